Background: an optimization exercise with open tools, aiming at small area. Do not read the settings as production practice.
At most, simulation tests tie the RTL to the original design; equivalence was not proved.
The runs stand in the order in which they began. Some may have run side by side, so a run need not build on the results above it, and the first need not be the original design.
The series may have gaps, and a smaller design here may also do less where the tests do not look.
No functional check of the RTL was part of runs 1, 6, 7 and 9.
Power figures rest on the tool's default switching activity, not on a simulated workload.

[design/flow/run.sh]
#!/bin/bash
# synth_recipe.tcl (not shown) runs the flow's synth.tcl, then flattens the netlist and writes it again
# the make line also repeats each setting of config.mk as NAME=value (left out here)
make -C /OpenROAD-flow-scripts/flow DESIGN_CONFIG=/design/flow/config.mk WORK_HOME=/design/flow/orfs CLKGATE_MAP_FILE= SYNTH_SCRIPT=/design/flow/synth_recipe.tcl finish
[design/flow/config.mk]
export PLATFORM = sky130hd
export DESIGN_NAME = countdisplay_VGA
export DESIGN_NICKNAME = countdisplay_VGA
export VERILOG_FILES = /design/flow/design.v
export SDC_FILE = /design/flow/constraint.sdc
export NUM_CORES = 4
export LEC_CHECK = 0
export CAP_MARGIN = 20
export CORE_MARGIN = 2
export CORE_UTILIZATION = 40
export SLEW_MARGIN = 20
export SYNTH_MEMORY_MAX_BITS = 65536
[design/flow/constraint.sdc]
create_clock -name core_clock -period 20.0 [get_ports {clk}]
set_input_delay 4.0000 -clock core_clock [delete_from_list [all_inputs] [get_ports {clk}]]
set_output_delay 4.0000 -clock core_clock [all_outputs]
set_load 0.01 [all_outputs]
[design/flow/design.v]
`timescale 1ns / 1ps    
    module countdisplay_VGA(
        input clk,    
        input rst,    
        input [1:0]btn,
        input [1:0]btn2,
        input [1:0]count_light,
        input [3:0]count_55_0,
        input [3:0]count_55_1,
        input [3:0]turn_left_en,
        output reg [2:0] r,    
        output reg [2:0] g,    
        output reg [1:0] b,    
        output hs,    
        output vs    
        );    
        parameter UP_BOUND = 31;    
        parameter DOWN_BOUND = 510;    
        parameter LEFT_BOUND = 144;    
        parameter RIGHT_BOUND = 783;
        reg [9:0]jiantou_up_position[7:0],jiantou_down_position[7:0],jiantou_left_position[7:0],jiantou_right_position[7:0];        
        reg [10:0]jiantou_down_left[10:0],jiantou_down_right[10:0],jiantou_down_up[10:0],jiantou_down_down[10:0];
        reg [19:0]jiantou_double_left[19:0],jiantou_double_right[19:0],jiantou_double_up[19:0],jiantou_double_down[19:0];
        reg [19:0]jiantou_double_left1[19:0],jiantou_double_right1[19:0],jiantou_double_up1[19:0],jiantou_double_down1[19:0];
        reg h_speed[3:0], v_speed[3:0];    
        reg [9:0]up_pos[3:0],down_pos[3:0],left_pos[3:0],right_pos[3:0];    
        reg [9:0]black_line_up[3:0],black_line_down[3:0],black_line_left[3:0],black_line_right[3:0];
        wire pclk;    
        reg [1:0]count;    
        reg [9:0]hcount, vcount;
        reg [9:0]yellow_line_up[3:0],yellow_line_down[3:0],yellow_line_left[3:0],yellow_line_right[3:0]; 
        reg [9:0]down_car_position_up[4:0],down_car_position_down[4:0],down_car_position_left[4:0],down_car_position_right[4:0];
        reg [9:0]up_car_position_up[4:0],up_car_position_down[4:0],up_car_position_left[4:0],up_car_position_right[4:0];
        reg [9:0]left_car_position_up[4:0],left_car_position_down[4:0],left_car_position_left[4:0],left_car_position_right[4:0];
        reg [9:0]right_car_position_up[4:0],right_car_position_down[4:0],right_car_position_left[4:0],right_car_position_right[4:0];
        reg [9:0]VGA_count_up[3:0],VGA_count_down[3:0],VGA_count_left[3:0],VGA_count_right[3:0];   
        reg [9:0]divide_line_up[3:0],divide_line_down[3:0],divide_line_left[3:0],divide_line_right[3:0];
        reg [9:0]car_turn_right_up[3:0],car_turn_right_down[3:0],car_turn_right_left[3:0],car_turn_right_right[3:0];
        reg [9:0]car_turn_left_up[3:0],car_turn_left_down[3:0],car_turn_left_left[3:0],car_turn_left_right[3:0];
        assign pclk = count[1]; 
        wire pix_en = 1'b1;  
        wire vs_rise = pix_en && (hcount == 799) && (vcount == 1);
        reg [9:0]shuzi_up,shuzi_down,shuzi_left,shuzi_right;
        reg [19:0]count_left[19:0],count_right[19:0];
        always @ (posedge clk)    
        begin
            if (rst==0)    
                count <= 0;    
            else    
                count <= count+1;    
        end    
        assign hs = (hcount < 96) ? 0 : 1;    
        always @ (posedge clk) if (rst==0 || pix_en)    
        begin    
            if (rst==0)    
                hcount <= 0;    
            else if (hcount == 799)    
                hcount <= 0;    
            else    
                hcount <= hcount+1;    
        end    
        assign vs = (vcount < 2) ? 0 : 1;    
        always @ (posedge clk) if (rst==0 || pix_en)    
        begin    
            if (rst==0)    
                vcount <= 0;    
            else if (hcount == 799) begin    
                if (vcount == 520)    
                    vcount <= 0;    
                else    
                    vcount <= vcount+1;    
            end    
            else    
                vcount <= vcount;    
        end    
        always @ (posedge clk) if (rst==0 || pix_en)    
        begin    
                if (rst==0) 
                begin    
                r <= 0;    
                g <= 0;    
                b <= 0;
                end    
                else begin
                if(((vcount>=up_pos[0] && vcount<=down_pos[0]    
                && hcount>=left_pos[0] && hcount<=right_pos[0]&&btn==2'b00)
                ||(vcount>=up_pos[0] && vcount<=down_pos[0]    
                && hcount>=(left_pos[0]-30) && hcount<=(right_pos[0]-30)&&btn==2'b00))&&count_light==2'b01)
                begin    
                r <= 3'b111;    
                g <= 3'b000;    
                b <= 2'b00;    
                end
                else if(((vcount>=up_pos[0] && vcount<=down_pos[0]    
                && hcount>=left_pos[0] && hcount<=right_pos[0]&&btn==2'b01)
                ||(vcount>=up_pos[0] && vcount<=down_pos[0]    
                && hcount>=(left_pos[0]-30) && hcount<=(right_pos[0]-30)&&btn==2'b01))&&count_light==2'b01)                  
                begin    
                r <= 3'b111;    
                g <= 3'b111;    
                b <= 2'b00;    
                end 
                else if(((vcount>=up_pos[0] && vcount<=down_pos[0]&& hcount>=left_pos[0] && hcount<=right_pos[0]&&btn==2'b11)
                ||(vcount>=up_pos[0] && vcount<=down_pos[0]    
                && hcount>=(left_pos[0]-30) && hcount<=(right_pos[0]-30)&&btn==2'b11))&&count_light==2'b01) 
                begin    
                r <= 3'b000;    
                g <= 3'b111;    
                b <= 2'b00;    
                end
                else if(((vcount>=up_pos[0] && vcount<=down_pos[0]    
                && hcount>=left_pos[0] && hcount<=right_pos[0])
                ||(vcount>=up_pos[0] && vcount<=down_pos[0]    
                && hcount>=(left_pos[0]-30) && hcount<=(right_pos[0]-30)))&&count_light!=2'b01)
                begin    
                r <= 3'b111;    
                g <= 3'b000;    
                b <= 2'b00;    
                end
                else if(vcount>=up_pos[0] && vcount<=down_pos[0]&& hcount>=(left_pos[0]+30) && hcount<=(right_pos[0]+30)) 
                begin    
                r <= 3'b000;    
                g <= 3'b111;    
                b <= 2'b00;    
                end                                                                            
                else if(((vcount>=up_pos[1] && vcount<=down_pos[1]&&hcount>=left_pos[1]&&hcount<=right_pos[1]&&btn2==2'b00)
                ||(vcount>=(up_pos[1]+30) && vcount<=(down_pos[1]+30)&&hcount>=left_pos[1]&&hcount<=right_pos[1]&&btn2==2'b00))&&count_light==2'b10)
                begin    
                r <= 3'b111;    
                g <= 3'b000;    
                b <= 2'b00;    
                end   
                else if(((vcount>=up_pos[1]&&vcount<=down_pos[1]&&hcount>=left_pos[1]&&hcount<=right_pos[1]&&btn2==2'b01)
                ||(vcount>=(up_pos[1]+30) && vcount<=(down_pos[1]+30)&&hcount>=left_pos[1]&&hcount<=right_pos[1]&&btn2==2'b01))&&count_light==2'b10)                
                begin    
                r <= 3'b111;    
                g <= 3'b111;    
                b <= 2'b00;    
                end
                else if(((vcount>=up_pos[1]&&vcount<=down_pos[1]&&hcount>=left_pos[1]&&hcount<=right_pos[1]&&btn2==2'b11)
                ||(vcount>=(up_pos[1]+30) && vcount<=(down_pos[1]+30)&&hcount>=left_pos[1]&&hcount<=right_pos[1]&&btn2==2'b11))&&count_light==2'b10)
                begin    
                r <= 3'b000;    
                g <= 3'b111;    
                b <= 2'b00;      
                end
                else if(((vcount>=up_pos[1]&&vcount<=down_pos[1]&&hcount>=left_pos[1]&&hcount<=right_pos[1])
                ||(vcount>=(up_pos[1]+30) && vcount<=(down_pos[1]+30)&&hcount>=left_pos[1]&&hcount<=right_pos[1]))&&count_light!=2'b10)
                begin    
                r <= 3'b111;    
                g <= 3'b000;    
                b <= 2'b00;      
                end 
                else if(vcount>=(up_pos[1]-30) && vcount<=(down_pos[1]-30)&& hcount>=(left_pos[1]) && hcount<=(right_pos[1])) 
                begin    
                r <= 3'b000;    
                g <= 3'b111;    
                b <= 2'b00;    
                end
                else if(((vcount>=up_pos[2] && vcount<=down_pos[2]    
                && hcount>=left_pos[2] && hcount<=right_pos[2])
                ||(vcount>=up_pos[2] && vcount<=down_pos[2]    
                && hcount>=(left_pos[2]+30) && hcount<=(right_pos[2]+30)))&&count_light==2'b11)
                begin 
                if(btn==2'b01||btn2==2'b01)
                begin   
                r <= 3'b111;    
                g <= 3'b111;    
                b <= 2'b00;    
                end
                else begin
                r <= 3'b000;    
                g <= 3'b111;    
                b <= 2'b00;
                end
                end
                else if(((vcount>=up_pos[2] && vcount<=down_pos[2]    
                && hcount>=left_pos[2] && hcount<=right_pos[2])
                ||(vcount>=up_pos[2] && vcount<=down_pos[2]    
                && hcount>=(left_pos[2]+30) && hcount<=(right_pos[2]+30)))&&count_light!=2'b11)
                begin    
                r <= 3'b111;    
                g <= 3'b000;    
                b <= 2'b00;    
                end
                else if(vcount>=up_pos[2] && vcount<=down_pos[2]&& hcount>=(left_pos[2]-30) && hcount<=(right_pos[2]-30)) 
                begin    
                r <= 3'b000;    
                g <= 3'b111;    
                b <= 2'b00;    
                end 
                else if(((vcount>=up_pos[3] && vcount<=down_pos[3]&&hcount>=left_pos[3]&&hcount<=right_pos[3]&&btn2==2'b00)
                ||(vcount>=(up_pos[3]-30) && vcount<=(down_pos[3]-30)&&hcount>=left_pos[3]&&hcount<=right_pos[3]&&btn2==2'b00))&&count_light!=2'b11&&count_light!=2'b10&&count_light!=2'b01)
                begin    
                r <= 3'b111;    
                g <= 3'b000;    
                b <= 2'b00;    
                end   
                else if(((vcount>=up_pos[3]&&vcount<=down_pos[3]&&hcount>=left_pos[3]&&hcount<=right_pos[3]&&btn2==2'b01)
                ||(vcount>=(up_pos[3]-30) && vcount<=(down_pos[3]-30)&&hcount>=left_pos[3]&&hcount<=right_pos[3]&&btn2==2'b01))&&count_light!=2'b11&&count_light!=2'b10&&count_light!=2'b01)                
                begin    
                r <= 3'b111;    
                g <= 3'b111;    
                b <= 2'b00;    
                end
                else if(((vcount>=up_pos[3]&&vcount<=down_pos[3]&&hcount>=left_pos[3]&&hcount<=right_pos[3]&&btn2==2'b11)
                ||(vcount>=(up_pos[3]-30) && vcount<=(down_pos[3]-30)&&hcount>=left_pos[3]&&hcount<=right_pos[3]&&btn2==2'b11))&&count_light!=2'b11&&count_light!=2'b10&&count_light!=2'b01)
                begin    
                r <= 3'b000;    
                g <= 3'b111;    
                b <= 2'b00;      
                end                                               
                else if(((vcount>=up_pos[3]&&vcount<=down_pos[3]&&hcount>=left_pos[3]&&hcount<=right_pos[3])
                ||(vcount>=(up_pos[3]-30) && vcount<=(down_pos[3]-30)&&hcount>=left_pos[3]&&hcount<=right_pos[3]))&&count_light!=2'b00)
                begin    
                r <= 3'b111;    
                g <= 3'b000;    
                b <= 2'b00;      
                end 
                else if(vcount>=(up_pos[3]+30) && vcount<=(down_pos[3]+30)&& hcount>=(left_pos[3]) && hcount<=(right_pos[3])) 
                begin    
                r <= 3'b000;    
                g <= 3'b111;    
                b <= 2'b00;    
                end                                                                                
                else if(vcount>=black_line_up[0]&&vcount<=black_line_down[0]
                &&hcount>=black_line_left[0]&&hcount<=black_line_right[0]
                &&(hcount%10)<3&&btn==2'b00)
                begin
                r <= 3'b000;    
                g <= 3'b111;    
                b <= 2'b00; 
                end
                else if(vcount>=black_line_up[0]&&vcount<=black_line_down[0]
                &&hcount>=black_line_left[0]&&hcount<=black_line_right[0]
                &&(hcount%10)<3&&btn==2'b01)
                begin
                r <= 3'b111;    
                g <= 3'b111;    
                b <= 2'b00; 
                end
                else if(vcount>=black_line_up[0]&&vcount<=black_line_down[0]
                &&hcount>=black_line_left[0]&&hcount<=black_line_right[0]
                &&(hcount%10)<3&&btn==2'b11)
                begin
                r <= 3'b111;    
                g <= 3'b000;    
                b <= 2'b00; 
                end                  
                else if(vcount>=black_line_up[1]&&vcount<=black_line_down[1]
                &&hcount>=black_line_left[1]&&hcount<=black_line_right[1]
                &&(hcount%10)<3&&btn==2'b00)
                begin
                r <= 3'b000;    
                g <= 3'b111;    
                b <= 2'b00; 
                end
                else if(vcount>=black_line_up[1]&&vcount<=black_line_down[1]
                &&hcount>=black_line_left[1]&&hcount<=black_line_right[1]
                &&(hcount%10)<3&&btn==2'b01)
                begin
                r <= 3'b111;    
                g <= 3'b111;    
                b <= 2'b00; 
                end
                else if(vcount>=black_line_up[1]&&vcount<=black_line_down[1]
                &&hcount>=black_line_left[1]&&hcount<=black_line_right[1]
                &&(hcount%10)<3&&btn==2'b11)
                begin
                r <= 3'b111;    
                g <= 3'b000;    
                b <= 2'b00; 
                end
                else if(hcount>=black_line_left[2]&&hcount<=black_line_right[2]
                &&vcount>=black_line_up[2]
                &&(vcount%10)<3&&vcount<=black_line_down[2]&&btn2==2'b00)
                begin
                r <= 3'b000;    
                g <= 3'b111;    
                b <= 2'b00; 
                end
                else if(hcount>=black_line_left[2]&&hcount<=black_line_right[2]
                &&vcount>=black_line_up[2]
                &&(vcount%10)<3&&vcount<=black_line_down[2]&&btn2==2'b01)
                begin
                r <= 3'b111;    
                g <= 3'b111;    
                b <= 2'b00; 
                end
                else if(hcount>=black_line_left[2]&&hcount<=black_line_right[2]
                &&vcount>=black_line_up[2]
                &&(vcount%10)<3&&vcount<=black_line_down[2]&&btn2==2'b11)
                begin
                r <= 3'b111;    
                g <= 3'b000;    
                b <= 2'b00; 
                end                      
                else if(hcount>=black_line_left[3]&&hcount<=black_line_right[3]
                &&vcount>=black_line_up[3]
                &&(vcount%10)<3&&vcount<=black_line_down[3]&&btn2==2'b00)
                begin
                r <= 3'b000;    
                g <= 3'b111;    
                b <= 2'b00; 
                end
                else if(hcount>=black_line_left[3]&&hcount<=black_line_right[3]
                &&vcount>=black_line_up[3]
                &&(vcount%10)<3&&vcount<=black_line_down[3]&&btn2==2'b01)
                begin
                r <= 3'b111;    
                g <= 3'b111;    
                b <= 2'b00; 
                end
                else if(hcount>=black_line_left[3]&&hcount<=black_line_right[3]
                &&vcount>=black_line_up[3]
                &&(vcount%10)<3&&vcount<=black_line_down[3]&&btn2==2'b11)
                begin
                r <= 3'b111;    
                g <= 3'b000;    
                b <= 2'b00; 
                end                 
                else if(hcount>=yellow_line_left[0]&&hcount<=yellow_line_right[0]
                &&vcount>=yellow_line_up[0]&&vcount<=yellow_line_down[0])
                begin
                r <= 3'b111;    
                g <= 3'b111;    
                b <= 2'b00;                 
                end 
                else if(hcount>=yellow_line_left[2]&&hcount<=yellow_line_right[2]
                &&vcount>=yellow_line_up[2]&&vcount<=yellow_line_down[2])
                begin
                r <= 3'b111;    
                g <= 3'b111;    
                b <= 2'b00;                 
                end
                else if(hcount>=yellow_line_left[1]&&hcount<=yellow_line_right[1]
                &&vcount>=yellow_line_up[1]&&vcount<=yellow_line_down[1])
                begin
                r <= 3'b111;    
                g <= 3'b111;    
                b <= 2'b00;                 
                end  
                else if(hcount>=yellow_line_left[3]&&hcount<=yellow_line_right[3]
                &&vcount>=yellow_line_up[3]&&vcount<=yellow_line_down[3])
                begin
                r <= 3'b111;    
                g <= 3'b111;    
                b <= 2'b00;                 
                end
                else if(hcount>=divide_line_left[0]&&hcount<=divide_line_right[0]
                &&vcount>=divide_line_up[0]&&vcount<=divide_line_down[0]&&(hcount%10<3)&&(hcount<230||hcount>700))
                begin
                r<=3'b111;
                g<=3'b000;
                b<=2'b00;
                end
                else if(hcount>=divide_line_left[1]&&hcount<=divide_line_right[1]
                &&vcount>=divide_line_up[1]&&vcount<=divide_line_down[1]&&(hcount%10<3)&&(hcount<230||hcount>700))
                begin
                r<=3'b111;
                g<=3'b000;
                b<=2'b00;
                end                
                else if(hcount>=divide_line_left[2]&&hcount<=divide_line_right[2]
                &&vcount>=divide_line_up[2]&&vcount<=divide_line_down[2]&&(vcount%10<3)&&(vcount<120||vcount>415))
                begin
                r<=3'b111;
                g<=3'b000;
                b<=2'b00;
                end
                else if(hcount>=divide_line_left[3]&&hcount<=divide_line_right[3]
                &&vcount>=divide_line_up[3]&&vcount<=divide_line_down[3]&&(vcount%10<3)&&(vcount<120||vcount>415))
                begin
                r<=3'b111;
                g<=3'b000;
                b<=2'b00;
                end
                else if((hcount>=car_turn_right_left[0]&&hcount<=car_turn_right_right[0]&&
                vcount>=car_turn_right_up[0]&&vcount<=car_turn_right_down[0])||
                (hcount>=car_turn_right_left[0]&&hcount<=car_turn_right_right[0]&&
                vcount>=car_turn_right_up[0]+6&&vcount<=car_turn_right_down[0]+6)||
                (hcount>=car_turn_right_left[0]&&hcount<=car_turn_right_right[0]&&
                vcount>=car_turn_right_up[0]+12&&vcount<=car_turn_right_down[0]+12))
                begin
                r<=3'b111;
                g<=3'b000;
                b<=2'b00;               
                end                                           
                else if((hcount>=car_turn_right_left[2]&&hcount<=car_turn_right_right[2]&&
                vcount>=car_turn_right_up[2]&&vcount<=car_turn_right_down[2])||
                (hcount>=car_turn_right_left[2]&&hcount<=car_turn_right_right[2]&&
                vcount>=car_turn_right_up[2]-6&&vcount<=car_turn_right_down[2]-6)||
                (hcount>=car_turn_right_left[2]&&hcount<=car_turn_right_right[2]&&
                vcount>=car_turn_right_up[2]-12&&vcount<=car_turn_right_down[2]-12)||
                (hcount>=car_turn_right_left[2]&&hcount<=car_turn_right_right[2]&&
                vcount>=car_turn_right_up[2]-18&&vcount<=car_turn_right_down[2]-18))
                begin
                r<=3'b111;
                g<=3'b000;
                b<=2'b00;               
                end
                else if((hcount>=car_turn_right_left[3]&&hcount<=car_turn_right_right[3]&&
                vcount>=car_turn_right_up[3]&&vcount<=car_turn_right_down[3])||
                (hcount>=car_turn_right_left[3]-6&&hcount<=car_turn_right_right[3]-6&&
                vcount>=car_turn_right_up[3]&&vcount<=car_turn_right_down[3])||
                (hcount>=car_turn_right_left[3]-12&&hcount<=car_turn_right_right[3]-12&&
                vcount>=car_turn_right_up[3]&&vcount<=car_turn_right_down[3])||
                (hcount>=car_turn_right_left[3]-18&&hcount<=car_turn_right_right[3]-18&&
                vcount>=car_turn_right_up[3]&&vcount<=car_turn_right_down[3]))
                begin
                r<=3'b111;
                g<=3'b000;
                b<=2'b00;               
                end 
                else if((hcount>=car_turn_left_left[3]&&hcount<=car_turn_left_right[3]&&
                vcount>=car_turn_left_up[3]&&vcount<=car_turn_left_down[3])||
                (hcount>=car_turn_left_left[3]-6&&hcount<=car_turn_left_right[3]-6&&
                vcount>=car_turn_left_up[3]&&vcount<=car_turn_left_down[3])||
                (hcount>=car_turn_left_left[3]-12&&hcount<=car_turn_left_right[3]-12&&
                vcount>=car_turn_left_up[3]&&vcount<=car_turn_left_down[3]))
                begin
                r<=3'b111;
                g<=3'b000;
                b<=2'b00;                               
                end                                
                else if((hcount>=car_turn_left_left[0]&&hcount<=car_turn_left_right[0]&&
                vcount>=car_turn_left_up[0]&&vcount<=car_turn_left_down[0])||
                (hcount>=car_turn_left_left[0]&&hcount<=car_turn_left_right[0]&&
                vcount>=car_turn_left_up[0]+6&&vcount<=car_turn_left_down[0]+6)||
                (hcount>=car_turn_left_left[0]&&hcount<=car_turn_left_right[0]&&
                vcount>=car_turn_left_up[0]+12&&vcount<=car_turn_left_down[0]+12))
                begin
                r<=3'b111;
                g<=3'b000;
                b<=2'b00;                               
                end
                else if((hcount>=car_turn_left_left[1]&&hcount<=car_turn_left_right[1]&&
                vcount>=car_turn_left_up[1]&&vcount<=car_turn_left_down[1])||
                (hcount>=car_turn_left_left[1]+6&&hcount<=car_turn_left_right[1]+6&&
                vcount>=car_turn_left_up[1]&&vcount<=car_turn_left_down[1])||
                (hcount>=car_turn_left_left[1]+12&&hcount<=car_turn_left_right[1]+12&&
                vcount>=car_turn_left_up[1]&&vcount<=car_turn_left_down[1]))
                begin
                r<=3'b111;
                g<=3'b000;
                b<=2'b00;                               
                end
                else if((hcount>=car_turn_left_left[2]&&hcount<=car_turn_left_right[2]&&
                vcount>=car_turn_left_up[2]&&vcount<=car_turn_left_down[2])||
                (hcount>=car_turn_left_left[2]&&hcount<=car_turn_left_right[2]&&
                vcount>=car_turn_left_up[2]-6&&vcount<=car_turn_left_down[2]-6)||
                (hcount>=car_turn_left_left[2]&&hcount<=car_turn_left_right[2]&&
                vcount>=car_turn_left_up[2]-12&&vcount<=car_turn_left_down[2]-12))
                begin
                r<=3'b111;
                g<=3'b000;
                b<=2'b00;                               
                end                                  
                else if((hcount>=down_car_position_left[0]&&hcount<=down_car_position_right[0]
                &&vcount>=down_car_position_up[0]&&vcount<=down_car_position_down[0])||
                (hcount>=down_car_position_left[0]&&hcount<=down_car_position_right[0]
                &&vcount>=(down_car_position_up[0]+12)&&vcount<=(down_car_position_down[0]+12))||
                (hcount>=down_car_position_left[0]&&hcount<=down_car_position_right[0]
                &&vcount>=(down_car_position_up[0]+6)&&vcount<=(down_car_position_down[0]+6))||
                (hcount>=down_car_position_left[0]&&hcount<=down_car_position_right[0]
               &&vcount>=(down_car_position_up[0]+18)&&vcount<=(down_car_position_down[0]+18))|| 
               (hcount>=down_car_position_left[0]+15&&hcount<=down_car_position_right[0]+15
               &&vcount>=down_car_position_up[0]&&vcount<=down_car_position_down[0])||
               (hcount>=down_car_position_left[0]+15&&hcount<=down_car_position_right[0]+15
               &&vcount>=(down_car_position_up[0]+12)&&vcount<=(down_car_position_down[0]+12))||
               (hcount>=down_car_position_left[0]+15&&hcount<=down_car_position_right[0]+15
               &&vcount>=(down_car_position_up[0]+6)&&vcount<=(down_car_position_down[0]+6))||
               (hcount>=down_car_position_left[0]+15&&hcount<=down_car_position_right[0]+15
               &&vcount>=(down_car_position_up[0]+18)&&vcount<=(down_car_position_down[0]+18))||           
               (hcount>=down_car_position_left[0]+30&&hcount<=down_car_position_right[0]+30
               &&vcount>=down_car_position_up[0]&&vcount<=down_car_position_down[0])||
               (hcount>=down_car_position_left[0]+30&&hcount<=down_car_position_right[0]+30
               &&vcount>=(down_car_position_up[0]+12)&&vcount<=(down_car_position_down[0]+12))||
               (hcount>=down_car_position_left[0]+30&&hcount<=down_car_position_right[0]+30
               &&vcount>=(down_car_position_up[0]+6)&&vcount<=(down_car_position_down[0]+6))||
               (hcount>=down_car_position_left[0]+30&&hcount<=down_car_position_right[0]+30
               &&vcount>=(down_car_position_up[0]+18)&&vcount<=(down_car_position_down[0]+18))               
               )
                begin
                r<=3'b111;
                g<=3'b000;
                b<=2'b00;
                end
                else if((hcount>=down_car_position_left[0]+60+60&&hcount<=down_car_position_right[0]+60+60
                &&vcount>=down_car_position_up[0]&&vcount<=down_car_position_down[0])||
                (hcount>=down_car_position_left[0]+60+60&&hcount<=down_car_position_right[0]+60+60
                &&vcount>=(down_car_position_up[0]+12)&&vcount<=(down_car_position_down[0]+12))||
                (hcount>=down_car_position_left[0]+60+60&&hcount<=down_car_position_right[0]+60+60
                &&vcount>=(down_car_position_up[0]+6)&&vcount<=(down_car_position_down[0]+6))||
                (hcount>=down_car_position_left[0]+60+60&&hcount<=down_car_position_right[0]+60+60
               &&vcount>=(down_car_position_up[0]+18)&&vcount<=(down_car_position_down[0]+18))||
               (hcount>=down_car_position_left[0]+75+60&&hcount<=down_car_position_right[0]+75+60
               &&vcount>=down_car_position_up[0]&&vcount<=down_car_position_down[0])||
               (hcount>=down_car_position_left[0]+75+60&&hcount<=down_car_position_right[0]+75+60
               &&vcount>=(down_car_position_up[0]+12)&&vcount<=(down_car_position_down[0]+12))||
               (hcount>=down_car_position_left[0]+75+60&&hcount<=down_car_position_right[0]+75+60
               &&vcount>=(down_car_position_up[0]+6)&&vcount<=(down_car_position_down[0]+6))||
               (hcount>=down_car_position_left[0]+75+60&&hcount<=down_car_position_right[0]+75+60
               &&vcount>=(down_car_position_up[0]+18)&&vcount<=(down_car_position_down[0]+18))||                             
               (hcount>=down_car_position_left[0]+90+60&&hcount<=down_car_position_right[0]+90+60
               &&vcount>=down_car_position_up[0]&&vcount<=down_car_position_down[0])||
               (hcount>=down_car_position_left[0]+90+60&&hcount<=down_car_position_right[0]+90+60
               &&vcount>=(down_car_position_up[0]+12)&&vcount<=(down_car_position_down[0]+12))||
               (hcount>=down_car_position_left[0]+90+60&&hcount<=down_car_position_right[0]+90+60
               &&vcount>=(down_car_position_up[0]+6)&&vcount<=(down_car_position_down[0]+6))||
               (hcount>=down_car_position_left[0]+90+60&&hcount<=down_car_position_right[0]+90+60
               &&vcount>=(down_car_position_up[0]+18)&&vcount<=(down_car_position_down[0]+18))                              
               )
                begin
                r<=3'b111;
                g<=3'b000;
                b<=2'b00;
                end                 
                else if((hcount>=up_car_position_left[0]&&hcount<=up_car_position_right[0]
                &&vcount>=up_car_position_up[0]&&vcount<=up_car_position_down[0])||
                (hcount>=up_car_position_left[0]&&hcount<=up_car_position_right[0]
                &&vcount>=(up_car_position_up[0]-12)&&vcount<=(up_car_position_down[0]-12))||
                (hcount>=up_car_position_left[0]&&hcount<=up_car_position_right[0]
                &&vcount>=(up_car_position_up[0]-6)&&vcount<=(up_car_position_down[0]-6))||
                (hcount>=up_car_position_left[0]&&hcount<=up_car_position_right[0]
               &&vcount>=(up_car_position_up[0]-18)&&vcount<=(up_car_position_down[0]-18))||         
               (hcount>=up_car_position_left[0]+15&&hcount<=up_car_position_right[0]+15
               &&vcount>=up_car_position_up[0]&&vcount<=up_car_position_down[0])||
               (hcount>=up_car_position_left[0]+15&&hcount<=up_car_position_right[0]+15
               &&vcount>=(up_car_position_up[0]-12)&&vcount<=(up_car_position_down[0]-12))||
               (hcount>=up_car_position_left[0]+15&&hcount<=up_car_position_right[0]+15
               &&vcount>=(up_car_position_up[0]-6)&&vcount<=(up_car_position_down[0]-6))||
               (hcount>=up_car_position_left[0]+15&&hcount<=up_car_position_right[0]+15
               &&vcount>=(up_car_position_up[0]-18)&&vcount<=(up_car_position_down[0]-18))||                                         
               (hcount>=up_car_position_left[0]+30&&hcount<=up_car_position_right[0]+30
               &&vcount>=up_car_position_up[0]&&vcount<=up_car_position_down[0])||
               (hcount>=up_car_position_left[0]+30&&hcount<=up_car_position_right[0]+30
               &&vcount>=(up_car_position_up[0]-12)&&vcount<=(up_car_position_down[0]-12))||
               (hcount>=up_car_position_left[0]+30&&hcount<=up_car_position_right[0]+30
               &&vcount>=(up_car_position_up[0]-6)&&vcount<=(up_car_position_down[0]-6))||
               (hcount>=up_car_position_left[0]+30&&hcount<=up_car_position_right[0]+30
               &&vcount>=(up_car_position_up[0]-18)&&vcount<=(up_car_position_down[0]-18))                              
               )
                begin
                r<=3'b111;
                g<=3'b000;
                b<=2'b00;
                end
                else if((hcount>=up_car_position_left[0]-60-40&&hcount<=up_car_position_right[0]-60-40
                &&vcount>=up_car_position_up[0]&&vcount<=up_car_position_down[0])||
                (hcount>=up_car_position_left[0]-60-40&&hcount<=up_car_position_right[0]-60-40
                &&vcount>=(up_car_position_up[0]-12)&&vcount<=(up_car_position_down[0]-12))||
                (hcount>=up_car_position_left[0]-60-40&&hcount<=up_car_position_right[0]-60-40
                &&vcount>=(up_car_position_up[0]-6)&&vcount<=(up_car_position_down[0]-6))||
                (hcount>=up_car_position_left[0]-60-40&&hcount<=up_car_position_right[0]-60-40
               &&vcount>=(up_car_position_up[0]-18)&&vcount<=(up_car_position_down[0]-18))||
               (hcount>=up_car_position_left[0]-75-40&&hcount<=up_car_position_right[0]-75-40
               &&vcount>=up_car_position_up[0]&&vcount<=up_car_position_down[0])||
               (hcount>=up_car_position_left[0]-75-40&&hcount<=up_car_position_right[0]-75-40
               &&vcount>=(up_car_position_up[0]-12)&&vcount<=(up_car_position_down[0]-12))||
               (hcount>=up_car_position_left[0]-75-40&&hcount<=up_car_position_right[0]-75-40
               &&vcount>=(up_car_position_up[0]-6)&&vcount<=(up_car_position_down[0]-6))||
               (hcount>=up_car_position_left[0]-75-40&&hcount<=up_car_position_right[0]-75-40
               &&vcount>=(up_car_position_up[0]-18)&&vcount<=(up_car_position_down[0]-18))||                             
               (hcount>=up_car_position_left[0]-90-40&&hcount<=up_car_position_right[0]-90-40
               &&vcount>=up_car_position_up[0]&&vcount<=up_car_position_down[0])||
               (hcount>=up_car_position_left[0]-90-40&&hcount<=up_car_position_right[0]-90-40
               &&vcount>=(up_car_position_up[0]-12)&&vcount<=(up_car_position_down[0]-12))||
               (hcount>=up_car_position_left[0]-90-40&&hcount<=up_car_position_right[0]-90-40
               &&vcount>=(up_car_position_up[0]-6)&&vcount<=(up_car_position_down[0]-6))||
               (hcount>=up_car_position_left[0]-90-40&&hcount<=up_car_position_right[0]-90-40
               &&vcount>=(up_car_position_up[0]-18)&&vcount<=(up_car_position_down[0]-18))                              
               )
                begin
                r<=3'b111;
                g<=3'b000;
                b<=2'b00;
                end
                else if((hcount>=right_car_position_left[0]&&hcount<=right_car_position_right[0]
                &&vcount>=right_car_position_up[0]&&vcount<=right_car_position_down[0])||
                (hcount>=right_car_position_left[0]+6&&hcount<=right_car_position_right[0]+6
                &&vcount>=(right_car_position_up[0])&&vcount<=(right_car_position_down[0]))||
                (hcount>=right_car_position_left[0]+12&&hcount<=right_car_position_right[0]+12
                &&vcount>=(right_car_position_up[0])&&vcount<=(right_car_position_down[0]))||
                (hcount>=right_car_position_left[0]+18&&hcount<=right_car_position_right[0]+18
               &&vcount>=(right_car_position_up[0])&&vcount<=(right_car_position_down[0]))||          
               (hcount>=right_car_position_left[0]&&hcount<=right_car_position_right[0]
               &&vcount>=right_car_position_up[0]+10&&vcount<=right_car_position_down[0]+10)||
               (hcount>=right_car_position_left[0]+6&&hcount<=right_car_position_right[0]+6
               &&vcount>=(right_car_position_up[0]+10)&&vcount<=(right_car_position_down[0]+10))||
               (hcount>=right_car_position_left[0]+12&&hcount<=right_car_position_right[0]+12
               &&vcount>=(right_car_position_up[0]+10)&&vcount<=(right_car_position_down[0]+10))||
               (hcount>=right_car_position_left[0]+18&&hcount<=right_car_position_right[0]+18
               &&vcount>=(right_car_position_up[0]+10)&&vcount<=(right_car_position_down[0]+10))||                                          
               (hcount>=right_car_position_left[0]&&hcount<=right_car_position_right[0]
               &&vcount>=right_car_position_up[0]+20&&vcount<=right_car_position_down[0]+20)||
               (hcount>=right_car_position_left[0]+6&&hcount<=right_car_position_right[0]+6
               &&vcount>=(right_car_position_up[0]+20)&&vcount<=(right_car_position_down[0]+20))||
               (hcount>=right_car_position_left[0]+12&&hcount<=right_car_position_right[0]+12
               &&vcount>=(right_car_position_up[0]+20)&&vcount<=(right_car_position_down[0]+20))||
               (hcount>=right_car_position_left[0]+18&&hcount<=right_car_position_right[0]+18
               &&vcount>=(right_car_position_up[0]+20)&&vcount<=(right_car_position_down[0]+20))                              
               )
                begin
                r<=3'b111;
                g<=3'b000;
                b<=2'b00;
                end
                else if((hcount>=right_car_position_left[0]&&hcount<=right_car_position_right[0]
                &&vcount>=right_car_position_up[0]-40&&vcount<=right_car_position_down[0]-40)||
                (hcount>=right_car_position_left[0]+6&&hcount<=right_car_position_right[0]+6
                &&vcount>=(right_car_position_up[0]-40)&&vcount<=(right_car_position_down[0]-40))||
                (hcount>=right_car_position_left[0]+12&&hcount<=right_car_position_right[0]+12
                &&vcount>=(right_car_position_up[0]-40)&&vcount<=(right_car_position_down[0]-40))||
                (hcount>=right_car_position_left[0]+18&&hcount<=right_car_position_right[0]+18
               &&vcount>=(right_car_position_up[0]-40)&&vcount<=(right_car_position_down[0]-40))||           
               (hcount>=right_car_position_left[0]&&hcount<=right_car_position_right[0]
               &&vcount>=right_car_position_up[0]-20&&vcount<=right_car_position_down[0]-20)||
               (hcount>=right_car_position_left[0]+6&&hcount<=right_car_position_right[0]+6
               &&vcount>=(right_car_position_up[0]-20)&&vcount<=(right_car_position_down[0]-20))||
               (hcount>=right_car_position_left[0]+12&&hcount<=right_car_position_right[0]+12
               &&vcount>=(right_car_position_up[0]-20)&&vcount<=(right_car_position_down[0]-20))||
               (hcount>=right_car_position_left[0]+18&&hcount<=right_car_position_right[0]+18
               &&vcount>=(right_car_position_up[0]-20)&&vcount<=(right_car_position_down[0]-20))||
               (hcount>=right_car_position_left[0]&&hcount<=right_car_position_right[0]
               &&vcount>=right_car_position_up[0]-30&&vcount<=right_car_position_down[0]-30)||
               (hcount>=right_car_position_left[0]+6&&hcount<=right_car_position_right[0]+6
               &&vcount>=(right_car_position_up[0]-30)&&vcount<=(right_car_position_down[0]-30))||
               (hcount>=right_car_position_left[0]+12&&hcount<=right_car_position_right[0]+12
               &&vcount>=(right_car_position_up[0]-30)&&vcount<=(right_car_position_down[0]-30))||
               (hcount>=right_car_position_left[0]+18&&hcount<=right_car_position_right[0]+18
               &&vcount>=(right_car_position_up[0]-30)&&vcount<=(right_car_position_down[0]-30))                              
               )
                begin
                r<=3'b111;
                g<=3'b000;
                b<=2'b00;
                end 
                else if((hcount>=left_car_position_left[0]&&hcount<=left_car_position_right[0]
                &&vcount>=left_car_position_up[0]&&vcount<=left_car_position_down[0])||
                (hcount>=left_car_position_left[0]-6&&hcount<=left_car_position_right[0]-6
                &&vcount>=(left_car_position_up[0])&&vcount<=(left_car_position_down[0]))||
                (hcount>=left_car_position_left[0]-12&&hcount<=left_car_position_right[0]-12
                &&vcount>=(left_car_position_up[0])&&vcount<=(left_car_position_down[0]))||
                (hcount>=left_car_position_left[0]-18&&hcount<=left_car_position_right[0]-18
               &&vcount>=(left_car_position_up[0])&&vcount<=(left_car_position_down[0]))||                     
               (hcount>=left_car_position_left[0]&&hcount<=left_car_position_right[0]
               &&vcount>=left_car_position_up[0]-10&&vcount<=left_car_position_down[0]-10)||
               (hcount>=left_car_position_left[0]-6&&hcount<=left_car_position_right[0]-6
               &&vcount>=(left_car_position_up[0]-10)&&vcount<=(left_car_position_down[0]-10))||
               (hcount>=left_car_position_left[0]-12&&hcount<=left_car_position_right[0]-12
               &&vcount>=(left_car_position_up[0]-10)&&vcount<=(left_car_position_down[0]-10))||
               (hcount>=left_car_position_left[0]-18&&hcount<=left_car_position_right[0]-18
               &&vcount>=(left_car_position_up[0]-10)&&vcount<=(left_car_position_down[0]-10))||    
               (hcount>=left_car_position_left[0]&&hcount<=left_car_position_right[0]
               &&vcount>=left_car_position_up[0]-20&&vcount<=left_car_position_down[0]-20)||
               (hcount>=left_car_position_left[0]-6&&hcount<=left_car_position_right[0]-6
               &&vcount>=(left_car_position_up[0]-20)&&vcount<=(left_car_position_down[0]-20))||
               (hcount>=left_car_position_left[0]-12&&hcount<=left_car_position_right[0]-12
               &&vcount>=(left_car_position_up[0]-20)&&vcount<=(left_car_position_down[0]-20))||
               (hcount>=left_car_position_left[0]-18&&hcount<=left_car_position_right[0]-18
               &&vcount>=(left_car_position_up[0]-20)&&vcount<=(left_car_position_down[0]-20))                              
               )
                begin
                r<=3'b111;
                g<=3'b000;
                b<=2'b00;
                end
                else if((hcount>=left_car_position_left[0]&&hcount<=left_car_position_right[0]
                &&vcount>=left_car_position_up[0]+20&&vcount<=left_car_position_down[0]+20)||
                (hcount>=left_car_position_left[0]-6&&hcount<=left_car_position_right[0]-6
                &&vcount>=(left_car_position_up[0]+20)&&vcount<=(left_car_position_down[0]+20))||
                (hcount>=left_car_position_left[0]-12&&hcount<=left_car_position_right[0]-12
                &&vcount>=(left_car_position_up[0]+20)&&vcount<=(left_car_position_down[0]+20))||
                (hcount>=left_car_position_left[0]-18&&hcount<=left_car_position_right[0]-18
               &&vcount>=(left_car_position_up[0]+20)&&vcount<=(left_car_position_down[0]+20))||                           
               (hcount>=left_car_position_left[0]&&hcount<=left_car_position_right[0]
               &&vcount>=left_car_position_up[0]+30&&vcount<=left_car_position_down[0]+30)||
               (hcount>=left_car_position_left[0]-6&&hcount<=left_car_position_right[0]-6
               &&vcount>=(left_car_position_up[0]+30)&&vcount<=(left_car_position_down[0]+30))||
               (hcount>=left_car_position_left[0]-12&&hcount<=left_car_position_right[0]-12
               &&vcount>=(left_car_position_up[0]+30)&&vcount<=(left_car_position_down[0]+30))||
               (hcount>=left_car_position_left[0]-18&&hcount<=left_car_position_right[0]-18
               &&vcount>=(left_car_position_up[0]+30)&&vcount<=(left_car_position_down[0]+30))|| 
               (hcount>=left_car_position_left[0]&&hcount<=left_car_position_right[0]
               &&vcount>=left_car_position_up[0]+40&&vcount<=left_car_position_down[0]+40)||
               (hcount>=left_car_position_left[0]-6&&hcount<=left_car_position_right[0]-6
               &&vcount>=(left_car_position_up[0]+40)&&vcount<=(left_car_position_down[0]+40))||
               (hcount>=left_car_position_left[0]-12&&hcount<=left_car_position_right[0]-12
               &&vcount>=(left_car_position_up[0]+40)&&vcount<=(left_car_position_down[0]+40))||
               (hcount>=left_car_position_left[0]-18&&hcount<=left_car_position_right[0]-18
               &&vcount>=(left_car_position_up[0]+40)&&vcount<=(left_car_position_down[0]+40))                              
               )
                begin
                r<=3'b111;
                g<=3'b000;
                b<=2'b00;
                end                            
                else if((hcount>=car_turn_right_left[1]+6&&hcount<=car_turn_right_right[1]+6&&
                vcount>=car_turn_right_up[1]&&vcount<=car_turn_right_down[1])||
                (hcount>=car_turn_right_left[1]+12&&hcount<=car_turn_right_right[2]+12&&
                vcount>=car_turn_right_up[1]&&vcount<=car_turn_right_down[1])||
                (hcount>=car_turn_right_left[1]+18&&hcount<=car_turn_right_right[1]+18&&
                vcount>=car_turn_right_up[1]&&vcount<=car_turn_right_down[1])||
                (hcount>=car_turn_right_left[1]&&hcount<=car_turn_right_right[1]&&
                vcount>=car_turn_right_up[1]&&vcount<=car_turn_right_down[1]))
                begin
                r<=3'b111;
                g<=3'b000;
                b<=2'b00;               
                end  
                else if(hcount>=shuzi_left&&hcount<shuzi_right&&vcount>=shuzi_up&&vcount<shuzi_down&&
                (((((vcount-shuzi_up)) < 20) && ((19-(hcount-shuzi_left)) < 20)) ? count_left[(vcount-shuzi_up)][19-(hcount-shuzi_left)] : 1'b0)==1&&count_light==2'b01)
                begin
                r<=3'b000;
                g<=3'b111;
                b<=2'b00; 
                end
                else if(hcount>=shuzi_left-30&&hcount<shuzi_right-30&&vcount>=shuzi_up&&vcount<shuzi_down&&
                (((((vcount-shuzi_up)) < 20) && ((19-(hcount-shuzi_left+30)) < 20)) ? count_right[(vcount-shuzi_up)][19-(hcount-shuzi_left+30)] : 1'b0)==1&&count_light==2'b01)
                begin
                r<=3'b000;
                g<=3'b111;
                b<=2'b00; 
                end                         
                else if(hcount>=shuzi_left&&hcount<shuzi_right&&vcount>=shuzi_up-30&&vcount<shuzi_down-30&&
                ((((hcount-shuzi_left) < 20) && ((vcount-shuzi_up+30) < 20)) ? count_left[hcount-shuzi_left][vcount-shuzi_up+30] : 1'b0)==1&&count_light==2'b10)
                begin
                r<=3'b000;
                g<=3'b111;
                b<=2'b00; 
                end
                else if(hcount>=shuzi_left&&hcount<shuzi_right&&vcount>=shuzi_up&&vcount<shuzi_down&&
                ((((hcount-shuzi_left) < 20) && ((vcount-shuzi_up) < 20)) ? count_right[hcount-shuzi_left][vcount-shuzi_up] : 1'b0)==1&&count_light==2'b10)
                begin
                r<=3'b000;
                g<=3'b111;
                b<=2'b00; 
                end 
                else if(hcount>=shuzi_left&&hcount<shuzi_right&&vcount>=shuzi_up&&vcount<shuzi_down&&
                (((((vcount-shuzi_up)) < 20) && ((19-(hcount-shuzi_left)) < 20)) ? count_left[(vcount-shuzi_up)][19-(hcount-shuzi_left)] : 1'b0)==1&&count_light==2'b11)
                begin
                r<=3'b000;
                g<=3'b111;
                b<=2'b00; 
                end
                else if(hcount>=shuzi_left-30&&hcount<shuzi_right-30&&vcount>=shuzi_up&&vcount<shuzi_down&&
                (((((vcount-shuzi_up)) < 20) && ((19-(hcount-shuzi_left+30)) < 20)) ? count_right[(vcount-shuzi_up)][19-(hcount-shuzi_left+30)] : 1'b0)==1&&count_light==2'b11)
                begin
                r<=3'b000;
                g<=3'b111;
                b<=2'b00; 
                end                                     
                else if(hcount>=shuzi_left&&hcount<shuzi_right&&vcount>=shuzi_up&&vcount<shuzi_down&&
                ((((hcount-shuzi_left) < 20) && ((vcount-shuzi_up) < 20)) ? count_left[hcount-shuzi_left][vcount-shuzi_up] : 1'b0)==1&&count_light==2'b00)
                begin
                r<=3'b000;
                g<=3'b111;
                b<=2'b00; 
                end
                else if(hcount>=shuzi_left&&hcount<shuzi_right&&vcount>=shuzi_up+30&&vcount<shuzi_down+30&&
                ((((hcount-shuzi_left) < 20) && ((vcount-shuzi_up-30) < 20)) ? count_right[hcount-shuzi_left][vcount-shuzi_up-30] : 1'b0)==1&&count_light==2'b00)
                begin
                r<=3'b000;
                g<=3'b111;
                b<=2'b00; 
                end
                else if((hcount>=jiantou_left_position[0]&&hcount<=jiantou_right_position[0]
                &&vcount>=jiantou_up_position[0]&&vcount<=jiantou_down_position[0]
                &&((((vcount-jiantou_up_position[0]) < 11) && ((10-(hcount-jiantou_left_position[0])) < 11)) ? jiantou_down_down[vcount-jiantou_up_position[0]][10-(hcount-jiantou_left_position[0])] : 1'b0)==1))
                begin
                r<=3'b000;
                g<=3'b111;
                b<=2'b00; 
                end
                else if((hcount>=(jiantou_left_position[0]+120)&&hcount<=(jiantou_right_position[0]+120)
                &&vcount>=jiantou_up_position[0]&&vcount<=jiantou_down_position[0]
                &&((((vcount-jiantou_up_position[0]) < 11) && ((10-(hcount-jiantou_left_position[0]-120)) < 11)) ? jiantou_down_down[vcount-jiantou_up_position[0]][10-(hcount-jiantou_left_position[0]-120)] : 1'b0)==1))
                begin
                r<=3'b000;
                g<=3'b111;
                b<=2'b00; 
                end                      
                else if(hcount>=jiantou_left_position[1]&&hcount<=jiantou_right_position[1]
                &&vcount>=jiantou_up_position[1]&&vcount<=jiantou_down_position[1]
                &&((((vcount-jiantou_up_position[1]) < 20) && ((19-(hcount-jiantou_left_position[1])) < 20)) ? jiantou_double_down[vcount-jiantou_up_position[1]][19-(hcount-jiantou_left_position[1])] : 1'b0)==1)
                begin
                r<=3'b000;
                g<=3'b111;
                b<=2'b00; 
                end                 
                else if(hcount>=(jiantou_left_position[1]+120)&&hcount<=(jiantou_right_position[1]+120)
                &&vcount>=jiantou_up_position[1]&&vcount<=jiantou_down_position[1]
                &&((((vcount-jiantou_up_position[1]) < 20) && ((19-(hcount-jiantou_left_position[1]-120)) < 20)) ? jiantou_double_down1[vcount-jiantou_up_position[1]][19-(hcount-jiantou_left_position[1]-120)] : 1'b0)==1)
                begin
                r<=3'b000;
                g<=3'b111;
                b<=2'b00; 
                end        
                else if(hcount>=jiantou_left_position[2]&&hcount<=jiantou_right_position[2]
                &&vcount>=jiantou_up_position[2]&&vcount<=jiantou_down_position[2]
                &&((((vcount-jiantou_up_position[2]) < 11) && ((hcount-jiantou_left_position[2]) < 11)) ? jiantou_down_right[vcount-jiantou_up_position[2]][hcount-jiantou_left_position[2]] : 1'b0)==1)
                begin
                r<=3'b000;
                g<=3'b111;
                b<=2'b00; 
                end                 
                else if(hcount>=(jiantou_left_position[2])&&hcount<=(jiantou_right_position[2])
                &&vcount>=(jiantou_up_position[2]-60)&&vcount<=(jiantou_down_position[2]-60)
                &&((((vcount-jiantou_up_position[2]+60) < 11) && ((hcount-jiantou_left_position[2]) < 11)) ? jiantou_down_right[vcount-jiantou_up_position[2]+60][hcount-jiantou_left_position[2]] : 1'b0)==1)
                begin
                r<=3'b000;
                g<=3'b111;
                b<=2'b00; 
                end       
                else if(hcount>=jiantou_left_position[3]&&hcount<=jiantou_right_position[3]
                &&vcount>=jiantou_up_position[3]&&vcount<=jiantou_down_position[3]
                &&((((vcount-jiantou_up_position[3]) < 20) && ((hcount-jiantou_left_position[3]) < 20)) ? jiantou_double_right[vcount-jiantou_up_position[3]][hcount-jiantou_left_position[3]] : 1'b0)==1)
                begin
                r<=3'b000;
                g<=3'b111;
                b<=2'b00; 
                end                 
                else if(hcount>=(jiantou_left_position[3])&&hcount<=(jiantou_right_position[3])
                &&vcount>=(jiantou_up_position[3]-60)&&vcount<=(jiantou_down_position[3]-60)
                &&((((vcount-jiantou_up_position[3]+60) < 20) && ((hcount-jiantou_left_position[3]) < 20)) ? jiantou_double_right1[vcount-jiantou_up_position[3]+60][hcount-jiantou_left_position[3]] : 1'b0)==1)
                begin
                r<=3'b000;
                g<=3'b111;
                b<=2'b00; 
                end                 
                else if(hcount>=jiantou_left_position[4]&&hcount<=jiantou_right_position[4]
                &&vcount>=jiantou_up_position[4]&&vcount<=jiantou_down_position[4]
                &&((((vcount-jiantou_up_position[4]) < 11) && ((10-(hcount-jiantou_left_position[4])) < 11)) ? jiantou_down_up[vcount-jiantou_up_position[4]][10-(hcount-jiantou_left_position[4])] : 1'b0)==1)
                begin
                r<=3'b000;
                g<=3'b111;
                b<=2'b00; 
                end                 
                else if(hcount>=(jiantou_left_position[4]-120)&&hcount<=(jiantou_right_position[4]-120)
                &&vcount>=(jiantou_up_position[4])&&vcount<=(jiantou_down_position[4])
                &&((((vcount-jiantou_up_position[4]) < 11) && ((10-(hcount-jiantou_left_position[4]+120)) < 11)) ? jiantou_down_up[vcount-jiantou_up_position[4]][10-(hcount-jiantou_left_position[4]+120)] : 1'b0)==1)
                begin
                r<=3'b000;
                g<=3'b111;
                b<=2'b00; 
                end                
                else if(hcount>=jiantou_left_position[5]&&hcount<=jiantou_right_position[5]
                &&vcount>=jiantou_up_position[5]&&vcount<=jiantou_down_position[5]
                &&((((vcount-jiantou_up_position[5]) < 20) && ((19-(hcount-jiantou_left_position[5])) < 20)) ? jiantou_double_up[vcount-jiantou_up_position[5]][19-(hcount-jiantou_left_position[5])] : 1'b0)==1)
                begin
                r<=3'b000;
                g<=3'b111;
                b<=2'b00; 
                end                 
                else if(hcount>=(jiantou_left_position[5]-120)&&hcount<=(jiantou_right_position[5]-120)
                &&vcount>=(jiantou_up_position[5])&&vcount<=(jiantou_down_position[5])
                &&((((vcount-jiantou_up_position[5]) < 20) && ((19-(hcount-jiantou_left_position[5]+120)) < 20)) ? jiantou_double_up1[vcount-jiantou_up_position[5]][19-(hcount-jiantou_left_position[5]+120)] : 1'b0)==1)
                begin
                r<=3'b000;
                g<=3'b111;
                b<=2'b00; 
                end
                else if(hcount>=jiantou_left_position[6]&&hcount<=jiantou_right_position[6]
                &&vcount>=jiantou_up_position[6]&&vcount<=jiantou_down_position[6]
                &&((((vcount-jiantou_up_position[6]) < 11) && ((hcount-jiantou_left_position[6]) < 11)) ? jiantou_down_left[vcount-jiantou_up_position[6]][hcount-jiantou_left_position[6]] : 1'b0)==1)
                begin
                r<=3'b000;
                g<=3'b111;
                b<=2'b00; 
                end                 
                else if(hcount>=(jiantou_left_position[6])&&hcount<=(jiantou_right_position[6])
                &&vcount>=(jiantou_up_position[6]+60)&&vcount<=(jiantou_down_position[6]+60)
                &&((((vcount-jiantou_up_position[6]-60) < 11) && ((hcount-jiantou_left_position[6]) < 11)) ? jiantou_down_left[vcount-jiantou_up_position[6]-60][hcount-jiantou_left_position[6]] : 1'b0)==1)
                begin
                r<=3'b000;
                g<=3'b111;
                b<=2'b00; 
                end
                else if(hcount>=jiantou_left_position[7]&&hcount<=jiantou_right_position[7]
                &&vcount>=jiantou_up_position[7]&&vcount<=jiantou_down_position[7]
                &&((((19-(vcount-jiantou_up_position[7])) < 20) && ((hcount-jiantou_left_position[7]) < 20)) ? jiantou_double_left[19-(vcount-jiantou_up_position[7])][hcount-jiantou_left_position[7]] : 1'b0)==1)
                begin
                r<=3'b000;
                g<=3'b111;
                b<=2'b00; 
                end                 
                else if(hcount>=(jiantou_left_position[7])&&hcount<=(jiantou_right_position[7])
                &&vcount>=(jiantou_up_position[7]+60)&&vcount<=(jiantou_down_position[7]+60)
                &&((((19-(vcount-jiantou_up_position[7]-60)) < 20) && ((hcount-jiantou_left_position[7]) < 20)) ? jiantou_double_left1[19-(vcount-jiantou_up_position[7]-60)][hcount-jiantou_left_position[7]] : 1'b0)==1)
                begin
                r<=3'b000;
                g<=3'b111;
                b<=2'b00; 
                end                                                                                                                                                 
                else begin    
                r <= 3'b000;    
                g <= 3'b000;    
                b <= 2'b00;    
                end 
                end      
        end    
        always @ (posedge clk) if (rst==0 || vs_rise)    
        begin        
            if (rst==0) 
            begin 
            jiantou_down_up[0]<=11'b00000100000;
            jiantou_down_up[1]<=11'b00001110000;
            jiantou_down_up[2]<=11'b00011111000;
            jiantou_down_up[3]<=11'b00111111100;
            jiantou_down_up[4]<=11'b01111111110;
            jiantou_down_up[5]<=11'b00011111000;
            jiantou_down_up[6]<=11'b00011111000;
            jiantou_down_up[7]<=11'b00011111000;
            jiantou_down_up[8]<=11'b00011111000;
            jiantou_down_up[9]<=11'b00011111000;
            jiantou_down_up[10]<=11'b00011111000;              
            jiantou_down_down[0]<=11'b00011111000;
            jiantou_down_down[1]<=11'b00011111000;
            jiantou_down_down[2]<=11'b00011111000;
            jiantou_down_down[3]<=11'b00011111000;
            jiantou_down_down[4]<=11'b00011111000;
            jiantou_down_down[5]<=11'b00011111000; 
            jiantou_down_down[6]<=11'b01111111110;
            jiantou_down_down[7]<=11'b00111111100;
            jiantou_down_down[8]<=11'b00011111000;
            jiantou_down_down[9]<=11'b00001110000; 
            jiantou_down_down[10]<=11'b00000100000;
            jiantou_down_left[0]<=11'b00000000000;
            jiantou_down_left[1]<=11'b00001000000;
            jiantou_down_left[2]<=11'b00011000000;
            jiantou_down_left[3]<=11'b00111111111;
            jiantou_down_left[4]<=11'b01111111111;
            jiantou_down_left[5]<=11'b11111111111; 
            jiantou_down_left[6]<=11'b01111111111;
            jiantou_down_left[7]<=11'b00111111111;
            jiantou_down_left[8]<=11'b00011000000;
            jiantou_down_left[9]<=11'b00001000000; 
            jiantou_down_left[10]<=11'b00000000000;
            jiantou_down_right[0]<=11'b00000000000;
            jiantou_down_right[1]<=11'b00000010000;
            jiantou_down_right[2]<=11'b00000011000;
            jiantou_down_right[3]<=11'b11111111100;
            jiantou_down_right[4]<=11'b11111111110;
            jiantou_down_right[5]<=11'b11111111111; 
            jiantou_down_right[6]<=11'b11111111110;
            jiantou_down_right[7]<=11'b11111111100;
            jiantou_down_right[8]<=11'b00000011000;
            jiantou_down_right[9]<=11'b00000010000; 
            jiantou_down_right[10]<=11'b00000000000;   
            jiantou_double_left[0]<=20'b00000000000100000000;
            jiantou_double_left[1]<=20'b00000000001110000000; 
            jiantou_double_left[2]<=20'b00000000011111000000; 
            jiantou_double_left[3]<=20'b00000000111111100000; 
            jiantou_double_left[4]<=20'b00000001111111110000; 
            jiantou_double_left[5]<=20'b00000000011111000000; 
            jiantou_double_left[6]<=20'b00000000111110000000; 
            jiantou_double_left[7]<=20'b00000001111100000000; 
            jiantou_double_left[8]<=20'b00000011111000010000;
            jiantou_double_left[9]<=20'b00000111110000011000;
           jiantou_double_left[10]<=20'b11111111111111111100; 
           jiantou_double_left[11]<=20'b11111111111111111110; 
           jiantou_double_left[12]<=20'b11111111111111111111; 
           jiantou_double_left[13]<=20'b11111111111111111110; 
           jiantou_double_left[14]<=20'b11111111111111111100; 
           jiantou_double_left[15]<=20'b00000000000000011000; 
           jiantou_double_left[16]<=20'b00000000000000010000;
           jiantou_double_left[17]<=20'b00000000000000000000; 
           jiantou_double_left[18]<=20'b00000000000000000000; 
           jiantou_double_left[19]<=20'b00000000000000000000;               
           jiantou_double_right[0]<=20'b00001000000000000000;
           jiantou_double_right[1]<=20'b00011000000000000000;
           jiantou_double_right[2]<=20'b00111111111111111111;
           jiantou_double_right[3]<=20'b01111111111111111111;
           jiantou_double_right[4]<=20'b11111111111111111111; 
           jiantou_double_right[5]<=20'b01111111111111111111;; 
           jiantou_double_right[6]<=20'b00111111111111111111; 
           jiantou_double_right[7]<=20'b00011000001111100000; 
           jiantou_double_right[8]<=20'b00001000011111000000;
           jiantou_double_right[9]<=20'b00000000111110000000;
          jiantou_double_right[10]<=20'b00000001111100000000; 
          jiantou_double_right[11]<=20'b00000011111000000000; 
          jiantou_double_right[12]<=20'b00001111111110000000; 
          jiantou_double_right[13]<=20'b00000111111100000000; 
          jiantou_double_right[14]<=20'b00000011111000000000; 
          jiantou_double_right[15]<=20'b00000001110000000000; 
          jiantou_double_right[16]<=20'b00000000100000000000;
          jiantou_double_right[17]<=20'b00000000000000000000; 
          jiantou_double_right[18]<=20'b00000000000000000000; 
          jiantou_double_right[19]<=20'b00000000000000000000;                             
          jiantou_double_left1[0]<=20'b00000000000000000000;
          jiantou_double_left1[1]<=20'b00000000000000000000; 
          jiantou_double_left1[2]<=20'b00000000000000000000; 
          jiantou_double_left1[3]<=20'b00000000000000010000; 
          jiantou_double_left1[4]<=20'b00000000000000011000; 
          jiantou_double_left1[5]<=20'b11111111111111111100; 
          jiantou_double_left1[6]<=20'b11111111111111111110; 
          jiantou_double_left1[7]<=20'b11111111111111111111; 
          jiantou_double_left1[8]<=20'b11111111111111111110;
          jiantou_double_left1[9]<=20'b11111111111111111100;
         jiantou_double_left1[10]<=20'b00000111110000011000; 
         jiantou_double_left1[11]<=20'b00000011111000010000; 
         jiantou_double_left1[12]<=20'b00000001111100000000; 
         jiantou_double_left1[13]<=20'b00000000111110000000; 
         jiantou_double_left1[14]<=20'b00000000011111000000; 
         jiantou_double_left1[15]<=20'b00000001111111110000; 
         jiantou_double_left1[16]<=20'b00000000111111100000;
         jiantou_double_left1[17]<=20'b00000000011111000000; 
         jiantou_double_left1[18]<=20'b00000000001110000000; 
         jiantou_double_left1[19]<=20'b00000000000100000000;               
         jiantou_double_right1[0]<=20'b00000000000000000000;
         jiantou_double_right1[1]<=20'b00000000000000000000;
         jiantou_double_right1[2]<=20'b00000000000000000000;
         jiantou_double_right1[3]<=20'b00000000100000000000;
         jiantou_double_right1[4]<=20'b00000001110000000000; 
         jiantou_double_right1[5]<=20'b00000011111000000000;; 
         jiantou_double_right1[6]<=20'b00000111111100000000; 
         jiantou_double_right1[7]<=20'b00001111111110000000; 
         jiantou_double_right1[8]<=20'b00000011110000000000;
         jiantou_double_right1[9]<=20'b00000001111000000000;
        jiantou_double_right1[10]<=20'b0000000011110000000; 
        jiantou_double_right1[11]<=20'b00001000011110000000; 
        jiantou_double_right1[12]<=20'b00011000001111000000; 
        jiantou_double_right1[13]<=20'b00111111111111111111; 
        jiantou_double_right1[14]<=20'b01111111111111111111; 
        jiantou_double_right1[15]<=20'b11111111111111111111;
        jiantou_double_right1[16]<=20'b01111111111111111111; 
        jiantou_double_right1[17]<=20'b00111111111111111111; 
        jiantou_double_right1[18]<=20'b00011000000000000000;               
        jiantou_double_right1[19]<=20'b00001000000000000000;                
          jiantou_double_up[0]<=20'b00000000000001111100;
          jiantou_double_up[1]<=20'b00000000000001111100;
          jiantou_double_up[2]<=20'b00000000000001111100;
          jiantou_double_up[3]<=20'b00000000000001111100;
          jiantou_double_up[4]<=20'b00000001000001111100; 
          jiantou_double_up[5]<=20'b00000011000011111100;
          jiantou_double_up[6]<=20'b00000111000111111100; 
          jiantou_double_up[7]<=20'b00001111001111111100; 
          jiantou_double_up[8]<=20'b00011111011111111100;
          jiantou_double_up[9]<=20'b00111111111111111100;
         jiantou_double_up[10]<=20'b01111111111101111100; 
         jiantou_double_up[11]<=20'b11111111111001111100; 
         jiantou_double_up[12]<=20'b01111111110001111100; 
         jiantou_double_up[13]<=20'b00111111100001111100; 
         jiantou_double_up[14]<=20'b00011111000001111100; 
         jiantou_double_up[15]<=20'b00001111000111111111; 
         jiantou_double_up[16]<=20'b00000111000011111110;
         jiantou_double_up[17]<=20'b00000011000001111100; 
         jiantou_double_up[18]<=20'b00000001000000111000; 
         jiantou_double_up[19]<=20'b00000000000000010000;               
          jiantou_double_up1[0]<=20'b00111110000000000000;
          jiantou_double_up1[1]<=20'b00111110000000000000;
          jiantou_double_up1[2]<=20'b00111110000000000000;
          jiantou_double_up1[3]<=20'b00111110000000000000;
          jiantou_double_up1[4]<=20'b00111110000000000000; 
          jiantou_double_up1[5]<=20'b00111111000000000000;
          jiantou_double_up1[6]<=20'b00111111100001000000; 
          jiantou_double_up1[7]<=20'b00111111110001100000; 
          jiantou_double_up1[8]<=20'b00111111111001110000;
          jiantou_double_up1[9]<=20'b00111111111101111000;
         jiantou_double_up1[10]<=20'b00111110111111111100; 
         jiantou_double_up1[11]<=20'b00111110011111111110; 
         jiantou_double_up1[12]<=20'b00111110001111111111; 
         jiantou_double_up1[13]<=20'b00111110000111111110; 
         jiantou_double_up1[14]<=20'b00111110000011111100; 
         jiantou_double_up1[15]<=20'b11111111100001111000; 
         jiantou_double_up1[16]<=20'b01111111000001110000;
         jiantou_double_up1[17]<=20'b00111110000001100000; 
         jiantou_double_up1[18]<=20'b00011100000001000000; 
         jiantou_double_up1[19]<=20'b00001000000000000000;
             jiantou_double_down[0]<=20'b00000000000000010000;
             jiantou_double_down[1]<=20'b00000000000000111000;
             jiantou_double_down[2]<=20'b00000010000001111100;
             jiantou_double_down[3]<=20'b00000110000011111110;
             jiantou_double_down[4]<=20'b0000111000111111111; 
             jiantou_double_down[5]<=20'b00011111000001111100;; 
             jiantou_double_down[6]<=20'b00111111100001111100; 
             jiantou_double_down[7]<=20'b01111111110001111100; 
             jiantou_double_down[8]<=20'b11111111111001111100;
             jiantou_double_down[9]<=20'b01111111111101111100;
             jiantou_double_down[10]<=20'b00111110111111111100; 
             jiantou_double_down[11]<=20'b00011110011111111100; 
             jiantou_double_down[12]<=20'b00001110001111111100; 
             jiantou_double_down[13]<=20'b00000110000111111100; 
             jiantou_double_down[14]<=20'b00000010000011111100; 
             jiantou_double_down[15]<=20'b00000000000001111100; 
             jiantou_double_down[16]<=20'b00000000000001111100;
             jiantou_double_down[17]<=20'b00000000000001111100; 
             jiantou_double_down[18]<=20'b00000000000001111100; 
             jiantou_double_down[19]<=20'b00000000000001111100;
            jiantou_double_down1[0]<=20'b00001000000000000000;
            jiantou_double_down1[1]<=20'b00011100000001000000;
            jiantou_double_down1[2]<=20'b00111110000001100000;
            jiantou_double_down1[3]<=20'b01111111000001110000;
            jiantou_double_down1[4]<=20'b11111111100001111000; 
            jiantou_double_down1[5]<=20'b00111110000011111100;
            jiantou_double_down1[6]<=20'b00111110000111111110;
            jiantou_double_down1[7]<=20'b00111110001111111111; 
            jiantou_double_down1[8]<=20'b00111110011111111110;
            jiantou_double_down1[9]<=20'b00111110111111111100;
            jiantou_double_down1[10]<=20'b00111111111101111000; 
            jiantou_double_down1[11]<=20'b00111111111001110000; 
            jiantou_double_down1[12]<=20'b00111111110001100000; 
            jiantou_double_down1[13]<=20'b00111111100001000000; 
            jiantou_double_down1[14]<=20'b00111111000000000000; 
            jiantou_double_down1[15]<=20'b00111110000000000000; 
            jiantou_double_down1[16]<=20'b00111110000000000000;
            jiantou_double_down1[17]<=20'b00111110000000000000; 
            jiantou_double_down1[18]<=20'b00111110000000000000; 
            jiantou_double_down1[19]<=20'b00111110000000000000;               
            jiantou_up_position[0]<=416;
            jiantou_down_position[0]<=427;
            jiantou_left_position[0]<=276;
            jiantou_right_position[0]<=287;
            jiantou_up_position[1]<=416;
            jiantou_down_position[1]<=436;
            jiantou_left_position[1]<=516;
            jiantou_right_position[1]<=536;
            jiantou_up_position[2]<=370;
            jiantou_down_position[2]<=381;
            jiantou_left_position[2]<=715;
            jiantou_right_position[2]<=726;
            jiantou_up_position[3]<=235;
            jiantou_down_position[3]<=255;
            jiantou_left_position[3]<=715;
            jiantou_right_position[3]<=735;
            jiantou_up_position[4]<=104;
            jiantou_down_position[4]<=115;
            jiantou_left_position[4]<=637;
            jiantou_right_position[4]<=648;
            jiantou_up_position[5]<=115;
            jiantou_down_position[5]<=95;
            jiantou_left_position[5]<=400;
            jiantou_right_position[5]<=420;
            jiantou_up_position[6]<=162;
            jiantou_down_position[6]<=173;
            jiantou_left_position[6]<=214;
            jiantou_right_position[6]<=225;
            jiantou_up_position[7]<=305;
            jiantou_down_position[7]<=325;
            jiantou_left_position[7]<=205;
            jiantou_right_position[7]<=225;                                                               
            down_car_position_up[0]<=418;
            down_car_position_down[0]<=421;
            down_car_position_left[0]<=488;
            down_car_position_right[0]<=491;
            car_turn_left_up[0]<=418;
            car_turn_left_down[0]<=421;
            car_turn_left_left[0]<=471;
            car_turn_left_right[0]<=474;
            up_pos[0] <= 390;    
            down_pos[0] <= 410;    
            left_pos[0] <= 500;    
            right_pos[0] <= 520;   
            up_pos[1] <= 225;    
            down_pos[1] <= 245;    
            left_pos[1] <= 663;    
            right_pos[1] <= 683;        
            up_pos[2] <= 140;    
            down_pos[2] <= 160;    
            left_pos[2] <= 380;    
            right_pos[2] <=400 ; 
            up_pos[3] <= 350;    
            down_pos[3] <= 370;    
            left_pos[3] <= 243;    
            right_pos[3] <= 263;                                 
            black_line_up[0]<=405; 
            black_line_down[0]<=415;             
            black_line_left[0]<=15; 
            black_line_right[0]<=783;               
            black_line_up[1]<=120; 
            black_line_down[1]<=130;             
            black_line_left[1]<=15; 
            black_line_right[1]<=783;           
            black_line_up[2]<=15; 
            black_line_down[2]<=740;             
            black_line_left[2]<=230; 
            black_line_right[2]<=240;     
            black_line_up[3]<=15; 
            black_line_down[3]<=740;             
            black_line_left[3]<=700; 
            black_line_right[3]<=710;  
            yellow_line_up[0]<=282; 
            yellow_line_down[0]<=285;             
            yellow_line_left[0]<=15; 
            yellow_line_right[0]<=230;                 
            yellow_line_up[1]<=415; 
            yellow_line_down[1]<=480;             
            yellow_line_left[1]<=465; 
            yellow_line_right[1]<=468;                   
            yellow_line_up[2]<=282; 
            yellow_line_down[2]<=285;             
            yellow_line_left[2]<=710; 
            yellow_line_right[2]<=775;   
            yellow_line_up[3]<=15; 
            yellow_line_down[3]<=120;             
            yellow_line_left[3]<=465; 
            yellow_line_right[3]<=468; 
            divide_line_up[0]<=206;
            divide_line_down[0]<=209;
            divide_line_left[0]<=15;
            divide_line_right[0]<=783;
            divide_line_up[1]<=345;
            divide_line_down[1]<=348;
            divide_line_left[1]<=15;
            divide_line_right[1]<=783;
            divide_line_up[2]<=15;
            divide_line_down[2]<=783;
            divide_line_left[2]<=584;
            divide_line_right[2]<=587;
            divide_line_up[3]<=15;
            divide_line_down[3]<=783;
            divide_line_left[3]<=352;
            divide_line_right[3]<=355;                                                
            end 
            else if (down_car_position_up[0] == UP_BOUND)  
            begin
            down_car_position_up[0]<=418;
            down_car_position_down[0]<=421;
            down_car_position_left[0]<=488;
            down_car_position_right[0]<=491;  
            end
            else if((btn==2'b11&&count_light==2'b01)||((btn==2'b00||btn==2'b01)&&(down_car_position_up[0]<black_line_up[0]||car_turn_left_up[0]<black_line_up[0])))
            begin
            if((btn==2'b11&&count_light==2'b01)||((btn==2'b00||btn==2'b01)&&(down_car_position_up[0]<black_line_up[0])))
            begin
            down_car_position_up[0]<=down_car_position_up[0]-1;
            down_car_position_down[0]<=down_car_position_down[0]-1;
            down_car_position_left[0]<=down_car_position_left[0];
            down_car_position_right[0]<=down_car_position_right[0]; 
            end
            if(car_turn_left_up[0]>390)
            begin
            car_turn_left_up[0]<=car_turn_left_up[0]-1;
            car_turn_left_down[0]<=car_turn_left_down[0]-1;
            car_turn_left_left[0]<=car_turn_left_left[0];
            car_turn_left_right[0]<=car_turn_left_right[0];
            end
            else if(car_turn_left_up[0]<=390&&car_turn_left_up[0]>240)
            begin
            car_turn_left_up[0]<=car_turn_left_up[0]-1;
            car_turn_left_down[0]<=car_turn_left_down[0]-1;
            car_turn_left_left[0]<=car_turn_left_left[0]-1;
            car_turn_left_right[0]<=car_turn_left_right[0]-1;              
            end
            else if(car_turn_left_up[0]<=240&&car_turn_left_left[0]>80)
            begin
            car_turn_left_up[0]<=car_turn_left_up[0];
            car_turn_left_down[0]<=car_turn_left_down[0];
            car_turn_left_left[0]<=car_turn_left_left[0]-1;
            car_turn_left_right[0]<=car_turn_left_right[0]-1;      
            end 
            else if(car_turn_left_left[0]<=80)
            begin
            car_turn_left_up[0]<=418;
            car_turn_left_down[0]<=421;
            car_turn_left_left[0]<=471;
            car_turn_left_right[0]<=474;              
            end                                
            end 
        end    
        always @ (posedge clk) if (rst==0 || vs_rise)    
        begin
        if (rst==0)
        begin
        car_turn_right_up[0]<=448; 
        car_turn_right_down[0]<=451;
        car_turn_right_left[0]<=670;
        car_turn_right_right[0]<=673;              
        end
        else if(turn_left_en[0]==0||(car_turn_right_up[0]<405&&turn_left_en[0]==1))        
        begin
        if(car_turn_right_up[0]>385)
        begin
        car_turn_right_up[0]<=car_turn_right_up[0]-2; 
        car_turn_right_down[0]<=car_turn_right_down[0]-2;
        car_turn_right_left[0]<=car_turn_right_left[0]+1;
        car_turn_right_right[0]<=car_turn_right_right[0]+1;              
        end 
        else if(car_turn_right_up[0]<=385&&car_turn_right_left[0]<=733)
        begin
        car_turn_right_up[0]<=car_turn_right_up[0]; 
        car_turn_right_down[0]<=car_turn_right_down[0];
        car_turn_right_left[0]<=car_turn_right_left[0]+1;
        car_turn_right_right[0]<=car_turn_right_right[0]+1;                  
        end
        else if(car_turn_right_left[0]>733)
        begin
        car_turn_right_up[0]<=448; 
        car_turn_right_down[0]<=451;
        car_turn_right_left[0]<=670;
        car_turn_right_right[0]<=673;           
        end 
        end
        end
        always @ (posedge clk) if (rst==0 || vs_rise)    
        begin
        if (rst==0)
        begin
        car_turn_right_up[1]<=135; 
        car_turn_right_down[1]<=138;
        car_turn_right_left[1]<=715;
        car_turn_right_right[1]<=718;              
        end
        else if(turn_left_en[1]==0||(car_turn_right_left[1]<700&&turn_left_en[1]==1)) 
        begin
        if(car_turn_right_left[1]>643)
        begin
        car_turn_right_up[1]<=car_turn_right_up[1]-1; 
        car_turn_right_down[1]<=car_turn_right_down[1]-1;
        car_turn_right_left[1]<=car_turn_right_left[1]-2;
        car_turn_right_right[1]<=car_turn_right_right[1]-2;              
        end 
        else if(car_turn_right_left[1]<=643&&car_turn_right_up[1]>=30)
        begin
        car_turn_right_up[1]<=car_turn_right_up[1]-1; 
        car_turn_right_down[1]<=car_turn_right_down[1]-1;
        car_turn_right_left[1]<=car_turn_right_left[1];
        car_turn_right_right[1]<=car_turn_right_right[1];                  
        end
        else if(car_turn_right_up[1]<30)
        begin
        car_turn_right_up[1]<=135; 
        car_turn_right_down[1]<=138;
        car_turn_right_left[1]<=715;
        car_turn_right_right[1]<=718;          
        end 
        end         
        end     
        always @ (posedge clk) if (rst==0 || vs_rise)    
        begin
        if (rst==0)
        begin
        car_turn_right_up[2]<=112; 
        car_turn_right_down[2]<=115;
        car_turn_right_left[2]<=240;
        car_turn_right_right[2]<=243;              
        end
        else if(turn_left_en[2]==0||(car_turn_right_down[2]>130&&turn_left_en[2]==1))
        begin 
        if(car_turn_right_up[2]<168)
        begin
        car_turn_right_up[2]<=car_turn_right_up[2]+2; 
        car_turn_right_down[2]<=car_turn_right_down[2]+2;
        car_turn_right_left[2]<=car_turn_right_left[2]-1;
        car_turn_right_right[2]<=car_turn_right_right[2]-1;              
        end 
        else if(car_turn_right_up[2]>=168&&car_turn_right_left[2]>=30)
        begin
        car_turn_right_up[2]<=car_turn_right_up[2]; 
        car_turn_right_down[2]<=car_turn_right_down[2];
        car_turn_right_left[2]<=car_turn_right_left[2]-1;
        car_turn_right_right[2]<=car_turn_right_right[2]-1;                  
        end
        else if(car_turn_right_left[2]<30)
        begin
        car_turn_right_up[2]<=112; 
        car_turn_right_down[2]<=115;
        car_turn_right_left[2]<=240;
        car_turn_right_right[2]<=243;          
        end 
        end 
        end      
        always @ (posedge clk) if (rst==0 || vs_rise)    
        begin
        if (rst==0)
        begin
        car_turn_right_up[3]<=400; 
        car_turn_right_down[3]<=403;
        car_turn_right_left[3]<=220;
        car_turn_right_right[3]<=223;              
        end
        else if(turn_left_en[3]==0||(car_turn_right_right[3]>240&&turn_left_en[3]==1))
        begin 
        if(car_turn_right_left[3]<296)
        begin
        car_turn_right_up[3]<=car_turn_right_up[3]+1; 
        car_turn_right_down[3]<=car_turn_right_down[3]+1;
        car_turn_right_left[3]<=car_turn_right_left[3]+2;
        car_turn_right_right[3]<=car_turn_right_right[3]+2;              
        end 
        else if(car_turn_right_left[3]>=296&&car_turn_right_up[3]<=530)
        begin
        car_turn_right_up[3]<=car_turn_right_up[3]+1; 
        car_turn_right_down[3]<=car_turn_right_down[3]+1;
        car_turn_right_left[3]<=car_turn_right_left[3];
        car_turn_right_right[3]<=car_turn_right_right[3];                  
        end
        else if(car_turn_right_up[3]>530)
        begin
        car_turn_right_up[3]<=400; 
        car_turn_right_down[3]<=403;
        car_turn_right_left[3]<=220;
        car_turn_right_right[3]<=223;         
        end
        end 
        end        
        always @ (posedge clk) if (rst==0 || vs_rise)    
        begin
        if(rst==0)
        begin
        right_car_position_up[0]<=212;
        right_car_position_down[0]<=215;
        right_car_position_left[0]<=715;
        right_car_position_right[0]<=718;
        car_turn_left_up[1]<=240;
        car_turn_left_down[1]<=243;
        car_turn_left_left[1]<=715;
        car_turn_left_right[1]<=718;       
        end
        else if(right_car_position_right[0]==LEFT_BOUND)
        begin
        right_car_position_up[0]<=212;
        right_car_position_down[0]<=215;
        right_car_position_left[0]<=715;
        right_car_position_right[0]<=718;   
        end  
        else if((btn2==2'b11&&count_light==2'b10)||((btn2==2'b00||btn2==2'b01)&&(right_car_position_left[0]<black_line_left[3]||car_turn_left_left[1]<black_line_left[3])))
        begin
        if((btn2==2'b11&&count_light==2'b10)||((btn2==2'b00||btn2==2'b01)&&(right_car_position_left[0]<black_line_left[3])))
        begin
        right_car_position_up[0]<=right_car_position_up[0];
        right_car_position_down[0]<=right_car_position_down[0];
        right_car_position_left[0]<=right_car_position_left[0]-1;
        right_car_position_right[0]<=right_car_position_right[0]-1; 
        end
        if(car_turn_left_left[1]>690)
        begin
        car_turn_left_up[1]<=car_turn_left_up[1];
        car_turn_left_down[1]<=car_turn_left_down[1];
        car_turn_left_left[1]<=car_turn_left_left[1]-1;
        car_turn_left_right[1]<=car_turn_left_right[1]-1;              
        end
        else if(car_turn_left_left[1]<=690&&car_turn_left_up[1]<=403&&car_turn_left_left[1]>355)
        begin
        car_turn_left_up[1]<=car_turn_left_up[1]+1;
        car_turn_left_down[1]<=car_turn_left_down[1]+1;
        car_turn_left_left[1]<=car_turn_left_left[1]-2;
        car_turn_left_right[1]<=car_turn_left_right[1]-2;
        end
        else if(car_turn_left_up[1]<600&&car_turn_left_left[1]<=355)
        begin
        car_turn_left_up[1]<=car_turn_left_up[1]+1;
        car_turn_left_down[1]<=car_turn_left_down[1]+1;
        car_turn_left_left[1]<=car_turn_left_left[1];
        car_turn_left_right[1]<=car_turn_left_right[1];
        end
        else if(car_turn_left_up[1]>=600)
        begin
        car_turn_left_up[1]<=240;
        car_turn_left_down[1]<=243;
        car_turn_left_left[1]<=715;
        car_turn_left_right[1]<=718; 
        end
        end
        end
        always @ (posedge clk) if (rst==0 || vs_rise)    
        begin
        if(rst==0)
        begin
        left_car_position_up[0]<=339;
        left_car_position_down[0]<=342;
        left_car_position_left[0]<=214;
        left_car_position_right[0]<=217; 
        car_turn_left_up[3]<=290;  
        car_turn_left_down[3]<=293;
        car_turn_left_right[3]<=217;
        car_turn_left_left[3]<=214;               
        end
        else if(left_car_position_right[0]==RIGHT_BOUND)
        begin
        left_car_position_up[0]<=339;
        left_car_position_down[0]<=342;
        left_car_position_left[0]<=214;
        left_car_position_right[0]<=217; 
        end  
        else if((btn2==2'b11&&count_light==2'b00)||((btn2==2'b00||btn2==2'b01)&&(left_car_position_right[0]>black_line_right[2]||car_turn_left_right[3]>black_line_right[2])))
        begin
        if((btn2==2'b11&&count_light==2'b00)||((btn2==2'b00||btn2==2'b01)&&(left_car_position_right[0]>black_line_right[2])))
        begin
        left_car_position_up[0]<=left_car_position_up[0];
        left_car_position_down[0]<=left_car_position_down[0];
        left_car_position_left[0]<=left_car_position_left[0]+1;
        left_car_position_right[0]<=left_car_position_right[0]+1; 
        end
        if(car_turn_left_up[3]>148)
        begin
        car_turn_left_up[3]<=car_turn_left_up[3]-1;  
        car_turn_left_down[3]<=car_turn_left_down[3]-1;
        car_turn_left_right[3]<=car_turn_left_right[3]+2;
        car_turn_left_left[3]<=car_turn_left_left[3]+2; 
        end
        else if(car_turn_left_up[3]<=148&&car_turn_left_up[3]>=90)
        begin
        car_turn_left_up[3]<=car_turn_left_up[3]-1;  
        car_turn_left_down[3]<=car_turn_left_down[3]-1;
        car_turn_left_right[3]<=car_turn_left_right[3];
        car_turn_left_left[3]<=car_turn_left_left[3]; 
        end
        else if(car_turn_left_up[3]<90)
        begin
        car_turn_left_up[3]<=290;  
        car_turn_left_down[3]<=293;
        car_turn_left_right[3]<=217;
        car_turn_left_left[3]<=214;  
        end
        end
        end
        always @ (posedge clk) if (rst==0 || vs_rise)    
        begin
        if(rst==0)
        begin
        up_car_position_up[0]<=112;
        up_car_position_down[0]<=115;
        up_car_position_left[0]<=398+10;
        up_car_position_right[0]<=401+10; 
        car_turn_left_up[2]<=112;  
        car_turn_left_down[2]<=115;
        car_turn_left_right[2]<=445+3;
        car_turn_left_left[2]<=442+3;  
        end
        else if(up_car_position_down[0]==DOWN_BOUND)
        begin
        up_car_position_up[0]<=112;
        up_car_position_down[0]<=115;
        up_car_position_left[0]<=398+10;
        up_car_position_right[0]<=401+10;
        end  
        else if((btn==2'b11&&count_light==2'b11)||((btn==2'b00||btn==2'b01)&&(up_car_position_up[0]>black_line_up[1]||car_turn_left_up[2]>black_line_up[1])))
        begin
        if((btn==2'b11&&count_light==2'b11)||((btn==2'b00||btn==2'b01)&&(up_car_position_up[0]>black_line_up[1])))
        begin
        up_car_position_up[0]<=up_car_position_up[0]+1;
        up_car_position_down[0]<=up_car_position_down[0]+1;
        up_car_position_left[0]<=up_car_position_left[0];
        up_car_position_right[0]<=up_car_position_right[0]; 
        end
        if(car_turn_left_up[2]<190)
        begin
        car_turn_left_up[2]<=car_turn_left_up[2]+1;
        car_turn_left_down[2]<=car_turn_left_down[2]+1;
        car_turn_left_left[2]<=car_turn_left_left[2];
        car_turn_left_right[2]<=car_turn_left_right[2];   
        end
        else if(car_turn_left_up[2]>=190&&car_turn_left_left[2]<692)
        begin
        car_turn_left_up[2]<=car_turn_left_up[2]+1;
        car_turn_left_down[2]<=car_turn_left_down[2]+1;
        car_turn_left_left[2]<=car_turn_left_left[2]+2;
        car_turn_left_right[2]<=car_turn_left_right[2]+2;         
        end
        else if(car_turn_left_left[2]>=692&&car_turn_left_right[2]<RIGHT_BOUND)
        begin
        car_turn_left_up[2]<=car_turn_left_up[2];
        car_turn_left_down[2]<=car_turn_left_down[2];
        car_turn_left_left[2]<=car_turn_left_left[2]+1;
        car_turn_left_right[2]<=car_turn_left_right[2]+1;           
        end
        else if(car_turn_left_right[2]>=RIGHT_BOUND)
        begin
        car_turn_left_up[2]<=112;  
        car_turn_left_down[2]<=115;
        car_turn_left_right[2]<=445+3;
        car_turn_left_left[2]<=442+3;        
        end
        end
        end
        always @*
        begin
        case(count_light)
        2'b00:
        begin
        shuzi_up<=350;
        shuzi_down<=370;
        shuzi_left<=273;
        shuzi_right<=293;
        end
        2'b01:begin
        shuzi_up<=360;
        shuzi_down<=380;
        shuzi_left<=500;
        shuzi_right<=520;
        end        
        2'b10:
        begin
        shuzi_up<=225;
        shuzi_down<=245;
        shuzi_left<=620;
        shuzi_right<=640;
        end
        default:
        begin
        shuzi_up<=170;
        shuzi_down<=190;
        shuzi_left<=380;
        shuzi_right<=400;
        end
        endcase
        end        
        integer ci;
        always @*
        begin
        for (ci = 0; ci < 20; ci = ci + 1) begin
        count_left[ci] = 20'b0;
        count_right[ci] = 20'b0;
        end
        case(count_55_0)
        4'b0000:
        begin
        count_left[0]=20'b11111111111111111111;
        count_left[1]=20'b11111111111111111111;
        count_left[2]=20'b11111111111111111111;
        count_left[3]=20'b11111000000000011111;
        count_left[4]=20'b11111000000000011111;
        count_left[5]=20'b11111000000000011111;
        count_left[6]=20'b11111000000000011111;
        count_left[7]=20'b11111000000000011111;
        count_left[8]=20'b11111000000000011111;
        count_left[9]=20'b11111000000000011111;
        count_left[10]=20'b11111000000000011111;
        count_left[11]=20'b11111000000000011111;
        count_left[12]=20'b11111000000000011111;
        count_left[13]=20'b11111000000000011111;
        count_left[14]=20'b11111000000000011111;
        count_left[15]=20'b11111000000000011111;
        count_left[16]=20'b11111000000000011111;
        count_left[17]=20'b11111111111111111111;
        count_left[18]=20'b11111111111111111111;
        count_left[19]=20'b11111111111111111111;
        end        
        4'b0001:
        begin
        count_left[0]=20'b00000000001111100000;
        count_left[1]=20'b00000011111111100000;
        count_left[2]=20'b00011111111111100000;
        count_left[3]=20'b00000000001111100000;
        count_left[4]=20'b00000000001111100000;
        count_left[5]=20'b00000000001111100000;
        count_left[6]=20'b00000000001111100000;
        count_left[7]=20'b00000000001111100000;
        count_left[8]=20'b00000000001111100000;
        count_left[9]=20'b00000000001111100000;
        count_left[10]=20'b00000000001111100000 ;
        count_left[11]=20'b00000000001111100000 ;
        count_left[12]=20'b00000000001111100000 ;
        count_left[13]=20'b00000000001111100000 ;
        count_left[14]=20'b00000000001111100000 ;
        count_left[15]=20'b00000000001111100000 ;
        count_left[16]=20'b00000000001111100000 ;
        count_left[17]=20'b00000000001111100000 ;
        count_left[18]=20'b00000111111111111111 ;
        count_left[19]=20'b00000111111111111111 ;
        end
        4'b0010:
        begin
        count_left[0]=20'b11111111111111111111;
        count_left[1]=20'b11111111111111111111;
        count_left[2]=20'b11111111111111111111;
        count_left[3]=20'b00000000000000011111;
        count_left[4]=20'b00000000000000011111;
        count_left[5]=20'b00000000000000011111;
        count_left[6]=20'b00000000000000011111;
        count_left[7]=20'b00000000000000011111;
        count_left[8]=20'b00000000000000011111;
        count_left[9]=20'b11111111111111111111;
        count_left[10]=20'b11111111111111111111;
        count_left[11]=20'b11111000000000000000;
        count_left[12]=20'b11111000000000000000;
        count_left[13]=20'b11111000000000000000;
        count_left[14]=20'b11111000000000000000;
        count_left[15]=20'b11111000000000000000;
        count_left[16]=20'b11111000000000000000;
        count_left[17]=20'b11111111111111111111;
        count_left[18]=20'b11111111111111111111;
        count_left[19]=20'b11111111111111111111;
        end        
        4'b0011:
        begin
        count_left[0]=20'b11111111111111111111;
        count_left[1]=20'b11111111111111111111;
        count_left[2]=20'b11111111111111111111;
        count_left[3]=20'b00000000000000011111;
        count_left[4]=20'b00000000000000011111;
        count_left[5]=20'b00000000000000011111;
        count_left[6]=20'b00000000000000011111;
        count_left[7]=20'b00000000000000011111;
        count_left[8]=20'b00000000000000011111;
        count_left[9]=20'b11111111111111111111;
        count_left[10]=20'b11111111111111111111;
        count_left[11]=20'b00000000000000011111;
        count_left[12]=20'b00000000000000011111;
        count_left[13]=20'b00000000000000011111;
        count_left[14]=20'b00000000000000011111;
        count_left[15]=20'b00000000000000011111;
        count_left[16]=20'b00000000000000011111;
        count_left[17]=20'b11111111111111111111;
        count_left[18]=20'b11111111111111111111;
        count_left[19]=20'b11111111111111111111;
        end        
        4'b0100:
        begin
        count_left[0]=20'b11111000001111100000 ;
        count_left[1]=20'b11111000001111100000 ;
        count_left[2]=20'b11111000001111100000 ;
        count_left[3]=20'b11111000001111100000 ;
        count_left[4]=20'b11111000001111100000 ;
        count_left[5]=20'b11111000001111100000 ;
        count_left[6]=20'b11111000001111100000 ;
        count_left[7]=20'b11111000001111100000 ;
        count_left[8]=20'b11111000001111100000 ;
        count_left[9]=20'b11111111111111111111;
        count_left[10]=20'b11111111111111111111;
        count_left[11]=20'b00000000001111100000 ;
        count_left[12]=20'b00000000001111100000 ;
        count_left[13]=20'b00000000001111100000 ;
        count_left[14]=20'b00000000001111100000 ;
        count_left[15]=20'b00000000001111100000;
        count_left[16]=20'b00000000001111100000 ;
        count_left[17]=20'b00000000001111100000 ;
        count_left[18]=20'b00000000001111100000 ;
        count_left[19]=20'b00000000001111100000 ;
        end
        4'b0101:
        begin
        count_left[0]=20'b11111111111111111111;
        count_left[1]=20'b11111111111111111111;
        count_left[2]=20'b11111111111111111111;
        count_left[3]=20'b11111000000000000000 ;
        count_left[4]=20'b11111000000000000000 ;
        count_left[5]=20'b11111000000000000000 ;
        count_left[6]=20'b11111000000000000000 ;
        count_left[7]=20'b11111000000000000000 ;
        count_left[8]=20'b11111000000000000000 ;
        count_left[9]=20'b11111111111111111111;
        count_left[10]=20'b11111111111111111111;
        count_left[11]=20'b00000000000000011111;
        count_left[12]=20'b00000000000000011111;
        count_left[13]=20'b00000000000000011111;
        count_left[14]=20'b00000000000000011111;
        count_left[15]=20'b00000000000000011111;
        count_left[16]=20'b00000000000000011111;
        count_left[17]=20'b11111111111111111111;
        count_left[18]=20'b11111111111111111111;
        count_left[19]=20'b11111111111111111111;
        end        
        4'b0110:
        begin
        count_left[0]=20'b11111111111111111111;
        count_left[1]=20'b11111111111111111111;
        count_left[2]=20'b11111111111111111111;
        count_left[3]=20'b11111000000000000000 ;
        count_left[4]=20'b11111000000000000000 ;
        count_left[5]=20'b11111000000000000000 ;
        count_left[6]=20'b11111000000000000000 ;
        count_left[7]=20'b11111000000000000000 ;
        count_left[8]=20'b11111000000000000000 ;
        count_left[9]=20'b11111111111111111111;
        count_left[10]=20'b11111111111111111111;
        count_left[11]=20'b11111000000000011111;
        count_left[12]=20'b11111000000000011111;
        count_left[13]=20'b11111000000000011111;
        count_left[14]=20'b11111000000000011111;
        count_left[15]=20'b11111000000000011111;
        count_left[16]=20'b11111000000000011111;
        count_left[17]=20'b11111111111111111111;
        count_left[18]=20'b11111111111111111111;
        count_left[19]=20'b11111111111111111111;
        end        
        4'b0111:
        begin
        count_left[0]=20'b11111111111111111111;
        count_left[1]=20'b11111111111111111111;
        count_left[2]=20'b11111111111111111111;
        count_left[3]=20'b00000000000000011111;
        count_left[4]=20'b0000000000000011111;
        count_left[5]=20'b00000000000000011111;
        count_left[6]=20'b00000000000000011111;
        count_left[7]=20'b00000000000000011111;
        count_left[8]=20'b00000000000000011111;
        count_left[9]=20'b00000000000000011111;
        count_left[10]=20'b00000000000000011111;
        count_left[11]=20'b00000000000000011111;
        count_left[12]=20'b00000000000000011111;
        count_left[13]=20'b00000000000000011111;
        count_left[14]=20'b00000000000000011111;
        count_left[15]=20'b00000000000000011111;
        count_left[16]=20'b00000000000000011111;
        count_left[17]=20'b00000000000000011111;
        count_left[18]=20'b00000000000000011111;
        count_left[19]=20'b00000000000000011111;
        end        
        4'b1000:
        begin
        count_left[0]=20'b11111111111111111111;
        count_left[1]=20'b11111111111111111111;
        count_left[2]=20'b11111111111111111111;
        count_left[3]=20'b11111000000000011111;
        count_left[4]=20'b11111000000000011111;
        count_left[5]=20'b11111000000000011111;
        count_left[6]=20'b11111000000000011111;
        count_left[7]=20'b11111000000000011111;
        count_left[8]=20'b11111000000000011111;
        count_left[9]=20'b11111111111111111111;
        count_left[10]=20'b11111111111111111111;
        count_left[11]=20'b11111000000000011111;
        count_left[12]=20'b11111000000000011111;
        count_left[13]=20'b11111000000000011111;
        count_left[14]=20'b11111000000000011111;
        count_left[15]=20'b11111000000000011111;
        count_left[16]=20'b11111000000000011111;
        count_left[17]=20'b11111111111111111111;
        count_left[18]=20'b11111111111111111111;
        count_left[19]=20'b11111111111111111111;
        end        
        4'b1001:
        begin
        count_left[0]=20'b11111111111111111111;
        count_left[1]=20'b11111111111111111111;
        count_left[2]=20'b11111111111111111111;
        count_left[3]=20'b11111000000000011111;
        count_left[4]=20'b11111000000000011111;
        count_left[5]=20'b11111000000000011111;
        count_left[6]=20'b11111000000000011111;
        count_left[7]=20'b11111000000000011111;
        count_left[8]=20'b11111000000000011111;
        count_left[9]=20'b11111111111111111111;
        count_left[10]=20'b11111111111111111111;
        count_left[11]=20'b00000000000000011111;
        count_left[12]=20'b00000000000000011111;
        count_left[13]=20'b00000000000000011111;
        count_left[14]=20'b00000000000000011111;
        count_left[15]=20'b00000000000000011111;
        count_left[16]=20'b00000000000000011111;
        count_left[17]=20'b00000000000000011111;
        count_left[18]=20'b00000000000000011111;
        count_left[19]=20'b00000000000000011111;
        end        
        default:
        begin
        end                                
        endcase
        case(count_55_1)
        4'b0000:
        begin
        count_right[0]=20'b11111111111111111111;
        count_right[1]=20'b11111111111111111111;
        count_right[2]=20'b11111111111111111111;
        count_right[3]=20'b11111000000000011111;
        count_right[4]=20'b11111000000000011111;
        count_right[5]=20'b11111000000000011111;
        count_right[6]=20'b11111000000000011111;
        count_right[7]=20'b11111000000000011111;
        count_right[8]=20'b11111000000000011111;
        count_right[9]=20'b11111000000000011111;
        count_right[10]=20'b11111000000000011111;
        count_right[11]=20'b11111000000000011111;
        count_right[12]=20'b11111000000000011111;
        count_right[13]=20'b11111000000000011111;
        count_right[14]=20'b11111000000000011111;
        count_right[15]=20'b11111000000000011111;
        count_right[16]=20'b11111000000000011111;
        count_right[17]=20'b11111111111111111111;
        count_right[18]=20'b11111111111111111111;
        count_right[19]=20'b11111111111111111111;
        end        
        4'b0001:
        begin
        count_right[0]=20'b00000000001111100000;
        count_right[1]=20'b00000011111111100000;
        count_right[2]=20'b00011111111111100000;
        count_right[3]=20'b00000000001111100000;
        count_right[4]=20'b00000000001111100000;
        count_right[5]=20'b00000000001111100000;
        count_right[6]=20'b00000000001111100000;
        count_right[7]=20'b00000000001111100000;
        count_right[8]=20'b00000000001111100000;
        count_right[9]=20'b00000000001111100000;
        count_right[10]=20'b00000000001111100000 ;
        count_right[11]=20'b00000000001111100000 ;
        count_right[12]=20'b00000000001111100000 ;
        count_right[13]=20'b00000000001111100000 ;
        count_right[14]=20'b00000000001111100000 ;
        count_right[15]=20'b00000000001111100000 ;
        count_right[16]=20'b00000000001111100000 ;
        count_right[17]=20'b00000000001111100000 ;
        count_right[18]=20'b00000111111111111111 ;
        count_right[19]=20'b00000111111111111111 ;
        end
        4'b0010:
        begin
        count_right[0]=20'b11111111111111111111;
        count_right[1]=20'b11111111111111111111;
        count_right[2]=20'b11111111111111111111;
        count_right[3]=20'b00000000000000011111;
        count_right[4]=20'b00000000000000011111;
        count_right[5]=20'b00000000000000011111;
        count_right[6]=20'b00000000000000011111;
        count_right[7]=20'b00000000000000011111;
        count_right[8]=20'b00000000000000011111;
        count_right[9]=20'b11111111111111111111;
        count_right[10]=20'b11111111111111111111;
        count_right[11]=20'b11111000000000000000;
        count_right[12]=20'b11111000000000000000;
        count_right[13]=20'b11111000000000000000;
        count_right[14]=20'b11111000000000000000;
        count_right[15]=20'b11111000000000000000;
        count_right[16]=20'b11111000000000000000;
        count_right[17]=20'b11111111111111111111;
        count_right[18]=20'b11111111111111111111;
        count_right[19]=20'b11111111111111111111;
        end        
        4'b0011:
        begin
        count_right[0]=20'b11111111111111111111;
        count_right[1]=20'b11111111111111111111;
        count_right[2]=20'b11111111111111111111;
        count_right[3]=20'b00000000000000011111;
        count_right[4]=20'b00000000000000011111;
        count_right[5]=20'b00000000000000011111;
        count_right[6]=20'b00000000000000011111;
        count_right[7]=20'b00000000000000011111;
        count_right[8]=20'b00000000000000011111;
        count_right[9]=20'b11111111111111111111;
        count_right[10]=20'b11111111111111111111;
        count_right[11]=20'b00000000000000011111;
        count_right[12]=20'b00000000000000011111;
        count_right[13]=20'b00000000000000011111;
        count_right[14]=20'b00000000000000011111;
        count_right[15]=20'b00000000000000011111;
        count_right[16]=20'b00000000000000011111;
        count_right[17]=20'b11111111111111111111;
        count_right[18]=20'b11111111111111111111;
        count_right[19]=20'b11111111111111111111;
        end        
        4'b0100:
        begin
        count_right[0]=20'b11111000001111100000 ;
        count_right[1]=20'b11111000001111100000 ;
        count_right[2]=20'b11111000001111100000 ;
        count_right[3]=20'b11111000001111100000 ;
        count_right[4]=20'b11111000001111100000 ;
        count_right[5]=20'b11111000001111100000 ;
        count_right[6]=20'b11111000001111100000 ;
        count_right[7]=20'b11111000001111100000 ;
        count_right[8]=20'b11111000001111100000 ;
        count_right[9]=20'b11111111111111111111;
        count_right[10]=20'b11111111111111111111;
        count_right[11]=20'b00000000001111100000 ;
        count_right[12]=20'b00000000001111100000 ;
        count_right[13]=20'b00000000001111100000 ;
        count_right[14]=20'b00000000001111100000 ;
        count_right[15]=20'b00000000001111100000;
        count_right[16]=20'b00000000001111100000 ;
        count_right[17]=20'b00000000001111100000 ;
        count_right[18]=20'b00000000001111100000 ;
        count_right[19]=20'b00000000001111100000 ;
        end
        4'b0101:
        begin
        count_right[0]=20'b11111111111111111111;
        count_right[1]=20'b11111111111111111111;
        count_right[2]=20'b11111111111111111111;
        count_right[3]=20'b11111000000000000000 ;
        count_right[4]=20'b11111000000000000000 ;
        count_right[5]=20'b11111000000000000000 ;
        count_right[6]=20'b11111000000000000000 ;
        count_right[7]=20'b11111000000000000000 ;
        count_right[8]=20'b11111000000000000000 ;
        count_right[9]=20'b11111111111111111111;
        count_right[10]=20'b11111111111111111111;
        count_right[11]=20'b00000000000000011111;
        count_right[12]=20'b00000000000000011111;
        count_right[13]=20'b00000000000000011111;
        count_right[14]=20'b00000000000000011111;
        count_right[15]=20'b00000000000000011111;
        count_right[16]=20'b00000000000000011111;
        count_right[17]=20'b11111111111111111111;
        count_right[18]=20'b11111111111111111111;
        count_right[19]=20'b11111111111111111111;
        end        
        4'b0110:
        begin
        count_right[0]=20'b11111111111111111111;
        count_right[1]=20'b11111111111111111111;
        count_right[2]=20'b11111111111111111111;
        count_right[3]=20'b11111000000000000000 ;
        count_right[4]=20'b11111000000000000000 ;
        count_right[5]=20'b11111000000000000000 ;
        count_right[6]=20'b11111000000000000000 ;
        count_right[7]=20'b11111000000000000000 ;
        count_right[8]=20'b11111000000000000000 ;
        count_right[9]=20'b11111111111111111111;
        count_right[10]=20'b11111111111111111111;
        count_right[11]=20'b11111000000000011111;
        count_right[12]=20'b11111000000000011111;
        count_right[13]=20'b11111000000000011111;
        count_right[14]=20'b11111000000000011111;
        count_right[15]=20'b11111000000000011111;
        count_right[16]=20'b11111000000000011111;
        count_right[17]=20'b11111111111111111111;
        count_right[18]=20'b11111111111111111111;
        count_right[19]=20'b11111111111111111111;
        end        
        4'b0111:
        begin
        count_right[0]=20'b11111111111111111111;
        count_right[1]=20'b11111111111111111111;
        count_right[2]=20'b11111111111111111111;
        count_right[3]=20'b00000000000000011111;
        count_right[4]=20'b0000000000000011111;
        count_right[5]=20'b00000000000000011111;
        count_right[6]=20'b00000000000000011111;
        count_right[7]=20'b00000000000000011111;
        count_right[8]=20'b00000000000000011111;
        count_right[9]=20'b00000000000000011111;
        count_right[10]=20'b00000000000000011111;
        count_right[11]=20'b00000000000000011111;
        count_right[12]=20'b00000000000000011111;
        count_right[13]=20'b00000000000000011111;
        count_right[14]=20'b00000000000000011111;
        count_right[15]=20'b00000000000000011111;
        count_right[16]=20'b00000000000000011111;
        count_right[17]=20'b00000000000000011111;
        count_right[18]=20'b00000000000000011111;
        count_right[19]=20'b00000000000000011111;
        end        
        4'b1000:
        begin
        count_right[0]=20'b11111111111111111111;
        count_right[1]=20'b11111111111111111111;
        count_right[2]=20'b11111111111111111111;
        count_right[3]=20'b11111000000000011111;
        count_right[4]=20'b11111000000000011111;
        count_right[5]=20'b11111000000000011111;
        count_right[6]=20'b11111000000000011111;
        count_right[7]=20'b11111000000000011111;
        count_right[8]=20'b11111000000000011111;
        count_right[9]=20'b11111111111111111111;
        count_right[10]=20'b11111111111111111111;
        count_right[11]=20'b11111000000000011111;
        count_right[12]=20'b11111000000000011111;
        count_right[13]=20'b11111000000000011111;
        count_right[14]=20'b11111000000000011111;
        count_right[15]=20'b11111000000000011111;
        count_right[16]=20'b11111000000000011111;
        count_right[17]=20'b11111111111111111111;
        count_right[18]=20'b11111111111111111111;
        count_right[19]=20'b11111111111111111111;
        end        
        4'b1001:
        begin
        count_right[0]=20'b11111111111111111111;
        count_right[1]=20'b11111111111111111111;
        count_right[2]=20'b11111111111111111111;
        count_right[3]=20'b11111000000000011111;
        count_right[4]=20'b11111000000000011111;
        count_right[5]=20'b11111000000000011111;
        count_right[6]=20'b11111000000000011111;
        count_right[7]=20'b11111000000000011111;
        count_right[8]=20'b11111000000000011111;
        count_right[9]=20'b11111111111111111111;
        count_right[10]=20'b11111111111111111111;
        count_right[11]=20'b00000000000000011111;
        count_right[12]=20'b00000000000000011111;
        count_right[13]=20'b00000000000000011111;
        count_right[14]=20'b00000000000000011111;
        count_right[15]=20'b00000000000000011111;
        count_right[16]=20'b00000000000000011111;
        count_right[17]=20'b00000000000000011111;
        count_right[18]=20'b00000000000000011111;
        count_right[19]=20'b00000000000000011111;
        end        
        default:
        begin 
        end                                        
        endcase         
        end           
endmodule    
==> summary.txt, run 1 <==
Status
  – Run status: no timing/DRC/antenna violations

Timing
  – Worst slew margin: 10.7%
  – Clk_skew: 0.0358 ns
  – Hold Vio Cnt, Final: 0
  – FMAX: 0.0916 GHz
  – Finish-stage setup viols: 0
  – Final min period: between 10 and 15 ns
  – Tcrit/Tclk final: 54.6%
  – Setup TNS: 0 ns
  – RSZ-0062 raised after global routing: no
  – Slew @ Worst Pin: around 1.3 ns
  – Fin. max-slew vios: 0

Worst setup path
  – Stages on the worst setup path: 26
  – Slowest CP cell: o21ai_0
  – Critical Path Source: count_light[0]
  – CP max stage delay: 0.73 ns
  – WS Path Type: input pin to flop
  – Maximum fanout along the worst path: 12
  – Data arrival, critical path: 11.47 ns
  – Worst reg2reg path endpoint: r[1]$_SDFF_PN0_
  – R2r setup slk: ~12 ns
  – Delay-heaviest family, CP: compound AO/OA/AOI/OAI gates
  – Worst setup EP type: flop
  – Worst reg2reg startpoint: hcount[7]$_SDFF_PP0_
  – R2R cell count: 22
  – Worst Path Buf+Inv: 5
  – Worst Setup EP: g[1]$_SDFF_PP0_
  – Critical path startpoint category: input pin
  – WP data required: between 20 and 25 ns
  – Most common cell on crit path: inv_1

GRT
  – Initial antenna violation count: 9
  – GRT overflow: 0
  – Overall routing resource usage: between 20% and 30%
  – Largest net degree at the start of global routing: 70
  – First-pass GRT wire length: 342,000 um
  – Number of global-route vias before repair: 60,800

Clock network
  – # resized after CTS: 0
  – Clk slew on worst S/H paths: 0.06 ns
  – Total CTS buffers: 58
  – CTS tree: yes
  – CTS max path bufs: 3
  – Root cell of the clock tree: clkbuf_16
  – Clk Latency, worst-skew pair: between 0.6 and 0.7 ns
  – CTS H-tree lvls: 2
  – Post-CTS Setup Bufs: 0
  – # clock sinks: approximately 420
  – CTS Hold Bufs: 0

Yosys
  – Async SR Flop Fraction: 0%
  – EDFF count, synth: 400
  – Synth Register Bits: 422
  – Top_reg_cell synth: edfxtp_1
  – Sequential share of the synthesized area: between 15 and 20%
  – Distinct cell type count after synthesis: approximately 120
  – Mean Syn Cell Area: a little under 8 sq um
  – Synthesized area: 67,100 sq um
  – Cells after synthesis: 8,436
  – Yosys warns: 60

Run
  – Max Cap Viol: 0

Pwr
  – Cell Pwr Density: between 40 and 50 nW/um^2
  – Leakage power: 0.0327 uW
  – Tot Pwr: 2910 uW
  – Max VDD drop: slightly above 0.00007 V

Layout
  – Non-filler cells, final: 10,500
  – Core Util, Final: around 43%
  – Fill count: 16,700
  – Final instance area: 71,500 sq um
  – Area added between synthesis and finish: 6.54%
  – Final nets: 9,566
  – Share of cells above drive strength 1: 3.70%

Drt
  – DR iter-0 viols: 5,298
  – DR vias/cell: between 5 and 6
  – Final ANT Viol Nets: 0
  – DR DRC count: 0
  – Pre-antenna DRT Iters: 8
  – Via count: 62,500
  – Final WL: 217,000 um
  – Wire per inst: 20.6 um

Place
  – Post-DP HPWL: 159,000 um
  – Placed cells: about 10,000
  – GP Congestion: 0.991
  – Port Buffers: 27
  – Placed cell area: 69,600 sq um

Floorplan
  – Initial core utilization: 40.2%
  – Core ar.: approximately 170,000 sq um
  – Die area: between 150,000 and 200,000 sq um
  – Ports: 30
  – Die Y: 414 um
  – Num rows: 150
  – DIE WIDTH: 414 um

Min path
  – Hold crit path type: flop to flop
-- flip-flops by register name, indices dropped and copies added (netlist names), 40 cells and up --
signal / count
car_turn_left_right: 40
car_turn_right_down: 40
car_turn_right_right: 40
car_turn_left_down: 40
car_turn_left_up: 40
car_turn_right_up: 40
car_turn_left_left: 40
car_turn_right_left: 40
-- through the flow --
step	worst slack [ns]	hold WS, ns
2_1_floorplan	10.70	0.510
3_3_place_gp	8.59	0.536
3_5_place_dp	8.45	0.535
4_1_cts	9.16	0.556
5_1_grt	8.31	0.597
6_report	9.09	0.552
-- logic make-up after synthesis --
group / synth area share [%]
AOI/OAI and AO/OA: 20.8
other: 0.0112
DFF: 18.6
adders and majority gates: 23.9
buffers and inverters: 5.27
muxes: 0.421
and+or+nand+nor: 20.6
xor gates and xnor gates: 10.5
-- cells in the final DEF (no fill, tap or decap), drive strengths merged, types with 39 or more instances in the layout --
cell type	count
o2111ai	40
edfxtp	400
clkbuf	71
xnor2	726
inv	545
o21bai	68
and2	56
nand4	214
nand3	213
xor2	76
nand2b	173
buf	89
o31ai	39
o22ai	59
o21a	59
or3	51
nor2b	183
a21oi	618
o21ai	455
nand2	747
clkinv	49
a21o	332
nor2	681
nor3	248
and3	66
o211ai	53
ha	1276
nor4	86
a31oi	77
a211oi	57
-- layer usage --
metal | wire (um) | global-route usage, % | vias up
met1 | 99700 | 33.4 | 29800
met2 | 97100 | 40.4 | 2033
li1 | - | - | 30200
met5 | 34 | 0 | -
met3 | 12700 | 3.11 | 443
met4 | 7490 | 8.47 | 6
-- synthesized netlist by cell type (65+ instances only) --
master    number  area [sq um]
ha_1        1276         16000
nand2_1      746          2800
xnor2_1      726          6360
nor2_1       676          2540
a21oi_1      616          3080
inv_1        530          1990
o21ai_0      447          2240
edfxtp_1     400         12000
a21o_1       332          2490
clkbuf_1     283          1060
nor3_1       245          1230
nand4_1      213          1330
nand3_1      212          1060
nor2b_1      183          1140
nand2b_1     171          1070
nor4_1        84           526
a31oi_1       77           482
xor2_1        76           666
o21bai_1      68           510
and3_1        65           407
-- worst min-delay path by stage --
stage | start | end | slack, ns | cells after the start
2_1_floorplan | car_turn_right_left[1][0]$_SDFFCE_PN1P_ | car_turn_right_left[1][0]$_SDFFCE_PN1P_ | 0.51 | 1
3_3_place_gp | car_turn_right_left[1][0]$_SDFFCE_PN1P_ | car_turn_right_left[1][0]$_SDFFCE_PN1P_ | 0.54 | 1
3_5_place_dp | car_turn_right_left[1][0]$_SDFFCE_PN1P_ | car_turn_right_left[1][0]$_SDFFCE_PN1P_ | 0.54 | 1
4_1_cts | car_turn_right_left[1][0]$_SDFFCE_PN1P_ | car_turn_right_left[1][0]$_SDFFCE_PN1P_ | 0.56 | 1
5_1_grt | car_turn_right_down[2][0]$_SDFFCE_PN1P_ | car_turn_right_down[2][0]$_SDFFCE_PN1P_ | 0.60 | 2
6_report | car_turn_right_left[1][0]$_SDFFCE_PN1P_ | car_turn_right_left[1][0]$_SDFFCE_PN1P_ | 0.55 | 1
-- power by group --
part | total, uW | switching, uW | internal (uW)
Sequential | 1090 | 71.5 | 1010
Clock | 1050 | 449 | 606
Combinational | 768 | 472 | 296
-- layout make-up --
type | count | area, sq um | area share (%)
tap | 2204 | 2760 | 3.86
multi-input combinational | 7105 | 51300 | 71.7
clock inverter | 35 | 342 | 0.478
inverter | 566 | 2120 | 2.97
clock buffer | 71 | 1520 | 2.13
sequential | 422 | 12500 | 17.5
timing repair buffer | 115 | 945 | 1.32
antenna | 2 | 5.00 | 0.00700
==> inputs of run 2 (changes only) <==
==> design/flow/design.v (replaced) <==
`timescale 1ns / 1ps
module countdisplay_VGA(
    input clk,
    input rst,
    input [1:0]btn,
    input [1:0]btn2,
    input [1:0]count_light,
    input [3:0]count_55_0,
    input [3:0]count_55_1,
    input [3:0]turn_left_en,
    output [2:0] r,
    output [2:0] g,
    output [1:0] b,
    output hs,
    output vs
    );
    reg [9:0] hcount, vcount;
    reg rr, gg;
    assign r = {3{rr}};
    assign g = {3{gg}};
    assign b = 2'b00;
    assign hs = (hcount >= 10'd96);
    assign vs = (vcount >= 10'd2);
    wire [9:0] h = hcount;
    wire [9:0] v = vcount;
    wire h_end = (hcount == 10'd799);
    wire vs_rise = h_end && (vcount == 10'd1);
    always @(posedge clk) begin
        if (!rst) hcount <= 10'd0;
        else if (h_end) hcount <= 10'd0;
        else hcount <= hcount + 10'd1;
    end
    always @(posedge clk) begin
        if (!rst) vcount <= 10'd0;
        else if (h_end) begin
            if (vcount == 10'd520) vcount <= 10'd0;
            else vcount <= vcount + 10'd1;
        end
    end
    wire [1:0] cl = count_light;
    wire red1 = ~btn[1];           
    wire red2 = ~btn2[1];
    wire go_d = (btn == 2'b11) && (cl == 2'b01);
    wire go_r = (btn2 == 2'b11) && (cl == 2'b10);
    wire go_l = (btn2 == 2'b11) && (cl == 2'b00);
    wire go_u = (btn == 2'b11) && (cl == 2'b11);
    reg [9:0] dcu, tl0u, tl0l;
    always @(posedge clk) begin
        if (!rst) begin
            dcu <= 10'd418; tl0u <= 10'd418; tl0l <= 10'd471;
        end else if (vs_rise) begin
            if (dcu == 10'd31) dcu <= 10'd418;
            else if (go_d || (red1 && (dcu < 10'd405 || tl0u < 10'd405))) begin
                if (go_d || (red1 && dcu < 10'd405)) dcu <= dcu - 10'd1;
                if (tl0u > 10'd390) tl0u <= tl0u - 10'd1;
                else if (tl0u > 10'd240) begin tl0u <= tl0u - 10'd1; tl0l <= tl0l - 10'd1; end
                else if (tl0l > 10'd80) tl0l <= tl0l - 10'd1;
                else begin tl0u <= 10'd418; tl0l <= 10'd471; end
            end
        end
    end
    reg [9:0] tr0u, tr0l, tr1u, tr1l, tr2u, tr2l, tr3u, tr3l;
    always @(posedge clk) begin
        if (!rst) begin tr0u <= 10'd448; tr0l <= 10'd670; end
        else if (vs_rise && (!turn_left_en[0] || tr0u < 10'd405)) begin
            if (tr0u > 10'd385) begin tr0u <= tr0u - 10'd2; tr0l <= tr0l + 10'd1; end
            else if (tr0l <= 10'd733) tr0l <= tr0l + 10'd1;
            else begin tr0u <= 10'd448; tr0l <= 10'd670; end
        end
    end
    always @(posedge clk) begin
        if (!rst) begin tr1u <= 10'd135; tr1l <= 10'd715; end
        else if (vs_rise && (!turn_left_en[1] || tr1l < 10'd700)) begin
            if (tr1l > 10'd643) begin tr1u <= tr1u - 10'd1; tr1l <= tr1l - 10'd2; end
            else if (tr1u >= 10'd30) tr1u <= tr1u - 10'd1;
            else begin tr1u <= 10'd135; tr1l <= 10'd715; end
        end
    end
    always @(posedge clk) begin
        if (!rst) begin tr2u <= 10'd112; tr2l <= 10'd240; end
        else if (vs_rise && (!turn_left_en[2] || tr2u > 10'd127)) begin
            if (tr2u < 10'd168) begin tr2u <= tr2u + 10'd2; tr2l <= tr2l - 10'd1; end
            else if (tr2l >= 10'd30) tr2l <= tr2l - 10'd1;
            else begin tr2u <= 10'd112; tr2l <= 10'd240; end
        end
    end
    always @(posedge clk) begin
        if (!rst) begin tr3u <= 10'd400; tr3l <= 10'd220; end
        else if (vs_rise && (!turn_left_en[3] || tr3l > 10'd237)) begin
            if (tr3l < 10'd296) begin tr3u <= tr3u + 10'd1; tr3l <= tr3l + 10'd2; end
            else if (tr3u <= 10'd530) tr3u <= tr3u + 10'd1;
            else begin tr3u <= 10'd400; tr3l <= 10'd220; end
        end
    end
    reg [9:0] rcl, tl1u, tl1l;
    always @(posedge clk) begin
        if (!rst) begin
            rcl <= 10'd715; tl1u <= 10'd240; tl1l <= 10'd715;
        end else if (vs_rise) begin
            if (rcl == 10'd141) rcl <= 10'd715;
            else if (go_r || (red2 && (rcl < 10'd700 || tl1l < 10'd700))) begin
                if (go_r || (red2 && rcl < 10'd700)) rcl <= rcl - 10'd1;
                if (tl1l > 10'd690) tl1l <= tl1l - 10'd1;
                else if (tl1u <= 10'd403 && tl1l > 10'd355) begin tl1u <= tl1u + 10'd1; tl1l <= tl1l - 10'd2; end
                else if (tl1u < 10'd600 && tl1l <= 10'd355) tl1u <= tl1u + 10'd1;
                else if (tl1u >= 10'd600) begin tl1u <= 10'd240; tl1l <= 10'd715; end
            end
        end
    end
    reg [9:0] lcl, tl3u, tl3l;
    always @(posedge clk) begin
        if (!rst) begin
            lcl <= 10'd214; tl3u <= 10'd290; tl3l <= 10'd214;
        end else if (vs_rise) begin
            if (lcl == 10'd780) lcl <= 10'd214;
            else if (go_l || (red2 && (lcl > 10'd237 || tl3l > 10'd237))) begin
                if (go_l || (red2 && lcl > 10'd237)) lcl <= lcl + 10'd1;
                if (tl3u > 10'd148) begin tl3u <= tl3u - 10'd1; tl3l <= tl3l + 10'd2; end
                else if (tl3u >= 10'd90) tl3u <= tl3u - 10'd1;
                else begin tl3u <= 10'd290; tl3l <= 10'd214; end
            end
        end
    end
    reg [9:0] ucu, tl2u, tl2l;
    always @(posedge clk) begin
        if (!rst) begin
            ucu <= 10'd112; tl2u <= 10'd112; tl2l <= 10'd445;
        end else if (vs_rise) begin
            if (ucu == 10'd507) ucu <= 10'd112;
            else if (go_u || (red1 && (ucu > 10'd120 || tl2u > 10'd120))) begin
                if (go_u || (red1 && ucu > 10'd120)) ucu <= ucu + 10'd1;
                if (tl2u < 10'd190) tl2u <= tl2u + 10'd1;
                else if (tl2l < 10'd692) begin tl2u <= tl2u + 10'd1; tl2l <= tl2l + 10'd2; end
                else if (tl2l < 10'd780) tl2l <= tl2l + 10'd1;
                else begin tl2u <= 10'd112; tl2l <= 10'd445; end
            end
        end
    end
    wire [9:0] tr0_dh = h - tr0l;
    wire [9:0] tr0_dv = v - tr0u;
    wire tr0_hit = ((tr0_dh >= 10'd0 && tr0_dh <= 10'd3))
        && ((tr0_dv >= 10'd0 && tr0_dv <= 10'd3) || (tr0_dv >= 10'd6 && tr0_dv <= 10'd9) || (tr0_dv >= 10'd12 && tr0_dv <= 10'd15));
    wire [9:0] tr2_dh = h - tr2l;
    wire [9:0] tr2_dv = v - tr2u;
    wire tr2_hit = ((tr2_dh >= 10'd0 && tr2_dh <= 10'd3))
        && ((tr2_dv >= 10'd0 && tr2_dv <= 10'd3) || (tr2_dv >= 10'd1018 && tr2_dv <= 10'd1021) || (tr2_dv >= 10'd1012 && tr2_dv <= 10'd1015) || (tr2_dv >= 10'd1006 && tr2_dv <= 10'd1009));
    wire [9:0] tr3_dh = h - tr3l;
    wire [9:0] tr3_dv = v - tr3u;
    wire tr3_hit = ((tr3_dh >= 10'd0 && tr3_dh <= 10'd3) || (tr3_dh >= 10'd1018 && tr3_dh <= 10'd1021) || (tr3_dh >= 10'd1012 && tr3_dh <= 10'd1015) || (tr3_dh >= 10'd1006 && tr3_dh <= 10'd1009))
        && ((tr3_dv >= 10'd0 && tr3_dv <= 10'd3));
    wire [9:0] tl3_dh = h - tl3l;
    wire [9:0] tl3_dv = v - tl3u;
    wire tl3_hit = ((tl3_dh >= 10'd0 && tl3_dh <= 10'd3) || (tl3_dh >= 10'd1018 && tl3_dh <= 10'd1021) || (tl3_dh >= 10'd1012 && tl3_dh <= 10'd1015))
        && ((tl3_dv >= 10'd0 && tl3_dv <= 10'd3));
    wire [9:0] tl0_dh = h - tl0l;
    wire [9:0] tl0_dv = v - tl0u;
    wire tl0_hit = ((tl0_dh >= 10'd0 && tl0_dh <= 10'd3))
        && ((tl0_dv >= 10'd0 && tl0_dv <= 10'd3) || (tl0_dv >= 10'd6 && tl0_dv <= 10'd9) || (tl0_dv >= 10'd12 && tl0_dv <= 10'd15));
    wire [9:0] tl1_dh = h - tl1l;
    wire [9:0] tl1_dv = v - tl1u;
    wire tl1_hit = ((tl1_dh >= 10'd0 && tl1_dh <= 10'd3) || (tl1_dh >= 10'd6 && tl1_dh <= 10'd9) || (tl1_dh >= 10'd12 && tl1_dh <= 10'd15))
        && ((tl1_dv >= 10'd0 && tl1_dv <= 10'd3));
    wire [9:0] tl2_dh = h - tl2l;
    wire [9:0] tl2_dv = v - tl2u;
    wire tl2_hit = ((tl2_dh >= 10'd0 && tl2_dh <= 10'd3))
        && ((tl2_dv >= 10'd0 && tl2_dv <= 10'd3) || (tl2_dv >= 10'd1018 && tl2_dv <= 10'd1021) || (tl2_dv >= 10'd1012 && tl2_dv <= 10'd1015));
    wire [9:0] dc_dh = h - 10'd488;
    wire [9:0] dc_dv = v - dcu;
    wire dc_hit = ((dc_dh >= 10'd0 && dc_dh <= 10'd3) || (dc_dh >= 10'd15 && dc_dh <= 10'd18) || (dc_dh >= 10'd30 && dc_dh <= 10'd33) || (dc_dh >= 10'd120 && dc_dh <= 10'd123) || (dc_dh >= 10'd135 && dc_dh <= 10'd138) || (dc_dh >= 10'd150 && dc_dh <= 10'd153))
        && ((dc_dv >= 10'd0 && dc_dv <= 10'd3) || (dc_dv >= 10'd6 && dc_dv <= 10'd9) || (dc_dv >= 10'd12 && dc_dv <= 10'd15) || (dc_dv >= 10'd18 && dc_dv <= 10'd21));
    wire [9:0] uc_dh = h - 10'd408;
    wire [9:0] uc_dv = v - ucu;
    wire uc_hit = ((uc_dh >= 10'd0 && uc_dh <= 10'd3) || (uc_dh >= 10'd15 && uc_dh <= 10'd18) || (uc_dh >= 10'd30 && uc_dh <= 10'd33) || (uc_dh >= 10'd924 && uc_dh <= 10'd927) || (uc_dh >= 10'd909 && uc_dh <= 10'd912) || (uc_dh >= 10'd894 && uc_dh <= 10'd897))
        && ((uc_dv >= 10'd0 && uc_dv <= 10'd3) || (uc_dv >= 10'd1012 && uc_dv <= 10'd1015) || (uc_dv >= 10'd1018 && uc_dv <= 10'd1021) || (uc_dv >= 10'd1006 && uc_dv <= 10'd1009));
    wire [9:0] rc_dh = h - rcl;
    wire [9:0] rc_dv = v - 10'd212;
    wire rc_hit = ((rc_dh >= 10'd0 && rc_dh <= 10'd3) || (rc_dh >= 10'd6 && rc_dh <= 10'd9) || (rc_dh >= 10'd12 && rc_dh <= 10'd15) || (rc_dh >= 10'd18 && rc_dh <= 10'd21))
        && ((rc_dv >= 10'd0 && rc_dv <= 10'd3) || (rc_dv >= 10'd10 && rc_dv <= 10'd13) || (rc_dv >= 10'd20 && rc_dv <= 10'd23) || (rc_dv >= 10'd984 && rc_dv <= 10'd987) || (rc_dv >= 10'd1004 && rc_dv <= 10'd1007) || (rc_dv >= 10'd994 && rc_dv <= 10'd997));
    wire [9:0] lc_dh = h - lcl;
    wire [9:0] lc_dv = v - 10'd339;
    wire lc_hit = ((lc_dh >= 10'd0 && lc_dh <= 10'd3) || (lc_dh >= 10'd1018 && lc_dh <= 10'd1021) || (lc_dh >= 10'd1012 && lc_dh <= 10'd1015) || (lc_dh >= 10'd1006 && lc_dh <= 10'd1009))
        && ((lc_dv >= 10'd0 && lc_dv <= 10'd3) || (lc_dv >= 10'd1014 && lc_dv <= 10'd1017) || (lc_dv >= 10'd1004 && lc_dv <= 10'd1007) || (lc_dv >= 10'd20 && lc_dv <= 10'd23) || (lc_dv >= 10'd30 && lc_dv <= 10'd33) || (lc_dv >= 10'd40 && lc_dv <= 10'd43));
    wire [9:0] tr1_dh = h - tr1l;
    wire [9:0] tr1_dv = v - tr1u;
    wire tr1_hit = ((tr1_dh >= 10'd0 && tr1_dh <= 10'd3) || (tr1_dh >= 10'd6 && tr1_dh <= 10'd9) || (tr1_dh >= 10'd18 && tr1_dh <= 10'd21))
        && ((tr1_dv >= 10'd0 && tr1_dv <= 10'd3));
    wire car_hit = tr0_hit | tr2_hit | tr3_hit | tl3_hit | tl0_hit | tl1_hit | tl2_hit | dc_hit | uc_hit | rc_hit | lc_hit | tr1_hit;
    wire arrow_hit = ((v==104) && (h==522 || h==642))
      || ((v==105) && ((h>=521 && h<=523) || (h>=641 && h<=643)))
      || ((v==106 || (v>=109 && v<=114)) && ((h>=520 && h<=524) || (h>=640 && h<=644)))
      || ((v==107) && ((h>=519 && h<=525) || (h>=639 && h<=645)))
      || ((v==108) && ((h>=518 && h<=526) || (h>=638 && h<=646)))
      || ((v==163 || v==171 || v==223 || v==231) && (h==220))
      || ((v==164 || v==170 || v==224 || v==230) && ((h>=220 && h<=221)))
      || ((v==165 || v==169 || v==225 || v==229) && ((h>=214 && h<=222)))
      || ((v==166 || v==168 || v==226 || v==228) && ((h>=214 && h<=223)))
      || ((v==167 || v==227) && ((h>=214 && h<=224)))
      || ((v==178 || v==251) && (h==726))
      || ((v==179 || v==250) && ((h>=725 && h<=727)))
      || ((v==180 || v==246 || v==249) && ((h>=724 && h<=728)))
      || ((v==181 || v==248) && ((h>=723 && h<=729)))
      || ((v==182 || v==247) && ((h>=722 && h<=730)))
      || ((v==183) && ((h>=725 && h<=728)))
      || ((v==184) && ((h>=724 && h<=727)))
      || ((v==185) && ((h>=722 && h<=725)))
      || ((v==186) && ((h>=722 && h<=725) || h==730))
      || ((v==187) && ((h>=721 && h<=724) || (h>=730 && h<=731)))
      || ((v==188 || v==192 || v==237 || v==241) && ((h>=715 && h<=732)))
      || ((v==189 || v==191 || v==238 || v==240) && ((h>=715 && h<=733)))
      || ((v==190 || v==239) && ((h>=715 && h<=734)))
      || ((v==193 || v==236) && ((h>=730 && h<=731)))
      || ((v==194 || v==235) && (h==730))
      || ((v==242) && ((h>=720 && h<=724) || (h>=730 && h<=731)))
      || ((v==243) && ((h>=721 && h<=725) || h==730))
      || ((v==244) && ((h>=722 && h<=726)))
      || ((v==245) && ((h>=723 && h<=727)))
      || ((v==308 || v==381) && (h==209))
      || ((v==309 || v==380) && ((h>=208 && h<=209)))
      || ((v==310) && ((h>=207 && h<=224)))
      || ((v==311) && ((h>=206 && h<=224) || h==719))
      || ((v==312) && ((h>=205 && h<=224) || (h>=718 && h<=719)))
      || ((v==313) && ((h>=206 && h<=224) || (h>=717 && h<=725)))
      || ((v==314) && ((h>=207 && h<=224) || (h>=716 && h<=725)))
      || ((v==315) && ((h>=208 && h<=209) || (h>=215 && h<=219) || (h>=715 && h<=725)))
      || ((v==316) && (h==209 || (h>=214 && h<=218) || (h>=716 && h<=725)))
      || ((v==317) && ((h>=213 && h<=217) || (h>=717 && h<=725)))
      || ((v==318) && ((h>=212 && h<=216) || (h>=718 && h<=719)))
      || ((v==319) && ((h>=211 && h<=215) || h==719))
      || ((v==320 || v==369) && ((h>=209 && h<=217)))
      || ((v==321 || v==368) && ((h>=210 && h<=216)))
      || ((v==322 || v==367 || v==370) && ((h>=211 && h<=215)))
      || ((v==323 || v==366) && ((h>=212 && h<=214)))
      || ((v==324 || v==365) && (h==213))
      || ((v==371) && ((h>=212 && h<=216) || h==719))
      || ((v==372) && ((h>=213 && h<=217) || (h>=718 && h<=719)))
      || ((v==373) && (h==209 || (h>=214 && h<=218) || (h>=717 && h<=725)))
      || ((v==374) && ((h>=208 && h<=209) || (h>=215 && h<=219) || (h>=716 && h<=725)))
      || ((v==375) && ((h>=207 && h<=224) || (h>=715 && h<=725)))
      || ((v==376) && ((h>=206 && h<=224) || (h>=716 && h<=725)))
      || ((v==377) && ((h>=205 && h<=224) || (h>=717 && h<=725)))
      || ((v==378) && ((h>=206 && h<=224) || (h>=718 && h<=719)))
      || ((v==379) && ((h>=207 && h<=224) || h==719))
      || ((v==416) && ((h>=279 && h<=283) || (h>=399 && h<=403) || h==531 || h==640))
      || ((v==417) && ((h>=279 && h<=283) || (h>=399 && h<=403) || (h>=530 && h<=532) || (h>=639 && h<=641) || h==649))
      || ((v==418) && ((h>=279 && h<=283) || (h>=399 && h<=403) || h==522 || (h>=529 && h<=533) || (h>=638 && h<=642) || (h>=649 && h<=650)))
      || ((v==419) && ((h>=279 && h<=283) || (h>=399 && h<=403) || (h>=521 && h<=522) || (h>=528 && h<=534) || (h>=637 && h<=643) || (h>=649 && h<=651)))
      || ((v==420) && ((h>=279 && h<=283) || (h>=399 && h<=403) || (h>=521 && h<=523) || (h>=527 && h<=535) || (h>=636 && h<=644) || (h>=649 && h<=652)))
      || ((v==421) && ((h>=279 && h<=283) || (h>=399 && h<=403) || (h>=519 && h<=523) || (h>=529 && h<=533) || (h>=638 && h<=642) || (h>=648 && h<=653)))
      || ((v==422) && ((h>=277 && h<=285) || (h>=397 && h<=405) || (h>=518 && h<=524) || (h>=529 && h<=533) || (h>=638 && h<=642) || (h>=647 && h<=654)))
      || ((v==423) && ((h>=278 && h<=284) || (h>=398 && h<=404) || (h>=517 && h<=525) || (h>=529 && h<=533) || (h>=638 && h<=642) || (h>=646 && h<=655)))
      || ((v==424) && ((h>=279 && h<=283) || (h>=399 && h<=403) || (h>=516 && h<=526) || (h>=529 && h<=533) || (h>=638 && h<=642) || (h>=645 && h<=654)))
      || ((v==425) && ((h>=280 && h<=282) || (h>=400 && h<=402) || (h>=517 && h<=527) || (h>=529 && h<=533) || (h>=638 && h<=642) || (h>=644 && h<=653)))
      || ((v==426) && (h==281 || h==401 || (h>=518 && h<=522) || (h>=524 && h<=533) || (h>=638 && h<=647) || (h>=649 && h<=652)))
      || ((v==427) && ((h>=519 && h<=522) || (h>=525 && h<=533) || (h>=638 && h<=646) || (h>=649 && h<=651)))
      || ((v==428) && ((h>=520 && h<=522) || (h>=526 && h<=533) || (h>=638 && h<=645) || (h>=649 && h<=650)))
      || ((v==429) && ((h>=521 && h<=522) || (h>=527 && h<=533) || (h>=638 && h<=644) || h==649))
      || ((v==430) && (h==522 || (h>=528 && h<=533) || (h>=638 && h<=643)))
      || (((v>=431 && v<=435)) && ((h>=529 && h<=533) || (h>=638 && h<=642)));
    function glyph;
        input [3:0] d;
        input [4:0] x;
        input [4:0] y;
        reg T, M, B, U, L, Lc, Rc, Cc;
        begin
            T = (y <= 2); M = (y >= 9 && y <= 10); B = (y >= 17 && y <= 19);
            U = (y >= 3 && y <= 8); L = (y >= 11 && y <= 16);
            Lc = (x <= 4); Rc = (x >= 15 && x <= 19); Cc = (x >= 10 && x <= 14);
            case (d)
            4'd0: glyph = T | B | ((y >= 3 && y <= 16) & (Lc | Rc));
            4'd1: glyph = ((y == 0) & Cc) | ((y == 1) & (x >= 6 && x <= 14)) | ((y == 2) & (x >= 3 && x <= 14))
                        | ((y >= 3 && y <= 17) & Cc) | ((y >= 18 && y <= 19) & (x >= 5 && x <= 19));
            4'd2: glyph = T | M | B | (U & Rc) | (L & Lc);
            4'd3: glyph = T | M | B | ((U | L) & Rc);
            4'd4: glyph = ((y <= 8) & (Lc | Cc)) | M | ((y >= 11 && y <= 19) & Cc);
            4'd5: glyph = T | M | B | (U & Lc) | (L & Rc);
            4'd6: glyph = T | M | B | (U & Lc) | (L & (Lc | Rc));
            4'd7: glyph = T | ((y >= 3 && y <= 19) & Rc);
            4'd8: glyph = T | M | B | ((U | L) & (Lc | Rc));
            4'd9: glyph = T | M | (U & (Lc | Rc)) | ((y >= 11 && y <= 19) & Rc);
            default: glyph = 1'b0;
            endcase
        end
    endfunction
    reg win_l, win_r;
    reg [9:0] xl, yl, xr, yr;
    always @* begin
        case (cl)
        2'b01: begin
            win_l = h >= 500 && h < 520 && v >= 360 && v < 380; xl = h - 10'd500; yl = v - 10'd360;
            win_r = h >= 470 && h < 490 && v >= 360 && v < 380; xr = h - 10'd470; yr = v - 10'd360;
        end
        2'b10: begin
            win_l = h >= 620 && h < 640 && v >= 195 && v < 215; xl = 10'd214 - v; yl = h - 10'd620;
            win_r = h >= 620 && h < 640 && v >= 225 && v < 245; xr = 10'd244 - v; yr = h - 10'd620;
        end
        2'b11: begin
            win_l = h >= 380 && h < 400 && v >= 170 && v < 190; xl = h - 10'd380; yl = v - 10'd170;
            win_r = h >= 350 && h < 370 && v >= 170 && v < 190; xr = h - 10'd350; yr = v - 10'd170;
        end
        default: begin
            win_l = h >= 273 && h < 293 && v >= 350 && v < 370; xl = 10'd369 - v; yl = h - 10'd273;
            win_r = h >= 273 && h < 293 && v >= 380 && v < 400; xr = 10'd399 - v; yr = h - 10'd273;
        end
        endcase
    end
    wire digit_hit = (win_l & glyph(count_55_0, xl[4:0], yl[4:0])) | (win_r & glyph(count_55_1, xr[4:0], yr[4:0]));
    wire hm = (h % 10) < 3;
    wire vm = (v % 10) < 3;
    reg s_hit, s_r, s_g;
    always @* begin
        s_hit = 1'b1; s_r = 1'b0; s_g = 1'b0;
        if (v >= 390 && v <= 410 && ((h >= 500 && h <= 520) || (h >= 470 && h <= 490)) && cl == 2'b01 && btn == 2'b00) begin s_r = 1; s_g = 0; end
        else if (v >= 390 && v <= 410 && ((h >= 500 && h <= 520) || (h >= 470 && h <= 490)) && cl == 2'b01 && btn == 2'b01) begin s_r = 1; s_g = 1; end
        else if (v >= 390 && v <= 410 && ((h >= 500 && h <= 520) || (h >= 470 && h <= 490)) && cl == 2'b01 && btn == 2'b11) begin s_r = 0; s_g = 1; end
        else if (v >= 390 && v <= 410 && ((h >= 500 && h <= 520) || (h >= 470 && h <= 490)) && cl != 2'b01) begin s_r = 1; s_g = 0; end
        else if (v >= 390 && v <= 410 && h >= 530 && h <= 550) begin s_r = 0; s_g = 1; end
        else if (h >= 663 && h <= 683 && ((v >= 225 && v <= 245) || (v >= 255 && v <= 275)) && cl == 2'b10 && btn2 == 2'b00) begin s_r = 1; s_g = 0; end
        else if (h >= 663 && h <= 683 && ((v >= 225 && v <= 245) || (v >= 255 && v <= 275)) && cl == 2'b10 && btn2 == 2'b01) begin s_r = 1; s_g = 1; end
        else if (h >= 663 && h <= 683 && ((v >= 225 && v <= 245) || (v >= 255 && v <= 275)) && cl == 2'b10 && btn2 == 2'b11) begin s_r = 0; s_g = 1; end
        else if (h >= 663 && h <= 683 && ((v >= 225 && v <= 245) || (v >= 255 && v <= 275)) && cl != 2'b10) begin s_r = 1; s_g = 0; end
        else if (v >= 195 && v <= 215 && h >= 663 && h <= 683) begin s_r = 0; s_g = 1; end
        else if (v >= 140 && v <= 160 && ((h >= 380 && h <= 400) || (h >= 410 && h <= 430)) && cl == 2'b11) begin
            if (btn == 2'b01 || btn2 == 2'b01) begin s_r = 1; s_g = 1; end else begin s_r = 0; s_g = 1; end
        end
        else if (v >= 140 && v <= 160 && ((h >= 380 && h <= 400) || (h >= 410 && h <= 430)) && cl != 2'b11) begin s_r = 1; s_g = 0; end
        else if (v >= 140 && v <= 160 && h >= 350 && h <= 370) begin s_r = 0; s_g = 1; end
        else if (h >= 243 && h <= 263 && ((v >= 350 && v <= 370) || (v >= 320 && v <= 340)) && cl == 2'b00 && btn2 == 2'b00) begin s_r = 1; s_g = 0; end
        else if (h >= 243 && h <= 263 && ((v >= 350 && v <= 370) || (v >= 320 && v <= 340)) && cl == 2'b00 && btn2 == 2'b01) begin s_r = 1; s_g = 1; end
        else if (h >= 243 && h <= 263 && ((v >= 350 && v <= 370) || (v >= 320 && v <= 340)) && cl == 2'b00 && btn2 == 2'b11) begin s_r = 0; s_g = 1; end
        else if (h >= 243 && h <= 263 && ((v >= 350 && v <= 370) || (v >= 320 && v <= 340)) && cl != 2'b00) begin s_r = 1; s_g = 0; end
        else if (v >= 380 && v <= 400 && h >= 243 && h <= 263) begin s_r = 0; s_g = 1; end
        else if (v >= 405 && v <= 415 && h >= 15 && h <= 783 && hm && btn == 2'b00) begin s_r = 0; s_g = 1; end
        else if (v >= 405 && v <= 415 && h >= 15 && h <= 783 && hm && btn == 2'b01) begin s_r = 1; s_g = 1; end
        else if (v >= 405 && v <= 415 && h >= 15 && h <= 783 && hm && btn == 2'b11) begin s_r = 1; s_g = 0; end
        else if (v >= 120 && v <= 130 && h >= 15 && h <= 783 && hm && btn == 2'b00) begin s_r = 0; s_g = 1; end
        else if (v >= 120 && v <= 130 && h >= 15 && h <= 783 && hm && btn == 2'b01) begin s_r = 1; s_g = 1; end
        else if (v >= 120 && v <= 130 && h >= 15 && h <= 783 && hm && btn == 2'b11) begin s_r = 1; s_g = 0; end
        else if (h >= 230 && h <= 240 && v >= 15 && vm && v <= 740 && btn2 == 2'b00) begin s_r = 0; s_g = 1; end
        else if (h >= 230 && h <= 240 && v >= 15 && vm && v <= 740 && btn2 == 2'b01) begin s_r = 1; s_g = 1; end
        else if (h >= 230 && h <= 240 && v >= 15 && vm && v <= 740 && btn2 == 2'b11) begin s_r = 1; s_g = 0; end
        else if (h >= 700 && h <= 710 && v >= 15 && vm && v <= 740 && btn2 == 2'b00) begin s_r = 0; s_g = 1; end
        else if (h >= 700 && h <= 710 && v >= 15 && vm && v <= 740 && btn2 == 2'b01) begin s_r = 1; s_g = 1; end
        else if (h >= 700 && h <= 710 && v >= 15 && vm && v <= 740 && btn2 == 2'b11) begin s_r = 1; s_g = 0; end
        else if (h >= 15 && h <= 230 && v >= 282 && v <= 285) begin s_r = 1; s_g = 1; end
        else if (h >= 710 && h <= 775 && v >= 282 && v <= 285) begin s_r = 1; s_g = 1; end
        else if (h >= 465 && h <= 468 && v >= 415 && v <= 480) begin s_r = 1; s_g = 1; end
        else if (h >= 465 && h <= 468 && v >= 15 && v <= 120) begin s_r = 1; s_g = 1; end
        else if (h >= 15 && h <= 783 && v >= 206 && v <= 209 && hm && (h < 230 || h > 700)) begin s_r = 1; s_g = 0; end
        else if (h >= 15 && h <= 783 && v >= 345 && v <= 348 && hm && (h < 230 || h > 700)) begin s_r = 1; s_g = 0; end
        else if (h >= 584 && h <= 587 && v >= 15 && v <= 783 && vm && (v < 120 || v > 415)) begin s_r = 1; s_g = 0; end
        else if (h >= 352 && h <= 355 && v >= 15 && v <= 783 && vm && (v < 120 || v > 415)) begin s_r = 1; s_g = 0; end
        else s_hit = 1'b0;
    end
    wire r_next = s_hit ? s_r : car_hit;
    wire g_next = s_hit ? s_g : (!car_hit && (digit_hit || arrow_hit));
    always @(posedge clk) begin
        if (!rst) begin rr <= 1'b0; gg <= 1'b0; end
        else begin rr <= r_next; gg <= g_next; end
    end
endmodule
==> run 2 against run 1 <==
Compared with the run above: non-clock buffer count down 31; first-iteration DRC count shrank 26%; via count shrank 46%; synthesized cell count shrank 48%; area after synthesis is 55% lower; cell count shrank 49%; routed wire length down 45%; design area is 54% lower; clock skew fell by 0.020 ns.
==> summary.txt, run 2 <==
Timing
  – RSZ-0062 raised after global routing: no
  – Finish-stage setup viols: 0
  – FMAX: just under 0.09 GHz
  – Setup TNS: 0 ns
  – Hold Vio Cnt, Final: 0
  – Tcrit/Tclk final: between 50% and 60%
  – Worst slew margin: 14.5%
  – Fin. max-slew vios: 0
  – Final min period: 11.19 ns
  – Clk_skew: around 0.015 ns
  – Slew @ Worst Pin: about 1.3 ns

Drt
  – Pre-antenna DRT Iters: 9
  – DR DRC count: 0
  – Wire per inst: 22.2 um
  – DR vias/cell: 6.32
  – Final WL: between 100,000 and 150,000 um
  – DR iter-0 viols: 3,926
  – Final ANT Viol Nets: 0
  – Via count: 33,800

Worst setup path
  – Critical Path Source: hcount[4]$_SDFF_PP0_
  – R2r setup slk: 8.81 ns
  – Maximum fanout along the worst path: 27
  – Worst reg2reg startpoint: hcount[4]$_SDFF_PP0_
  – Slowest CP cell: a311oi_2
  – CP max stage delay: 0.93 ns
  – WP data required: 20.46 ns
  – R2R cell count: 36
  – Worst reg2reg path endpoint: gg$_SDFF_PN0_
  – Critical path startpoint category: flop
  – WS Path Type: flop to flop
  – Worst setup EP type: flop
  – Data arrival, critical path: 11.64 ns
  – Worst Setup EP: gg$_SDFF_PN0_
  – Most common cell on crit path: ha_1

Floorplan
  – Ports: 30
  – DIE WIDTH: 280 um
  – Initial core utilization: 40.3%
  – Die area: a little under 80,000 sq um
  – Num rows: 101
  – Die Y: 280 um
  – Core ar.: 75,700 sq um

Clock network
  – Post-CTS Setup Bufs: 0
  – Clk Latency, worst-skew pair: 0.58 ns
  – CTS tree: yes
  – # resized after CTS: 0
  – # clock sinks: 218
  – Root cell of the clock tree: clkbuf_16
  – CTS max path bufs: 3
  – CTS H-tree lvls: 1
  – Total CTS buffers: 29
  – CTS Hold Bufs: 0
  – Clk slew on worst S/H paths: 0.06 ns

Layout
  – Commonest cells after routing, fill and taps aside: nand2_1 (477), nor2_1 (411), a21oi_1 (377)
  – Final nets: 4,655
  – Fill count: roughly 7,900
  – Core Util, Final: 43.1%
  – ANT cells: 0
  – Share of cells above drive strength 1: 4.87%
  – Leading cell type in the layout, fill and taps excluded: nand2_1
  – Non-filler cells, final: 5,354
  – Area added between synthesis and finish: 6.99%

Yosys
  – Synthesized area: 30,500 sq um
  – Yosys top cell by area: dfxtp_1
  – EDFF count, synth: 0
  – Async SR Flop Fraction: 0%
  – Count leader, synth: nand2_1
  – Cells after synthesis: 4,423
  – Synth cell count leaders: nand2_1 (477), nor2_1 (411), a21oi_1 (377), inv_1 (286), xnor2_1 (282)
  – Yosys warns: 1
  – Top_reg_cell synth: dfxtp_1
  – Mean Syn Cell Area: 6.90 sq um
  – Distinct cell type count after synthesis: 117
  – Sequential share of the synthesized area: 14.3%
  – Top cell type's share of synthesized area: between 10% and 20%
  – Top area cells in the synthesized netlist: dfxtp_1 (14%), ha_1 (11%), xnor2_1 (8.1%), a21oi_1 (6.2%), nand2_1 (5.9%)
  – Synth Register Bits: roughly 220

Min path
  – Worst Hold Launch: tr1l[0]$_SDFFE_PN1P_
  – Hold crit path type: flop to flop

GRT
  – First-pass GRT wire length: 182,000 um
  – Number of global-route vias before repair: 31,000
  – Initial antenna violation count: 3
  – Largest net degree at the start of global routing: 61
  – GRT overflow: 0
  – Overall routing resource usage: 29.1%

Pwr
  – Max VDD drop: ~0.000061 V
  – Cell Pwr Density: 34.5 nW/um^2
  – Leakage power: ~0.013 uW
  – Tot Pwr: 1120 uW

Place
  – GP Congestion: 1.09
  – Placed cells: 5,300
  – Port Buffers: 27
  – Post-DP HPWL: 85,600 um

Run
  – Max Cap Viol: 0

Status
  – Run status: no timing/DRC/antenna violations
run 2: cell count changes after synthesis, sizes merged, moves of 142 or more:
cell | before | now
dfxtp | 22 | 218
xnor2 | 726 | 283
nor2b | 183 | 41
nand2 | 747 | 479
o21ai | 455 | 298
a21oi | 618 | 380
inv | 540 | 289
nor2 | 681 | 412
clkbuf | 284 | 132
ha | 1276 | 261
a21o | 332 | 109
edfxtp | 400 | 0
run 2: layout make-up:
class | instances | area, sq um | area share (%)
tap | 978 | 1220 | 3.75
inverter | 295 | 1110 | 3.39
sequential | 218 | 4390 | 13.4
clock inverter | 16 | 140 | 0.429
timing repair buffer | 84 | 693 | 2.12
clock buffer | 38 | 810 | 2.48
multi-input combinational | 3725 | 24300 | 74.4
run 2: worst min-delay path by stage:
| stage | end | slack [ns] | cells after the start |
|---|---|---|---|
| 2_1_floorplan | tr1l[0]$_SDFFE_PN1P_ | 0.42 | 1 |
| 3_3_place_gp | tl3u[1]$_SDFFE_PN1P_ | 0.46 | 2 |
| 3_5_place_dp | tr1l[0]$_SDFFE_PN1P_ | 0.46 | 1 |
| 4_1_cts | tr1l[0]$_SDFFE_PN1P_ | 0.48 | 1 |
| 5_1_grt | tl3u[1]$_SDFFE_PN1P_ | 0.49 | 2 |
| 6_report | tr1l[0]$_SDFFE_PN1P_ | 0.48 | 1 |
run 2: kinds of logic after synthesis:
family,after synthesis,share of synthesized area [%]
AOI/OAI and AO/OA,1366,29.2
xor gates and xnor gates,358,10.3
adders and majority gates,287,12.2
buffers and inverters,484,6.20
DFF,218,14.3
muxes,30,1.07
other,2,0.0246
and+or+nand+nor,1678,26.7
run 2: stage by stage:
| step | setup WS [ns] | hold slack [ns] | cell area (sq um) |
|---|---|---|---|
| 6_report | 8.81 | 0.480 | 32700 |
| 5_1_grt | 8.10 | 0.494 | 32700 |
| 4_1_cts | 9.14 | 0.481 | 32700 |
| 3_5_place_dp | 9.18 | 0.464 | 31700 |
| 3_3_place_gp | 9.28 | 0.458 | 31700 |
| 2_1_floorplan | 11.36 | 0.418 | 30500 |
run 2: layer usage:
metal | GRT usage, % | part of all wire (%) | vias up
li1 | - | - | 16000
met1 | 39.2 | 44 | 15700
met2 | 45.0 | 42 | 1686
met3 | 5.40 | 9.1 | 423
met4 | 13.4 | 5.0 | 6
met5 | 0 | 0.036 | -
run 2: power by group:
part	leakage (uW)	internal (uW)	switching, uW
registers	0.00177	435	3.10
clock network	0.000479	310	218
logic	0.0108	49.3	109
run 2: worst max-delay path, delay by kind of cell, from the launching register on:
family / cells / cell delay [ns]
adders and majority gates: 3 / 1.24
buffers and inverters: 5 / 1.58
muxes: 1 / 0.19
xor gates and xnor gates: 2 / 0.33
DFF: 1 / 0.31
and+or+nand+nor: 10 / 3.01
AOI/OAI and AO/OA: 15 / 4.38
==> inputs of run 3 (changes only) <==
--- a/design/flow/design.v
+++ b/design/flow/design.v
@@ -14,29 +14,60 @@
     output hs,
     output vs
     );
+    function [9:0] add10; input [9:0] a; input [9:0] b; integer i; reg c; begin
+        c = 1'b0;
+        for (i = 0; i < 10; i = i + 1) begin add10[i] = a[i] ^ b[i] ^ c; c = (a[i] & b[i]) | (c & (a[i] ^ b[i])); end
+    end endfunction
+    function [9:0] sub10; input [9:0] a; input [9:0] b; integer i; reg c; begin
+        c = 1'b0;   
+        for (i = 0; i < 10; i = i + 1) begin sub10[i] = a[i] ^ b[i] ^ c; c = (~a[i] & b[i]) | (c & ~(a[i] ^ b[i])); end
+    end endfunction
+    function [9:0] inc10; input [9:0] a; integer i; reg c; begin
+        c = 1'b1;
+        for (i = 0; i < 10; i = i + 1) begin inc10[i] = a[i] ^ c; c = a[i] & c; end
+    end endfunction
+    function lt10; input [9:0] a; input [9:0] b; integer i; reg r; begin
+        r = 1'b0;
+        for (i = 0; i < 10; i = i + 1) r = (~a[i] & b[i]) | (~(a[i] ^ b[i]) & r);
+        lt10 = r;
+    end endfunction
+    function inr; input [9:0] x; input [9:0] lo; input [9:0] hi; begin
+        inr = ~lt10(x, lo) & ~lt10(hi, x);
+    end endfunction
+    function ltc7; input [6:0] a; input [6:0] b; begin ltc7 = lt10({3'd0, a}, {3'd0, b}); end endfunction
+    function ltc8; input [7:0] a; input [7:0] b; begin ltc8 = lt10({2'd0, a}, {2'd0, b}); end endfunction
+    function ltc9; input [8:0] a; input [8:0] b; begin ltc9 = lt10({1'd0, a}, {1'd0, b}); end endfunction
+    function ltc10; input [9:0] a; input [9:0] b; begin ltc10 = lt10(a, b); end endfunction
     reg [9:0] hcount, vcount;
     reg rr, gg;
     assign r = {3{rr}};
     assign g = {3{gg}};
     assign b = 2'b00;
-    assign hs = (hcount >= 10'd96);
-    assign vs = (vcount >= 10'd2);
+    assign hs = ~lt10(hcount, 10'd96);
+    assign vs = ~lt10(vcount, 10'd2);
     wire [9:0] h = hcount;
     wire [9:0] v = vcount;
     wire h_end = (hcount == 10'd799);
     wire vs_rise = h_end && (vcount == 10'd1);
     always @(posedge clk) begin
-        if (!rst) hcount <= 10'd0;
-        else if (h_end) hcount <= 10'd0;
-        else hcount <= hcount + 10'd1;
+        if (!rst || h_end) hcount <= 10'd0;
+        else hcount <= inc10(hcount);
     end
     always @(posedge clk) begin
         if (!rst) vcount <= 10'd0;
-        else if (h_end) begin
-            if (vcount == 10'd520) vcount <= 10'd0;
-            else vcount <= vcount + 10'd1;
-        end
+        else if (h_end) vcount <= (vcount == 10'd520) ? 10'd0 : inc10(vcount);
+    end
+    reg [4:0] hj, vj;
+    always @(posedge clk) begin
+        if (!rst) hj <= 5'd0;
+        else hj <= {hj[3:0], ~hj[4]};
+    end
+    always @(posedge clk) begin
+        if (!rst) vj <= 5'd0;
+        else if (h_end) vj <= (vcount == 10'd520) ? 5'd0 : {vj[3:0], ~vj[4]};
     end
+    wire hm = ~hj[4] & ~hj[2];    
+    wire vm = ~vj[4] & ~vj[2];    
     wire [1:0] cl = count_light;
     wire red1 = ~btn[1];           
     wire red2 = ~btn2[1];
@@ -44,146 +75,132 @@
     wire go_r = (btn2 == 2'b11) && (cl == 2'b10);
     wire go_l = (btn2 == 2'b11) && (cl == 2'b00);
     wire go_u = (btn == 2'b11) && (cl == 2'b11);
-    reg [9:0] dcu, tl0u, tl0l;
+    reg [8:0] dc_k, tl0_k, uc_k, tl2_k;
+    reg [9:0] rc_k, lc_k;
+    reg [7:0] tl1_k, tl3_k, tr2_k, tr3_k;
+    reg [6:0] tr0_k, tr1_k;
+    wire dc_mv = go_d || (red1 && !ltc9(dc_k, 9'd14));
     always @(posedge clk) begin
-        if (!rst) begin
-            dcu <= 10'd418; tl0u <= 10'd418; tl0l <= 10'd471;
-        end else if (vs_rise) begin
-            if (dcu == 10'd31) dcu <= 10'd418;
-            else if (go_d || (red1 && (dcu < 10'd405 || tl0u < 10'd405))) begin
-                if (go_d || (red1 && dcu < 10'd405)) dcu <= dcu - 10'd1;
-                if (tl0u > 10'd390) tl0u <= tl0u - 10'd1;
-                else if (tl0u > 10'd240) begin tl0u <= tl0u - 10'd1; tl0l <= tl0l - 10'd1; end
-                else if (tl0l > 10'd80) tl0l <= tl0l - 10'd1;
-                else begin tl0u <= 10'd418; tl0l <= 10'd471; end
+        if (!rst) begin dc_k <= 9'd0; tl0_k <= 9'd0; end
+        else if (vs_rise) begin
+            if (dc_k == 9'd387) dc_k <= 9'd0;
+            else if (dc_mv || (red1 && !ltc9(tl0_k, 9'd14))) begin
+                if (dc_mv) dc_k <= inc10({1'b0, dc_k});
+                tl0_k <= (tl0_k == 9'd419) ? 9'd0 : inc10({1'b0, tl0_k});
             end
         end
     end
-    reg [9:0] tr0u, tr0l, tr1u, tr1l, tr2u, tr2l, tr3u, tr3l;
+    wire rc_mv = go_r || (red2 && !ltc10(rc_k, 10'd16));
     always @(posedge clk) begin
-        if (!rst) begin tr0u <= 10'd448; tr0l <= 10'd670; end
-        else if (vs_rise && (!turn_left_en[0] || tr0u < 10'd405)) begin
-            if (tr0u > 10'd385) begin tr0u <= tr0u - 10'd2; tr0l <= tr0l + 10'd1; end
-            else if (tr0l <= 10'd733) tr0l <= tr0l + 10'd1;
-            else begin tr0u <= 10'd448; tr0l <= 10'd670; end
+        if (!rst) begin rc_k <= 10'd0; tl1_k <= 8'd0; end
+        else if (vs_rise) begin
+            if (rc_k == 10'd574) rc_k <= 10'd0;
+            else if (rc_mv || (red2 && !ltc8(tl1_k, 8'd16))) begin
+                if (rc_mv) rc_k <= inc10(rc_k);
+                if (tl1_k != 8'd189) tl1_k <= inc10({2'b0, tl1_k});
+            end
         end
     end
+    wire lc_mv = go_l || (red2 && !ltc10(lc_k, 10'd24));
     always @(posedge clk) begin
-        if (!rst) begin tr1u <= 10'd135; tr1l <= 10'd715; end
-        else if (vs_rise && (!turn_left_en[1] || tr1l < 10'd700)) begin
-            if (tr1l > 10'd643) begin tr1u <= tr1u - 10'd1; tr1l <= tr1l - 10'd2; end
-            else if (tr1u >= 10'd30) tr1u <= tr1u - 10'd1;
-            else begin tr1u <= 10'd135; tr1l <= 10'd715; end
+        if (!rst) begin lc_k <= 10'd0; tl3_k <= 8'd0; end
+        else if (vs_rise) begin
+            if (lc_k == 10'd566) lc_k <= 10'd0;
+            else if (lc_mv || (red2 && !ltc8(tl3_k, 8'd12))) begin
+                if (lc_mv) lc_k <= inc10(lc_k);
+                tl3_k <= (tl3_k == 8'd201) ? 8'd0 : inc10({2'b0, tl3_k});
+            end
         end
     end
+    wire uc_mv = go_u || (red1 && !ltc9(uc_k, 9'd9));
     always @(posedge clk) begin
-        if (!rst) begin tr2u <= 10'd112; tr2l <= 10'd240; end
-        else if (vs_rise && (!turn_left_en[2] || tr2u > 10'd127)) begin
-            if (tr2u < 10'd168) begin tr2u <= tr2u + 10'd2; tr2l <= tr2l - 10'd1; end
-            else if (tr2l >= 10'd30) tr2l <= tr2l - 10'd1;
-            else begin tr2u <= 10'd112; tr2l <= 10'd240; end
+        if (!rst) begin uc_k <= 9'd0; tl2_k <= 9'd0; end
+        else if (vs_rise) begin
+            if (uc_k == 9'd395) uc_k <= 9'd0;
+            else if (uc_mv || (red1 && !ltc9(tl2_k, 9'd9))) begin
+                if (uc_mv) uc_k <= inc10({1'b0, uc_k});
+                tl2_k <= (tl2_k == 9'd289) ? 9'd0 : inc10({1'b0, tl2_k});
+            end
         end
     end
     always @(posedge clk) begin
-        if (!rst) begin tr3u <= 10'd400; tr3l <= 10'd220; end
-        else if (vs_rise && (!turn_left_en[3] || tr3l > 10'd237)) begin
-            if (tr3l < 10'd296) begin tr3u <= tr3u + 10'd1; tr3l <= tr3l + 10'd2; end
-            else if (tr3u <= 10'd530) tr3u <= tr3u + 10'd1;
-            else begin tr3u <= 10'd400; tr3l <= 10'd220; end
-        end
+        if (!rst) tr0_k <= 7'd0;
+        else if (vs_rise && (!turn_left_en[0] || !ltc7(tr0_k, 7'd22)))
+            tr0_k <= (tr0_k == 7'd64) ? 7'd0 : inc10({3'b0, tr0_k});
     end
-    reg [9:0] rcl, tl1u, tl1l;
     always @(posedge clk) begin
-        if (!rst) begin
-            rcl <= 10'd715; tl1u <= 10'd240; tl1l <= 10'd715;
-        end else if (vs_rise) begin
-            if (rcl == 10'd141) rcl <= 10'd715;
-            else if (go_r || (red2 && (rcl < 10'd700 || tl1l < 10'd700))) begin
-                if (go_r || (red2 && rcl < 10'd700)) rcl <= rcl - 10'd1;
-                if (tl1l > 10'd690) tl1l <= tl1l - 10'd1;
-                else if (tl1u <= 10'd403 && tl1l > 10'd355) begin tl1u <= tl1u + 10'd1; tl1l <= tl1l - 10'd2; end
-                else if (tl1u < 10'd600 && tl1l <= 10'd355) tl1u <= tl1u + 10'd1;
-                else if (tl1u >= 10'd600) begin tl1u <= 10'd240; tl1l <= 10'd715; end
-            end
-        end
+        if (!rst) tr1_k <= 7'd0;
+        else if (vs_rise && (!turn_left_en[1] || !ltc7(tr1_k, 7'd8)))
+            tr1_k <= (tr1_k == 7'd106) ? 7'd0 : inc10({3'b0, tr1_k});
     end
-    reg [9:0] lcl, tl3u, tl3l;
     always @(posedge clk) begin
-        if (!rst) begin
-            lcl <= 10'd214; tl3u <= 10'd290; tl3l <= 10'd214;
-        end else if (vs_rise) begin
-            if (lcl == 10'd780) lcl <= 10'd214;
-            else if (go_l || (red2 && (lcl > 10'd237 || tl3l > 10'd237))) begin
-                if (go_l || (red2 && lcl > 10'd237)) lcl <= lcl + 10'd1;
-                if (tl3u > 10'd148) begin tl3u <= tl3u - 10'd1; tl3l <= tl3l + 10'd2; end
-                else if (tl3u >= 10'd90) tl3u <= tl3u - 10'd1;
-                else begin tl3u <= 10'd290; tl3l <= 10'd214; end
-            end
-        end
+        if (!rst) tr2_k <= 8'd0;
+        else if (vs_rise && (!turn_left_en[2] || !ltc8(tr2_k, 8'd8)))
+            tr2_k <= (tr2_k == 8'd211) ? 8'd0 : inc10({2'b0, tr2_k});
     end
-    reg [9:0] ucu, tl2u, tl2l;
     always @(posedge clk) begin
-        if (!rst) begin
-            ucu <= 10'd112; tl2u <= 10'd112; tl2l <= 10'd445;
-        end else if (vs_rise) begin
-            if (ucu == 10'd507) ucu <= 10'd112;
-            else if (go_u || (red1 && (ucu > 10'd120 || tl2u > 10'd120))) begin
-                if (go_u || (red1 && ucu > 10'd120)) ucu <= ucu + 10'd1;
-                if (tl2u < 10'd190) tl2u <= tl2u + 10'd1;
-                else if (tl2l < 10'd692) begin tl2u <= tl2u + 10'd1; tl2l <= tl2l + 10'd2; end
-                else if (tl2l < 10'd780) tl2l <= tl2l + 10'd1;
-                else begin tl2u <= 10'd112; tl2l <= 10'd445; end
-            end
-        end
-    end
-    wire [9:0] tr0_dh = h - tr0l;
-    wire [9:0] tr0_dv = v - tr0u;
-    wire tr0_hit = ((tr0_dh >= 10'd0 && tr0_dh <= 10'd3))
-        && ((tr0_dv >= 10'd0 && tr0_dv <= 10'd3) || (tr0_dv >= 10'd6 && tr0_dv <= 10'd9) || (tr0_dv >= 10'd12 && tr0_dv <= 10'd15));
-    wire [9:0] tr2_dh = h - tr2l;
-    wire [9:0] tr2_dv = v - tr2u;
-    wire tr2_hit = ((tr2_dh >= 10'd0 && tr2_dh <= 10'd3))
-        && ((tr2_dv >= 10'd0 && tr2_dv <= 10'd3) || (tr2_dv >= 10'd1018 && tr2_dv <= 10'd1021) || (tr2_dv >= 10'd1012 && tr2_dv <= 10'd1015) || (tr2_dv >= 10'd1006 && tr2_dv <= 10'd1009));
-    wire [9:0] tr3_dh = h - tr3l;
-    wire [9:0] tr3_dv = v - tr3u;
-    wire tr3_hit = ((tr3_dh >= 10'd0 && tr3_dh <= 10'd3) || (tr3_dh >= 10'd1018 && tr3_dh <= 10'd1021) || (tr3_dh >= 10'd1012 && tr3_dh <= 10'd1015) || (tr3_dh >= 10'd1006 && tr3_dh <= 10'd1009))
-        && ((tr3_dv >= 10'd0 && tr3_dv <= 10'd3));
-    wire [9:0] tl3_dh = h - tl3l;
-    wire [9:0] tl3_dv = v - tl3u;
-    wire tl3_hit = ((tl3_dh >= 10'd0 && tl3_dh <= 10'd3) || (tl3_dh >= 10'd1018 && tl3_dh <= 10'd1021) || (tl3_dh >= 10'd1012 && tl3_dh <= 10'd1015))
-        && ((tl3_dv >= 10'd0 && tl3_dv <= 10'd3));
-    wire [9:0] tl0_dh = h - tl0l;
-    wire [9:0] tl0_dv = v - tl0u;
-    wire tl0_hit = ((tl0_dh >= 10'd0 && tl0_dh <= 10'd3))
-        && ((tl0_dv >= 10'd0 && tl0_dv <= 10'd3) || (tl0_dv >= 10'd6 && tl0_dv <= 10'd9) || (tl0_dv >= 10'd12 && tl0_dv <= 10'd15));
-    wire [9:0] tl1_dh = h - tl1l;
-    wire [9:0] tl1_dv = v - tl1u;
-    wire tl1_hit = ((tl1_dh >= 10'd0 && tl1_dh <= 10'd3) || (tl1_dh >= 10'd6 && tl1_dh <= 10'd9) || (tl1_dh >= 10'd12 && tl1_dh <= 10'd15))
-        && ((tl1_dv >= 10'd0 && tl1_dv <= 10'd3));
-    wire [9:0] tl2_dh = h - tl2l;
-    wire [9:0] tl2_dv = v - tl2u;
-    wire tl2_hit = ((tl2_dh >= 10'd0 && tl2_dh <= 10'd3))
-        && ((tl2_dv >= 10'd0 && tl2_dv <= 10'd3) || (tl2_dv >= 10'd1018 && tl2_dv <= 10'd1021) || (tl2_dv >= 10'd1012 && tl2_dv <= 10'd1015));
-    wire [9:0] dc_dh = h - 10'd488;
-    wire [9:0] dc_dv = v - dcu;
-    wire dc_hit = ((dc_dh >= 10'd0 && dc_dh <= 10'd3) || (dc_dh >= 10'd15 && dc_dh <= 10'd18) || (dc_dh >= 10'd30 && dc_dh <= 10'd33) || (dc_dh >= 10'd120 && dc_dh <= 10'd123) || (dc_dh >= 10'd135 && dc_dh <= 10'd138) || (dc_dh >= 10'd150 && dc_dh <= 10'd153))
-        && ((dc_dv >= 10'd0 && dc_dv <= 10'd3) || (dc_dv >= 10'd6 && dc_dv <= 10'd9) || (dc_dv >= 10'd12 && dc_dv <= 10'd15) || (dc_dv >= 10'd18 && dc_dv <= 10'd21));
-    wire [9:0] uc_dh = h - 10'd408;
-    wire [9:0] uc_dv = v - ucu;
-    wire uc_hit = ((uc_dh >= 10'd0 && uc_dh <= 10'd3) || (uc_dh >= 10'd15 && uc_dh <= 10'd18) || (uc_dh >= 10'd30 && uc_dh <= 10'd33) || (uc_dh >= 10'd924 && uc_dh <= 10'd927) || (uc_dh >= 10'd909 && uc_dh <= 10'd912) || (uc_dh >= 10'd894 && uc_dh <= 10'd897))
-        && ((uc_dv >= 10'd0 && uc_dv <= 10'd3) || (uc_dv >= 10'd1012 && uc_dv <= 10'd1015) || (uc_dv >= 10'd1018 && uc_dv <= 10'd1021) || (uc_dv >= 10'd1006 && uc_dv <= 10'd1009));
-    wire [9:0] rc_dh = h - rcl;
-    wire [9:0] rc_dv = v - 10'd212;
-    wire rc_hit = ((rc_dh >= 10'd0 && rc_dh <= 10'd3) || (rc_dh >= 10'd6 && rc_dh <= 10'd9) || (rc_dh >= 10'd12 && rc_dh <= 10'd15) || (rc_dh >= 10'd18 && rc_dh <= 10'd21))
-        && ((rc_dv >= 10'd0 && rc_dv <= 10'd3) || (rc_dv >= 10'd10 && rc_dv <= 10'd13) || (rc_dv >= 10'd20 && rc_dv <= 10'd23) || (rc_dv >= 10'd984 && rc_dv <= 10'd987) || (rc_dv >= 10'd1004 && rc_dv <= 10'd1007) || (rc_dv >= 10'd994 && rc_dv <= 10'd997));
-    wire [9:0] lc_dh = h - lcl;
-    wire [9:0] lc_dv = v - 10'd339;
-    wire lc_hit = ((lc_dh >= 10'd0 && lc_dh <= 10'd3) || (lc_dh >= 10'd1018 && lc_dh <= 10'd1021) || (lc_dh >= 10'd1012 && lc_dh <= 10'd1015) || (lc_dh >= 10'd1006 && lc_dh <= 10'd1009))
-        && ((lc_dv >= 10'd0 && lc_dv <= 10'd3) || (lc_dv >= 10'd1014 && lc_dv <= 10'd1017) || (lc_dv >= 10'd1004 && lc_dv <= 10'd1007) || (lc_dv >= 10'd20 && lc_dv <= 10'd23) || (lc_dv >= 10'd30 && lc_dv <= 10'd33) || (lc_dv >= 10'd40 && lc_dv <= 10'd43));
-    wire [9:0] tr1_dh = h - tr1l;
-    wire [9:0] tr1_dv = v - tr1u;
-    wire tr1_hit = ((tr1_dh >= 10'd0 && tr1_dh <= 10'd3) || (tr1_dh >= 10'd6 && tr1_dh <= 10'd9) || (tr1_dh >= 10'd18 && tr1_dh <= 10'd21))
-        && ((tr1_dv >= 10'd0 && tr1_dv <= 10'd3));
+        if (!rst) tr3_k <= 8'd0;
+        else if (vs_rise && (!turn_left_en[3] || !ltc8(tr3_k, 8'd9)))
+            tr3_k <= (tr3_k == 8'd131) ? 8'd0 : inc10({2'b0, tr3_k});
+    end
+    wire [9:0] tr0_h0 = sub10(h, {3'd0, tr0_k});
+    wire tr0_h = (inr(tr0_h0, 10'd670, 10'd673));
+    wire [9:0] tr0_v0 = add10(v, {2'd0, tr0_k, 1'b0});
+    wire tr0_v = ((ltc7(tr0_k, 7'd32)) && (inr(tr0_v0, 10'd448, 10'd451) | inr(tr0_v0, 10'd454, 10'd457) | inr(tr0_v0, 10'd460, 10'd463))) | ((!ltc7(tr0_k, 7'd32)) && (inr(v, 10'd384, 10'd387) | inr(v, 10'd390, 10'd393) | inr(v, 10'd396, 10'd399)));
+    wire tr0_hit = tr0_h & tr0_v;
+    wire [9:0] tr2_h0 = add10(h, {2'd0, tr2_k});
+    wire tr2_h = (inr(tr2_h0, 10'd240, 10'd243));
+    wire [9:0] tr2_v0 = sub10(v, {1'd0, tr2_k, 1'b0});
+    wire tr2_v = ((ltc8(tr2_k, 8'd28)) && (inr(tr2_v0, 10'd94, 10'd97) | inr(tr2_v0, 10'd100, 10'd103) | inr(tr2_v0, 10'd106, 10'd109) | inr(tr2_v0, 10'd112, 10'd115))) | ((!ltc8(tr2_k, 8'd28)) && (inr(v, 10'd150, 10'd153) | inr(v, 10'd156, 10'd159) | inr(v, 10'd162, 10'd165) | inr(v, 10'd168, 10'd171)));
+    wire tr2_hit = tr2_h & tr2_v;
+    wire [9:0] tr3_h0 = sub10(h, {1'd0, tr3_k, 1'b0});
+    wire tr3_h = ((ltc8(tr3_k, 8'd38)) && (inr(tr3_h0, 10'd202, 10'd205) | inr(tr3_h0, 10'd208, 10'd211) | inr(tr3_h0, 10'd214, 10'd217) | inr(tr3_h0, 10'd220, 10'd223))) | ((!ltc8(tr3_k, 8'd38)) && (inr(h, 10'd278, 10'd281) | inr(h, 10'd284, 10'd287) | inr(h, 10'd290, 10'd293) | inr(h, 10'd296, 10'd299)));
+    wire [9:0] tr3_v0 = sub10(v, {2'd0, tr3_k});
+    wire tr3_v = (inr(tr3_v0, 10'd400, 10'd403));
+    wire tr3_hit = tr3_h & tr3_v;
+    wire [9:0] tl3_h0 = sub10(h, {1'd0, tl3_k, 1'b0});
+    wire tl3_h = ((ltc8(tl3_k, 8'd142)) && (inr(tl3_h0, 10'd202, 10'd205) | inr(tl3_h0, 10'd208, 10'd211) | inr(tl3_h0, 10'd214, 10'd217))) | ((!ltc8(tl3_k, 8'd142)) && (inr(h, 10'd486, 10'd489) | inr(h, 10'd492, 10'd495) | inr(h, 10'd498, 10'd501)));
+    wire [9:0] tl3_v0 = add10(v, {2'd0, tl3_k});
+    wire tl3_v = (inr(tl3_v0, 10'd290, 10'd293));
+    wire tl3_hit = tl3_h & tl3_v;
+    wire [9:0] tl0_h1 = add10(h, {1'd0, tl0_k});
+    wire tl0_h = ((ltc9(tl0_k, 9'd28)) && (inr(h, 10'd471, 10'd474))) | ((!ltc9(tl0_k, 9'd28)) && (inr(tl0_h1, 10'd499, 10'd502)));
+    wire [9:0] tl0_v0 = add10(v, {1'd0, tl0_k});
+    wire tl0_v = ((ltc9(tl0_k, 9'd178)) && (inr(tl0_v0, 10'd418, 10'd421) | inr(tl0_v0, 10'd424, 10'd427) | inr(tl0_v0, 10'd430, 10'd433))) | ((!ltc9(tl0_k, 9'd178)) && (inr(v, 10'd240, 10'd243) | inr(v, 10'd246, 10'd249) | inr(v, 10'd252, 10'd255)));
+    wire tl0_hit = tl0_h & tl0_v;
+    wire [9:0] tl1_h0 = add10(h, {2'd0, tl1_k});
+    wire [9:0] tl1_h1 = add10(h, {1'd0, tl1_k, 1'b0});
+    wire tl1_h = ((ltc8(tl1_k, 8'd25)) && (inr(tl1_h0, 10'd715, 10'd718) | inr(tl1_h0, 10'd721, 10'd724) | inr(tl1_h0, 10'd727, 10'd730))) | ((!ltc8(tl1_k, 8'd25)) && (inr(tl1_h1, 10'd740, 10'd743) | inr(tl1_h1, 10'd746, 10'd749) | inr(tl1_h1, 10'd752, 10'd755)));
+    wire [9:0] tl1_v1 = sub10(v, {2'd0, tl1_k});
+    wire tl1_v = ((ltc8(tl1_k, 8'd25)) && (inr(v, 10'd240, 10'd243))) | ((!ltc8(tl1_k, 8'd25)) && (inr(tl1_v1, 10'd215, 10'd218)));
+    wire tl1_hit = tl1_h & tl1_v;
+    wire [9:0] tl2_h1 = sub10(h, {tl2_k[8:0],1'b0});
+    wire [9:0] tl2_h2 = sub10(h, {1'd0, tl2_k});
+    wire tl2_h = ((ltc9(tl2_k, 9'd78)) && (inr(h, 10'd445, 10'd448))) | ((!ltc9(tl2_k, 9'd78) && ltc9(tl2_k, 9'd202)) && (inr(tl2_h1, 10'd289, 10'd292))) | ((!ltc9(tl2_k, 9'd202)) && (inr(tl2_h2, 10'd491, 10'd494)));
+    wire [9:0] tl2_v0 = sub10(v, {1'd0, tl2_k});
+    wire tl2_v = ((ltc9(tl2_k, 9'd202)) && (inr(tl2_v0, 10'd100, 10'd103) | inr(tl2_v0, 10'd106, 10'd109) | inr(tl2_v0, 10'd112, 10'd115))) | ((!ltc9(tl2_k, 9'd202)) && (inr(v, 10'd302, 10'd305) | inr(v, 10'd308, 10'd311) | inr(v, 10'd314, 10'd317)));
+    wire tl2_hit = tl2_h & tl2_v;
+    wire dc_h = (inr(h, 10'd488, 10'd491) | inr(h, 10'd503, 10'd506) | inr(h, 10'd518, 10'd521) | inr(h, 10'd608, 10'd611) | inr(h, 10'd623, 10'd626) | inr(h, 10'd638, 10'd641));
+    wire [9:0] dc_v0 = add10(v, {1'd0, dc_k});
+    wire dc_v = (inr(dc_v0, 10'd418, 10'd421) | inr(dc_v0, 10'd424, 10'd427) | inr(dc_v0, 10'd430, 10'd433) | inr(dc_v0, 10'd436, 10'd439));
+    wire dc_hit = dc_h & dc_v;
+    wire uc_h = (inr(h, 10'd278, 10'd281) | inr(h, 10'd293, 10'd296) | inr(h, 10'd308, 10'd311) | inr(h, 10'd408, 10'd411) | inr(h, 10'd423, 10'd426) | inr(h, 10'd438, 10'd441));
+    wire [9:0] uc_v0 = sub10(v, {1'd0, uc_k});
+    wire uc_v = (inr(uc_v0, 10'd94, 10'd97) | inr(uc_v0, 10'd100, 10'd103) | inr(uc_v0, 10'd106, 10'd109) | inr(uc_v0, 10'd112, 10'd115));
+    wire uc_hit = uc_h & uc_v;
+    wire [9:0] rc_h0 = add10(h, rc_k);
+    wire rc_h = (inr(rc_h0, 10'd715, 10'd718) | inr(rc_h0, 10'd721, 10'd724) | inr(rc_h0, 10'd727, 10'd730) | inr(rc_h0, 10'd733, 10'd736));
+    wire rc_v = (inr(v, 10'd172, 10'd175) | inr(v, 10'd182, 10'd185) | inr(v, 10'd192, 10'd195) | inr(v, 10'd212, 10'd215) | inr(v, 10'd222, 10'd225) | inr(v, 10'd232, 10'd235));
+    wire rc_hit = rc_h & rc_v;
+    wire [9:0] lc_h0 = sub10(h, lc_k);
+    wire lc_h = (inr(lc_h0, 10'd196, 10'd199) | inr(lc_h0, 10'd202, 10'd205) | inr(lc_h0, 10'd208, 10'd211) | inr(lc_h0, 10'd214, 10'd217));
+    wire lc_v = (inr(v, 10'd319, 10'd322) | inr(v, 10'd329, 10'd332) | inr(v, 10'd339, 10'd342) | inr(v, 10'd359, 10'd362) | inr(v, 10'd369, 10'd372) | inr(v, 10'd379, 10'd382));
+    wire lc_hit = lc_h & lc_v;
+    wire [9:0] tr1_h0 = add10(h, {2'd0, tr1_k, 1'b0});
+    wire tr1_h = ((ltc7(tr1_k, 7'd36)) && (inr(tr1_h0, 10'd715, 10'd718) | inr(tr1_h0, 10'd721, 10'd724) | inr(tr1_h0, 10'd733, 10'd736))) | ((!ltc7(tr1_k, 7'd36)) && (inr(h, 10'd643, 10'd646) | inr(h, 10'd649, 10'd652) | inr(h, 10'd661, 10'd664)));
+    wire [9:0] tr1_v0 = add10(v, {3'd0, tr1_k});
+    wire tr1_v = (inr(tr1_v0, 10'd135, 10'd138));
+    wire tr1_hit = tr1_h & tr1_v;
     wire car_hit = tr0_hit | tr2_hit | tr3_hit | tl3_hit | tl0_hit | tl1_hit | tl2_hit | dc_hit | uc_hit | rc_hit | lc_hit | tr1_hit;
     wire arrow_hit = ((v==104) && (h==522 || h==642))
       || ((v==105) && ((h>=521 && h<=523) || (h>=641 && h<=643)))
@@ -303,9 +320,10 @@
         end
         endcase
     end
-    wire digit_hit = (win_l & glyph(count_55_0, xl[4:0], yl[4:0])) | (win_r & glyph(count_55_1, xr[4:0], yr[4:0]));
-    wire hm = (h % 10) < 3;
-    wire vm = (v % 10) < 3;
+    wire [3:0] dsel = win_l ? count_55_0 : count_55_1;
+    wire [4:0] xs = win_l ? xl[4:0] : xr[4:0];
+    wire [4:0] ys = win_l ? yl[4:0] : yr[4:0];
+    wire digit_hit = (win_l | win_r) & glyph(dsel, xs, ys);
     reg s_hit, s_r, s_g;
     always @* begin
         s_hit = 1'b1; s_r = 1'b0; s_g = 1'b0;
==> run 3 against run 2 <==
Compared with the run above: die area is 33% lower; clock power down 38%; sequential share of layout area decreased by 1.1 points; first-iteration DRC count shrank 29%; count of clock-buffer cells in the layout down 20; critical path depth down 21; critical path type is now input pin to flop; critical endpoint unchanged; largest power group unchanged.
==> summary.txt, run 3 <==
Yosys
  – Mean Syn Cell Area: 7.68 sq um
  – Top area cells in the synthesized netlist: fa_1 (16%), dfxtp_1 (13%), ha_1 (11%), a21oi_1 (4.9%), nor2_1 (4.8%)
  – Synth cell count leaders: nor2_1 (260), nand2_1 (246), a21oi_1 (198), inv_1 (188), ha_1 (176)
  – Top cell type's share of synthesized area: 15.6%
  – Synthesized area: 20,200 sq um
  – Sequential share of the synthesized area: 13.3%
  – Top_reg_cell synth: dfxtp_1
  – EDFF count, synth: 0
  – Synth Register Bits: 134
  – Distinct cell type count after synthesis: 96
  – Yosys warns: 1
  – Async SR Flop Fraction: 0%
  – Cells after synthesis: 2,632
  – Count leader, synth: nor2_1
  – Yosys top cell by area: fa_1

Worst setup path
  – Worst reg2reg path endpoint: rr$_SDFF_PN0_
  – R2R cell count: 16
  – Stages on the worst setup path: 15
  – CP max stage delay: 0.87 ns
  – Delay-heaviest family, CP: compound AO/OA/AOI/OAI gates
  – Worst setup EP type: flop
  – Data arrival, critical path: around 8.2 ns
  – Worst Path Buf+Inv: 2
  – Maximum fanout along the worst path: 30
  – Cell Chain, Critical Path: clkdlybuf4s50_1, buf_4, nand2_1, ha_1, ha_1, a21oi_1, xnor2_1, a2111oi_0, nand3_1, nand2_1, o32ai_1, o22ai_1, nor4bb_1, o211a_1, o21ai_1
  – Worst Setup EP: gg$_SDFF_PN0_
  – Critical Path Source: count_light[1]
  – WS Path Type: input pin to flop
  – Slowest CP cell: a2111oi_0
  – Critical path startpoint category: input pin
  – R2r setup slk: 13.92 ns
  – WP data required: between 20 and 25 ns
  – Worst reg2reg startpoint: hcount[4]$_SDFF_PP0_

Place
  – Port Buffers: 27
  – Post-DP HPWL: approximately 68,000 um
  – Placed cell area: between 20,000 and 25,000 sq um
  – GP Congestion: approximately 1.0
  – Placed cells: 3,247

Clock network
  – CTS max path bufs: 2
  – Clk slew on worst S/H paths: roughly 0.070 ns
  – CTS H-tree lvls: 4
  – # clock sinks: 134
  – CTS Hold Bufs: 0
  – Root cell of the clock tree: clkbuf_16
  – Clk Latency, worst-skew pair: approximately 0.46 ns
  – # resized after CTS: 0
  – Total CTS buffers: 17
  – Post-CTS Setup Bufs: 0
  – CTS tree: yes

Pwr
  – Comb pwr share: ~14%
  – Switch Pwr: 204 uW
  – Switching power share of the total: 29.6%
  – Leakage power: 0.00844 uW
  – Cell Pwr Density: 31.6 nW/um^2
  – Int Pwr: between 400 and 500 uW
  – Tot Pwr: between 600 and 700 uW
  – Clock power frac: 47.3%
  – Max VDD drop: 0.0000607 V
  – Sequential share of power: between 30 and 40%

Timing
  – Hold slack: 0.436 ns
  – Setup TNS: 0 ns
  – Hold Vio Cnt, Final: 0
  – Tcrit/Tclk final: approximately 40%
  – Slew @ Worst Pin: 1.14 ns
  – Fin. max-slew vios: 0
  – Final min period: 7.81 ns
  – Worst slew margin: a little under a quarter
  – Clk_skew: about 0.020 ns
  – RSZ-0062 raised after global routing: no
  – Finish-stage setup viols: 0
  – FMAX: around 0.13 GHz

Drt
  – Final ANT Viol Nets: 0
  – Pre-antenna DRT Iters: 8
  – DR iter-0 viols: 2,775
  – DR vias/cell: about 6.6
  – Final WL: 92,200 um
  – Wire per inst: 28.1 um
  – DR DRC count: 0
  – Via count: around 22,000

Status
  – Run status: no timing/DRC/antenna violations

GRT
  – GR Util met3: 8.25%
  – Overall routing resource usage: 34.5%
  – Grt met1 use: 43.9%
  – GRT overflow: 0
  – Gr busiest metal: met2
  – Largest net degree at the start of global routing: 67
  – First-pass GRT wire length: ~140,000 um
  – GR Util met2: between 50% and 60%
  – Number of global-route vias before repair: around 21,000
  – Initial antenna violation count: 4

Min path
  – Hold crit path type: flop to flop
  – Worst Hold Launch: hj[4]$_SDFF_PN0_
  – Worst hold path stage count: 1

Floorplan
  – DIE WIDTH: 229 um
  – Initial core utilization: 40.4%
  – Die Y: 229 um
  – Num rows: 82
  – Ports: 30
  – Core ar.: 50,000 sq um
  – Die area: 52,300 sq um

Layout
  – Fill count: 5,069
  – Final nets: 2,950
  – Commonest cells after routing, fill and taps aside: nor2_1 (260), nand2_1 (246), a21oi_1 (198)
  – Share of cells above drive strength 1: 5.52%
  – Non-filler cells, final: 3,283
  – Leading cell type in the layout, fill and taps excluded: nor2_1
  – Final instance area: 21,800 sq um
  – Area added between synthesis and finish: 8.07%

Run
  – Max Cap Viol: 0
==> run 3: cell count changes in the layout (fill, tap and decap cells not counted), sizes merged, moves of 97 or more <==
cell / delta
nand2: -233
a21oi: -182
nor2: -152
fa: +136
o21ai: -148
xnor2: -246
inv: -97
==> run 3: cells by family (layout without fill, tap and decap cells) <==
group	count (synthesis)	in the layout	synth area share, %
AND/OR/NAND/NOR	971	971	23.9
AO/OA/AOI/OAI	727	727	23.7
buffers and inverters	342	319	6.80
adder cells (fa/ha/maj)	335	335	26.5
flip-flops	134	134	13.3
XOR/XNOR	61	61	2.64
multiplexers	61	61	3.13
other	1	3	0.0186
==> run 3: routing by layer <==
metal / wire length, um / share of wire (%)
met5: 44 / 0.048
met4: 6860 / 7.4
met3: 9340 / 10
met2: 39600 / 43
met1: 36400 / 39
==> run 3: through the flow <==
stage / setup WS [ns] / utilization (%)
2_1_floorplan: 13.11 / -
3_3_place_gp: 11.79 / 42.4
3_5_place_dp: 11.71 / 42.4
4_1_cts: 12.20 / 43.6
5_1_grt: 11.82 / 43.7
6_report: 12.19 / 43.7
==> run 3: how the worst min path moves through the flow <==
| stage | to |
|---|---|
| 3_3_place_gp | hj[0]$_SDFF_PN0_ |
| 4_1_cts | hj[0]$_SDFF_PN0_ |
| 3_5_place_dp | hj[0]$_SDFF_PN0_ |
| 6_report | hj[0]$_SDFF_PN0_ |
| 5_1_grt | hj[2]$_SDFF_PN0_ |
| 2_1_floorplan | hj[0]$_SDFF_PN0_ |
==> run 3: power groups by stage <==
stage               Sequential [uW]  Clock, uW  Combinational, uW
finish                          268        327               96.3
global route                    268        344                102
CTS                             268        333               92.7
detailed placement              274          0               92.2
global placement                274          0               91.7
floorplan                       275          0               55.4
==> run 3: area by class of cell <==
class,instances,area (sq um),share of cell area [%]
Sequential cell,134,2700,12.3
Timing Repair Buffer,93,783,3.59
Inverter,194,728,3.33
Clock buffer,18,439,2.01
Multi-Input combinational cell,2157,16200,74.1
Clock inverter,14,163,0.745
Antenna cell,1,2.50,0.0115
Tap cell,672,841,3.85
==> inputs of run 4 (changes only) <==
==> design/flow/design.v (replaced) <==
`timescale 1ns / 1ps
module countdisplay_VGA(
    input clk,
    input rst,
    input [1:0]btn,
    input [1:0]btn2,
    input [1:0]count_light,
    input [3:0]count_55_0,
    input [3:0]count_55_1,
    input [3:0]turn_left_en,
    output [2:0] r,
    output [2:0] g,
    output [1:0] b,
    output hs,
    output vs
    );
    function [9:0] add10; input [9:0] a; input [9:0] b; integer i; reg c; begin
        c = 1'b0;
        for (i = 0; i < 10; i = i + 1) begin add10[i] = a[i] ^ b[i] ^ c; c = (a[i] & b[i]) | (c & (a[i] ^ b[i])); end
    end endfunction
    function [9:0] sub10; input [9:0] a; input [9:0] b; integer i; reg c; begin
        c = 1'b0;   
        for (i = 0; i < 10; i = i + 1) begin sub10[i] = a[i] ^ b[i] ^ c; c = (~a[i] & b[i]) | (c & ~(a[i] ^ b[i])); end
    end endfunction
    function [9:0] inc10; input [9:0] a; integer i; reg c; begin
        c = 1'b1;
        for (i = 0; i < 10; i = i + 1) begin inc10[i] = a[i] ^ c; c = a[i] & c; end
    end endfunction
    function lt10; input [9:0] a; input [9:0] b; integer i; reg r; begin
        r = 1'b0;
        for (i = 0; i < 10; i = i + 1) r = (~a[i] & b[i]) | (~(a[i] ^ b[i]) & r);
        lt10 = r;
    end endfunction
    function inr; input [9:0] x; input [9:0] lo; input [9:0] hi; begin
        inr = ~lt10(x, lo) & ~lt10(hi, x);
    end endfunction
    function ltc7; input [6:0] a; input [6:0] b; begin ltc7 = lt10({3'd0, a}, {3'd0, b}); end endfunction
    function ltc8; input [7:0] a; input [7:0] b; begin ltc8 = lt10({2'd0, a}, {2'd0, b}); end endfunction
    function ltc9; input [8:0] a; input [8:0] b; begin ltc9 = lt10({1'd0, a}, {1'd0, b}); end endfunction
    function ltc10; input [9:0] a; input [9:0] b; begin ltc10 = lt10(a, b); end endfunction
    function [9:0] stepk; input [9:0] a; input s; integer i; reg c; begin
        c = s;
        for (i = 0; i < 10; i = i + 1) begin stepk[i] = a[i] ^ c; c = a[i] & c; end
    end endfunction
    reg [9:0] hcount, vcount;
    reg rr, gg;
    assign r = {3{rr}};
    assign g = {3{gg}};
    assign b = 2'b00;
    assign hs = ~lt10(hcount, 10'd96);
    assign vs = |vcount[9:1];
    wire [9:0] h = hcount;
    wire [9:0] v = vcount;
    wire h_end = hcount[9] & hcount[8] & (&hcount[4:0]);           
    wire v_end = vcount[9] & vcount[3];                             
    wire vs_rise = h_end && (vcount[9:1] == 9'd0) && vcount[0];    
    always @(posedge clk) hcount <= (!rst || h_end) ? 10'd0 : stepk(hcount, 1'b1);
    always @(posedge clk) vcount <= (!rst || (h_end && v_end)) ? 10'd0 : stepk(vcount, h_end);
    reg [4:0] hj, vj;
    always @(posedge clk) begin
        if (!rst) hj <= 5'd0;
        else hj <= {hj[3:0], ~hj[4]};
    end
    always @(posedge clk) begin
        if (!rst) vj <= 5'd0;
        else if (h_end) vj <= v_end ? 5'd0 : {vj[3:0], ~vj[4]};
    end
    wire hm = ~hj[4] & ~hj[2];    
    wire vm = ~vj[4] & ~vj[2];    
    wire [1:0] cl = count_light;
    wire red1 = ~btn[1];           
    wire red2 = ~btn2[1];
    wire go_d = (btn == 2'b11) && (cl == 2'b01);
    wire go_r = (btn2 == 2'b11) && (cl == 2'b10);
    wire go_l = (btn2 == 2'b11) && (cl == 2'b00);
    wire go_u = (btn == 2'b11) && (cl == 2'b11);
    reg [8:0] dc_k, tl0_k, uc_k, tl2_k;
    reg [9:0] rc_k, lc_k;
    reg [7:0] tl1_k, tl3_k, tr2_k, tr3_k;
    reg [6:0] tr0_k, tr1_k;
    wire dc_last = (dc_k == 9'd387), tl0_last = (tl0_k == 9'd419);
    wire dc_mv = go_d || (red1 && !ltc9(dc_k, 9'd14));
    wire grpA = vs_rise && !dc_last && (dc_mv || (red1 && !ltc9(tl0_k, 9'd14)));
    always @(posedge clk) dc_k  <= (!rst || (vs_rise && dc_last)) ? 9'd0 : stepk({1'b0, dc_k}, grpA && dc_mv);
    always @(posedge clk) tl0_k <= (!rst || (grpA && tl0_last)) ? 9'd0 : stepk({1'b0, tl0_k}, grpA);
    wire rc_last = (rc_k == 10'd574);
    wire rc_mv = go_r || (red2 && !ltc10(rc_k, 10'd16));
    wire grpF = vs_rise && !rc_last && (rc_mv || (red2 && !ltc8(tl1_k, 8'd16)));
    always @(posedge clk) rc_k  <= (!rst || (vs_rise && rc_last)) ? 10'd0 : stepk(rc_k, grpF && rc_mv);
    always @(posedge clk) tl1_k <= !rst ? 8'd0 : stepk({2'b0, tl1_k}, grpF && (tl1_k != 8'd189));
    wire lc_last = (lc_k == 10'd566), tl3_last = (tl3_k == 8'd201);
    wire lc_mv = go_l || (red2 && !ltc10(lc_k, 10'd24));
    wire grpG = vs_rise && !lc_last && (lc_mv || (red2 && !ltc8(tl3_k, 8'd12)));
    always @(posedge clk) lc_k  <= (!rst || (vs_rise && lc_last)) ? 10'd0 : stepk(lc_k, grpG && lc_mv);
    always @(posedge clk) tl3_k <= (!rst || (grpG && tl3_last)) ? 8'd0 : stepk({2'b0, tl3_k}, grpG);
    wire uc_last = (uc_k == 9'd395), tl2_last = (tl2_k == 9'd289);
    wire uc_mv = go_u || (red1 && !ltc9(uc_k, 9'd9));
    wire grpH = vs_rise && !uc_last && (uc_mv || (red1 && !ltc9(tl2_k, 9'd9)));
    always @(posedge clk) uc_k  <= (!rst || (vs_rise && uc_last)) ? 9'd0 : stepk({1'b0, uc_k}, grpH && uc_mv);
    always @(posedge clk) tl2_k <= (!rst || (grpH && tl2_last)) ? 9'd0 : stepk({1'b0, tl2_k}, grpH);
    wire tr0_st = vs_rise && (!turn_left_en[0] || !ltc7(tr0_k, 7'd22));
    wire tr1_st = vs_rise && (!turn_left_en[1] || !ltc7(tr1_k, 7'd8));
    wire tr2_st = vs_rise && (!turn_left_en[2] || !ltc8(tr2_k, 8'd8));
    wire tr3_st = vs_rise && (!turn_left_en[3] || !ltc8(tr3_k, 8'd9));
    always @(posedge clk) tr0_k <= (!rst || (tr0_st && tr0_k == 7'd64)) ? 7'd0 : stepk({3'b0, tr0_k}, tr0_st);
    always @(posedge clk) tr1_k <= (!rst || (tr1_st && tr1_k == 7'd106)) ? 7'd0 : stepk({3'b0, tr1_k}, tr1_st);
    always @(posedge clk) tr2_k <= (!rst || (tr2_st && tr2_k == 8'd211)) ? 8'd0 : stepk({2'b0, tr2_k}, tr2_st);
    always @(posedge clk) tr3_k <= (!rst || (tr3_st && tr3_k == 8'd131)) ? 8'd0 : stepk({2'b0, tr3_k}, tr3_st);
    wire early = (hcount[9:4] == 6'd0);
    wire [9:0] bx_v   = early ? v : h;
    wire [9:0] bx_nvh = early ? ~{1'b0, v[9:1]} : h;
    wire [9:0] bx_v2  = early ? {v[8:0], 1'b0} : h;
    wire [9:0] bx_nv2 = early ? ~{v[8:0], 1'b0} : h;
    wire [9:0] tr0_op = {3'd0, tr0_k};
    wire [9:0] tr0_s = sub10(bx_nvh, tr0_op);
    wire tr0_h = (inr(tr0_s, 10'd670, 10'd673));
    wire [9:0] tr0_t = ~tr0_s;
    wire tr0_vt = ((ltc7(tr0_k, 7'd32)) && (inr(tr0_t, 10'd224, 10'd225) | inr(tr0_t, 10'd227, 10'd228) | inr(tr0_t, 10'd230, 10'd231))) | ((!ltc7(tr0_k, 7'd32)) && (inr(v, 10'd384, 10'd387) | inr(v, 10'd390, 10'd393) | inr(v, 10'd396, 10'd399)));
    reg tr0_vr;
    always @(posedge clk) if (early) tr0_vr <= tr0_vt;
    wire tr0_hit = tr0_h & tr0_vr;
    wire [9:0] tr2_op = {2'd0, tr2_k};
    wire [9:0] tr2_s = add10(bx_nvh, tr2_op);
    wire tr2_h = (inr(tr2_s, 10'd240, 10'd243));
    wire [9:0] tr2_t = ~tr2_s;
    wire tr2_vt = ((ltc8(tr2_k, 8'd28)) && (inr(tr2_t, 10'd47, 10'd48) | inr(tr2_t, 10'd50, 10'd51) | inr(tr2_t, 10'd53, 10'd54) | inr(tr2_t, 10'd56, 10'd57))) | ((!ltc8(tr2_k, 8'd28)) && (inr(v, 10'd150, 10'd153) | inr(v, 10'd156, 10'd159) | inr(v, 10'd162, 10'd165) | inr(v, 10'd168, 10'd171)));
    reg tr2_vr;
    always @(posedge clk) if (early) tr2_vr <= tr2_vt;
    wire tr2_hit = tr2_h & tr2_vr;
    wire [9:0] tr3_op = {1'd0, tr3_k, 1'b0};
    wire [9:0] tr3_s = sub10(bx_v2, tr3_op);
    wire tr3_h = ((ltc8(tr3_k, 8'd38)) && (inr(tr3_s, 10'd202, 10'd205) | inr(tr3_s, 10'd208, 10'd211) | inr(tr3_s, 10'd214, 10'd217) | inr(tr3_s, 10'd220, 10'd223))) | ((!ltc8(tr3_k, 8'd38)) && (inr(h, 10'd278, 10'd281) | inr(h, 10'd284, 10'd287) | inr(h, 10'd290, 10'd293) | inr(h, 10'd296, 10'd299)));
    wire [9:0] tr3_t = {1'b0, tr3_s[9:1]};
    wire tr3_vt = ((inr(tr3_t, 10'd400, 10'd403)) & (v[9] | v[8]));
    reg tr3_vr;
    always @(posedge clk) if (early) tr3_vr <= tr3_vt;
    wire tr3_hit = tr3_h & tr3_vr;
    wire [9:0] tl3_op = {1'd0, tl3_k, 1'b0};
    wire [9:0] tl3_s = sub10(bx_nv2, tl3_op);
    wire tl3_h = ((ltc8(tl3_k, 8'd142)) && (inr(tl3_s, 10'd202, 10'd205) | inr(tl3_s, 10'd208, 10'd211) | inr(tl3_s, 10'd214, 10'd217))) | ((!ltc8(tl3_k, 8'd142)) && (inr(h, 10'd486, 10'd489) | inr(h, 10'd492, 10'd495) | inr(h, 10'd498, 10'd501)));
    wire [9:0] tl3_t = {1'b0, ~tl3_s[9:1]};
    wire tl3_vt = (inr(tl3_t, 10'd290, 10'd293));
    reg tl3_vr;
    always @(posedge clk) if (early) tl3_vr <= tl3_vt;
    wire tl3_hit = tl3_h & tl3_vr;
    wire [9:0] tl0_op = {1'd0, tl0_k};
    wire [9:0] tl0_s = add10(bx_v, tl0_op);
    wire tl0_h = ((ltc9(tl0_k, 9'd28)) && (inr(h, 10'd471, 10'd474))) | ((!ltc9(tl0_k, 9'd28)) && (inr(tl0_s, 10'd499, 10'd502)));
    wire [9:0] tl0_t = tl0_s;
    wire tl0_vt = ((ltc9(tl0_k, 9'd178)) && (inr(tl0_t, 10'd418, 10'd421) | inr(tl0_t, 10'd424, 10'd427) | inr(tl0_t, 10'd430, 10'd433))) | ((!ltc9(tl0_k, 9'd178)) && (inr(v, 10'd240, 10'd243) | inr(v, 10'd246, 10'd249) | inr(v, 10'd252, 10'd255)));
    reg tl0_vr;
    always @(posedge clk) if (early) tl0_vr <= tl0_vt;
    wire tl0_hit = tl0_h & tl0_vr;
    wire [9:0] tl1_op = (ltc8(tl1_k, 8'd25)) ? {2'd0, tl1_k} : {1'd0, tl1_k, 1'b0};
    wire [9:0] tl1_s = add10(bx_nv2, tl1_op);
    wire tl1_h = ((ltc8(tl1_k, 8'd25)) && (inr(tl1_s, 10'd715, 10'd718) | inr(tl1_s, 10'd721, 10'd724) | inr(tl1_s, 10'd727, 10'd730))) | ((!ltc8(tl1_k, 8'd25)) && (inr(tl1_s, 10'd740, 10'd743) | inr(tl1_s, 10'd746, 10'd749) | inr(tl1_s, 10'd752, 10'd755)));
    wire [9:0] tl1_t = {1'b0, ~tl1_s[9:1]};
    wire tl1_vt = ((ltc8(tl1_k, 8'd25)) && (inr(v, 10'd240, 10'd243))) | ((!ltc8(tl1_k, 8'd25)) && (inr(tl1_t, 10'd215, 10'd218)));
    reg tl1_vr;
    always @(posedge clk) if (early) tl1_vr <= tl1_vt;
    wire tl1_hit = tl1_h & tl1_vr;
    wire [9:0] tl2_op = (ltc9(tl2_k, 9'd202)) ? {tl2_k[8:0],1'b0} : {1'd0, tl2_k};
    wire [9:0] tl2_s = sub10(bx_v2, tl2_op);
    wire tl2_h = ((ltc9(tl2_k, 9'd78)) && (inr(h, 10'd445, 10'd448))) | ((!ltc9(tl2_k, 9'd78) && ltc9(tl2_k, 9'd202)) && (inr(tl2_s, 10'd289, 10'd292))) | ((!ltc9(tl2_k, 9'd202)) && (inr(tl2_s, 10'd491, 10'd494)));
    wire [9:0] tl2_t = {1'b0, tl2_s[9:1]};
    wire tl2_vt = ((ltc9(tl2_k, 9'd202)) && (inr(tl2_t, 10'd100, 10'd103) | inr(tl2_t, 10'd106, 10'd109) | inr(tl2_t, 10'd112, 10'd115))) | ((!ltc9(tl2_k, 9'd202)) && (inr(v, 10'd302, 10'd305) | inr(v, 10'd308, 10'd311) | inr(v, 10'd314, 10'd317)));
    reg tl2_vr;
    always @(posedge clk) if (early) tl2_vr <= tl2_vt;
    wire tl2_hit = tl2_h & tl2_vr;
    wire [9:0] tr1_op = {2'd0, tr1_k, 1'b0};
    wire [9:0] tr1_s = add10(bx_v2, tr1_op);
    wire tr1_h = ((ltc7(tr1_k, 7'd36)) && (inr(tr1_s, 10'd715, 10'd718) | inr(tr1_s, 10'd721, 10'd724) | inr(tr1_s, 10'd733, 10'd736))) | ((!ltc7(tr1_k, 7'd36)) && (inr(h, 10'd643, 10'd646) | inr(h, 10'd649, 10'd652) | inr(h, 10'd661, 10'd664)));
    wire [9:0] tr1_t = {1'b0, tr1_s[9:1]};
    wire tr1_vt = (inr(tr1_t, 10'd135, 10'd138));
    reg tr1_vr;
    always @(posedge clk) if (early) tr1_vr <= tr1_vt;
    wire tr1_hit = tr1_h & tr1_vr;
    wire turn_hit = ~early & (tr0_hit | tr2_hit | tr3_hit | tl3_hit | tl0_hit | tl1_hit | tl2_hit | tr1_hit);
    wire dc_h = (inr(h, 10'd488, 10'd491) | inr(h, 10'd503, 10'd506) | inr(h, 10'd518, 10'd521) | inr(h, 10'd608, 10'd611) | inr(h, 10'd623, 10'd626) | inr(h, 10'd638, 10'd641));
    wire [9:0] dc_v0 = add10(v, {1'd0, dc_k});
    wire dc_v = (inr(dc_v0, 10'd418, 10'd421) | inr(dc_v0, 10'd424, 10'd427) | inr(dc_v0, 10'd430, 10'd433) | inr(dc_v0, 10'd436, 10'd439));
    wire dc_hit = dc_h & dc_v;
    wire uc_h = (inr(h, 10'd278, 10'd281) | inr(h, 10'd293, 10'd296) | inr(h, 10'd308, 10'd311) | inr(h, 10'd408, 10'd411) | inr(h, 10'd423, 10'd426) | inr(h, 10'd438, 10'd441));
    wire [9:0] uc_v0 = sub10(v, {1'd0, uc_k});
    wire uc_v = (inr(uc_v0, 10'd94, 10'd97) | inr(uc_v0, 10'd100, 10'd103) | inr(uc_v0, 10'd106, 10'd109) | inr(uc_v0, 10'd112, 10'd115));
    wire uc_hit = uc_h & uc_v;
    wire [9:0] rc_h0 = add10(h, rc_k);
    wire rc_h = (inr(rc_h0, 10'd715, 10'd718) | inr(rc_h0, 10'd721, 10'd724) | inr(rc_h0, 10'd727, 10'd730) | inr(rc_h0, 10'd733, 10'd736));
    wire rc_v = (inr(v, 10'd172, 10'd175) | inr(v, 10'd182, 10'd185) | inr(v, 10'd192, 10'd195) | inr(v, 10'd212, 10'd215) | inr(v, 10'd222, 10'd225) | inr(v, 10'd232, 10'd235));
    wire rc_hit = rc_h & rc_v;
    wire [9:0] lc_h0 = sub10(h, lc_k);
    wire lc_h = (inr(lc_h0, 10'd196, 10'd199) | inr(lc_h0, 10'd202, 10'd205) | inr(lc_h0, 10'd208, 10'd211) | inr(lc_h0, 10'd214, 10'd217));
    wire lc_v = (inr(v, 10'd319, 10'd322) | inr(v, 10'd329, 10'd332) | inr(v, 10'd339, 10'd342) | inr(v, 10'd359, 10'd362) | inr(v, 10'd369, 10'd372) | inr(v, 10'd379, 10'd382));
    wire lc_hit = lc_h & lc_v;
    wire car_hit = turn_hit | dc_hit | uc_hit | rc_hit | lc_hit;
    wire arrow_hit = ((v==104) && (h==522 || h==642))
      || ((v==105) && ((h>=521 && h<=523) || (h>=641 && h<=643)))
      || ((v==106 || (v>=109 && v<=114)) && ((h>=520 && h<=524) || (h>=640 && h<=644)))
      || ((v==107) && ((h>=519 && h<=525) || (h>=639 && h<=645)))
      || ((v==108) && ((h>=518 && h<=526) || (h>=638 && h<=646)))
      || ((v==163 || v==171 || v==223 || v==231) && (h==220))
      || ((v==164 || v==170 || v==224 || v==230) && ((h>=220 && h<=221)))
      || ((v==165 || v==169 || v==225 || v==229) && ((h>=214 && h<=222)))
      || ((v==166 || v==168 || v==226 || v==228) && ((h>=214 && h<=223)))
      || ((v==167 || v==227) && ((h>=214 && h<=224)))
      || ((v==178 || v==251) && (h==726))
      || ((v==179 || v==250) && ((h>=725 && h<=727)))
      || ((v==180 || v==246 || v==249) && ((h>=724 && h<=728)))
      || ((v==181 || v==248) && ((h>=723 && h<=729)))
      || ((v==182 || v==247) && ((h>=722 && h<=730)))
      || ((v==183) && ((h>=725 && h<=728)))
      || ((v==184) && ((h>=724 && h<=727)))
      || ((v==185) && ((h>=722 && h<=725)))
      || ((v==186) && ((h>=722 && h<=725) || h==730))
      || ((v==187) && ((h>=721 && h<=724) || (h>=730 && h<=731)))
      || ((v==188 || v==192 || v==237 || v==241) && ((h>=715 && h<=732)))
      || ((v==189 || v==191 || v==238 || v==240) && ((h>=715 && h<=733)))
      || ((v==190 || v==239) && ((h>=715 && h<=734)))
      || ((v==193 || v==236) && ((h>=730 && h<=731)))
      || ((v==194 || v==235) && (h==730))
      || ((v==242) && ((h>=720 && h<=724) || (h>=730 && h<=731)))
      || ((v==243) && ((h>=721 && h<=725) || h==730))
      || ((v==244) && ((h>=722 && h<=726)))
      || ((v==245) && ((h>=723 && h<=727)))
      || ((v==308 || v==381) && (h==209))
      || ((v==309 || v==380) && ((h>=208 && h<=209)))
      || ((v==310) && ((h>=207 && h<=224)))
      || ((v==311) && ((h>=206 && h<=224) || h==719))
      || ((v==312) && ((h>=205 && h<=224) || (h>=718 && h<=719)))
      || ((v==313) && ((h>=206 && h<=224) || (h>=717 && h<=725)))
      || ((v==314) && ((h>=207 && h<=224) || (h>=716 && h<=725)))
      || ((v==315) && ((h>=208 && h<=209) || (h>=215 && h<=219) || (h>=715 && h<=725)))
      || ((v==316) && (h==209 || (h>=214 && h<=218) || (h>=716 && h<=725)))
      || ((v==317) && ((h>=213 && h<=217) || (h>=717 && h<=725)))
      || ((v==318) && ((h>=212 && h<=216) || (h>=718 && h<=719)))
      || ((v==319) && ((h>=211 && h<=215) || h==719))
      || ((v==320 || v==369) && ((h>=209 && h<=217)))
      || ((v==321 || v==368) && ((h>=210 && h<=216)))
      || ((v==322 || v==367 || v==370) && ((h>=211 && h<=215)))
      || ((v==323 || v==366) && ((h>=212 && h<=214)))
      || ((v==324 || v==365) && (h==213))
      || ((v==371) && ((h>=212 && h<=216) || h==719))
      || ((v==372) && ((h>=213 && h<=217) || (h>=718 && h<=719)))
      || ((v==373) && (h==209 || (h>=214 && h<=218) || (h>=717 && h<=725)))
      || ((v==374) && ((h>=208 && h<=209) || (h>=215 && h<=219) || (h>=716 && h<=725)))
      || ((v==375) && ((h>=207 && h<=224) || (h>=715 && h<=725)))
      || ((v==376) && ((h>=206 && h<=224) || (h>=716 && h<=725)))
      || ((v==377) && ((h>=205 && h<=224) || (h>=717 && h<=725)))
      || ((v==378) && ((h>=206 && h<=224) || (h>=718 && h<=719)))
      || ((v==379) && ((h>=207 && h<=224) || h==719))
      || ((v==416) && ((h>=279 && h<=283) || (h>=399 && h<=403) || h==531 || h==640))
      || ((v==417) && ((h>=279 && h<=283) || (h>=399 && h<=403) || (h>=530 && h<=532) || (h>=639 && h<=641) || h==649))
      || ((v==418) && ((h>=279 && h<=283) || (h>=399 && h<=403) || h==522 || (h>=529 && h<=533) || (h>=638 && h<=642) || (h>=649 && h<=650)))
      || ((v==419) && ((h>=279 && h<=283) || (h>=399 && h<=403) || (h>=521 && h<=522) || (h>=528 && h<=534) || (h>=637 && h<=643) || (h>=649 && h<=651)))
      || ((v==420) && ((h>=279 && h<=283) || (h>=399 && h<=403) || (h>=521 && h<=523) || (h>=527 && h<=535) || (h>=636 && h<=644) || (h>=649 && h<=652)))
      || ((v==421) && ((h>=279 && h<=283) || (h>=399 && h<=403) || (h>=519 && h<=523) || (h>=529 && h<=533) || (h>=638 && h<=642) || (h>=648 && h<=653)))
      || ((v==422) && ((h>=277 && h<=285) || (h>=397 && h<=405) || (h>=518 && h<=524) || (h>=529 && h<=533) || (h>=638 && h<=642) || (h>=647 && h<=654)))
      || ((v==423) && ((h>=278 && h<=284) || (h>=398 && h<=404) || (h>=517 && h<=525) || (h>=529 && h<=533) || (h>=638 && h<=642) || (h>=646 && h<=655)))
      || ((v==424) && ((h>=279 && h<=283) || (h>=399 && h<=403) || (h>=516 && h<=526) || (h>=529 && h<=533) || (h>=638 && h<=642) || (h>=645 && h<=654)))
      || ((v==425) && ((h>=280 && h<=282) || (h>=400 && h<=402) || (h>=517 && h<=527) || (h>=529 && h<=533) || (h>=638 && h<=642) || (h>=644 && h<=653)))
      || ((v==426) && (h==281 || h==401 || (h>=518 && h<=522) || (h>=524 && h<=533) || (h>=638 && h<=647) || (h>=649 && h<=652)))
      || ((v==427) && ((h>=519 && h<=522) || (h>=525 && h<=533) || (h>=638 && h<=646) || (h>=649 && h<=651)))
      || ((v==428) && ((h>=520 && h<=522) || (h>=526 && h<=533) || (h>=638 && h<=645) || (h>=649 && h<=650)))
      || ((v==429) && ((h>=521 && h<=522) || (h>=527 && h<=533) || (h>=638 && h<=644) || h==649))
      || ((v==430) && (h==522 || (h>=528 && h<=533) || (h>=638 && h<=643)))
      || (((v>=431 && v<=435)) && ((h>=529 && h<=533) || (h>=638 && h<=642)));
    function glyph;
        input [3:0] d;
        input [4:0] x;
        input [4:0] y;
        reg T, M, B, U, L, Lc, Rc, Cc;
        begin
            T = (y <= 2); M = (y >= 9 && y <= 10); B = (y >= 17 && y <= 19);
            U = (y >= 3 && y <= 8); L = (y >= 11 && y <= 16);
            Lc = (x <= 4); Rc = (x >= 15 && x <= 19); Cc = (x >= 10 && x <= 14);
            case (d)
            4'd0: glyph = T | B | ((y >= 3 && y <= 16) & (Lc | Rc));
            4'd1: glyph = ((y == 0) & Cc) | ((y == 1) & (x >= 6 && x <= 14)) | ((y == 2) & (x >= 3 && x <= 14))
                        | ((y >= 3 && y <= 17) & Cc) | ((y >= 18 && y <= 19) & (x >= 5 && x <= 19));
            4'd2: glyph = T | M | B | (U & Rc) | (L & Lc);
            4'd3: glyph = T | M | B | ((U | L) & Rc);
            4'd4: glyph = ((y <= 8) & (Lc | Cc)) | M | ((y >= 11 && y <= 19) & Cc);
            4'd5: glyph = T | M | B | (U & Lc) | (L & Rc);
            4'd6: glyph = T | M | B | (U & Lc) | (L & (Lc | Rc));
            4'd7: glyph = T | ((y >= 3 && y <= 19) & Rc);
            4'd8: glyph = T | M | B | ((U | L) & (Lc | Rc));
            4'd9: glyph = T | M | (U & (Lc | Rc)) | ((y >= 11 && y <= 19) & Rc);
            default: glyph = 1'b0;
            endcase
        end
    endfunction
    reg win_l, win_r;
    reg [9:0] xl, yl, xr, yr;
    always @* begin
        case (cl)
        2'b01: begin
            win_l = h >= 500 && h < 520 && v >= 360 && v < 380; xl = h - 10'd500; yl = v - 10'd360;
            win_r = h >= 470 && h < 490 && v >= 360 && v < 380; xr = h - 10'd470; yr = v - 10'd360;
        end
        2'b10: begin
            win_l = h >= 620 && h < 640 && v >= 195 && v < 215; xl = 10'd214 - v; yl = h - 10'd620;
            win_r = h >= 620 && h < 640 && v >= 225 && v < 245; xr = 10'd244 - v; yr = h - 10'd620;
        end
        2'b11: begin
            win_l = h >= 380 && h < 400 && v >= 170 && v < 190; xl = h - 10'd380; yl = v - 10'd170;
            win_r = h >= 350 && h < 370 && v >= 170 && v < 190; xr = h - 10'd350; yr = v - 10'd170;
        end
        default: begin
            win_l = h >= 273 && h < 293 && v >= 350 && v < 370; xl = 10'd369 - v; yl = h - 10'd273;
            win_r = h >= 273 && h < 293 && v >= 380 && v < 400; xr = 10'd399 - v; yr = h - 10'd273;
        end
        endcase
    end
    wire [3:0] dsel = win_l ? count_55_0 : count_55_1;
    wire [4:0] xs = win_l ? xl[4:0] : xr[4:0];
    wire [4:0] ys = win_l ? yl[4:0] : yr[4:0];
    wire digit_hit = (win_l | win_r) & glyph(dsel, xs, ys);
    wire v390_410 = inr(v, 10'd390, 10'd410);
    wire a0 = v390_410 & (inr(h, 10'd470, 10'd490) | inr(h, 10'd500, 10'd520));
    wire c0 = v390_410 & inr(h, 10'd530, 10'd550);
    wire h663_683 = inr(h, 10'd663, 10'd683);
    wire a1 = h663_683 & (inr(v, 10'd225, 10'd245) | inr(v, 10'd255, 10'd275));
    wire c1 = h663_683 & inr(v, 10'd195, 10'd215);
    wire v140_160 = inr(v, 10'd140, 10'd160);
    wire a2 = v140_160 & (inr(h, 10'd380, 10'd400) | inr(h, 10'd410, 10'd430));
    wire c2 = v140_160 & inr(h, 10'd350, 10'd370);
    wire h243_263 = inr(h, 10'd243, 10'd263);
    wire a3 = h243_263 & (inr(v, 10'd350, 10'd370) | inr(v, 10'd320, 10'd340));
    wire c3 = h243_263 & inr(v, 10'd380, 10'd400);
    wire hwide = inr(h, 10'd15, 10'd783);
    wire vtall = ~lt10(v, 10'd15);
    wire bl01 = (inr(v, 10'd405, 10'd415) | inr(v, 10'd120, 10'd130)) & hwide & hm;
    wire bl23 = (inr(h, 10'd230, 10'd240) | inr(h, 10'd700, 10'd710)) & vtall & vm;
    wire ylin = (inr(v, 10'd282, 10'd285) & (inr(h, 10'd15, 10'd230) | inr(h, 10'd710, 10'd775)))
            | (inr(h, 10'd465, 10'd468) & (inr(v, 10'd415, 10'd480) | inr(v, 10'd15, 10'd120)));
    wire dl = ((inr(v, 10'd206, 10'd209) | inr(v, 10'd345, 10'd348)) & hwide & hm & (lt10(h, 10'd230) | lt10(10'd700, h)))
            | ((inr(h, 10'd584, 10'd587) | inr(h, 10'd352, 10'd355)) & vtall & vm & (lt10(v, 10'd120) | lt10(10'd415, v)));
    wire b1ok = ~(btn[1] & ~btn[0]);
    wire b2ok = ~(btn2[1] & ~btn2[0]);
    reg s_hit, s_r, s_g;
    always @* begin
        s_hit = 1'b1; s_r = 1'b1; s_g = 1'b0;
        if (a0 && (cl != 2'b01 || b1ok)) begin s_r = (cl != 2'b01) | ~btn[1]; s_g = (cl == 2'b01) & btn[0]; end
        else if (c0) begin s_r = 1'b0; s_g = 1'b1; end
        else if (a1 && (cl != 2'b10 || b2ok)) begin s_r = (cl != 2'b10) | ~btn2[1]; s_g = (cl == 2'b10) & btn2[0]; end
        else if (c1) begin s_r = 1'b0; s_g = 1'b1; end
        else if (a2) begin s_r = (cl != 2'b11) | (btn == 2'b01) | (btn2 == 2'b01); s_g = (cl == 2'b11); end
        else if (c2) begin s_r = 1'b0; s_g = 1'b1; end
        else if (a3 && (cl != 2'b00 || b2ok)) begin s_r = (cl != 2'b00) | ~btn2[1]; s_g = (cl == 2'b00) & btn2[0]; end
        else if (c3) begin s_r = 1'b0; s_g = 1'b1; end
        else if (bl01 && b1ok) begin s_r = btn[0]; s_g = ~btn[1]; end
        else if (bl23 && b2ok) begin s_r = btn2[0]; s_g = ~btn2[1]; end
        else if (ylin) begin s_r = 1'b1; s_g = 1'b1; end
        else if (dl) begin s_r = 1'b1; s_g = 1'b0; end
        else s_hit = 1'b0;
    end
    wire r_next = s_hit ? s_r : car_hit;
    wire g_next = s_hit ? s_g : (!car_hit && (digit_hit || arrow_hit));
    always @(posedge clk) begin
        if (!rst) begin rr <= 1'b0; gg <= 1'b0; end
        else begin rr <= r_next; gg <= g_next; end
    end
endmodule
==> run 4 against run 3 <==
Compared with the run above: highest routed layer is now met4; global-route usage fell by 0.23 points; critical endpoint unchanged; non-clock buffer count shrank 25; synthesized cell count is 11% lower; register-to-register slack worse by 2.2 ns; cell count shrank 12%; largest cell class unchanged; worst setup slack worse by 0.46 ns; fmax down 5.5%; die area decreased by 10%; area after synthesis shrank 10%; critical path type is now flop to flop; count of clock-buffer cells in the layout fell by 1.
==> summary.txt, run 4 <==
Pwr
  – Switch Pwr: 201 uW
  – Max VDD drop: ~0.000054 V
  – Leakage power: roughly 0.0077 uW
  – Int Pwr: 497 uW
  – Sequential share of power: 41.2%
  – Cell Pwr Density: 35.9 nW/um^2
  – Clock power frac: 46.5%
  – Switching power share of the total: 28.8%
  – Comb pwr share: around 12%

Timing
  – Tcrit/Tclk final: 41.3%
  – Final min period: 8.26 ns
  – Clk_skew: 0.0245 ns
  – Finish-stage setup viols: 0
  – Slew @ Worst Pin: 1.16 ns
  – Fin. max-slew vios: 0
  – FMAX: 0.121 GHz
  – RSZ-0062 raised after global routing: no
  – Hold Vio Cnt, Final: 0
  – Setup TNS: 0 ns
  – Worst slew margin: 20.8%

Yosys
  – Cells after synthesis: ~2,300
  – Top area cells in the synthesized netlist: dfxtp_1 (15%), ha_1 (11%), fa_1 (9.9%), and2_1 (4.5%), o21ai_0 (4.0%)
  – Mux cell area share after synthesis: 2.06%
  – EDFF count, synth: 8
  – Count leader, synth: nand2_1
  – Post-Synth Simple-Gate Area: between 20% and 30%
  – Synth cell count leaders: nand2_1 (187), ha_1 (166), nor2_1 (164), o21ai_0 (146), inv_1 (139)
  – Synth Area in Compound Gates: a little under a quarter
  – Adder-cell share of the synthesized area: roughly 21%
  – Sequential share of the synthesized area: 16.1%
  – Mean Syn Cell Area: 7.77 sq um
  – Top_reg_cell synth: dfxtp_1
  – Async SR Flop Fraction: 0%
  – Synth Register Bits: between 100 and 150
  – Largest family of logic cells by synthesized area: simple AND/OR/NAND/NOR gates
  – Top cell type's share of synthesized area: about 15%
  – Distinct cell type count after synthesis: 106
  – Yosys top cell by area: dfxtp_1
  – Post-Synth XOR/XNOR Area: roughly 2.5%
  – Yosys warns: 1
  – Synthesized area: 18,100 sq um

Clock network
  – # resized after CTS: 0
  – CTS H-tree lvls: 4
  – CTS tree: yes
  – Clk slew on worst S/H paths: 0.08 ns
  – Root cell of the clock tree: clkbuf_16
  – CTS max path bufs: 2
  – Total CTS buffers: 17
  – Post-CTS Setup Bufs: 0
  – Clk Latency, worst-skew pair: 0.47 ns
  – # clock sinks: 142
  – CTS Hold Bufs: 0

Worst setup path
  – WS Path Type: flop to flop
  – Maximum fanout along the worst path: 25
  – Data arrival, critical path: 8.59 ns
  – WP data required: 20.33 ns
  – Worst setup EP type: flop
  – Critical path startpoint category: flop
  – R2r setup slk: 11.74 ns

GRT
  – Largest net degree at the start of global routing: 57
  – First-pass GRT wire length: 122,000 um
  – Initial antenna violation count: 1
  – GRT overflow: 0
  – Number of global-route vias before repair: 19,300
  – Overall routing resource usage: 34.3%

Drt
  – Final ANT Viol Nets: 0
  – DR vias/cell: between 6 and 7
  – Final WL: approximately 81,000 um
  – Pre-antenna DRT Iters: 6
  – DR iter-0 viols: 2,517
  – DR DRC count: 0
  – Via count: 19,500
  – Wire per inst: between 20 and 30 um

Floorplan
  – Ports: 30
  – Die Y: 217 um
  – Core ar.: roughly 45,000 sq um
  – Die area: 47,000 sq um
  – DIE WIDTH: 217 um
  – Num rows: 77
  – Initial core utilization: 40.7%

Status
  – Run status: no timing/DRC/antenna violations

Layout
  – Final nets: around 2,600
  – Share of cells above drive strength 1: 5.45%
  – Area added between synthesis and finish: 7.16%
  – Fill count: between 4,000 and 5,000
  – Commonest cells after routing, fill and taps aside: nand2_1 (187), ha_1 (166), nor2_1 (163)
  – Leading cell type in the layout, fill and taps excluded: nand2_1
  – Non-filler cells, final: 2,885
  – Reg area: 2930 sq um
  – Area of the multi-input gates: 14,000 sq um

Run
  – Max Cap Viol: 0

Place
  – Post-DP HPWL: slightly above 60,000 um
  – Port Buffers: 27
  – GP Congestion: 1.05
  – Placed cells: 2,852

Min path
  – Hold crit path type: flop to flop
[run 4: cell types whose count changed in the layout (fill, tap and decap cells not counted), sizes merged, moves of 30 or more]
cell   change
a21oi     -70
inv       -48
and2     +111
mux2i     -30
fa        -67
nor2      -96
nand2     -58
[run 4: logic make-up (layout without fill, tap and decap cells)]
logic type,count (synthesis),after routing
xor gates and xnor gates,51,51
adders and majority gates,256,256
AOI/OAI and AO/OA,631,631
muxes,35,35
buffers and inverters,287,245
other,1,3
DFF,142,142
and+or+nand+nor,930,930
[run 4: per-stage QoR]
stage / setup slack (ns) / total power [uW] / hold WS, ns / util [%] / instance area (sq um)
after floorplan: 13.00 / 343 / 0.393 / - / 18100
after global placement: 12.00 / 376 / 0.414 / 42.3 / 18800
after detailed placement: 11.90 / 376 / 0.421 / 42.3 / 18800
after CTS: 12.08 / 701 / 0.437 / 43.6 / 19400
after global routing: 11.52 / 719 / 0.465 / 43.6 / 19400
final: 11.74 / 697 / 0.435 / 43.6 / 19400
[run 4: path summary, 6_finish.rpt]
path	startpoint	end	depth (start not counted)
worst min register to register	hj[1]$_SDFF_PN0_	hj[2]$_SDFF_PN0_	1
worst max-delay path	hcount[4]$_SDFF_PP0_	gg$_SDFF_PN0_	23
worst min-delay path	hj[1]$_SDFF_PN0_	hj[2]$_SDFF_PN0_	1
worst max register to register	hcount[4]$_SDFF_PP0_	gg$_SDFF_PN0_	23
[run 4: layer usage]
layer,global-route usage [%],routed length (um)
met5,0,0
met2,52.5,34500
met4,24.6,6490
met1,43.9,32300
met3,5.58,7500
[run 4: power groups by stage]
stage | logic [uW] | registers (uW) | clock network (uW)
after floorplan | 49.1 | 293 | 0
after global placement | 82.5 | 294 | 0
after detailed placement | 81.8 | 294 | 0
after CTS | 82.3 | 287 | 332
after global routing | 90.0 | 287 | 342
final | 85.7 | 287 | 324
[run 4: worst max-delay path, stage by stage, from the launching register on]
cell and delay (ns):
dfxtp_2 0.41, nor4_2 0.06, nand2_1 0.51, clkinv_1 0.89, nand2_1 0.42, nand2_1 0.21
fa_1 0.47, fa_1 0.39, fa_1 0.39, fa_1 0.40, fa_1 0.40, fa_1 0.40
fa_1 0.38, inv_1 0.08, fa_1 0.45, nor3b_1 0.28, nand4_1 0.12, mux2_2 0.28
o32ai_1 0.19, a22oi_1 0.15, a31oi_1 0.46, nor4_1 0.18, o21ai_0 0.52, a31oi_1 0.10
[run 4: area by class of cell]
cell class,count,area share (%)
clock buffer,17,2.19
sequential,142,15.1
antenna,1,0.0129
tap,592,3.81
clock inverter,15,0.825
timing repair buffer,68,2.98
inverter,145,2.80
multi-input combinational,1905,72.3
==> inputs of run 5 (changes only) <==
--- a/design/flow/config.mk
+++ b/design/flow/config.mk
@@ -5,6 +5,7 @@
 export SDC_FILE = /design/flow/constraint.sdc
 export NUM_CORES = 4
 export LEC_CHECK = 0
+export ABC_AREA = 1
 export CAP_MARGIN = 20
 export CORE_MARGIN = 2
 export CORE_UTILIZATION = 40
==> run 5 against run 4 <==
Compared with the run above: via count increased by 1.6%; routed wire length decreased by 0.96%; worst setup slack improved by 0.052 ns; hold slack got worse by 0.014 ns; clock power increased by 4%; die area decreased by 0.99%; fmax increased by 0.63%.
==> summary.txt, run 5 <==
Status
  – Run status: no timing/DRC/antenna violations

Yosys
  – Top cell type's share of synthesized area: 15.0%
  – Count leader, synth: inv_1
  – Distinct cell type count after synthesis: 72
  – Post-Synth XOR/XNOR Area: under 10%
  – Synth cell count leaders: inv_1 (484), nand2_1 (476), nor2_1 (402), o21ai_0 (189), ha_1 (166)
  – Mean Syn Cell Area: 6.50 sq um
  – Synth Register Bits: 142
  – Mux cell area share after synthesis: less than 1%
  – Largest family of logic cells by synthesized area: simple AND/OR/NAND/NOR gates
  – Adder-cell share of the synthesized area: about 22%
  – Async SR Flop Fraction: 0%
  – Synth Area in Compound Gates: 17.1%
  – Sequential share of the synthesized area: 16.3%
  – Yosys warns: 1
  – Post-Synth Simple-Gate Area: 30.5%
  – Top_reg_cell synth: dfxtp_1
  – Top area cells in the synthesized netlist: dfxtp_1 (15%), ha_1 (12%), inv_1 (10%), fa_1 (10%), nand2_1 (10%)
  – Cells after synthesis: 2,758
  – Yosys top cell by area: dfxtp_1
  – EDFF count, synth: 8
  – Synthesized area: 17,900 sq um

Worst setup path
  – Slowest CP cell: nor2_2
  – Data arrival, critical path: 8.60 ns
  – Most common cell on crit path: fa_1
  – Worst setup EP type: flop
  – R2R cell count: 28
  – Critical Path Source: hcount[9]$_SDFF_PP0_
  – R2r setup slk: around 12 ns
  – Maximum fanout along the worst path: 24
  – CP max stage delay: 0.71 ns
  – Worst reg2reg startpoint: hcount[9]$_SDFF_PP0_
  – Worst reg2reg path endpoint: rr$_SDFF_PN0_
  – WP data required: 20.39 ns
  – Critical path startpoint category: flop
  – Worst Setup EP: rr$_SDFF_PN0_
  – WS Path Type: flop to flop

Layout
  – Commonest cells after routing, fill and taps aside: inv_1 (484), nand2_1 (476), nor2_1 (401)
  – ANT cells: 0
  – Leading cell type in the layout, fill and taps excluded: inv_1
  – Share of cells above drive strength 1: under 10%
  – Area added between synthesis and finish: 8.08%
  – Final nets: 3,038
  – Fill count: ~4,700

Timing
  – Hold Vio Cnt, Final: 0
  – Final min period: ~8 ns
  – Finish-stage setup viols: 0
  – Setup TNS: 0 ns
  – Slew @ Worst Pin: 1.18 ns
  – FMAX: around 0.12 GHz
  – Clk_skew: 0.0102 ns
  – Fin. max-slew vios: 0
  – Tcrit/Tclk final: between 40% and 50%
  – Worst slew margin: 21.5%
  – RSZ-0062 raised after global routing: no

GRT
  – Largest net degree at the start of global routing: 30
  – Overall routing resource usage: 34.3%
  – First-pass GRT wire length: 121,000 um
  – Initial antenna violation count: 0
  – Number of global-route vias before repair: 19,500
  – GRT overflow: 0

Drt
  – Final WL: 80,000 um
  – DR iter-0 viols: 2,045
  – Final ANT Viol Nets: 0
  – DR vias/cell: just under 6
  – Via count: slightly below 20,000
  – Wire per inst: 23.8 um
  – Pre-antenna DRT Iters: 6
  – DR DRC count: 0

Clock network
  – Clk Latency, worst-skew pair: 0.45 ns
  – # resized after CTS: 0
  – CTS Hold Bufs: 0
  – Clk slew on worst S/H paths: 0.07 ns
  – Root cell of the clock tree: clkbuf_16
  – # clock sinks: 142
  – Post-CTS Setup Bufs: 0
  – CTS max path bufs: 2
  – CTS H-tree lvls: 4
  – Total CTS buffers: 17
  – CTS tree: yes

Floorplan
  – Initial core utilization: about 40%
  – Core ar.: 44,200 sq um
  – Ports: 30
  – Die area: between 40,000 and 50,000 sq um
  – Num rows: 77
  – DIE WIDTH: 216 um
  – Die Y: 216 um

Place
  – Port Buffers: 27
  – Post-DP HPWL: about 64,000 um
  – GP Congestion: 1.03

Pwr
  – Max VDD drop: between 0.00006 and 0.00007 V
  – Leakage power: 0.00886 uW
  – Tot Pwr: 717 uW
  – Cell Pwr Density: about 37 nW/um^2

Min path
  – Hold crit path type: flop to flop
  – Worst Hold Launch: hj[1]$_SDFF_PN0_

Run
  – Max Cap Viol: 0
-- run 5: changes by cell type in the layout (fill, tap and decap cells not counted), moves of 27 or more --
cell	before	now
and2_1	130	1
nand2_1	187	476
nor2b_1	34	0
inv_1	139	484
o21ai_0	146	189
nand2b_1	27	0
nand3_1	75	149
nor2_1	163	401
-- run 5: cell families (layout without fill, tap and decap cells) --
family / after synthesis / after routing
AND/OR/NAND/NOR: 1248 / 1248
buffers and inverters: 579 / 595
AO/OA/AOI/OAI: 498 / 498
adder cells (fa/ha/maj): 256 / 256
flip-flops: 142 / 142
XOR/XNOR: 33 / 33
other: 1 / 2
multiplexers: 1 / 1
-- run 5: power breakdown --
part | switching [uW] | internal, uW | total [uW]
Combinational | 66.5 | 26.0 | 92.5
Clock | 148 | 191 | 338
Sequential | 0.908 | 286 | 287
-- run 5: layer usage --
layer / vias up / share of wire (%) / GRT usage, %
met3: 319 / 7.6 / 4.67
met1: 9309 / 39 / 42.1
met5: - / 0 / 0
met4: 0 / 8.0 / 23.9
met2: 1072 / 45 / 55.6
li1: 9088 / - / -
-- run 5: worst max-delay path: cells and delay by family (launching register included) --
kind                     cells  cell delay, ns
AO/OA/AOI/OAI                6            0.77
adder cells (fa/ha/maj)      9            3.28
buffers and inverters        5            0.92
flip-flops                   1            0.70
AND/OR/NAND/NOR              8            2.46
-- run 5: worst min-delay path by stage --
stage	endpoint	slack, ns	depth (start not counted)
floorplan	hj[0]$_SDFF_PN0_	0.39	1
global placement	hj[2]$_SDFF_PN0_	0.40	2
detailed placement	hj[2]$_SDFF_PN0_	0.41	2
CTS	hj[2]$_SDFF_PN0_	0.43	2
global route	hj[4]$_SDFF_PN0_	0.44	2
finish	hj[2]$_SDFF_PN0_	0.42	2
-- run 5: stage by stage --
step / std cells / setup slack [ns] / hold WS [ns] / instance area [sq um] / util [%]
global placement: 3335 / 12.13 / 0.400 / 18800 / 42.5
global route: 3367 / 11.35 / 0.438 / 19400 / 43.8
finish: 3367 / 11.79 / 0.422 / 19400 / 43.8
detailed placement: 3335 / 12.02 / 0.413 / 18800 / 42.5
CTS: 3367 / 12.01 / 0.426 / 19400 / 43.8
floorplan: 2759 / 13.28 / 0.389 / 17900 / -
-- run 5: final cells by class --
| type | count | area [sq um] | share of cell area [%] |
|---|---|---|---|
| clock buffer | 17 | 425 | 2.19 |
| clock inverter | 15 | 186 | 0.961 |
| timing repair buffer | 52 | 458 | 2.36 |
| multi-input combinational | 2038 | 12700 | 65.7 |
| inverter | 511 | 1920 | 9.92 |
| tap | 592 | 741 | 3.82 |
| sequential | 142 | 2920 | 15.1 |
==> inputs of run 6 (changes only) <==
--- a/design/flow/design.v
+++ b/design/flow/design.v
@@ -289,32 +289,22 @@
             endcase
         end
     endfunction
-    reg win_l, win_r;
-    reg [9:0] xl, yl, xr, yr;
+    wire t = cl[0];
+    wire [4:0] P = t ? h[4:0] : v[4:0];
+    wire [4:0] Q = t ? v[4:0] : h[4:0];
+    reg rowin, inL, inR; reg [4:0] yc, xcL, xcR;
     always @* begin
         case (cl)
-        2'b01: begin
-            win_l = h >= 500 && h < 520 && v >= 360 && v < 380; xl = h - 10'd500; yl = v - 10'd360;
-            win_r = h >= 470 && h < 490 && v >= 360 && v < 380; xr = h - 10'd470; yr = v - 10'd360;
-        end
-        2'b10: begin
-            win_l = h >= 620 && h < 640 && v >= 195 && v < 215; xl = 10'd214 - v; yl = h - 10'd620;
-            win_r = h >= 620 && h < 640 && v >= 225 && v < 245; xr = 10'd244 - v; yr = h - 10'd620;
-        end
-        2'b11: begin
-            win_l = h >= 380 && h < 400 && v >= 170 && v < 190; xl = h - 10'd380; yl = v - 10'd170;
-            win_r = h >= 350 && h < 370 && v >= 170 && v < 190; xr = h - 10'd350; yr = v - 10'd170;
-        end
-        default: begin
-            win_l = h >= 273 && h < 293 && v >= 350 && v < 370; xl = 10'd369 - v; yl = h - 10'd273;
-            win_r = h >= 273 && h < 293 && v >= 380 && v < 400; xr = 10'd399 - v; yr = h - 10'd273;
-        end
+        2'b01: begin rowin = inr(v, 10'd360, 10'd379); inL = inr(h, 10'd500, 10'd519); inR = inr(h, 10'd470, 10'd489); yc = 5'd24; xcL = 5'd12; xcR = 5'd10; end
+        2'b11: begin rowin = inr(v, 10'd170, 10'd189); inL = inr(h, 10'd380, 10'd399); inR = inr(h, 10'd350, 10'd369); yc = 5'd22; xcL = 5'd4;  xcR = 5'd2;  end
+        2'b10: begin rowin = inr(h, 10'd620, 10'd639); inL = inr(v, 10'd195, 10'd214); inR = inr(v, 10'd225, 10'd244); yc = 5'd20; xcL = 5'd23; xcR = 5'd21; end
+        default: begin rowin = inr(h, 10'd273, 10'd292); inL = inr(v, 10'd350, 10'd369); inR = inr(v, 10'd380, 10'd399); yc = 5'd15; xcL = 5'd18; xcR = 5'd16; end
         endcase
     end
-    wire [3:0] dsel = win_l ? count_55_0 : count_55_1;
-    wire [4:0] xs = win_l ? xl[4:0] : xr[4:0];
-    wire [4:0] ys = win_l ? yl[4:0] : yr[4:0];
-    wire digit_hit = (win_l | win_r) & glyph(dsel, xs, ys);
+    wire [4:0] y = Q + yc;
+    wire [4:0] x = (t ? P : ~P) + (inL ? xcL : xcR);
+    wire [3:0] dsel = inL ? count_55_0 : count_55_1;
+    wire digit_hit = rowin & (inL | inR) & glyph(dsel, x, y);
     wire v390_410 = inr(v, 10'd390, 10'd410);
     wire a0 = v390_410 & (inr(h, 10'd470, 10'd490) | inr(h, 10'd500, 10'd520));
     wire c0 = v390_410 & inr(h, 10'd530, 10'd550);
--- a/design/flow/config.mk
+++ b/design/flow/config.mk
@@ -5,9 +5,9 @@
 export SDC_FILE = /design/flow/constraint.sdc
 export NUM_CORES = 4
 export LEC_CHECK = 0
-export ABC_AREA = 1
 export CAP_MARGIN = 20
 export CORE_MARGIN = 2
 export CORE_UTILIZATION = 40
+export CTS_BUF_LIST = sky130_fd_sc_hd__clkbuf_8
 export SLEW_MARGIN = 20
 export SYNTH_MEMORY_MAX_BITS = 65536
==> run 6 against run 5 <==
Compared with the run above: power down 12%; combinational power increased by 6.5%; worst setup slack got worse by 0.57 ns; via count shrank 4.6%; sequential power about the same; count of clock-buffer cells in the layout is 1 higher.
==> summary.txt, run 6 <==
Clock network
  – Total CTS buffers: 17
  – Root cell of the clock tree: clkbuf_8
  – # resized after CTS: 0
  – Post-CTS Setup Bufs: 0
  – CTS H-tree lvls: 4
  – CTS tree: yes
  – CTS Hold Bufs: 0
  – Clk slew on worst S/H paths: 0.10 ns
  – CTS max path bufs: 2
  – # clock sinks: 142
  – Clk Latency, worst-skew pair: about 0.54 ns

GRT
  – Overall routing resource usage: 34.4%
  – Largest net degree at the start of global routing: 59
  – Number of global-route vias before repair: 18,000
  – GRT overflow: 0
  – First-pass GRT wire length: 119,000 um
  – Initial antenna violation count: 2

Floorplan
  – Die area: 46,200 sq um
  – DIE WIDTH: between 200 and 250 um
  – Num rows: 77
  – Ports: 30
  – Core ar.: 44,100 sq um
  – Die Y: 215 um
  – Initial core utilization: 40.4%

Timing
  – Hold slack: 0.449 ns
  – Final min period: 8.78 ns
  – Hold Vio Cnt, Final: 0
  – Slew @ Worst Pin: a little over 1 ns
  – FMAX: 0.114 GHz
  – Fin. max-slew vios: 0
  – Finish-stage setup viols: 0
  – RSZ-0062 raised after global routing: no
  – Clk_skew: between 0.02 and 0.025 ns
  – Tcrit/Tclk final: ~44%
  – Setup TNS: 0 ns
  – Worst slew margin: a little under a third

Worst setup path
  – Critical Path Source: count_light[0]
  – R2R cell count: 21
  – WP data required: roughly 20 ns
  – Worst Setup EP: gg$_SDFF_PN0_
  – Worst setup EP type: flop
  – Worst reg2reg path endpoint: rr$_SDFF_PN0_
  – WS Path Type: input pin to flop
  – Data arrival, critical path: slightly above 9 ns
  – Critical path startpoint category: input pin
  – Maximum fanout along the worst path: 24
  – Worst reg2reg startpoint: hcount[6]$_SDFF_PP0_
  – R2r setup slk: 12.06 ns

Pwr
  – Max VDD drop: 0.0000632 V
  – Clock power frac: 38.9%
  – Int Pwr: 431 uW
  – Switching power share of the total: 31.5%
  – Cell Pwr Density: 33.3 nW/um^2
  – Comb pwr share: 15.7%
  – Leakage power: between 0.007 and 0.008 uW
  – Switch Pwr: 198 uW
  – Sequential share of power: 45.5%

Place
  – GP Congestion: between 1 and 1.5
  – Post-DP HPWL: 60,800 um
  – Port Buffers: 27

Yosys
  – Synth Register Bits: 142
  – Yosys warns: 1
  – Synthesized area: between 15,000 and 20,000 sq um
  – Top_reg_cell synth: dfxtp_1
  – Top area cells in the synthesized netlist: dfxtp_1 (15%), fa_1 (10%), ha_1 (10%), and2_1 (4.7%), nand2_1 (3.6%)
  – Count leader, synth: nand2_1
  – EDFF count, synth: 8
  – Cells after synthesis: 2,254
  – Sequential share of the synthesized area: 16.4%
  – Yosys top cell by area: dfxtp_1
  – Top cell type's share of synthesized area: between 10% and 20%
  – Synth cell count leaders: nand2_1 (170), nor2_1 (147), ha_1 (142), dfxtp_1 (134), and2_1 (133)
  – Mean Syn Cell Area: 7.90 sq um
  – Distinct cell type count after synthesis: 107
  – Async SR Flop Fraction: 0%

Status
  – Run status: no timing/DRC/antenna violations

Layout
  – Commonest cells after routing, fill and taps aside: nand2_1 (170), nor2_1 (147), ha_1 (142)
  – ANT cells: 0
  – Final nets: 2,447
  – Core Util, Final: 42.8%
  – Fill count: 4,593
  – Area added between synthesis and finish: 6.06%
  – Share of cells above drive strength 1: 6.62%
  – Leading cell type in the layout, fill and taps excluded: nand2_1

Drt
  – Final WL: 80,800 um
  – DR iter-0 viols: around 2,400
  – Via count: 18,900
  – Final ANT Viol Nets: 0
  – Wire per inst: 28.9 um
  – DR DRC count: 0
  – Pre-antenna DRT Iters: 7
  – DR vias/cell: ~6.7

Run
  – Max Cap Viol: 0

Min path
  – Hold crit path type: flop to flop
[run 6: changes by cell type after synthesis, moves of 33 or more]
cell      change
inv_1       -362
nand2_1     -306
nor2_1      -255
and2_1      +132
nand3_1      -85
o21ai_0      -75
clkbuf_1     +40
buf_2        +35
nand2b_1     +33
[run 6: per-stage QoR]
step	instance area, sq um	std cells	worst slack (ns)	total power (uW)
4_1_cts	18900	2799	11.36	634
2_1_floorplan	17800	2255	11.90	352
6_report	18900	2799	11.22	629
3_3_place_gp	18500	2767	10.84	387
3_5_place_dp	18500	2767	10.75	387
5_1_grt	18900	2799	10.92	653
[run 6: per-layer routing]
metal  part of all wire (%)  routed length (um)  GRT usage [%]
met4                    4.9                3920           15.0
met2                     43               34700           52.3
met1                     41               33300           45.8
met3                     11                8800           9.26
met5                  0.031                  25              0
[run 6: final cells by class]
| class | count | area, sq um | share of cell area, % |
|---|---|---|---|
| inverters | 133 | 499 | 2.64 |
| clock buffers | 18 | 248 | 1.31 |
| well taps | 592 | 741 | 3.92 |
| clock inverters | 14 | 156 | 0.828 |
| repair buffers | 74 | 623 | 3.30 |
| flip-flops and latches | 142 | 2940 | 15.5 |
| multi-input cells | 1826 | 13700 | 72.5 |
[run 6: cells by family after synthesis]
logic type      share of synthesized area, %
mux                                     1.66
buf+inv                                 6.94
fa+ha+maj                               20.2
other cells                           0.0211
xor+xnor                                2.59
simple gates                            29.3
compound gates                          22.9
flops                                   16.4
[run 6: how the worst min path moves through the flow]
stage	depth (start not counted)	slack [ns]	to	start
after floorplan	1	0.39	hj[0]$_SDFF_PN0_	hj[4]$_SDFF_PN0_
after global placement	1	0.42	hj[4]$_SDFF_PN0_	hj[3]$_SDFF_PN0_
after detailed placement	1	0.43	hj[4]$_SDFF_PN0_	hj[3]$_SDFF_PN0_
after CTS	1	0.45	hj[4]$_SDFF_PN0_	hj[3]$_SDFF_PN0_
after global routing	1	0.46	hj[4]$_SDFF_PN0_	hj[3]$_SDFF_PN0_
final	1	0.45	hj[4]$_SDFF_PN0_	hj[3]$_SDFF_PN0_
[run 6: power by group through the flow]
| stage | clock [uW] | combinational [uW] | sequential, uW |
|---|---|---|---|
| finish | 245 | 98.5 | 286 |
| global route | 264 | 104 | 286 |
| CTS | 254 | 94.5 | 286 |
| detailed placement | 0 | 94.0 | 293 |
| global placement | 0 | 94.1 | 293 |
| floorplan | 0 | 58.9 | 293 |
[run 6: worst max-delay path, stage by stage]
cell	delay, ns
clkdlybuf4s50_1	0.93
inv_1	0.21
ha_1	0.38
nand4_1	0.14
o32a_1	0.19
a31o_2	0.50
a21oi_1	0.15
ha_1	0.38
a21o_1	0.20
a21oi_1	0.16
xnor3_1	0.37
mux2i_1	0.50
a31oi_1	0.14
o311ai_1	0.28
o2111a_1	0.22
a211oi_1	0.05
a311o_1	0.34
o21ai_2	0.11
==> inputs of run 7 (changes only) <==
--- a/design/flow/config.mk
+++ b/design/flow/config.mk
@@ -5,6 +5,7 @@
 export SDC_FILE = /design/flow/constraint.sdc
 export NUM_CORES = 4
 export LEC_CHECK = 0
+export ABC_AREA = 1
 export CAP_MARGIN = 20
 export CORE_MARGIN = 2
 export CORE_UTILIZATION = 40
==> run 7 against run 6 <==
Compared with the run above: routed wire length is 14% lower; combinational power fell by 8.7%; global-route usage down 4.2 points; via count up 2.1%; area after synthesis is 0.92% lower; die area fell by 0.91%; clock skew fell by 0.0050 ns; count of clock-buffer cells in the layout increased by 1; worst setup slack improved by 0.25 ns; design area fell by 0.55%.
==> summary.txt, run 7 <==
Yosys
  – Synth Register Bits: 142
  – EDFF count, synth: 8
  – Synthesized area: ~18,000 sq um
  – Yosys warns: 1
  – Distinct cell type count after synthesis: ~70
  – Top area cells in the synthesized netlist: dfxtp_1 (15%), nand2_1 (15%), fa_1 (10%), ha_1 (10%), inv_1 (9.5%)
  – Count leader, synth: nand2_1
  – Synth cell count leaders: nand2_1 (683), inv_1 (445), nor2_1 (363), nand3_1 (222), o21ai_0 (143)
  – Sequential share of the synthesized area: roughly 17%
  – Mean Syn Cell Area: around 6.3 sq um
  – Yosys top cell by area: dfxtp_1
  – Top cell type's share of synthesized area: 15.2%
  – Top_reg_cell synth: dfxtp_1
  – Async SR Flop Fraction: 0%
  – Cells after synthesis: 2,781

Worst setup path
  – Delay-heaviest family, CP: buffers and inverters
  – Slowest CP cell: clkdlybuf4s50_1
  – R2R cell count: 27
  – WS Path Type: input pin to flop
  – Most common cell on crit path: nand2_1
  – Data arrival, critical path: 8.96 ns
  – Stages on the worst setup path: 27
  – CP max stage delay: roughly 0.9 ns
  – WP data required: 20.43 ns
  – Worst Path Buf+Inv: 5
  – Worst setup EP type: flop
  – Maximum fanout along the worst path: 23
  – Critical path startpoint category: input pin

Timing
  – Setup TNS: 0 ns
  – Tcrit/Tclk final: 42.7%
  – Worst slew margin: 34.7%
  – Final min period: 8.53 ns
  – FMAX: 0.117 GHz
  – Hold Vio Cnt, Final: 0
  – Finish-stage setup viols: 0
  – Hold slack: 0.416 ns
  – Fin. max-slew vios: 0
  – RSZ-0062 raised after global routing: no
  – Clk_skew: approximately 0.016 ns
  – Slew @ Worst Pin: 0.976 ns

Drt
  – Final ANT Viol Nets: 0
  – Pre-antenna DRT Iters: 6
  – DR vias/cell: 5.70
  – DR iter-0 viols: approximately 2,000
  – Via count: 19,300
  – Final WL: 69,700 um
  – DR DRC count: 0
  – Wire per inst: slightly above 20 um

GRT
  – Largest net degree at the start of global routing: 27
  – Initial antenna violation count: 2
  – First-pass GRT wire length: 107,000 um
  – GRT overflow: 0
  – Overall routing resource usage: 30.2%
  – Number of global-route vias before repair: around 19,000

Place
  – Post-DP HPWL: 55,500 um
  – GP Congestion: 1.05
  – Port Buffers: 27
  – Placed cells: 3,351

Floorplan
  – Core ar.: 43,300 sq um
  – Die Y: 214 um
  – Num rows: 76
  – Initial core utilization: 40.8%
  – Die area: 45,800 sq um
  – Ports: 30
  – DIE WIDTH: 214 um

Pwr
  – Cell Pwr Density: approximately 33 nW/um^2
  – Leakage power: 0.00936 uW
  – Switch Pwr: approximately 190 uW
  – Clock power frac: 38.8%
  – Comb pwr share: between 10% and 20%
  – Switching power share of the total: 30.2%
  – Max VDD drop: about 0.000046 V
  – Sequential share of power: 46.6%
  – Int Pwr: 429 uW
  – Tot Pwr: 614 uW

Layout
  – Reg area: 2920 sq um
  – Leading cell type in the layout, fill and taps excluded: nand2_1
  – Fill count: 4,654
  – Area of the multi-input gates: 12,600 sq um
  – Share of cells above drive strength 1: 6.36%
  – Core Util, Final: 43.4%
  – Commonest cells after routing, fill and taps aside: nand2_1 (683), inv_1 (446), nor2_1 (363)
  – Final nets: 3,038
  – Area added between synthesis and finish: 6.45%
  – Non-filler cells, final: 3,384

Clock network
  – CTS Hold Bufs: 0
  – Root cell of the clock tree: clkbuf_8
  – CTS max path bufs: 2
  – Total CTS buffers: 17
  – Clk Latency, worst-skew pair: 0.50 ns
  – Post-CTS Setup Bufs: 0
  – CTS H-tree lvls: 4
  – Clk slew on worst S/H paths: 0.09 ns
  – # clock sinks: around 140
  – # resized after CTS: 0
  – CTS tree: yes

Run
  – Max Cap Viol: 0

Min path
  – Hold crit path type: flop to flop
  – Worst hold path stage count: 1

Status
  – Run status: no timing/DRC/antenna violations
run 7: cell types whose count changed in the layout (fill, tap and decap cells not counted), sizes merged, moves of 34 or more:
cell,previous run,this run
nor2,149,405
inv,133,468
nor3,80,46
nand2,171,723
o21ai,118,175
and2,134,1
nand3,65,225
run 7: path summary, 6_finish.rpt:
| kind | start | to | slack, ns |
|---|---|---|---|
| hold reg to reg | hj[4]$_SDFF_PN0_ | hj[0]$_SDFF_PN0_ | 0.42 |
| setup reg to reg | hcount[8]$_SDFF_PP0_ | rr$_SDFF_PN0_ | 13.07 |
| hold / removal | hj[4]$_SDFF_PN0_ | hj[0]$_SDFF_PN0_ | 0.42 |
| setup / recovery | count_light[0] | gg$_SDFF_PN0_ | 11.47 |
run 7: through the flow:
stage	setup WS [ns]	instance area, sq um
after floorplan	12.84	17600
after global placement	11.20	18400
after detailed placement	10.99	18400
after CTS	11.53	18800
after global routing	10.92	18800
final	11.47	18800
run 7: final cells by class:
| class | instances | share of cell area (%) |
|---|---|---|
| Sequential cell | 142 | 15.6 |
| Clock inverter | 13 | 0.713 |
| Multi-Input combinational cell | 2112 | 66.8 |
| Timing Repair Buffer | 48 | 2.28 |
| Tap cell | 585 | 3.90 |
| Inverter | 464 | 9.30 |
| Antenna cell | 1 | 0.0133 |
| Clock buffer | 19 | 1.39 |
run 7: cells by family after synthesis:
| kind of cell | count (synthesis) | share of synthesized area (%) |
|---|---|---|
| adders and majority gates | 233 | 20.4 |
| buffers and inverters | 528 | 12.3 |
| and+or+nand+nor | 1486 | 36.9 |
| AOI/OAI and AO/OA | 360 | 12.2 |
| DFF | 142 | 16.6 |
| other | 1 | 0.0213 |
| xor gates and xnor gates | 30 | 1.49 |
| muxes | 1 | 0.0567 |
run 7: metal layers:
| layer | track usage, % | vias up | part of all wire (%) |
|---|---|---|---|
| li1 | - | 8952 | - |
| met4 | 22.0 | 2 | 8.0 |
| met2 | 47.2 | 1136 | 43 |
| met5 | 0 | - | 0.019 |
| met1 | 37.5 | 8840 | 39 |
| met3 | 5.36 | 345 | 9.3 |
run 7: power by group through the flow:
| stage | sequential, uW | clock, uW | combinational [uW] |
|---|---|---|---|
| floorplan | 293 | 0 | 59.3 |
| detailed placement | 293 | 0 | 86.9 |
| CTS | 286 | 246 | 87.2 |
| global placement | 293 | 0 | 85.1 |
| finish | 286 | 239 | 89.9 |
| global route | 286 | 257 | 98.3 |
==> inputs of run 8 (changes only) <==
--- a/design/flow/design.v
+++ b/design/flow/design.v
@@ -78,22 +78,22 @@
     reg [9:0] rc_k, lc_k;
     reg [7:0] tl1_k, tl3_k, tr2_k, tr3_k;
     reg [6:0] tr0_k, tr1_k;
-    wire dc_last = (dc_k == 9'd387), tl0_last = (tl0_k == 9'd419);
+    wire dc_last = (&{dc_k[8], dc_k[7], dc_k[1], dc_k[0]}), tl0_last = (&{tl0_k[8], tl0_k[7], tl0_k[5], tl0_k[1], tl0_k[0]});
     wire dc_mv = go_d || (red1 && !ltc9(dc_k, 9'd14));
     wire grpA = vs_rise && !dc_last && (dc_mv || (red1 && !ltc9(tl0_k, 9'd14)));
     always @(posedge clk) dc_k  <= (!rst || (vs_rise && dc_last)) ? 9'd0 : stepk({1'b0, dc_k}, grpA && dc_mv);
     always @(posedge clk) tl0_k <= (!rst || (grpA && tl0_last)) ? 9'd0 : stepk({1'b0, tl0_k}, grpA);
-    wire rc_last = (rc_k == 10'd574);
+    wire rc_last = (&{rc_k[9], rc_k[5], rc_k[4], rc_k[3], rc_k[2], rc_k[1]});
     wire rc_mv = go_r || (red2 && !ltc10(rc_k, 10'd16));
     wire grpF = vs_rise && !rc_last && (rc_mv || (red2 && !ltc8(tl1_k, 8'd16)));
     always @(posedge clk) rc_k  <= (!rst || (vs_rise && rc_last)) ? 10'd0 : stepk(rc_k, grpF && rc_mv);
-    always @(posedge clk) tl1_k <= !rst ? 8'd0 : stepk({2'b0, tl1_k}, grpF && (tl1_k != 8'd189));
-    wire lc_last = (lc_k == 10'd566), tl3_last = (tl3_k == 8'd201);
+    always @(posedge clk) tl1_k <= !rst ? 8'd0 : stepk({2'b0, tl1_k}, grpF && !(&{tl1_k[7], tl1_k[5], tl1_k[4], tl1_k[3], tl1_k[2], tl1_k[0]}));
+    wire lc_last = (&{lc_k[9], lc_k[5], lc_k[4], lc_k[2], lc_k[1]}), tl3_last = (&{tl3_k[7], tl3_k[6], tl3_k[3], tl3_k[0]});
     wire lc_mv = go_l || (red2 && !ltc10(lc_k, 10'd24));
     wire grpG = vs_rise && !lc_last && (lc_mv || (red2 && !ltc8(tl3_k, 8'd12)));
     always @(posedge clk) lc_k  <= (!rst || (vs_rise && lc_last)) ? 10'd0 : stepk(lc_k, grpG && lc_mv);
     always @(posedge clk) tl3_k <= (!rst || (grpG && tl3_last)) ? 8'd0 : stepk({2'b0, tl3_k}, grpG);
-    wire uc_last = (uc_k == 9'd395), tl2_last = (tl2_k == 9'd289);
+    wire uc_last = (&{uc_k[8], uc_k[7], uc_k[3], uc_k[1], uc_k[0]}), tl2_last = (&{tl2_k[8], tl2_k[5], tl2_k[0]});
     wire uc_mv = go_u || (red1 && !ltc9(uc_k, 9'd9));
     wire grpH = vs_rise && !uc_last && (uc_mv || (red1 && !ltc9(tl2_k, 9'd9)));
     always @(posedge clk) uc_k  <= (!rst || (vs_rise && uc_last)) ? 9'd0 : stepk({1'b0, uc_k}, grpH && uc_mv);
@@ -102,10 +102,10 @@
     wire tr1_st = vs_rise && (!turn_left_en[1] || !ltc7(tr1_k, 7'd8));
     wire tr2_st = vs_rise && (!turn_left_en[2] || !ltc8(tr2_k, 8'd8));
     wire tr3_st = vs_rise && (!turn_left_en[3] || !ltc8(tr3_k, 8'd9));
-    always @(posedge clk) tr0_k <= (!rst || (tr0_st && tr0_k == 7'd64)) ? 7'd0 : stepk({3'b0, tr0_k}, tr0_st);
-    always @(posedge clk) tr1_k <= (!rst || (tr1_st && tr1_k == 7'd106)) ? 7'd0 : stepk({3'b0, tr1_k}, tr1_st);
-    always @(posedge clk) tr2_k <= (!rst || (tr2_st && tr2_k == 8'd211)) ? 8'd0 : stepk({2'b0, tr2_k}, tr2_st);
-    always @(posedge clk) tr3_k <= (!rst || (tr3_st && tr3_k == 8'd131)) ? 8'd0 : stepk({2'b0, tr3_k}, tr3_st);
+    always @(posedge clk) tr0_k <= (!rst || (tr0_st && (&{tr0_k[6]}))) ? 7'd0 : stepk({3'b0, tr0_k}, tr0_st);
+    always @(posedge clk) tr1_k <= (!rst || (tr1_st && (&{tr1_k[6], tr1_k[5], tr1_k[3], tr1_k[1]}))) ? 7'd0 : stepk({3'b0, tr1_k}, tr1_st);
+    always @(posedge clk) tr2_k <= (!rst || (tr2_st && (&{tr2_k[7], tr2_k[6], tr2_k[4], tr2_k[1], tr2_k[0]}))) ? 8'd0 : stepk({2'b0, tr2_k}, tr2_st);
+    always @(posedge clk) tr3_k <= (!rst || (tr3_st && (&{tr3_k[7], tr3_k[1], tr3_k[0]}))) ? 8'd0 : stepk({2'b0, tr3_k}, tr3_st);
     wire early = (hcount[9:4] == 6'd0);
     wire [9:0] bx_v   = early ? v : h;
     wire [9:0] bx_nvh = early ? ~{1'b0, v[9:1]} : h;
@@ -193,98 +193,106 @@
     wire lc_v = (inr(v, 10'd319, 10'd322) | inr(v, 10'd329, 10'd332) | inr(v, 10'd339, 10'd342) | inr(v, 10'd359, 10'd362) | inr(v, 10'd369, 10'd372) | inr(v, 10'd379, 10'd382));
     wire lc_hit = lc_h & lc_v;
     wire car_hit = turn_hit | dc_hit | uc_hit | rc_hit | lc_hit;
-    wire arrow_hit = ((v==104) && (h==522 || h==642))
-      || ((v==105) && ((h>=521 && h<=523) || (h>=641 && h<=643)))
-      || ((v==106 || (v>=109 && v<=114)) && ((h>=520 && h<=524) || (h>=640 && h<=644)))
-      || ((v==107) && ((h>=519 && h<=525) || (h>=639 && h<=645)))
-      || ((v==108) && ((h>=518 && h<=526) || (h>=638 && h<=646)))
-      || ((v==163 || v==171 || v==223 || v==231) && (h==220))
-      || ((v==164 || v==170 || v==224 || v==230) && ((h>=220 && h<=221)))
-      || ((v==165 || v==169 || v==225 || v==229) && ((h>=214 && h<=222)))
-      || ((v==166 || v==168 || v==226 || v==228) && ((h>=214 && h<=223)))
-      || ((v==167 || v==227) && ((h>=214 && h<=224)))
-      || ((v==178 || v==251) && (h==726))
-      || ((v==179 || v==250) && ((h>=725 && h<=727)))
-      || ((v==180 || v==246 || v==249) && ((h>=724 && h<=728)))
-      || ((v==181 || v==248) && ((h>=723 && h<=729)))
-      || ((v==182 || v==247) && ((h>=722 && h<=730)))
-      || ((v==183) && ((h>=725 && h<=728)))
-      || ((v==184) && ((h>=724 && h<=727)))
-      || ((v==185) && ((h>=722 && h<=725)))
-      || ((v==186) && ((h>=722 && h<=725) || h==730))
-      || ((v==187) && ((h>=721 && h<=724) || (h>=730 && h<=731)))
-      || ((v==188 || v==192 || v==237 || v==241) && ((h>=715 && h<=732)))
-      || ((v==189 || v==191 || v==238 || v==240) && ((h>=715 && h<=733)))
-      || ((v==190 || v==239) && ((h>=715 && h<=734)))
-      || ((v==193 || v==236) && ((h>=730 && h<=731)))
-      || ((v==194 || v==235) && (h==730))
-      || ((v==242) && ((h>=720 && h<=724) || (h>=730 && h<=731)))
-      || ((v==243) && ((h>=721 && h<=725) || h==730))
-      || ((v==244) && ((h>=722 && h<=726)))
-      || ((v==245) && ((h>=723 && h<=727)))
-      || ((v==308 || v==381) && (h==209))
-      || ((v==309 || v==380) && ((h>=208 && h<=209)))
-      || ((v==310) && ((h>=207 && h<=224)))
-      || ((v==311) && ((h>=206 && h<=224) || h==719))
-      || ((v==312) && ((h>=205 && h<=224) || (h>=718 && h<=719)))
-      || ((v==313) && ((h>=206 && h<=224) || (h>=717 && h<=725)))
-      || ((v==314) && ((h>=207 && h<=224) || (h>=716 && h<=725)))
-      || ((v==315) && ((h>=208 && h<=209) || (h>=215 && h<=219) || (h>=715 && h<=725)))
-      || ((v==316) && (h==209 || (h>=214 && h<=218) || (h>=716 && h<=725)))
-      || ((v==317) && ((h>=213 && h<=217) || (h>=717 && h<=725)))
-      || ((v==318) && ((h>=212 && h<=216) || (h>=718 && h<=719)))
-      || ((v==319) && ((h>=211 && h<=215) || h==719))
-      || ((v==320 || v==369) && ((h>=209 && h<=217)))
-      || ((v==321 || v==368) && ((h>=210 && h<=216)))
-      || ((v==322 || v==367 || v==370) && ((h>=211 && h<=215)))
-      || ((v==323 || v==366) && ((h>=212 && h<=214)))
-      || ((v==324 || v==365) && (h==213))
-      || ((v==371) && ((h>=212 && h<=216) || h==719))
-      || ((v==372) && ((h>=213 && h<=217) || (h>=718 && h<=719)))
-      || ((v==373) && (h==209 || (h>=214 && h<=218) || (h>=717 && h<=725)))
-      || ((v==374) && ((h>=208 && h<=209) || (h>=215 && h<=219) || (h>=716 && h<=725)))
-      || ((v==375) && ((h>=207 && h<=224) || (h>=715 && h<=725)))
-      || ((v==376) && ((h>=206 && h<=224) || (h>=716 && h<=725)))
-      || ((v==377) && ((h>=205 && h<=224) || (h>=717 && h<=725)))
-      || ((v==378) && ((h>=206 && h<=224) || (h>=718 && h<=719)))
-      || ((v==379) && ((h>=207 && h<=224) || h==719))
-      || ((v==416) && ((h>=279 && h<=283) || (h>=399 && h<=403) || h==531 || h==640))
-      || ((v==417) && ((h>=279 && h<=283) || (h>=399 && h<=403) || (h>=530 && h<=532) || (h>=639 && h<=641) || h==649))
-      || ((v==418) && ((h>=279 && h<=283) || (h>=399 && h<=403) || h==522 || (h>=529 && h<=533) || (h>=638 && h<=642) || (h>=649 && h<=650)))
-      || ((v==419) && ((h>=279 && h<=283) || (h>=399 && h<=403) || (h>=521 && h<=522) || (h>=528 && h<=534) || (h>=637 && h<=643) || (h>=649 && h<=651)))
-      || ((v==420) && ((h>=279 && h<=283) || (h>=399 && h<=403) || (h>=521 && h<=523) || (h>=527 && h<=535) || (h>=636 && h<=644) || (h>=649 && h<=652)))
-      || ((v==421) && ((h>=279 && h<=283) || (h>=399 && h<=403) || (h>=519 && h<=523) || (h>=529 && h<=533) || (h>=638 && h<=642) || (h>=648 && h<=653)))
-      || ((v==422) && ((h>=277 && h<=285) || (h>=397 && h<=405) || (h>=518 && h<=524) || (h>=529 && h<=533) || (h>=638 && h<=642) || (h>=647 && h<=654)))
-      || ((v==423) && ((h>=278 && h<=284) || (h>=398 && h<=404) || (h>=517 && h<=525) || (h>=529 && h<=533) || (h>=638 && h<=642) || (h>=646 && h<=655)))
-      || ((v==424) && ((h>=279 && h<=283) || (h>=399 && h<=403) || (h>=516 && h<=526) || (h>=529 && h<=533) || (h>=638 && h<=642) || (h>=645 && h<=654)))
-      || ((v==425) && ((h>=280 && h<=282) || (h>=400 && h<=402) || (h>=517 && h<=527) || (h>=529 && h<=533) || (h>=638 && h<=642) || (h>=644 && h<=653)))
-      || ((v==426) && (h==281 || h==401 || (h>=518 && h<=522) || (h>=524 && h<=533) || (h>=638 && h<=647) || (h>=649 && h<=652)))
-      || ((v==427) && ((h>=519 && h<=522) || (h>=525 && h<=533) || (h>=638 && h<=646) || (h>=649 && h<=651)))
-      || ((v==428) && ((h>=520 && h<=522) || (h>=526 && h<=533) || (h>=638 && h<=645) || (h>=649 && h<=650)))
-      || ((v==429) && ((h>=521 && h<=522) || (h>=527 && h<=533) || (h>=638 && h<=644) || h==649))
-      || ((v==430) && (h==522 || (h>=528 && h<=533) || (h>=638 && h<=643)))
-      || (((v>=431 && v<=435)) && ((h>=529 && h<=533) || (h>=638 && h<=642)));
+    wire arrow_hit = (((v == 10'd104)) && ((h == 10'd522) || (h == 10'd642)))
+      || (((v == 10'd105)) && (inr(h, 10'd521, 10'd523) || inr(h, 10'd641, 10'd643)))
+      || (((v == 10'd106) || inr(v, 10'd109, 10'd114)) && (inr(h, 10'd520, 10'd524) || inr(h, 10'd640, 10'd644)))
+      || (((v == 10'd107)) && (inr(h, 10'd519, 10'd525) || inr(h, 10'd639, 10'd645)))
+      || (((v == 10'd108)) && (inr(h, 10'd518, 10'd526) || inr(h, 10'd638, 10'd646)))
+      || (((v == 10'd163) || (v == 10'd171) || (v == 10'd223) || (v == 10'd231)) && ((h == 10'd220)))
+      || (((v == 10'd164) || (v == 10'd170) || (v == 10'd224) || (v == 10'd230)) && (inr(h, 10'd220, 10'd221)))
+      || (((v == 10'd165) || (v == 10'd169) || (v == 10'd225) || (v == 10'd229)) && (inr(h, 10'd214, 10'd222)))
+      || (((v == 10'd166) || (v == 10'd168) || (v == 10'd226) || (v == 10'd228)) && (inr(h, 10'd214, 10'd223)))
+      || (((v == 10'd167) || (v == 10'd227)) && (inr(h, 10'd214, 10'd224)))
+      || (((v == 10'd178) || (v == 10'd251)) && ((h == 10'd726)))
+      || (((v == 10'd179) || (v == 10'd250)) && (inr(h, 10'd725, 10'd727)))
+      || (((v == 10'd180) || (v == 10'd246) || (v == 10'd249)) && (inr(h, 10'd724, 10'd728)))
+      || (((v == 10'd181) || (v == 10'd248)) && (inr(h, 10'd723, 10'd729)))
+      || (((v == 10'd182) || (v == 10'd247)) && (inr(h, 10'd722, 10'd730)))
+      || (((v == 10'd183)) && (inr(h, 10'd725, 10'd728)))
+      || (((v == 10'd184)) && (inr(h, 10'd724, 10'd727)))
+      || (((v == 10'd185)) && (inr(h, 10'd722, 10'd725)))
+      || (((v == 10'd186)) && (inr(h, 10'd722, 10'd725) || (h == 10'd730)))
+      || (((v == 10'd187)) && (inr(h, 10'd721, 10'd724) || inr(h, 10'd730, 10'd731)))
+      || (((v == 10'd188) || (v == 10'd192) || (v == 10'd237) || (v == 10'd241)) && (inr(h, 10'd715, 10'd732)))
+      || (((v == 10'd189) || (v == 10'd191) || (v == 10'd238) || (v == 10'd240)) && (inr(h, 10'd715, 10'd733)))
+      || (((v == 10'd190) || (v == 10'd239)) && (inr(h, 10'd715, 10'd734)))
+      || (((v == 10'd193) || (v == 10'd236)) && (inr(h, 10'd730, 10'd731)))
+      || (((v == 10'd194) || (v == 10'd235)) && ((h == 10'd730)))
+      || (((v == 10'd242)) && (inr(h, 10'd720, 10'd724) || inr(h, 10'd730, 10'd731)))
+      || (((v == 10'd243)) && (inr(h, 10'd721, 10'd725) || (h == 10'd730)))
+      || (((v == 10'd244)) && (inr(h, 10'd722, 10'd726)))
+      || (((v == 10'd245)) && (inr(h, 10'd723, 10'd727)))
+      || (((v == 10'd308) || (v == 10'd381)) && ((h == 10'd209)))
+      || (((v == 10'd309) || (v == 10'd380)) && (inr(h, 10'd208, 10'd209)))
+      || (((v == 10'd310)) && (inr(h, 10'd207, 10'd224)))
+      || (((v == 10'd311)) && (inr(h, 10'd206, 10'd224) || (h == 10'd719)))
+      || (((v == 10'd312)) && (inr(h, 10'd205, 10'd224) || inr(h, 10'd718, 10'd719)))
+      || (((v == 10'd313)) && (inr(h, 10'd206, 10'd224) || inr(h, 10'd717, 10'd725)))
+      || (((v == 10'd314)) && (inr(h, 10'd207, 10'd224) || inr(h, 10'd716, 10'd725)))
+      || (((v == 10'd315)) && (inr(h, 10'd208, 10'd209) || inr(h, 10'd215, 10'd219) || inr(h, 10'd715, 10'd725)))
+      || (((v == 10'd316)) && ((h == 10'd209) || inr(h, 10'd214, 10'd218) || inr(h, 10'd716, 10'd725)))
+      || (((v == 10'd317)) && (inr(h, 10'd213, 10'd217) || inr(h, 10'd717, 10'd725)))
+      || (((v == 10'd318)) && (inr(h, 10'd212, 10'd216) || inr(h, 10'd718, 10'd719)))
+      || (((v == 10'd319)) && (inr(h, 10'd211, 10'd215) || (h == 10'd719)))
+      || (((v == 10'd320) || (v == 10'd369)) && (inr(h, 10'd209, 10'd217)))
+      || (((v == 10'd321) || (v == 10'd368)) && (inr(h, 10'd210, 10'd216)))
+      || (((v == 10'd322) || (v == 10'd367) || (v == 10'd370)) && (inr(h, 10'd211, 10'd215)))
+      || (((v == 10'd323) || (v == 10'd366)) && (inr(h, 10'd212, 10'd214)))
+      || (((v == 10'd324) || (v == 10'd365)) && ((h == 10'd213)))
+      || (((v == 10'd371)) && (inr(h, 10'd212, 10'd216) || (h == 10'd719)))
+      || (((v == 10'd372)) && (inr(h, 10'd213, 10'd217) || inr(h, 10'd718, 10'd719)))
+      || (((v == 10'd373)) && ((h == 10'd209) || inr(h, 10'd214, 10'd218) || inr(h, 10'd717, 10'd725)))
+      || (((v == 10'd374)) && (inr(h, 10'd208, 10'd209) || inr(h, 10'd215, 10'd219) || inr(h, 10'd716, 10'd725)))
+      || (((v == 10'd375)) && (inr(h, 10'd207, 10'd224) || inr(h, 10'd715, 10'd725)))
+      || (((v == 10'd376)) && (inr(h, 10'd206, 10'd224) || inr(h, 10'd716, 10'd725)))
+      || (((v == 10'd377)) && (inr(h, 10'd205, 10'd224) || inr(h, 10'd717, 10'd725)))
+      || (((v == 10'd378)) && (inr(h, 10'd206, 10'd224) || inr(h, 10'd718, 10'd719)))
+      || (((v == 10'd379)) && (inr(h, 10'd207, 10'd224) || (h == 10'd719)))
+      || (((v == 10'd416)) && (inr(h, 10'd279, 10'd283) || inr(h, 10'd399, 10'd403) || (h == 10'd531) || (h == 10'd640)))
+      || (((v == 10'd417)) && (inr(h, 10'd279, 10'd283) || inr(h, 10'd399, 10'd403) || inr(h, 10'd530, 10'd532) || inr(h, 10'd639, 10'd641) || (h == 10'd649)))
+      || (((v == 10'd418)) && (inr(h, 10'd279, 10'd283) || inr(h, 10'd399, 10'd403) || (h == 10'd522) || inr(h, 10'd529, 10'd533) || inr(h, 10'd638, 10'd642) || inr(h, 10'd649, 10'd650)))
+      || (((v == 10'd419)) && (inr(h, 10'd279, 10'd283) || inr(h, 10'd399, 10'd403) || inr(h, 10'd521, 10'd522) || inr(h, 10'd528, 10'd534) || inr(h, 10'd637, 10'd643) || inr(h, 10'd649, 10'd651)))
+      || (((v == 10'd420)) && (inr(h, 10'd279, 10'd283) || inr(h, 10'd399, 10'd403) || inr(h, 10'd521, 10'd523) || inr(h, 10'd527, 10'd535) || inr(h, 10'd636, 10'd644) || inr(h, 10'd649, 10'd652)))
+      || (((v == 10'd421)) && (inr(h, 10'd279, 10'd283) || inr(h, 10'd399, 10'd403) || inr(h, 10'd519, 10'd523) || inr(h, 10'd529, 10'd533) || inr(h, 10'd638, 10'd642) || inr(h, 10'd648, 10'd653)))
+      || (((v == 10'd422)) && (inr(h, 10'd277, 10'd285) || inr(h, 10'd397, 10'd405) || inr(h, 10'd518, 10'd524) || inr(h, 10'd529, 10'd533) || inr(h, 10'd638, 10'd642) || inr(h, 10'd647, 10'd654)))
+      || (((v == 10'd423)) && (inr(h, 10'd278, 10'd284) || inr(h, 10'd398, 10'd404) || inr(h, 10'd517, 10'd525) || inr(h, 10'd529, 10'd533) || inr(h, 10'd638, 10'd642) || inr(h, 10'd646, 10'd655)))
+      || (((v == 10'd424)) && (inr(h, 10'd279, 10'd283) || inr(h, 10'd399, 10'd403) || inr(h, 10'd516, 10'd526) || inr(h, 10'd529, 10'd533) || inr(h, 10'd638, 10'd642) || inr(h, 10'd645, 10'd654)))
+      || (((v == 10'd425)) && (inr(h, 10'd280, 10'd282) || inr(h, 10'd400, 10'd402) || inr(h, 10'd517, 10'd527) || inr(h, 10'd529, 10'd533) || inr(h, 10'd638, 10'd642) || inr(h, 10'd644, 10'd653)))
+      || (((v == 10'd426)) && ((h == 10'd281) || (h == 10'd401) || inr(h, 10'd518, 10'd522) || inr(h, 10'd524, 10'd533) || inr(h, 10'd638, 10'd647) || inr(h, 10'd649, 10'd652)))
+      || (((v == 10'd427)) && (inr(h, 10'd519, 10'd522) || inr(h, 10'd525, 10'd533) || inr(h, 10'd638, 10'd646) || inr(h, 10'd649, 10'd651)))
+      || (((v == 10'd428)) && (inr(h, 10'd520, 10'd522) || inr(h, 10'd526, 10'd533) || inr(h, 10'd638, 10'd645) || inr(h, 10'd649, 10'd650)))
+      || (((v == 10'd429)) && (inr(h, 10'd521, 10'd522) || inr(h, 10'd527, 10'd533) || inr(h, 10'd638, 10'd644) || (h == 10'd649)))
+      || (((v == 10'd430)) && ((h == 10'd522) || inr(h, 10'd528, 10'd533) || inr(h, 10'd638, 10'd643)))
+      || ((inr(v, 10'd431, 10'd435)) && (inr(h, 10'd529, 10'd533) || inr(h, 10'd638, 10'd642)));
+    function le5; input [4:0] a; input [4:0] c; integer i; reg r; begin
+        r = 1'b1;
+        for (i = 0; i < 5; i = i + 1) r = (~a[i] & c[i]) | (~(a[i] ^ c[i]) & r);
+        le5 = r;
+    end endfunction
+    function in5; input [4:0] x; input [4:0] lo; input [4:0] hi; begin
+        in5 = le5(lo, x) & le5(x, hi);
+    end endfunction
     function glyph;
         input [3:0] d;
         input [4:0] x;
         input [4:0] y;
         reg T, M, B, U, L, Lc, Rc, Cc;
         begin
-            T = (y <= 2); M = (y >= 9 && y <= 10); B = (y >= 17 && y <= 19);
-            U = (y >= 3 && y <= 8); L = (y >= 11 && y <= 16);
-            Lc = (x <= 4); Rc = (x >= 15 && x <= 19); Cc = (x >= 10 && x <= 14);
+            T = le5(y, 5'd2); M = in5(y, 5'd9, 5'd10); B = in5(y, 5'd17, 5'd19);
+            U = in5(y, 5'd3, 5'd8); L = in5(y, 5'd11, 5'd16);
+            Lc = le5(x, 5'd4); Rc = in5(x, 5'd15, 5'd19); Cc = in5(x, 5'd10, 5'd14);
             case (d)
-            4'd0: glyph = T | B | ((y >= 3 && y <= 16) & (Lc | Rc));
-            4'd1: glyph = ((y == 0) & Cc) | ((y == 1) & (x >= 6 && x <= 14)) | ((y == 2) & (x >= 3 && x <= 14))
-                        | ((y >= 3 && y <= 17) & Cc) | ((y >= 18 && y <= 19) & (x >= 5 && x <= 19));
+            4'd0: glyph = T | B | (in5(y, 5'd3, 5'd16) & (Lc | Rc));
+            4'd1: glyph = ((y == 5'd0) & Cc) | ((y == 5'd1) & in5(x, 5'd6, 5'd14)) | ((y == 5'd2) & in5(x, 5'd3, 5'd14))
+                        | (in5(y, 5'd3, 5'd17) & Cc) | (in5(y, 5'd18, 5'd19) & in5(x, 5'd5, 5'd19));
             4'd2: glyph = T | M | B | (U & Rc) | (L & Lc);
             4'd3: glyph = T | M | B | ((U | L) & Rc);
-            4'd4: glyph = ((y <= 8) & (Lc | Cc)) | M | ((y >= 11 && y <= 19) & Cc);
+            4'd4: glyph = (le5(y, 5'd8) & (Lc | Cc)) | M | (in5(y, 5'd11, 5'd19) & Cc);
             4'd5: glyph = T | M | B | (U & Lc) | (L & Rc);
             4'd6: glyph = T | M | B | (U & Lc) | (L & (Lc | Rc));
-            4'd7: glyph = T | ((y >= 3 && y <= 19) & Rc);
+            4'd7: glyph = T | (in5(y, 5'd3, 5'd19) & Rc);
             4'd8: glyph = T | M | B | ((U | L) & (Lc | Rc));
-            4'd9: glyph = T | M | (U & (Lc | Rc)) | ((y >= 11 && y <= 19) & Rc);
+            4'd9: glyph = T | M | (U & (Lc | Rc)) | (in5(y, 5'd11, 5'd19) & Rc);
             default: glyph = 1'b0;
             endcase
         end
==> run 8 against run 7 <==
Compared with the run above: still clean on timing, DRC and antenna; combinational power fell by about 10%; hold slack better by 0.010 ns; cell count down 9.8%; critical path type unchanged; critical endpoint unchanged; largest power group unchanged; highest routed layer is now met4.
==> summary.txt, run 8 <==
Floorplan
  – Die Y: 205 um
  – Initial core utilization: 40.7%
  – Die area: between 40,000 and 50,000 sq um
  – Num rows: 73
  – Ports: 30
  – Core ar.: roughly 40,000 sq um
  – DIE WIDTH: approximately 210 um

Yosys
  – Post-Synth XOR/XNOR Area: around 1.5%
  – Synth Register Bits: 142
  – Synth Area in Compound Gates: between 10 and 15%
  – Sequential share of the synthesized area: between 10% and 20%
  – Async SR Flop Fraction: 0%
  – Mean Syn Cell Area: 6.48 sq um
  – Post-Synth Simple-Gate Area: 32.8%
  – Top cell type's share of synthesized area: 16.5%
  – Count leader, synth: nand2_1
  – Top_reg_cell synth: dfxtp_1
  – Cells after synthesis: 2,507
  – Yosys warns: 1
  – Synthesized area: 16,200 sq um
  – Mux cell area share after synthesis: less than 1%
  – Top area cells in the synthesized netlist: dfxtp_1 (17%), nand2_1 (12%), fa_1 (11%), ha_1 (11%), inv_1 (10%)
  – Distinct cell type count after synthesis: 69
  – Largest family of logic cells by synthesized area: simple AND/OR/NAND/NOR gates
  – Synth cell count leaders: nand2_1 (503), inv_1 (432), nor2_1 (381), nand3_1 (157), ha_1 (143)
  – Adder-cell share of the synthesized area: between 20% and 30%
  – Yosys top cell by area: dfxtp_1
  – EDFF count, synth: 8

Worst setup path
  – Worst setup EP type: flop
  – Delay-heaviest family, CP: buffers and inverters
  – Worst reg2reg startpoint: hcount[8]$_SDFF_PP0_
  – Most common cell on crit path: nand2_1
  – R2r setup slk: ~13 ns
  – Slowest CP cell: clkdlybuf4s50_1
  – Worst reg2reg path endpoint: gg$_SDFF_PN0_
  – R2R cell count: 30
  – CP max stage delay: 0.94 ns
  – WS Path Type: input pin to flop
  – Critical path startpoint category: input pin
  – Maximum fanout along the worst path: 26
  – WP data required: between 20 and 25 ns
  – Worst Path Buf+Inv: 5
  – Data arrival, critical path: about 9.2 ns

GRT
  – Number of global-route vias before repair: 17,200
  – Overall routing resource usage: 31.8%
  – GRT overflow: 0
  – Initial antenna violation count: 0
  – First-pass GRT wire length: just over 100,000 um
  – Largest net degree at the start of global routing: 27

Min path
  – Worst hold path stage count: 2
  – Hold crit path type: flop to flop
  – Worst Hold Launch: hj[1]$_SDFF_PN0_
  – WHS Endpoint: hj[2]$_SDFF_PN0_

Drt
  – Routed length on met2: 29,200 um
  – Pre-antenna DRT Iters: 9
  – Wire per inst: 21.6 um
  – Via count: between 15,000 and 20,000
  – DR iter-0 viols: about 1,900
  – Met3 WL post-DR: 5990 um
  – Final ANT Viol Nets: 0
  – DRT met1 WL: between 20,000 and 30,000 um
  – Final WL: roughly 66,000 um
  – DR vias/cell: 5.74
  – DR DRC count: 0
  – Top layer in use: met4

Layout
  – Fill count: 4,237
  – Final nets: 2,767
  – Share of cells above drive strength 1: 4.48%
  – Commonest cells after routing, fill and taps aside: nand2_1 (503), inv_1 (433), nor2_1 (381)
  – Area of the multi-input gates: 11,300 sq um
  – Leading cell type in the layout, fill and taps excluded: nand2_1
  – Final instance area: around 17,000 sq um
  – Core Util, Final: 43.5%
  – Area added between synthesis and finish: 6.94%
  – Reg area: slightly below 3000 sq um

Clock network
  – Root cell of the clock tree: clkbuf_8
  – # resized after CTS: 0
  – CTS Hold Bufs: 0
  – Clk Latency, worst-skew pair: approximately 0.5 ns
  – Total CTS buffers: 17
  – Clk slew on worst S/H paths: about 0.090 ns
  – CTS tree: yes
  – Post-CTS Setup Bufs: 0
  – CTS H-tree lvls: 4
  – CTS max path bufs: 2
  – # clock sinks: 142

Timing
  – FMAX: between 0.1 and 0.15 GHz
  – RSZ-0062 raised after global routing: no
  – Slew @ Worst Pin: 1.07 ns
  – Setup TNS: 0 ns
  – Finish-stage setup viols: 0
  – Final min period: between 8 and 9 ns
  – Clk_skew: 0.0154 ns
  – Final setup margin: 11.26 ns
  – Fin. max-slew vios: 0
  – Tcrit/Tclk final: 43.7%
  – Worst slew margin: 28.6%
  – Hold Vio Cnt, Final: 0

Status
  – Run status: no timing/DRC/antenna violations

Place
  – Port Buffers: 27
  – Post-DP HPWL: 52,000 um
  – Placed cell area: 17,000 sq um
  – GP Congestion: 1.02
  – Setup WS pre-CTS: 10.84 ns

Pwr
  – Leakage power: 0.00847 uW
  – Cell Pwr Density: 34.2 nW/um^2
  – Max VDD drop: ~0.000051 V

Run
  – Max Cap Viol: 0
-- run 8: cell types whose count changed after synthesis, moves of 8 or more --
cell,change
o31ai_1,+8
buf_4,-13
o21ai_0,-16
nand4_1,+33
a21oi_1,+13
o21ai_1,-10
nand2_2,-22
nor2_1,+18
nand2_1,-180
nor2_2,-23
nand3_1,-65
inv_1,-13
-- run 8: power breakdown --
group	switching [uW]	internal (uW)	leakage, uW
clock network	120	107	0.000197
registers	1.03	286	0.00118
logic	56.4	24.1	0.00709
total	178	416	0.00847
-- run 8: worst register-to-register path: cells and delay by family (launching register included) --
family | cells | cell delay (ns)
AOI/OAI and AO/OA | 2 | 0.18
adders and majority gates | 9 | 3.13
buffers and inverters | 5 | 0.93
DFF | 1 | 0.31
and+or+nand+nor | 14 | 2.51
-- run 8: worst max path at each step --
stage / startpoint / endpoint / slack (ns) / depth (start not counted)
after floorplan: count_light[0] / gg$_SDFF_PN0_ / 12.47 / 27
after global placement: count_light[0] / gg$_SDFF_PN0_ / 10.99 / 27
after detailed placement: count_light[0] / gg$_SDFF_PN0_ / 10.84 / 28
after CTS: count_light[0] / gg$_SDFF_PN0_ / 11.35 / 28
after global routing: count_light[0] / gg$_SDFF_PN0_ / 10.66 / 26
final: count_light[0] / gg$_SDFF_PN0_ / 11.26 / 26
-- run 8: layout make-up --
cell class                 instances  area share, %
timing repair buffer              49           2.51
antenna                            1         0.0144
clock buffer                      20           1.59
sequential                       142           16.8
tap                              525           3.78
inverter                         455           9.84
multi-input combinational       1848           64.9
clock inverter                    11          0.512
-- run 8: cells by family after synthesis --
family,Yosys count
buf+inv,518
compound gates,350
flops,142
mux,1
xor+xnor,28
other cells,1
simple gates,1233
fa+ha+maj,234
-- run 8: layer usage --
metal	vias to the layer above	track usage [%]
met5	-	0
met4	0	19.4
met3	271	5.81
li1	8126	-
met1	8128	39.6
met2	986	51.2
-- run 8: per-stage QoR --
| step | instances | power (uW) | hold slack, ns |
|---|---|---|---|
| after floorplan | 2508 | 346 | 0.390 |
| after global placement | 3019 | 371 | 0.393 |
| after detailed placement | 3019 | 372 | 0.404 |
| after CTS | 3050 | 599 | 0.426 |
| after global routing | 3050 | 621 | 0.448 |
| final | 3051 | 594 | 0.426 |
==> inputs of run 9 (changes only) <==
--- a/design/flow/design.v
+++ b/design/flow/design.v
@@ -106,11 +106,11 @@
     always @(posedge clk) tr1_k <= (!rst || (tr1_st && (&{tr1_k[6], tr1_k[5], tr1_k[3], tr1_k[1]}))) ? 7'd0 : stepk({3'b0, tr1_k}, tr1_st);
     always @(posedge clk) tr2_k <= (!rst || (tr2_st && (&{tr2_k[7], tr2_k[6], tr2_k[4], tr2_k[1], tr2_k[0]}))) ? 8'd0 : stepk({2'b0, tr2_k}, tr2_st);
     always @(posedge clk) tr3_k <= (!rst || (tr3_st && (&{tr3_k[7], tr3_k[1], tr3_k[0]}))) ? 8'd0 : stepk({2'b0, tr3_k}, tr3_st);
-    wire early = (hcount[9:4] == 6'd0);
-    wire [9:0] bx_v   = early ? v : h;
-    wire [9:0] bx_nvh = early ? ~{1'b0, v[9:1]} : h;
-    wire [9:0] bx_v2  = early ? {v[8:0], 1'b0} : h;
-    wire [9:0] bx_nv2 = early ? ~{v[8:0], 1'b0} : h;
+    wire early = (hcount == 10'd0);
+    wire [9:0] bx_v   = h | ({10{early}} & v);
+    wire [9:0] bx_nvh = h | ({10{early}} & ~{1'b0, v[9:1]});
+    wire [9:0] bx_v2  = h | ({10{early}} & {v[8:0], 1'b0});
+    wire [9:0] bx_nv2 = h | ({10{early}} & ~{v[8:0], 1'b0});
     wire [9:0] tr0_op = {3'd0, tr0_k};
     wire [9:0] tr0_s = sub10(bx_nvh, tr0_op);
     wire tr0_h = (inr(tr0_s, 10'd670, 10'd673));
==> run 9 against run 8 <==
Compared with the run above: first-iteration DRC count is 1.0% lower; power is 11% higher; hold slack worse by 0.012 ns; sequential power hardly changed; critical path type unchanged; area after synthesis is 0.27% higher.
==> summary.txt, run 9 <==
Status
  – Run status: no timing/DRC/antenna violations

Clock network
  – # resized after CTS: 0
  – Clk Latency, worst-skew pair: 0.50 ns
  – Clk slew on worst S/H paths: about 0.1 ns
  – # clock sinks: 142
  – CTS tree: yes
  – CTS Hold Bufs: 0
  – CTS max path bufs: 2
  – CTS H-tree lvls: 4
  – Post-CTS Setup Bufs: 0
  – Root cell of the clock tree: clkbuf_8
  – Total CTS buffers: 17

Yosys
  – Synth Register Bits: 142
  – Count leader, synth: nand2_1
  – Yosys top cell by area: dfxtp_1
  – Distinct cell type count after synthesis: 62
  – Sequential share of the synthesized area: around 18%
  – Synthesized area: around 16,000 sq um
  – Top_reg_cell synth: dfxtp_1
  – Yosys warns: 1
  – Mean Syn Cell Area: 6.52 sq um
  – EDFF count, synth: 8
  – Cells after synthesis: around 2,500
  – Synth cell count leaders: nand2_1 (472), inv_1 (442), nor2_1 (347), nand3_1 (183), o21ai_0 (155)
  – Async SR Flop Fraction: 0%
  – Top area cells in the synthesized netlist: dfxtp_1 (16%), fa_1 (11%), ha_1 (11%), nand2_1 (11%), inv_1 (10%)
  – Top cell type's share of synthesized area: 16.5%

Worst setup path
  – Critical Path Source: count_light[0]
  – Most common cell on crit path: nand2_1
  – WP data required: just over 20 ns
  – CP max stage delay: 0.75 ns
  – Worst setup EP type: flop
  – Critical path startpoint category: input pin
  – Data arrival, critical path: 8.58 ns
  – Slowest CP cell: clkdlybuf4s50_1
  – Worst reg2reg startpoint: hcount[4]$_SDFF_PP0_
  – Maximum fanout along the worst path: 24
  – WS Path Type: input pin to flop

Run
  – Max Cap Viol: 0

Place
  – Placed cells: 3,008
  – Port Buffers: 27
  – GP Congestion: 1.01
  – Post-DP HPWL: around 52,000 um

Floorplan
  – Initial core utilization: 40.8%
  – Num rows: 73
  – DIE WIDTH: around 210 um
  – Ports: 30
  – Core ar.: 39,900 sq um
  – Die area: about 42,000 sq um
  – Die Y: about 210 um

Timing
  – Fin. max-slew vios: 0
  – Slew @ Worst Pin: 1.02 ns
  – Hold Vio Cnt, Final: 0
  – Clk_skew: 0.0214 ns
  – Finish-stage setup viols: 0
  – Setup TNS: 0 ns
  – Final min period: 8.14 ns
  – Tcrit/Tclk final: 40.7%
  – Worst slew margin: a little under a third
  – RSZ-0062 raised after global routing: no
  – FMAX: ~0.12 GHz
  – Hold slack: 0.414 ns

GRT
  – Overall routing resource usage: 31.8%
  – Initial antenna violation count: 2
  – First-pass GRT wire length: 100,000 um
  – GRT overflow: 0
  – Largest net degree at the start of global routing: 26
  – Number of global-route vias before repair: 17,000

Layout
  – Core Util, Final: 43.6%
  – Share of cells above drive strength 1: ~4.6%
  – Fill count: 4,261
  – Reg area: 2920 sq um
  – Final nets: 2,756
  – Area of the multi-input gates: roughly 11,000 sq um
  – Non-filler cells, final: 3,040
  – Leading cell type in the layout, fill and taps excluded: nand2_1
  – Commonest cells after routing, fill and taps aside: nand2_1 (472), inv_1 (444), nor2_1 (347)
  – ANT cells: 0
  – Area added between synthesis and finish: 7.00%

Drt
  – Via count: 17,500
  – Final ANT Viol Nets: 0
  – Wire per inst: 21.8 um
  – DR vias/cell: 5.76
  – DR DRC count: 0
  – Pre-antenna DRT Iters: 8
  – DR iter-0 viols: between 1,500 and 2,000
  – Final WL: 66,400 um

Min path
  – Hold crit path type: flop to flop
  – Worst Hold Launch: hj[0]$_SDFF_PN0_

Pwr
  – Leakage power: 0.00855 uW
  – Max VDD drop: 0.0000510 V
  – Cell Pwr Density: 37.8 nW/um^2
-- run 9: cell types whose count changed after synthesis, sizes merged, moves of 8 or more --
cell / previous run / this run
a21oi: 86 / 98
nand2: 514 / 478
nand3: 159 / 186
nor2: 397 / 359
nor3: 51 / 59
o21ai: 148 / 163
-- run 9: stage by stage --
step                      setup WS, ns  power [uW]  instance area (sq um)
after global placement           11.51         434                  17100
after global routing             11.40         695                  17400
final                            11.86         659                  17400
after floorplan                  12.96         394                  16300
after CTS                        11.95         664                  17400
after detailed placement         11.40         436                  17100
-- run 9: worst max-delay path: cells and delay by family --
| family | cells | cell delay [ns] |
|---|---|---|
| adder cells (fa/ha/maj) | 2 | 0.99 |
| AO/OA/AOI/OAI | 2 | 0.38 |
| AND/OR/NAND/NOR | 17 | 1.59 |
| buffers and inverters | 6 | 1.62 |
-- run 9: cell families after synthesis --
logic type	share of synthesized area, %
AOI/OAI and AO/OA	13.2
xor gates and xnor gates	1.45
adders and majority gates	22.2
buffers and inverters	12.7
DFF	18.0
other	0.0230
and+or+nand+nor	32.5
-- run 9: final cells by class --
| class | count | share of cell area [%] |
|---|---|---|
| multi-input cells | 1834 | 64.8 |
| flip-flops and latches | 142 | 16.8 |
| inverters | 452 | 9.74 |
| well taps | 525 | 3.77 |
| repair buffers | 55 | 2.76 |
| clock buffers | 18 | 1.42 |
| clock inverters | 14 | 0.675 |
-- run 9: report_power, final --
group | total, uW | switching, uW | internal (uW)
registers | 289 | 0.947 | 288
clock network | 226 | 125 | 101
logic | 143 | 97.7 | 45.4
-- run 9: final timing paths --
path                                    endpoint  slack, ns  cells past startpoint
worst max-delay path               gg$_SDFF_PN0_      11.86                     27
worst min-delay path            hj[1]$_SDFF_PN0_       0.41                      2
worst max register to register     gg$_SDFF_PN0_      12.61                     31
worst min register to register  hj[1]$_SDFF_PN0_       0.41                      2
-- run 9: metal layers --
layer	global-route usage, %	wire [um]
met1	39.4	26400
met2	51.9	30500
met3	6.08	5900
met4	17.1	3580
met5	0	24
==> inputs of run 10 (changes only) <==
--- a/design/flow/design.v
+++ b/design/flow/design.v
@@ -276,25 +276,32 @@
         input [3:0] d;
         input [4:0] x;
         input [4:0] y;
-        reg T, M, B, U, L, Lc, Rc, Cc;
+        reg T, U, M, L, B, Lc, Cc, Rc, one;
+        reg [9:0] dd;
         begin
-            T = le5(y, 5'd2); M = in5(y, 5'd9, 5'd10); B = in5(y, 5'd17, 5'd19);
-            U = in5(y, 5'd3, 5'd8); L = in5(y, 5'd11, 5'd16);
-            Lc = le5(x, 5'd4); Rc = in5(x, 5'd15, 5'd19); Cc = in5(x, 5'd10, 5'd14);
+            T = le5(y, 5'd2); U = in5(y, 5'd3, 5'd8); M = in5(y, 5'd9, 5'd10);
+            L = in5(y, 5'd11, 5'd16); B = in5(y, 5'd17, 5'd19);
+            Lc = le5(x, 5'd4); Cc = in5(x, 5'd10, 5'd14); Rc = in5(x, 5'd15, 5'd19);
+            one = ((y == 5'd0) & Cc) | ((y == 5'd1) & in5(x, 5'd6, 5'd14)) | ((y == 5'd2) & in5(x, 5'd3, 5'd14))
+                | (in5(y, 5'd3, 5'd17) & Cc) | (in5(y, 5'd18, 5'd19) & in5(x, 5'd5, 5'd19));
+            dd = 10'd0;
             case (d)
-            4'd0: glyph = T | B | (in5(y, 5'd3, 5'd16) & (Lc | Rc));
-            4'd1: glyph = ((y == 5'd0) & Cc) | ((y == 5'd1) & in5(x, 5'd6, 5'd14)) | ((y == 5'd2) & in5(x, 5'd3, 5'd14))
-                        | (in5(y, 5'd3, 5'd17) & Cc) | (in5(y, 5'd18, 5'd19) & in5(x, 5'd5, 5'd19));
-            4'd2: glyph = T | M | B | (U & Rc) | (L & Lc);
-            4'd3: glyph = T | M | B | ((U | L) & Rc);
-            4'd4: glyph = (le5(y, 5'd8) & (Lc | Cc)) | M | (in5(y, 5'd11, 5'd19) & Cc);
-            4'd5: glyph = T | M | B | (U & Lc) | (L & Rc);
-            4'd6: glyph = T | M | B | (U & Lc) | (L & (Lc | Rc));
-            4'd7: glyph = T | (in5(y, 5'd3, 5'd19) & Rc);
-            4'd8: glyph = T | M | B | ((U | L) & (Lc | Rc));
-            4'd9: glyph = T | M | (U & (Lc | Rc)) | (in5(y, 5'd11, 5'd19) & Rc);
-            default: glyph = 1'b0;
+            4'd0: dd[0] = 1'b1; 4'd1: dd[1] = 1'b1; 4'd2: dd[2] = 1'b1; 4'd3: dd[3] = 1'b1; 4'd4: dd[4] = 1'b1;
+            4'd5: dd[5] = 1'b1; 4'd6: dd[6] = 1'b1; 4'd7: dd[7] = 1'b1; 4'd8: dd[8] = 1'b1; 4'd9: dd[9] = 1'b1;
+            default: dd = 10'd0;
             endcase
+            glyph = ((dd[0] | dd[2] | dd[3] | dd[5] | dd[6] | dd[7] | dd[8] | dd[9]) & T)
+                  | ((dd[2] | dd[3] | dd[4] | dd[5] | dd[6] | dd[8] | dd[9]) & M)
+                  | ((dd[0] | dd[2] | dd[3] | dd[5] | dd[6] | dd[8]) & B)
+                  | ((dd[0] | dd[4] | dd[5] | dd[6] | dd[8] | dd[9]) & U & Lc)
+                  | ((dd[0] | dd[2] | dd[3] | dd[7] | dd[8] | dd[9]) & U & Rc)
+                  | ((dd[0] | dd[2] | dd[6] | dd[8]) & L & Lc)
+                  | ((dd[0] | dd[3] | dd[5] | dd[6] | dd[7] | dd[8] | dd[9]) & L & Rc)
+                  | (dd[0] & M & Lc)
+                  | ((dd[0] | dd[7]) & M & Rc)
+                  | ((dd[7] | dd[9]) & B & Rc)
+                  | (dd[4] & (((T | U) & (Lc | Cc)) | ((L | B) & Cc)))
+                  | (dd[1] & one);
         end
     endfunction
     wire t = cl[0];
@@ -309,8 +316,12 @@
         default: begin rowin = inr(h, 10'd273, 10'd292); inL = inr(v, 10'd350, 10'd369); inR = inr(v, 10'd380, 10'd399); yc = 5'd15; xcL = 5'd18; xcR = 5'd16; end
         endcase
     end
-    wire [4:0] y = Q + yc;
-    wire [4:0] x = (t ? P : ~P) + (inL ? xcL : xcR);
+    function [4:0] add5; input [4:0] a; input [4:0] b; integer i; reg c; begin
+        c = 1'b0;
+        for (i = 0; i < 5; i = i + 1) begin add5[i] = a[i] ^ b[i] ^ c; c = (a[i] & b[i]) | (c & (a[i] ^ b[i])); end
+    end endfunction
+    wire [4:0] y = add5(Q, yc);
+    wire [4:0] x = add5(t ? P : ~P, inL ? xcL : xcR);
     wire [3:0] dsel = inL ? count_55_0 : count_55_1;
     wire digit_hit = rowin & (inL | inR) & glyph(dsel, x, y);
     wire v390_410 = inr(v, 10'd390, 10'd410);
==> run 10 against run 9 <==
Compared with the run above: power is 2.8% higher; via count is 4.2% lower; sequential cell count stayed put; clock power is 15% higher; non-clock buffer count stayed put; still clean on timing, DRC and antenna; clock skew is 0.00060 ns lower; core utilization is 0.14 points lower; global-route usage is 1.0 points higher; sequential share of layout area is 0.25 points higher; critical path type unchanged.
==> summary.txt, run 10 <==
Status
  – Run status: no timing/DRC/antenna violations

Yosys
  – Post-Synth Simple-Gate Area: 29.1%
  – Synth Register Bits: 142
  – Top cell type's share of synthesized area: approximately 17%
  – Distinct cell type count after synthesis: 66
  – Yosys top cell by area: dfxtp_1
  – Yosys warns: 1
  – Mux cell area share after synthesis: 0%
  – Top area cells in the synthesized netlist: dfxtp_1 (17%), fa_1 (12%), ha_1 (11%), inv_1 (10%), nand2_1 (8.6%)
  – Count leader, synth: inv_1
  – Async SR Flop Fraction: 0%
  – Top_reg_cell synth: dfxtp_1
  – Cells after synthesis: approximately 2,400
  – Synth Area in Compound Gates: approximately 16%
  – Adder-cell share of the synthesized area: 22.7%
  – EDFF count, synth: 8
  – Synth cell count leaders: inv_1 (438), nand2_1 (365), nor2_1 (331), o21ai_0 (171), nand3_1 (154)
  – Synthesized area: about 16,000 sq um
  – Post-Synth XOR/XNOR Area: 1.60%
  – Sequential share of the synthesized area: a little under a fifth
  – Mean Syn Cell Area: roughly 6.7 sq um
  – Largest family of logic cells by synthesized area: simple AND/OR/NAND/NOR gates

Worst setup path
  – Critical path startpoint category: input pin
  – WS Path Type: input pin to flop
  – Data arrival, critical path: 8.98 ns
  – Worst reg2reg path endpoint: rr$_SDFF_PN0_
  – R2R cell count: 27
  – Slowest CP cell: clkdlybuf4s50_1
  – Most common cell on crit path: nand2_1
  – Cell Chain, Critical Path: clkdlybuf4s50_1, inv_1, ha_1, inv_1, nand2_4, nand2_2, o32ai_1, inv_1, fa_1, fa_1, fa_1, a21oi_1, a21boi_0, nand2_1, nand4_1, o211ai_1, nand3b_1, nand2_1, a21oi_1, nand3_1, nand2_1, nand2_1, nand2_1, a21oi_2
  – Maximum fanout along the worst path: 26
  – WP data required: 20.43 ns
  – Worst setup EP type: flop
  – Worst reg2reg startpoint: hcount[1]$_SDFF_PP0_
  – R2r setup slk: 12.29 ns
  – CP max stage delay: 0.79 ns
  – Worst Path Buf+Inv: 4
  – Delay-heaviest family, CP: adder cells

Drt
  – Pre-antenna DRT Iters: 6
  – Final ANT Viol Nets: 0
  – Final WL: about 67,000 um
  – DR vias/cell: approximately 5.7
  – DR iter-0 viols: 1,669
  – Wire per inst: 22.9 um
  – DR DRC count: 0
  – Via count: 16,800

Layout
  – Core Util, Final: 43.5%
  – Leading cell type in the layout, fill and taps excluded: inv_1
  – Reg area: 2920 sq um
  – Area of the multi-input gates: about 11,000 sq um
  – Commonest cells after routing, fill and taps aside: inv_1 (439), nand2_1 (365), nor2_1 (331)
  – Final nets: roughly 2,600
  – Area added between synthesis and finish: 7.95%
  – Fill count: 4,270
  – Share of cells above drive strength 1: between 5 and 6%

GRT
  – Largest net degree at the start of global routing: 38
  – Number of global-route vias before repair: 16,500
  – First-pass GRT wire length: approximately 100,000 um
  – GRT overflow: 0
  – Initial antenna violation count: 2
  – Overall routing resource usage: around a third

Run
  – Max Cap Viol: 0

Clock network
  – Clk slew on worst S/H paths: 0.10 ns
  – Root cell of the clock tree: clkbuf_8
  – CTS Hold Bufs: 0
  – CTS H-tree lvls: 4
  – Total CTS buffers: 17
  – Post-CTS Setup Bufs: 0
  – # clock sinks: 142
  – CTS max path bufs: 2
  – # resized after CTS: 0
  – CTS tree: yes
  – Clk Latency, worst-skew pair: roughly 0.55 ns

Timing
  – RSZ-0062 raised after global routing: no
  – Clk_skew: roughly 0.021 ns
  – Worst slew margin: approximately 23%
  – Setup TNS: 0 ns
  – Slew @ Worst Pin: 1.15 ns
  – Hold Vio Cnt, Final: 0
  – Final setup margin: 11.45 ns
  – Final min period: 8.55 ns
  – FMAX: approximately 0.12 GHz
  – Tcrit/Tclk final: between 40% and 50%
  – Finish-stage setup viols: 0
  – Fin. max-slew vios: 0

Min path
  – WHS Endpoint: hj[0]$_SDFF_PN0_
  – Worst Hold Launch: hj[4]$_SDFF_PN0_
  – Hold crit path type: flop to flop
  – Worst hold path stage count: 1

Floorplan
  – Core ar.: 39,500 sq um
  – DIE WIDTH: 203 um
  – Num rows: 73
  – Ports: 30
  – Die area: just over 40,000 sq um
  – Die Y: just over 200 um
  – Initial core utilization: 40.3%

Pwr
  – Max VDD drop: 0.0000803 V
  – Leakage power: approximately 0.008 uW
  – Tot Pwr: 677 uW
  – Cell Pwr Density: 39.5 nW/um^2

Place
  – Post-DP HPWL: 52,900 um
  – GP Congestion: around 1.1
  – Setup WS pre-CTS: 10.87 ns
  – Port Buffers: 27
[run 10: area by class of cell]
type / count / area share, %
clock buffer: 18 / 1.44
antenna: 1 / 0.0146
timing repair buffer: 55 / 2.80
clock inverter: 14 / 1.05
tap: 525 / 3.83
multi-input combinational: 1714 / 63.9
inverter: 454 / 9.94
sequential: 142 / 17.0
[run 10: metal layers]
metal	track usage (%)	up-vias	routed length, um
met2	51.5	828	29600
met4	20.0	2	4550
met3	7.43	230	5200
met5	0	-	13
li1	-	7806	-
met1	40.9	7902	27600
[run 10: power by group]
group	leakage (uW)	switching, uW	internal, uW
logic	0.00661	87.9	40.3
clock network	0.000216	130	129
registers	0.00116	1.66	288
[run 10: how the worst max path moves through the flow]
stage	from	to	slack, ns	depth (start not counted)
after floorplan	count_light[0]	gg$_SDFF_PN0_	11.94	28
after global placement	count_light[0]	gg$_SDFF_PN0_	11.00	27
after detailed placement	count_light[0]	gg$_SDFF_PN0_	10.87	24
after CTS	count_light[0]	gg$_SDFF_PN0_	11.52	24
after global routing	count_light[0]	gg$_SDFF_PN0_	11.07	24
final	count_light[0]	gg$_SDFF_PN0_	11.45	24
[run 10: logic make-up after synthesis]
group                    Yosys count
AO/OA/AOI/OAI                    411
XOR/XNOR                          29
adder cells (fa/ha/maj)          232
buffers and inverters            516
flip-flops                       142
other                              1
AND/OR/NAND/NOR                 1040
[run 10: per-stage QoR]
| stage | cell area (sq um) | hold slack [ns] | instances |
|---|---|---|---|
| after floorplan | 15900 | 0.390 | 2372 |
| after global placement | 16700 | 0.394 | 2890 |
| after detailed placement | 16700 | 0.400 | 2890 |
| after CTS | 17200 | 0.423 | 2922 |
| after global routing | 17200 | 0.434 | 2922 |
| final | 17200 | 0.410 | 2923 |
==> inputs of run 11 (changes only) <==
--- a/design/flow/config.mk
+++ b/design/flow/config.mk
@@ -6,9 +6,9 @@
 export NUM_CORES = 4
 export LEC_CHECK = 0
 export ABC_AREA = 1
-export CAP_MARGIN = 20
+export CAP_MARGIN = 0
 export CORE_MARGIN = 2
 export CORE_UTILIZATION = 40
 export CTS_BUF_LIST = sky130_fd_sc_hd__clkbuf_8
-export SLEW_MARGIN = 20
+export SLEW_MARGIN = 0
 export SYNTH_MEMORY_MAX_BITS = 65536
==> run 11 against run 10 <==
Compared with the run above: power stayed put; clock skew stayed put; critical path type unchanged; critical endpoint unchanged; worst setup slack stayed put; first-iteration DRC count stayed put.
==> summary.txt, run 11 <==
Clock network
  – Clk slew on worst S/H paths: 0.10 ns
  – CTS tree: yes
  – Root cell of the clock tree: clkbuf_8
  – # resized after CTS: 0
  – # clock sinks: 142
  – Total CTS buffers: 17
  – Post-CTS Setup Bufs: 0
  – CTS H-tree lvls: 4
  – CTS max path bufs: 2
  – Clk Latency, worst-skew pair: 0.55 ns
  – CTS Hold Bufs: 0

Timing
  – Finish-stage setup viols: 0
  – FMAX: 0.117 GHz
  – Final setup margin: 11.45 ns
  – Tcrit/Tclk final: 42.8%
  – Final min period: 8.55 ns
  – Slew @ Worst Pin: 1.15 ns
  – Setup TNS: 0 ns
  – Hold Vio Cnt, Final: 0
  – RSZ-0062 raised after global routing: no
  – Fin. max-slew vios: 0
  – Clk_skew: 0.0208 ns
  – Worst slew margin: between 20% and 30%

GRT
  – Number of global-route vias before repair: around 16,000
  – First-pass GRT wire length: 100,000 um
  – Largest net degree at the start of global routing: 38
  – Initial antenna violation count: 2
  – Overall routing resource usage: roughly 33%
  – GRT overflow: 0

Min path
  – Hold crit path type: flop to flop
  – Worst hold path stage count: 1
  – Worst Hold Launch: hj[4]$_SDFF_PN0_

Yosys
  – Synth Area in Compound Gates: 15.5%
  – Top area cells in the synthesized netlist: dfxtp_1 (17%), fa_1 (12%), ha_1 (11%), inv_1 (10%), nand2_1 (8.6%)
  – Mux cell area share after synthesis: 0%
  – Cells after synthesis: 2,371
  – Post-Synth Simple-Gate Area: 29.1%
  – Top_reg_cell synth: dfxtp_1
  – Post-Synth XOR/XNOR Area: 1.60%
  – Synth Register Bits: about 140
  – Yosys top cell by area: dfxtp_1
  – Synth cell count leaders: inv_1 (438), nand2_1 (365), nor2_1 (331), o21ai_0 (171), nand3_1 (154)
  – Async SR Flop Fraction: 0%
  – EDFF count, synth: 8
  – Largest family of logic cells by synthesized area: simple AND/OR/NAND/NOR gates
  – Adder-cell share of the synthesized area: about 23%
  – Mean Syn Cell Area: 6.71 sq um
  – Count leader, synth: inv_1
  – Yosys warns: 1
  – Sequential share of the synthesized area: ~18%
  – Top cell type's share of synthesized area: 16.9%
  – Synthesized area: ~16,000 sq um
  – Distinct cell type count after synthesis: 66

Floorplan
  – Num rows: 73
  – Die Y: 203 um
  – DIE WIDTH: 203 um
  – Core ar.: 39,500 sq um
  – Ports: 30
  – Die area: around 41,000 sq um
  – Initial core utilization: 40.3%

Layout
  – Share of cells above drive strength 1: roughly 5.5%
  – Final nets: 2,636
  – Core Util, Final: 43.5%
  – Commonest cells after routing, fill and taps aside: inv_1 (439), nand2_1 (365), nor2_1 (331)
  – Fill count: approximately 4,300
  – Non-filler cells, final: 2,923
  – Leading cell type in the layout, fill and taps excluded: inv_1
  – Final instance area: 17,200 sq um
  – Area added between synthesis and finish: 7.95%

Worst setup path
  – Critical Path Source: count_light[0]
  – WP data required: 20.43 ns
  – WS Path Type: input pin to flop
  – Data arrival, critical path: 8.98 ns
  – Worst reg2reg startpoint: hcount[1]$_SDFF_PP0_
  – Maximum fanout along the worst path: 26
  – Critical path startpoint category: input pin
  – R2R cell count: 27
  – Worst setup EP type: flop

Place
  – Setup WS pre-CTS: 10.87 ns
  – Placed cells: 2,890
  – Placed cell area: 16,700 sq um
  – GP Congestion: roughly 1.1
  – Post-DP HPWL: ~53,000 um
  – Port Buffers: 27

Pwr
  – Leakage power: between 0.007 and 0.008 uW
  – Cell Pwr Density: 39.5 nW/um^2
  – Max VDD drop: ~0.00008 V

Drt
  – DR DRC count: 0
  – Final ANT Viol Nets: 0
  – Final WL: 66,900 um
  – DR iter-0 viols: 1,669
  – Via count: 16,800
  – Wire per inst: 22.9 um
  – Pre-antenna DRT Iters: 6
  – DR vias/cell: approximately 5.7

Run
  – Max Cap Viol: 0

Status
  – Run status: no timing/DRC/antenna violations
run 11: cell counts after synthesis:
Identical to the previous run, type by type.
run 11: path summary, 6_finish.rpt:
check                endpoint  slack [ns]
max             gg$_SDFF_PN0_       11.45
min          hj[0]$_SDFF_PN0_        0.41
max reg2reg     rr$_SDFF_PN0_       12.29
min reg2reg  hj[0]$_SDFF_PN0_        0.41
run 11: power by group:
part           leakage, uW  internal, uW  switching (uW)
combinational      0.00661          40.3            87.9
clock             0.000216           129             130
sequential         0.00116           288            1.66
run 11: area by class of cell:
| class | count | area (sq um) | share of cell area (%) |
|---|---|---|---|
| inverters | 454 | 1710 | 9.94 |
| well taps | 525 | 657 | 3.83 |
| multi-input cells | 1714 | 11000 | 63.9 |
| repair buffers | 55 | 480 | 2.80 |
| clock buffers | 18 | 248 | 1.44 |
| clock inverters | 14 | 180 | 1.05 |
| flip-flops and latches | 142 | 2920 | 17.0 |
| diodes | 1 | 2.50 | 0.0146 |
run 11: routing by layer:
metal  vias to the layer above  GRT usage (%)  share of wire (%)
met4                         2           20.0                6.8
met5                         -              0              0.019
met3                       230           7.43                7.8
li1                       7806              -                  -
met2                       828           51.5                 44
met1                      7902           40.9                 41
run 11: logic make-up (layout without fill, tap and decap cells):
logic type	Yosys count	in the layout
DFF	142	142
adders and majority gates	232	232
other	1	3
AOI/OAI and AO/OA	411	411
and+or+nand+nor	1040	1040
buffers and inverters	516	541
xor gates and xnor gates	29	29
run 11: critical path: stages:
cell             delay, ns
clkdlybuf4s50_1       0.79
inv_1                 0.27
ha_1                  0.44
inv_1                 0.23
nand2_4               0.18
nand2_2               0.09
o32ai_1               0.23
inv_1                 0.09
fa_1                  0.41
fa_1                  0.38
fa_1                  0.50
a21oi_1               0.21
a21boi_0              0.22
nand2_1               0.12
nand4_1               0.10
o211ai_1              0.09
nand3b_1              0.10
nand2_1               0.05
a21oi_1               0.12
nand3_1               0.10
nand2_1               0.07
nand2_1               0.05
nand2_1               0.09
a21oi_2               0.05
run 11: metrics by stage:
step,power [uW],hold WS (ns)
after floorplan,384,0.390
after global routing,714,0.434
final,677,0.410
after global placement,422,0.394
after CTS,688,0.423
after detailed placement,422,0.400
==> inputs of run 12 (changes only) <==
--- a/design/flow/design.v
+++ b/design/flow/design.v
@@ -74,38 +74,46 @@
     wire go_r = (btn2 == 2'b11) && (cl == 2'b10);
     wire go_l = (btn2 == 2'b11) && (cl == 2'b00);
     wire go_u = (btn == 2'b11) && (cl == 2'b11);
-    reg [8:0] dc_k, tl0_k, uc_k, tl2_k;
-    reg [9:0] rc_k, lc_k;
-    reg [7:0] tl1_k, tl3_k, tr2_k, tr3_k;
-    reg [6:0] tr0_k, tr1_k;
-    wire dc_last = (&{dc_k[8], dc_k[7], dc_k[1], dc_k[0]}), tl0_last = (&{tl0_k[8], tl0_k[7], tl0_k[5], tl0_k[1], tl0_k[0]});
-    wire dc_mv = go_d || (red1 && !ltc9(dc_k, 9'd14));
-    wire grpA = vs_rise && !dc_last && (dc_mv || (red1 && !ltc9(tl0_k, 9'd14)));
-    always @(posedge clk) dc_k  <= (!rst || (vs_rise && dc_last)) ? 9'd0 : stepk({1'b0, dc_k}, grpA && dc_mv);
-    always @(posedge clk) tl0_k <= (!rst || (grpA && tl0_last)) ? 9'd0 : stepk({1'b0, tl0_k}, grpA);
-    wire rc_last = (&{rc_k[9], rc_k[5], rc_k[4], rc_k[3], rc_k[2], rc_k[1]});
-    wire rc_mv = go_r || (red2 && !ltc10(rc_k, 10'd16));
-    wire grpF = vs_rise && !rc_last && (rc_mv || (red2 && !ltc8(tl1_k, 8'd16)));
-    always @(posedge clk) rc_k  <= (!rst || (vs_rise && rc_last)) ? 10'd0 : stepk(rc_k, grpF && rc_mv);
-    always @(posedge clk) tl1_k <= !rst ? 8'd0 : stepk({2'b0, tl1_k}, grpF && !(&{tl1_k[7], tl1_k[5], tl1_k[4], tl1_k[3], tl1_k[2], tl1_k[0]}));
-    wire lc_last = (&{lc_k[9], lc_k[5], lc_k[4], lc_k[2], lc_k[1]}), tl3_last = (&{tl3_k[7], tl3_k[6], tl3_k[3], tl3_k[0]});
-    wire lc_mv = go_l || (red2 && !ltc10(lc_k, 10'd24));
-    wire grpG = vs_rise && !lc_last && (lc_mv || (red2 && !ltc8(tl3_k, 8'd12)));
-    always @(posedge clk) lc_k  <= (!rst || (vs_rise && lc_last)) ? 10'd0 : stepk(lc_k, grpG && lc_mv);
-    always @(posedge clk) tl3_k <= (!rst || (grpG && tl3_last)) ? 8'd0 : stepk({2'b0, tl3_k}, grpG);
-    wire uc_last = (&{uc_k[8], uc_k[7], uc_k[3], uc_k[1], uc_k[0]}), tl2_last = (&{tl2_k[8], tl2_k[5], tl2_k[0]});
-    wire uc_mv = go_u || (red1 && !ltc9(uc_k, 9'd9));
-    wire grpH = vs_rise && !uc_last && (uc_mv || (red1 && !ltc9(tl2_k, 9'd9)));
-    always @(posedge clk) uc_k  <= (!rst || (vs_rise && uc_last)) ? 9'd0 : stepk({1'b0, uc_k}, grpH && uc_mv);
-    always @(posedge clk) tl2_k <= (!rst || (grpH && tl2_last)) ? 9'd0 : stepk({1'b0, tl2_k}, grpH);
-    wire tr0_st = vs_rise && (!turn_left_en[0] || !ltc7(tr0_k, 7'd22));
-    wire tr1_st = vs_rise && (!turn_left_en[1] || !ltc7(tr1_k, 7'd8));
-    wire tr2_st = vs_rise && (!turn_left_en[2] || !ltc8(tr2_k, 8'd8));
-    wire tr3_st = vs_rise && (!turn_left_en[3] || !ltc8(tr3_k, 8'd9));
-    always @(posedge clk) tr0_k <= (!rst || (tr0_st && (&{tr0_k[6]}))) ? 7'd0 : stepk({3'b0, tr0_k}, tr0_st);
-    always @(posedge clk) tr1_k <= (!rst || (tr1_st && (&{tr1_k[6], tr1_k[5], tr1_k[3], tr1_k[1]}))) ? 7'd0 : stepk({3'b0, tr1_k}, tr1_st);
-    always @(posedge clk) tr2_k <= (!rst || (tr2_st && (&{tr2_k[7], tr2_k[6], tr2_k[4], tr2_k[1], tr2_k[0]}))) ? 8'd0 : stepk({2'b0, tr2_k}, tr2_st);
-    always @(posedge clk) tr3_k <= (!rst || (tr3_st && (&{tr3_k[7], tr3_k[1], tr3_k[0]}))) ? 8'd0 : stepk({2'b0, tr3_k}, tr3_st);
+    reg [6:0] tr0_k;    
+    reg [6:0] tr1_k;    
+    reg [7:0] tr2_k;    
+    reg [7:0] tr3_k;    
+    reg [8:0] tl0_k;    
+    reg [7:0] tl1_k;    
+    reg [8:0] tl2_k;    
+    reg [7:0] tl3_k;    
+    reg [8:0] dc_k;    
+    reg [8:0] uc_k;    
+    reg [9:0] rc_k;    
+    reg [9:0] lc_k;    
+    wire dc_last = (&{dc_k[8], dc_k[7], dc_k[6], dc_k[4], dc_k[0]}), tl0_last = (&{tl0_k[8], tl0_k[7], tl0_k[6], tl0_k[5], tl0_k[4], tl0_k[0]});
+    wire dc_mv = go_d || (red1 && !ltc9(dc_k, 9'd92));
+    wire grpA = vs_rise && !dc_last && (dc_mv || (red1 && !ltc9(tl0_k, 9'd92)));
+    always @(posedge clk) dc_k <= (!rst || (vs_rise && dc_last)) ? 9'd78 : stepk({1'd0, dc_k}, grpA && dc_mv);
+    always @(posedge clk) tl0_k <= (!rst || (grpA && tl0_last)) ? 9'd78 : stepk({1'd0, tl0_k}, grpA);
+    wire rc_last = (&{rc_k[9], rc_k[8], rc_k[6], rc_k[5], rc_k[0]});
+    wire rc_mv = go_r || (red2 && !ltc10(rc_k, 10'd307));
+    wire grpF = vs_rise && !rc_last && (rc_mv || (red2 && !ltc8(tl1_k, 8'd55)));
+    always @(posedge clk) rc_k <= (!rst || (vs_rise && rc_last)) ? 10'd291 : stepk(rc_k, grpF && rc_mv);
+    always @(posedge clk) tl1_k <= (!rst) ? 8'd39 : stepk({2'd0, tl1_k}, grpF && !(&{tl1_k[7], tl1_k[6], tl1_k[5], tl1_k[2]}));
+    wire lc_last = (&{lc_k[9], lc_k[8]}), tl3_last = (&{tl3_k[7], tl3_k[6], tl3_k[5], tl3_k[1], tl3_k[0]});
+    wire lc_mv = go_l || (red2 && !ltc10(lc_k, 10'd226));
+    wire grpG = vs_rise && !lc_last && (lc_mv || (red2 && !ltc8(tl3_k, 8'd38)));
+    always @(posedge clk) lc_k <= (!rst || (vs_rise && lc_last)) ? 10'd202 : stepk(lc_k, grpG && lc_mv);
+    always @(posedge clk) tl3_k <= (!rst || (grpG && tl3_last)) ? 8'd26 : stepk({2'd0, tl3_k}, grpG);
+    wire uc_last = (&{uc_k[8], uc_k[7], uc_k[6], uc_k[5], uc_k[3], uc_k[0]}), tl2_last = (&{tl2_k[8], tl2_k[6], tl2_k[4], tl2_k[2], tl2_k[1], tl2_k[0]});
+    wire uc_mv = go_u || (red1 && !ltc9(uc_k, 9'd103));
+    wire grpH = vs_rise && !uc_last && (uc_mv || (red1 && !ltc9(tl2_k, 9'd63)));
+    always @(posedge clk) uc_k <= (!rst || (vs_rise && uc_last)) ? 9'd94 : stepk({1'd0, uc_k}, grpH && uc_mv);
+    always @(posedge clk) tl2_k <= (!rst || (grpH && tl2_last)) ? 9'd54 : stepk({1'd0, tl2_k}, grpH);
+    wire tr0_st = vs_rise && (!turn_left_en[0] || !ltc7(tr0_k, 7'd54));
+    always @(posedge clk) tr0_k <= (!rst || (tr0_st && (&{tr0_k[6], tr0_k[5]}))) ? 7'd32 : stepk({3'd0, tr0_k}, tr0_st);
+    wire tr1_st = vs_rise && (!turn_left_en[1] || !ltc7(tr1_k, 7'd20));
+    always @(posedge clk) tr1_k <= (!rst || (tr1_st && (&{tr1_k[6], tr1_k[5], tr1_k[4], tr1_k[2], tr1_k[1]}))) ? 7'd12 : stepk({3'd0, tr1_k}, tr1_st);
+    wire tr2_st = vs_rise && (!turn_left_en[2] || !ltc8(tr2_k, 8'd44));
+    always @(posedge clk) tr2_k <= (!rst || (tr2_st && (&{tr2_k[7], tr2_k[6], tr2_k[5], tr2_k[4], tr2_k[2], tr2_k[1], tr2_k[0]}))) ? 8'd36 : stepk({2'd0, tr2_k}, tr2_st);
+    wire tr3_st = vs_rise && (!turn_left_en[3] || !ltc8(tr3_k, 8'd99));
+    always @(posedge clk) tr3_k <= (!rst || (tr3_st && (&{tr3_k[7], tr3_k[6], tr3_k[4], tr3_k[3], tr3_k[2], tr3_k[0]}))) ? 8'd90 : stepk({2'd0, tr3_k}, tr3_st);
     wire early = (hcount == 10'd0);
     wire [9:0] bx_v   = h | ({10{early}} & v);
     wire [9:0] bx_nvh = h | ({10{early}} & ~{1'b0, v[9:1]});
@@ -113,86 +121,97 @@
     wire [9:0] bx_nv2 = h | ({10{early}} & ~{v[8:0], 1'b0});
     wire [9:0] tr0_op = {3'd0, tr0_k};
     wire [9:0] tr0_s = sub10(bx_nvh, tr0_op);
-    wire tr0_h = (inr(tr0_s, 10'd670, 10'd673));
     wire [9:0] tr0_t = ~tr0_s;
-    wire tr0_vt = ((ltc7(tr0_k, 7'd32)) && (inr(tr0_t, 10'd224, 10'd225) | inr(tr0_t, 10'd227, 10'd228) | inr(tr0_t, 10'd230, 10'd231))) | ((!ltc7(tr0_k, 7'd32)) && (inr(v, 10'd384, 10'd387) | inr(v, 10'd390, 10'd393) | inr(v, 10'd396, 10'd399)));
+    wire tr0_h = (inr(tr0_s, 10'd638, 10'd641));
+    wire tr0_v = ((ltc7(tr0_k, 7'd64)) && (inr(tr0_t, 10'd256, 10'd257) | inr(tr0_t, 10'd259, 10'd260) | inr(tr0_t, 10'd262, 10'd263)))
+        | ((!ltc7(tr0_k, 7'd64)) && (inr(v, 10'd384, 10'd387) | inr(v, 10'd390, 10'd393) | inr(v, 10'd396, 10'd399)));
     reg tr0_vr;
-    always @(posedge clk) if (early) tr0_vr <= tr0_vt;
+    always @(posedge clk) if (early) tr0_vr <= tr0_v;
     wire tr0_hit = tr0_h & tr0_vr;
+    wire [9:0] tr1_op = {2'd0, tr1_k, 1'b0};
+    wire [9:0] tr1_s = add10(bx_v2, tr1_op);
+    wire [9:0] tr1_t = {1'b0, tr1_s[9:1]};
+    wire tr1_h = ((ltc7(tr1_k, 7'd48)) && (inr(tr1_s, 10'd739, 10'd742) | inr(tr1_s, 10'd745, 10'd748) | inr(tr1_s, 10'd757, 10'd760)))
+        | ((!ltc7(tr1_k, 7'd48)) && (inr(h, 10'd643, 10'd646) | inr(h, 10'd649, 10'd652) | inr(h, 10'd661, 10'd664)));
+    wire tr1_v = (inr(tr1_t, 10'd147, 10'd150));
+    reg tr1_vr;
+    always @(posedge clk) if (early) tr1_vr <= tr1_v;
+    wire tr1_hit = tr1_h & tr1_vr;
     wire [9:0] tr2_op = {2'd0, tr2_k};
     wire [9:0] tr2_s = add10(bx_nvh, tr2_op);
-    wire tr2_h = (inr(tr2_s, 10'd240, 10'd243));
     wire [9:0] tr2_t = ~tr2_s;
-    wire tr2_vt = ((ltc8(tr2_k, 8'd28)) && (inr(tr2_t, 10'd47, 10'd48) | inr(tr2_t, 10'd50, 10'd51) | inr(tr2_t, 10'd53, 10'd54) | inr(tr2_t, 10'd56, 10'd57))) | ((!ltc8(tr2_k, 8'd28)) && (inr(v, 10'd150, 10'd153) | inr(v, 10'd156, 10'd159) | inr(v, 10'd162, 10'd165) | inr(v, 10'd168, 10'd171)));
+    wire tr2_h = (inr(tr2_s, 10'd276, 10'd279));
+    wire tr2_v = ((ltc8(tr2_k, 8'd64)) && (inr(tr2_t, 10'd11, 10'd12) | inr(tr2_t, 10'd14, 10'd15) | inr(tr2_t, 10'd17, 10'd18) | inr(tr2_t, 10'd20, 10'd21)))
+        | ((!ltc8(tr2_k, 8'd64)) && (inr(v, 10'd150, 10'd153) | inr(v, 10'd156, 10'd159) | inr(v, 10'd162, 10'd165) | inr(v, 10'd168, 10'd171)));
     reg tr2_vr;
-    always @(posedge clk) if (early) tr2_vr <= tr2_vt;
+    always @(posedge clk) if (early) tr2_vr <= tr2_v;
     wire tr2_hit = tr2_h & tr2_vr;
     wire [9:0] tr3_op = {1'd0, tr3_k, 1'b0};
     wire [9:0] tr3_s = sub10(bx_v2, tr3_op);
-    wire tr3_h = ((ltc8(tr3_k, 8'd38)) && (inr(tr3_s, 10'd202, 10'd205) | inr(tr3_s, 10'd208, 10'd211) | inr(tr3_s, 10'd214, 10'd217) | inr(tr3_s, 10'd220, 10'd223))) | ((!ltc8(tr3_k, 8'd38)) && (inr(h, 10'd278, 10'd281) | inr(h, 10'd284, 10'd287) | inr(h, 10'd290, 10'd293) | inr(h, 10'd296, 10'd299)));
     wire [9:0] tr3_t = {1'b0, tr3_s[9:1]};
-    wire tr3_vt = ((inr(tr3_t, 10'd400, 10'd403)) & (v[9] | v[8]));
+    wire tr3_h = ((ltc8(tr3_k, 8'd128)) && (inr(tr3_s, 10'd22, 10'd25) | inr(tr3_s, 10'd28, 10'd31) | inr(tr3_s, 10'd34, 10'd37) | inr(tr3_s, 10'd40, 10'd43)))
+        | ((!ltc8(tr3_k, 8'd128)) && (inr(h, 10'd278, 10'd281) | inr(h, 10'd284, 10'd287) | inr(h, 10'd290, 10'd293) | inr(h, 10'd296, 10'd299)));
+    wire tr3_v = ((inr(tr3_t, 10'd310, 10'd313)) & (v[9] | v[8]));
     reg tr3_vr;
-    always @(posedge clk) if (early) tr3_vr <= tr3_vt;
+    always @(posedge clk) if (early) tr3_vr <= tr3_v;
     wire tr3_hit = tr3_h & tr3_vr;
-    wire [9:0] tl3_op = {1'd0, tl3_k, 1'b0};
-    wire [9:0] tl3_s = sub10(bx_nv2, tl3_op);
-    wire tl3_h = ((ltc8(tl3_k, 8'd142)) && (inr(tl3_s, 10'd202, 10'd205) | inr(tl3_s, 10'd208, 10'd211) | inr(tl3_s, 10'd214, 10'd217))) | ((!ltc8(tl3_k, 8'd142)) && (inr(h, 10'd486, 10'd489) | inr(h, 10'd492, 10'd495) | inr(h, 10'd498, 10'd501)));
-    wire [9:0] tl3_t = {1'b0, ~tl3_s[9:1]};
-    wire tl3_vt = (inr(tl3_t, 10'd290, 10'd293));
-    reg tl3_vr;
-    always @(posedge clk) if (early) tl3_vr <= tl3_vt;
-    wire tl3_hit = tl3_h & tl3_vr;
     wire [9:0] tl0_op = {1'd0, tl0_k};
     wire [9:0] tl0_s = add10(bx_v, tl0_op);
-    wire tl0_h = ((ltc9(tl0_k, 9'd28)) && (inr(h, 10'd471, 10'd474))) | ((!ltc9(tl0_k, 9'd28)) && (inr(tl0_s, 10'd499, 10'd502)));
     wire [9:0] tl0_t = tl0_s;
-    wire tl0_vt = ((ltc9(tl0_k, 9'd178)) && (inr(tl0_t, 10'd418, 10'd421) | inr(tl0_t, 10'd424, 10'd427) | inr(tl0_t, 10'd430, 10'd433))) | ((!ltc9(tl0_k, 9'd178)) && (inr(v, 10'd240, 10'd243) | inr(v, 10'd246, 10'd249) | inr(v, 10'd252, 10'd255)));
+    wire tl0_h = ((ltc9(tl0_k, 9'd106)) && (inr(h, 10'd471, 10'd474)))
+        | ((!ltc9(tl0_k, 9'd106)) && (inr(tl0_s, 10'd577, 10'd580)));
+    wire tl0_v = ((ltc9(tl0_k, 9'd256)) && (inr(tl0_t, 10'd496, 10'd499) | inr(tl0_t, 10'd502, 10'd505) | inr(tl0_t, 10'd508, 10'd511)))
+        | ((!ltc9(tl0_k, 9'd256)) && (inr(v, 10'd240, 10'd243) | inr(v, 10'd246, 10'd249) | inr(v, 10'd252, 10'd255)));
     reg tl0_vr;
-    always @(posedge clk) if (early) tl0_vr <= tl0_vt;
+    always @(posedge clk) if (early) tl0_vr <= tl0_v;
     wire tl0_hit = tl0_h & tl0_vr;
-    wire [9:0] tl1_op = (ltc8(tl1_k, 8'd25)) ? {2'd0, tl1_k} : {1'd0, tl1_k, 1'b0};
+    wire [9:0] tl1_op = (ltc8(tl1_k, 8'd64)) ? {2'd0, tl1_k} : {1'd0, tl1_k, 1'b0};
     wire [9:0] tl1_s = add10(bx_nv2, tl1_op);
-    wire tl1_h = ((ltc8(tl1_k, 8'd25)) && (inr(tl1_s, 10'd715, 10'd718) | inr(tl1_s, 10'd721, 10'd724) | inr(tl1_s, 10'd727, 10'd730))) | ((!ltc8(tl1_k, 8'd25)) && (inr(tl1_s, 10'd740, 10'd743) | inr(tl1_s, 10'd746, 10'd749) | inr(tl1_s, 10'd752, 10'd755)));
     wire [9:0] tl1_t = {1'b0, ~tl1_s[9:1]};
-    wire tl1_vt = ((ltc8(tl1_k, 8'd25)) && (inr(v, 10'd240, 10'd243))) | ((!ltc8(tl1_k, 8'd25)) && (inr(tl1_t, 10'd215, 10'd218)));
+    wire tl1_h = ((ltc8(tl1_k, 8'd64)) && (inr(tl1_s, 10'd754, 10'd757) | inr(tl1_s, 10'd760, 10'd763) | inr(tl1_s, 10'd766, 10'd769)))
+        | ((!ltc8(tl1_k, 8'd64)) && (inr(tl1_s, 10'd818, 10'd821) | inr(tl1_s, 10'd824, 10'd827) | inr(tl1_s, 10'd830, 10'd833)));
+    wire tl1_v = ((ltc8(tl1_k, 8'd64)) && (inr(v, 10'd240, 10'd243)))
+        | ((!ltc8(tl1_k, 8'd64)) && (inr(tl1_t, 10'd176, 10'd179)));
     reg tl1_vr;
-    always @(posedge clk) if (early) tl1_vr <= tl1_vt;
+    always @(posedge clk) if (early) tl1_vr <= tl1_v;
     wire tl1_hit = tl1_h & tl1_vr;
-    wire [9:0] tl2_op = (ltc9(tl2_k, 9'd202)) ? {tl2_k[8:0],1'b0} : {1'd0, tl2_k};
+    wire [9:0] tl2_op = (ltc9(tl2_k, 9'd256)) ? {tl2_k[8:0], 1'b0} : {1'd0, tl2_k};
     wire [9:0] tl2_s = sub10(bx_v2, tl2_op);
-    wire tl2_h = ((ltc9(tl2_k, 9'd78)) && (inr(h, 10'd445, 10'd448))) | ((!ltc9(tl2_k, 9'd78) && ltc9(tl2_k, 9'd202)) && (inr(tl2_s, 10'd289, 10'd292))) | ((!ltc9(tl2_k, 9'd202)) && (inr(tl2_s, 10'd491, 10'd494)));
     wire [9:0] tl2_t = {1'b0, tl2_s[9:1]};
-    wire tl2_vt = ((ltc9(tl2_k, 9'd202)) && (inr(tl2_t, 10'd100, 10'd103) | inr(tl2_t, 10'd106, 10'd109) | inr(tl2_t, 10'd112, 10'd115))) | ((!ltc9(tl2_k, 9'd202)) && (inr(v, 10'd302, 10'd305) | inr(v, 10'd308, 10'd311) | inr(v, 10'd314, 10'd317)));
+    wire tl2_h = ((ltc9(tl2_k, 9'd132)) && (inr(h, 10'd445, 10'd448)))
+        | ((!ltc9(tl2_k, 9'd132) && ltc9(tl2_k, 9'd256)) && (inr(tl2_s, 10'd181, 10'd184)))
+        | ((!ltc9(tl2_k, 9'd256)) && (inr(tl2_s, 10'd437, 10'd440)));
+    wire tl2_v = ((ltc9(tl2_k, 9'd256)) && (inr(tl2_t, 10'd46, 10'd49) | inr(tl2_t, 10'd52, 10'd55) | inr(tl2_t, 10'd58, 10'd61)))
+        | ((!ltc9(tl2_k, 9'd256)) && (inr(v, 10'd302, 10'd305) | inr(v, 10'd308, 10'd311) | inr(v, 10'd314, 10'd317)));
     reg tl2_vr;
-    always @(posedge clk) if (early) tl2_vr <= tl2_vt;
+    always @(posedge clk) if (early) tl2_vr <= tl2_v;
     wire tl2_hit = tl2_h & tl2_vr;
-    wire [9:0] tr1_op = {2'd0, tr1_k, 1'b0};
-    wire [9:0] tr1_s = add10(bx_v2, tr1_op);
-    wire tr1_h = ((ltc7(tr1_k, 7'd36)) && (inr(tr1_s, 10'd715, 10'd718) | inr(tr1_s, 10'd721, 10'd724) | inr(tr1_s, 10'd733, 10'd736))) | ((!ltc7(tr1_k, 7'd36)) && (inr(h, 10'd643, 10'd646) | inr(h, 10'd649, 10'd652) | inr(h, 10'd661, 10'd664)));
-    wire [9:0] tr1_t = {1'b0, tr1_s[9:1]};
-    wire tr1_vt = (inr(tr1_t, 10'd135, 10'd138));
-    reg tr1_vr;
-    always @(posedge clk) if (early) tr1_vr <= tr1_vt;
-    wire tr1_hit = tr1_h & tr1_vr;
-    wire turn_hit = ~early & (tr0_hit | tr2_hit | tr3_hit | tl3_hit | tl0_hit | tl1_hit | tl2_hit | tr1_hit);
+    wire [9:0] tl3_op = {1'd0, tl3_k, 1'b0};
+    wire [9:0] tl3_s = sub10(bx_nv2, tl3_op);
+    wire [9:0] tl3_t = {1'b0, ~tl3_s[9:1]};
+    wire tl3_h = ((ltc8(tl3_k, 8'd168)) && (inr(tl3_s, 10'd150, 10'd153) | inr(tl3_s, 10'd156, 10'd159) | inr(tl3_s, 10'd162, 10'd165)))
+        | ((!ltc8(tl3_k, 8'd168)) && (inr(h, 10'd486, 10'd489) | inr(h, 10'd492, 10'd495) | inr(h, 10'd498, 10'd501)));
+    wire tl3_v = (inr(tl3_t, 10'd316, 10'd319));
+    reg tl3_vr;
+    always @(posedge clk) if (early) tl3_vr <= tl3_v;
+    wire tl3_hit = tl3_h & tl3_vr;
+    wire [9:0] dc_s = add10(v, {1'd0, dc_k});
     wire dc_h = (inr(h, 10'd488, 10'd491) | inr(h, 10'd503, 10'd506) | inr(h, 10'd518, 10'd521) | inr(h, 10'd608, 10'd611) | inr(h, 10'd623, 10'd626) | inr(h, 10'd638, 10'd641));
-    wire [9:0] dc_v0 = add10(v, {1'd0, dc_k});
-    wire dc_v = (inr(dc_v0, 10'd418, 10'd421) | inr(dc_v0, 10'd424, 10'd427) | inr(dc_v0, 10'd430, 10'd433) | inr(dc_v0, 10'd436, 10'd439));
+    wire dc_v = (inr(dc_s, 10'd496, 10'd499) | inr(dc_s, 10'd502, 10'd505) | inr(dc_s, 10'd508, 10'd511) | inr(dc_s, 10'd514, 10'd517));
     wire dc_hit = dc_h & dc_v;
+    wire [9:0] uc_s = sub10(v, {1'd0, uc_k});
     wire uc_h = (inr(h, 10'd278, 10'd281) | inr(h, 10'd293, 10'd296) | inr(h, 10'd308, 10'd311) | inr(h, 10'd408, 10'd411) | inr(h, 10'd423, 10'd426) | inr(h, 10'd438, 10'd441));
-    wire [9:0] uc_v0 = sub10(v, {1'd0, uc_k});
-    wire uc_v = (inr(uc_v0, 10'd94, 10'd97) | inr(uc_v0, 10'd100, 10'd103) | inr(uc_v0, 10'd106, 10'd109) | inr(uc_v0, 10'd112, 10'd115));
+    wire uc_v = (~lt10(10'd3, uc_s) | inr(uc_s, 10'd6, 10'd9) | inr(uc_s, 10'd12, 10'd15) | inr(uc_s, 10'd18, 10'd21));
     wire uc_hit = uc_h & uc_v;
-    wire [9:0] rc_h0 = add10(h, rc_k);
-    wire rc_h = (inr(rc_h0, 10'd715, 10'd718) | inr(rc_h0, 10'd721, 10'd724) | inr(rc_h0, 10'd727, 10'd730) | inr(rc_h0, 10'd733, 10'd736));
+    wire [9:0] rc_s = add10(h, rc_k);
+    wire rc_h = (~lt10(10'd3, rc_s) | inr(rc_s, 10'd1006, 10'd1009) | inr(rc_s, 10'd1012, 10'd1015) | inr(rc_s, 10'd1018, 10'd1021));
     wire rc_v = (inr(v, 10'd172, 10'd175) | inr(v, 10'd182, 10'd185) | inr(v, 10'd192, 10'd195) | inr(v, 10'd212, 10'd215) | inr(v, 10'd222, 10'd225) | inr(v, 10'd232, 10'd235));
     wire rc_hit = rc_h & rc_v;
-    wire [9:0] lc_h0 = sub10(h, lc_k);
-    wire lc_h = (inr(lc_h0, 10'd196, 10'd199) | inr(lc_h0, 10'd202, 10'd205) | inr(lc_h0, 10'd208, 10'd211) | inr(lc_h0, 10'd214, 10'd217));
+    wire [9:0] lc_s = sub10(h, lc_k);
+    wire lc_h = (~lt10(10'd3, lc_s) | inr(lc_s, 10'd6, 10'd9) | inr(lc_s, 10'd12, 10'd15) | inr(lc_s, 10'd1018, 10'd1021));
     wire lc_v = (inr(v, 10'd319, 10'd322) | inr(v, 10'd329, 10'd332) | inr(v, 10'd339, 10'd342) | inr(v, 10'd359, 10'd362) | inr(v, 10'd369, 10'd372) | inr(v, 10'd379, 10'd382));
     wire lc_hit = lc_h & lc_v;
-    wire car_hit = turn_hit | dc_hit | uc_hit | rc_hit | lc_hit;
+    wire car_hit = (~early & (tr0_hit | tr1_hit | tr2_hit | tr3_hit | tl0_hit | tl1_hit | tl2_hit | tl3_hit)) | dc_hit | uc_hit | rc_hit | lc_hit;
     wire arrow_hit = (((v == 10'd104)) && ((h == 10'd522) || (h == 10'd642)))
       || (((v == 10'd105)) && (inr(h, 10'd521, 10'd523) || inr(h, 10'd641, 10'd643)))
       || (((v == 10'd106) || inr(v, 10'd109, 10'd114)) && (inr(h, 10'd520, 10'd524) || inr(h, 10'd640, 10'd644)))
==> run 12 against run 11 <==
Compared with the run above: area after synthesis fell by 1.8%; die area fell by 1.8%; clock power fell by 8.9%; highest routed layer unchanged; sequential share of layout area rose by 0.32 points; still clean on timing, DRC and antenna; critical path type unchanged; count of clock-buffer cells in the layout did not move; largest cell class unchanged; core utilization rose by 0.19 points.
==> summary.txt, run 12 <==
Yosys
  – EDFF count, synth: 8
  – Distinct cell type count after synthesis: 71
  – Top_reg_cell synth: dfxtp_1
  – Synth cell count leaders: nand2_1 (402), inv_1 (380), nor2_1 (296), o21ai_0 (152), ha_1 (135)
  – Async SR Flop Fraction: 0%
  – Top cell type's share of synthesized area: 17.2%
  – Count leader, synth: nand2_1
  – Yosys top cell by area: dfxtp_1
  – Synth Register Bits: ~140
  – Top area cells in the synthesized netlist: dfxtp_1 (17%), fa_1 (12%), ha_1 (11%), nand2_1 (9.7%), inv_1 (9.1%)
  – Mean Syn Cell Area: 6.81 sq um
  – Synthesized area: 15,600 sq um
  – Yosys warns: 1
  – Sequential share of the synthesized area: 18.7%
  – Cells after synthesis: 2,292

Clock network
  – CTS tree: yes
  – # resized after CTS: 0
  – CTS H-tree lvls: 4
  – # clock sinks: 142
  – CTS Hold Bufs: 0
  – Total CTS buffers: 17
  – Root cell of the clock tree: clkbuf_8
  – Clk Latency, worst-skew pair: roughly 0.50 ns
  – Post-CTS Setup Bufs: 0
  – Clk slew on worst S/H paths: 0.10 ns
  – CTS max path bufs: 2

Timing
  – Clk_skew: ~0.026 ns
  – RSZ-0062 raised after global routing: no
  – FMAX: 0.111 GHz
  – Hold Vio Cnt, Final: 0
  – Finish-stage setup viols: 0
  – Tcrit/Tclk final: a little under half
  – Fin. max-slew vios: 0
  – Final min period: 9.01 ns
  – Worst slew margin: 13.2%
  – Hold slack: 0.424 ns
  – Slew @ Worst Pin: 1.29 ns
  – Setup TNS: 0 ns

Place
  – Port Buffers: 27
  – GP Congestion: 1.02
  – Post-DP HPWL: just under 50,000 um

Drt
  – Final WL: 62,700 um
  – DR DRC count: 0
  – Top layer in use: met5
  – Final ANT Viol Nets: 0
  – Wire per inst: roughly 22 um
  – Met3 WL post-DR: 6150 um
  – Via count: between 15,000 and 20,000
  – Routed length on met2: 27,700 um
  – DRT met1 WL: 25,200 um
  – Pre-antenna DRT Iters: 6
  – DR iter-0 viols: 1,912
  – DR vias/cell: 5.79

Pwr
  – Comb pwr share: between 20% and 30%
  – Int Pwr: 456 uW
  – Switch Pwr: 227 uW
  – Cell Pwr Density: ~41 nW/um^2
  – Sequential share of power: 42.5%
  – Tot Pwr: 683 uW
  – Max VDD drop: about 0.000064 V
  – Leakage power: 0.00782 uW
  – Clock power frac: about a third
  – Switching power share of the total: approximately 33%

Layout
  – Commonest cells after routing, fill and taps aside: nand2_1 (402), inv_1 (381), nor2_1 (296)
  – Area added between synthesis and finish: 7.88%
  – Share of cells above drive strength 1: 7.12%
  – Leading cell type in the layout, fill and taps excluded: nand2_1
  – Fill count: 4,188
  – Final nets: 2,556

Worst setup path
  – Worst setup EP type: flop
  – WP data required: between 20 and 25 ns
  – WS Path Type: input pin to flop
  – Maximum fanout along the worst path: 25
  – Critical path startpoint category: input pin
  – CP max stage delay: 0.95 ns
  – Data arrival, critical path: 9.37 ns
  – Slowest CP cell: clkdlybuf4s50_1

Min path
  – Hold crit path type: flop to flop

Floorplan
  – Die area: 40,600 sq um
  – Num rows: 72
  – Core ar.: 38,600 sq um
  – Die Y: 202 um
  – DIE WIDTH: around 200 um
  – Ports: 30
  – Initial core utilization: 40.5%

GRT
  – Largest net degree at the start of global routing: 39
  – First-pass GRT wire length: 95,600 um
  – Initial antenna violation count: 2
  – Number of global-route vias before repair: 16,200
  – GRT overflow: 0
  – Overall routing resource usage: 30.9%

Status
  – Run status: no timing/DRC/antenna violations

Run
  – Max Cap Viol: 0
## run 12: cell types whose count changed in the layout (fill, tap and decap cells not counted), sizes merged, moves of 21 or more
cell,before,now
inv,457,404
or2,7,49
nor2,350,309
nand2,382,416
nand3,156,130
o21ai,189,168
## run 12: final timing paths
| kind | start | endpoint | slack (ns) | cells after the start |
|---|---|---|---|---|
| setup / recovery | count_light[0] | gg$_SDFF_PN0_ | 10.99 | 29 |
| hold / removal | hj[0]$_SDFF_PN0_ | hj[1]$_SDFF_PN0_ | 0.42 | 2 |
| setup reg to reg | hcount[9]$_SDFF_PP0_ | rr$_SDFF_PN0_ | 12.16 | 25 |
| hold reg to reg | hj[0]$_SDFF_PN0_ | hj[1]$_SDFF_PN0_ | 0.42 | 2 |
## run 12: metrics by stage
stage,instances,utilization (%),worst slack [ns],cell area [sq um]
floorplan,2293,-,12.19,15600
global placement,2805,42.7,10.65,16400
detailed placement,2805,42.7,10.52,16400
CTS,2836,43.7,11.07,16800
global route,2836,43.7,10.42,16800
finish,2840,43.7,10.99,16800
## run 12: final cells by class
cell class              count  area, sq um  share of cell area, %
multi-input cells        1690        10900                   64.7
flip-flops and latches    142         2920                   17.4
inverters                 401         1510                   8.94
well taps                 518          648                   3.85
repair buffers             54          473                   2.81
clock buffers              18          248                   1.47
clock inverters            13          139                  0.825
diodes                      4         10.0                 0.0594
## run 12: kinds of logic (layout without fill, tap and decap cells)
logic type	Yosys count	after routing	synth area share, %
AO/OA/AOI/OAI	384	384	15.1
XOR/XNOR	32	32	1.80
adder cells (fa/ha/maj)	230	230	23.0
AND/OR/NAND/NOR	1040	1040	29.6
other	1	6	0.0240
buffers and inverters	461	486	11.6
multiplexers	2	2	0.144
flip-flops	142	142	18.7
## run 12: power by group through the flow
stage               logic, uW  registers (uW)  clock network (uW)
detailed placement        154             297                   0
floorplan                 111             296                   0
global route              178             290                 252
global placement          152             296                   0
CTS                       155             290                 243
finish                    157             290                 236
## run 12: critical path, delay by kind of cell
kind | cells | cell delay (ns)
simple gates | 18 | 1.71
buf+inv | 5 | 1.61
compound gates | 2 | 0.29
fa+ha+maj | 4 | 1.74
## run 12: metal layers
| layer | global-route usage, % | vias to the layer above |
|---|---|---|
| li1 | - | 7548 |
| met1 | 39.1 | 7736 |
| met2 | 48.7 | 902 |
| met3 | 7.00 | 257 |
| met4 | 16.9 | 2 |
| met5 | 0 | - |
==> inputs of run 13 (changes only) <==
--- a/design/flow/design.v
+++ b/design/flow/design.v
@@ -119,6 +119,10 @@
     wire [9:0] bx_nvh = h | ({10{early}} & ~{1'b0, v[9:1]});
     wire [9:0] bx_v2  = h | ({10{early}} & {v[8:0], 1'b0});
     wire [9:0] bx_nv2 = h | ({10{early}} & ~{v[8:0], 1'b0});
+    wire [9:0] rc_s = add10(bx_v, early ? {1'd0, dc_k} : rc_k);
+    wire [9:0] lc_s = sub10(bx_v, early ? {1'd0, uc_k} : lc_k);
+    wire [9:0] dc_s = rc_s;    
+    wire [9:0] uc_s = lc_s;    
     wire [9:0] tr0_op = {3'd0, tr0_k};
     wire [9:0] tr0_s = sub10(bx_nvh, tr0_op);
     wire [9:0] tr0_t = ~tr0_s;
@@ -195,23 +199,23 @@
     reg tl3_vr;
     always @(posedge clk) if (early) tl3_vr <= tl3_v;
     wire tl3_hit = tl3_h & tl3_vr;
-    wire [9:0] dc_s = add10(v, {1'd0, dc_k});
     wire dc_h = (inr(h, 10'd488, 10'd491) | inr(h, 10'd503, 10'd506) | inr(h, 10'd518, 10'd521) | inr(h, 10'd608, 10'd611) | inr(h, 10'd623, 10'd626) | inr(h, 10'd638, 10'd641));
     wire dc_v = (inr(dc_s, 10'd496, 10'd499) | inr(dc_s, 10'd502, 10'd505) | inr(dc_s, 10'd508, 10'd511) | inr(dc_s, 10'd514, 10'd517));
-    wire dc_hit = dc_h & dc_v;
-    wire [9:0] uc_s = sub10(v, {1'd0, uc_k});
+    reg dc_vr;
+    always @(posedge clk) if (early) dc_vr <= dc_v;
+    wire dc_hit = dc_h & dc_vr;
     wire uc_h = (inr(h, 10'd278, 10'd281) | inr(h, 10'd293, 10'd296) | inr(h, 10'd308, 10'd311) | inr(h, 10'd408, 10'd411) | inr(h, 10'd423, 10'd426) | inr(h, 10'd438, 10'd441));
     wire uc_v = (~lt10(10'd3, uc_s) | inr(uc_s, 10'd6, 10'd9) | inr(uc_s, 10'd12, 10'd15) | inr(uc_s, 10'd18, 10'd21));
-    wire uc_hit = uc_h & uc_v;
-    wire [9:0] rc_s = add10(h, rc_k);
+    reg uc_vr;
+    always @(posedge clk) if (early) uc_vr <= uc_v;
+    wire uc_hit = uc_h & uc_vr;
     wire rc_h = (~lt10(10'd3, rc_s) | inr(rc_s, 10'd1006, 10'd1009) | inr(rc_s, 10'd1012, 10'd1015) | inr(rc_s, 10'd1018, 10'd1021));
     wire rc_v = (inr(v, 10'd172, 10'd175) | inr(v, 10'd182, 10'd185) | inr(v, 10'd192, 10'd195) | inr(v, 10'd212, 10'd215) | inr(v, 10'd222, 10'd225) | inr(v, 10'd232, 10'd235));
     wire rc_hit = rc_h & rc_v;
-    wire [9:0] lc_s = sub10(h, lc_k);
     wire lc_h = (~lt10(10'd3, lc_s) | inr(lc_s, 10'd6, 10'd9) | inr(lc_s, 10'd12, 10'd15) | inr(lc_s, 10'd1018, 10'd1021));
     wire lc_v = (inr(v, 10'd319, 10'd322) | inr(v, 10'd329, 10'd332) | inr(v, 10'd339, 10'd342) | inr(v, 10'd359, 10'd362) | inr(v, 10'd369, 10'd372) | inr(v, 10'd379, 10'd382));
     wire lc_hit = lc_h & lc_v;
-    wire car_hit = (~early & (tr0_hit | tr1_hit | tr2_hit | tr3_hit | tl0_hit | tl1_hit | tl2_hit | tl3_hit)) | dc_hit | uc_hit | rc_hit | lc_hit;
+    wire car_hit = (~early & (tr0_hit | tr1_hit | tr2_hit | tr3_hit | tl0_hit | tl1_hit | tl2_hit | tl3_hit | rc_hit | lc_hit)) | dc_hit | uc_hit;
     wire arrow_hit = (((v == 10'd104)) && ((h == 10'd522) || (h == 10'd642)))
       || (((v == 10'd105)) && (inr(h, 10'd521, 10'd523) || inr(h, 10'd641, 10'd643)))
       || (((v == 10'd106) || inr(v, 10'd109, 10'd114)) && (inr(h, 10'd520, 10'd524) || inr(h, 10'd640, 10'd644)))
==> run 13 against run 12 <==
Compared with the run above: critical path depth shrank 1; area after synthesis shrank 0.61%; routed wire length grew 3.8%; critical path type unchanged; register-to-register slack lost 0.24 ns; design area shrank 1.4%; critical endpoint unchanged; core utilization shrank 0.51 points; worst setup slack gained 0.25 ns; clock power is essentially flat; count of clock-buffer cells in the layout is the same; clock skew shrank 0.0086 ns; global-route usage grew 1.4 points; fmax grew 2.9%.
==> summary.txt, run 13 <==
Status
  – Run status: no timing/DRC/antenna violations

Yosys
  – Synthesized area: 15,500 sq um
  – Yosys warns: 1
  – Adder-cell share of the synthesized area: 21.1%
  – Synth cell count leaders: nand2_1 (402), inv_1 (364), nor2_1 (301), o21ai_0 (153), nand3_1 (149)
  – Cells after synthesis: 2,306
  – Mean Syn Cell Area: slightly below 7 sq um
  – Post-Synth XOR/XNOR Area: 1.58%
  – Mux cell area share after synthesis: 0.790%
  – Top_reg_cell synth: dfxtp_1
  – Synth Register Bits: 144
  – Largest family of logic cells by synthesized area: simple AND/OR/NAND/NOR gates
  – Top cell type's share of synthesized area: 17.3%
  – Top area cells in the synthesized netlist: dfxtp_1 (17%), ha_1 (11%), fa_1 (10%), nand2_1 (9.7%), inv_1 (8.8%)
  – EDFF count, synth: 10
  – Distinct cell type count after synthesis: 68
  – Yosys top cell by area: dfxtp_1
  – Async SR Flop Fraction: 0%
  – Post-Synth Simple-Gate Area: 30.8%
  – Sequential share of the synthesized area: 19.2%
  – Synth Area in Compound Gates: between 10% and 20%
  – Count leader, synth: nand2_1

Drt
  – Final ANT Viol Nets: 0
  – Via count: between 15,000 and 20,000
  – DR DRC count: 0
  – DR iter-0 viols: ~1,300
  – Wire per inst: approximately 23 um
  – Final WL: 65,000 um
  – Pre-antenna DRT Iters: 8
  – DR vias/cell: a little under 6

Place
  – GP Congestion: 1.04
  – Post-DP HPWL: 51,800 um
  – Setup WS pre-CTS: 10.75 ns
  – Port Buffers: 27
  – Placed cell area: 16,200 sq um
  – Placed cells: 2,799

Run
  – Max Cap Viol: 0

GRT
  – Initial antenna violation count: 1
  – GRT overflow: 0
  – Overall routing resource usage: 32.3%
  – Number of global-route vias before repair: 16,200
  – Largest net degree at the start of global routing: 56
  – First-pass GRT wire length: between 90,000 and 100,000 um

Worst setup path
  – Slowest CP cell: clkdlybuf4s50_1
  – R2R cell count: 31
  – R2r setup slk: 11.92 ns
  – Worst Path Buf+Inv: 4
  – CP max stage delay: 0.88 ns
  – WP data required: approximately 20 ns
  – Critical path startpoint category: input pin
  – Maximum fanout along the worst path: 24
  – Worst setup EP type: flop
  – Delay-heaviest family, CP: adder cells
  – Worst reg2reg startpoint: hcount[0]$_SDFF_PP0_
  – WS Path Type: input pin to flop
  – Data arrival, critical path: 9.11 ns
  – Worst reg2reg path endpoint: gg$_SDFF_PN0_

Timing
  – Hold Vio Cnt, Final: 0
  – Fin. max-slew vios: 0
  – Finish-stage setup viols: 0
  – Worst slew margin: 15.0%
  – Setup TNS: 0 ns
  – Final setup margin: 11.25 ns
  – RSZ-0062 raised after global routing: no
  – Clk_skew: 0.0178 ns
  – FMAX: 0.114 GHz
  – Tcrit/Tclk final: 43.8%
  – Slew @ Worst Pin: 1.26 ns
  – Final min period: 8.75 ns

Pwr
  – Max VDD drop: 0.0000584 V
  – Cell Pwr Density: 42.7 nW/um^2
  – Leakage power: around 0.0078 uW

Clock network
  – CTS H-tree lvls: 4
  – CTS Hold Bufs: 0
  – Total CTS buffers: 17
  – Clk Latency, worst-skew pair: ~0.5 ns
  – CTS tree: yes
  – CTS max path bufs: 2
  – Clk slew on worst S/H paths: roughly 0.090 ns
  – Post-CTS Setup Bufs: 0
  – # clock sinks: 144
  – # resized after CTS: 0
  – Root cell of the clock tree: clkbuf_8

Min path
  – Worst Hold Launch: hj[0]$_SDFF_PN0_
  – WHS Endpoint: hj[1]$_SDFF_PN0_
  – Worst hold path stage count: 2
  – Hold crit path type: flop to flop

Floorplan
  – Die Y: 201 um
  – Initial core utilization: about 40%
  – Num rows: 72
  – DIE WIDTH: 201 um
  – Core ar.: 38,500 sq um
  – Ports: 30
  – Die area: 40,400 sq um

Layout
  – Share of cells above drive strength 1: 6.53%
  – Non-filler cells, final: 2,832
  – Leading cell type in the layout, fill and taps excluded: nand2_1
  – Final instance area: 16,600 sq um
  – Final nets: 2,534
  – Commonest cells after routing, fill and taps aside: nand2_1 (402), inv_1 (366), nor2_1 (301)
  – Area added between synthesis and finish: 7.01%
run 13: stage by stage:
| stage | util, % | total power, uW | hold WS (ns) |
|---|---|---|---|
| after detailed placement | 42.2 | 480 | 0.395 |
| final | 43.2 | 709 | 0.417 |
| after global placement | 42.2 | 476 | 0.395 |
| after global routing | 43.2 | 751 | 0.452 |
| after floorplan | - | 431 | 0.390 |
| after CTS | 43.2 | 716 | 0.418 |
run 13: final cells by class:
type	count	area, sq um
antenna	1	2.50
clock buffer	18	248
clock inverter	14	143
fill	4167	21900
inverter	377	1420
multi-input combinational	1718	10800
sequential	144	2980
tap	518	648
timing repair buffer	42	383
run 13: worst max path at each step:
stage,endpoint,from,slack (ns),cells after the start
after floorplan,gg$_SDFF_PN0_,count_light[0],12.05,31
after global placement,gg$_SDFF_PN0_,count_light[0],10.88,28
after CTS,gg$_SDFF_PN0_,count_light[0],11.30,28
after global routing,gg$_SDFF_PN0_,count_light[0],10.75,28
final,gg$_SDFF_PN0_,count_light[0],11.25,28
after detailed placement,gg$_SDFF_PN0_,count_light[0],10.75,28
run 13: per-layer routing:
metal  part of all wire, %  GRT usage (%)  vias up
li1                      -              -     7609
met1                    40           39.5     7615
met2                    44           51.2      858
met3                   8.4           6.44      267
met4                   7.6           22.2        0
met5                     0              0        -
run 13: worst reg2reg max path: cells and delay by family, from the launching register on:
kind                       cells  cell delay (ns)
DFF                            1             0.31
AOI/OAI and AO/OA              3             0.62
and+or+nand+nor               13             1.96
buffers and inverters          6             1.53
adders and majority gates      9             3.60
run 13: power breakdown:
part / internal, uW / leakage (uW) / switching (uW)
combinational: 61.2 / 0.00645 / 120
sequential: 293 / 0.00118 / 1.18
clock: 114 / 0.000206 / 120
run 13: kinds of logic (layout without fill, tap and decap cells):
| logic type | count (synthesis) | in the layout |
|---|---|---|
| mux | 12 | 12 |
| buf+inv | 445 | 451 |
| xor+xnor | 28 | 28 |
| compound gates | 393 | 393 |
| fa+ha+maj | 214 | 214 |
| flops | 144 | 144 |
| simple gates | 1069 | 1069 |
| other cells | 1 | 3 |
==> inputs of run 14 (changes only) <==
--- a/design/flow/config.mk
+++ b/design/flow/config.mk
@@ -9,6 +9,6 @@
 export CAP_MARGIN = 0
 export CORE_MARGIN = 2
 export CORE_UTILIZATION = 40
-export CTS_BUF_LIST = sky130_fd_sc_hd__clkbuf_8
+export CTS_BUF_LIST = sky130_fd_sc_hd__clkbuf_4 sky130_fd_sc_hd__clkbuf_8
 export SLEW_MARGIN = 0
 export SYNTH_MEMORY_MAX_BITS = 65536
==> run 14 against run 13 <==
Compared with the run above: fmax is essentially flat; die area stayed put; clock skew about the same; non-clock buffer count unchanged; via count grew 0.10%; global-route usage barely moved; clock power up 2%; worst setup slack worse by 0.0025 ns.
==> summary.txt, run 14 <==
Status
  – Run status: no timing/DRC/antenna violations

Layout
  – Final nets: 2,534
  – Area added between synthesis and finish: 7.06%
  – Final instance area: ~17,000 sq um
  – Core Util, Final: a little over two fifths
  – Commonest cells after routing, fill and taps aside: nand2_1 (402), inv_1 (364), nor2_1 (301)
  – Leading cell type in the layout, fill and taps excluded: nand2_1
  – Share of cells above drive strength 1: 6.61%

Place
  – Placed cell area: ~16,000 sq um
  – Post-DP HPWL: 51,800 um
  – GP Congestion: ~1.0
  – Port Buffers: 27

Yosys
  – Yosys top cell by area: dfxtp_1
  – Post-Synth Simple-Gate Area: between 30% and 40%
  – Async SR Flop Fraction: 0%
  – Largest family of logic cells by synthesized area: simple AND/OR/NAND/NOR gates
  – Post-Synth XOR/XNOR Area: 1.58%
  – Top area cells in the synthesized netlist: dfxtp_1 (17%), ha_1 (11%), fa_1 (10%), nand2_1 (9.7%), inv_1 (8.8%)
  – Yosys warns: 1
  – Adder-cell share of the synthesized area: 21.1%
  – Top cell type's share of synthesized area: 17.3%
  – Synth cell count leaders: nand2_1 (402), inv_1 (364), nor2_1 (301), o21ai_0 (153), nand3_1 (149)
  – Sequential share of the synthesized area: between 10% and 20%
  – EDFF count, synth: 10
  – Synth Area in Compound Gates: 15.2%
  – Top_reg_cell synth: dfxtp_1
  – Synth Register Bits: roughly 140
  – Mux cell area share after synthesis: less than 1%
  – Mean Syn Cell Area: 6.73 sq um
  – Distinct cell type count after synthesis: slightly below 70
  – Cells after synthesis: around 2,300
  – Synthesized area: 15,500 sq um
  – Count leader, synth: nand2_1

Timing
  – Tcrit/Tclk final: a little over two fifths
  – Fin. max-slew vios: 0
  – Clk_skew: ~0.018 ns
  – FMAX: 0.114 GHz
  – Hold Vio Cnt, Final: 0
  – Setup TNS: 0 ns
  – Worst slew margin: 8.41%
  – RSZ-0062 raised after global routing: no
  – Final min period: about 8.8 ns
  – Finish-stage setup viols: 0
  – Slew @ Worst Pin: 1.36 ns

Worst setup path
  – Maximum fanout along the worst path: 24
  – Data arrival, critical path: 9.11 ns
  – Worst reg2reg path endpoint: gg$_SDFF_PN0_
  – Critical path startpoint category: input pin
  – Worst reg2reg startpoint: hcount[0]$_SDFF_PP0_
  – Worst Setup EP: gg$_SDFF_PN0_
  – R2R cell count: 31
  – Worst setup EP type: flop
  – Critical Path Source: count_light[0]
  – WP data required: 20.36 ns
  – WS Path Type: input pin to flop
  – R2r setup slk: 11.93 ns

GRT
  – Largest net degree at the start of global routing: 56
  – First-pass GRT wire length: 98,600 um
  – Initial antenna violation count: 1
  – Number of global-route vias before repair: 16,200
  – GRT overflow: 0
  – Overall routing resource usage: 32.3%

Floorplan
  – Core ar.: 38,500 sq um
  – Num rows: 72
  – Die Y: 201 um
  – Die area: 40,400 sq um
  – Ports: 30
  – Initial core utilization: 40.3%
  – DIE WIDTH: 201 um

Clock network
  – # clock sinks: 144
  – Clk Latency, worst-skew pair: 0.49 ns
  – CTS max path bufs: 2
  – Root cell of the clock tree: clkbuf_8
  – Total CTS buffers: 17
  – # resized after CTS: 0
  – CTS H-tree lvls: 4
  – CTS Hold Bufs: 0
  – Post-CTS Setup Bufs: 0
  – Clk slew on worst S/H paths: 0.09 ns
  – CTS tree: yes

Drt
  – Final WL: 65,100 um
  – Top layer in use: met4
  – DR iter-0 viols: 1,226
  – DR vias/cell: 5.78
  – Routed length on met2: 28,900 um
  – Wire per inst: 23.0 um
  – Via count: 16,400
  – DRT met1 WL: 25,700 um
  – Pre-antenna DRT Iters: 8
  – DR DRC count: 0
  – Final ANT Viol Nets: 0
  – Met3 WL post-DR: 5690 um

Min path
  – Hold crit path type: flop to flop
  – Worst hold path stage count: 2

Pwr
  – Tot Pwr: around 700 uW
  – Leakage power: slightly below 0.008 uW
  – Cell Pwr Density: 43.0 nW/um^2
  – Max VDD drop: slightly below 0.00006 V

Run
  – Max Cap Viol: 0
## run 14: worst min-delay path by stage
stage / start / endpoint
floorplan: hj[0]$_SDFF_PN0_ / hj[1]$_SDFF_PN0_
global placement: hj[0]$_SDFF_PN0_ / hj[1]$_SDFF_PN0_
detailed placement: hj[0]$_SDFF_PN0_ / hj[1]$_SDFF_PN0_
CTS: hj[0]$_SDFF_PN0_ / hj[1]$_SDFF_PN0_
global route: hj[1]$_SDFF_PN0_ / hj[2]$_SDFF_PN0_
finish: hj[0]$_SDFF_PN0_ / hj[1]$_SDFF_PN0_
## run 14: final cells by class
class | count | area [sq um]
Fill cell | 4166 | 21900
Clock buffer | 20 | 263
Inverter | 377 | 1420
Antenna cell | 1 | 2.50
Tap cell | 518 | 648
Multi-Input combinational cell | 1718 | 10800
Timing Repair Buffer | 42 | 383
Clock inverter | 12 | 135
Sequential cell | 144 | 2980
## run 14: worst max-delay path: stages
cell             delay, ns
clkdlybuf4s50_1       0.88
inv_1                 0.22
ha_1                  0.45
nor2_2                0.22
nand3_4               0.14
nand2_2               0.24
nand3_1               0.12
nand2_1               0.08
inv_1                 0.05
fa_1                  0.41
fa_1                  0.40
fa_1                  0.47
inv_1                 0.12
o21ai_0               0.13
a21oi_1               0.15
nand3_1               0.13
nand3_1               0.11
nand3_1               0.08
nand3_1               0.09
nand2_1               0.05
a21oi_1               0.10
nand3_1               0.07
nor2_1                0.08
nand2_1               0.08
nand2_1               0.06
nand2_1               0.04
nand2_1               0.08
a21oi_2               0.05
## run 14: kinds of logic (layout without fill, tap and decap cells)
| family | after synthesis | count (layout) |
|---|---|---|
| AO/OA/AOI/OAI | 393 | 393 |
| XOR/XNOR | 28 | 28 |
| adder cells (fa/ha/maj) | 214 | 214 |
| buffers and inverters | 445 | 451 |
| flip-flops | 144 | 144 |
| multiplexers | 12 | 12 |
| other | 1 | 3 |
| AND/OR/NAND/NOR | 1069 | 1069 |
## run 14: stage by stage
| step | hold slack [ns] | setup WS [ns] | instances |
|---|---|---|---|
| 3_3_place_gp | 0.395 | 10.88 | 2799 |
| 4_1_cts | 0.418 | 11.30 | 2831 |
| 5_1_grt | 0.452 | 10.75 | 2831 |
| 3_5_place_dp | 0.395 | 10.75 | 2799 |
| 2_1_floorplan | 0.390 | 12.05 | 2307 |
| 6_report | 0.415 | 11.25 | 2832 |
## run 14: metal layers
metal / up-vias / track usage (%)
met5: - / 0
li1: 7608 / -
met4: 0 / 22.2
met3: 251 / 6.44
met1: 7607 / 39.5
met2: 900 / 51.2
## run 14: power breakdown
group	leakage [uW]	switching, uW	internal (uW)	total, uW
Clock	0.000204	121	117	238
Combinational	0.00645	120	61.2	181
Sequential	0.00118	1.17	293	295
Total	0.00784	242	472	714
==> inputs of run 15 (changes only) <==
--- a/design/flow/config.mk
+++ b/design/flow/config.mk
@@ -9,6 +9,8 @@
 export CAP_MARGIN = 0
 export CORE_MARGIN = 2
 export CORE_UTILIZATION = 40
-export CTS_BUF_LIST = sky130_fd_sc_hd__clkbuf_4 sky130_fd_sc_hd__clkbuf_8
+export CTS_BUF_LIST = sky130_fd_sc_hd__clkbuf_8
+export CTS_CLUSTER_DIAMETER = 300
+export CTS_CLUSTER_SIZE = 60
 export SLEW_MARGIN = 0
 export SYNTH_MEMORY_MAX_BITS = 65536
==> run 15 against run 14 <==
Compared with the run above: core utilization is essentially flat; sequential power is essentially flat; clock skew is essentially flat; critical path depth is the same.
==> summary.txt, run 15 <==
Clock network
  – Total CTS buffers: 17
  – Clk slew on worst S/H paths: roughly 0.09 ns
  – Post-CTS Setup Bufs: 0
  – CTS Hold Bufs: 0
  – # resized after CTS: 0
  – CTS H-tree lvls: 4
  – Clk Latency, worst-skew pair: 0.49 ns
  – Root cell of the clock tree: clkbuf_8
  – # clock sinks: 144
  – CTS max path bufs: 2
  – CTS tree: yes

GRT
  – Overall routing resource usage: 32.3%
  – First-pass GRT wire length: 98,600 um
  – GRT overflow: 0
  – Largest net degree at the start of global routing: 56
  – Initial antenna violation count: 1
  – Number of global-route vias before repair: 16,200

Yosys
  – Top cell type's share of synthesized area: 17.3%
  – Top_reg_cell synth: dfxtp_1
  – Synth Register Bits: 144
  – Cells after synthesis: 2,306
  – EDFF count, synth: 10
  – Top area cells in the synthesized netlist: dfxtp_1 (17%), ha_1 (11%), fa_1 (10%), nand2_1 (9.7%), inv_1 (8.8%)
  – Synthesized area: between 15,000 and 20,000 sq um
  – Count leader, synth: nand2_1
  – Async SR Flop Fraction: 0%
  – Synth cell count leaders: nand2_1 (402), inv_1 (364), nor2_1 (301), o21ai_0 (153), nand3_1 (149)
  – Distinct cell type count after synthesis: just under 70
  – Sequential share of the synthesized area: 19.2%
  – Yosys top cell by area: dfxtp_1
  – Yosys warns: 1
  – Mean Syn Cell Area: 6.73 sq um

Place
  – Post-DP HPWL: 51,800 um
  – Port Buffers: 27
  – Setup WS pre-CTS: 10.75 ns
  – GP Congestion: 1.04
  – Placed cell area: 16,200 sq um

Pwr
  – Switch Pwr: 241 uW
  – Comb pwr share: 25.5%
  – Switching power share of the total: about a third
  – Max VDD drop: 0.0000584 V
  – Int Pwr: 468 uW
  – Leakage power: 0.00784 uW
  – Sequential share of power: 41.5%
  – Cell Pwr Density: 42.7 nW/um^2
  – Clock power frac: 32.9%

Drt
  – DR DRC count: 0
  – Via count: between 15,000 and 20,000
  – Wire per inst: 23.0 um
  – Final ANT Viol Nets: 0
  – DR vias/cell: 5.77
  – Pre-antenna DRT Iters: 8
  – Final WL: 65,000 um
  – DR iter-0 viols: 1,281

Timing
  – RSZ-0062 raised after global routing: no
  – Finish-stage setup viols: 0
  – Hold slack: roughly 0.42 ns
  – Final setup margin: 11.25 ns
  – Fin. max-slew vios: 0
  – Worst slew margin: around 15%
  – Hold Vio Cnt, Final: 0
  – Clk_skew: roughly 0.018 ns
  – FMAX: between 0.1 and 0.15 GHz
  – Slew @ Worst Pin: 1.26 ns
  – Final min period: 8.75 ns
  – Tcrit/Tclk final: 43.8%
  – Setup TNS: 0 ns

Worst setup path
  – Worst reg2reg startpoint: hcount[0]$_SDFF_PP0_
  – R2r setup slk: 11.92 ns
  – Delay-heaviest family, CP: adder cells
  – Slowest CP cell: clkdlybuf4s50_1
  – Maximum fanout along the worst path: 24
  – Worst setup EP type: flop
  – WS Path Type: input pin to flop
  – CP max stage delay: 0.88 ns
  – Worst Path Buf+Inv: 4
  – Critical path startpoint category: input pin
  – WP data required: 20.36 ns
  – Worst reg2reg path endpoint: gg$_SDFF_PN0_
  – Data arrival, critical path: around 9.1 ns
  – R2R cell count: 31

Status
  – Run status: no timing/DRC/antenna violations

Min path
  – Worst hold path stage count: 2
  – Hold crit path type: flop to flop
  – WHS Endpoint: hj[1]$_SDFF_PN0_
  – Worst Hold Launch: hj[0]$_SDFF_PN0_

Layout
  – Share of cells above drive strength 1: 6.53%
  – Area added between synthesis and finish: 7.01%
  – Final nets: 2,534
  – Fill count: 4,167
  – Commonest cells after routing, fill and taps aside: nand2_1 (402), inv_1 (366), nor2_1 (301)
  – Area of the multi-input gates: 10,800 sq um
  – Leading cell type in the layout, fill and taps excluded: nand2_1
  – Final instance area: 16,600 sq um
  – Core Util, Final: 43.2%
  – Reg area: 2980 sq um

Floorplan
  – Num rows: slightly above 70
  – Initial core utilization: 40.3%
  – Ports: 30
  – Die area: 40,400 sq um
  – Core ar.: 38,500 sq um
  – DIE WIDTH: 201 um
  – Die Y: about 200 um

Run
  – Max Cap Viol: 0
## run 15: metal layers
metal	routed length, um	vias up	GRT usage, %
li1	-	7609	-
met1	25800	7615	39.5
met2	28800	858	51.2
met3	5480	267	6.44
met4	4970	0	22.2
met5	0	-	0
## run 15: metrics by stage
stage	cells	power (uW)
6_report	2832	709
5_1_grt	2831	751
4_1_cts	2831	716
3_5_place_dp	2799	480
3_3_place_gp	2799	476
2_1_floorplan	2307	431
## run 15: worst max-delay path by stage
stage	slack, ns	end	start	depth (start not counted)
after floorplan	12.05	gg$_SDFF_PN0_	count_light[0]	31
after global placement	10.88	gg$_SDFF_PN0_	count_light[0]	28
after detailed placement	10.75	gg$_SDFF_PN0_	count_light[0]	28
after CTS	11.30	gg$_SDFF_PN0_	count_light[0]	28
after global routing	10.75	gg$_SDFF_PN0_	count_light[0]	28
final	11.25	gg$_SDFF_PN0_	count_light[0]	28
## run 15: area by class of cell
| type | count | share of cell area (%) |
|---|---|---|
| clock buffers | 18 | 1.49 |
| clock inverters | 14 | 0.859 |
| multi-input cells | 1718 | 64.9 |
| well taps | 518 | 3.90 |
| diodes | 1 | 0.0151 |
| inverters | 377 | 8.54 |
| flip-flops and latches | 144 | 18.0 |
| repair buffers | 42 | 2.31 |
## run 15: cells by family (layout without fill, tap and decap cells)
kind of cell             count (synthesis)  after routing  share of synthesized area [%]
AND/OR/NAND/NOR                       1069           1069                           30.8
buffers and inverters                  445            451                           11.3
AO/OA/AOI/OAI                          393            393                           15.2
adder cells (fa/ha/maj)                214            214                           21.1
flip-flops                             144            144                           19.2
XOR/XNOR                                28             28                           1.58
multiplexers                            12             12                          0.790
other                                    1              3                         0.0242
## run 15: worst min-delay path, cell delays in order (launching register included)
cell     delay [ns]
dfxtp_1        0.31
nand2_1        0.04
inv_1          0.04
## run 15: power by group through the flow
| stage | sequential, uW | clock (uW) | combinational [uW] |
|---|---|---|---|
| global placement | 301 | 0 | 175 |
| floorplan | 301 | 0 | 130 |
| global route | 295 | 251 | 204 |
| CTS | 295 | 242 | 180 |
| detailed placement | 301 | 0 | 179 |
| finish | 295 | 234 | 181 |

## port drivers added, routing unchanged
The results above use ideal ports. As a check the final layouts listed here were re-extracted and re-timed, cells and wires unchanged.
Step 1 (the two cells are an assumption about what drives the block):
set clk [get_ports {clk}]
set_driving_cell -lib_cell sky130_fd_sc_hd__clkbuf_16 $clk
set_driving_cell -lib_cell sky130_fd_sc_hd__buf_2 [delete_from_list [all_inputs] $clk]
Step 2 moves the port delays by t, midway between the first and last clock arrival at a register: inputs arrive t later, outputs are due t later. That takes back most of the time a late clock gives input paths.
Three values: no drivers, after step 1, after step 2; two values: the first two.
run | t (ns) | setup WS [ns] | hold WS [ns] | worst register clock-pin slew, ns
run 1 | 0.754 | 9.088 / 9.123 / 8.369 | 0.552 / 0.552 / 0.552 | 0.07 / 0.07
run 2 | 0.637 | 8.814 / 8.814 / 8.814 | 0.480 / 0.480 / 0.480 | 0.06 / 0.06
run 3 | 0.502 | 12.191 / 12.219 / 11.717 | 0.436 / 0.436 / 0.436 | 0.07 / 0.07
run 4 | 0.504 | 11.736 / 11.736 / 11.736 | 0.435 / 0.435 / 0.435 | 0.08 / 0.08
run 5 | 0.498 | 11.787 / 11.787 / 11.787 | 0.422 / 0.422 / 0.422 | 0.07 / 0.07
run 6 | 0.581 | 11.216 / 11.210 / 10.628 | 0.449 / 0.449 / 0.449 | 0.10 / 0.10
run 7 | 0.536 | 11.467 / 11.478 / 10.942 | 0.416 / 0.416 / 0.416 | 0.09 / 0.09
run 8 | 0.530 | 11.261 / 11.269 / 10.739 | 0.426 / 0.426 / 0.426 | 0.09 / 0.09
run 9 | 0.542 | 11.856 / 11.884 / 11.341 | 0.414 / 0.414 / 0.414 | 0.10 / 0.10
run 10 | 0.591 | 11.450 / 11.478 / 10.886 | 0.410 / 0.410 / 0.410 | 0.10 / 0.10
run 11 | 0.591 | 11.450 / 11.478 / 10.886 | 0.410 / 0.410 / 0.410 | 0.10 / 0.10
run 12 | 0.532 | 10.994 / 11.017 / 10.485 | 0.424 / 0.424 / 0.424 | 0.10 / 0.10
run 13 | 0.532 | 11.249 / 11.254 / 10.722 | 0.417 / 0.417 / 0.417 | 0.09 / 0.09
run 14 | 0.532 | 11.246 / 11.254 / 10.722 | 0.415 / 0.415 / 0.415 | 0.09 / 0.09
run 15 | 0.532 | 11.249 / 11.254 / 10.722 | 0.417 / 0.417 / 0.417 | 0.09 / 0.09
After both steps setup and hold are still met in every run listed. The setup slack of run 1, which loses most, moves by +0.035 ns with the drivers and by -0.719 ns with both steps.
